Background: an optimization exercise with open tools, aiming at small area. Do not read the settings as production practice. Function was checked by simulation only, so behaviour that the tests miss may differ from the original. Order is by start time. A run may have started before the one above it ended, and the first run may already hold edits. The series may have gaps, and a smaller design here may also do less where the tests do not look. Power and IR drop assume default switching activity.

**design/flow/run.sh**
```bash
#!/bin/bash
# synth_recipe.tcl (not shown) runs the flow's synth.tcl, then flattens the netlist and writes it again
# the make line also repeats each setting of config.mk as NAME=value (left out here)
make -C /OpenROAD-flow-scripts/flow DESIGN_CONFIG=/design/flow/config.mk WORK_HOME=/design/flow/orfs CLKGATE_MAP_FILE= SYNTH_SCRIPT=/design/flow/synth_recipe.tcl finish
```
**design/flow/config.mk**
```make
export PLATFORM = sky130hd
export DESIGN_NAME = CompUnit
export DESIGN_NICKNAME = CompUnit
export VERILOG_FILES = /design/flow/design.v
export SDC_FILE = /design/flow/constraint.sdc
export NUM_CORES = 4
export LEC_CHECK = 0
export CAP_MARGIN = 20
export CORE_MARGIN = 2
export CORE_UTILIZATION = 40
export SLEW_MARGIN = 20
```
**design/flow/constraint.sdc**
```tcl
create_clock -name core_clock -period 10.0 [get_ports {clk}]
set_input_delay 2.0000 -clock core_clock [delete_from_list [all_inputs] [get_ports {clk}]]
set_output_delay 2.0000 -clock core_clock [all_outputs]
set_load 0.01 [all_outputs]
```
**design/flow/design.v**
```verilog
module CompUnit #(
    parameter value_width = 16
) (
    input wire clk,
    input wire [2:0] instr,
    input wire [value_width-1:0] A1,
    input wire [value_width-1:0] A2,
    input wire [value_width-1:0] W1,
    input wire [value_width-1:0] W2,
    output reg [value_width-1:0] out1
);
localparam clear = 3'b000; 
localparam mult_acc_A1_W1_A2_W2 = 3'b111;
reg [value_width*2-1:0] _mult_result1;
reg [value_width*2-1:0] _mult_result2;
reg [value_width*2-1:0] _sum_result; 
always @(*) begin
    casex (instr) 
        3'b000: begin
            _mult_result1 = 0;
            _mult_result2 = 0;
        end
        3'b111: begin 
            _mult_result1 = A1 * W1;
            _mult_result2 = A2 * W2;
        end
        3'b110: begin
            _mult_result1 = 0;
            _mult_result2 = A2 * W2; 
        end
        3'b101: begin
            _mult_result1 = {16'b0, W1};
            _mult_result2 = {16'b0, W2};
        end
        default: begin
            _mult_result1 = out1;
            _mult_result2 = 0; 
        end 
    endcase
    _sum_result = _mult_result1 + _mult_result2 + (instr[2]? out1: 0); 
end
always @(posedge clk) begin
    out1 <= _sum_result; 
end
endmodule
```
==> impl_table.tex, run 1 <==
\begin{tabular}{lr}
\hline
Metric & Value \\
\hline
\multicolumn{2}{l}{\textbf{Status}} \\
Run status & timing/DRC/antenna clean \\
\multicolumn{2}{l}{\textbf{Hold path}} \\
Worst hold path startpoint & out1[0] \\
Classification of the worst-slack hold path & flop to flop \\
\multicolumn{2}{l}{\textbf{Clock tree}} \\
Total number of clock tree sinks & 16 \\
CTS Buf Count & 3 \\
Number of setup buffers added after CTS & 0 \\
Post-cts repair resize count & 0 \\
Clock-pin slew on the worst setup and hold paths & 0.05 ns \\
\# hold bufs at CTS & 0 \\
Root cell of the clock tree & sky130\_fd\_sc\_hd\_\_clkbuf\_16 \\
H-tree levels & 1 \\
Clock tree from TritonCTS & done \\
Clock Path Buffers & 2 \\
Source-to-sink clock delay at the later pin of the worst-skew pair & 0.25 ns \\
\multicolumn{2}{l}{\textbf{Final layout}} \\
Number of flip-flops under the largest register name & 16 \\
Final std cells w/o fill & 1,544 \\
Summed area of non-filler cells in the final layout & 0.0110 mm² \\
N\_diodes & 0 \\
Fraction of layout instances using a drive strength above 1 & 0.0246 \\
Area growth from synthesis to layout & 12.7\% \\
Largest reg by FF count & out1 \\
Final net count & 1,577 \\
Biggest regs & out1 (16) \\
\multicolumn{2}{l}{\textbf{Job}} \\
Max-Cap Viols & 0 \\
\multicolumn{2}{l}{\textbf{Critical path}} \\
Worst setup path endpoint & out1[15] \\
Cell depth of the worst setup path & 26 \\
Beginning of the critical path & W2[1] \\
Kind of start point of the critical path & primary input \\
R2r setup slk & 6.38 ns \\
Startpoint of the worst register-to-register path & out1[0] \\
CP Capture Type & flop \\
CP Buf/Inv Count & 5 \\
Library cell contributing the largest single delay on the critical path & sky130\_fd\_sc\_hd\_\_clkdlybuf4s50\_1 \\
Worst Reg-to-Reg Cells & 17 \\
Reg2reg end & out1[15] \\
Type of the setup path with the least slack & primary input to flop \\
Crit-path most repeated cell & sky130\_fd\_sc\_hd\_\_fa\_1 \\
Top Family by Delay on Critical Path & adder cells \\
Worst path required time & 10.13 ns \\
Data arrival time of the worst path & 9.26 ns \\
Crit path largest cell delay & 0.80 ns \\
Largest fanout of any net on the critical path & 16 \\
\multicolumn{2}{l}{\textbf{Power and ir drop}} \\
Net Switching & 1.82 mW \\
Comb power frac & 0.931 \\
Proportion of power drawn by the clock network & 0.025 \\
Proportion of power drawn by flip-flops and latches & 0.044 \\
Leakage component of the power & 5.41 nW \\
Switching fraction of total power & 0.523 \\
Internal Power & 1.66 mW \\
Total power consumption of the routed design & 3.47 mW \\
Total power divided by cell area & 316 mW/mm² \\
IR drop worst, VDD & 0.188 mV \\
\multicolumn{2}{l}{\textbf{Drt}} \\
WL final & 24.9 mm \\
Per-cell via count in the routed design & 4.85 \\
Number of search-and-repair iterations in the first detailed-routing pass & 4 \\
Number of DRC markers in iteration 0 & 307 \\
Final routed DRC violation total & 0 \\
Top routing layer in use & met4 \\
Via Count & 7,495 \\
Detailed-routed wire length on met2 & 11.5 mm \\
Wire length per cell & 16.1 µm \\
Post-route met1 wirelength & 12.3 mm \\
Remaining antenna violation count & 0 \\
Total length of routed met3 wires & 975 µm \\
\multicolumn{2}{l}{\textbf{Die}} \\
Initial core utilization & 0.404 \\
Num rows & 57 \\
Die area & 0.0257 mm² \\
Horiz. Die Dim & 160 µm \\
Count of boundary I/O pins & 84 \\
Die span in y & 160 µm \\
Placeable core region & 0.0242 mm² \\
\multicolumn{2}{l}{\textbf{Timing}} \\
RSZ-0062 raised after global routing & no \\
Hold\_ws & 0.706 ns \\
Total setup violations reported at the end of the flow & 0 \\
Worst-Margin Slew & 0.734 ns \\
Worst slew slack as a fraction of its limit & 0.509 \\
Fin crit period & 9.13 ns \\
Final clock period utilization by the worst path & 0.913 \\
Fmax & 0.110 GHz \\
Final Hold Violating Endpoints & 0 \\
Layout Skew & 0.00372 ns \\
Total negative slack for setup checks & 0 ns \\
Count of final max-slew check failures & 0 \\
\multicolumn{2}{l}{\textbf{Yosys}} \\
Share of flip-flops with an asynchronous set or reset & 0 \\
Area share of the leading cell type in the synthesized netlist & 0.361 \\
Mean cell area of the mapped netlist & 8.39 µm² \\
Post-Synthesis Cell Area & 0.00977 mm² \\
Share of synthesized area occupied by flip-flops and latches & 0.0328 \\
Cells after synthesis & 1,164 \\
Post-synth top area cell & sky130\_fd\_sc\_hd\_\_fa\_1 \\
Count of unique library cells instantiated by Yosys & 56 \\
Net Count, Synth & 1,520 \\
Main synth FF type & sky130\_fd\_sc\_hd\_\_dfxtp\_1 \\
Leading cell types by total area after synthesis & sky130\_fd\_sc\_hd\_\_fa\_1, sky130\_fd\_sc\_hd\_\_ha\_1, sky130\_fd\_sc\_hd\_\_and2\_1 \\
Warnings, synthesis & 1 \\
Count of flip-flops with a built-in enable after synthesis & 0 \\
FF+latch count, synth & 16 \\
\multicolumn{2}{l}{\textbf{Global route}} \\
Overall Global Routing Usage & 0.204 \\
Overflow left after global routing & 0 \\
Antenna violations before repair & 0 \\
Maximum number of pins on one net before global-route repair & 26 \\
First-pass GRT wire length & 42.1 mm \\
Number of global-route vias before repair & 8,005 \\
\multicolumn{2}{l}{\textbf{Place}} \\
Routability congestion estimate from global placement & 0.861 \\
\# port buffers & 83 \\
Placed Instance Area & 0.0109 mm² \\
\# placed instances & 1,540 \\
Dpl hpwl & 20.6 mm \\
\hline
\end{tabular}
[synthesized netlist by cell type, drive strengths merged (2+ instances only)]
| cell type | n |
|---|---|
| inv | 244 |
| fa | 176 |
| nand2 | 164 |
| and2 | 150 |
| ha | 112 |
| xnor2 | 70 |
| clkbuf | 38 |
| nor2 | 32 |
| a21oi | 28 |
| o21ai | 24 |
| xor2 | 18 |
| dfxtp | 16 |
| mux2i | 12 |
| nor3 | 7 |
| nand2b | 6 |
| nand3 | 6 |
| a21o | 5 |
| a22oi | 5 |
| nor2b | 5 |
| buf | 4 |
| o21bai | 4 |
| a211oi | 3 |
| a21boi | 3 |
| o211ai | 3 |
| o41ai | 3 |
| a31oi | 2 |
| a32o | 2 |
| o31ai | 2 |
[cell usage in the layout, fill, tap and decap left out, types with 7 or more instances in the layout]
cell type and n:
sky130_fd_sc_hd__o21ai_1 20, sky130_fd_sc_hd__fa_1 176, sky130_fd_sc_hd__nor2_1 32, sky130_fd_sc_hd__nand2_1 159, sky130_fd_sc_hd__xnor2_1 65, sky130_fd_sc_hd__and2_1 148, sky130_fd_sc_hd__buf_4 11, sky130_fd_sc_hd__a21oi_1 28
sky130_fd_sc_hd__clkdlybuf4s50_1 83, sky130_fd_sc_hd__dfxtp_1 16, sky130_fd_sc_hd__mux2i_1 12, sky130_fd_sc_hd__ha_1 112, sky130_fd_sc_hd__xor2_1 18, sky130_fd_sc_hd__inv_1 244, sky130_fd_sc_hd__nor3_1 7
[logic make-up (layout without fill, tap and decap cells)]
group / after synthesis / in the layout / synth area share
muxes: 12 / 12 / 0.0123
and+or+nand+nor: 378 / 378 / 0.193
adders and majority gates: 288 / 288 / 0.504
DFF: 16 / 16 / 0.0328
buffers and inverters: 287 / 343 / 0.111
xor gates and xnor gates: 89 / 89 / 0.0851
AOI/OAI and AO/OA: 94 / 94 / 0.0612
[per-layer routing]
layer,up-vias,GRT usage
met5,-,0
li1,3613,-
met1,3730,0.300
met2,141,0.341
met3,11,0.0164
met4,0,0.0225
[stage by stage]
step	setup WS, ns	utilization
finish	0.868	0.455
global route	0.471	0.455
CTS	0.908	0.455
detailed placement	0.694	0.452
global placement	0.725	0.452
floorplan	1.78	-
[layout make-up]
class	instances	area (µm²)
multi-input cells	861	8360
repair buffers	94	913
inverters	245	921
fillers	2390	13200
flip-flops and latches	16	320
clock buffers	4	88.8
well taps	324	405
[power by group through the flow]
stage | Combinational, mW | Sequential, mW | Clock (mW)
finish | 3.23 | 0.153 | 0.0881
global placement | 3.20 | 0.154 | 0
detailed placement | 3.22 | 0.153 | 0
floorplan | 2.41 | 0.156 | 0
CTS | 3.27 | 0.153 | 0.0898
global route | 3.67 | 0.157 | 0.0929
[worst min path at each step]
stage	end	slack (ns)	cells past startpoint
after CTS	out1[0]	0.71	2
after detailed placement	out1[0]	0.70	2
after floorplan	out1[0]	0.70	2
after global routing	out1[0]	0.79	2
final	out1[0]	0.71	2
after global placement	out1[0]	0.69	2
[worst min-delay path, stage by stage, from the launching register on]
cell                      delay [ns]
sky130_fd_sc_hd__dfxtp_1        0.37
sky130_fd_sc_hd__and2_1         0.16
sky130_fd_sc_hd__fa_1           0.15
==> run 2, diff against run 1 <==
==> design/flow/design.v (replaced) <==
module CompUnit #(
    parameter value_width = 16
) (
    input wire clk,
    input wire [2:0] instr,
    input wire [value_width-1:0] A1,
    input wire [value_width-1:0] A2,
    input wire [value_width-1:0] W1,
    input wire [value_width-1:0] W2,
    output reg [value_width-1:0] out1
);
wire t1;
wire tc2;
wire s3;
wire c4;
wire s5;
wire c6;
wire s7;
wire c8;
wire s9;
wire c10;
wire s11;
wire c12;
wire s13;
wire c14;
wire s15;
wire c16;
wire s17;
wire c18;
wire s19;
wire c20;
wire s21;
wire c22;
wire s23;
wire c24;
wire s25;
wire c26;
wire s27;
wire c28;
wire t29;
wire pa0_30;
wire qa0_31;
wire ra0_32;
wire za0_33;
wire na0_0_34;
wire na0_1_35;
wire na0_2_36;
wire na0_3_37;
wire na0_4_38;
wire na0_5_39;
wire na0_6_40;
wire na0_7_41;
wire na0_8_42;
wire na0_9_43;
wire na0_10_44;
wire na0_11_45;
wire na0_12_46;
wire na0_13_47;
wire na0_14_48;
wire na0_15_49;
wire pa1_50;
wire qa1_51;
wire ra1_52;
wire za1_53;
wire na1_0_54;
wire na1_1_55;
wire na1_2_56;
wire na1_3_57;
wire na1_4_58;
wire na1_5_59;
wire na1_6_60;
wire na1_7_61;
wire na1_8_62;
wire na1_9_63;
wire na1_10_64;
wire na1_11_65;
wire na1_12_66;
wire na1_13_67;
wire pa2_68;
wire qa2_69;
wire ra2_70;
wire za2_71;
wire na2_0_72;
wire na2_1_73;
wire na2_2_74;
wire na2_3_75;
wire na2_4_76;
wire na2_5_77;
wire na2_6_78;
wire na2_7_79;
wire na2_8_80;
wire na2_9_81;
wire na2_10_82;
wire na2_11_83;
wire pa3_84;
wire qa3_85;
wire ra3_86;
wire za3_87;
wire na3_0_88;
wire na3_1_89;
wire na3_2_90;
wire na3_3_91;
wire na3_4_92;
wire na3_5_93;
wire na3_6_94;
wire na3_7_95;
wire na3_8_96;
wire na3_9_97;
wire pa4_98;
wire qa4_99;
wire ra4_100;
wire za4_101;
wire na4_0_102;
wire na4_1_103;
wire na4_2_104;
wire na4_3_105;
wire na4_4_106;
wire na4_5_107;
wire na4_6_108;
wire na4_7_109;
wire pa5_110;
wire qa5_111;
wire ra5_112;
wire za5_113;
wire na5_0_114;
wire na5_1_115;
wire na5_2_116;
wire na5_3_117;
wire na5_4_118;
wire na5_5_119;
wire pa6_120;
wire qa6_121;
wire ra6_122;
wire za6_123;
wire na6_0_124;
wire na6_1_125;
wire na6_2_126;
wire na6_3_127;
wire pa7_128;
wire qa7_129;
wire ra7_130;
wire za7_131;
wire na7_0_132;
wire na7_1_133;
wire t134;
wire tc135;
wire s136;
wire c137;
wire s138;
wire c139;
wire s140;
wire c141;
wire s142;
wire c143;
wire s144;
wire c145;
wire s146;
wire c147;
wire s148;
wire c149;
wire s150;
wire c151;
wire s152;
wire c153;
wire s154;
wire c155;
wire s156;
wire c157;
wire s158;
wire c159;
wire s160;
wire c161;
wire t162;
wire pb0_163;
wire qb0_164;
wire rb0_165;
wire zb0_166;
wire nb0_0_167;
wire nb0_1_168;
wire nb0_2_169;
wire nb0_3_170;
wire nb0_4_171;
wire nb0_5_172;
wire nb0_6_173;
wire nb0_7_174;
wire nb0_8_175;
wire nb0_9_176;
wire nb0_10_177;
wire nb0_11_178;
wire nb0_12_179;
wire nb0_13_180;
wire nb0_14_181;
wire nb0_15_182;
wire pb1_183;
wire qb1_184;
wire rb1_185;
wire zb1_186;
wire nb1_0_187;
wire nb1_1_188;
wire nb1_2_189;
wire nb1_3_190;
wire nb1_4_191;
wire nb1_5_192;
wire nb1_6_193;
wire nb1_7_194;
wire nb1_8_195;
wire nb1_9_196;
wire nb1_10_197;
wire nb1_11_198;
wire nb1_12_199;
wire nb1_13_200;
wire pb2_201;
wire qb2_202;
wire rb2_203;
wire zb2_204;
wire nb2_0_205;
wire nb2_1_206;
wire nb2_2_207;
wire nb2_3_208;
wire nb2_4_209;
wire nb2_5_210;
wire nb2_6_211;
wire nb2_7_212;
wire nb2_8_213;
wire nb2_9_214;
wire nb2_10_215;
wire nb2_11_216;
wire pb3_217;
wire qb3_218;
wire rb3_219;
wire zb3_220;
wire nb3_0_221;
wire nb3_1_222;
wire nb3_2_223;
wire nb3_3_224;
wire nb3_4_225;
wire nb3_5_226;
wire nb3_6_227;
wire nb3_7_228;
wire nb3_8_229;
wire nb3_9_230;
wire pb4_231;
wire qb4_232;
wire rb4_233;
wire zb4_234;
wire nb4_0_235;
wire nb4_1_236;
wire nb4_2_237;
wire nb4_3_238;
wire nb4_4_239;
wire nb4_5_240;
wire nb4_6_241;
wire nb4_7_242;
wire pb5_243;
wire qb5_244;
wire rb5_245;
wire zb5_246;
wire nb5_0_247;
wire nb5_1_248;
wire nb5_2_249;
wire nb5_3_250;
wire nb5_4_251;
wire nb5_5_252;
wire pb6_253;
wire qb6_254;
wire rb6_255;
wire zb6_256;
wire nb6_0_257;
wire nb6_1_258;
wire nb6_2_259;
wire nb6_3_260;
wire pb7_261;
wire qb7_262;
wire rb7_263;
wire zb7_264;
wire nb7_0_265;
wire nb7_1_266;
wire nacc0_267;
wire nacc1_268;
wire nacc2_269;
wire nacc3_270;
wire nacc4_271;
wire nacc5_272;
wire nacc6_273;
wire nacc7_274;
wire nacc8_275;
wire nacc9_276;
wire nacc10_277;
wire nacc11_278;
wire nacc12_279;
wire nacc13_280;
wire nacc14_281;
wire nacc15_282;
wire s283;
wire c284;
wire hs285;
wire hc286;
wire s287;
wire c288;
wire s289;
wire c290;
wire s291;
wire c292;
wire s293;
wire c294;
wire hs295;
wire hc296;
wire s297;
wire c298;
wire s299;
wire c300;
wire s301;
wire c302;
wire s303;
wire c304;
wire s305;
wire c306;
wire s307;
wire c308;
wire s309;
wire c310;
wire s311;
wire c312;
wire hs313;
wire hc314;
wire s315;
wire c316;
wire s317;
wire c318;
wire s319;
wire c320;
wire s321;
wire c322;
wire s323;
wire c324;
wire s325;
wire c326;
wire s327;
wire c328;
wire s329;
wire c330;
wire s331;
wire c332;
wire s333;
wire c334;
wire s335;
wire c336;
wire s337;
wire c338;
wire hs339;
wire hc340;
wire s341;
wire c342;
wire s343;
wire c344;
wire s345;
wire c346;
wire s347;
wire c348;
wire s349;
wire c350;
wire s351;
wire c352;
wire s353;
wire c354;
wire s355;
wire c356;
wire s357;
wire c358;
wire s359;
wire c360;
wire s361;
wire c362;
wire s363;
wire c364;
wire s365;
wire c366;
wire s367;
wire c368;
wire s369;
wire c370;
wire s371;
wire c372;
wire hs373;
wire hc374;
wire s375;
wire c376;
wire s377;
wire c378;
wire s379;
wire c380;
wire s381;
wire c382;
wire s383;
wire c384;
wire s385;
wire c386;
wire s387;
wire c388;
wire s389;
wire c390;
wire s391;
wire c392;
wire s393;
wire c394;
wire s395;
wire c396;
wire s397;
wire c398;
wire s399;
wire c400;
wire s401;
wire c402;
wire s403;
wire c404;
wire s405;
wire c406;
wire s407;
wire c408;
wire s409;
wire c410;
wire s411;
wire c412;
wire s413;
wire c414;
wire hs415;
wire hc416;
wire s417;
wire c418;
wire s419;
wire c420;
wire s421;
wire c422;
wire s423;
wire c424;
wire s425;
wire c426;
wire s427;
wire c428;
wire s429;
wire c430;
wire s431;
wire c432;
wire s433;
wire c434;
wire s435;
wire c436;
wire s437;
wire c438;
wire s439;
wire c440;
wire s441;
wire c442;
wire s443;
wire c444;
wire s445;
wire c446;
wire s447;
wire c448;
wire s449;
wire c450;
wire s451;
wire c452;
wire s453;
wire c454;
wire s455;
wire c456;
wire s457;
wire c458;
wire s459;
wire c460;
wire s461;
wire c462;
wire s463;
wire c464;
wire hs465;
wire hc466;
wire s467;
wire c468;
wire s469;
wire c470;
wire s471;
wire c472;
wire s473;
wire c474;
wire s475;
wire c476;
wire s477;
wire c478;
wire s479;
wire c480;
wire s481;
wire c482;
wire s483;
wire c484;
wire s485;
wire c486;
wire s487;
wire c488;
wire s489;
wire c490;
wire s491;
wire c492;
wire s493;
wire c494;
wire s495;
wire c496;
wire s497;
wire c498;
wire s499;
wire c500;
wire s501;
wire c502;
wire s503;
wire c504;
wire s505;
wire c506;
wire s507;
wire c508;
wire s509;
wire c510;
wire s511;
wire c512;
wire s513;
wire c514;
wire s515;
wire c516;
wire s517;
wire c518;
wire s519;
wire c520;
wire s521;
wire c522;
wire x523;
wire x524;
wire x525;
wire x526;
wire x527;
wire x528;
wire x529;
wire x530;
wire x531;
wire x532;
wire x533;
wire x534;
wire x535;
wire x536;
wire x537;
wire x538;
wire x539;
wire x540;
wire x541;
wire x542;
wire x543;
wire x544;
wire x545;
wire x546;
wire x547;
wire x548;
wire x549;
wire x550;
wire x551;
wire x552;
wire x553;
wire i2 = instr[2], i1 = instr[1], i0 = instr[0];
wire en1 = i2 & i1 & i0;         
wire en2 = i2 & i1;              
wire one = i2 & ~i1 & i0;        
wire keep = i1 | i0;             
wire dbl = i2 & ~i1 & ~i0;       
assign t1 = W1[1] ^ W1[0];
assign tc2 = W1[1] & W1[0];
FullAdd us3 (.a(W1[1]), .b(W1[2]), .ci(tc2), .s(s3), .co(c4));
FullAdd us5 (.a(W1[2]), .b(W1[3]), .ci(c4), .s(s5), .co(c6));
FullAdd us7 (.a(W1[3]), .b(W1[4]), .ci(c6), .s(s7), .co(c8));
FullAdd us9 (.a(W1[4]), .b(W1[5]), .ci(c8), .s(s9), .co(c10));
FullAdd us11 (.a(W1[5]), .b(W1[6]), .ci(c10), .s(s11), .co(c12));
FullAdd us13 (.a(W1[6]), .b(W1[7]), .ci(c12), .s(s13), .co(c14));
FullAdd us15 (.a(W1[7]), .b(W1[8]), .ci(c14), .s(s15), .co(c16));
FullAdd us17 (.a(W1[8]), .b(W1[9]), .ci(c16), .s(s17), .co(c18));
FullAdd us19 (.a(W1[10]), .b(W1[9]), .ci(c18), .s(s19), .co(c20));
FullAdd us21 (.a(W1[10]), .b(W1[11]), .ci(c20), .s(s21), .co(c22));
FullAdd us23 (.a(W1[11]), .b(W1[12]), .ci(c22), .s(s23), .co(c24));
FullAdd us25 (.a(W1[12]), .b(W1[13]), .ci(c24), .s(s25), .co(c26));
FullAdd us27 (.a(W1[13]), .b(W1[14]), .ci(c26), .s(s27), .co(c28));
assign t29 = W1[15] ^ W1[14] ^ c28;
assign pa0_30 = (en1 & ~A1[1] & A1[0]) | one;
assign qa0_31 = en1 & A1[1] & ~A1[0];
assign ra0_32 = en1 & A1[1] & A1[0];
assign za0_33 = (en1 & A1[0]) | one;
assign na0_0_34 = ~(W1[0] & za0_33);
SelN una0_1_35 (.s1(pa0_30), .a(W1[1]), .s2(qa0_31), .b(W1[0]), .s3(ra0_32), .c(t1), .y(na0_1_35));
SelN una0_2_36 (.s1(pa0_30), .a(W1[2]), .s2(qa0_31), .b(W1[1]), .s3(ra0_32), .c(s3), .y(na0_2_36));
SelN una0_3_37 (.s1(pa0_30), .a(W1[3]), .s2(qa0_31), .b(W1[2]), .s3(ra0_32), .c(s5), .y(na0_3_37));
SelN una0_4_38 (.s1(pa0_30), .a(W1[4]), .s2(qa0_31), .b(W1[3]), .s3(ra0_32), .c(s7), .y(na0_4_38));
SelN una0_5_39 (.s1(pa0_30), .a(W1[5]), .s2(qa0_31), .b(W1[4]), .s3(ra0_32), .c(s9), .y(na0_5_39));
SelN una0_6_40 (.s1(pa0_30), .a(W1[6]), .s2(qa0_31), .b(W1[5]), .s3(ra0_32), .c(s11), .y(na0_6_40));
SelN una0_7_41 (.s1(pa0_30), .a(W1[7]), .s2(qa0_31), .b(W1[6]), .s3(ra0_32), .c(s13), .y(na0_7_41));
SelN una0_8_42 (.s1(pa0_30), .a(W1[8]), .s2(qa0_31), .b(W1[7]), .s3(ra0_32), .c(s15), .y(na0_8_42));
SelN una0_9_43 (.s1(pa0_30), .a(W1[9]), .s2(qa0_31), .b(W1[8]), .s3(ra0_32), .c(s17), .y(na0_9_43));
SelN una0_10_44 (.s1(pa0_30), .a(W1[10]), .s2(qa0_31), .b(W1[9]), .s3(ra0_32), .c(s19), .y(na0_10_44));
SelN una0_11_45 (.s1(pa0_30), .a(W1[11]), .s2(qa0_31), .b(W1[10]), .s3(ra0_32), .c(s21), .y(na0_11_45));
SelN una0_12_46 (.s1(pa0_30), .a(W1[12]), .s2(qa0_31), .b(W1[11]), .s3(ra0_32), .c(s23), .y(na0_12_46));
SelN una0_13_47 (.s1(pa0_30), .a(W1[13]), .s2(qa0_31), .b(W1[12]), .s3(ra0_32), .c(s25), .y(na0_13_47));
SelN una0_14_48 (.s1(pa0_30), .a(W1[14]), .s2(qa0_31), .b(W1[13]), .s3(ra0_32), .c(s27), .y(na0_14_48));
SelN una0_15_49 (.s1(pa0_30), .a(W1[15]), .s2(qa0_31), .b(W1[14]), .s3(ra0_32), .c(t29), .y(na0_15_49));
assign pa1_50 = (en1 & ~A1[3] & A1[2]);
assign qa1_51 = en1 & A1[3] & ~A1[2];
assign ra1_52 = en1 & A1[3] & A1[2];
assign za1_53 = (en1 & A1[2]);
assign na1_0_54 = ~(W1[0] & za1_53);
SelN una1_1_55 (.s1(pa1_50), .a(W1[1]), .s2(qa1_51), .b(W1[0]), .s3(ra1_52), .c(t1), .y(na1_1_55));
SelN una1_2_56 (.s1(pa1_50), .a(W1[2]), .s2(qa1_51), .b(W1[1]), .s3(ra1_52), .c(s3), .y(na1_2_56));
SelN una1_3_57 (.s1(pa1_50), .a(W1[3]), .s2(qa1_51), .b(W1[2]), .s3(ra1_52), .c(s5), .y(na1_3_57));
SelN una1_4_58 (.s1(pa1_50), .a(W1[4]), .s2(qa1_51), .b(W1[3]), .s3(ra1_52), .c(s7), .y(na1_4_58));
SelN una1_5_59 (.s1(pa1_50), .a(W1[5]), .s2(qa1_51), .b(W1[4]), .s3(ra1_52), .c(s9), .y(na1_5_59));
SelN una1_6_60 (.s1(pa1_50), .a(W1[6]), .s2(qa1_51), .b(W1[5]), .s3(ra1_52), .c(s11), .y(na1_6_60));
SelN una1_7_61 (.s1(pa1_50), .a(W1[7]), .s2(qa1_51), .b(W1[6]), .s3(ra1_52), .c(s13), .y(na1_7_61));
SelN una1_8_62 (.s1(pa1_50), .a(W1[8]), .s2(qa1_51), .b(W1[7]), .s3(ra1_52), .c(s15), .y(na1_8_62));
SelN una1_9_63 (.s1(pa1_50), .a(W1[9]), .s2(qa1_51), .b(W1[8]), .s3(ra1_52), .c(s17), .y(na1_9_63));
SelN una1_10_64 (.s1(pa1_50), .a(W1[10]), .s2(qa1_51), .b(W1[9]), .s3(ra1_52), .c(s19), .y(na1_10_64));
SelN una1_11_65 (.s1(pa1_50), .a(W1[11]), .s2(qa1_51), .b(W1[10]), .s3(ra1_52), .c(s21), .y(na1_11_65));
SelN una1_12_66 (.s1(pa1_50), .a(W1[12]), .s2(qa1_51), .b(W1[11]), .s3(ra1_52), .c(s23), .y(na1_12_66));
SelN una1_13_67 (.s1(pa1_50), .a(W1[13]), .s2(qa1_51), .b(W1[12]), .s3(ra1_52), .c(s25), .y(na1_13_67));
assign pa2_68 = (en1 & ~A1[5] & A1[4]);
assign qa2_69 = en1 & A1[5] & ~A1[4];
assign ra2_70 = en1 & A1[5] & A1[4];
assign za2_71 = (en1 & A1[4]);
assign na2_0_72 = ~(W1[0] & za2_71);
SelN una2_1_73 (.s1(pa2_68), .a(W1[1]), .s2(qa2_69), .b(W1[0]), .s3(ra2_70), .c(t1), .y(na2_1_73));
SelN una2_2_74 (.s1(pa2_68), .a(W1[2]), .s2(qa2_69), .b(W1[1]), .s3(ra2_70), .c(s3), .y(na2_2_74));
SelN una2_3_75 (.s1(pa2_68), .a(W1[3]), .s2(qa2_69), .b(W1[2]), .s3(ra2_70), .c(s5), .y(na2_3_75));
SelN una2_4_76 (.s1(pa2_68), .a(W1[4]), .s2(qa2_69), .b(W1[3]), .s3(ra2_70), .c(s7), .y(na2_4_76));
SelN una2_5_77 (.s1(pa2_68), .a(W1[5]), .s2(qa2_69), .b(W1[4]), .s3(ra2_70), .c(s9), .y(na2_5_77));
SelN una2_6_78 (.s1(pa2_68), .a(W1[6]), .s2(qa2_69), .b(W1[5]), .s3(ra2_70), .c(s11), .y(na2_6_78));
SelN una2_7_79 (.s1(pa2_68), .a(W1[7]), .s2(qa2_69), .b(W1[6]), .s3(ra2_70), .c(s13), .y(na2_7_79));
SelN una2_8_80 (.s1(pa2_68), .a(W1[8]), .s2(qa2_69), .b(W1[7]), .s3(ra2_70), .c(s15), .y(na2_8_80));
SelN una2_9_81 (.s1(pa2_68), .a(W1[9]), .s2(qa2_69), .b(W1[8]), .s3(ra2_70), .c(s17), .y(na2_9_81));
SelN una2_10_82 (.s1(pa2_68), .a(W1[10]), .s2(qa2_69), .b(W1[9]), .s3(ra2_70), .c(s19), .y(na2_10_82));
SelN una2_11_83 (.s1(pa2_68), .a(W1[11]), .s2(qa2_69), .b(W1[10]), .s3(ra2_70), .c(s21), .y(na2_11_83));
assign pa3_84 = (en1 & ~A1[7] & A1[6]);
assign qa3_85 = en1 & A1[7] & ~A1[6];
assign ra3_86 = en1 & A1[7] & A1[6];
assign za3_87 = (en1 & A1[6]);
assign na3_0_88 = ~(W1[0] & za3_87);
SelN una3_1_89 (.s1(pa3_84), .a(W1[1]), .s2(qa3_85), .b(W1[0]), .s3(ra3_86), .c(t1), .y(na3_1_89));
SelN una3_2_90 (.s1(pa3_84), .a(W1[2]), .s2(qa3_85), .b(W1[1]), .s3(ra3_86), .c(s3), .y(na3_2_90));
SelN una3_3_91 (.s1(pa3_84), .a(W1[3]), .s2(qa3_85), .b(W1[2]), .s3(ra3_86), .c(s5), .y(na3_3_91));
SelN una3_4_92 (.s1(pa3_84), .a(W1[4]), .s2(qa3_85), .b(W1[3]), .s3(ra3_86), .c(s7), .y(na3_4_92));
SelN una3_5_93 (.s1(pa3_84), .a(W1[5]), .s2(qa3_85), .b(W1[4]), .s3(ra3_86), .c(s9), .y(na3_5_93));
SelN una3_6_94 (.s1(pa3_84), .a(W1[6]), .s2(qa3_85), .b(W1[5]), .s3(ra3_86), .c(s11), .y(na3_6_94));
SelN una3_7_95 (.s1(pa3_84), .a(W1[7]), .s2(qa3_85), .b(W1[6]), .s3(ra3_86), .c(s13), .y(na3_7_95));
SelN una3_8_96 (.s1(pa3_84), .a(W1[8]), .s2(qa3_85), .b(W1[7]), .s3(ra3_86), .c(s15), .y(na3_8_96));
SelN una3_9_97 (.s1(pa3_84), .a(W1[9]), .s2(qa3_85), .b(W1[8]), .s3(ra3_86), .c(s17), .y(na3_9_97));
assign pa4_98 = (en1 & ~A1[9] & A1[8]);
assign qa4_99 = en1 & A1[9] & ~A1[8];
assign ra4_100 = en1 & A1[9] & A1[8];
assign za4_101 = (en1 & A1[8]);
assign na4_0_102 = ~(W1[0] & za4_101);
SelN una4_1_103 (.s1(pa4_98), .a(W1[1]), .s2(qa4_99), .b(W1[0]), .s3(ra4_100), .c(t1), .y(na4_1_103));
SelN una4_2_104 (.s1(pa4_98), .a(W1[2]), .s2(qa4_99), .b(W1[1]), .s3(ra4_100), .c(s3), .y(na4_2_104));
SelN una4_3_105 (.s1(pa4_98), .a(W1[3]), .s2(qa4_99), .b(W1[2]), .s3(ra4_100), .c(s5), .y(na4_3_105));
SelN una4_4_106 (.s1(pa4_98), .a(W1[4]), .s2(qa4_99), .b(W1[3]), .s3(ra4_100), .c(s7), .y(na4_4_106));
SelN una4_5_107 (.s1(pa4_98), .a(W1[5]), .s2(qa4_99), .b(W1[4]), .s3(ra4_100), .c(s9), .y(na4_5_107));
SelN una4_6_108 (.s1(pa4_98), .a(W1[6]), .s2(qa4_99), .b(W1[5]), .s3(ra4_100), .c(s11), .y(na4_6_108));
SelN una4_7_109 (.s1(pa4_98), .a(W1[7]), .s2(qa4_99), .b(W1[6]), .s3(ra4_100), .c(s13), .y(na4_7_109));
assign pa5_110 = (en1 & ~A1[11] & A1[10]);
assign qa5_111 = en1 & A1[11] & ~A1[10];
assign ra5_112 = en1 & A1[11] & A1[10];
assign za5_113 = (en1 & A1[10]);
assign na5_0_114 = ~(W1[0] & za5_113);
SelN una5_1_115 (.s1(pa5_110), .a(W1[1]), .s2(qa5_111), .b(W1[0]), .s3(ra5_112), .c(t1), .y(na5_1_115));
SelN una5_2_116 (.s1(pa5_110), .a(W1[2]), .s2(qa5_111), .b(W1[1]), .s3(ra5_112), .c(s3), .y(na5_2_116));
SelN una5_3_117 (.s1(pa5_110), .a(W1[3]), .s2(qa5_111), .b(W1[2]), .s3(ra5_112), .c(s5), .y(na5_3_117));
SelN una5_4_118 (.s1(pa5_110), .a(W1[4]), .s2(qa5_111), .b(W1[3]), .s3(ra5_112), .c(s7), .y(na5_4_118));
SelN una5_5_119 (.s1(pa5_110), .a(W1[5]), .s2(qa5_111), .b(W1[4]), .s3(ra5_112), .c(s9), .y(na5_5_119));
assign pa6_120 = (en1 & ~A1[13] & A1[12]);
assign qa6_121 = en1 & A1[13] & ~A1[12];
assign ra6_122 = en1 & A1[13] & A1[12];
assign za6_123 = (en1 & A1[12]);
assign na6_0_124 = ~(W1[0] & za6_123);
SelN una6_1_125 (.s1(pa6_120), .a(W1[1]), .s2(qa6_121), .b(W1[0]), .s3(ra6_122), .c(t1), .y(na6_1_125));
SelN una6_2_126 (.s1(pa6_120), .a(W1[2]), .s2(qa6_121), .b(W1[1]), .s3(ra6_122), .c(s3), .y(na6_2_126));
SelN una6_3_127 (.s1(pa6_120), .a(W1[3]), .s2(qa6_121), .b(W1[2]), .s3(ra6_122), .c(s5), .y(na6_3_127));
assign pa7_128 = (en1 & ~A1[15] & A1[14]);
assign qa7_129 = en1 & A1[15] & ~A1[14];
assign ra7_130 = en1 & A1[15] & A1[14];
assign za7_131 = (en1 & A1[14]);
assign na7_0_132 = ~(W1[0] & za7_131);
SelN una7_1_133 (.s1(pa7_128), .a(W1[1]), .s2(qa7_129), .b(W1[0]), .s3(ra7_130), .c(t1), .y(na7_1_133));
assign t134 = W2[1] ^ W2[0];
assign tc135 = W2[1] & W2[0];
FullAdd us136 (.a(W2[1]), .b(W2[2]), .ci(tc135), .s(s136), .co(c137));
FullAdd us138 (.a(W2[2]), .b(W2[3]), .ci(c137), .s(s138), .co(c139));
FullAdd us140 (.a(W2[3]), .b(W2[4]), .ci(c139), .s(s140), .co(c141));
FullAdd us142 (.a(W2[4]), .b(W2[5]), .ci(c141), .s(s142), .co(c143));
FullAdd us144 (.a(W2[5]), .b(W2[6]), .ci(c143), .s(s144), .co(c145));
FullAdd us146 (.a(W2[6]), .b(W2[7]), .ci(c145), .s(s146), .co(c147));
FullAdd us148 (.a(W2[7]), .b(W2[8]), .ci(c147), .s(s148), .co(c149));
FullAdd us150 (.a(W2[8]), .b(W2[9]), .ci(c149), .s(s150), .co(c151));
FullAdd us152 (.a(W2[10]), .b(W2[9]), .ci(c151), .s(s152), .co(c153));
FullAdd us154 (.a(W2[10]), .b(W2[11]), .ci(c153), .s(s154), .co(c155));
FullAdd us156 (.a(W2[11]), .b(W2[12]), .ci(c155), .s(s156), .co(c157));
FullAdd us158 (.a(W2[12]), .b(W2[13]), .ci(c157), .s(s158), .co(c159));
FullAdd us160 (.a(W2[13]), .b(W2[14]), .ci(c159), .s(s160), .co(c161));
assign t162 = W2[15] ^ W2[14] ^ c161;
assign pb0_163 = (en2 & ~A2[1] & A2[0]) | one;
assign qb0_164 = en2 & A2[1] & ~A2[0];
assign rb0_165 = en2 & A2[1] & A2[0];
assign zb0_166 = (en2 & A2[0]) | one;
assign nb0_0_167 = ~(W2[0] & zb0_166);
SelN unb0_1_168 (.s1(pb0_163), .a(W2[1]), .s2(qb0_164), .b(W2[0]), .s3(rb0_165), .c(t134), .y(nb0_1_168));
SelN unb0_2_169 (.s1(pb0_163), .a(W2[2]), .s2(qb0_164), .b(W2[1]), .s3(rb0_165), .c(s136), .y(nb0_2_169));
SelN unb0_3_170 (.s1(pb0_163), .a(W2[3]), .s2(qb0_164), .b(W2[2]), .s3(rb0_165), .c(s138), .y(nb0_3_170));
SelN unb0_4_171 (.s1(pb0_163), .a(W2[4]), .s2(qb0_164), .b(W2[3]), .s3(rb0_165), .c(s140), .y(nb0_4_171));
SelN unb0_5_172 (.s1(pb0_163), .a(W2[5]), .s2(qb0_164), .b(W2[4]), .s3(rb0_165), .c(s142), .y(nb0_5_172));
SelN unb0_6_173 (.s1(pb0_163), .a(W2[6]), .s2(qb0_164), .b(W2[5]), .s3(rb0_165), .c(s144), .y(nb0_6_173));
SelN unb0_7_174 (.s1(pb0_163), .a(W2[7]), .s2(qb0_164), .b(W2[6]), .s3(rb0_165), .c(s146), .y(nb0_7_174));
SelN unb0_8_175 (.s1(pb0_163), .a(W2[8]), .s2(qb0_164), .b(W2[7]), .s3(rb0_165), .c(s148), .y(nb0_8_175));
SelN unb0_9_176 (.s1(pb0_163), .a(W2[9]), .s2(qb0_164), .b(W2[8]), .s3(rb0_165), .c(s150), .y(nb0_9_176));
SelN unb0_10_177 (.s1(pb0_163), .a(W2[10]), .s2(qb0_164), .b(W2[9]), .s3(rb0_165), .c(s152), .y(nb0_10_177));
SelN unb0_11_178 (.s1(pb0_163), .a(W2[11]), .s2(qb0_164), .b(W2[10]), .s3(rb0_165), .c(s154), .y(nb0_11_178));
SelN unb0_12_179 (.s1(pb0_163), .a(W2[12]), .s2(qb0_164), .b(W2[11]), .s3(rb0_165), .c(s156), .y(nb0_12_179));
SelN unb0_13_180 (.s1(pb0_163), .a(W2[13]), .s2(qb0_164), .b(W2[12]), .s3(rb0_165), .c(s158), .y(nb0_13_180));
SelN unb0_14_181 (.s1(pb0_163), .a(W2[14]), .s2(qb0_164), .b(W2[13]), .s3(rb0_165), .c(s160), .y(nb0_14_181));
SelN unb0_15_182 (.s1(pb0_163), .a(W2[15]), .s2(qb0_164), .b(W2[14]), .s3(rb0_165), .c(t162), .y(nb0_15_182));
assign pb1_183 = (en2 & ~A2[3] & A2[2]);
assign qb1_184 = en2 & A2[3] & ~A2[2];
assign rb1_185 = en2 & A2[3] & A2[2];
assign zb1_186 = (en2 & A2[2]);
assign nb1_0_187 = ~(W2[0] & zb1_186);
SelN unb1_1_188 (.s1(pb1_183), .a(W2[1]), .s2(qb1_184), .b(W2[0]), .s3(rb1_185), .c(t134), .y(nb1_1_188));
SelN unb1_2_189 (.s1(pb1_183), .a(W2[2]), .s2(qb1_184), .b(W2[1]), .s3(rb1_185), .c(s136), .y(nb1_2_189));
SelN unb1_3_190 (.s1(pb1_183), .a(W2[3]), .s2(qb1_184), .b(W2[2]), .s3(rb1_185), .c(s138), .y(nb1_3_190));
SelN unb1_4_191 (.s1(pb1_183), .a(W2[4]), .s2(qb1_184), .b(W2[3]), .s3(rb1_185), .c(s140), .y(nb1_4_191));
SelN unb1_5_192 (.s1(pb1_183), .a(W2[5]), .s2(qb1_184), .b(W2[4]), .s3(rb1_185), .c(s142), .y(nb1_5_192));
SelN unb1_6_193 (.s1(pb1_183), .a(W2[6]), .s2(qb1_184), .b(W2[5]), .s3(rb1_185), .c(s144), .y(nb1_6_193));
SelN unb1_7_194 (.s1(pb1_183), .a(W2[7]), .s2(qb1_184), .b(W2[6]), .s3(rb1_185), .c(s146), .y(nb1_7_194));
SelN unb1_8_195 (.s1(pb1_183), .a(W2[8]), .s2(qb1_184), .b(W2[7]), .s3(rb1_185), .c(s148), .y(nb1_8_195));
SelN unb1_9_196 (.s1(pb1_183), .a(W2[9]), .s2(qb1_184), .b(W2[8]), .s3(rb1_185), .c(s150), .y(nb1_9_196));
SelN unb1_10_197 (.s1(pb1_183), .a(W2[10]), .s2(qb1_184), .b(W2[9]), .s3(rb1_185), .c(s152), .y(nb1_10_197));
SelN unb1_11_198 (.s1(pb1_183), .a(W2[11]), .s2(qb1_184), .b(W2[10]), .s3(rb1_185), .c(s154), .y(nb1_11_198));
SelN unb1_12_199 (.s1(pb1_183), .a(W2[12]), .s2(qb1_184), .b(W2[11]), .s3(rb1_185), .c(s156), .y(nb1_12_199));
SelN unb1_13_200 (.s1(pb1_183), .a(W2[13]), .s2(qb1_184), .b(W2[12]), .s3(rb1_185), .c(s158), .y(nb1_13_200));
assign pb2_201 = (en2 & ~A2[5] & A2[4]);
assign qb2_202 = en2 & A2[5] & ~A2[4];
assign rb2_203 = en2 & A2[5] & A2[4];
assign zb2_204 = (en2 & A2[4]);
assign nb2_0_205 = ~(W2[0] & zb2_204);
SelN unb2_1_206 (.s1(pb2_201), .a(W2[1]), .s2(qb2_202), .b(W2[0]), .s3(rb2_203), .c(t134), .y(nb2_1_206));
SelN unb2_2_207 (.s1(pb2_201), .a(W2[2]), .s2(qb2_202), .b(W2[1]), .s3(rb2_203), .c(s136), .y(nb2_2_207));
SelN unb2_3_208 (.s1(pb2_201), .a(W2[3]), .s2(qb2_202), .b(W2[2]), .s3(rb2_203), .c(s138), .y(nb2_3_208));
SelN unb2_4_209 (.s1(pb2_201), .a(W2[4]), .s2(qb2_202), .b(W2[3]), .s3(rb2_203), .c(s140), .y(nb2_4_209));
SelN unb2_5_210 (.s1(pb2_201), .a(W2[5]), .s2(qb2_202), .b(W2[4]), .s3(rb2_203), .c(s142), .y(nb2_5_210));
SelN unb2_6_211 (.s1(pb2_201), .a(W2[6]), .s2(qb2_202), .b(W2[5]), .s3(rb2_203), .c(s144), .y(nb2_6_211));
SelN unb2_7_212 (.s1(pb2_201), .a(W2[7]), .s2(qb2_202), .b(W2[6]), .s3(rb2_203), .c(s146), .y(nb2_7_212));
SelN unb2_8_213 (.s1(pb2_201), .a(W2[8]), .s2(qb2_202), .b(W2[7]), .s3(rb2_203), .c(s148), .y(nb2_8_213));
SelN unb2_9_214 (.s1(pb2_201), .a(W2[9]), .s2(qb2_202), .b(W2[8]), .s3(rb2_203), .c(s150), .y(nb2_9_214));
SelN unb2_10_215 (.s1(pb2_201), .a(W2[10]), .s2(qb2_202), .b(W2[9]), .s3(rb2_203), .c(s152), .y(nb2_10_215));
SelN unb2_11_216 (.s1(pb2_201), .a(W2[11]), .s2(qb2_202), .b(W2[10]), .s3(rb2_203), .c(s154), .y(nb2_11_216));
assign pb3_217 = (en2 & ~A2[7] & A2[6]);
assign qb3_218 = en2 & A2[7] & ~A2[6];
assign rb3_219 = en2 & A2[7] & A2[6];
assign zb3_220 = (en2 & A2[6]);
assign nb3_0_221 = ~(W2[0] & zb3_220);
SelN unb3_1_222 (.s1(pb3_217), .a(W2[1]), .s2(qb3_218), .b(W2[0]), .s3(rb3_219), .c(t134), .y(nb3_1_222));
SelN unb3_2_223 (.s1(pb3_217), .a(W2[2]), .s2(qb3_218), .b(W2[1]), .s3(rb3_219), .c(s136), .y(nb3_2_223));
SelN unb3_3_224 (.s1(pb3_217), .a(W2[3]), .s2(qb3_218), .b(W2[2]), .s3(rb3_219), .c(s138), .y(nb3_3_224));
SelN unb3_4_225 (.s1(pb3_217), .a(W2[4]), .s2(qb3_218), .b(W2[3]), .s3(rb3_219), .c(s140), .y(nb3_4_225));
SelN unb3_5_226 (.s1(pb3_217), .a(W2[5]), .s2(qb3_218), .b(W2[4]), .s3(rb3_219), .c(s142), .y(nb3_5_226));
SelN unb3_6_227 (.s1(pb3_217), .a(W2[6]), .s2(qb3_218), .b(W2[5]), .s3(rb3_219), .c(s144), .y(nb3_6_227));
SelN unb3_7_228 (.s1(pb3_217), .a(W2[7]), .s2(qb3_218), .b(W2[6]), .s3(rb3_219), .c(s146), .y(nb3_7_228));
SelN unb3_8_229 (.s1(pb3_217), .a(W2[8]), .s2(qb3_218), .b(W2[7]), .s3(rb3_219), .c(s148), .y(nb3_8_229));
SelN unb3_9_230 (.s1(pb3_217), .a(W2[9]), .s2(qb3_218), .b(W2[8]), .s3(rb3_219), .c(s150), .y(nb3_9_230));
assign pb4_231 = (en2 & ~A2[9] & A2[8]);
assign qb4_232 = en2 & A2[9] & ~A2[8];
assign rb4_233 = en2 & A2[9] & A2[8];
assign zb4_234 = (en2 & A2[8]);
assign nb4_0_235 = ~(W2[0] & zb4_234);
SelN unb4_1_236 (.s1(pb4_231), .a(W2[1]), .s2(qb4_232), .b(W2[0]), .s3(rb4_233), .c(t134), .y(nb4_1_236));
SelN unb4_2_237 (.s1(pb4_231), .a(W2[2]), .s2(qb4_232), .b(W2[1]), .s3(rb4_233), .c(s136), .y(nb4_2_237));
SelN unb4_3_238 (.s1(pb4_231), .a(W2[3]), .s2(qb4_232), .b(W2[2]), .s3(rb4_233), .c(s138), .y(nb4_3_238));
SelN unb4_4_239 (.s1(pb4_231), .a(W2[4]), .s2(qb4_232), .b(W2[3]), .s3(rb4_233), .c(s140), .y(nb4_4_239));
SelN unb4_5_240 (.s1(pb4_231), .a(W2[5]), .s2(qb4_232), .b(W2[4]), .s3(rb4_233), .c(s142), .y(nb4_5_240));
SelN unb4_6_241 (.s1(pb4_231), .a(W2[6]), .s2(qb4_232), .b(W2[5]), .s3(rb4_233), .c(s144), .y(nb4_6_241));
SelN unb4_7_242 (.s1(pb4_231), .a(W2[7]), .s2(qb4_232), .b(W2[6]), .s3(rb4_233), .c(s146), .y(nb4_7_242));
assign pb5_243 = (en2 & ~A2[11] & A2[10]);
assign qb5_244 = en2 & A2[11] & ~A2[10];
assign rb5_245 = en2 & A2[11] & A2[10];
assign zb5_246 = (en2 & A2[10]);
assign nb5_0_247 = ~(W2[0] & zb5_246);
SelN unb5_1_248 (.s1(pb5_243), .a(W2[1]), .s2(qb5_244), .b(W2[0]), .s3(rb5_245), .c(t134), .y(nb5_1_248));
SelN unb5_2_249 (.s1(pb5_243), .a(W2[2]), .s2(qb5_244), .b(W2[1]), .s3(rb5_245), .c(s136), .y(nb5_2_249));
SelN unb5_3_250 (.s1(pb5_243), .a(W2[3]), .s2(qb5_244), .b(W2[2]), .s3(rb5_245), .c(s138), .y(nb5_3_250));
SelN unb5_4_251 (.s1(pb5_243), .a(W2[4]), .s2(qb5_244), .b(W2[3]), .s3(rb5_245), .c(s140), .y(nb5_4_251));
SelN unb5_5_252 (.s1(pb5_243), .a(W2[5]), .s2(qb5_244), .b(W2[4]), .s3(rb5_245), .c(s142), .y(nb5_5_252));
assign pb6_253 = (en2 & ~A2[13] & A2[12]);
assign qb6_254 = en2 & A2[13] & ~A2[12];
assign rb6_255 = en2 & A2[13] & A2[12];
assign zb6_256 = (en2 & A2[12]);
assign nb6_0_257 = ~(W2[0] & zb6_256);
SelN unb6_1_258 (.s1(pb6_253), .a(W2[1]), .s2(qb6_254), .b(W2[0]), .s3(rb6_255), .c(t134), .y(nb6_1_258));
SelN unb6_2_259 (.s1(pb6_253), .a(W2[2]), .s2(qb6_254), .b(W2[1]), .s3(rb6_255), .c(s136), .y(nb6_2_259));
SelN unb6_3_260 (.s1(pb6_253), .a(W2[3]), .s2(qb6_254), .b(W2[2]), .s3(rb6_255), .c(s138), .y(nb6_3_260));
assign pb7_261 = (en2 & ~A2[15] & A2[14]);
assign qb7_262 = en2 & A2[15] & ~A2[14];
assign rb7_263 = en2 & A2[15] & A2[14];
assign zb7_264 = (en2 & A2[14]);
assign nb7_0_265 = ~(W2[0] & zb7_264);
SelN unb7_1_266 (.s1(pb7_261), .a(W2[1]), .s2(qb7_262), .b(W2[0]), .s3(rb7_263), .c(t134), .y(nb7_1_266));
assign nacc0_267 = ~(keep & out1[0]);
assign nacc1_268 = ~((keep & out1[1]) | (dbl & out1[0]));
assign nacc2_269 = ~((keep & out1[2]) | (dbl & out1[1]));
assign nacc3_270 = ~((keep & out1[3]) | (dbl & out1[2]));
assign nacc4_271 = ~((keep & out1[4]) | (dbl & out1[3]));
assign nacc5_272 = ~((keep & out1[5]) | (dbl & out1[4]));
assign nacc6_273 = ~((keep & out1[6]) | (dbl & out1[5]));
assign nacc7_274 = ~((keep & out1[7]) | (dbl & out1[6]));
assign nacc8_275 = ~((keep & out1[8]) | (dbl & out1[7]));
assign nacc9_276 = ~((keep & out1[9]) | (dbl & out1[8]));
assign nacc10_277 = ~((keep & out1[10]) | (dbl & out1[9]));
assign nacc11_278 = ~((keep & out1[11]) | (dbl & out1[10]));
assign nacc12_279 = ~((keep & out1[12]) | (dbl & out1[11]));
assign nacc13_280 = ~((keep & out1[13]) | (dbl & out1[12]));
assign nacc14_281 = ~((keep & out1[14]) | (dbl & out1[13]));
assign nacc15_282 = ~((keep & out1[15]) | (dbl & out1[14]));
FullAdd us283 (.a(nacc0_267), .b(na0_0_34), .ci(nb0_0_167), .s(s283), .co(c284));
XnorN uhs285 (.a(nacc1_268), .b(na0_1_35), .y(hs285));
OrN uhc286 (.a(nacc1_268), .b(na0_1_35), .y(hc286));
FullAdd us287 (.a(nb0_1_168), .b(hs285), .ci(c284), .s(s287), .co(c288));
FullAdd us289 (.a(nacc2_269), .b(na1_0_54), .ci(nb1_0_187), .s(s289), .co(c290));
FullAdd us291 (.a(na0_2_36), .b(nb0_2_169), .ci(hc286), .s(s291), .co(c292));
FullAdd us293 (.a(s289), .b(s291), .ci(c288), .s(s293), .co(c294));
XnorN uhs295 (.a(nacc3_270), .b(na1_1_55), .y(hs295));
OrN uhc296 (.a(nacc3_270), .b(na1_1_55), .y(hc296));
FullAdd us297 (.a(nb1_1_188), .b(hs295), .ci(c290), .s(s297), .co(c298));
FullAdd us299 (.a(na0_3_37), .b(nb0_3_170), .ci(c292), .s(s299), .co(c300));
FullAdd us301 (.a(s297), .b(s299), .ci(c294), .s(s301), .co(c302));
FullAdd us303 (.a(nacc4_271), .b(na2_0_72), .ci(nb2_0_205), .s(s303), .co(c304));
FullAdd us305 (.a(na1_2_56), .b(nb1_2_189), .ci(hc296), .s(s305), .co(c306));
FullAdd us307 (.a(s303), .b(s305), .ci(c298), .s(s307), .co(c308));
FullAdd us309 (.a(na0_4_38), .b(nb0_4_171), .ci(c300), .s(s309), .co(c310));
FullAdd us311 (.a(s307), .b(s309), .ci(c302), .s(s311), .co(c312));
XnorN uhs313 (.a(nacc5_272), .b(na2_1_73), .y(hs313));
OrN uhc314 (.a(nacc5_272), .b(na2_1_73), .y(hc314));
FullAdd us315 (.a(nb2_1_206), .b(hs313), .ci(c304), .s(s315), .co(c316));
FullAdd us317 (.a(na1_3_57), .b(nb1_3_190), .ci(c306), .s(s317), .co(c318));
FullAdd us319 (.a(s315), .b(s317), .ci(c308), .s(s319), .co(c320));
FullAdd us321 (.a(na0_5_39), .b(nb0_5_172), .ci(c310), .s(s321), .co(c322));
FullAdd us323 (.a(s319), .b(s321), .ci(c312), .s(s323), .co(c324));
FullAdd us325 (.a(nacc6_273), .b(na3_0_88), .ci(nb3_0_221), .s(s325), .co(c326));
FullAdd us327 (.a(na2_2_74), .b(nb2_2_207), .ci(hc314), .s(s327), .co(c328));
FullAdd us329 (.a(s325), .b(s327), .ci(c316), .s(s329), .co(c330));
FullAdd us331 (.a(na1_4_58), .b(nb1_4_191), .ci(c318), .s(s331), .co(c332));
FullAdd us333 (.a(s329), .b(s331), .ci(c320), .s(s333), .co(c334));
FullAdd us335 (.a(na0_6_40), .b(nb0_6_173), .ci(c322), .s(s335), .co(c336));
FullAdd us337 (.a(s333), .b(s335), .ci(c324), .s(s337), .co(c338));
XnorN uhs339 (.a(nacc7_274), .b(na3_1_89), .y(hs339));
OrN uhc340 (.a(nacc7_274), .b(na3_1_89), .y(hc340));
FullAdd us341 (.a(nb3_1_222), .b(hs339), .ci(c326), .s(s341), .co(c342));
FullAdd us343 (.a(na2_3_75), .b(nb2_3_208), .ci(c328), .s(s343), .co(c344));
FullAdd us345 (.a(s341), .b(s343), .ci(c330), .s(s345), .co(c346));
FullAdd us347 (.a(na1_5_59), .b(nb1_5_192), .ci(c332), .s(s347), .co(c348));
FullAdd us349 (.a(s345), .b(s347), .ci(c334), .s(s349), .co(c350));
FullAdd us351 (.a(na0_7_41), .b(nb0_7_174), .ci(c336), .s(s351), .co(c352));
FullAdd us353 (.a(s349), .b(s351), .ci(c338), .s(s353), .co(c354));
FullAdd us355 (.a(nacc8_275), .b(na4_0_102), .ci(nb4_0_235), .s(s355), .co(c356));
FullAdd us357 (.a(na3_2_90), .b(nb3_2_223), .ci(hc340), .s(s357), .co(c358));
FullAdd us359 (.a(s355), .b(s357), .ci(c342), .s(s359), .co(c360));
FullAdd us361 (.a(na2_4_76), .b(nb2_4_209), .ci(c344), .s(s361), .co(c362));
FullAdd us363 (.a(s359), .b(s361), .ci(c346), .s(s363), .co(c364));
FullAdd us365 (.a(na1_6_60), .b(nb1_6_193), .ci(c348), .s(s365), .co(c366));
FullAdd us367 (.a(s363), .b(s365), .ci(c350), .s(s367), .co(c368));
FullAdd us369 (.a(na0_8_42), .b(nb0_8_175), .ci(c352), .s(s369), .co(c370));
FullAdd us371 (.a(s367), .b(s369), .ci(c354), .s(s371), .co(c372));
XnorN uhs373 (.a(nacc9_276), .b(na4_1_103), .y(hs373));
OrN uhc374 (.a(nacc9_276), .b(na4_1_103), .y(hc374));
FullAdd us375 (.a(nb4_1_236), .b(hs373), .ci(c356), .s(s375), .co(c376));
FullAdd us377 (.a(na3_3_91), .b(nb3_3_224), .ci(c358), .s(s377), .co(c378));
FullAdd us379 (.a(s375), .b(s377), .ci(c360), .s(s379), .co(c380));
FullAdd us381 (.a(na2_5_77), .b(nb2_5_210), .ci(c362), .s(s381), .co(c382));
FullAdd us383 (.a(s379), .b(s381), .ci(c364), .s(s383), .co(c384));
FullAdd us385 (.a(na1_7_61), .b(nb1_7_194), .ci(c366), .s(s385), .co(c386));
FullAdd us387 (.a(s383), .b(s385), .ci(c368), .s(s387), .co(c388));
FullAdd us389 (.a(na0_9_43), .b(nb0_9_176), .ci(c370), .s(s389), .co(c390));
FullAdd us391 (.a(s387), .b(s389), .ci(c372), .s(s391), .co(c392));
FullAdd us393 (.a(nacc10_277), .b(na5_0_114), .ci(nb5_0_247), .s(s393), .co(c394));
FullAdd us395 (.a(na4_2_104), .b(nb4_2_237), .ci(hc374), .s(s395), .co(c396));
FullAdd us397 (.a(s393), .b(s395), .ci(c376), .s(s397), .co(c398));
FullAdd us399 (.a(na3_4_92), .b(nb3_4_225), .ci(c378), .s(s399), .co(c400));
FullAdd us401 (.a(s397), .b(s399), .ci(c380), .s(s401), .co(c402));
FullAdd us403 (.a(na2_6_78), .b(nb2_6_211), .ci(c382), .s(s403), .co(c404));
FullAdd us405 (.a(s401), .b(s403), .ci(c384), .s(s405), .co(c406));
FullAdd us407 (.a(na1_8_62), .b(nb1_8_195), .ci(c386), .s(s407), .co(c408));
FullAdd us409 (.a(s405), .b(s407), .ci(c388), .s(s409), .co(c410));
FullAdd us411 (.a(na0_10_44), .b(nb0_10_177), .ci(c390), .s(s411), .co(c412));
FullAdd us413 (.a(s409), .b(s411), .ci(c392), .s(s413), .co(c414));
XnorN uhs415 (.a(nacc11_278), .b(na5_1_115), .y(hs415));
OrN uhc416 (.a(nacc11_278), .b(na5_1_115), .y(hc416));
FullAdd us417 (.a(nb5_1_248), .b(hs415), .ci(c394), .s(s417), .co(c418));
FullAdd us419 (.a(na4_3_105), .b(nb4_3_238), .ci(c396), .s(s419), .co(c420));
FullAdd us421 (.a(s417), .b(s419), .ci(c398), .s(s421), .co(c422));
FullAdd us423 (.a(na3_5_93), .b(nb3_5_226), .ci(c400), .s(s423), .co(c424));
FullAdd us425 (.a(s421), .b(s423), .ci(c402), .s(s425), .co(c426));
FullAdd us427 (.a(na2_7_79), .b(nb2_7_212), .ci(c404), .s(s427), .co(c428));
FullAdd us429 (.a(s425), .b(s427), .ci(c406), .s(s429), .co(c430));
FullAdd us431 (.a(na1_9_63), .b(nb1_9_196), .ci(c408), .s(s431), .co(c432));
FullAdd us433 (.a(s429), .b(s431), .ci(c410), .s(s433), .co(c434));
FullAdd us435 (.a(na0_11_45), .b(nb0_11_178), .ci(c412), .s(s435), .co(c436));
FullAdd us437 (.a(s433), .b(s435), .ci(c414), .s(s437), .co(c438));
FullAdd us439 (.a(nacc12_279), .b(na6_0_124), .ci(nb6_0_257), .s(s439), .co(c440));
FullAdd us441 (.a(na5_2_116), .b(nb5_2_249), .ci(hc416), .s(s441), .co(c442));
FullAdd us443 (.a(s439), .b(s441), .ci(c418), .s(s443), .co(c444));
FullAdd us445 (.a(na4_4_106), .b(nb4_4_239), .ci(c420), .s(s445), .co(c446));
FullAdd us447 (.a(s443), .b(s445), .ci(c422), .s(s447), .co(c448));
FullAdd us449 (.a(na3_6_94), .b(nb3_6_227), .ci(c424), .s(s449), .co(c450));
FullAdd us451 (.a(s447), .b(s449), .ci(c426), .s(s451), .co(c452));
FullAdd us453 (.a(na2_8_80), .b(nb2_8_213), .ci(c428), .s(s453), .co(c454));
FullAdd us455 (.a(s451), .b(s453), .ci(c430), .s(s455), .co(c456));
FullAdd us457 (.a(na1_10_64), .b(nb1_10_197), .ci(c432), .s(s457), .co(c458));
FullAdd us459 (.a(s455), .b(s457), .ci(c434), .s(s459), .co(c460));
FullAdd us461 (.a(na0_12_46), .b(nb0_12_179), .ci(c436), .s(s461), .co(c462));
FullAdd us463 (.a(s459), .b(s461), .ci(c438), .s(s463), .co(c464));
XnorN uhs465 (.a(nacc13_280), .b(na6_1_125), .y(hs465));
OrN uhc466 (.a(nacc13_280), .b(na6_1_125), .y(hc466));
FullAdd us467 (.a(nb6_1_258), .b(hs465), .ci(c440), .s(s467), .co(c468));
FullAdd us469 (.a(na5_3_117), .b(nb5_3_250), .ci(c442), .s(s469), .co(c470));
FullAdd us471 (.a(s467), .b(s469), .ci(c444), .s(s471), .co(c472));
FullAdd us473 (.a(na4_5_107), .b(nb4_5_240), .ci(c446), .s(s473), .co(c474));
FullAdd us475 (.a(s471), .b(s473), .ci(c448), .s(s475), .co(c476));
FullAdd us477 (.a(na3_7_95), .b(nb3_7_228), .ci(c450), .s(s477), .co(c478));
FullAdd us479 (.a(s475), .b(s477), .ci(c452), .s(s479), .co(c480));
FullAdd us481 (.a(na2_9_81), .b(nb2_9_214), .ci(c454), .s(s481), .co(c482));
FullAdd us483 (.a(s479), .b(s481), .ci(c456), .s(s483), .co(c484));
FullAdd us485 (.a(na1_11_65), .b(nb1_11_198), .ci(c458), .s(s485), .co(c486));
FullAdd us487 (.a(s483), .b(s485), .ci(c460), .s(s487), .co(c488));
FullAdd us489 (.a(na0_13_47), .b(nb0_13_180), .ci(c462), .s(s489), .co(c490));
FullAdd us491 (.a(s487), .b(s489), .ci(c464), .s(s491), .co(c492));
FullAdd us493 (.a(nacc14_281), .b(na7_0_132), .ci(nb7_0_265), .s(s493), .co(c494));
FullAdd us495 (.a(na6_2_126), .b(nb6_2_259), .ci(hc466), .s(s495), .co(c496));
FullAdd us497 (.a(s493), .b(s495), .ci(c468), .s(s497), .co(c498));
FullAdd us499 (.a(na5_4_118), .b(nb5_4_251), .ci(c470), .s(s499), .co(c500));
FullAdd us501 (.a(s497), .b(s499), .ci(c472), .s(s501), .co(c502));
FullAdd us503 (.a(na4_6_108), .b(nb4_6_241), .ci(c474), .s(s503), .co(c504));
FullAdd us505 (.a(s501), .b(s503), .ci(c476), .s(s505), .co(c506));
FullAdd us507 (.a(na3_8_96), .b(nb3_8_229), .ci(c478), .s(s507), .co(c508));
FullAdd us509 (.a(s505), .b(s507), .ci(c480), .s(s509), .co(c510));
FullAdd us511 (.a(na2_10_82), .b(nb2_10_215), .ci(c482), .s(s511), .co(c512));
FullAdd us513 (.a(s509), .b(s511), .ci(c484), .s(s513), .co(c514));
FullAdd us515 (.a(na1_12_66), .b(nb1_12_199), .ci(c486), .s(s515), .co(c516));
FullAdd us517 (.a(s513), .b(s515), .ci(c488), .s(s517), .co(c518));
FullAdd us519 (.a(na0_14_48), .b(nb0_14_181), .ci(c490), .s(s519), .co(c520));
FullAdd us521 (.a(s517), .b(s519), .ci(c492), .s(s521), .co(c522));
XorN ux523 (.a(nacc15_282), .b(na7_1_133), .y(x523));
XorN ux524 (.a(nb7_1_266), .b(x523), .y(x524));
XorN ux525 (.a(x524), .b(c494), .y(x525));
XorN ux526 (.a(na6_3_127), .b(nb6_3_260), .y(x526));
XorN ux527 (.a(c496), .b(x525), .y(x527));
XorN ux528 (.a(x526), .b(x527), .y(x528));
XorN ux529 (.a(x528), .b(c498), .y(x529));
XorN ux530 (.a(na5_5_119), .b(nb5_5_252), .y(x530));
XorN ux531 (.a(c500), .b(x529), .y(x531));
XorN ux532 (.a(x530), .b(x531), .y(x532));
XorN ux533 (.a(x532), .b(c502), .y(x533));
XorN ux534 (.a(na4_7_109), .b(nb4_7_242), .y(x534));
XorN ux535 (.a(c504), .b(x533), .y(x535));
XorN ux536 (.a(x534), .b(x535), .y(x536));
XorN ux537 (.a(x536), .b(c506), .y(x537));
XorN ux538 (.a(na3_9_97), .b(nb3_9_230), .y(x538));
XorN ux539 (.a(c508), .b(x537), .y(x539));
XorN ux540 (.a(x538), .b(x539), .y(x540));
XorN ux541 (.a(x540), .b(c510), .y(x541));
XorN ux542 (.a(na2_11_83), .b(nb2_11_216), .y(x542));
XorN ux543 (.a(c512), .b(x541), .y(x543));
XorN ux544 (.a(x542), .b(x543), .y(x544));
XorN ux545 (.a(x544), .b(c514), .y(x545));
XorN ux546 (.a(na1_13_67), .b(nb1_13_200), .y(x546));
XorN ux547 (.a(c516), .b(x545), .y(x547));
XorN ux548 (.a(x546), .b(x547), .y(x548));
XorN ux549 (.a(na0_15_49), .b(nb0_15_182), .y(x549));
XorN ux550 (.a(x548), .b(c518), .y(x550));
XorN ux551 (.a(x549), .b(c520), .y(x551));
XorN ux552 (.a(x550), .b(x551), .y(x552));
XorN ux553 (.a(x552), .b(c522), .y(x553));
wire [15:0] nxt = {x553, ~s521, ~s491, ~s463, ~s437, ~s413, ~s391, ~s371, ~s353, ~s337, ~s323, ~s311, ~s301, ~s293, ~s287, ~s283};
always @(posedge clk) begin
    out1 <= nxt;
end
endmodule
module FullAdd (
    input wire a,
    input wire b,
    input wire ci,
    output wire s,
    output wire co
);
assign s = a ^ b ^ ci;
assign co = (a & b) | (ci & (a ^ b));
endmodule
module SelN (
    input wire s1,
    input wire a,
    input wire s2,
    input wire b,
    input wire s3,
    input wire c,
    output wire y
);
assign y = ~((s1 & a) | (s2 & b) | (s3 & c));
endmodule
module XnorN (
    input wire a,
    input wire b,
    output wire y
);
assign y = ~(a ^ b);
endmodule
module XorN (
    input wire a,
    input wire b,
    output wire y
);
assign y = a ^ b;
endmodule
module OrN (
    input wire a,
    input wire b,
    output wire y
);
assign y = a | b;
endmodule
--- a/design/flow/config.mk
+++ b/design/flow/config.mk
@@ -5,7 +5,9 @@
 export SDC_FILE = /design/flow/constraint.sdc
 export NUM_CORES = 4
 export LEC_CHECK = 0
+export ABC_CLOCK_PERIOD_IN_PS = 10000
 export CAP_MARGIN = 20
 export CORE_MARGIN = 2
 export CORE_UTILIZATION = 40
 export SLEW_MARGIN = 20
+export SYNTH_HIERARCHICAL = 1
==> impl_table.tex, run 2 <==
\begin{tabular}{lr}
\hline
Metric & Value \\
\hline
\multicolumn{2}{l}{\textbf{Power and ir drop}} \\
Total power divided by cell area & 205 mW/mm² (was 316 mW/mm²) \\
Proportion of power drawn by the clock network & 0.058 (was 0.025) \\
Switching fraction of total power & 0.503 (was 0.523) \\
Internal Power & 732 µW (was 1.66 mW) \\
Leakage component of the power & 2.04 nW (was 5.41 nW) \\
Net Switching & 741 µW (was 1.82 mW) \\
Proportion of power drawn by flip-flops and latches & 0.105 (was 0.044) \\
Comb power frac & 0.837 (was 0.931) \\
IR drop worst, VDD & 0.142 mV (was 0.188 mV) \\
\multicolumn{2}{l}{\textbf{Final layout}} \\
Biggest regs & out1 (16) (unchanged) \\
N\_diodes & 0 (unchanged) \\
Area growth from synthesis to layout & 25.8\% (was 12.7\%) \\
Number of flip-flops under the largest register name & 16 (unchanged) \\
Largest reg by FF count & out1 (unchanged) \\
Area of the multi-input gates & 0.00526 mm² (was 0.00836 mm²) \\
Fill cell count & 1,253 (was 2,390) \\
Final net count & 807 (was 1,577) \\
Summed area of non-filler cells in the final layout & 0.00717 mm² (was 0.0110 mm²) \\
Most frequent cells in the layout & sky130\_fd\_sc\_hd\_\_fa\_1, sky130\_fd\_sc\_hd\_\_a222oi\_1, sky130\_fd\_sc\_hd\_\_clkdlybuf4s50\_1, sky130\_fd\_sc\_hd\_\_buf\_4, sky130\_fd\_sc\_hd\_\_xor2\_1 (was sky130\_fd\_sc\_hd\_\_inv\_1, sky130\_fd\_sc\_hd\_\_fa\_1, sky130\_fd\_sc\_hd\_\_nand2\_1, sky130\_fd\_sc\_hd\_\_and2\_1, sky130\_fd\_sc\_hd\_\_ha\_1) \\
Sequential cell area in the final layout & 320 µm² (unchanged) \\
Fraction of layout instances using a drive strength above 1 & 0.117 (was 0.0246) \\
Most common cell after layout, fill and taps aside & sky130\_fd\_sc\_hd\_\_fa\_1 (was sky130\_fd\_sc\_hd\_\_inv\_1) \\
\multicolumn{2}{l}{\textbf{Status}} \\
Run status & timing/DRC/antenna clean (unchanged) \\
\multicolumn{2}{l}{\textbf{Yosys}} \\
Post-Synthesis Cell Area & 0.00570 mm² (was 0.00977 mm²) \\
Main synth FF type & sky130\_fd\_sc\_hd\_\_dfxtp\_1 (unchanged) \\
FF+latch count, synth & 16 (unchanged) \\
Leading cell types by total area after synthesis & sky130\_fd\_sc\_hd\_\_fa\_1, sky130\_fd\_sc\_hd\_\_a222oi\_1, sky130\_fd\_sc\_hd\_\_dfxtp\_1 (was sky130\_fd\_sc\_hd\_\_fa\_1, sky130\_fd\_sc\_hd\_\_ha\_1, sky130\_fd\_sc\_hd\_\_and2\_1) \\
Warnings, synthesis & 7 (was 1) \\
Cells after synthesis & 470 (was 1,164) \\
Area share of the leading cell type in the synthesized netlist & 0.488 (was 0.361) \\
Count of unique library cells instantiated by Yosys & 30 (was 56) \\
Post-synth top area cell & sky130\_fd\_sc\_hd\_\_fa\_1 (unchanged) \\
Count of flip-flops with a built-in enable after synthesis & 0 (unchanged) \\
Share of flip-flops with an asynchronous set or reset & 0 (unchanged) \\
Mean cell area of the mapped netlist & 12.1 µm² (was 8.39 µm²) \\
Share of synthesized area occupied by flip-flops and latches & 0.0562 (was 0.0328) \\
Leading post-synthesis cells by instance count & sky130\_fd\_sc\_hd\_\_fa\_1, sky130\_fd\_sc\_hd\_\_a222oi\_1, sky130\_fd\_sc\_hd\_\_xor2\_1 (was sky130\_fd\_sc\_hd\_\_inv\_1, sky130\_fd\_sc\_hd\_\_fa\_1, sky130\_fd\_sc\_hd\_\_nand2\_1) \\
Net Count, Synth & 679 (was 1,520) \\
Cell with the most instances after synthesis & sky130\_fd\_sc\_hd\_\_fa\_1 (was sky130\_fd\_sc\_hd\_\_inv\_1) \\
\multicolumn{2}{l}{\textbf{Clock tree}} \\
CTS Buf Count & 3 (unchanged) \\
Clock tree from TritonCTS & done (unchanged) \\
Clock-pin slew on the worst setup and hold paths & 0.05 ns (about the same) \\
Total number of clock tree sinks & 16 (unchanged) \\
\# hold bufs at CTS & 0 (unchanged) \\
Root cell of the clock tree & sky130\_fd\_sc\_hd\_\_clkbuf\_16 (unchanged) \\
Clock Path Buffers & 2 (unchanged) \\
H-tree levels & 1 (unchanged) \\
Source-to-sink clock delay at the later pin of the worst-skew pair & 0.24 ns (was 0.25 ns) \\
Post-cts repair resize count & 0 (unchanged) \\
Number of setup buffers added after CTS & 0 (unchanged) \\
\multicolumn{2}{l}{\textbf{Timing}} \\
Worst slew slack as a fraction of its limit & 0.525 (was 0.509) \\
Worst-Margin Slew & 0.709 ns (was 0.734 ns) \\
Total negative slack for setup checks & 0 ns (unchanged) \\
RSZ-0062 raised after global routing & no (unchanged) \\
Total setup violations reported at the end of the flow & 0 (unchanged) \\
Final setup margin & 0.513 ns (was 0.868 ns) \\
Final clock period utilization by the worst path & 0.949 (was 0.913) \\
Fin crit period & 9.49 ns (was 9.13 ns) \\
Layout Skew & 0.00111 ns (was 0.00372 ns) \\
Final Hold Violating Endpoints & 0 (unchanged) \\
Count of final max-slew check failures & 0 (unchanged) \\
Fmax & 0.105 GHz (was 0.110 GHz) \\
\multicolumn{2}{l}{\textbf{Global route}} \\
Number of global-route vias before repair & 5,614 (was 8,005) \\
First-pass GRT wire length & 31.9 mm (was 42.1 mm) \\
Maximum number of pins on one net before global-route repair & 21 (was 26) \\
Overall Global Routing Usage & 0.276 (was 0.204) \\
Antenna violations before repair & 0 (unchanged) \\
Overflow left after global routing & 0 (unchanged) \\
\multicolumn{2}{l}{\textbf{Place}} \\
Routability congestion estimate from global placement & 0.914 (was 0.861) \\
Worst setup slack after placement & 0.234 ns (was 0.694 ns) \\
Dpl hpwl & 16.6 mm (was 20.6 mm) \\
\# port buffers & 83 (unchanged) \\
Placed Instance Area & 0.00708 mm² (was 0.0109 mm²) \\
\multicolumn{2}{l}{\textbf{Die}} \\
Die area & 0.0152 mm² (was 0.0257 mm²) \\
Num rows & 43 (was 57) \\
Placeable core region & 0.0139 mm² (was 0.0242 mm²) \\
Count of boundary I/O pins & 84 (unchanged) \\
Die span in y & 123 µm (was 160 µm) \\
Horiz. Die Dim & 123 µm (was 160 µm) \\
Initial core utilization & 0.410 (was 0.404) \\
\multicolumn{2}{l}{\textbf{Job}} \\
Max-Cap Viols & 0 (unchanged) \\
\multicolumn{2}{l}{\textbf{Hold path}} \\
Classification of the worst-slack hold path & flop to flop (unchanged) \\
\multicolumn{2}{l}{\textbf{Critical path}} \\
Type of the setup path with the least slack & primary input to flop (unchanged) \\
Largest fanout of any net on the critical path & 6 (was 16) \\
Data arrival time of the worst path & 9.61 ns (was 9.26 ns) \\
Worst path required time & 10.13 ns (about the same) \\
Kind of start point of the critical path & primary input (unchanged) \\
CP Capture Type & flop (unchanged) \\
\multicolumn{2}{l}{\textbf{Drt}} \\
Final routed DRC violation total & 0 (unchanged) \\
Wire length per cell & 26.7 µm (was 16.1 µm) \\
Number of DRC markers in iteration 0 & 1,442 (was 307) \\
WL final & 20.7 mm (was 24.9 mm) \\
Per-cell via count in the routed design & 7.23 (was 4.85) \\
Via Count & 5,615 (was 7,495) \\
Remaining antenna violation count & 0 (unchanged) \\
Number of search-and-repair iterations in the first detailed-routing pass & 11 (was 4) \\
\hline
\end{tabular}
## run 2: cell count changes after synthesis, sizes merged, moves of 31 or more
cell and delta:
inv -228, ha -110, fa -37, nor2 -31, clkbuf -37, nand2 -146
a222oi +128, xnor2 -59, and2 -149
## run 2: final timing paths
kind,slack [ns],cells past startpoint,from,to
worst min register to register,0.69,3,out1[0],out1[0]
worst max register to register,3.24,17,out1[0],out1[15]
worst max-delay path,0.51,19,W2[1],out1[15]
worst min-delay path,0.69,3,out1[0],out1[0]
## run 2: cell families after synthesis
kind of cell             count (synthesis)  share of synthesized area
adder cells (fa/ha/maj)                141                      0.493
XOR/XNOR                                42                     0.0646
AND/OR/NAND/NOR                         80                     0.0971
flip-flops                              16                     0.0562
AO/OA/AOI/OAI                          163                      0.267
buffers and inverters                   28                     0.0224
## run 2: per-module statistics from Yosys (local to each module, per instance)
| module | cells | area (µm²) | flip-flops and latches | copies in the design |
|---|---|---|---|---|
| CompUnit | 158 | 1260 | 16 | 1 |
| XnorN | 1 | 8.76 | 0 | 7 |
| XorN | 1 | 8.76 | 0 | 31 |
| SelN | 1 | 10.0 | 0 | 128 |
| OrN | 1 | 6.26 | 0 | 7 |
| FullAdd | 1 | 20.0 | 0 | 139 |
## run 2: through the flow
step / instances / power (mW) / util / hold slack (ns)
after floorplan: 470 / 0.931 / - / 0.694
after global placement: 773 / 1.37 / 0.510 / 0.681
after detailed placement: 773 / 1.38 / 0.510 / 0.690
after CTS: 777 / 1.49 / 0.516 / 0.697
after global routing: 777 / 1.62 / 0.517 / 0.763
final: 777 / 1.47 / 0.517 / 0.693
## run 2: cell type report
cell class	instances	share of cell area
flip-flops and latches	16	0.0447
repair buffers	135	0.170
multi-input cells	426	0.733
inverters	16	0.00838
well taps	180	0.0314
clock buffers	4	0.0124
## run 2: metal layers
metal,GRT usage,vias up,part of all wire
li1,-,2268,-
met1,0.387,2792,0.39
met2,0.451,505,0.47
met3,0.0304,50,0.11
met4,0.0803,0,0.032
met5,0,-,0
## run 2: critical path, cell delays in order
cell and delay (ns):
sky130_fd_sc_hd__clkdlybuf4s50_1 0.46, sky130_fd_sc_hd__buf_4 0.19, sky130_fd_sc_hd__fa_1 0.43, sky130_fd_sc_hd__fa_1 0.43, sky130_fd_sc_hd__fa_1 0.40, sky130_fd_sc_hd__fa_1 0.38, sky130_fd_sc_hd__fa_1 0.38, sky130_fd_sc_hd__fa_1 0.40
sky130_fd_sc_hd__fa_1 0.39, sky130_fd_sc_hd__fa_1 0.53, sky130_fd_sc_hd__a222oi_1 0.53, sky130_fd_sc_hd__fa_1 0.55, sky130_fd_sc_hd__fa_1 0.42, sky130_fd_sc_hd__fa_1 0.39, sky130_fd_sc_hd__fa_1 0.39, sky130_fd_sc_hd__fa_1 0.38
sky130_fd_sc_hd__fa_1 0.39, sky130_fd_sc_hd__fa_1 0.38, sky130_fd_sc_hd__xor2_1 0.17
## run 2: power by group through the flow
| stage | sequential [mW] | clock [mW] | combinational [mW] |
|---|---|---|---|
| 2_1_floorplan | 0.155 | 0 | 0.775 |
| 3_3_place_gp | 0.153 | 0 | 1.22 |
| 3_5_place_dp | 0.154 | 0 | 1.23 |
| 4_1_cts | 0.153 | 0.0873 | 1.24 |
| 5_1_grt | 0.157 | 0.0897 | 1.37 |
| 6_report | 0.155 | 0.0854 | 1.23 |
==> run 3, diff against run 2 <==
--- a/design/flow/design.v
+++ b/design/flow/design.v
@@ -809,21 +809,21 @@
 assign nb7_0_265 = ~(W2[0] & zb7_264);
 SelN unb7_1_266 (.s1(pb7_261), .a(W2[1]), .s2(qb7_262), .b(W2[0]), .s3(rb7_263), .c(t134), .y(nb7_1_266));
 assign nacc0_267 = ~(keep & out1[0]);
-assign nacc1_268 = ~((keep & out1[1]) | (dbl & out1[0]));
-assign nacc2_269 = ~((keep & out1[2]) | (dbl & out1[1]));
-assign nacc3_270 = ~((keep & out1[3]) | (dbl & out1[2]));
-assign nacc4_271 = ~((keep & out1[4]) | (dbl & out1[3]));
-assign nacc5_272 = ~((keep & out1[5]) | (dbl & out1[4]));
-assign nacc6_273 = ~((keep & out1[6]) | (dbl & out1[5]));
-assign nacc7_274 = ~((keep & out1[7]) | (dbl & out1[6]));
-assign nacc8_275 = ~((keep & out1[8]) | (dbl & out1[7]));
-assign nacc9_276 = ~((keep & out1[9]) | (dbl & out1[8]));
-assign nacc10_277 = ~((keep & out1[10]) | (dbl & out1[9]));
-assign nacc11_278 = ~((keep & out1[11]) | (dbl & out1[10]));
-assign nacc12_279 = ~((keep & out1[12]) | (dbl & out1[11]));
-assign nacc13_280 = ~((keep & out1[13]) | (dbl & out1[12]));
-assign nacc14_281 = ~((keep & out1[14]) | (dbl & out1[13]));
-assign nacc15_282 = ~((keep & out1[15]) | (dbl & out1[14]));
+AccSelN unacc1_268 (.k(keep), .a(out1[1]), .d(dbl), .b(out1[0]), .y(nacc1_268));
+AccSelN unacc2_269 (.k(keep), .a(out1[2]), .d(dbl), .b(out1[1]), .y(nacc2_269));
+AccSelN unacc3_270 (.k(keep), .a(out1[3]), .d(dbl), .b(out1[2]), .y(nacc3_270));
+AccSelN unacc4_271 (.k(keep), .a(out1[4]), .d(dbl), .b(out1[3]), .y(nacc4_271));
+AccSelN unacc5_272 (.k(keep), .a(out1[5]), .d(dbl), .b(out1[4]), .y(nacc5_272));
+AccSelN unacc6_273 (.k(keep), .a(out1[6]), .d(dbl), .b(out1[5]), .y(nacc6_273));
+AccSelN unacc7_274 (.k(keep), .a(out1[7]), .d(dbl), .b(out1[6]), .y(nacc7_274));
+AccSelN unacc8_275 (.k(keep), .a(out1[8]), .d(dbl), .b(out1[7]), .y(nacc8_275));
+AccSelN unacc9_276 (.k(keep), .a(out1[9]), .d(dbl), .b(out1[8]), .y(nacc9_276));
+AccSelN unacc10_277 (.k(keep), .a(out1[10]), .d(dbl), .b(out1[9]), .y(nacc10_277));
+AccSelN unacc11_278 (.k(keep), .a(out1[11]), .d(dbl), .b(out1[10]), .y(nacc11_278));
+AccSelN unacc12_279 (.k(keep), .a(out1[12]), .d(dbl), .b(out1[11]), .y(nacc12_279));
+AccSelN unacc13_280 (.k(keep), .a(out1[13]), .d(dbl), .b(out1[12]), .y(nacc13_280));
+AccSelN unacc14_281 (.k(keep), .a(out1[14]), .d(dbl), .b(out1[13]), .y(nacc14_281));
+AccSelN unacc15_282 (.k(keep), .a(out1[15]), .d(dbl), .b(out1[14]), .y(nacc15_282));
 FullAdd us283 (.a(nacc0_267), .b(na0_0_34), .ci(nb0_0_167), .s(s283), .co(c284));
 XnorN uhs285 (.a(nacc1_268), .b(na0_1_35), .y(hs285));
 OrN uhc286 (.a(nacc1_268), .b(na0_1_35), .y(hc286));
@@ -1008,6 +1008,15 @@
 );
 assign y = ~((s1 & a) | (s2 & b) | (s3 & c));
 endmodule
+module AccSelN (
+    input wire k,
+    input wire a,
+    input wire d,
+    input wire b,
+    output wire y
+);
+assign y = ~((k & a) | (d & b));
+endmodule
 module XnorN (
     input wire a,
     input wire b,
==> design/flow/flow/run.sh (new file) <==
#!/bin/bash
# The standard layout (standard.sh), with two changes:
#  - ABC sees a light load on each output of a module, so it keeps the
#    smallest drive strength instead of upsizing every module output;
#  - the port buffers are the smallest buffer cell.
# Each step's full output goes to its own log in this folder.
set -euo pipefail
export BUFFER_PORTS_ARGS="-buffer_cell sky130_fd_sc_hd__buf_1"
bash standard.sh ABC_LOAD_IN_FF=0.005 synth > synth.log 2>&1
bash standard.sh ABC_LOAD_IN_FF=0.005 finish > finish.log 2>&1
==> design/flow/standard.sh (new file) <==
#!/bin/bash
# synth_recipe.tcl (not shown) runs the flow's synth.tcl, then flattens the netlist and writes it again
# the make line also repeats each setting of config.mk as NAME=value (left out here)
make -C /OpenROAD-flow-scripts/flow DESIGN_CONFIG=/design/flow/config.mk WORK_HOME=/design/flow/orfs CLKGATE_MAP_FILE= SYNTH_SCRIPT=/design/flow/synth_recipe.tcl "${@:-finish}"
--- a/design/flow/config.mk
+++ b/design/flow/config.mk
@@ -6,8 +6,11 @@
 export NUM_CORES = 4
 export LEC_CHECK = 0
 export ABC_CLOCK_PERIOD_IN_PS = 10000
-export CAP_MARGIN = 20
+export CAP_MARGIN = 0
 export CORE_MARGIN = 2
 export CORE_UTILIZATION = 40
-export SLEW_MARGIN = 20
+export CTS_BUF_LIST = sky130_fd_sc_hd__clkbuf_4
+export GPL_TIMING_DRIVEN = 0
+export PLACE_DENSITY = 0.5
+export SLEW_MARGIN = 0
 export SYNTH_HIERARCHICAL = 1
removed: design/flow/run.sh
==> impl_table.tex, run 3 <==
\begin{tabular}{lr}
\hline
Metric & Value \\
\hline
\multicolumn{2}{l}{\textbf{Status}} \\
Run status & timing/DRC/antenna clean (unchanged) \\
\multicolumn{2}{l}{\textbf{Die}} \\
Count of boundary I/O pins & 84 (unchanged) \\
Die span in y & 122 µm (was 123 µm) \\
Placeable core region & 0.0137 mm² (was 0.0139 mm²) \\
Num rows & 43 (unchanged) \\
Horiz. Die Dim & 122 µm (was 123 µm) \\
Initial core utilization & 0.405 (was 0.410) \\
Die area & 0.0148 mm² (was 0.0152 mm²) \\
\multicolumn{2}{l}{\textbf{Timing}} \\
Layout Skew & 0.00941 ns (was 0.00111 ns) \\
Fin crit period & 9.69 ns (was 9.49 ns) \\
Worst-Margin Slew & 1.27 ns (was 0.709 ns) \\
RSZ-0062 raised after global routing & no (unchanged) \\
Final clock period utilization by the worst path & 0.969 (was 0.949) \\
Hold\_ws & 0.662 ns (was 0.693 ns) \\
Worst slew slack as a fraction of its limit & 0.155 (was 0.525) \\
Final Hold Violating Endpoints & 0 (unchanged) \\
Count of final max-slew check failures & 0 (unchanged) \\
Fmax & 0.103 GHz (was 0.105 GHz) \\
Final setup margin & 0.311 ns (was 0.513 ns) \\
Total setup violations reported at the end of the flow & 0 (unchanged) \\
Total negative slack for setup checks & 0 ns (unchanged) \\
\multicolumn{2}{l}{\textbf{Power and ir drop}} \\
Total power consumption of the routed design & 1.29 mW (was 1.47 mW) \\
Proportion of power drawn by the clock network & 0.026 (was 0.058) \\
Total power divided by cell area & 209 mW/mm² (was 205 mW/mm²) \\
Comb power frac & 0.862 (was 0.837) \\
Leakage component of the power & 1.55 nW (was 2.04 nW) \\
Switching fraction of total power & 0.539 (was 0.503) \\
IR drop worst, VDD & 0.186 mV (was 0.142 mV) \\
Proportion of power drawn by flip-flops and latches & 0.112 (was 0.105) \\
Internal Power & 595 µW (was 732 µW) \\
Net Switching & 695 µW (was 741 µW) \\
\multicolumn{2}{l}{\textbf{Yosys}} \\
Count of unique library cells instantiated by Yosys & 28 (was 30) \\
Post-synthesis simple-gate area fraction & 0.0969 (was 0.0971) \\
Post-synth top area cell & sky130\_fd\_sc\_hd\_\_fa\_1 (unchanged) \\
Cell with the most instances after synthesis & sky130\_fd\_sc\_hd\_\_fa\_1 (unchanged) \\
Share of synthesized area occupied by flip-flops and latches & 0.0577 (was 0.0562) \\
Xor/xnor share of the synthesized area & 0.0662 (was 0.0646) \\
Cells after synthesis & 453 (was 470) \\
Post-Synthesis Cell Area & 0.00555 mm² (was 0.00570 mm²) \\
Mean cell area of the mapped netlist & 12.3 µm² (was 12.1 µm²) \\
Leading post-synthesis cells by instance count & sky130\_fd\_sc\_hd\_\_fa\_1, sky130\_fd\_sc\_hd\_\_a222oi\_1, sky130\_fd\_sc\_hd\_\_xor2\_1 (unchanged) \\
Count of flip-flops with a built-in enable after synthesis & 0 (unchanged) \\
Main synth FF type & sky130\_fd\_sc\_hd\_\_dfxtp\_1 (unchanged) \\
Warnings, synthesis & 7 (unchanged) \\
Leading cell types by total area after synthesis & sky130\_fd\_sc\_hd\_\_fa\_1, sky130\_fd\_sc\_hd\_\_a222oi\_1, sky130\_fd\_sc\_hd\_\_dfxtp\_1 (unchanged) \\
Combinational family with the most area after synthesis & adder cells (unchanged) \\
Compound-Gate Fraction of Synth Area & 0.254 (was 0.267) \\
Net Count, Synth & 662 (was 679) \\
Share of flip-flops with an asynchronous set or reset & 0 (unchanged) \\
Multiplexer share of the synthesized area & 0 (unchanged) \\
FF+latch count, synth & 16 (unchanged) \\
Adder and majority gate portion of the synthesized area & 0.506 (was 0.493) \\
Area share of the leading cell type in the synthesized netlist & 0.501 (was 0.488) \\
\multicolumn{2}{l}{\textbf{Final layout}} \\
Sequential cell area in the final layout & 320 µm² (unchanged) \\
Fraction of layout instances using a drive strength above 1 & 0.0462 (was 0.117) \\
Largest reg by FF count & out1 (unchanged) \\
Area growth from synthesis to layout & 11.3\% (was 25.8\%) \\
Final net count & 751 (was 807) \\
Number of flip-flops under the largest register name & 16 (unchanged) \\
Most common cell after layout, fill and taps aside & sky130\_fd\_sc\_hd\_\_fa\_1 (unchanged) \\
N\_diodes & 0 (unchanged) \\
Most frequent cells in the layout & sky130\_fd\_sc\_hd\_\_fa\_1, sky130\_fd\_sc\_hd\_\_a222oi\_1, sky130\_fd\_sc\_hd\_\_buf\_1, sky130\_fd\_sc\_hd\_\_xor2\_1, sky130\_fd\_sc\_hd\_\_nor3b\_1 (was sky130\_fd\_sc\_hd\_\_fa\_1, sky130\_fd\_sc\_hd\_\_a222oi\_1, sky130\_fd\_sc\_hd\_\_clkdlybuf4s50\_1, sky130\_fd\_sc\_hd\_\_buf\_4, sky130\_fd\_sc\_hd\_\_xor2\_1) \\
Biggest regs & out1 (16) (unchanged) \\
Area of the multi-input gates & 0.00518 mm² (was 0.00526 mm²) \\
Final std cells w/o fill & 721 (was 777) \\
Fill cell count & 1,364 (was 1,253) \\
\multicolumn{2}{l}{\textbf{Global route}} \\
Overflow left after global routing & 0 (unchanged) \\
Antenna violations before repair & 0 (unchanged) \\
Maximum number of pins on one net before global-route repair & 18 (was 21) \\
First-pass GRT wire length & 29.1 mm (was 31.9 mm) \\
Overall Global Routing Usage & 0.258 (was 0.276) \\
Number of global-route vias before repair & 5,172 (was 5,614) \\
\multicolumn{2}{l}{\textbf{Critical path}} \\
R2r setup slk & 3.33 ns (was 3.24 ns) \\
Worst path required time & 10.17 ns (was 10.13 ns) \\
Reg2reg end & out1[15] (unchanged) \\
Worst Reg-to-Reg Cells & 17 (unchanged) \\
Largest fanout of any net on the critical path & 17 (was 6) \\
Startpoint of the worst register-to-register path & out1[1] (was out1[0]) \\
Type of the setup path with the least slack & primary input to flop (unchanged) \\
Kind of start point of the critical path & primary input (unchanged) \\
Data arrival time of the worst path & 9.86 ns (was 9.61 ns) \\
CP Capture Type & flop (unchanged) \\
\multicolumn{2}{l}{\textbf{Drt}} \\
Via Count & 5,155 (was 5,615) \\
Number of DRC markers in iteration 0 & 1,254 (was 1,442) \\
Remaining antenna violation count & 0 (unchanged) \\
Per-cell via count in the routed design & 7.15 (was 7.23) \\
WL final & 18.8 mm (was 20.7 mm) \\
Number of search-and-repair iterations in the first detailed-routing pass & 11 (unchanged) \\
Final routed DRC violation total & 0 (unchanged) \\
Wire length per cell & 26.1 µm (was 26.7 µm) \\
\multicolumn{2}{l}{\textbf{Clock tree}} \\
Clock-pin slew on the worst setup and hold paths & 0.09 ns (was 0.05 ns) \\
Clock Path Buffers & 2 (unchanged) \\
Total number of clock tree sinks & 16 (unchanged) \\
\# hold bufs at CTS & 0 (unchanged) \\
CTS Buf Count & 3 (unchanged) \\
H-tree levels & 1 (unchanged) \\
Source-to-sink clock delay at the later pin of the worst-skew pair & 0.29 ns (was 0.24 ns) \\
Root cell of the clock tree & sky130\_fd\_sc\_hd\_\_clkbuf\_4 (was sky130\_fd\_sc\_hd\_\_clkbuf\_16) \\
Clock tree from TritonCTS & done (unchanged) \\
Number of setup buffers added after CTS & 0 (unchanged) \\
Post-cts repair resize count & 0 (unchanged) \\
\multicolumn{2}{l}{\textbf{Place}} \\
Routability congestion estimate from global placement & 0.829 (was 0.914) \\
Worst setup slack after placement & 0.0232 ns (was 0.234 ns) \\
Dpl hpwl & 15.4 mm (was 16.6 mm) \\
\# placed instances & 717 (was 773) \\
\# port buffers & 83 (unchanged) \\
\multicolumn{2}{l}{\textbf{Hold path}} \\
Classification of the worst-slack hold path & flop to flop (unchanged) \\
Worst hold path startpoint & out1[0] (unchanged) \\
Cell count of the worst hold path & 3 (unchanged) \\
End point of the most critical hold path & out1[0] (unchanged) \\
\multicolumn{2}{l}{\textbf{Job}} \\
Max-Cap Viols & 0 (unchanged) \\
\hline
\end{tabular}
## run 3: stage by stage
step	utilization	cell area, µm²
6_report	0.450	6180
5_1_grt	0.450	6180
4_1_cts	0.448	6150
3_5_place_dp	0.447	6130
3_3_place_gp	0.444	6090
2_1_floorplan	-	5550
## run 3: worst max-delay path: stages
cell and delay (ns):
sky130_fd_sc_hd__buf_1 0.72, sky130_fd_sc_hd__ha_1 0.33, sky130_fd_sc_hd__fa_1 0.57, sky130_fd_sc_hd__a222oi_1 0.46
sky130_fd_sc_hd__fa_1 0.51, sky130_fd_sc_hd__fa_1 0.42, sky130_fd_sc_hd__fa_1 0.39, sky130_fd_sc_hd__fa_1 0.38
sky130_fd_sc_hd__fa_1 0.38, sky130_fd_sc_hd__fa_1 0.38, sky130_fd_sc_hd__fa_1 0.39, sky130_fd_sc_hd__fa_1 0.40
sky130_fd_sc_hd__fa_1 0.39, sky130_fd_sc_hd__fa_1 0.39, sky130_fd_sc_hd__fa_1 0.39, sky130_fd_sc_hd__fa_1 0.39
sky130_fd_sc_hd__fa_1 0.40, sky130_fd_sc_hd__fa_1 0.39, sky130_fd_sc_hd__xor2_1 0.17
## run 3: cells by family (layout without fill, tap and decap cells)
| logic type | after synthesis | after routing |
|---|---|---|
| DFF | 16 | 16 |
| AOI/OAI and AO/OA | 146 | 146 |
| adders and majority gates | 141 | 141 |
| buffers and inverters | 22 | 110 |
| xor gates and xnor gates | 42 | 42 |
| and+or+nand+nor | 86 | 86 |
## run 3: worst max path at each step
stage / startpoint / to / slack [ns] / cells past startpoint
2_1_floorplan: instr[2] / out1[15] / 0.77 / 20
3_3_place_gp: instr[0] / out1[15] / -0.39 / 20
3_5_place_dp: instr[0] / out1[15] / 0.02 / 20
4_1_cts: instr[0] / out1[15] / 0.32 / 20
5_1_grt: instr[0] / out1[15] / 0.09 / 20
6_report: W2[1] / out1[15] / 0.31 / 19
## run 3: power by group through the flow
stage                     sequential [mW]  clock (mW)  combinational (mW)
after detailed placement            0.146           0                1.13
after CTS                           0.145      0.0348                1.14
final                               0.145      0.0336                1.11
after global placement              0.145           0                1.13
after global routing                0.149      0.0373                1.26
after floorplan                     0.155           0               0.759
## run 3: layout make-up
type / count / area share
well taps: 180 / 0.0365
flip-flops and latches: 16 / 0.0518
clock buffers: 3 / 0.00365
repair buffers: 84 / 0.0522
plain buffers: 6 / 0.00770
multi-input cells: 415 / 0.838
inverters: 16 / 0.00972
clock inverters: 1 / 0.000608
## run 3: per-module statistics from Yosys (local to each module, per instance)
module,flip-flops and latches,cell area [µm²],times used,cells
XorN,0,8.76,31,1
SelN,0,10.0,128,1
CompUnit,16,1000,1,126
FullAdd,0,20.0,139,1
XnorN,0,8.76,7,1
AccSelN,0,7.51,15,1
OrN,0,6.26,7,1
## run 3: metal layers
metal,GRT usage,wire (µm),vias to the layer above
li1,-,-,2130
met1,0.366,7230,2623
met2,0.408,8690,366
met3,0.0295,2100,36
met4,0.0963,787,0
met5,0,0,-
==> run 4, diff against run 3 <==
==> design/flow/design.v (replaced) <==
module CompUnit #(
    parameter value_width = 16
) (
    input wire clk,
    input wire [2:0] instr,
    input wire [value_width-1:0] A1,
    input wire [value_width-1:0] A2,
    input wire [value_width-1:0] W1,
    input wire [value_width-1:0] W2,
    output reg [value_width-1:0] out1
);
wire t1;
wire tc2;
wire s3;
wire c4;
wire s5;
wire c6;
wire s7;
wire c8;
wire s9;
wire c10;
wire s11;
wire c12;
wire s13;
wire c14;
wire s15;
wire c16;
wire s17;
wire c18;
wire s19;
wire c20;
wire s21;
wire c22;
wire s23;
wire c24;
wire s25;
wire c26;
wire s27;
wire c28;
wire t29;
wire pa0_30;
wire qa0_31;
wire ra0_32;
wire za0_33;
wire na0_0_34;
wire na0_1_35;
wire na0_2_36;
wire na0_3_37;
wire na0_4_38;
wire na0_5_39;
wire na0_6_40;
wire na0_7_41;
wire na0_8_42;
wire na0_9_43;
wire na0_10_44;
wire na0_11_45;
wire na0_12_46;
wire na0_13_47;
wire na0_14_48;
wire na0_15_49;
wire pa1_50;
wire qa1_51;
wire ra1_52;
wire za1_53;
wire na1_0_54;
wire na1_1_55;
wire na1_2_56;
wire na1_3_57;
wire na1_4_58;
wire na1_5_59;
wire na1_6_60;
wire na1_7_61;
wire na1_8_62;
wire na1_9_63;
wire na1_10_64;
wire na1_11_65;
wire na1_12_66;
wire na1_13_67;
wire pa2_68;
wire qa2_69;
wire ra2_70;
wire za2_71;
wire na2_0_72;
wire na2_1_73;
wire na2_2_74;
wire na2_3_75;
wire na2_4_76;
wire na2_5_77;
wire na2_6_78;
wire na2_7_79;
wire na2_8_80;
wire na2_9_81;
wire na2_10_82;
wire na2_11_83;
wire pa3_84;
wire qa3_85;
wire ra3_86;
wire za3_87;
wire na3_0_88;
wire na3_1_89;
wire na3_2_90;
wire na3_3_91;
wire na3_4_92;
wire na3_5_93;
wire na3_6_94;
wire na3_7_95;
wire na3_8_96;
wire na3_9_97;
wire pa4_98;
wire qa4_99;
wire ra4_100;
wire za4_101;
wire na4_0_102;
wire na4_1_103;
wire na4_2_104;
wire na4_3_105;
wire na4_4_106;
wire na4_5_107;
wire na4_6_108;
wire na4_7_109;
wire pa5_110;
wire qa5_111;
wire ra5_112;
wire za5_113;
wire na5_0_114;
wire na5_1_115;
wire na5_2_116;
wire na5_3_117;
wire na5_4_118;
wire na5_5_119;
wire pa6_120;
wire qa6_121;
wire ra6_122;
wire za6_123;
wire na6_0_124;
wire na6_1_125;
wire na6_2_126;
wire na6_3_127;
wire na7_14_128;
wire na7_15_129;
wire na7_15_130;
wire t131;
wire tc132;
wire s133;
wire c134;
wire s135;
wire c136;
wire s137;
wire c138;
wire s139;
wire c140;
wire s141;
wire c142;
wire s143;
wire c144;
wire s145;
wire c146;
wire s147;
wire c148;
wire s149;
wire c150;
wire s151;
wire c152;
wire s153;
wire c154;
wire s155;
wire c156;
wire s157;
wire c158;
wire t159;
wire pb0_160;
wire qb0_161;
wire rb0_162;
wire zb0_163;
wire nb0_0_164;
wire nb0_1_165;
wire nb0_2_166;
wire nb0_3_167;
wire nb0_4_168;
wire nb0_5_169;
wire nb0_6_170;
wire nb0_7_171;
wire nb0_8_172;
wire nb0_9_173;
wire nb0_10_174;
wire nb0_11_175;
wire nb0_12_176;
wire nb0_13_177;
wire nb0_14_178;
wire nb0_15_179;
wire pb1_180;
wire qb1_181;
wire rb1_182;
wire zb1_183;
wire nb1_0_184;
wire nb1_1_185;
wire nb1_2_186;
wire nb1_3_187;
wire nb1_4_188;
wire nb1_5_189;
wire nb1_6_190;
wire nb1_7_191;
wire nb1_8_192;
wire nb1_9_193;
wire nb1_10_194;
wire nb1_11_195;
wire nb1_12_196;
wire nb1_13_197;
wire pb2_198;
wire qb2_199;
wire rb2_200;
wire zb2_201;
wire nb2_0_202;
wire nb2_1_203;
wire nb2_2_204;
wire nb2_3_205;
wire nb2_4_206;
wire nb2_5_207;
wire nb2_6_208;
wire nb2_7_209;
wire nb2_8_210;
wire nb2_9_211;
wire nb2_10_212;
wire nb2_11_213;
wire pb3_214;
wire qb3_215;
wire rb3_216;
wire zb3_217;
wire nb3_0_218;
wire nb3_1_219;
wire nb3_2_220;
wire nb3_3_221;
wire nb3_4_222;
wire nb3_5_223;
wire nb3_6_224;
wire nb3_7_225;
wire nb3_8_226;
wire nb3_9_227;
wire pb4_228;
wire qb4_229;
wire rb4_230;
wire zb4_231;
wire nb4_0_232;
wire nb4_1_233;
wire nb4_2_234;
wire nb4_3_235;
wire nb4_4_236;
wire nb4_5_237;
wire nb4_6_238;
wire nb4_7_239;
wire pb5_240;
wire qb5_241;
wire rb5_242;
wire zb5_243;
wire nb5_0_244;
wire nb5_1_245;
wire nb5_2_246;
wire nb5_3_247;
wire nb5_4_248;
wire nb5_5_249;
wire pb6_250;
wire qb6_251;
wire rb6_252;
wire zb6_253;
wire nb6_0_254;
wire nb6_1_255;
wire nb6_2_256;
wire nb6_3_257;
wire nb7_14_258;
wire nb7_15_259;
wire nb7_15_260;
wire nacc0_261;
wire nacc1_262;
wire nacc2_263;
wire nacc3_264;
wire nacc4_265;
wire nacc5_266;
wire nacc6_267;
wire nacc7_268;
wire nacc8_269;
wire nacc9_270;
wire nacc10_271;
wire nacc11_272;
wire nacc12_273;
wire nacc13_274;
wire nacc14_275;
wire nacc15_276;
wire s277;
wire c278;
wire hs279;
wire hc280;
wire s281;
wire c282;
wire s283;
wire c284;
wire s285;
wire c286;
wire s287;
wire c288;
wire hs289;
wire hc290;
wire s291;
wire c292;
wire s293;
wire c294;
wire s295;
wire c296;
wire s297;
wire c298;
wire s299;
wire c300;
wire s301;
wire c302;
wire s303;
wire c304;
wire s305;
wire c306;
wire hs307;
wire hc308;
wire s309;
wire c310;
wire s311;
wire c312;
wire s313;
wire c314;
wire s315;
wire c316;
wire s317;
wire c318;
wire s319;
wire c320;
wire s321;
wire c322;
wire s323;
wire c324;
wire s325;
wire c326;
wire s327;
wire c328;
wire s329;
wire c330;
wire s331;
wire c332;
wire hs333;
wire hc334;
wire s335;
wire c336;
wire s337;
wire c338;
wire s339;
wire c340;
wire s341;
wire c342;
wire s343;
wire c344;
wire s345;
wire c346;
wire s347;
wire c348;
wire s349;
wire c350;
wire s351;
wire c352;
wire s353;
wire c354;
wire s355;
wire c356;
wire s357;
wire c358;
wire s359;
wire c360;
wire s361;
wire c362;
wire s363;
wire c364;
wire s365;
wire c366;
wire hs367;
wire hc368;
wire s369;
wire c370;
wire s371;
wire c372;
wire s373;
wire c374;
wire s375;
wire c376;
wire s377;
wire c378;
wire s379;
wire c380;
wire s381;
wire c382;
wire s383;
wire c384;
wire s385;
wire c386;
wire s387;
wire c388;
wire s389;
wire c390;
wire s391;
wire c392;
wire s393;
wire c394;
wire s395;
wire c396;
wire s397;
wire c398;
wire s399;
wire c400;
wire s401;
wire c402;
wire s403;
wire c404;
wire s405;
wire c406;
wire s407;
wire c408;
wire hs409;
wire hc410;
wire s411;
wire c412;
wire s413;
wire c414;
wire s415;
wire c416;
wire s417;
wire c418;
wire s419;
wire c420;
wire s421;
wire c422;
wire s423;
wire c424;
wire s425;
wire c426;
wire s427;
wire c428;
wire s429;
wire c430;
wire s431;
wire c432;
wire s433;
wire c434;
wire s435;
wire c436;
wire s437;
wire c438;
wire s439;
wire c440;
wire s441;
wire c442;
wire s443;
wire c444;
wire s445;
wire c446;
wire s447;
wire c448;
wire s449;
wire c450;
wire s451;
wire c452;
wire s453;
wire c454;
wire s455;
wire c456;
wire s457;
wire c458;
wire hs459;
wire hc460;
wire s461;
wire c462;
wire s463;
wire c464;
wire s465;
wire c466;
wire s467;
wire c468;
wire s469;
wire c470;
wire s471;
wire c472;
wire s473;
wire c474;
wire s475;
wire c476;
wire s477;
wire c478;
wire s479;
wire c480;
wire s481;
wire c482;
wire s483;
wire c484;
wire s485;
wire c486;
wire s487;
wire c488;
wire s489;
wire c490;
wire s491;
wire c492;
wire s493;
wire c494;
wire s495;
wire c496;
wire s497;
wire c498;
wire s499;
wire c500;
wire s501;
wire c502;
wire s503;
wire c504;
wire s505;
wire c506;
wire s507;
wire c508;
wire s509;
wire c510;
wire s511;
wire c512;
wire s513;
wire c514;
wire s515;
wire c516;
wire x517;
wire x518;
wire x519;
wire x520;
wire x521;
wire x522;
wire x523;
wire x524;
wire x525;
wire x526;
wire x527;
wire x528;
wire x529;
wire x530;
wire x531;
wire x532;
wire x533;
wire x534;
wire x535;
wire x536;
wire x537;
wire x538;
wire x539;
wire x540;
wire x541;
wire x542;
wire x543;
wire x544;
wire x545;
wire x546;
wire x547;
wire x548;
wire x549;
wire i2 = instr[2], i1 = instr[1], i0 = instr[0];
wire en1 = i2 & i1 & i0;         
wire en2 = i2 & i1;              
wire one = i2 & ~i1 & i0;        
wire keep = i1 | i0;             
wire dbl = i2 & ~i1 & ~i0;       
assign t1 = W1[1] ^ W1[0];
assign tc2 = W1[1] & W1[0];
FullAdd us3 (.a(W1[1]), .b(W1[2]), .ci(tc2), .s(s3), .co(c4));
FullAdd us5 (.a(W1[2]), .b(W1[3]), .ci(c4), .s(s5), .co(c6));
FullAdd us7 (.a(W1[3]), .b(W1[4]), .ci(c6), .s(s7), .co(c8));
FullAdd us9 (.a(W1[4]), .b(W1[5]), .ci(c8), .s(s9), .co(c10));
FullAdd us11 (.a(W1[5]), .b(W1[6]), .ci(c10), .s(s11), .co(c12));
FullAdd us13 (.a(W1[6]), .b(W1[7]), .ci(c12), .s(s13), .co(c14));
FullAdd us15 (.a(W1[7]), .b(W1[8]), .ci(c14), .s(s15), .co(c16));
FullAdd us17 (.a(W1[8]), .b(W1[9]), .ci(c16), .s(s17), .co(c18));
FullAdd us19 (.a(W1[10]), .b(W1[9]), .ci(c18), .s(s19), .co(c20));
FullAdd us21 (.a(W1[10]), .b(W1[11]), .ci(c20), .s(s21), .co(c22));
FullAdd us23 (.a(W1[11]), .b(W1[12]), .ci(c22), .s(s23), .co(c24));
FullAdd us25 (.a(W1[12]), .b(W1[13]), .ci(c24), .s(s25), .co(c26));
FullAdd us27 (.a(W1[13]), .b(W1[14]), .ci(c26), .s(s27), .co(c28));
assign t29 = W1[15] ^ W1[14] ^ c28;
assign pa0_30 = (en1 & ~A1[1] & A1[0]) | one;
assign qa0_31 = en1 & A1[1] & ~A1[0];
assign ra0_32 = en1 & A1[1] & A1[0];
assign za0_33 = (en1 & A1[0]) | one;
assign na0_0_34 = ~(W1[0] & za0_33);
SelN una0_1_35 (.s1(pa0_30), .a(W1[1]), .s2(qa0_31), .b(W1[0]), .s3(ra0_32), .c(t1), .y(na0_1_35));
SelN una0_2_36 (.s1(pa0_30), .a(W1[2]), .s2(qa0_31), .b(W1[1]), .s3(ra0_32), .c(s3), .y(na0_2_36));
SelN una0_3_37 (.s1(pa0_30), .a(W1[3]), .s2(qa0_31), .b(W1[2]), .s3(ra0_32), .c(s5), .y(na0_3_37));
SelN una0_4_38 (.s1(pa0_30), .a(W1[4]), .s2(qa0_31), .b(W1[3]), .s3(ra0_32), .c(s7), .y(na0_4_38));
SelN una0_5_39 (.s1(pa0_30), .a(W1[5]), .s2(qa0_31), .b(W1[4]), .s3(ra0_32), .c(s9), .y(na0_5_39));
SelN una0_6_40 (.s1(pa0_30), .a(W1[6]), .s2(qa0_31), .b(W1[5]), .s3(ra0_32), .c(s11), .y(na0_6_40));
SelN una0_7_41 (.s1(pa0_30), .a(W1[7]), .s2(qa0_31), .b(W1[6]), .s3(ra0_32), .c(s13), .y(na0_7_41));
SelN una0_8_42 (.s1(pa0_30), .a(W1[8]), .s2(qa0_31), .b(W1[7]), .s3(ra0_32), .c(s15), .y(na0_8_42));
SelN una0_9_43 (.s1(pa0_30), .a(W1[9]), .s2(qa0_31), .b(W1[8]), .s3(ra0_32), .c(s17), .y(na0_9_43));
SelN una0_10_44 (.s1(pa0_30), .a(W1[10]), .s2(qa0_31), .b(W1[9]), .s3(ra0_32), .c(s19), .y(na0_10_44));
SelN una0_11_45 (.s1(pa0_30), .a(W1[11]), .s2(qa0_31), .b(W1[10]), .s3(ra0_32), .c(s21), .y(na0_11_45));
SelN una0_12_46 (.s1(pa0_30), .a(W1[12]), .s2(qa0_31), .b(W1[11]), .s3(ra0_32), .c(s23), .y(na0_12_46));
SelN una0_13_47 (.s1(pa0_30), .a(W1[13]), .s2(qa0_31), .b(W1[12]), .s3(ra0_32), .c(s25), .y(na0_13_47));
SelN una0_14_48 (.s1(pa0_30), .a(W1[14]), .s2(qa0_31), .b(W1[13]), .s3(ra0_32), .c(s27), .y(na0_14_48));
SelN una0_15_49 (.s1(pa0_30), .a(W1[15]), .s2(qa0_31), .b(W1[14]), .s3(ra0_32), .c(t29), .y(na0_15_49));
assign pa1_50 = (en1 & ~A1[3] & A1[2]);
assign qa1_51 = en1 & A1[3] & ~A1[2];
assign ra1_52 = en1 & A1[3] & A1[2];
assign za1_53 = (en1 & A1[2]);
assign na1_0_54 = ~(W1[0] & za1_53);
SelN una1_1_55 (.s1(pa1_50), .a(W1[1]), .s2(qa1_51), .b(W1[0]), .s3(ra1_52), .c(t1), .y(na1_1_55));
SelN una1_2_56 (.s1(pa1_50), .a(W1[2]), .s2(qa1_51), .b(W1[1]), .s3(ra1_52), .c(s3), .y(na1_2_56));
SelN una1_3_57 (.s1(pa1_50), .a(W1[3]), .s2(qa1_51), .b(W1[2]), .s3(ra1_52), .c(s5), .y(na1_3_57));
SelN una1_4_58 (.s1(pa1_50), .a(W1[4]), .s2(qa1_51), .b(W1[3]), .s3(ra1_52), .c(s7), .y(na1_4_58));
SelN una1_5_59 (.s1(pa1_50), .a(W1[5]), .s2(qa1_51), .b(W1[4]), .s3(ra1_52), .c(s9), .y(na1_5_59));
SelN una1_6_60 (.s1(pa1_50), .a(W1[6]), .s2(qa1_51), .b(W1[5]), .s3(ra1_52), .c(s11), .y(na1_6_60));
SelN una1_7_61 (.s1(pa1_50), .a(W1[7]), .s2(qa1_51), .b(W1[6]), .s3(ra1_52), .c(s13), .y(na1_7_61));
SelN una1_8_62 (.s1(pa1_50), .a(W1[8]), .s2(qa1_51), .b(W1[7]), .s3(ra1_52), .c(s15), .y(na1_8_62));
SelN una1_9_63 (.s1(pa1_50), .a(W1[9]), .s2(qa1_51), .b(W1[8]), .s3(ra1_52), .c(s17), .y(na1_9_63));
SelN una1_10_64 (.s1(pa1_50), .a(W1[10]), .s2(qa1_51), .b(W1[9]), .s3(ra1_52), .c(s19), .y(na1_10_64));
SelN una1_11_65 (.s1(pa1_50), .a(W1[11]), .s2(qa1_51), .b(W1[10]), .s3(ra1_52), .c(s21), .y(na1_11_65));
SelN una1_12_66 (.s1(pa1_50), .a(W1[12]), .s2(qa1_51), .b(W1[11]), .s3(ra1_52), .c(s23), .y(na1_12_66));
SelN una1_13_67 (.s1(pa1_50), .a(W1[13]), .s2(qa1_51), .b(W1[12]), .s3(ra1_52), .c(s25), .y(na1_13_67));
assign pa2_68 = (en1 & ~A1[5] & A1[4]);
assign qa2_69 = en1 & A1[5] & ~A1[4];
assign ra2_70 = en1 & A1[5] & A1[4];
assign za2_71 = (en1 & A1[4]);
assign na2_0_72 = ~(W1[0] & za2_71);
SelN una2_1_73 (.s1(pa2_68), .a(W1[1]), .s2(qa2_69), .b(W1[0]), .s3(ra2_70), .c(t1), .y(na2_1_73));
SelN una2_2_74 (.s1(pa2_68), .a(W1[2]), .s2(qa2_69), .b(W1[1]), .s3(ra2_70), .c(s3), .y(na2_2_74));
SelN una2_3_75 (.s1(pa2_68), .a(W1[3]), .s2(qa2_69), .b(W1[2]), .s3(ra2_70), .c(s5), .y(na2_3_75));
SelN una2_4_76 (.s1(pa2_68), .a(W1[4]), .s2(qa2_69), .b(W1[3]), .s3(ra2_70), .c(s7), .y(na2_4_76));
SelN una2_5_77 (.s1(pa2_68), .a(W1[5]), .s2(qa2_69), .b(W1[4]), .s3(ra2_70), .c(s9), .y(na2_5_77));
SelN una2_6_78 (.s1(pa2_68), .a(W1[6]), .s2(qa2_69), .b(W1[5]), .s3(ra2_70), .c(s11), .y(na2_6_78));
SelN una2_7_79 (.s1(pa2_68), .a(W1[7]), .s2(qa2_69), .b(W1[6]), .s3(ra2_70), .c(s13), .y(na2_7_79));
SelN una2_8_80 (.s1(pa2_68), .a(W1[8]), .s2(qa2_69), .b(W1[7]), .s3(ra2_70), .c(s15), .y(na2_8_80));
SelN una2_9_81 (.s1(pa2_68), .a(W1[9]), .s2(qa2_69), .b(W1[8]), .s3(ra2_70), .c(s17), .y(na2_9_81));
SelN una2_10_82 (.s1(pa2_68), .a(W1[10]), .s2(qa2_69), .b(W1[9]), .s3(ra2_70), .c(s19), .y(na2_10_82));
SelN una2_11_83 (.s1(pa2_68), .a(W1[11]), .s2(qa2_69), .b(W1[10]), .s3(ra2_70), .c(s21), .y(na2_11_83));
assign pa3_84 = (en1 & ~A1[7] & A1[6]);
assign qa3_85 = en1 & A1[7] & ~A1[6];
assign ra3_86 = en1 & A1[7] & A1[6];
assign za3_87 = (en1 & A1[6]);
assign na3_0_88 = ~(W1[0] & za3_87);
SelN una3_1_89 (.s1(pa3_84), .a(W1[1]), .s2(qa3_85), .b(W1[0]), .s3(ra3_86), .c(t1), .y(na3_1_89));
SelN una3_2_90 (.s1(pa3_84), .a(W1[2]), .s2(qa3_85), .b(W1[1]), .s3(ra3_86), .c(s3), .y(na3_2_90));
SelN una3_3_91 (.s1(pa3_84), .a(W1[3]), .s2(qa3_85), .b(W1[2]), .s3(ra3_86), .c(s5), .y(na3_3_91));
SelN una3_4_92 (.s1(pa3_84), .a(W1[4]), .s2(qa3_85), .b(W1[3]), .s3(ra3_86), .c(s7), .y(na3_4_92));
SelN una3_5_93 (.s1(pa3_84), .a(W1[5]), .s2(qa3_85), .b(W1[4]), .s3(ra3_86), .c(s9), .y(na3_5_93));
SelN una3_6_94 (.s1(pa3_84), .a(W1[6]), .s2(qa3_85), .b(W1[5]), .s3(ra3_86), .c(s11), .y(na3_6_94));
SelN una3_7_95 (.s1(pa3_84), .a(W1[7]), .s2(qa3_85), .b(W1[6]), .s3(ra3_86), .c(s13), .y(na3_7_95));
SelN una3_8_96 (.s1(pa3_84), .a(W1[8]), .s2(qa3_85), .b(W1[7]), .s3(ra3_86), .c(s15), .y(na3_8_96));
SelN una3_9_97 (.s1(pa3_84), .a(W1[9]), .s2(qa3_85), .b(W1[8]), .s3(ra3_86), .c(s17), .y(na3_9_97));
assign pa4_98 = (en1 & ~A1[9] & A1[8]);
assign qa4_99 = en1 & A1[9] & ~A1[8];
assign ra4_100 = en1 & A1[9] & A1[8];
assign za4_101 = (en1 & A1[8]);
assign na4_0_102 = ~(W1[0] & za4_101);
SelN una4_1_103 (.s1(pa4_98), .a(W1[1]), .s2(qa4_99), .b(W1[0]), .s3(ra4_100), .c(t1), .y(na4_1_103));
SelN una4_2_104 (.s1(pa4_98), .a(W1[2]), .s2(qa4_99), .b(W1[1]), .s3(ra4_100), .c(s3), .y(na4_2_104));
SelN una4_3_105 (.s1(pa4_98), .a(W1[3]), .s2(qa4_99), .b(W1[2]), .s3(ra4_100), .c(s5), .y(na4_3_105));
SelN una4_4_106 (.s1(pa4_98), .a(W1[4]), .s2(qa4_99), .b(W1[3]), .s3(ra4_100), .c(s7), .y(na4_4_106));
SelN una4_5_107 (.s1(pa4_98), .a(W1[5]), .s2(qa4_99), .b(W1[4]), .s3(ra4_100), .c(s9), .y(na4_5_107));
SelN una4_6_108 (.s1(pa4_98), .a(W1[6]), .s2(qa4_99), .b(W1[5]), .s3(ra4_100), .c(s11), .y(na4_6_108));
SelN una4_7_109 (.s1(pa4_98), .a(W1[7]), .s2(qa4_99), .b(W1[6]), .s3(ra4_100), .c(s13), .y(na4_7_109));
assign pa5_110 = (en1 & ~A1[11] & A1[10]);
assign qa5_111 = en1 & A1[11] & ~A1[10];
assign ra5_112 = en1 & A1[11] & A1[10];
assign za5_113 = (en1 & A1[10]);
assign na5_0_114 = ~(W1[0] & za5_113);
SelN una5_1_115 (.s1(pa5_110), .a(W1[1]), .s2(qa5_111), .b(W1[0]), .s3(ra5_112), .c(t1), .y(na5_1_115));
SelN una5_2_116 (.s1(pa5_110), .a(W1[2]), .s2(qa5_111), .b(W1[1]), .s3(ra5_112), .c(s3), .y(na5_2_116));
SelN una5_3_117 (.s1(pa5_110), .a(W1[3]), .s2(qa5_111), .b(W1[2]), .s3(ra5_112), .c(s5), .y(na5_3_117));
SelN una5_4_118 (.s1(pa5_110), .a(W1[4]), .s2(qa5_111), .b(W1[3]), .s3(ra5_112), .c(s7), .y(na5_4_118));
SelN una5_5_119 (.s1(pa5_110), .a(W1[5]), .s2(qa5_111), .b(W1[4]), .s3(ra5_112), .c(s9), .y(na5_5_119));
assign pa6_120 = (en1 & ~A1[13] & A1[12]);
assign qa6_121 = en1 & A1[13] & ~A1[12];
assign ra6_122 = en1 & A1[13] & A1[12];
assign za6_123 = (en1 & A1[12]);
assign na6_0_124 = ~(W1[0] & za6_123);
SelN una6_1_125 (.s1(pa6_120), .a(W1[1]), .s2(qa6_121), .b(W1[0]), .s3(ra6_122), .c(t1), .y(na6_1_125));
SelN una6_2_126 (.s1(pa6_120), .a(W1[2]), .s2(qa6_121), .b(W1[1]), .s3(ra6_122), .c(s3), .y(na6_2_126));
SelN una6_3_127 (.s1(pa6_120), .a(W1[3]), .s2(qa6_121), .b(W1[2]), .s3(ra6_122), .c(s5), .y(na6_3_127));
assign na7_14_128 = ~(en1 & A1[14] & W1[0]);
assign na7_15_129 = ~(en1 & A1[14] & W1[1]);
assign na7_15_130 = ~(en1 & A1[15] & W1[0]);
assign t131 = W2[1] ^ W2[0];
assign tc132 = W2[1] & W2[0];
FullAdd us133 (.a(W2[1]), .b(W2[2]), .ci(tc132), .s(s133), .co(c134));
FullAdd us135 (.a(W2[2]), .b(W2[3]), .ci(c134), .s(s135), .co(c136));
FullAdd us137 (.a(W2[3]), .b(W2[4]), .ci(c136), .s(s137), .co(c138));
FullAdd us139 (.a(W2[4]), .b(W2[5]), .ci(c138), .s(s139), .co(c140));
FullAdd us141 (.a(W2[5]), .b(W2[6]), .ci(c140), .s(s141), .co(c142));
FullAdd us143 (.a(W2[6]), .b(W2[7]), .ci(c142), .s(s143), .co(c144));
FullAdd us145 (.a(W2[7]), .b(W2[8]), .ci(c144), .s(s145), .co(c146));
FullAdd us147 (.a(W2[8]), .b(W2[9]), .ci(c146), .s(s147), .co(c148));
FullAdd us149 (.a(W2[10]), .b(W2[9]), .ci(c148), .s(s149), .co(c150));
FullAdd us151 (.a(W2[10]), .b(W2[11]), .ci(c150), .s(s151), .co(c152));
FullAdd us153 (.a(W2[11]), .b(W2[12]), .ci(c152), .s(s153), .co(c154));
FullAdd us155 (.a(W2[12]), .b(W2[13]), .ci(c154), .s(s155), .co(c156));
FullAdd us157 (.a(W2[13]), .b(W2[14]), .ci(c156), .s(s157), .co(c158));
assign t159 = W2[15] ^ W2[14] ^ c158;
assign pb0_160 = (en2 & ~A2[1] & A2[0]) | one;
assign qb0_161 = en2 & A2[1] & ~A2[0];
assign rb0_162 = en2 & A2[1] & A2[0];
assign zb0_163 = (en2 & A2[0]) | one;
assign nb0_0_164 = ~(W2[0] & zb0_163);
SelN unb0_1_165 (.s1(pb0_160), .a(W2[1]), .s2(qb0_161), .b(W2[0]), .s3(rb0_162), .c(t131), .y(nb0_1_165));
SelN unb0_2_166 (.s1(pb0_160), .a(W2[2]), .s2(qb0_161), .b(W2[1]), .s3(rb0_162), .c(s133), .y(nb0_2_166));
SelN unb0_3_167 (.s1(pb0_160), .a(W2[3]), .s2(qb0_161), .b(W2[2]), .s3(rb0_162), .c(s135), .y(nb0_3_167));
SelN unb0_4_168 (.s1(pb0_160), .a(W2[4]), .s2(qb0_161), .b(W2[3]), .s3(rb0_162), .c(s137), .y(nb0_4_168));
SelN unb0_5_169 (.s1(pb0_160), .a(W2[5]), .s2(qb0_161), .b(W2[4]), .s3(rb0_162), .c(s139), .y(nb0_5_169));
SelN unb0_6_170 (.s1(pb0_160), .a(W2[6]), .s2(qb0_161), .b(W2[5]), .s3(rb0_162), .c(s141), .y(nb0_6_170));
SelN unb0_7_171 (.s1(pb0_160), .a(W2[7]), .s2(qb0_161), .b(W2[6]), .s3(rb0_162), .c(s143), .y(nb0_7_171));
SelN unb0_8_172 (.s1(pb0_160), .a(W2[8]), .s2(qb0_161), .b(W2[7]), .s3(rb0_162), .c(s145), .y(nb0_8_172));
SelN unb0_9_173 (.s1(pb0_160), .a(W2[9]), .s2(qb0_161), .b(W2[8]), .s3(rb0_162), .c(s147), .y(nb0_9_173));
SelN unb0_10_174 (.s1(pb0_160), .a(W2[10]), .s2(qb0_161), .b(W2[9]), .s3(rb0_162), .c(s149), .y(nb0_10_174));
SelN unb0_11_175 (.s1(pb0_160), .a(W2[11]), .s2(qb0_161), .b(W2[10]), .s3(rb0_162), .c(s151), .y(nb0_11_175));
SelN unb0_12_176 (.s1(pb0_160), .a(W2[12]), .s2(qb0_161), .b(W2[11]), .s3(rb0_162), .c(s153), .y(nb0_12_176));
SelN unb0_13_177 (.s1(pb0_160), .a(W2[13]), .s2(qb0_161), .b(W2[12]), .s3(rb0_162), .c(s155), .y(nb0_13_177));
SelN unb0_14_178 (.s1(pb0_160), .a(W2[14]), .s2(qb0_161), .b(W2[13]), .s3(rb0_162), .c(s157), .y(nb0_14_178));
SelN unb0_15_179 (.s1(pb0_160), .a(W2[15]), .s2(qb0_161), .b(W2[14]), .s3(rb0_162), .c(t159), .y(nb0_15_179));
assign pb1_180 = (en2 & ~A2[3] & A2[2]);
assign qb1_181 = en2 & A2[3] & ~A2[2];
assign rb1_182 = en2 & A2[3] & A2[2];
assign zb1_183 = (en2 & A2[2]);
assign nb1_0_184 = ~(W2[0] & zb1_183);
SelN unb1_1_185 (.s1(pb1_180), .a(W2[1]), .s2(qb1_181), .b(W2[0]), .s3(rb1_182), .c(t131), .y(nb1_1_185));
SelN unb1_2_186 (.s1(pb1_180), .a(W2[2]), .s2(qb1_181), .b(W2[1]), .s3(rb1_182), .c(s133), .y(nb1_2_186));
SelN unb1_3_187 (.s1(pb1_180), .a(W2[3]), .s2(qb1_181), .b(W2[2]), .s3(rb1_182), .c(s135), .y(nb1_3_187));
SelN unb1_4_188 (.s1(pb1_180), .a(W2[4]), .s2(qb1_181), .b(W2[3]), .s3(rb1_182), .c(s137), .y(nb1_4_188));
SelN unb1_5_189 (.s1(pb1_180), .a(W2[5]), .s2(qb1_181), .b(W2[4]), .s3(rb1_182), .c(s139), .y(nb1_5_189));
SelN unb1_6_190 (.s1(pb1_180), .a(W2[6]), .s2(qb1_181), .b(W2[5]), .s3(rb1_182), .c(s141), .y(nb1_6_190));
SelN unb1_7_191 (.s1(pb1_180), .a(W2[7]), .s2(qb1_181), .b(W2[6]), .s3(rb1_182), .c(s143), .y(nb1_7_191));
SelN unb1_8_192 (.s1(pb1_180), .a(W2[8]), .s2(qb1_181), .b(W2[7]), .s3(rb1_182), .c(s145), .y(nb1_8_192));
SelN unb1_9_193 (.s1(pb1_180), .a(W2[9]), .s2(qb1_181), .b(W2[8]), .s3(rb1_182), .c(s147), .y(nb1_9_193));
SelN unb1_10_194 (.s1(pb1_180), .a(W2[10]), .s2(qb1_181), .b(W2[9]), .s3(rb1_182), .c(s149), .y(nb1_10_194));
SelN unb1_11_195 (.s1(pb1_180), .a(W2[11]), .s2(qb1_181), .b(W2[10]), .s3(rb1_182), .c(s151), .y(nb1_11_195));
SelN unb1_12_196 (.s1(pb1_180), .a(W2[12]), .s2(qb1_181), .b(W2[11]), .s3(rb1_182), .c(s153), .y(nb1_12_196));
SelN unb1_13_197 (.s1(pb1_180), .a(W2[13]), .s2(qb1_181), .b(W2[12]), .s3(rb1_182), .c(s155), .y(nb1_13_197));
assign pb2_198 = (en2 & ~A2[5] & A2[4]);
assign qb2_199 = en2 & A2[5] & ~A2[4];
assign rb2_200 = en2 & A2[5] & A2[4];
assign zb2_201 = (en2 & A2[4]);
assign nb2_0_202 = ~(W2[0] & zb2_201);
SelN unb2_1_203 (.s1(pb2_198), .a(W2[1]), .s2(qb2_199), .b(W2[0]), .s3(rb2_200), .c(t131), .y(nb2_1_203));
SelN unb2_2_204 (.s1(pb2_198), .a(W2[2]), .s2(qb2_199), .b(W2[1]), .s3(rb2_200), .c(s133), .y(nb2_2_204));
SelN unb2_3_205 (.s1(pb2_198), .a(W2[3]), .s2(qb2_199), .b(W2[2]), .s3(rb2_200), .c(s135), .y(nb2_3_205));
SelN unb2_4_206 (.s1(pb2_198), .a(W2[4]), .s2(qb2_199), .b(W2[3]), .s3(rb2_200), .c(s137), .y(nb2_4_206));
SelN unb2_5_207 (.s1(pb2_198), .a(W2[5]), .s2(qb2_199), .b(W2[4]), .s3(rb2_200), .c(s139), .y(nb2_5_207));
SelN unb2_6_208 (.s1(pb2_198), .a(W2[6]), .s2(qb2_199), .b(W2[5]), .s3(rb2_200), .c(s141), .y(nb2_6_208));
SelN unb2_7_209 (.s1(pb2_198), .a(W2[7]), .s2(qb2_199), .b(W2[6]), .s3(rb2_200), .c(s143), .y(nb2_7_209));
SelN unb2_8_210 (.s1(pb2_198), .a(W2[8]), .s2(qb2_199), .b(W2[7]), .s3(rb2_200), .c(s145), .y(nb2_8_210));
SelN unb2_9_211 (.s1(pb2_198), .a(W2[9]), .s2(qb2_199), .b(W2[8]), .s3(rb2_200), .c(s147), .y(nb2_9_211));
SelN unb2_10_212 (.s1(pb2_198), .a(W2[10]), .s2(qb2_199), .b(W2[9]), .s3(rb2_200), .c(s149), .y(nb2_10_212));
SelN unb2_11_213 (.s1(pb2_198), .a(W2[11]), .s2(qb2_199), .b(W2[10]), .s3(rb2_200), .c(s151), .y(nb2_11_213));
assign pb3_214 = (en2 & ~A2[7] & A2[6]);
assign qb3_215 = en2 & A2[7] & ~A2[6];
assign rb3_216 = en2 & A2[7] & A2[6];
assign zb3_217 = (en2 & A2[6]);
assign nb3_0_218 = ~(W2[0] & zb3_217);
SelN unb3_1_219 (.s1(pb3_214), .a(W2[1]), .s2(qb3_215), .b(W2[0]), .s3(rb3_216), .c(t131), .y(nb3_1_219));
SelN unb3_2_220 (.s1(pb3_214), .a(W2[2]), .s2(qb3_215), .b(W2[1]), .s3(rb3_216), .c(s133), .y(nb3_2_220));
SelN unb3_3_221 (.s1(pb3_214), .a(W2[3]), .s2(qb3_215), .b(W2[2]), .s3(rb3_216), .c(s135), .y(nb3_3_221));
SelN unb3_4_222 (.s1(pb3_214), .a(W2[4]), .s2(qb3_215), .b(W2[3]), .s3(rb3_216), .c(s137), .y(nb3_4_222));
SelN unb3_5_223 (.s1(pb3_214), .a(W2[5]), .s2(qb3_215), .b(W2[4]), .s3(rb3_216), .c(s139), .y(nb3_5_223));
SelN unb3_6_224 (.s1(pb3_214), .a(W2[6]), .s2(qb3_215), .b(W2[5]), .s3(rb3_216), .c(s141), .y(nb3_6_224));
SelN unb3_7_225 (.s1(pb3_214), .a(W2[7]), .s2(qb3_215), .b(W2[6]), .s3(rb3_216), .c(s143), .y(nb3_7_225));
SelN unb3_8_226 (.s1(pb3_214), .a(W2[8]), .s2(qb3_215), .b(W2[7]), .s3(rb3_216), .c(s145), .y(nb3_8_226));
SelN unb3_9_227 (.s1(pb3_214), .a(W2[9]), .s2(qb3_215), .b(W2[8]), .s3(rb3_216), .c(s147), .y(nb3_9_227));
assign pb4_228 = (en2 & ~A2[9] & A2[8]);
assign qb4_229 = en2 & A2[9] & ~A2[8];
assign rb4_230 = en2 & A2[9] & A2[8];
assign zb4_231 = (en2 & A2[8]);
assign nb4_0_232 = ~(W2[0] & zb4_231);
SelN unb4_1_233 (.s1(pb4_228), .a(W2[1]), .s2(qb4_229), .b(W2[0]), .s3(rb4_230), .c(t131), .y(nb4_1_233));
SelN unb4_2_234 (.s1(pb4_228), .a(W2[2]), .s2(qb4_229), .b(W2[1]), .s3(rb4_230), .c(s133), .y(nb4_2_234));
SelN unb4_3_235 (.s1(pb4_228), .a(W2[3]), .s2(qb4_229), .b(W2[2]), .s3(rb4_230), .c(s135), .y(nb4_3_235));
SelN unb4_4_236 (.s1(pb4_228), .a(W2[4]), .s2(qb4_229), .b(W2[3]), .s3(rb4_230), .c(s137), .y(nb4_4_236));
SelN unb4_5_237 (.s1(pb4_228), .a(W2[5]), .s2(qb4_229), .b(W2[4]), .s3(rb4_230), .c(s139), .y(nb4_5_237));
SelN unb4_6_238 (.s1(pb4_228), .a(W2[6]), .s2(qb4_229), .b(W2[5]), .s3(rb4_230), .c(s141), .y(nb4_6_238));
SelN unb4_7_239 (.s1(pb4_228), .a(W2[7]), .s2(qb4_229), .b(W2[6]), .s3(rb4_230), .c(s143), .y(nb4_7_239));
assign pb5_240 = (en2 & ~A2[11] & A2[10]);
assign qb5_241 = en2 & A2[11] & ~A2[10];
assign rb5_242 = en2 & A2[11] & A2[10];
assign zb5_243 = (en2 & A2[10]);
assign nb5_0_244 = ~(W2[0] & zb5_243);
SelN unb5_1_245 (.s1(pb5_240), .a(W2[1]), .s2(qb5_241), .b(W2[0]), .s3(rb5_242), .c(t131), .y(nb5_1_245));
SelN unb5_2_246 (.s1(pb5_240), .a(W2[2]), .s2(qb5_241), .b(W2[1]), .s3(rb5_242), .c(s133), .y(nb5_2_246));
SelN unb5_3_247 (.s1(pb5_240), .a(W2[3]), .s2(qb5_241), .b(W2[2]), .s3(rb5_242), .c(s135), .y(nb5_3_247));
SelN unb5_4_248 (.s1(pb5_240), .a(W2[4]), .s2(qb5_241), .b(W2[3]), .s3(rb5_242), .c(s137), .y(nb5_4_248));
SelN unb5_5_249 (.s1(pb5_240), .a(W2[5]), .s2(qb5_241), .b(W2[4]), .s3(rb5_242), .c(s139), .y(nb5_5_249));
assign pb6_250 = (en2 & ~A2[13] & A2[12]);
assign qb6_251 = en2 & A2[13] & ~A2[12];
assign rb6_252 = en2 & A2[13] & A2[12];
assign zb6_253 = (en2 & A2[12]);
assign nb6_0_254 = ~(W2[0] & zb6_253);
SelN unb6_1_255 (.s1(pb6_250), .a(W2[1]), .s2(qb6_251), .b(W2[0]), .s3(rb6_252), .c(t131), .y(nb6_1_255));
SelN unb6_2_256 (.s1(pb6_250), .a(W2[2]), .s2(qb6_251), .b(W2[1]), .s3(rb6_252), .c(s133), .y(nb6_2_256));
SelN unb6_3_257 (.s1(pb6_250), .a(W2[3]), .s2(qb6_251), .b(W2[2]), .s3(rb6_252), .c(s135), .y(nb6_3_257));
assign nb7_14_258 = ~(en2 & A2[14] & W2[0]);
assign nb7_15_259 = ~(en2 & A2[14] & W2[1]);
assign nb7_15_260 = ~(en2 & A2[15] & W2[0]);
assign nacc0_261 = ~(keep & out1[0]);
AccSelN unacc1_262 (.k(keep), .a(out1[1]), .d(dbl), .b(out1[0]), .y(nacc1_262));
AccSelN unacc2_263 (.k(keep), .a(out1[2]), .d(dbl), .b(out1[1]), .y(nacc2_263));
AccSelN unacc3_264 (.k(keep), .a(out1[3]), .d(dbl), .b(out1[2]), .y(nacc3_264));
AccSelN unacc4_265 (.k(keep), .a(out1[4]), .d(dbl), .b(out1[3]), .y(nacc4_265));
AccSelN unacc5_266 (.k(keep), .a(out1[5]), .d(dbl), .b(out1[4]), .y(nacc5_266));
AccSelN unacc6_267 (.k(keep), .a(out1[6]), .d(dbl), .b(out1[5]), .y(nacc6_267));
AccSelN unacc7_268 (.k(keep), .a(out1[7]), .d(dbl), .b(out1[6]), .y(nacc7_268));
AccSelN unacc8_269 (.k(keep), .a(out1[8]), .d(dbl), .b(out1[7]), .y(nacc8_269));
AccSelN unacc9_270 (.k(keep), .a(out1[9]), .d(dbl), .b(out1[8]), .y(nacc9_270));
AccSelN unacc10_271 (.k(keep), .a(out1[10]), .d(dbl), .b(out1[9]), .y(nacc10_271));
AccSelN unacc11_272 (.k(keep), .a(out1[11]), .d(dbl), .b(out1[10]), .y(nacc11_272));
AccSelN unacc12_273 (.k(keep), .a(out1[12]), .d(dbl), .b(out1[11]), .y(nacc12_273));
AccSelN unacc13_274 (.k(keep), .a(out1[13]), .d(dbl), .b(out1[12]), .y(nacc13_274));
AccSelN unacc14_275 (.k(keep), .a(out1[14]), .d(dbl), .b(out1[13]), .y(nacc14_275));
AccSelN unacc15_276 (.k(keep), .a(out1[15]), .d(dbl), .b(out1[14]), .y(nacc15_276));
FullAdd us277 (.a(nacc0_261), .b(na0_0_34), .ci(nb0_0_164), .s(s277), .co(c278));
XnorN uhs279 (.a(nacc1_262), .b(na0_1_35), .y(hs279));
OrN uhc280 (.a(nacc1_262), .b(na0_1_35), .y(hc280));
FullAdd us281 (.a(nb0_1_165), .b(hs279), .ci(c278), .s(s281), .co(c282));
FullAdd us283 (.a(nacc2_263), .b(na1_0_54), .ci(nb1_0_184), .s(s283), .co(c284));
FullAdd us285 (.a(na0_2_36), .b(nb0_2_166), .ci(hc280), .s(s285), .co(c286));
FullAdd us287 (.a(s283), .b(s285), .ci(c282), .s(s287), .co(c288));
XnorN uhs289 (.a(nacc3_264), .b(na1_1_55), .y(hs289));
OrN uhc290 (.a(nacc3_264), .b(na1_1_55), .y(hc290));
FullAdd us291 (.a(nb1_1_185), .b(hs289), .ci(c284), .s(s291), .co(c292));
FullAdd us293 (.a(na0_3_37), .b(nb0_3_167), .ci(c286), .s(s293), .co(c294));
FullAdd us295 (.a(s291), .b(s293), .ci(c288), .s(s295), .co(c296));
FullAdd us297 (.a(nacc4_265), .b(na2_0_72), .ci(nb2_0_202), .s(s297), .co(c298));
FullAdd us299 (.a(na1_2_56), .b(nb1_2_186), .ci(hc290), .s(s299), .co(c300));
FullAdd us301 (.a(s297), .b(s299), .ci(c292), .s(s301), .co(c302));
FullAdd us303 (.a(na0_4_38), .b(nb0_4_168), .ci(c294), .s(s303), .co(c304));
FullAdd us305 (.a(s301), .b(s303), .ci(c296), .s(s305), .co(c306));
XnorN uhs307 (.a(nacc5_266), .b(na2_1_73), .y(hs307));
OrN uhc308 (.a(nacc5_266), .b(na2_1_73), .y(hc308));
FullAdd us309 (.a(nb2_1_203), .b(hs307), .ci(c298), .s(s309), .co(c310));
FullAdd us311 (.a(na1_3_57), .b(nb1_3_187), .ci(c300), .s(s311), .co(c312));
FullAdd us313 (.a(s309), .b(s311), .ci(c302), .s(s313), .co(c314));
FullAdd us315 (.a(na0_5_39), .b(nb0_5_169), .ci(c304), .s(s315), .co(c316));
FullAdd us317 (.a(s313), .b(s315), .ci(c306), .s(s317), .co(c318));
FullAdd us319 (.a(nacc6_267), .b(na3_0_88), .ci(nb3_0_218), .s(s319), .co(c320));
FullAdd us321 (.a(na2_2_74), .b(nb2_2_204), .ci(hc308), .s(s321), .co(c322));
FullAdd us323 (.a(s319), .b(s321), .ci(c310), .s(s323), .co(c324));
FullAdd us325 (.a(na1_4_58), .b(nb1_4_188), .ci(c312), .s(s325), .co(c326));
FullAdd us327 (.a(s323), .b(s325), .ci(c314), .s(s327), .co(c328));
FullAdd us329 (.a(na0_6_40), .b(nb0_6_170), .ci(c316), .s(s329), .co(c330));
FullAdd us331 (.a(s327), .b(s329), .ci(c318), .s(s331), .co(c332));
XnorN uhs333 (.a(nacc7_268), .b(na3_1_89), .y(hs333));
OrN uhc334 (.a(nacc7_268), .b(na3_1_89), .y(hc334));
FullAdd us335 (.a(nb3_1_219), .b(hs333), .ci(c320), .s(s335), .co(c336));
FullAdd us337 (.a(na2_3_75), .b(nb2_3_205), .ci(c322), .s(s337), .co(c338));
FullAdd us339 (.a(s335), .b(s337), .ci(c324), .s(s339), .co(c340));
FullAdd us341 (.a(na1_5_59), .b(nb1_5_189), .ci(c326), .s(s341), .co(c342));
FullAdd us343 (.a(s339), .b(s341), .ci(c328), .s(s343), .co(c344));
FullAdd us345 (.a(na0_7_41), .b(nb0_7_171), .ci(c330), .s(s345), .co(c346));
FullAdd us347 (.a(s343), .b(s345), .ci(c332), .s(s347), .co(c348));
FullAdd us349 (.a(nacc8_269), .b(na4_0_102), .ci(nb4_0_232), .s(s349), .co(c350));
FullAdd us351 (.a(na3_2_90), .b(nb3_2_220), .ci(hc334), .s(s351), .co(c352));
FullAdd us353 (.a(s349), .b(s351), .ci(c336), .s(s353), .co(c354));
FullAdd us355 (.a(na2_4_76), .b(nb2_4_206), .ci(c338), .s(s355), .co(c356));
FullAdd us357 (.a(s353), .b(s355), .ci(c340), .s(s357), .co(c358));
FullAdd us359 (.a(na1_6_60), .b(nb1_6_190), .ci(c342), .s(s359), .co(c360));
FullAdd us361 (.a(s357), .b(s359), .ci(c344), .s(s361), .co(c362));
FullAdd us363 (.a(na0_8_42), .b(nb0_8_172), .ci(c346), .s(s363), .co(c364));
FullAdd us365 (.a(s361), .b(s363), .ci(c348), .s(s365), .co(c366));
XnorN uhs367 (.a(nacc9_270), .b(na4_1_103), .y(hs367));
OrN uhc368 (.a(nacc9_270), .b(na4_1_103), .y(hc368));
FullAdd us369 (.a(nb4_1_233), .b(hs367), .ci(c350), .s(s369), .co(c370));
FullAdd us371 (.a(na3_3_91), .b(nb3_3_221), .ci(c352), .s(s371), .co(c372));
FullAdd us373 (.a(s369), .b(s371), .ci(c354), .s(s373), .co(c374));
FullAdd us375 (.a(na2_5_77), .b(nb2_5_207), .ci(c356), .s(s375), .co(c376));
FullAdd us377 (.a(s373), .b(s375), .ci(c358), .s(s377), .co(c378));
FullAdd us379 (.a(na1_7_61), .b(nb1_7_191), .ci(c360), .s(s379), .co(c380));
FullAdd us381 (.a(s377), .b(s379), .ci(c362), .s(s381), .co(c382));
FullAdd us383 (.a(na0_9_43), .b(nb0_9_173), .ci(c364), .s(s383), .co(c384));
FullAdd us385 (.a(s381), .b(s383), .ci(c366), .s(s385), .co(c386));
FullAdd us387 (.a(nacc10_271), .b(na5_0_114), .ci(nb5_0_244), .s(s387), .co(c388));
FullAdd us389 (.a(na4_2_104), .b(nb4_2_234), .ci(hc368), .s(s389), .co(c390));
FullAdd us391 (.a(s387), .b(s389), .ci(c370), .s(s391), .co(c392));
FullAdd us393 (.a(na3_4_92), .b(nb3_4_222), .ci(c372), .s(s393), .co(c394));
FullAdd us395 (.a(s391), .b(s393), .ci(c374), .s(s395), .co(c396));
FullAdd us397 (.a(na2_6_78), .b(nb2_6_208), .ci(c376), .s(s397), .co(c398));
FullAdd us399 (.a(s395), .b(s397), .ci(c378), .s(s399), .co(c400));
FullAdd us401 (.a(na1_8_62), .b(nb1_8_192), .ci(c380), .s(s401), .co(c402));
FullAdd us403 (.a(s399), .b(s401), .ci(c382), .s(s403), .co(c404));
FullAdd us405 (.a(na0_10_44), .b(nb0_10_174), .ci(c384), .s(s405), .co(c406));
FullAdd us407 (.a(s403), .b(s405), .ci(c386), .s(s407), .co(c408));
XnorN uhs409 (.a(nacc11_272), .b(na5_1_115), .y(hs409));
OrN uhc410 (.a(nacc11_272), .b(na5_1_115), .y(hc410));
FullAdd us411 (.a(nb5_1_245), .b(hs409), .ci(c388), .s(s411), .co(c412));
FullAdd us413 (.a(na4_3_105), .b(nb4_3_235), .ci(c390), .s(s413), .co(c414));
FullAdd us415 (.a(s411), .b(s413), .ci(c392), .s(s415), .co(c416));
FullAdd us417 (.a(na3_5_93), .b(nb3_5_223), .ci(c394), .s(s417), .co(c418));
FullAdd us419 (.a(s415), .b(s417), .ci(c396), .s(s419), .co(c420));
FullAdd us421 (.a(na2_7_79), .b(nb2_7_209), .ci(c398), .s(s421), .co(c422));
FullAdd us423 (.a(s419), .b(s421), .ci(c400), .s(s423), .co(c424));
FullAdd us425 (.a(na1_9_63), .b(nb1_9_193), .ci(c402), .s(s425), .co(c426));
FullAdd us427 (.a(s423), .b(s425), .ci(c404), .s(s427), .co(c428));
FullAdd us429 (.a(na0_11_45), .b(nb0_11_175), .ci(c406), .s(s429), .co(c430));
FullAdd us431 (.a(s427), .b(s429), .ci(c408), .s(s431), .co(c432));
FullAdd us433 (.a(nacc12_273), .b(na6_0_124), .ci(nb6_0_254), .s(s433), .co(c434));
FullAdd us435 (.a(na5_2_116), .b(nb5_2_246), .ci(hc410), .s(s435), .co(c436));
FullAdd us437 (.a(s433), .b(s435), .ci(c412), .s(s437), .co(c438));
FullAdd us439 (.a(na4_4_106), .b(nb4_4_236), .ci(c414), .s(s439), .co(c440));
FullAdd us441 (.a(s437), .b(s439), .ci(c416), .s(s441), .co(c442));
FullAdd us443 (.a(na3_6_94), .b(nb3_6_224), .ci(c418), .s(s443), .co(c444));
FullAdd us445 (.a(s441), .b(s443), .ci(c420), .s(s445), .co(c446));
FullAdd us447 (.a(na2_8_80), .b(nb2_8_210), .ci(c422), .s(s447), .co(c448));
FullAdd us449 (.a(s445), .b(s447), .ci(c424), .s(s449), .co(c450));
FullAdd us451 (.a(na1_10_64), .b(nb1_10_194), .ci(c426), .s(s451), .co(c452));
FullAdd us453 (.a(s449), .b(s451), .ci(c428), .s(s453), .co(c454));
FullAdd us455 (.a(na0_12_46), .b(nb0_12_176), .ci(c430), .s(s455), .co(c456));
FullAdd us457 (.a(s453), .b(s455), .ci(c432), .s(s457), .co(c458));
XnorN uhs459 (.a(nacc13_274), .b(na6_1_125), .y(hs459));
OrN uhc460 (.a(nacc13_274), .b(na6_1_125), .y(hc460));
FullAdd us461 (.a(nb6_1_255), .b(hs459), .ci(c434), .s(s461), .co(c462));
FullAdd us463 (.a(na5_3_117), .b(nb5_3_247), .ci(c436), .s(s463), .co(c464));
FullAdd us465 (.a(s461), .b(s463), .ci(c438), .s(s465), .co(c466));
FullAdd us467 (.a(na4_5_107), .b(nb4_5_237), .ci(c440), .s(s467), .co(c468));
FullAdd us469 (.a(s465), .b(s467), .ci(c442), .s(s469), .co(c470));
FullAdd us471 (.a(na3_7_95), .b(nb3_7_225), .ci(c444), .s(s471), .co(c472));
FullAdd us473 (.a(s469), .b(s471), .ci(c446), .s(s473), .co(c474));
FullAdd us475 (.a(na2_9_81), .b(nb2_9_211), .ci(c448), .s(s475), .co(c476));
FullAdd us477 (.a(s473), .b(s475), .ci(c450), .s(s477), .co(c478));
FullAdd us479 (.a(na1_11_65), .b(nb1_11_195), .ci(c452), .s(s479), .co(c480));
FullAdd us481 (.a(s477), .b(s479), .ci(c454), .s(s481), .co(c482));
FullAdd us483 (.a(na0_13_47), .b(nb0_13_177), .ci(c456), .s(s483), .co(c484));
FullAdd us485 (.a(s481), .b(s483), .ci(c458), .s(s485), .co(c486));
FullAdd us487 (.a(nacc14_275), .b(na7_14_128), .ci(nb7_14_258), .s(s487), .co(c488));
FullAdd us489 (.a(na6_2_126), .b(nb6_2_256), .ci(hc460), .s(s489), .co(c490));
FullAdd us491 (.a(s487), .b(s489), .ci(c462), .s(s491), .co(c492));
FullAdd us493 (.a(na5_4_118), .b(nb5_4_248), .ci(c464), .s(s493), .co(c494));
FullAdd us495 (.a(s491), .b(s493), .ci(c466), .s(s495), .co(c496));
FullAdd us497 (.a(na4_6_108), .b(nb4_6_238), .ci(c468), .s(s497), .co(c498));
FullAdd us499 (.a(s495), .b(s497), .ci(c470), .s(s499), .co(c500));
FullAdd us501 (.a(na3_8_96), .b(nb3_8_226), .ci(c472), .s(s501), .co(c502));
FullAdd us503 (.a(s499), .b(s501), .ci(c474), .s(s503), .co(c504));
FullAdd us505 (.a(na2_10_82), .b(nb2_10_212), .ci(c476), .s(s505), .co(c506));
FullAdd us507 (.a(s503), .b(s505), .ci(c478), .s(s507), .co(c508));
FullAdd us509 (.a(na1_12_66), .b(nb1_12_196), .ci(c480), .s(s509), .co(c510));
FullAdd us511 (.a(s507), .b(s509), .ci(c482), .s(s511), .co(c512));
FullAdd us513 (.a(na0_14_48), .b(nb0_14_178), .ci(c484), .s(s513), .co(c514));
FullAdd us515 (.a(s511), .b(s513), .ci(c486), .s(s515), .co(c516));
XorN ux517 (.a(nacc15_276), .b(na7_15_129), .y(x517));
XorN ux518 (.a(na7_15_130), .b(nb7_15_259), .y(x518));
XorN ux519 (.a(nb7_15_260), .b(x517), .y(x519));
XorN ux520 (.a(x518), .b(x519), .y(x520));
XorN ux521 (.a(c488), .b(na6_3_127), .y(x521));
XorN ux522 (.a(nb6_3_257), .b(c490), .y(x522));
XorN ux523 (.a(x520), .b(x521), .y(x523));
XorN ux524 (.a(x522), .b(x523), .y(x524));
XorN ux525 (.a(x524), .b(c492), .y(x525));
XorN ux526 (.a(na5_5_119), .b(nb5_5_249), .y(x526));
XorN ux527 (.a(c494), .b(x525), .y(x527));
XorN ux528 (.a(x526), .b(x527), .y(x528));
XorN ux529 (.a(x528), .b(c496), .y(x529));
XorN ux530 (.a(na4_7_109), .b(nb4_7_239), .y(x530));
XorN ux531 (.a(c498), .b(x529), .y(x531));
XorN ux532 (.a(x530), .b(x531), .y(x532));
XorN ux533 (.a(x532), .b(c500), .y(x533));
XorN ux534 (.a(na3_9_97), .b(nb3_9_227), .y(x534));
XorN ux535 (.a(c502), .b(x533), .y(x535));
XorN ux536 (.a(x534), .b(x535), .y(x536));
XorN ux537 (.a(x536), .b(c504), .y(x537));
XorN ux538 (.a(na2_11_83), .b(nb2_11_213), .y(x538));
XorN ux539 (.a(c506), .b(x537), .y(x539));
XorN ux540 (.a(x538), .b(x539), .y(x540));
XorN ux541 (.a(x540), .b(c508), .y(x541));
XorN ux542 (.a(na1_13_67), .b(nb1_13_197), .y(x542));
XorN ux543 (.a(c510), .b(x541), .y(x543));
XorN ux544 (.a(x542), .b(x543), .y(x544));
XorN ux545 (.a(na0_15_49), .b(nb0_15_179), .y(x545));
XorN ux546 (.a(x544), .b(c512), .y(x546));
XorN ux547 (.a(x545), .b(c514), .y(x547));
XorN ux548 (.a(x546), .b(x547), .y(x548));
XorN ux549 (.a(x548), .b(c516), .y(x549));
wire [15:0] nxt = {x549, ~s515, ~s485, ~s457, ~s431, ~s407, ~s385, ~s365, ~s347, ~s331, ~s317, ~s305, ~s295, ~s287, ~s281, ~s277};
always @(posedge clk) begin
    out1 <= nxt;
end
endmodule
module FullAdd (
    input wire a,
    input wire b,
    input wire ci,
    output wire s,
    output wire co
);
assign s = a ^ b ^ ci;
assign co = (a & b) | (ci & (a ^ b));
endmodule
module SelN (
    input wire s1,
    input wire a,
    input wire s2,
    input wire b,
    input wire s3,
    input wire c,
    output wire y
);
assign y = ~((s1 & a) | (s2 & b) | (s3 & c));
endmodule
module AccSelN (
    input wire k,
    input wire a,
    input wire d,
    input wire b,
    output wire y
);
assign y = ~((k & a) | (d & b));
endmodule
module XnorN (
    input wire a,
    input wire b,
    output wire y
);
assign y = ~(a ^ b);
endmodule
module XorN (
    input wire a,
    input wire b,
    output wire y
);
assign y = a ^ b;
endmodule
module OrN (
    input wire a,
    input wire b,
    output wire y
);
assign y = a | b;
endmodule
--- a/design/flow/config.mk
+++ b/design/flow/config.mk
@@ -7,9 +7,12 @@
 export LEC_CHECK = 0
 export ABC_CLOCK_PERIOD_IN_PS = 10000
 export CAP_MARGIN = 0
+export CELL_PAD_IN_SITES_DETAIL_PLACEMENT = 1
+export CELL_PAD_IN_SITES_GLOBAL_PLACEMENT = 1
 export CORE_MARGIN = 2
 export CORE_UTILIZATION = 40
 export CTS_BUF_LIST = sky130_fd_sc_hd__clkbuf_4
+export CTS_CLUSTER_SIZE = 20
 export GPL_TIMING_DRIVEN = 0
 export PLACE_DENSITY = 0.5
 export SLEW_MARGIN = 0
==> impl_table.tex, run 4 <==
\begin{tabular}{lr}
\hline
Metric & Value \\
\hline
\multicolumn{2}{l}{\textbf{Place}} \\
Routability congestion estimate from global placement & 0.893 (was 0.829) \\
Dpl hpwl & 16.8 mm (was 15.4 mm) \\
Worst setup slack after placement & -0.110 ns (was 0.0232 ns) \\
\# port buffers & 83 (unchanged) \\
\multicolumn{2}{l}{\textbf{Critical path}} \\
Type of the setup path with the least slack & primary input to flop (unchanged) \\
Top Family by Delay on Critical Path & adder cells (unchanged) \\
Kind of start point of the critical path & primary input (unchanged) \\
Beginning of the critical path & W2[1] (unchanged) \\
Data arrival time of the worst path & 9.88 ns (was 9.86 ns) \\
CP Capture Type & flop (unchanged) \\
Reg2reg end & out1[15] (unchanged) \\
CP Buf/Inv Count & 1 (unchanged) \\
Worst path cell trace & buf\_1 -> ha\_1 -> fa\_1 -> a222oi\_1 -> fa\_1 -> fa\_1 -> fa\_1 -> fa\_1 -> fa\_1 -> fa\_1 -> fa\_1 -> fa\_1 -> fa\_1 -> fa\_1 -> fa\_1 -> fa\_1 -> fa\_1 -> fa\_1 -> xor2\_1 (unchanged) \\
Library cell contributing the largest single delay on the critical path & sky130\_fd\_sc\_hd\_\_buf\_1 (unchanged) \\
Crit-path most repeated cell & sky130\_fd\_sc\_hd\_\_fa\_1 (unchanged) \\
Worst setup path endpoint & out1[15] (unchanged) \\
Crit path largest cell delay & 0.71 ns (was 0.72 ns) \\
Largest fanout of any net on the critical path & 17 (unchanged) \\
Worst Reg-to-Reg Cells & 17 (unchanged) \\
R2r setup slk & 3.25 ns (was 3.33 ns) \\
Worst path required time & 10.17 ns (about the same) \\
Startpoint of the worst register-to-register path & out1[1] (unchanged) \\
Cell depth of the worst setup path & 19 (unchanged) \\
\multicolumn{2}{l}{\textbf{Die}} \\
Placeable core region & 0.0133 mm² (was 0.0137 mm²) \\
Die span in y & 121 µm (was 122 µm) \\
Die area & 0.0147 mm² (was 0.0148 mm²) \\
Num rows & 42 (was 43) \\
Initial core utilization & 0.413 (was 0.405) \\
Horiz. Die Dim & 121 µm (was 122 µm) \\
Count of boundary I/O pins & 84 (unchanged) \\
\multicolumn{2}{l}{\textbf{Drt}} \\
Per-cell via count in the routed design & 7.27 (was 7.15) \\
Remaining antenna violation count & 0 (unchanged) \\
Number of DRC markers in iteration 0 & 1,051 (was 1,254) \\
WL final & 21.0 mm (was 18.8 mm) \\
Final routed DRC violation total & 0 (unchanged) \\
Number of search-and-repair iterations in the first detailed-routing pass & 12 (was 11) \\
Wire length per cell & 29.3 µm (was 26.1 µm) \\
Via Count & 5,223 (was 5,155) \\
\multicolumn{2}{l}{\textbf{Yosys}} \\
Area share of the leading cell type in the synthesized netlist & 0.505 (was 0.501) \\
Count of flip-flops with a built-in enable after synthesis & 0 (unchanged) \\
Cell with the most instances after synthesis & sky130\_fd\_sc\_hd\_\_fa\_1 (unchanged) \\
FF+latch count, synth & 16 (unchanged) \\
Share of synthesized area occupied by flip-flops and latches & 0.0581 (was 0.0577) \\
Net Count, Synth & 660 (was 662) \\
Count of unique library cells instantiated by Yosys & 28 (unchanged) \\
Post-Synthesis Cell Area & 0.00551 mm² (was 0.00555 mm²) \\
Leading cell types by total area after synthesis & sky130\_fd\_sc\_hd\_\_fa\_1, sky130\_fd\_sc\_hd\_\_a222oi\_1, sky130\_fd\_sc\_hd\_\_dfxtp\_1 (unchanged) \\
Leading post-synthesis cells by instance count & sky130\_fd\_sc\_hd\_\_fa\_1, sky130\_fd\_sc\_hd\_\_a222oi\_1, sky130\_fd\_sc\_hd\_\_xor2\_1 (unchanged) \\
Main synth FF type & sky130\_fd\_sc\_hd\_\_dfxtp\_1 (unchanged) \\
Share of flip-flops with an asynchronous set or reset & 0 (unchanged) \\
Cells after synthesis & 451 (was 453) \\
Warnings, synthesis & 7 (unchanged) \\
Post-synth top area cell & sky130\_fd\_sc\_hd\_\_fa\_1 (unchanged) \\
Mean cell area of the mapped netlist & 12.2 µm² (was 12.3 µm²) \\
\multicolumn{2}{l}{\textbf{Hold path}} \\
Classification of the worst-slack hold path & flop to flop (unchanged) \\
\multicolumn{2}{l}{\textbf{Global route}} \\
Number of global-route vias before repair & 5,473 (was 5,172) \\
Maximum number of pins on one net before global-route repair & 18 (unchanged) \\
Antenna violations before repair & 0 (unchanged) \\
Overall Global Routing Usage & 0.287 (was 0.258) \\
Overflow left after global routing & 0 (unchanged) \\
First-pass GRT wire length & 31.8 mm (was 29.1 mm) \\
\multicolumn{2}{l}{\textbf{Clock tree}} \\
Total number of clock tree sinks & 16 (unchanged) \\
H-tree levels & 1 (unchanged) \\
CTS Buf Count & 3 (unchanged) \\
Clock-pin slew on the worst setup and hold paths & 0.08 ns (was 0.09 ns) \\
Root cell of the clock tree & sky130\_fd\_sc\_hd\_\_clkbuf\_4 (unchanged) \\
Clock tree from TritonCTS & done (unchanged) \\
\# hold bufs at CTS & 0 (unchanged) \\
Clock Path Buffers & 2 (unchanged) \\
Source-to-sink clock delay at the later pin of the worst-skew pair & 0.29 ns (about the same) \\
\multicolumn{2}{l}{\textbf{Timing}} \\
Worst slew slack as a fraction of its limit & 0.144 (was 0.155) \\
Final Hold Violating Endpoints & 0 (unchanged) \\
Layout Skew & 0.0101 ns (was 0.00941 ns) \\
RSZ-0062 raised after global routing & no (unchanged) \\
Total setup violations reported at the end of the flow & 0 (unchanged) \\
Fmax & 0.103 GHz (about the same) \\
Final clock period utilization by the worst path & 0.972 (was 0.969) \\
Total negative slack for setup checks & 0 ns (unchanged) \\
Hold\_ws & 0.655 ns (was 0.662 ns) \\
Count of final max-slew check failures & 0 (unchanged) \\
Worst-Margin Slew & 1.28 ns (was 1.27 ns) \\
Fin crit period & 9.72 ns (was 9.69 ns) \\
Final setup margin & 0.284 ns (was 0.311 ns) \\
\multicolumn{2}{l}{\textbf{Status}} \\
Run status & timing/DRC/antenna clean (unchanged) \\
\multicolumn{2}{l}{\textbf{Final layout}} \\
Largest reg by FF count & out1 (unchanged) \\
Most frequent cells in the layout & sky130\_fd\_sc\_hd\_\_fa\_1, sky130\_fd\_sc\_hd\_\_a222oi\_1, sky130\_fd\_sc\_hd\_\_buf\_1, sky130\_fd\_sc\_hd\_\_xor2\_1, sky130\_fd\_sc\_hd\_\_nand2\_1 (was sky130\_fd\_sc\_hd\_\_fa\_1, sky130\_fd\_sc\_hd\_\_a222oi\_1, sky130\_fd\_sc\_hd\_\_buf\_1, sky130\_fd\_sc\_hd\_\_xor2\_1, sky130\_fd\_sc\_hd\_\_nor3b\_1) \\
Fraction of layout instances using a drive strength above 1 & 0.0554 (was 0.0462) \\
Biggest regs & out1 (16) (unchanged) \\
Final net count & 753 (was 751) \\
Number of flip-flops under the largest register name & 16 (unchanged) \\
Area growth from synthesis to layout & 12.0\% (was 11.3\%) \\
Most common cell after layout, fill and taps aside & sky130\_fd\_sc\_hd\_\_fa\_1 (unchanged) \\
N\_diodes & 0 (unchanged) \\
\multicolumn{2}{l}{\textbf{Power and ir drop}} \\
Total power consumption of the routed design & 1.39 mW (was 1.29 mW) \\
IR drop worst, VDD & 0.185 mV (was 0.186 mV) \\
Leakage component of the power & 1.56 nW (was 1.55 nW) \\
Total power divided by cell area & 225 mW/mm² (was 209 mW/mm²) \\
\multicolumn{2}{l}{\textbf{Job}} \\
Max-Cap Viols & 0 (unchanged) \\
\hline
\end{tabular}
-- run 4: cells by family (layout without fill, tap and decap cells) --
kind of cell,Yosys count,in the layout,synth area share
compound gates,144,144,0.252
fa+ha+maj,141,141,0.509
simple gates,84,84,0.0910
xor+xnor,44,44,0.0699
buf+inv,22,113,0.0195
flops,16,16,0.0581
-- run 4: worst min path at each step --
stage	startpoint	endpoint	slack, ns	depth (start not counted)
3_3_place_gp	out1[0]	out1[0]	0.64	3
5_1_grt	out1[0]	out1[0]	0.69	3
3_5_place_dp	out1[0]	out1[0]	0.65	3
4_1_cts	out1[0]	out1[0]	0.66	3
6_report	out1[0]	out1[0]	0.65	3
2_1_floorplan	out1[0]	out1[0]	0.65	3
-- run 4: modules after synthesis (local to each module, per instance) --
module | flip-flops and latches | cell area [µm²] | copies in the design | cells inside
XnorN | 0 | 8.76 | 7 | 1
AccSelN | 0 | 7.51 | 15 | 1
XorN | 0 | 8.76 | 33 | 1
CompUnit | 16 | 963 | 1 | 124
SelN | 0 | 10.0 | 126 | 1
OrN | 0 | 6.26 | 7 | 1
FullAdd | 0 | 20.0 | 139 | 1
-- run 4: worst min-delay path: stages, from the launching register on --
cell and delay (ns):
sky130_fd_sc_hd__dfxtp_1 0.33, sky130_fd_sc_hd__nand2_1 0.09, sky130_fd_sc_hd__fa_1 0.17, sky130_fd_sc_hd__inv_1 0.03
-- run 4: per-stage QoR --
stage                     cells  cell area, µm²  utilization
after floorplan             451            5510            -
after global placement      710            6050        0.453
after detailed placement    715            6130        0.459
after CTS                   718            6150        0.461
after global routing        718            6170        0.463
final                       718            6170        0.463
-- run 4: final cells by class --
| type | instances | area, µm² |
|---|---|---|
| clock buffer | 3 | 22.5 |
| inverter | 16 | 60.1 |
| fill | 1469 | 7170 |
| sequential | 16 | 320 |
| multi-input combinational | 413 | 5140 |
| tap | 176 | 220 |
| timing repair buffer | 88 | 362 |
| buffer | 6 | 47.5 |
-- run 4: repair_timing --
item                                   CTS  global route
setup endpoints to repair                0             2
resized for setup                        0             1
endpoints found under the hold margin    0             0
buffers inserted                         0             0
-- run 4: power breakdown --
group / leakage [nW] / switching (mW) / internal (mW)
clock network: 0.0138 / 0.0202 / 0.0140
logic: 1.41 / 0.708 / 0.497
registers: 0.135 / 0.0302 / 0.116
-- run 4: layer usage --
layer  wire, µm  GRT usage
met1       8320      0.416
met2       9660      0.451
met3       2330     0.0320
met4        720     0.0941
met5          0          0
==> run 5, diff against run 4 <==
--- a/design/flow/config.mk
+++ b/design/flow/config.mk
@@ -7,8 +7,6 @@
 export LEC_CHECK = 0
 export ABC_CLOCK_PERIOD_IN_PS = 10000
 export CAP_MARGIN = 0
-export CELL_PAD_IN_SITES_DETAIL_PLACEMENT = 1
-export CELL_PAD_IN_SITES_GLOBAL_PLACEMENT = 1
 export CORE_MARGIN = 2
 export CORE_UTILIZATION = 40
 export CTS_BUF_LIST = sky130_fd_sc_hd__clkbuf_4
==> impl_table.tex, run 5 <==
\begin{tabular}{lr}
\hline
Metric & Value \\
\hline
\multicolumn{2}{l}{\textbf{Status}} \\
Run status & timing/DRC/antenna clean (unchanged) \\
\multicolumn{2}{l}{\textbf{Timing}} \\
Worst slew slack as a fraction of its limit & 0.115 (was 0.144) \\
Fmax & 0.103 GHz (about the same) \\
Total setup violations reported at the end of the flow & 0 (unchanged) \\
Count of final max-slew check failures & 0 (unchanged) \\
Fin crit period & 9.67 ns (was 9.72 ns) \\
Final setup margin & 0.331 ns (was 0.284 ns) \\
Final clock period utilization by the worst path & 0.967 (was 0.972) \\
Worst-Margin Slew & 1.32 ns (was 1.28 ns) \\
Layout Skew & 0.00147 ns (was 0.0101 ns) \\
Final Hold Violating Endpoints & 0 (unchanged) \\
Hold\_ws & 0.656 ns (was 0.655 ns) \\
RSZ-0062 raised after global routing & no (unchanged) \\
\multicolumn{2}{l}{\textbf{Drt}} \\
Number of search-and-repair iterations in the first detailed-routing pass & 11 (was 12) \\
Final routed DRC violation total & 0 (unchanged) \\
Via Count & 5,170 (was 5,223) \\
Wire length per cell & 27.7 µm (was 29.3 µm) \\
WL final & 19.9 mm (was 21.0 mm) \\
Per-cell via count in the routed design & 7.20 (was 7.27) \\
Number of DRC markers in iteration 0 & 1,222 (was 1,051) \\
Remaining antenna violation count & 0 (unchanged) \\
\multicolumn{2}{l}{\textbf{Clock tree}} \\
Total number of clock tree sinks & 16 (unchanged) \\
Number of setup buffers added after CTS & 0 (unchanged) \\
H-tree levels & 1 (unchanged) \\
Source-to-sink clock delay at the later pin of the worst-skew pair & 0.29 ns (about the same) \\
Clock tree from TritonCTS & done (unchanged) \\
Post-cts repair resize count & 0 (unchanged) \\
\# hold bufs at CTS & 0 (unchanged) \\
CTS Buf Count & 3 (unchanged) \\
Root cell of the clock tree & sky130\_fd\_sc\_hd\_\_clkbuf\_4 (unchanged) \\
Clock Path Buffers & 2 (unchanged) \\
Clock-pin slew on the worst setup and hold paths & 0.09 ns (was 0.08 ns) \\
\multicolumn{2}{l}{\textbf{Yosys}} \\
Post-synth top area cell & sky130\_fd\_sc\_hd\_\_fa\_1 (unchanged) \\
Main synth FF type & sky130\_fd\_sc\_hd\_\_dfxtp\_1 (unchanged) \\
Cells after synthesis & 451 (unchanged) \\
FF+latch count, synth & 16 (unchanged) \\
Leading post-synthesis cells by instance count & sky130\_fd\_sc\_hd\_\_fa\_1, sky130\_fd\_sc\_hd\_\_a222oi\_1, sky130\_fd\_sc\_hd\_\_xor2\_1 (unchanged) \\
Count of flip-flops with a built-in enable after synthesis & 0 (unchanged) \\
Mean cell area of the mapped netlist & 12.2 µm² (unchanged) \\
Leading cell types by total area after synthesis & sky130\_fd\_sc\_hd\_\_fa\_1, sky130\_fd\_sc\_hd\_\_a222oi\_1, sky130\_fd\_sc\_hd\_\_dfxtp\_1 (unchanged) \\
Area share of the leading cell type in the synthesized netlist & 0.505 (unchanged) \\
Count of unique library cells instantiated by Yosys & 28 (unchanged) \\
Cell with the most instances after synthesis & sky130\_fd\_sc\_hd\_\_fa\_1 (unchanged) \\
Share of synthesized area occupied by flip-flops and latches & 0.0581 (unchanged) \\
Post-Synthesis Cell Area & 0.00551 mm² (unchanged) \\
Share of flip-flops with an asynchronous set or reset & 0 (unchanged) \\
Warnings, synthesis & 7 (unchanged) \\
Net Count, Synth & 660 (unchanged) \\
\multicolumn{2}{l}{\textbf{Power and ir drop}} \\
Total power consumption of the routed design & 1.39 mW (about the same) \\
IR drop worst, VDD & 0.182 mV (was 0.185 mV) \\
Leakage component of the power & 1.56 nW (about the same) \\
Total power divided by cell area & 225 mW/mm² (about the same) \\
\multicolumn{2}{l}{\textbf{Final layout}} \\
Summed area of non-filler cells in the final layout & 0.00616 mm² (was 0.00617 mm²) \\
Final net count & 752 (was 753) \\
Most frequent cells in the layout & sky130\_fd\_sc\_hd\_\_fa\_1, sky130\_fd\_sc\_hd\_\_a222oi\_1, sky130\_fd\_sc\_hd\_\_buf\_1, sky130\_fd\_sc\_hd\_\_xor2\_1, sky130\_fd\_sc\_hd\_\_nand2\_1 (unchanged) \\
N\_diodes & 0 (unchanged) \\
Most common cell after layout, fill and taps aside & sky130\_fd\_sc\_hd\_\_fa\_1 (unchanged) \\
Largest reg by FF count & out1 (unchanged) \\
Biggest regs & out1 (16) (unchanged) \\
Fraction of layout instances using a drive strength above 1 & 0.0517 (was 0.0554) \\
Area growth from synthesis to layout & 11.7\% (was 12.0\%) \\
Number of flip-flops under the largest register name & 16 (unchanged) \\
\multicolumn{2}{l}{\textbf{Die}} \\
Horiz. Die Dim & 121 µm (unchanged) \\
Die span in y & 121 µm (unchanged) \\
Placeable core region & 0.0133 mm² (unchanged) \\
Num rows & 42 (unchanged) \\
Count of boundary I/O pins & 84 (unchanged) \\
Initial core utilization & 0.413 (unchanged) \\
Die area & 0.0147 mm² (unchanged) \\
\multicolumn{2}{l}{\textbf{Place}} \\
Routability congestion estimate from global placement & 0.858 (was 0.893) \\
Worst setup slack after placement & -0.112 ns (was -0.110 ns) \\
Dpl hpwl & 15.6 mm (was 16.8 mm) \\
Placed Instance Area & 0.00609 mm² (was 0.00613 mm²) \\
\# port buffers & 83 (unchanged) \\
\multicolumn{2}{l}{\textbf{Critical path}} \\
Type of the setup path with the least slack & primary input to flop (unchanged) \\
Library cell contributing the largest single delay on the critical path & sky130\_fd\_sc\_hd\_\_buf\_1 (unchanged) \\
Kind of start point of the critical path & primary input (unchanged) \\
Crit path largest cell delay & 0.63 ns (was 0.71 ns) \\
Largest fanout of any net on the critical path & 17 (unchanged) \\
Worst path cell trace & buf\_1 -> ha\_1 -> fa\_1 -> a222oi\_1 -> fa\_1 -> fa\_1 -> fa\_1 -> fa\_1 -> fa\_1 -> fa\_1 -> fa\_1 -> fa\_1 -> fa\_1 -> fa\_1 -> fa\_1 -> fa\_1 -> fa\_1 -> fa\_1 -> xor2\_1 (unchanged) \\
Crit-path most repeated cell & sky130\_fd\_sc\_hd\_\_fa\_1 (unchanged) \\
CP Capture Type & flop (unchanged) \\
Data arrival time of the worst path & 9.86 ns (was 9.88 ns) \\
Worst path required time & 10.19 ns (was 10.17 ns) \\
\multicolumn{2}{l}{\textbf{Global route}} \\
First-pass GRT wire length & 30.8 mm (was 31.8 mm) \\
Number of global-route vias before repair & 5,232 (was 5,473) \\
Antenna violations before repair & 0 (unchanged) \\
Overall Global Routing Usage & 0.276 (was 0.287) \\
Overflow left after global routing & 0 (unchanged) \\
Maximum number of pins on one net before global-route repair & 18 (unchanged) \\
\multicolumn{2}{l}{\textbf{Hold path}} \\
Classification of the worst-slack hold path & flop to flop (unchanged) \\
\multicolumn{2}{l}{\textbf{Job}} \\
Max-Cap Viols & 0 (unchanged) \\
\hline
\end{tabular}
## run 5: final cells by class
cell class	instances	area (µm²)
fill	1304	7190
multi-input combinational	413	5130
timing repair buffer	87	348
sequential	16	320
tap	176	220
inverter	16	60.1
buffer	6	47.5
clock buffer	3	22.5
clock inverter	1	3.75
## run 5: final timing paths
kind	cells after the start	to	slack [ns]	from
max reg2reg	17	out1[15]	3.22	out1[1]
min	3	out1[0]	0.66	out1[0]
min reg2reg	3	out1[0]	0.66	out1[0]
max	19	out1[15]	0.33	W1[1]
## run 5: logic make-up (layout without fill, tap and decap cells)
logic type / Yosys count / in the layout / synth area share
and+or+nand+nor: 84 / 84 / 0.0910
buffers and inverters: 22 / 113 / 0.0195
DFF: 16 / 16 / 0.0581
AOI/OAI and AO/OA: 144 / 144 / 0.252
adders and majority gates: 141 / 141 / 0.509
xor gates and xnor gates: 44 / 44 / 0.0699
## run 5: per-stage QoR
stage / setup TNS (ns) / util / instances
after CTS: 0 / 0.459 / 717
after detailed placement: -0.178 / 0.457 / 713
final: 0 / 0.461 / 718
after floorplan: 0 / - / 451
after global placement: -1.41 / 0.453 / 710
after global routing: 0 / 0.461 / 718
## run 5: where the power goes
group | total (mW) | leakage, nW | internal [mW] | switching [mW]
clock | 0.0352 | 0.0154 | 0.0145 | 0.0206
sequential | 0.144 | 0.135 | 0.116 | 0.0287
combinational | 1.21 | 1.41 | 0.498 | 0.710
## run 5: per-layer routing
metal / part of all wire / global-route usage
met2: 0.47 / 0.440
met4: 0.018 / 0.0582
met3: 0.12 / 0.0390
met5: 0 / 0
met1: 0.39 / 0.401
## run 5: critical path, delay by kind of cell
family / cells / cell delay [ns]
fa+ha+maj: 16 / 6.50
buf+inv: 1 / 0.63
compound gates: 1 / 0.45
xor+xnor: 1 / 0.27
## run 5: modules after synthesis (local to each module, per instance)
module	flip-flops and latches	cell area (µm²)	copies in the design
SelN	0	10.0	126
XnorN	0	8.76	7
XorN	0	8.76	33
CompUnit	16	963	1
FullAdd	0	20.0	139
OrN	0	6.26	7
AccSelN	0	7.51	15
==> run 6, diff against run 5 <==
--- a/design/flow/config.mk
+++ b/design/flow/config.mk
@@ -7,11 +7,11 @@
 export LEC_CHECK = 0
 export ABC_CLOCK_PERIOD_IN_PS = 10000
 export CAP_MARGIN = 0
+export CELL_PAD_IN_SITES_DETAIL_PLACEMENT = 1
 export CORE_MARGIN = 2
-export CORE_UTILIZATION = 40
+export CORE_UTILIZATION = 55
 export CTS_BUF_LIST = sky130_fd_sc_hd__clkbuf_4
-export CTS_CLUSTER_SIZE = 20
 export GPL_TIMING_DRIVEN = 0
-export PLACE_DENSITY = 0.5
+export PLACE_DENSITY = 0.7
 export SLEW_MARGIN = 0
 export SYNTH_HIERARCHICAL = 1
==> impl_table.tex, run 6 <==
\begin{tabular}{lr}
\hline
Metric & Value \\
\hline
\multicolumn{2}{l}{\textbf{Status}} \\
Run status & timing/DRC/antenna clean (unchanged) \\
\multicolumn{2}{l}{\textbf{Yosys}} \\
Cells after synthesis & 451 (unchanged) \\
Area share of the leading cell type in the synthesized netlist & 0.505 (unchanged) \\
Post-synthesis simple-gate area fraction & 0.0910 (unchanged) \\
Adder and majority gate portion of the synthesized area & 0.509 (unchanged) \\
Net Count, Synth & 660 (unchanged) \\
Xor/xnor share of the synthesized area & 0.0699 (unchanged) \\
Post-Synthesis Cell Area & 0.00551 mm² (unchanged) \\
Multiplexer share of the synthesized area & 0 (unchanged) \\
Count of unique library cells instantiated by Yosys & 28 (unchanged) \\
Share of flip-flops with an asynchronous set or reset & 0 (unchanged) \\
Post-synth top area cell & sky130\_fd\_sc\_hd\_\_fa\_1 (unchanged) \\
Leading post-synthesis cells by instance count & sky130\_fd\_sc\_hd\_\_fa\_1, sky130\_fd\_sc\_hd\_\_a222oi\_1, sky130\_fd\_sc\_hd\_\_xor2\_1 (unchanged) \\
Share of synthesized area occupied by flip-flops and latches & 0.0581 (unchanged) \\
Mean cell area of the mapped netlist & 12.2 µm² (unchanged) \\
Count of flip-flops with a built-in enable after synthesis & 0 (unchanged) \\
Cell with the most instances after synthesis & sky130\_fd\_sc\_hd\_\_fa\_1 (unchanged) \\
Compound-Gate Fraction of Synth Area & 0.252 (unchanged) \\
Combinational family with the most area after synthesis & adder cells (unchanged) \\
Leading cell types by total area after synthesis & sky130\_fd\_sc\_hd\_\_fa\_1, sky130\_fd\_sc\_hd\_\_a222oi\_1, sky130\_fd\_sc\_hd\_\_dfxtp\_1 (unchanged) \\
Main synth FF type & sky130\_fd\_sc\_hd\_\_dfxtp\_1 (unchanged) \\
Warnings, synthesis & 7 (unchanged) \\
FF+latch count, synth & 16 (unchanged) \\
\multicolumn{2}{l}{\textbf{Drt}} \\
Number of search-and-repair iterations in the first detailed-routing pass & 13 (was 11) \\
Final routed DRC violation total & 0 (unchanged) \\
WL final & 20.7 mm (was 19.9 mm) \\
Number of DRC markers in iteration 0 & 1,272 (was 1,222) \\
Remaining antenna violation count & 0 (unchanged) \\
Per-cell via count in the routed design & 8.06 (was 7.20) \\
Wire length per cell & 30.7 µm (was 27.7 µm) \\
Via Count & 5,433 (was 5,170) \\
\multicolumn{2}{l}{\textbf{Final layout}} \\
Biggest regs & out1 (16) (unchanged) \\
Most common cell after layout, fill and taps aside & sky130\_fd\_sc\_hd\_\_fa\_1 (unchanged) \\
Most frequent cells in the layout & sky130\_fd\_sc\_hd\_\_fa\_1, sky130\_fd\_sc\_hd\_\_a222oi\_1, sky130\_fd\_sc\_hd\_\_buf\_1, sky130\_fd\_sc\_hd\_\_xor2\_1, sky130\_fd\_sc\_hd\_\_nand2\_1 (unchanged) \\
Sequential cell area in the final layout & 320 µm² (unchanged) \\
Final net count & 751 (was 752) \\
Largest reg by FF count & out1 (unchanged) \\
Fraction of layout instances using a drive strength above 1 & 0.0536 (was 0.0517) \\
Area growth from synthesis to layout & 10.6\% (was 11.7\%) \\
Area of the multi-input gates & 0.00514 mm² (was 0.00513 mm²) \\
Number of flip-flops under the largest register name & 16 (unchanged) \\
Fill cell count & 1,076 (was 1,304) \\
N\_diodes & 0 (unchanged) \\
\multicolumn{2}{l}{\textbf{Power and ir drop}} \\
Leakage component of the power & 1.56 nW (about the same) \\
IR drop worst, VDD & 0.167 mV (was 0.182 mV) \\
Total power divided by cell area & 232 mW/mm² (was 225 mW/mm²) \\
\multicolumn{2}{l}{\textbf{Die}} \\
Count of boundary I/O pins & 84 (unchanged) \\
Die area & 0.0108 mm² (was 0.0147 mm²) \\
Initial core utilization & 0.564 (was 0.413) \\
Horiz. Die Dim & 104 µm (was 121 µm) \\
Num rows & 36 (was 42) \\
Placeable core region & 0.00977 mm² (was 0.0133 mm²) \\
Die span in y & 104 µm (was 121 µm) \\
\multicolumn{2}{l}{\textbf{Place}} \\
Routability congestion estimate from global placement & 0.892 (was 0.858) \\
\# port buffers & 83 (unchanged) \\
Dpl hpwl & 16.2 mm (was 15.6 mm) \\
\multicolumn{2}{l}{\textbf{Global route}} \\
First-pass GRT wire length & 33.1 mm (was 30.8 mm) \\
Overflow left after global routing & 0 (unchanged) \\
Number of global-route vias before repair & 5,936 (was 5,232) \\
Antenna violations before repair & 0 (unchanged) \\
Overall Global Routing Usage & 0.390 (was 0.276) \\
Maximum number of pins on one net before global-route repair & 18 (unchanged) \\
\multicolumn{2}{l}{\textbf{Timing}} \\
Fmax & 0.103 GHz (about the same) \\
Final clock period utilization by the worst path & 0.968 (was 0.967) \\
Total setup violations reported at the end of the flow & 0 (unchanged) \\
Layout Skew & 0.00366 ns (was 0.00147 ns) \\
Hold\_ws & 0.719 ns (was 0.656 ns) \\
Fin crit period & 9.68 ns (was 9.67 ns) \\
Worst-Margin Slew & 1.28 ns (was 1.32 ns) \\
RSZ-0062 raised after global routing & no (unchanged) \\
Count of final max-slew check failures & 0 (unchanged) \\
Total negative slack for setup checks & 0 ns (unchanged) \\
Worst slew slack as a fraction of its limit & 0.142 (was 0.115) \\
Final Hold Violating Endpoints & 0 (unchanged) \\
\multicolumn{2}{l}{\textbf{Clock tree}} \\
CTS Buf Count & 3 (unchanged) \\
\# hold bufs at CTS & 0 (unchanged) \\
Clock-pin slew on the worst setup and hold paths & 0.09 ns (about the same) \\
Source-to-sink clock delay at the later pin of the worst-skew pair & 0.29 ns (about the same) \\
Total number of clock tree sinks & 16 (unchanged) \\
Root cell of the clock tree & sky130\_fd\_sc\_hd\_\_clkbuf\_4 (unchanged) \\
Clock Path Buffers & 2 (unchanged) \\
Clock tree from TritonCTS & done (unchanged) \\
H-tree levels & 1 (unchanged) \\
\multicolumn{2}{l}{\textbf{Hold path}} \\
Classification of the worst-slack hold path & flop to flop (unchanged) \\
\multicolumn{2}{l}{\textbf{Critical path}} \\
Data arrival time of the worst path & 9.87 ns (was 9.86 ns) \\
Worst path cell trace & buf\_1 -> buf\_4 -> nand3\_2 -> buf\_6 -> nor3b\_1 -> a222oi\_1 -> or2\_0 -> fa\_1 -> fa\_1 -> fa\_1 -> fa\_1 -> fa\_1 -> fa\_1 -> fa\_1 -> fa\_1 -> xor2\_1 -> xor2\_1 -> xor2\_1 -> xor2\_1 -> xor2\_1 -> xor2\_1 -> xor2\_1 -> xor2\_1 -> xor2\_1 (was buf\_1 -> ha\_1 -> fa\_1 -> a222oi\_1 -> fa\_1 -> fa\_1 -> fa\_1 -> fa\_1 -> fa\_1 -> fa\_1 -> fa\_1 -> fa\_1 -> fa\_1 -> fa\_1 -> fa\_1 -> fa\_1 -> fa\_1 -> fa\_1 -> xor2\_1) \\
Worst path required time & 10.20 ns (was 10.19 ns) \\
Type of the setup path with the least slack & primary input to flop (unchanged) \\
Kind of start point of the critical path & primary input (unchanged) \\
Crit-path most repeated cell & sky130\_fd\_sc\_hd\_\_xor2\_1 (was sky130\_fd\_sc\_hd\_\_fa\_1) \\
Library cell contributing the largest single delay on the critical path & sky130\_fd\_sc\_hd\_\_nor3b\_1 (was sky130\_fd\_sc\_hd\_\_buf\_1) \\
Crit path largest cell delay & 1.01 ns (was 0.63 ns) \\
CP Capture Type & flop (unchanged) \\
Largest fanout of any net on the critical path & 10 (was 17) \\
\multicolumn{2}{l}{\textbf{Job}} \\
Max-Cap Viols & 0 (unchanged) \\
\hline
\end{tabular}
## run 6: cell counts after synthesis
No cell type changed its count.
## run 6: timing repair
action	4_1_cts	5_1_grt
setup endpoints to repair	1	2
endpoints found under the hold margin	0	0
gates resized for setup	1	6
buffers inserted	0	0
gates cloned	0	0
## run 6: cell families (layout without fill, tap and decap cells)
logic type	Yosys count	count (layout)
AO/OA/AOI/OAI	144	144
adder cells (fa/ha/maj)	141	141
AND/OR/NAND/NOR	84	84
XOR/XNOR	44	44
buffers and inverters	22	112
flip-flops	16	16
## run 6: critical path: cells and delay by family
kind | cells | cell delay (ns)
AO/OA/AOI/OAI | 1 | 0.36
XOR/XNOR | 9 | 2.15
adder cells (fa/ha/maj) | 8 | 3.35
buffers and inverters | 3 | 0.53
AND/OR/NAND/NOR | 3 | 1.46
## run 6: area by class of cell
class | count | share of cell area
clock inverters | 1 | 0.000615
multi-input cells | 413 | 0.842
inverters | 16 | 0.00984
flip-flops and latches | 16 | 0.0525
plain buffers | 6 | 0.00779
well taps | 133 | 0.0273
clock buffers | 3 | 0.00369
repair buffers | 86 | 0.0560
## run 6: layer usage
| metal | vias to the layer above | track usage | share of wire |
|---|---|---|---|
| li1 | 2106 | - | - |
| met1 | 2711 | 0.512 | 0.34 |
| met2 | 530 | 0.640 | 0.48 |
| met3 | 86 | 0.0564 | 0.13 |
| met4 | 0 | 0.189 | 0.050 |
| met5 | - | 0 | 0 |
## run 6: through the flow
stage | instances | setup slack (ns) | instance area [µm²] | power [mW] | utilization
6_report | 674 | 0.321 | 6100 | 1.42 | 0.624
5_1_grt | 674 | 0.0140 | 6100 | 1.53 | 0.624
4_1_cts | 672 | 0.0862 | 6060 | 1.40 | 0.620
3_5_place_dp | 668 | -0.306 | 6030 | 1.35 | 0.617
3_3_place_gp | 667 | -0.448 | 5990 | 1.30 | 0.613
2_1_floorplan | 451 | 0.773 | 5510 | 0.913 | -
## run 6: power breakdown
group | internal (mW) | switching [mW]
sequential | 0.116 | 0.0279
combinational | 0.502 | 0.736
clock | 0.0145 | 0.0208
## run 6: path summary, 6_finish.rpt
kind | from | to | cells past startpoint | slack (ns)
worst min-delay path | out1[0] | out1[0] | 3 | 0.72
worst min register to register | out1[0] | out1[0] | 3 | 0.72
worst max register to register | out1[0] | out1[15] | 17 | 3.13
worst max-delay path | instr[1] | out1[15] | 24 | 0.32
## run 6: per-module statistics from Yosys (local to each module, per instance), a selection
module    flops+latches  cells inside  copies in the design  cell area, µm²
AccSelN               0             1                    15            7.51
OrN                   0             1                     7            6.26
XorN                  0             1                    33            8.76
XnorN                 0             1                     7            8.76
SelN                  0             1                   126            10.0
CompUnit             16           124                     1             963
==> run 7, diff against run 6 <==
==> design/flow/design.v (replaced) <==
module CompUnit #(
    parameter value_width = 16
) (
    input wire clk,
    input wire [2:0] instr,
    input wire [value_width-1:0] A1,
    input wire [value_width-1:0] A2,
    input wire [value_width-1:0] W1,
    input wire [value_width-1:0] W2,
    output reg [value_width-1:0] out1
);
wire t1;
wire tc2;
wire s3;
wire c4;
wire s5;
wire c6;
wire s7;
wire c8;
wire s9;
wire c10;
wire s11;
wire c12;
wire s13;
wire c14;
wire s15;
wire c16;
wire s17;
wire c18;
wire s19;
wire c20;
wire s21;
wire c22;
wire s23;
wire c24;
wire s25;
wire c26;
wire s27;
wire c28;
wire t29;
wire tx30;
wire pa0_31;
wire qa0_32;
wire ra0_33;
wire za0_34;
wire na0_0_35;
wire na0_1_36;
wire na0_2_37;
wire na0_3_38;
wire na0_4_39;
wire na0_5_40;
wire na0_6_41;
wire na0_7_42;
wire na0_8_43;
wire na0_9_44;
wire na0_10_45;
wire na0_11_46;
wire na0_12_47;
wire na0_13_48;
wire na0_14_49;
wire na0_15_50;
wire pa1_51;
wire qa1_52;
wire ra1_53;
wire za1_54;
wire na1_0_55;
wire na1_1_56;
wire na1_2_57;
wire na1_3_58;
wire na1_4_59;
wire na1_5_60;
wire na1_6_61;
wire na1_7_62;
wire na1_8_63;
wire na1_9_64;
wire na1_10_65;
wire na1_11_66;
wire na1_12_67;
wire na1_13_68;
wire pa2_69;
wire qa2_70;
wire ra2_71;
wire za2_72;
wire na2_0_73;
wire na2_1_74;
wire na2_2_75;
wire na2_3_76;
wire na2_4_77;
wire na2_5_78;
wire na2_6_79;
wire na2_7_80;
wire na2_8_81;
wire na2_9_82;
wire na2_10_83;
wire na2_11_84;
wire pa3_85;
wire qa3_86;
wire ra3_87;
wire za3_88;
wire na3_0_89;
wire na3_1_90;
wire na3_2_91;
wire na3_3_92;
wire na3_4_93;
wire na3_5_94;
wire na3_6_95;
wire na3_7_96;
wire na3_8_97;
wire na3_9_98;
wire pa4_99;
wire qa4_100;
wire ra4_101;
wire za4_102;
wire na4_0_103;
wire na4_1_104;
wire na4_2_105;
wire na4_3_106;
wire na4_4_107;
wire na4_5_108;
wire na4_6_109;
wire na4_7_110;
wire pa5_111;
wire qa5_112;
wire ra5_113;
wire za5_114;
wire na5_0_115;
wire na5_1_116;
wire na5_2_117;
wire na5_3_118;
wire na5_4_119;
wire na5_5_120;
wire pa6_121;
wire qa6_122;
wire ra6_123;
wire za6_124;
wire na6_0_125;
wire na6_1_126;
wire na6_2_127;
wire na6_3_128;
wire na7_14_129;
wire na7_15_130;
wire na7_15_131;
wire t132;
wire tc133;
wire s134;
wire c135;
wire s136;
wire c137;
wire s138;
wire c139;
wire s140;
wire c141;
wire s142;
wire c143;
wire s144;
wire c145;
wire s146;
wire c147;
wire s148;
wire c149;
wire s150;
wire c151;
wire s152;
wire c153;
wire s154;
wire c155;
wire s156;
wire c157;
wire s158;
wire c159;
wire t160;
wire tx161;
wire pb0_162;
wire qb0_163;
wire rb0_164;
wire zb0_165;
wire nb0_0_166;
wire nb0_1_167;
wire nb0_2_168;
wire nb0_3_169;
wire nb0_4_170;
wire nb0_5_171;
wire nb0_6_172;
wire nb0_7_173;
wire nb0_8_174;
wire nb0_9_175;
wire nb0_10_176;
wire nb0_11_177;
wire nb0_12_178;
wire nb0_13_179;
wire nb0_14_180;
wire nb0_15_181;
wire pb1_182;
wire qb1_183;
wire rb1_184;
wire zb1_185;
wire nb1_0_186;
wire nb1_1_187;
wire nb1_2_188;
wire nb1_3_189;
wire nb1_4_190;
wire nb1_5_191;
wire nb1_6_192;
wire nb1_7_193;
wire nb1_8_194;
wire nb1_9_195;
wire nb1_10_196;
wire nb1_11_197;
wire nb1_12_198;
wire nb1_13_199;
wire pb2_200;
wire qb2_201;
wire rb2_202;
wire zb2_203;
wire nb2_0_204;
wire nb2_1_205;
wire nb2_2_206;
wire nb2_3_207;
wire nb2_4_208;
wire nb2_5_209;
wire nb2_6_210;
wire nb2_7_211;
wire nb2_8_212;
wire nb2_9_213;
wire nb2_10_214;
wire nb2_11_215;
wire pb3_216;
wire qb3_217;
wire rb3_218;
wire zb3_219;
wire nb3_0_220;
wire nb3_1_221;
wire nb3_2_222;
wire nb3_3_223;
wire nb3_4_224;
wire nb3_5_225;
wire nb3_6_226;
wire nb3_7_227;
wire nb3_8_228;
wire nb3_9_229;
wire pb4_230;
wire qb4_231;
wire rb4_232;
wire zb4_233;
wire nb4_0_234;
wire nb4_1_235;
wire nb4_2_236;
wire nb4_3_237;
wire nb4_4_238;
wire nb4_5_239;
wire nb4_6_240;
wire nb4_7_241;
wire pb5_242;
wire qb5_243;
wire rb5_244;
wire zb5_245;
wire nb5_0_246;
wire nb5_1_247;
wire nb5_2_248;
wire nb5_3_249;
wire nb5_4_250;
wire nb5_5_251;
wire pb6_252;
wire qb6_253;
wire rb6_254;
wire zb6_255;
wire nb6_0_256;
wire nb6_1_257;
wire nb6_2_258;
wire nb6_3_259;
wire nb7_14_260;
wire nb7_15_261;
wire nb7_15_262;
wire nacc0_263;
wire nacc1_264;
wire nacc2_265;
wire nacc3_266;
wire nacc4_267;
wire nacc5_268;
wire nacc6_269;
wire nacc7_270;
wire nacc8_271;
wire nacc9_272;
wire nacc10_273;
wire nacc11_274;
wire nacc12_275;
wire nacc13_276;
wire nacc14_277;
wire nacc15_278;
wire s279;
wire c280;
wire hs281;
wire hc282;
wire s283;
wire c284;
wire s285;
wire c286;
wire s287;
wire c288;
wire s289;
wire c290;
wire hs291;
wire hc292;
wire s293;
wire c294;
wire s295;
wire c296;
wire s297;
wire c298;
wire s299;
wire c300;
wire s301;
wire c302;
wire s303;
wire c304;
wire s305;
wire c306;
wire s307;
wire c308;
wire hs309;
wire hc310;
wire s311;
wire c312;
wire s313;
wire c314;
wire s315;
wire c316;
wire s317;
wire c318;
wire s319;
wire c320;
wire s321;
wire c322;
wire s323;
wire c324;
wire s325;
wire c326;
wire s327;
wire c328;
wire s329;
wire c330;
wire s331;
wire c332;
wire s333;
wire c334;
wire hs335;
wire hc336;
wire s337;
wire c338;
wire s339;
wire c340;
wire s341;
wire c342;
wire s343;
wire c344;
wire s345;
wire c346;
wire s347;
wire c348;
wire s349;
wire c350;
wire s351;
wire c352;
wire s353;
wire c354;
wire s355;
wire c356;
wire s357;
wire c358;
wire s359;
wire c360;
wire s361;
wire c362;
wire s363;
wire c364;
wire s365;
wire c366;
wire s367;
wire c368;
wire hs369;
wire hc370;
wire s371;
wire c372;
wire s373;
wire c374;
wire s375;
wire c376;
wire s377;
wire c378;
wire s379;
wire c380;
wire s381;
wire c382;
wire s383;
wire c384;
wire s385;
wire c386;
wire s387;
wire c388;
wire s389;
wire c390;
wire s391;
wire c392;
wire s393;
wire c394;
wire s395;
wire c396;
wire s397;
wire c398;
wire s399;
wire c400;
wire s401;
wire c402;
wire s403;
wire c404;
wire s405;
wire c406;
wire s407;
wire c408;
wire s409;
wire c410;
wire hs411;
wire hc412;
wire s413;
wire c414;
wire s415;
wire c416;
wire s417;
wire c418;
wire s419;
wire c420;
wire s421;
wire c422;
wire s423;
wire c424;
wire s425;
wire c426;
wire s427;
wire c428;
wire s429;
wire c430;
wire s431;
wire c432;
wire s433;
wire c434;
wire s435;
wire c436;
wire s437;
wire c438;
wire s439;
wire c440;
wire s441;
wire c442;
wire s443;
wire c444;
wire s445;
wire c446;
wire s447;
wire c448;
wire s449;
wire c450;
wire s451;
wire c452;
wire s453;
wire c454;
wire s455;
wire c456;
wire s457;
wire c458;
wire s459;
wire c460;
wire hs461;
wire hc462;
wire s463;
wire c464;
wire s465;
wire c466;
wire s467;
wire c468;
wire s469;
wire c470;
wire s471;
wire c472;
wire s473;
wire c474;
wire s475;
wire c476;
wire s477;
wire c478;
wire s479;
wire c480;
wire s481;
wire c482;
wire s483;
wire c484;
wire s485;
wire c486;
wire s487;
wire c488;
wire s489;
wire c490;
wire s491;
wire c492;
wire s493;
wire c494;
wire s495;
wire c496;
wire s497;
wire c498;
wire s499;
wire c500;
wire s501;
wire c502;
wire s503;
wire c504;
wire s505;
wire c506;
wire s507;
wire c508;
wire s509;
wire c510;
wire s511;
wire c512;
wire s513;
wire c514;
wire s515;
wire c516;
wire s517;
wire c518;
wire x519;
wire x520;
wire x521;
wire x522;
wire x523;
wire x524;
wire x525;
wire x526;
wire x527;
wire x528;
wire x529;
wire x530;
wire x531;
wire x532;
wire x533;
wire x534;
wire x535;
wire x536;
wire x537;
wire x538;
wire x539;
wire x540;
wire x541;
wire x542;
wire x543;
wire x544;
wire x545;
wire x546;
wire x547;
wire x548;
wire x549;
wire x550;
wire x551;
wire en1, en1_n, en2, en2_n, one, keep, dbl;
InstrDec udec (.instr(instr), .en1(en1), .en1_n(en1_n), .en2(en2), .en2_n(en2_n),
               .one(one), .keep(keep), .dbl(dbl));
HalfAdd ut1 (.a(W1[1]), .b(W1[0]), .s(t1), .co(tc2));
FullAdd us3 (.a(W1[1]), .b(W1[2]), .ci(tc2), .s(s3), .co(c4));
FullAdd us5 (.a(W1[2]), .b(W1[3]), .ci(c4), .s(s5), .co(c6));
FullAdd us7 (.a(W1[3]), .b(W1[4]), .ci(c6), .s(s7), .co(c8));
FullAdd us9 (.a(W1[4]), .b(W1[5]), .ci(c8), .s(s9), .co(c10));
FullAdd us11 (.a(W1[5]), .b(W1[6]), .ci(c10), .s(s11), .co(c12));
FullAdd us13 (.a(W1[6]), .b(W1[7]), .ci(c12), .s(s13), .co(c14));
FullAdd us15 (.a(W1[7]), .b(W1[8]), .ci(c14), .s(s15), .co(c16));
FullAdd us17 (.a(W1[8]), .b(W1[9]), .ci(c16), .s(s17), .co(c18));
FullAdd us19 (.a(W1[10]), .b(W1[9]), .ci(c18), .s(s19), .co(c20));
FullAdd us21 (.a(W1[10]), .b(W1[11]), .ci(c20), .s(s21), .co(c22));
FullAdd us23 (.a(W1[11]), .b(W1[12]), .ci(c22), .s(s23), .co(c24));
FullAdd us25 (.a(W1[12]), .b(W1[13]), .ci(c24), .s(s25), .co(c26));
FullAdd us27 (.a(W1[13]), .b(W1[14]), .ci(c26), .s(s27), .co(c28));
XorN utx30 (.a(W1[15]), .b(W1[14]), .y(tx30));
XorN ut29 (.a(tx30), .b(c28), .y(t29));
assign pa0_31 = (en1 & ~A1[1] & A1[0]) | one;
assign za0_34 = (en1 & A1[0]) | one;
AndNN3 uqa0_32 (.a_n(en1_n), .b_n(A1[0]), .c(A1[1]), .y(qa0_32));
And3 ura0_33 (.a(en1), .b(A1[1]), .c(A1[0]), .y(ra0_33));
assign na0_0_35 = ~(W1[0] & za0_34);
SelN una0_1_36 (.s1(pa0_31), .a(W1[1]), .s2(qa0_32), .b(W1[0]), .s3(ra0_33), .c(t1), .y(na0_1_36));
SelN una0_2_37 (.s1(pa0_31), .a(W1[2]), .s2(qa0_32), .b(W1[1]), .s3(ra0_33), .c(s3), .y(na0_2_37));
SelN una0_3_38 (.s1(pa0_31), .a(W1[3]), .s2(qa0_32), .b(W1[2]), .s3(ra0_33), .c(s5), .y(na0_3_38));
SelN una0_4_39 (.s1(pa0_31), .a(W1[4]), .s2(qa0_32), .b(W1[3]), .s3(ra0_33), .c(s7), .y(na0_4_39));
SelN una0_5_40 (.s1(pa0_31), .a(W1[5]), .s2(qa0_32), .b(W1[4]), .s3(ra0_33), .c(s9), .y(na0_5_40));
SelN una0_6_41 (.s1(pa0_31), .a(W1[6]), .s2(qa0_32), .b(W1[5]), .s3(ra0_33), .c(s11), .y(na0_6_41));
SelN una0_7_42 (.s1(pa0_31), .a(W1[7]), .s2(qa0_32), .b(W1[6]), .s3(ra0_33), .c(s13), .y(na0_7_42));
SelN una0_8_43 (.s1(pa0_31), .a(W1[8]), .s2(qa0_32), .b(W1[7]), .s3(ra0_33), .c(s15), .y(na0_8_43));
SelN una0_9_44 (.s1(pa0_31), .a(W1[9]), .s2(qa0_32), .b(W1[8]), .s3(ra0_33), .c(s17), .y(na0_9_44));
SelN una0_10_45 (.s1(pa0_31), .a(W1[10]), .s2(qa0_32), .b(W1[9]), .s3(ra0_33), .c(s19), .y(na0_10_45));
SelN una0_11_46 (.s1(pa0_31), .a(W1[11]), .s2(qa0_32), .b(W1[10]), .s3(ra0_33), .c(s21), .y(na0_11_46));
SelN una0_12_47 (.s1(pa0_31), .a(W1[12]), .s2(qa0_32), .b(W1[11]), .s3(ra0_33), .c(s23), .y(na0_12_47));
SelN una0_13_48 (.s1(pa0_31), .a(W1[13]), .s2(qa0_32), .b(W1[12]), .s3(ra0_33), .c(s25), .y(na0_13_48));
SelN una0_14_49 (.s1(pa0_31), .a(W1[14]), .s2(qa0_32), .b(W1[13]), .s3(ra0_33), .c(s27), .y(na0_14_49));
SelN una0_15_50 (.s1(pa0_31), .a(W1[15]), .s2(qa0_32), .b(W1[14]), .s3(ra0_33), .c(t29), .y(na0_15_50));
AndNN3 upa1_51 (.a_n(en1_n), .b_n(A1[3]), .c(A1[2]), .y(pa1_51));
AndNN3 uqa1_52 (.a_n(en1_n), .b_n(A1[2]), .c(A1[3]), .y(qa1_52));
And3 ura1_53 (.a(en1), .b(A1[3]), .c(A1[2]), .y(ra1_53));
Nand3 una1_0_55 (.a(en1), .b(A1[2]), .c(W1[0]), .y(na1_0_55));
SelN una1_1_56 (.s1(pa1_51), .a(W1[1]), .s2(qa1_52), .b(W1[0]), .s3(ra1_53), .c(t1), .y(na1_1_56));
SelN una1_2_57 (.s1(pa1_51), .a(W1[2]), .s2(qa1_52), .b(W1[1]), .s3(ra1_53), .c(s3), .y(na1_2_57));
SelN una1_3_58 (.s1(pa1_51), .a(W1[3]), .s2(qa1_52), .b(W1[2]), .s3(ra1_53), .c(s5), .y(na1_3_58));
SelN una1_4_59 (.s1(pa1_51), .a(W1[4]), .s2(qa1_52), .b(W1[3]), .s3(ra1_53), .c(s7), .y(na1_4_59));
SelN una1_5_60 (.s1(pa1_51), .a(W1[5]), .s2(qa1_52), .b(W1[4]), .s3(ra1_53), .c(s9), .y(na1_5_60));
SelN una1_6_61 (.s1(pa1_51), .a(W1[6]), .s2(qa1_52), .b(W1[5]), .s3(ra1_53), .c(s11), .y(na1_6_61));
SelN una1_7_62 (.s1(pa1_51), .a(W1[7]), .s2(qa1_52), .b(W1[6]), .s3(ra1_53), .c(s13), .y(na1_7_62));
SelN una1_8_63 (.s1(pa1_51), .a(W1[8]), .s2(qa1_52), .b(W1[7]), .s3(ra1_53), .c(s15), .y(na1_8_63));
SelN una1_9_64 (.s1(pa1_51), .a(W1[9]), .s2(qa1_52), .b(W1[8]), .s3(ra1_53), .c(s17), .y(na1_9_64));
SelN una1_10_65 (.s1(pa1_51), .a(W1[10]), .s2(qa1_52), .b(W1[9]), .s3(ra1_53), .c(s19), .y(na1_10_65));
SelN una1_11_66 (.s1(pa1_51), .a(W1[11]), .s2(qa1_52), .b(W1[10]), .s3(ra1_53), .c(s21), .y(na1_11_66));
SelN una1_12_67 (.s1(pa1_51), .a(W1[12]), .s2(qa1_52), .b(W1[11]), .s3(ra1_53), .c(s23), .y(na1_12_67));
SelN una1_13_68 (.s1(pa1_51), .a(W1[13]), .s2(qa1_52), .b(W1[12]), .s3(ra1_53), .c(s25), .y(na1_13_68));
AndNN3 upa2_69 (.a_n(en1_n), .b_n(A1[5]), .c(A1[4]), .y(pa2_69));
AndNN3 uqa2_70 (.a_n(en1_n), .b_n(A1[4]), .c(A1[5]), .y(qa2_70));
And3 ura2_71 (.a(en1), .b(A1[5]), .c(A1[4]), .y(ra2_71));
Nand3 una2_0_73 (.a(en1), .b(A1[4]), .c(W1[0]), .y(na2_0_73));
SelN una2_1_74 (.s1(pa2_69), .a(W1[1]), .s2(qa2_70), .b(W1[0]), .s3(ra2_71), .c(t1), .y(na2_1_74));
SelN una2_2_75 (.s1(pa2_69), .a(W1[2]), .s2(qa2_70), .b(W1[1]), .s3(ra2_71), .c(s3), .y(na2_2_75));
SelN una2_3_76 (.s1(pa2_69), .a(W1[3]), .s2(qa2_70), .b(W1[2]), .s3(ra2_71), .c(s5), .y(na2_3_76));
SelN una2_4_77 (.s1(pa2_69), .a(W1[4]), .s2(qa2_70), .b(W1[3]), .s3(ra2_71), .c(s7), .y(na2_4_77));
SelN una2_5_78 (.s1(pa2_69), .a(W1[5]), .s2(qa2_70), .b(W1[4]), .s3(ra2_71), .c(s9), .y(na2_5_78));
SelN una2_6_79 (.s1(pa2_69), .a(W1[6]), .s2(qa2_70), .b(W1[5]), .s3(ra2_71), .c(s11), .y(na2_6_79));
SelN una2_7_80 (.s1(pa2_69), .a(W1[7]), .s2(qa2_70), .b(W1[6]), .s3(ra2_71), .c(s13), .y(na2_7_80));
SelN una2_8_81 (.s1(pa2_69), .a(W1[8]), .s2(qa2_70), .b(W1[7]), .s3(ra2_71), .c(s15), .y(na2_8_81));
SelN una2_9_82 (.s1(pa2_69), .a(W1[9]), .s2(qa2_70), .b(W1[8]), .s3(ra2_71), .c(s17), .y(na2_9_82));
SelN una2_10_83 (.s1(pa2_69), .a(W1[10]), .s2(qa2_70), .b(W1[9]), .s3(ra2_71), .c(s19), .y(na2_10_83));
SelN una2_11_84 (.s1(pa2_69), .a(W1[11]), .s2(qa2_70), .b(W1[10]), .s3(ra2_71), .c(s21), .y(na2_11_84));
AndNN3 upa3_85 (.a_n(en1_n), .b_n(A1[7]), .c(A1[6]), .y(pa3_85));
AndNN3 uqa3_86 (.a_n(en1_n), .b_n(A1[6]), .c(A1[7]), .y(qa3_86));
And3 ura3_87 (.a(en1), .b(A1[7]), .c(A1[6]), .y(ra3_87));
Nand3 una3_0_89 (.a(en1), .b(A1[6]), .c(W1[0]), .y(na3_0_89));
SelN una3_1_90 (.s1(pa3_85), .a(W1[1]), .s2(qa3_86), .b(W1[0]), .s3(ra3_87), .c(t1), .y(na3_1_90));
SelN una3_2_91 (.s1(pa3_85), .a(W1[2]), .s2(qa3_86), .b(W1[1]), .s3(ra3_87), .c(s3), .y(na3_2_91));
SelN una3_3_92 (.s1(pa3_85), .a(W1[3]), .s2(qa3_86), .b(W1[2]), .s3(ra3_87), .c(s5), .y(na3_3_92));
SelN una3_4_93 (.s1(pa3_85), .a(W1[4]), .s2(qa3_86), .b(W1[3]), .s3(ra3_87), .c(s7), .y(na3_4_93));
SelN una3_5_94 (.s1(pa3_85), .a(W1[5]), .s2(qa3_86), .b(W1[4]), .s3(ra3_87), .c(s9), .y(na3_5_94));
SelN una3_6_95 (.s1(pa3_85), .a(W1[6]), .s2(qa3_86), .b(W1[5]), .s3(ra3_87), .c(s11), .y(na3_6_95));
SelN una3_7_96 (.s1(pa3_85), .a(W1[7]), .s2(qa3_86), .b(W1[6]), .s3(ra3_87), .c(s13), .y(na3_7_96));
SelN una3_8_97 (.s1(pa3_85), .a(W1[8]), .s2(qa3_86), .b(W1[7]), .s3(ra3_87), .c(s15), .y(na3_8_97));
SelN una3_9_98 (.s1(pa3_85), .a(W1[9]), .s2(qa3_86), .b(W1[8]), .s3(ra3_87), .c(s17), .y(na3_9_98));
AndNN3 upa4_99 (.a_n(en1_n), .b_n(A1[9]), .c(A1[8]), .y(pa4_99));
AndNN3 uqa4_100 (.a_n(en1_n), .b_n(A1[8]), .c(A1[9]), .y(qa4_100));
And3 ura4_101 (.a(en1), .b(A1[9]), .c(A1[8]), .y(ra4_101));
Nand3 una4_0_103 (.a(en1), .b(A1[8]), .c(W1[0]), .y(na4_0_103));
SelN una4_1_104 (.s1(pa4_99), .a(W1[1]), .s2(qa4_100), .b(W1[0]), .s3(ra4_101), .c(t1), .y(na4_1_104));
SelN una4_2_105 (.s1(pa4_99), .a(W1[2]), .s2(qa4_100), .b(W1[1]), .s3(ra4_101), .c(s3), .y(na4_2_105));
SelN una4_3_106 (.s1(pa4_99), .a(W1[3]), .s2(qa4_100), .b(W1[2]), .s3(ra4_101), .c(s5), .y(na4_3_106));
SelN una4_4_107 (.s1(pa4_99), .a(W1[4]), .s2(qa4_100), .b(W1[3]), .s3(ra4_101), .c(s7), .y(na4_4_107));
SelN una4_5_108 (.s1(pa4_99), .a(W1[5]), .s2(qa4_100), .b(W1[4]), .s3(ra4_101), .c(s9), .y(na4_5_108));
SelN una4_6_109 (.s1(pa4_99), .a(W1[6]), .s2(qa4_100), .b(W1[5]), .s3(ra4_101), .c(s11), .y(na4_6_109));
SelN una4_7_110 (.s1(pa4_99), .a(W1[7]), .s2(qa4_100), .b(W1[6]), .s3(ra4_101), .c(s13), .y(na4_7_110));
AndNN3 upa5_111 (.a_n(en1_n), .b_n(A1[11]), .c(A1[10]), .y(pa5_111));
AndNN3 uqa5_112 (.a_n(en1_n), .b_n(A1[10]), .c(A1[11]), .y(qa5_112));
And3 ura5_113 (.a(en1), .b(A1[11]), .c(A1[10]), .y(ra5_113));
Nand3 una5_0_115 (.a(en1), .b(A1[10]), .c(W1[0]), .y(na5_0_115));
SelN una5_1_116 (.s1(pa5_111), .a(W1[1]), .s2(qa5_112), .b(W1[0]), .s3(ra5_113), .c(t1), .y(na5_1_116));
SelN una5_2_117 (.s1(pa5_111), .a(W1[2]), .s2(qa5_112), .b(W1[1]), .s3(ra5_113), .c(s3), .y(na5_2_117));
SelN una5_3_118 (.s1(pa5_111), .a(W1[3]), .s2(qa5_112), .b(W1[2]), .s3(ra5_113), .c(s5), .y(na5_3_118));
SelN una5_4_119 (.s1(pa5_111), .a(W1[4]), .s2(qa5_112), .b(W1[3]), .s3(ra5_113), .c(s7), .y(na5_4_119));
SelN una5_5_120 (.s1(pa5_111), .a(W1[5]), .s2(qa5_112), .b(W1[4]), .s3(ra5_113), .c(s9), .y(na5_5_120));
AndNN3 upa6_121 (.a_n(en1_n), .b_n(A1[13]), .c(A1[12]), .y(pa6_121));
AndNN3 uqa6_122 (.a_n(en1_n), .b_n(A1[12]), .c(A1[13]), .y(qa6_122));
And3 ura6_123 (.a(en1), .b(A1[13]), .c(A1[12]), .y(ra6_123));
Nand3 una6_0_125 (.a(en1), .b(A1[12]), .c(W1[0]), .y(na6_0_125));
SelN una6_1_126 (.s1(pa6_121), .a(W1[1]), .s2(qa6_122), .b(W1[0]), .s3(ra6_123), .c(t1), .y(na6_1_126));
SelN una6_2_127 (.s1(pa6_121), .a(W1[2]), .s2(qa6_122), .b(W1[1]), .s3(ra6_123), .c(s3), .y(na6_2_127));
SelN una6_3_128 (.s1(pa6_121), .a(W1[3]), .s2(qa6_122), .b(W1[2]), .s3(ra6_123), .c(s5), .y(na6_3_128));
Nand3 una7_14_129 (.a(en1), .b(A1[14]), .c(W1[0]), .y(na7_14_129));
Nand3 una7_15_130 (.a(en1), .b(A1[14]), .c(W1[1]), .y(na7_15_130));
Nand3 una7_15_131 (.a(en1), .b(A1[15]), .c(W1[0]), .y(na7_15_131));
HalfAdd ut132 (.a(W2[1]), .b(W2[0]), .s(t132), .co(tc133));
FullAdd us134 (.a(W2[1]), .b(W2[2]), .ci(tc133), .s(s134), .co(c135));
FullAdd us136 (.a(W2[2]), .b(W2[3]), .ci(c135), .s(s136), .co(c137));
FullAdd us138 (.a(W2[3]), .b(W2[4]), .ci(c137), .s(s138), .co(c139));
FullAdd us140 (.a(W2[4]), .b(W2[5]), .ci(c139), .s(s140), .co(c141));
FullAdd us142 (.a(W2[5]), .b(W2[6]), .ci(c141), .s(s142), .co(c143));
FullAdd us144 (.a(W2[6]), .b(W2[7]), .ci(c143), .s(s144), .co(c145));
FullAdd us146 (.a(W2[7]), .b(W2[8]), .ci(c145), .s(s146), .co(c147));
FullAdd us148 (.a(W2[8]), .b(W2[9]), .ci(c147), .s(s148), .co(c149));
FullAdd us150 (.a(W2[10]), .b(W2[9]), .ci(c149), .s(s150), .co(c151));
FullAdd us152 (.a(W2[10]), .b(W2[11]), .ci(c151), .s(s152), .co(c153));
FullAdd us154 (.a(W2[11]), .b(W2[12]), .ci(c153), .s(s154), .co(c155));
FullAdd us156 (.a(W2[12]), .b(W2[13]), .ci(c155), .s(s156), .co(c157));
FullAdd us158 (.a(W2[13]), .b(W2[14]), .ci(c157), .s(s158), .co(c159));
XorN utx161 (.a(W2[15]), .b(W2[14]), .y(tx161));
XorN ut160 (.a(tx161), .b(c159), .y(t160));
assign pb0_162 = (en2 & ~A2[1] & A2[0]) | one;
assign zb0_165 = (en2 & A2[0]) | one;
AndNN3 uqb0_163 (.a_n(en2_n), .b_n(A2[0]), .c(A2[1]), .y(qb0_163));
And3 urb0_164 (.a(en2), .b(A2[1]), .c(A2[0]), .y(rb0_164));
assign nb0_0_166 = ~(W2[0] & zb0_165);
SelN unb0_1_167 (.s1(pb0_162), .a(W2[1]), .s2(qb0_163), .b(W2[0]), .s3(rb0_164), .c(t132), .y(nb0_1_167));
SelN unb0_2_168 (.s1(pb0_162), .a(W2[2]), .s2(qb0_163), .b(W2[1]), .s3(rb0_164), .c(s134), .y(nb0_2_168));
SelN unb0_3_169 (.s1(pb0_162), .a(W2[3]), .s2(qb0_163), .b(W2[2]), .s3(rb0_164), .c(s136), .y(nb0_3_169));
SelN unb0_4_170 (.s1(pb0_162), .a(W2[4]), .s2(qb0_163), .b(W2[3]), .s3(rb0_164), .c(s138), .y(nb0_4_170));
SelN unb0_5_171 (.s1(pb0_162), .a(W2[5]), .s2(qb0_163), .b(W2[4]), .s3(rb0_164), .c(s140), .y(nb0_5_171));
SelN unb0_6_172 (.s1(pb0_162), .a(W2[6]), .s2(qb0_163), .b(W2[5]), .s3(rb0_164), .c(s142), .y(nb0_6_172));
SelN unb0_7_173 (.s1(pb0_162), .a(W2[7]), .s2(qb0_163), .b(W2[6]), .s3(rb0_164), .c(s144), .y(nb0_7_173));
SelN unb0_8_174 (.s1(pb0_162), .a(W2[8]), .s2(qb0_163), .b(W2[7]), .s3(rb0_164), .c(s146), .y(nb0_8_174));
SelN unb0_9_175 (.s1(pb0_162), .a(W2[9]), .s2(qb0_163), .b(W2[8]), .s3(rb0_164), .c(s148), .y(nb0_9_175));
SelN unb0_10_176 (.s1(pb0_162), .a(W2[10]), .s2(qb0_163), .b(W2[9]), .s3(rb0_164), .c(s150), .y(nb0_10_176));
SelN unb0_11_177 (.s1(pb0_162), .a(W2[11]), .s2(qb0_163), .b(W2[10]), .s3(rb0_164), .c(s152), .y(nb0_11_177));
SelN unb0_12_178 (.s1(pb0_162), .a(W2[12]), .s2(qb0_163), .b(W2[11]), .s3(rb0_164), .c(s154), .y(nb0_12_178));
SelN unb0_13_179 (.s1(pb0_162), .a(W2[13]), .s2(qb0_163), .b(W2[12]), .s3(rb0_164), .c(s156), .y(nb0_13_179));
SelN unb0_14_180 (.s1(pb0_162), .a(W2[14]), .s2(qb0_163), .b(W2[13]), .s3(rb0_164), .c(s158), .y(nb0_14_180));
SelN unb0_15_181 (.s1(pb0_162), .a(W2[15]), .s2(qb0_163), .b(W2[14]), .s3(rb0_164), .c(t160), .y(nb0_15_181));
AndNN3 upb1_182 (.a_n(en2_n), .b_n(A2[3]), .c(A2[2]), .y(pb1_182));
AndNN3 uqb1_183 (.a_n(en2_n), .b_n(A2[2]), .c(A2[3]), .y(qb1_183));
And3 urb1_184 (.a(en2), .b(A2[3]), .c(A2[2]), .y(rb1_184));
Nand3 unb1_0_186 (.a(en2), .b(A2[2]), .c(W2[0]), .y(nb1_0_186));
SelN unb1_1_187 (.s1(pb1_182), .a(W2[1]), .s2(qb1_183), .b(W2[0]), .s3(rb1_184), .c(t132), .y(nb1_1_187));
SelN unb1_2_188 (.s1(pb1_182), .a(W2[2]), .s2(qb1_183), .b(W2[1]), .s3(rb1_184), .c(s134), .y(nb1_2_188));
SelN unb1_3_189 (.s1(pb1_182), .a(W2[3]), .s2(qb1_183), .b(W2[2]), .s3(rb1_184), .c(s136), .y(nb1_3_189));
SelN unb1_4_190 (.s1(pb1_182), .a(W2[4]), .s2(qb1_183), .b(W2[3]), .s3(rb1_184), .c(s138), .y(nb1_4_190));
SelN unb1_5_191 (.s1(pb1_182), .a(W2[5]), .s2(qb1_183), .b(W2[4]), .s3(rb1_184), .c(s140), .y(nb1_5_191));
SelN unb1_6_192 (.s1(pb1_182), .a(W2[6]), .s2(qb1_183), .b(W2[5]), .s3(rb1_184), .c(s142), .y(nb1_6_192));
SelN unb1_7_193 (.s1(pb1_182), .a(W2[7]), .s2(qb1_183), .b(W2[6]), .s3(rb1_184), .c(s144), .y(nb1_7_193));
SelN unb1_8_194 (.s1(pb1_182), .a(W2[8]), .s2(qb1_183), .b(W2[7]), .s3(rb1_184), .c(s146), .y(nb1_8_194));
SelN unb1_9_195 (.s1(pb1_182), .a(W2[9]), .s2(qb1_183), .b(W2[8]), .s3(rb1_184), .c(s148), .y(nb1_9_195));
SelN unb1_10_196 (.s1(pb1_182), .a(W2[10]), .s2(qb1_183), .b(W2[9]), .s3(rb1_184), .c(s150), .y(nb1_10_196));
SelN unb1_11_197 (.s1(pb1_182), .a(W2[11]), .s2(qb1_183), .b(W2[10]), .s3(rb1_184), .c(s152), .y(nb1_11_197));
SelN unb1_12_198 (.s1(pb1_182), .a(W2[12]), .s2(qb1_183), .b(W2[11]), .s3(rb1_184), .c(s154), .y(nb1_12_198));
SelN unb1_13_199 (.s1(pb1_182), .a(W2[13]), .s2(qb1_183), .b(W2[12]), .s3(rb1_184), .c(s156), .y(nb1_13_199));
AndNN3 upb2_200 (.a_n(en2_n), .b_n(A2[5]), .c(A2[4]), .y(pb2_200));
AndNN3 uqb2_201 (.a_n(en2_n), .b_n(A2[4]), .c(A2[5]), .y(qb2_201));
And3 urb2_202 (.a(en2), .b(A2[5]), .c(A2[4]), .y(rb2_202));
Nand3 unb2_0_204 (.a(en2), .b(A2[4]), .c(W2[0]), .y(nb2_0_204));
SelN unb2_1_205 (.s1(pb2_200), .a(W2[1]), .s2(qb2_201), .b(W2[0]), .s3(rb2_202), .c(t132), .y(nb2_1_205));
SelN unb2_2_206 (.s1(pb2_200), .a(W2[2]), .s2(qb2_201), .b(W2[1]), .s3(rb2_202), .c(s134), .y(nb2_2_206));
SelN unb2_3_207 (.s1(pb2_200), .a(W2[3]), .s2(qb2_201), .b(W2[2]), .s3(rb2_202), .c(s136), .y(nb2_3_207));
SelN unb2_4_208 (.s1(pb2_200), .a(W2[4]), .s2(qb2_201), .b(W2[3]), .s3(rb2_202), .c(s138), .y(nb2_4_208));
SelN unb2_5_209 (.s1(pb2_200), .a(W2[5]), .s2(qb2_201), .b(W2[4]), .s3(rb2_202), .c(s140), .y(nb2_5_209));
SelN unb2_6_210 (.s1(pb2_200), .a(W2[6]), .s2(qb2_201), .b(W2[5]), .s3(rb2_202), .c(s142), .y(nb2_6_210));
SelN unb2_7_211 (.s1(pb2_200), .a(W2[7]), .s2(qb2_201), .b(W2[6]), .s3(rb2_202), .c(s144), .y(nb2_7_211));
SelN unb2_8_212 (.s1(pb2_200), .a(W2[8]), .s2(qb2_201), .b(W2[7]), .s3(rb2_202), .c(s146), .y(nb2_8_212));
SelN unb2_9_213 (.s1(pb2_200), .a(W2[9]), .s2(qb2_201), .b(W2[8]), .s3(rb2_202), .c(s148), .y(nb2_9_213));
SelN unb2_10_214 (.s1(pb2_200), .a(W2[10]), .s2(qb2_201), .b(W2[9]), .s3(rb2_202), .c(s150), .y(nb2_10_214));
SelN unb2_11_215 (.s1(pb2_200), .a(W2[11]), .s2(qb2_201), .b(W2[10]), .s3(rb2_202), .c(s152), .y(nb2_11_215));
AndNN3 upb3_216 (.a_n(en2_n), .b_n(A2[7]), .c(A2[6]), .y(pb3_216));
AndNN3 uqb3_217 (.a_n(en2_n), .b_n(A2[6]), .c(A2[7]), .y(qb3_217));
And3 urb3_218 (.a(en2), .b(A2[7]), .c(A2[6]), .y(rb3_218));
Nand3 unb3_0_220 (.a(en2), .b(A2[6]), .c(W2[0]), .y(nb3_0_220));
SelN unb3_1_221 (.s1(pb3_216), .a(W2[1]), .s2(qb3_217), .b(W2[0]), .s3(rb3_218), .c(t132), .y(nb3_1_221));
SelN unb3_2_222 (.s1(pb3_216), .a(W2[2]), .s2(qb3_217), .b(W2[1]), .s3(rb3_218), .c(s134), .y(nb3_2_222));
SelN unb3_3_223 (.s1(pb3_216), .a(W2[3]), .s2(qb3_217), .b(W2[2]), .s3(rb3_218), .c(s136), .y(nb3_3_223));
SelN unb3_4_224 (.s1(pb3_216), .a(W2[4]), .s2(qb3_217), .b(W2[3]), .s3(rb3_218), .c(s138), .y(nb3_4_224));
SelN unb3_5_225 (.s1(pb3_216), .a(W2[5]), .s2(qb3_217), .b(W2[4]), .s3(rb3_218), .c(s140), .y(nb3_5_225));
SelN unb3_6_226 (.s1(pb3_216), .a(W2[6]), .s2(qb3_217), .b(W2[5]), .s3(rb3_218), .c(s142), .y(nb3_6_226));
SelN unb3_7_227 (.s1(pb3_216), .a(W2[7]), .s2(qb3_217), .b(W2[6]), .s3(rb3_218), .c(s144), .y(nb3_7_227));
SelN unb3_8_228 (.s1(pb3_216), .a(W2[8]), .s2(qb3_217), .b(W2[7]), .s3(rb3_218), .c(s146), .y(nb3_8_228));
SelN unb3_9_229 (.s1(pb3_216), .a(W2[9]), .s2(qb3_217), .b(W2[8]), .s3(rb3_218), .c(s148), .y(nb3_9_229));
AndNN3 upb4_230 (.a_n(en2_n), .b_n(A2[9]), .c(A2[8]), .y(pb4_230));
AndNN3 uqb4_231 (.a_n(en2_n), .b_n(A2[8]), .c(A2[9]), .y(qb4_231));
And3 urb4_232 (.a(en2), .b(A2[9]), .c(A2[8]), .y(rb4_232));
Nand3 unb4_0_234 (.a(en2), .b(A2[8]), .c(W2[0]), .y(nb4_0_234));
SelN unb4_1_235 (.s1(pb4_230), .a(W2[1]), .s2(qb4_231), .b(W2[0]), .s3(rb4_232), .c(t132), .y(nb4_1_235));
SelN unb4_2_236 (.s1(pb4_230), .a(W2[2]), .s2(qb4_231), .b(W2[1]), .s3(rb4_232), .c(s134), .y(nb4_2_236));
SelN unb4_3_237 (.s1(pb4_230), .a(W2[3]), .s2(qb4_231), .b(W2[2]), .s3(rb4_232), .c(s136), .y(nb4_3_237));
SelN unb4_4_238 (.s1(pb4_230), .a(W2[4]), .s2(qb4_231), .b(W2[3]), .s3(rb4_232), .c(s138), .y(nb4_4_238));
SelN unb4_5_239 (.s1(pb4_230), .a(W2[5]), .s2(qb4_231), .b(W2[4]), .s3(rb4_232), .c(s140), .y(nb4_5_239));
SelN unb4_6_240 (.s1(pb4_230), .a(W2[6]), .s2(qb4_231), .b(W2[5]), .s3(rb4_232), .c(s142), .y(nb4_6_240));
SelN unb4_7_241 (.s1(pb4_230), .a(W2[7]), .s2(qb4_231), .b(W2[6]), .s3(rb4_232), .c(s144), .y(nb4_7_241));
AndNN3 upb5_242 (.a_n(en2_n), .b_n(A2[11]), .c(A2[10]), .y(pb5_242));
AndNN3 uqb5_243 (.a_n(en2_n), .b_n(A2[10]), .c(A2[11]), .y(qb5_243));
And3 urb5_244 (.a(en2), .b(A2[11]), .c(A2[10]), .y(rb5_244));
Nand3 unb5_0_246 (.a(en2), .b(A2[10]), .c(W2[0]), .y(nb5_0_246));
SelN unb5_1_247 (.s1(pb5_242), .a(W2[1]), .s2(qb5_243), .b(W2[0]), .s3(rb5_244), .c(t132), .y(nb5_1_247));
SelN unb5_2_248 (.s1(pb5_242), .a(W2[2]), .s2(qb5_243), .b(W2[1]), .s3(rb5_244), .c(s134), .y(nb5_2_248));
SelN unb5_3_249 (.s1(pb5_242), .a(W2[3]), .s2(qb5_243), .b(W2[2]), .s3(rb5_244), .c(s136), .y(nb5_3_249));
SelN unb5_4_250 (.s1(pb5_242), .a(W2[4]), .s2(qb5_243), .b(W2[3]), .s3(rb5_244), .c(s138), .y(nb5_4_250));
SelN unb5_5_251 (.s1(pb5_242), .a(W2[5]), .s2(qb5_243), .b(W2[4]), .s3(rb5_244), .c(s140), .y(nb5_5_251));
AndNN3 upb6_252 (.a_n(en2_n), .b_n(A2[13]), .c(A2[12]), .y(pb6_252));
AndNN3 uqb6_253 (.a_n(en2_n), .b_n(A2[12]), .c(A2[13]), .y(qb6_253));
And3 urb6_254 (.a(en2), .b(A2[13]), .c(A2[12]), .y(rb6_254));
Nand3 unb6_0_256 (.a(en2), .b(A2[12]), .c(W2[0]), .y(nb6_0_256));
SelN unb6_1_257 (.s1(pb6_252), .a(W2[1]), .s2(qb6_253), .b(W2[0]), .s3(rb6_254), .c(t132), .y(nb6_1_257));
SelN unb6_2_258 (.s1(pb6_252), .a(W2[2]), .s2(qb6_253), .b(W2[1]), .s3(rb6_254), .c(s134), .y(nb6_2_258));
SelN unb6_3_259 (.s1(pb6_252), .a(W2[3]), .s2(qb6_253), .b(W2[2]), .s3(rb6_254), .c(s136), .y(nb6_3_259));
Nand3 unb7_14_260 (.a(en2), .b(A2[14]), .c(W2[0]), .y(nb7_14_260));
Nand3 unb7_15_261 (.a(en2), .b(A2[14]), .c(W2[1]), .y(nb7_15_261));
Nand3 unb7_15_262 (.a(en2), .b(A2[15]), .c(W2[0]), .y(nb7_15_262));
assign nacc0_263 = ~(keep & out1[0]);
AccSelN unacc1_264 (.k(keep), .a(out1[1]), .d(dbl), .b(out1[0]), .y(nacc1_264));
AccSelN unacc2_265 (.k(keep), .a(out1[2]), .d(dbl), .b(out1[1]), .y(nacc2_265));
AccSelN unacc3_266 (.k(keep), .a(out1[3]), .d(dbl), .b(out1[2]), .y(nacc3_266));
AccSelN unacc4_267 (.k(keep), .a(out1[4]), .d(dbl), .b(out1[3]), .y(nacc4_267));
AccSelN unacc5_268 (.k(keep), .a(out1[5]), .d(dbl), .b(out1[4]), .y(nacc5_268));
AccSelN unacc6_269 (.k(keep), .a(out1[6]), .d(dbl), .b(out1[5]), .y(nacc6_269));
AccSelN unacc7_270 (.k(keep), .a(out1[7]), .d(dbl), .b(out1[6]), .y(nacc7_270));
AccSelN unacc8_271 (.k(keep), .a(out1[8]), .d(dbl), .b(out1[7]), .y(nacc8_271));
AccSelN unacc9_272 (.k(keep), .a(out1[9]), .d(dbl), .b(out1[8]), .y(nacc9_272));
AccSelN unacc10_273 (.k(keep), .a(out1[10]), .d(dbl), .b(out1[9]), .y(nacc10_273));
AccSelN unacc11_274 (.k(keep), .a(out1[11]), .d(dbl), .b(out1[10]), .y(nacc11_274));
AccSelN unacc12_275 (.k(keep), .a(out1[12]), .d(dbl), .b(out1[11]), .y(nacc12_275));
AccSelN unacc13_276 (.k(keep), .a(out1[13]), .d(dbl), .b(out1[12]), .y(nacc13_276));
AccSelN unacc14_277 (.k(keep), .a(out1[14]), .d(dbl), .b(out1[13]), .y(nacc14_277));
AccSelN unacc15_278 (.k(keep), .a(out1[15]), .d(dbl), .b(out1[14]), .y(nacc15_278));
FullAdd us279 (.a(nacc0_263), .b(na0_0_35), .ci(nb0_0_166), .s(s279), .co(c280));
XnorN uhs281 (.a(nacc1_264), .b(na0_1_36), .y(hs281));
OrN uhc282 (.a(nacc1_264), .b(na0_1_36), .y(hc282));
FullAdd us283 (.a(nb0_1_167), .b(hs281), .ci(c280), .s(s283), .co(c284));
FullAdd us285 (.a(nacc2_265), .b(na1_0_55), .ci(nb1_0_186), .s(s285), .co(c286));
FullAdd us287 (.a(na0_2_37), .b(nb0_2_168), .ci(hc282), .s(s287), .co(c288));
FullAdd us289 (.a(s285), .b(s287), .ci(c284), .s(s289), .co(c290));
XnorN uhs291 (.a(nacc3_266), .b(na1_1_56), .y(hs291));
OrN uhc292 (.a(nacc3_266), .b(na1_1_56), .y(hc292));
FullAdd us293 (.a(nb1_1_187), .b(hs291), .ci(c286), .s(s293), .co(c294));
FullAdd us295 (.a(na0_3_38), .b(nb0_3_169), .ci(c288), .s(s295), .co(c296));
FullAdd us297 (.a(s293), .b(s295), .ci(c290), .s(s297), .co(c298));
FullAdd us299 (.a(nacc4_267), .b(na2_0_73), .ci(nb2_0_204), .s(s299), .co(c300));
FullAdd us301 (.a(na1_2_57), .b(nb1_2_188), .ci(hc292), .s(s301), .co(c302));
FullAdd us303 (.a(s299), .b(s301), .ci(c294), .s(s303), .co(c304));
FullAdd us305 (.a(na0_4_39), .b(nb0_4_170), .ci(c296), .s(s305), .co(c306));
FullAdd us307 (.a(s303), .b(s305), .ci(c298), .s(s307), .co(c308));
XnorN uhs309 (.a(nacc5_268), .b(na2_1_74), .y(hs309));
OrN uhc310 (.a(nacc5_268), .b(na2_1_74), .y(hc310));
FullAdd us311 (.a(nb2_1_205), .b(hs309), .ci(c300), .s(s311), .co(c312));
FullAdd us313 (.a(na1_3_58), .b(nb1_3_189), .ci(c302), .s(s313), .co(c314));
FullAdd us315 (.a(s311), .b(s313), .ci(c304), .s(s315), .co(c316));
FullAdd us317 (.a(na0_5_40), .b(nb0_5_171), .ci(c306), .s(s317), .co(c318));
FullAdd us319 (.a(s315), .b(s317), .ci(c308), .s(s319), .co(c320));
FullAdd us321 (.a(nacc6_269), .b(na3_0_89), .ci(nb3_0_220), .s(s321), .co(c322));
FullAdd us323 (.a(na2_2_75), .b(nb2_2_206), .ci(hc310), .s(s323), .co(c324));
FullAdd us325 (.a(s321), .b(s323), .ci(c312), .s(s325), .co(c326));
FullAdd us327 (.a(na1_4_59), .b(nb1_4_190), .ci(c314), .s(s327), .co(c328));
FullAdd us329 (.a(s325), .b(s327), .ci(c316), .s(s329), .co(c330));
FullAdd us331 (.a(na0_6_41), .b(nb0_6_172), .ci(c318), .s(s331), .co(c332));
FullAdd us333 (.a(s329), .b(s331), .ci(c320), .s(s333), .co(c334));
XnorN uhs335 (.a(nacc7_270), .b(na3_1_90), .y(hs335));
OrN uhc336 (.a(nacc7_270), .b(na3_1_90), .y(hc336));
FullAdd us337 (.a(nb3_1_221), .b(hs335), .ci(c322), .s(s337), .co(c338));
FullAdd us339 (.a(na2_3_76), .b(nb2_3_207), .ci(c324), .s(s339), .co(c340));
FullAdd us341 (.a(s337), .b(s339), .ci(c326), .s(s341), .co(c342));
FullAdd us343 (.a(na1_5_60), .b(nb1_5_191), .ci(c328), .s(s343), .co(c344));
FullAdd us345 (.a(s341), .b(s343), .ci(c330), .s(s345), .co(c346));
FullAdd us347 (.a(na0_7_42), .b(nb0_7_173), .ci(c332), .s(s347), .co(c348));
FullAdd us349 (.a(s345), .b(s347), .ci(c334), .s(s349), .co(c350));
FullAdd us351 (.a(nacc8_271), .b(na4_0_103), .ci(nb4_0_234), .s(s351), .co(c352));
FullAdd us353 (.a(na3_2_91), .b(nb3_2_222), .ci(hc336), .s(s353), .co(c354));
FullAdd us355 (.a(s351), .b(s353), .ci(c338), .s(s355), .co(c356));
FullAdd us357 (.a(na2_4_77), .b(nb2_4_208), .ci(c340), .s(s357), .co(c358));
FullAdd us359 (.a(s355), .b(s357), .ci(c342), .s(s359), .co(c360));
FullAdd us361 (.a(na1_6_61), .b(nb1_6_192), .ci(c344), .s(s361), .co(c362));
FullAdd us363 (.a(s359), .b(s361), .ci(c346), .s(s363), .co(c364));
FullAdd us365 (.a(na0_8_43), .b(nb0_8_174), .ci(c348), .s(s365), .co(c366));
FullAdd us367 (.a(s363), .b(s365), .ci(c350), .s(s367), .co(c368));
XnorN uhs369 (.a(nacc9_272), .b(na4_1_104), .y(hs369));
OrN uhc370 (.a(nacc9_272), .b(na4_1_104), .y(hc370));
FullAdd us371 (.a(nb4_1_235), .b(hs369), .ci(c352), .s(s371), .co(c372));
FullAdd us373 (.a(na3_3_92), .b(nb3_3_223), .ci(c354), .s(s373), .co(c374));
FullAdd us375 (.a(s371), .b(s373), .ci(c356), .s(s375), .co(c376));
FullAdd us377 (.a(na2_5_78), .b(nb2_5_209), .ci(c358), .s(s377), .co(c378));
FullAdd us379 (.a(s375), .b(s377), .ci(c360), .s(s379), .co(c380));
FullAdd us381 (.a(na1_7_62), .b(nb1_7_193), .ci(c362), .s(s381), .co(c382));
FullAdd us383 (.a(s379), .b(s381), .ci(c364), .s(s383), .co(c384));
FullAdd us385 (.a(na0_9_44), .b(nb0_9_175), .ci(c366), .s(s385), .co(c386));
FullAdd us387 (.a(s383), .b(s385), .ci(c368), .s(s387), .co(c388));
FullAdd us389 (.a(nacc10_273), .b(na5_0_115), .ci(nb5_0_246), .s(s389), .co(c390));
FullAdd us391 (.a(na4_2_105), .b(nb4_2_236), .ci(hc370), .s(s391), .co(c392));
FullAdd us393 (.a(s389), .b(s391), .ci(c372), .s(s393), .co(c394));
FullAdd us395 (.a(na3_4_93), .b(nb3_4_224), .ci(c374), .s(s395), .co(c396));
FullAdd us397 (.a(s393), .b(s395), .ci(c376), .s(s397), .co(c398));
FullAdd us399 (.a(na2_6_79), .b(nb2_6_210), .ci(c378), .s(s399), .co(c400));
FullAdd us401 (.a(s397), .b(s399), .ci(c380), .s(s401), .co(c402));
FullAdd us403 (.a(na1_8_63), .b(nb1_8_194), .ci(c382), .s(s403), .co(c404));
FullAdd us405 (.a(s401), .b(s403), .ci(c384), .s(s405), .co(c406));
FullAdd us407 (.a(na0_10_45), .b(nb0_10_176), .ci(c386), .s(s407), .co(c408));
FullAdd us409 (.a(s405), .b(s407), .ci(c388), .s(s409), .co(c410));
XnorN uhs411 (.a(nacc11_274), .b(na5_1_116), .y(hs411));
OrN uhc412 (.a(nacc11_274), .b(na5_1_116), .y(hc412));
FullAdd us413 (.a(nb5_1_247), .b(hs411), .ci(c390), .s(s413), .co(c414));
FullAdd us415 (.a(na4_3_106), .b(nb4_3_237), .ci(c392), .s(s415), .co(c416));
FullAdd us417 (.a(s413), .b(s415), .ci(c394), .s(s417), .co(c418));
FullAdd us419 (.a(na3_5_94), .b(nb3_5_225), .ci(c396), .s(s419), .co(c420));
FullAdd us421 (.a(s417), .b(s419), .ci(c398), .s(s421), .co(c422));
FullAdd us423 (.a(na2_7_80), .b(nb2_7_211), .ci(c400), .s(s423), .co(c424));
FullAdd us425 (.a(s421), .b(s423), .ci(c402), .s(s425), .co(c426));
FullAdd us427 (.a(na1_9_64), .b(nb1_9_195), .ci(c404), .s(s427), .co(c428));
FullAdd us429 (.a(s425), .b(s427), .ci(c406), .s(s429), .co(c430));
FullAdd us431 (.a(na0_11_46), .b(nb0_11_177), .ci(c408), .s(s431), .co(c432));
FullAdd us433 (.a(s429), .b(s431), .ci(c410), .s(s433), .co(c434));
FullAdd us435 (.a(nacc12_275), .b(na6_0_125), .ci(nb6_0_256), .s(s435), .co(c436));
FullAdd us437 (.a(na5_2_117), .b(nb5_2_248), .ci(hc412), .s(s437), .co(c438));
FullAdd us439 (.a(s435), .b(s437), .ci(c414), .s(s439), .co(c440));
FullAdd us441 (.a(na4_4_107), .b(nb4_4_238), .ci(c416), .s(s441), .co(c442));
FullAdd us443 (.a(s439), .b(s441), .ci(c418), .s(s443), .co(c444));
FullAdd us445 (.a(na3_6_95), .b(nb3_6_226), .ci(c420), .s(s445), .co(c446));
FullAdd us447 (.a(s443), .b(s445), .ci(c422), .s(s447), .co(c448));
FullAdd us449 (.a(na2_8_81), .b(nb2_8_212), .ci(c424), .s(s449), .co(c450));
FullAdd us451 (.a(s447), .b(s449), .ci(c426), .s(s451), .co(c452));
FullAdd us453 (.a(na1_10_65), .b(nb1_10_196), .ci(c428), .s(s453), .co(c454));
FullAdd us455 (.a(s451), .b(s453), .ci(c430), .s(s455), .co(c456));
FullAdd us457 (.a(na0_12_47), .b(nb0_12_178), .ci(c432), .s(s457), .co(c458));
FullAdd us459 (.a(s455), .b(s457), .ci(c434), .s(s459), .co(c460));
XnorN uhs461 (.a(nacc13_276), .b(na6_1_126), .y(hs461));
OrN uhc462 (.a(nacc13_276), .b(na6_1_126), .y(hc462));
FullAdd us463 (.a(nb6_1_257), .b(hs461), .ci(c436), .s(s463), .co(c464));
FullAdd us465 (.a(na5_3_118), .b(nb5_3_249), .ci(c438), .s(s465), .co(c466));
FullAdd us467 (.a(s463), .b(s465), .ci(c440), .s(s467), .co(c468));
FullAdd us469 (.a(na4_5_108), .b(nb4_5_239), .ci(c442), .s(s469), .co(c470));
FullAdd us471 (.a(s467), .b(s469), .ci(c444), .s(s471), .co(c472));
FullAdd us473 (.a(na3_7_96), .b(nb3_7_227), .ci(c446), .s(s473), .co(c474));
FullAdd us475 (.a(s471), .b(s473), .ci(c448), .s(s475), .co(c476));
FullAdd us477 (.a(na2_9_82), .b(nb2_9_213), .ci(c450), .s(s477), .co(c478));
FullAdd us479 (.a(s475), .b(s477), .ci(c452), .s(s479), .co(c480));
FullAdd us481 (.a(na1_11_66), .b(nb1_11_197), .ci(c454), .s(s481), .co(c482));
FullAdd us483 (.a(s479), .b(s481), .ci(c456), .s(s483), .co(c484));
FullAdd us485 (.a(na0_13_48), .b(nb0_13_179), .ci(c458), .s(s485), .co(c486));
FullAdd us487 (.a(s483), .b(s485), .ci(c460), .s(s487), .co(c488));
FullAdd us489 (.a(nacc14_277), .b(na7_14_129), .ci(nb7_14_260), .s(s489), .co(c490));
FullAdd us491 (.a(na6_2_127), .b(nb6_2_258), .ci(hc462), .s(s491), .co(c492));
FullAdd us493 (.a(s489), .b(s491), .ci(c464), .s(s493), .co(c494));
FullAdd us495 (.a(na5_4_119), .b(nb5_4_250), .ci(c466), .s(s495), .co(c496));
FullAdd us497 (.a(s493), .b(s495), .ci(c468), .s(s497), .co(c498));
FullAdd us499 (.a(na4_6_109), .b(nb4_6_240), .ci(c470), .s(s499), .co(c500));
FullAdd us501 (.a(s497), .b(s499), .ci(c472), .s(s501), .co(c502));
FullAdd us503 (.a(na3_8_97), .b(nb3_8_228), .ci(c474), .s(s503), .co(c504));
FullAdd us505 (.a(s501), .b(s503), .ci(c476), .s(s505), .co(c506));
FullAdd us507 (.a(na2_10_83), .b(nb2_10_214), .ci(c478), .s(s507), .co(c508));
FullAdd us509 (.a(s505), .b(s507), .ci(c480), .s(s509), .co(c510));
FullAdd us511 (.a(na1_12_67), .b(nb1_12_198), .ci(c482), .s(s511), .co(c512));
FullAdd us513 (.a(s509), .b(s511), .ci(c484), .s(s513), .co(c514));
FullAdd us515 (.a(na0_14_49), .b(nb0_14_180), .ci(c486), .s(s515), .co(c516));
FullAdd us517 (.a(s513), .b(s515), .ci(c488), .s(s517), .co(c518));
XorN ux519 (.a(nacc15_278), .b(na7_15_130), .y(x519));
XorN ux520 (.a(na7_15_131), .b(nb7_15_261), .y(x520));
XorN ux521 (.a(nb7_15_262), .b(x519), .y(x521));
XorN ux522 (.a(x520), .b(x521), .y(x522));
XorN ux523 (.a(c490), .b(na6_3_128), .y(x523));
XorN ux524 (.a(nb6_3_259), .b(c492), .y(x524));
XorN ux525 (.a(x522), .b(x523), .y(x525));
XorN ux526 (.a(x524), .b(x525), .y(x526));
XorN ux527 (.a(x526), .b(c494), .y(x527));
XorN ux528 (.a(na5_5_120), .b(nb5_5_251), .y(x528));
XorN ux529 (.a(c496), .b(x527), .y(x529));
XorN ux530 (.a(x528), .b(x529), .y(x530));
XorN ux531 (.a(x530), .b(c498), .y(x531));
XorN ux532 (.a(na4_7_110), .b(nb4_7_241), .y(x532));
XorN ux533 (.a(c500), .b(x531), .y(x533));
XorN ux534 (.a(x532), .b(x533), .y(x534));
XorN ux535 (.a(x534), .b(c502), .y(x535));
XorN ux536 (.a(na3_9_98), .b(nb3_9_229), .y(x536));
XorN ux537 (.a(c504), .b(x535), .y(x537));
XorN ux538 (.a(x536), .b(x537), .y(x538));
XorN ux539 (.a(x538), .b(c506), .y(x539));
XorN ux540 (.a(na2_11_84), .b(nb2_11_215), .y(x540));
XorN ux541 (.a(c508), .b(x539), .y(x541));
XorN ux542 (.a(x540), .b(x541), .y(x542));
XorN ux543 (.a(x542), .b(c510), .y(x543));
XorN ux544 (.a(na1_13_68), .b(nb1_13_199), .y(x544));
XorN ux545 (.a(c512), .b(x543), .y(x545));
XorN ux546 (.a(x544), .b(x545), .y(x546));
XorN ux547 (.a(na0_15_50), .b(nb0_15_181), .y(x547));
XorN ux548 (.a(x546), .b(c514), .y(x548));
XorN ux549 (.a(x547), .b(c516), .y(x549));
XorN ux550 (.a(x548), .b(x549), .y(x550));
XorN ux551 (.a(x550), .b(c518), .y(x551));
wire [15:0] nxt = {x551, ~s517, ~s487, ~s459, ~s433, ~s409, ~s387, ~s367, ~s349, ~s333, ~s319, ~s307, ~s297, ~s289, ~s283, ~s279};
always @(posedge clk) begin
    out1 <= nxt;
end
endmodule
module FullAdd (
    input wire a,
    input wire b,
    input wire ci,
    output wire s,
    output wire co
);
assign s = a ^ b ^ ci;
assign co = (a & b) | (ci & (a ^ b));
endmodule
module SelN (
    input wire s1,
    input wire a,
    input wire s2,
    input wire b,
    input wire s3,
    input wire c,
    output wire y
);
assign y = ~((s1 & a) | (s2 & b) | (s3 & c));
endmodule
module AccSelN (
    input wire k,
    input wire a,
    input wire d,
    input wire b,
    output wire y
);
assign y = ~((k & a) | (d & b));
endmodule
module InstrDec (
    input wire [2:0] instr,
    output wire en1,     
    output wire en1_n,
    output wire en2,     
    output wire en2_n,
    output wire one,     
    output wire keep,    
    output wire dbl      
);
assign en1 = instr[2] & instr[1] & instr[0];
assign en1_n = ~en1;
assign en2 = instr[2] & instr[1];
assign en2_n = ~en2;
assign one = instr[2] & ~instr[1] & instr[0];
assign keep = instr[1] | instr[0];
assign dbl = instr[2] & ~instr[1] & ~instr[0];
endmodule
module AndNN3 (
    input wire a_n,
    input wire b_n,
    input wire c,
    output wire y
);
assign y = ~a_n & ~b_n & c;
endmodule
module And3 (
    input wire a,
    input wire b,
    input wire c,
    output wire y
);
assign y = a & b & c;
endmodule
module Nand3 (
    input wire a,
    input wire b,
    input wire c,
    output wire y
);
assign y = ~(a & b & c);
endmodule
module HalfAdd (
    input wire a,
    input wire b,
    output wire s,
    output wire co
);
assign s = a ^ b;
assign co = a & b;
endmodule
module XnorN (
    input wire a,
    input wire b,
    output wire y
);
assign y = ~(a ^ b);
endmodule
module XorN (
    input wire a,
    input wire b,
    output wire y
);
assign y = a ^ b;
endmodule
module OrN (
    input wire a,
    input wire b,
    output wire y
);
assign y = a | b;
endmodule
--- a/design/flow/config.mk
+++ b/design/flow/config.mk
@@ -7,11 +7,11 @@
 export LEC_CHECK = 0
 export ABC_CLOCK_PERIOD_IN_PS = 10000
 export CAP_MARGIN = 0
-export CELL_PAD_IN_SITES_DETAIL_PLACEMENT = 1
 export CORE_MARGIN = 2
-export CORE_UTILIZATION = 55
+export CORE_UTILIZATION = 40
 export CTS_BUF_LIST = sky130_fd_sc_hd__clkbuf_4
+export CTS_CLUSTER_SIZE = 20
 export GPL_TIMING_DRIVEN = 0
-export PLACE_DENSITY = 0.7
+export PLACE_DENSITY = 0.5
 export SLEW_MARGIN = 0
 export SYNTH_HIERARCHICAL = 1
==> impl_table.tex, run 7 <==
\begin{tabular}{lr}
\hline
Metric & Value \\
\hline
\multicolumn{2}{l}{\textbf{Power and ir drop}} \\
IR drop worst, VDD & 0.142 mV (was 0.167 mV) \\
Total power consumption of the routed design & 1.34 mW (was 1.42 mW) \\
Total power divided by cell area & 219 mW/mm² (was 232 mW/mm²) \\
Leakage component of the power & 1.56 nW (about the same) \\
\multicolumn{2}{l}{\textbf{Clock tree}} \\
Clock-pin slew on the worst setup and hold paths & 0.10 ns (was 0.09 ns) \\
Clock tree from TritonCTS & done (unchanged) \\
Post-cts repair resize count & 0 (was 1) \\
\# hold bufs at CTS & 0 (unchanged) \\
CTS Buf Count & 3 (unchanged) \\
Source-to-sink clock delay at the later pin of the worst-skew pair & 0.29 ns (about the same) \\
H-tree levels & 1 (unchanged) \\
Total number of clock tree sinks & 16 (unchanged) \\
Root cell of the clock tree & sky130\_fd\_sc\_hd\_\_clkbuf\_4 (unchanged) \\
Number of setup buffers added after CTS & 0 (unchanged) \\
Clock Path Buffers & 2 (unchanged) \\
\multicolumn{2}{l}{\textbf{Final layout}} \\
Most common cell after layout, fill and taps aside & sky130\_fd\_sc\_hd\_\_fa\_1 (unchanged) \\
Core utilization of the finished layout & 0.461 (was 0.624) \\
Area growth from synthesis to layout & 12.5\% (was 10.6\%) \\
Sequential cell area in the final layout & 320 µm² (unchanged) \\
Final net count & 741 (was 751) \\
Most frequent cells in the layout & sky130\_fd\_sc\_hd\_\_fa\_1, sky130\_fd\_sc\_hd\_\_a222oi\_1, sky130\_fd\_sc\_hd\_\_buf\_1, sky130\_fd\_sc\_hd\_\_xor2\_1, sky130\_fd\_sc\_hd\_\_nand3\_1 (was sky130\_fd\_sc\_hd\_\_fa\_1, sky130\_fd\_sc\_hd\_\_a222oi\_1, sky130\_fd\_sc\_hd\_\_buf\_1, sky130\_fd\_sc\_hd\_\_xor2\_1, sky130\_fd\_sc\_hd\_\_nand2\_1) \\
Number of flip-flops under the largest register name & 16 (unchanged) \\
Largest reg by FF count & out1 (unchanged) \\
Fraction of layout instances using a drive strength above 1 & 0.0452 (was 0.0536) \\
N\_diodes & 0 (unchanged) \\
Fill cell count & 1,300 (was 1,076) \\
Biggest regs & out1 (16) (unchanged) \\
Area of the multi-input gates & 0.00513 mm² (was 0.00514 mm²) \\
\multicolumn{2}{l}{\textbf{Critical path}} \\
R2r setup slk & 3.22 ns (was 3.13 ns) \\
Reg2reg end & out1[15] (unchanged) \\
Worst Reg-to-Reg Cells & 17 (unchanged) \\
Worst path required time & 10.18 ns (was 10.20 ns) \\
Startpoint of the worst register-to-register path & out1[1] (was out1[0]) \\
Type of the setup path with the least slack & primary input to flop (unchanged) \\
CP Capture Type & flop (unchanged) \\
Largest fanout of any net on the critical path & 17 (was 10) \\
Kind of start point of the critical path & primary input (unchanged) \\
Data arrival time of the worst path & 9.83 ns (was 9.87 ns) \\
\multicolumn{2}{l}{\textbf{Yosys}} \\
Post-Synthesis Cell Area & 0.00546 mm² (was 0.00551 mm²) \\
Share of flip-flops with an asynchronous set or reset & 0 (unchanged) \\
Cells after synthesis & 438 (was 451) \\
FF+latch count, synth & 16 (unchanged) \\
Area share of the leading cell type in the synthesized netlist & 0.510 (was 0.505) \\
Leading cell types by total area after synthesis & sky130\_fd\_sc\_hd\_\_fa\_1, sky130\_fd\_sc\_hd\_\_a222oi\_1, sky130\_fd\_sc\_hd\_\_xor2\_1 (was sky130\_fd\_sc\_hd\_\_fa\_1, sky130\_fd\_sc\_hd\_\_a222oi\_1, sky130\_fd\_sc\_hd\_\_dfxtp\_1) \\
Warnings, synthesis & 7 (unchanged) \\
Leading post-synthesis cells by instance count & sky130\_fd\_sc\_hd\_\_fa\_1, sky130\_fd\_sc\_hd\_\_a222oi\_1, sky130\_fd\_sc\_hd\_\_xor2\_1 (unchanged) \\
Net Count, Synth & 647 (was 660) \\
Mean cell area of the mapped netlist & 12.5 µm² (was 12.2 µm²) \\
Cell with the most instances after synthesis & sky130\_fd\_sc\_hd\_\_fa\_1 (unchanged) \\
Post-synth top area cell & sky130\_fd\_sc\_hd\_\_fa\_1 (unchanged) \\
Count of flip-flops with a built-in enable after synthesis & 0 (unchanged) \\
Count of unique library cells instantiated by Yosys & 19 (was 28) \\
Share of synthesized area occupied by flip-flops and latches & 0.0587 (was 0.0581) \\
Main synth FF type & sky130\_fd\_sc\_hd\_\_dfxtp\_1 (unchanged) \\
\multicolumn{2}{l}{\textbf{Timing}} \\
RSZ-0062 raised after global routing & no (unchanged) \\
Total setup violations reported at the end of the flow & 0 (unchanged) \\
Final clock period utilization by the worst path & 0.965 (was 0.968) \\
Worst-Margin Slew & 1.24 ns (was 1.28 ns) \\
Total negative slack for setup checks & 0 ns (unchanged) \\
Final Hold Violating Endpoints & 0 (unchanged) \\
Fmax & 0.104 GHz (was 0.103 GHz) \\
Fin crit period & 9.65 ns (was 9.68 ns) \\
Layout Skew & 0.00652 ns (was 0.00366 ns) \\
Worst slew slack as a fraction of its limit & 0.175 (was 0.142) \\
Count of final max-slew check failures & 0 (unchanged) \\
Final setup margin & 0.351 ns (was 0.321 ns) \\
\multicolumn{2}{l}{\textbf{Global route}} \\
Number of global-route vias before repair & 5,035 (was 5,936) \\
Overall Global Routing Usage & 0.278 (was 0.390) \\
First-pass GRT wire length & 30.4 mm (was 33.1 mm) \\
Antenna violations before repair & 0 (unchanged) \\
Maximum number of pins on one net before global-route repair & 18 (unchanged) \\
Overflow left after global routing & 0 (unchanged) \\
\multicolumn{2}{l}{\textbf{Place}} \\
Worst setup slack after placement & -0.253 ns (was -0.306 ns) \\
Dpl hpwl & 15.4 mm (was 16.2 mm) \\
Routability congestion estimate from global placement & 0.882 (was 0.892) \\
\# port buffers & 83 (unchanged) \\
\multicolumn{2}{l}{\textbf{Job}} \\
Max-Cap Viols & 0 (unchanged) \\
\multicolumn{2}{l}{\textbf{Hold path}} \\
Worst hold path startpoint & out1[0] (unchanged) \\
End point of the most critical hold path & out1[0] (unchanged) \\
Cell count of the worst hold path & 3 (unchanged) \\
Classification of the worst-slack hold path & flop to flop (unchanged) \\
\multicolumn{2}{l}{\textbf{Drt}} \\
WL final & 19.9 mm (was 20.7 mm) \\
Wire length per cell & 28.2 µm (was 30.7 µm) \\
Number of DRC markers in iteration 0 & 1,120 (was 1,272) \\
Number of search-and-repair iterations in the first detailed-routing pass & 10 (was 13) \\
Via Count & 5,124 (was 5,433) \\
Per-cell via count in the routed design & 7.25 (was 8.06) \\
Final routed DRC violation total & 0 (unchanged) \\
Remaining antenna violation count & 0 (unchanged) \\
\multicolumn{2}{l}{\textbf{Die}} \\
Initial core utilization & 0.410 (was 0.564) \\
Die span in y & 121 µm (was 104 µm) \\
Num rows & 42 (was 36) \\
Placeable core region & 0.0133 mm² (was 0.00977 mm²) \\
Count of boundary I/O pins & 84 (unchanged) \\
Horiz. Die Dim & 121 µm (was 104 µm) \\
Die area & 0.0146 mm² (was 0.0108 mm²) \\
\multicolumn{2}{l}{\textbf{Status}} \\
Run status & timing/DRC/antenna clean (unchanged) \\
\hline
\end{tabular}
## run 7: Yosys stat by module, one instance, submodules excluded
| module | cell area, µm² | flip-flops and latches | cells | copies in the design |
|---|---|---|---|---|
| AndNN3 | 7.51 | 0 | 1 | 26 |
| FullAdd | 20.0 | 0 | 1 | 139 |
| CompUnit | 425 | 16 | 40 | 1 |
| SelN | 10.0 | 0 | 1 | 126 |
| XnorN | 8.76 | 0 | 1 | 7 |
| HalfAdd | 12.5 | 0 | 1 | 2 |
| Nand3 | 5.00 | 0 | 1 | 18 |
| AccSelN | 7.51 | 0 | 1 | 15 |
| And3 | 6.26 | 0 | 1 | 14 |
| XorN | 8.76 | 0 | 1 | 37 |
| OrN | 6.26 | 0 | 1 | 7 |
| InstrDec | 46.3 | 0 | 7 | 1 |
## run 7: cell type report
class,count,area share
clock buffer,3,0.00367
clock inverter,1,0.000612
inverter,17,0.0104
multi-input combinational,405,0.836
sequential,16,0.0522
tap,176,0.0359
timing repair buffer,89,0.0616
## run 7: how the worst max path moves through the flow
| stage | cells past startpoint | end | from | slack (ns) |
|---|---|---|---|---|
| 2_1_floorplan | 19 | out1[15] | instr[0] | 0.57 |
| 3_3_place_gp | 20 | out1[15] | instr[1] | -1.05 |
| 3_5_place_dp | 18 | out1[15] | instr[1] | -0.25 |
| 4_1_cts | 18 | out1[15] | instr[1] | 0.05 |
| 5_1_grt | 22 | out1[15] | instr[1] | 0.06 |
| 6_report | 21 | out1[15] | instr[1] | 0.35 |
## run 7: metal layers
metal  GRT usage  vias to the layer above  part of all wire
li1            -                     2100                 -
met1       0.406                     2615              0.40
met2       0.443                      389              0.47
met3      0.0453                       20              0.11
met4      0.0531                        0             0.022
met5           0                        -                 0
## run 7: cell families after synthesis
kind of cell	synth area share
compound gates	0.256
xor+xnor	0.0706
fa+ha+maj	0.515
buf+inv	0.0117
flops	0.0587
simple gates	0.0878
## run 7: report_power, final
part	leakage [nW]	internal [mW]	switching (mW)
combinational	1.41	0.482	0.677
sequential	0.135	0.116	0.0312
clock	0.0154	0.0145	0.0207
total	1.56	0.612	0.729
## run 7: critical path, cell delays in order
cell	delay [ns]
sky130_fd_sc_hd__buf_1	0.20
sky130_fd_sc_hd__and3_2	0.42
sky130_fd_sc_hd__and2_1	0.20
sky130_fd_sc_hd__a21o_1	0.53
sky130_fd_sc_hd__a222oi_1	0.28
sky130_fd_sc_hd__or2_0	0.30
sky130_fd_sc_hd__fa_1	0.38
sky130_fd_sc_hd__fa_1	0.39
sky130_fd_sc_hd__fa_1	0.40
sky130_fd_sc_hd__fa_1	0.40
sky130_fd_sc_hd__fa_1	0.39
sky130_fd_sc_hd__fa_1	0.39
sky130_fd_sc_hd__fa_1	0.40
sky130_fd_sc_hd__fa_1	0.40
sky130_fd_sc_hd__fa_1	0.41
sky130_fd_sc_hd__fa_1	0.41
sky130_fd_sc_hd__fa_1	0.48
sky130_fd_sc_hd__fa_1	0.47
sky130_fd_sc_hd__fa_1	0.43
sky130_fd_sc_hd__fa_1	0.39
sky130_fd_sc_hd__xor2_1	0.16
## run 7: per-stage QoR
stage	hold WS [ns]	cells	instance area, µm²
CTS	0.669	707	6120
detailed placement	0.654	703	6100
global placement	0.638	697	5990
global route	0.706	707	6130
floorplan	0.655	438	5460
finish	0.653	707	6130
==> run 8, diff against run 7 <==
--- a/design/flow/design.v
+++ b/design/flow/design.v
@@ -581,7 +581,7 @@
 XorN ut29 (.a(tx30), .b(c28), .y(t29));
 assign pa0_31 = (en1 & ~A1[1] & A1[0]) | one;
 assign za0_34 = (en1 & A1[0]) | one;
-AndNN3 uqa0_32 (.a_n(en1_n), .b_n(A1[0]), .c(A1[1]), .y(qa0_32));
+AndB3 uqa0_32 (.a(en1), .b(A1[1]), .c_n(A1[0]), .y(qa0_32));
 And3 ura0_33 (.a(en1), .b(A1[1]), .c(A1[0]), .y(ra0_33));
 assign na0_0_35 = ~(W1[0] & za0_34);
 SelN una0_1_36 (.s1(pa0_31), .a(W1[1]), .s2(qa0_32), .b(W1[0]), .s3(ra0_33), .c(t1), .y(na0_1_36));
@@ -599,8 +599,8 @@
 SelN una0_13_48 (.s1(pa0_31), .a(W1[13]), .s2(qa0_32), .b(W1[12]), .s3(ra0_33), .c(s25), .y(na0_13_48));
 SelN una0_14_49 (.s1(pa0_31), .a(W1[14]), .s2(qa0_32), .b(W1[13]), .s3(ra0_33), .c(s27), .y(na0_14_49));
 SelN una0_15_50 (.s1(pa0_31), .a(W1[15]), .s2(qa0_32), .b(W1[14]), .s3(ra0_33), .c(t29), .y(na0_15_50));
-AndNN3 upa1_51 (.a_n(en1_n), .b_n(A1[3]), .c(A1[2]), .y(pa1_51));
-AndNN3 uqa1_52 (.a_n(en1_n), .b_n(A1[2]), .c(A1[3]), .y(qa1_52));
+AndB3 upa1_51 (.a(en1), .b(A1[2]), .c_n(A1[3]), .y(pa1_51));
+AndB3 uqa1_52 (.a(en1), .b(A1[3]), .c_n(A1[2]), .y(qa1_52));
 And3 ura1_53 (.a(en1), .b(A1[3]), .c(A1[2]), .y(ra1_53));
 Nand3 una1_0_55 (.a(en1), .b(A1[2]), .c(W1[0]), .y(na1_0_55));
 SelN una1_1_56 (.s1(pa1_51), .a(W1[1]), .s2(qa1_52), .b(W1[0]), .s3(ra1_53), .c(t1), .y(na1_1_56));
@@ -692,7 +692,7 @@
 XorN ut160 (.a(tx161), .b(c159), .y(t160));
 assign pb0_162 = (en2 & ~A2[1] & A2[0]) | one;
 assign zb0_165 = (en2 & A2[0]) | one;
-AndNN3 uqb0_163 (.a_n(en2_n), .b_n(A2[0]), .c(A2[1]), .y(qb0_163));
+AndB3 uqb0_163 (.a(en2), .b(A2[1]), .c_n(A2[0]), .y(qb0_163));
 And3 urb0_164 (.a(en2), .b(A2[1]), .c(A2[0]), .y(rb0_164));
 assign nb0_0_166 = ~(W2[0] & zb0_165);
 SelN unb0_1_167 (.s1(pb0_162), .a(W2[1]), .s2(qb0_163), .b(W2[0]), .s3(rb0_164), .c(t132), .y(nb0_1_167));
@@ -710,8 +710,8 @@
 SelN unb0_13_179 (.s1(pb0_162), .a(W2[13]), .s2(qb0_163), .b(W2[12]), .s3(rb0_164), .c(s156), .y(nb0_13_179));
 SelN unb0_14_180 (.s1(pb0_162), .a(W2[14]), .s2(qb0_163), .b(W2[13]), .s3(rb0_164), .c(s158), .y(nb0_14_180));
 SelN unb0_15_181 (.s1(pb0_162), .a(W2[15]), .s2(qb0_163), .b(W2[14]), .s3(rb0_164), .c(t160), .y(nb0_15_181));
-AndNN3 upb1_182 (.a_n(en2_n), .b_n(A2[3]), .c(A2[2]), .y(pb1_182));
-AndNN3 uqb1_183 (.a_n(en2_n), .b_n(A2[2]), .c(A2[3]), .y(qb1_183));
+AndB3 upb1_182 (.a(en2), .b(A2[2]), .c_n(A2[3]), .y(pb1_182));
+AndB3 uqb1_183 (.a(en2), .b(A2[3]), .c_n(A2[2]), .y(qb1_183));
 And3 urb1_184 (.a(en2), .b(A2[3]), .c(A2[2]), .y(rb1_184));
 Nand3 unb1_0_186 (.a(en2), .b(A2[2]), .c(W2[0]), .y(nb1_0_186));
 SelN unb1_1_187 (.s1(pb1_182), .a(W2[1]), .s2(qb1_183), .b(W2[0]), .s3(rb1_184), .c(t132), .y(nb1_1_187));
@@ -1022,6 +1022,14 @@
 );
 assign y = ~a_n & ~b_n & c;
 endmodule
+module AndB3 (
+    input wire a,
+    input wire b,
+    input wire c_n,
+    output wire y
+);
+assign y = a & b & ~c_n;
+endmodule
 module And3 (
     input wire a,
     input wire b,
==> impl_table.tex, run 8 <==
\begin{tabular}{lr}
\hline
Metric & Value \\
\hline
\multicolumn{2}{l}{\textbf{Status}} \\
Run status & timing/DRC/antenna clean (unchanged) \\
\multicolumn{2}{l}{\textbf{Final layout}} \\
Fraction of layout instances using a drive strength above 1 & 0.0286 (was 0.0452) \\
Biggest regs & out1 (16) (unchanged) \\
Area growth from synthesis to layout & 10.8\% (was 12.5\%) \\
Core utilization of the finished layout & 0.455 (was 0.461) \\
Final net count & 735 (was 741) \\
Most common cell after layout, fill and taps aside & sky130\_fd\_sc\_hd\_\_fa\_1 (unchanged) \\
Fill cell count & 1,293 (was 1,300) \\
Largest reg by FF count & out1 (unchanged) \\
Most frequent cells in the layout & sky130\_fd\_sc\_hd\_\_fa\_1, sky130\_fd\_sc\_hd\_\_a222oi\_1, sky130\_fd\_sc\_hd\_\_buf\_1, sky130\_fd\_sc\_hd\_\_xor2\_1, sky130\_fd\_sc\_hd\_\_nand3\_1 (unchanged) \\
N\_diodes & 0 (unchanged) \\
Number of flip-flops under the largest register name & 16 (unchanged) \\
\multicolumn{2}{l}{\textbf{Yosys}} \\
FF+latch count, synth & 16 (unchanged) \\
Leading post-synthesis cells by instance count & sky130\_fd\_sc\_hd\_\_fa\_1, sky130\_fd\_sc\_hd\_\_a222oi\_1, sky130\_fd\_sc\_hd\_\_xor2\_1 (unchanged) \\
Xor/xnor share of the synthesized area & 0.0705 (was 0.0706) \\
Share of synthesized area occupied by flip-flops and latches & 0.0586 (was 0.0587) \\
Multiplexer share of the synthesized area & 0 (unchanged) \\
Combinational family with the most area after synthesis & adder cells (unchanged) \\
Cells after synthesis & 438 (unchanged) \\
Leading cell types by total area after synthesis & sky130\_fd\_sc\_hd\_\_fa\_1, sky130\_fd\_sc\_hd\_\_a222oi\_1, sky130\_fd\_sc\_hd\_\_xor2\_1 (unchanged) \\
Share of flip-flops with an asynchronous set or reset & 0 (unchanged) \\
Count of unique library cells instantiated by Yosys & 19 (unchanged) \\
Cell with the most instances after synthesis & sky130\_fd\_sc\_hd\_\_fa\_1 (unchanged) \\
Area share of the leading cell type in the synthesized netlist & 0.509 (was 0.510) \\
Post-Synthesis Cell Area & 0.00546 mm² (about the same) \\
Post-synth top area cell & sky130\_fd\_sc\_hd\_\_fa\_1 (unchanged) \\
Net Count, Synth & 647 (unchanged) \\
Post-synthesis simple-gate area fraction & 0.0891 (was 0.0878) \\
Compound-Gate Fraction of Synth Area & 0.256 (about the same) \\
Warnings, synthesis & 7 (unchanged) \\
Main synth FF type & sky130\_fd\_sc\_hd\_\_dfxtp\_1 (unchanged) \\
Mean cell area of the mapped netlist & 12.5 µm² (about the same) \\
Adder and majority gate portion of the synthesized area & 0.514 (was 0.515) \\
Count of flip-flops with a built-in enable after synthesis & 0 (unchanged) \\
\multicolumn{2}{l}{\textbf{Clock tree}} \\
Clock tree from TritonCTS & done (unchanged) \\
Source-to-sink clock delay at the later pin of the worst-skew pair & 0.29 ns (about the same) \\
Clock-pin slew on the worst setup and hold paths & 0.09 ns (was 0.10 ns) \\
\# hold bufs at CTS & 0 (unchanged) \\
CTS Buf Count & 3 (unchanged) \\
Total number of clock tree sinks & 16 (unchanged) \\
H-tree levels & 1 (unchanged) \\
Clock Path Buffers & 2 (unchanged) \\
Number of setup buffers added after CTS & 0 (unchanged) \\
Root cell of the clock tree & sky130\_fd\_sc\_hd\_\_clkbuf\_4 (unchanged) \\
\multicolumn{2}{l}{\textbf{Hold path}} \\
Classification of the worst-slack hold path & flop to flop (unchanged) \\
\multicolumn{2}{l}{\textbf{Drt}} \\
Via Count & 5,077 (was 5,124) \\
Wire length per cell & 28.2 µm (about the same) \\
Final routed DRC violation total & 0 (unchanged) \\
Number of search-and-repair iterations in the first detailed-routing pass & 13 (was 10) \\
Per-cell via count in the routed design & 7.24 (was 7.25) \\
WL final & 19.7 mm (was 19.9 mm) \\
Remaining antenna violation count & 0 (unchanged) \\
Number of DRC markers in iteration 0 & 1,088 (was 1,120) \\
\multicolumn{2}{l}{\textbf{Power and ir drop}} \\
Total power divided by cell area & 227 mW/mm² (was 219 mW/mm²) \\
IR drop worst, VDD & 0.171 mV (was 0.142 mV) \\
Leakage component of the power & 1.56 nW (about the same) \\
\multicolumn{2}{l}{\textbf{Global route}} \\
Overflow left after global routing & 0 (unchanged) \\
First-pass GRT wire length & 30.4 mm (about the same) \\
Number of global-route vias before repair & 5,052 (was 5,035) \\
Maximum number of pins on one net before global-route repair & 21 (was 18) \\
Antenna violations before repair & 0 (unchanged) \\
Overall Global Routing Usage & 0.274 (was 0.278) \\
\multicolumn{2}{l}{\textbf{Timing}} \\
Total negative slack for setup checks & 0 ns (unchanged) \\
RSZ-0062 raised after global routing & no (unchanged) \\
Final Hold Violating Endpoints & 0 (unchanged) \\
Count of final max-slew check failures & 0 (unchanged) \\
Layout Skew & 0.00531 ns (was 0.00652 ns) \\
Final clock period utilization by the worst path & 0.980 (was 0.965) \\
Worst-Margin Slew & 1.39 ns (was 1.24 ns) \\
Fin crit period & 9.80 ns (was 9.65 ns) \\
Total setup violations reported at the end of the flow & 0 (unchanged) \\
Final setup margin & 0.202 ns (was 0.351 ns) \\
Fmax & 0.102 GHz (was 0.104 GHz) \\
Worst slew slack as a fraction of its limit & 0.0743 (was 0.175) \\
\multicolumn{2}{l}{\textbf{Critical path}} \\
R2r setup slk & 3.07 ns (was 3.22 ns) \\
Kind of start point of the critical path & primary input (unchanged) \\
Type of the setup path with the least slack & primary input to flop (unchanged) \\
Data arrival time of the worst path & 9.98 ns (was 9.83 ns) \\
Largest fanout of any net on the critical path & 20 (was 17) \\
Worst path required time & 10.18 ns (about the same) \\
CP Capture Type & flop (unchanged) \\
\multicolumn{2}{l}{\textbf{Die}} \\
Placeable core region & 0.0133 mm² (unchanged) \\
Die area & 0.0146 mm² (about the same) \\
Initial core utilization & 0.411 (was 0.410) \\
Num rows & 42 (unchanged) \\
Die span in y & 121 µm (about the same) \\
Count of boundary I/O pins & 84 (unchanged) \\
Horiz. Die Dim & 121 µm (about the same) \\
\multicolumn{2}{l}{\textbf{Place}} \\
Routability congestion estimate from global placement & 0.859 (was 0.882) \\
Worst setup slack after placement & -0.126 ns (was -0.253 ns) \\
\# port buffers & 83 (unchanged) \\
Dpl hpwl & 15.0 mm (was 15.4 mm) \\
\multicolumn{2}{l}{\textbf{Job}} \\
Max-Cap Viols & 0 (unchanged) \\
\hline
\end{tabular}
-- run 8: cell types whose count changed in the layout (fill, tap and decap cells not counted), sizes merged --
cell | previous run | this run
nor3b | 27 | 21
and3b | 1 | 7
buf | 87 | 79
clkbuf | 5 | 7
-- run 8: modules after synthesis, one instance, submodules excluded --
module	flip-flops and latches	cells inside
CompUnit	16	40
InstrDec	0	7
FullAdd	0	1
HalfAdd	0	1
SelN	0	1
AndB3	0	1
XnorN	0	1
XorN	0	1
AccSelN	0	1
AndNN3	0	1
And3	0	1
OrN	0	1
Nand3	0	1
-- run 8: worst max-delay path, stage by stage --
cell and delay, ns:
sky130_fd_sc_hd__buf_1 0.20, sky130_fd_sc_hd__and3_2 0.51, sky130_fd_sc_hd__and3_1 0.69, sky130_fd_sc_hd__a222oi_1 0.24, sky130_fd_sc_hd__or2_0 0.29, sky130_fd_sc_hd__fa_1 0.39
sky130_fd_sc_hd__fa_1 0.39, sky130_fd_sc_hd__fa_1 0.40, sky130_fd_sc_hd__fa_1 0.42, sky130_fd_sc_hd__fa_1 0.42, sky130_fd_sc_hd__fa_1 0.40, sky130_fd_sc_hd__fa_1 0.52
sky130_fd_sc_hd__fa_1 0.43, sky130_fd_sc_hd__fa_1 0.40, sky130_fd_sc_hd__fa_1 0.39, sky130_fd_sc_hd__fa_1 0.39, sky130_fd_sc_hd__fa_1 0.39, sky130_fd_sc_hd__fa_1 0.40
sky130_fd_sc_hd__fa_1 0.38, sky130_fd_sc_hd__xor2_1 0.31
-- run 8: repair_timing --
item,4_1_cts,5_1_grt
endpoints found under the hold margin,0,0
setup endpoints to repair,0,2
resized for setup,0,9
-- run 8: cell families (layout without fill, tap and decap cells) --
| logic type | Yosys count | after routing |
|---|---|---|
| AOI/OAI and AO/OA | 145 | 145 |
| xor gates and xnor gates | 44 | 44 |
| adders and majority gates | 141 | 141 |
| buffers and inverters | 17 | 104 |
| DFF | 16 | 16 |
| and+or+nand+nor | 75 | 75 |
-- run 8: power by group --
| group | total [mW] | switching, mW | internal (mW) | leakage [nW] |
|---|---|---|---|---|
| registers | 0.143 | 0.0271 | 0.116 | 0.135 |
| clock network | 0.0348 | 0.0202 | 0.0145 | 0.0154 |
| logic | 1.20 | 0.719 | 0.478 | 1.41 |
-- run 8: final timing paths --
kind | from | end | cells past startpoint
worst min register to register | out1[0] | out1[0] | 3
worst min-delay path | out1[0] | out1[0] | 3
worst max-delay path | instr[1] | out1[15] | 20
worst max register to register | out1[0] | out1[15] | 17
-- run 8: layout make-up --
cell class / count / area, µm² / share of cell area
inverters: 17 / 63.8 / 0.0105
clock inverters: 1 / 3.75 / 0.000620
flip-flops and latches: 16 / 320 / 0.0529
repair buffers: 83 / 317 / 0.0523
clock buffers: 3 / 22.5 / 0.00372
multi-input cells: 405 / 5100 / 0.843
well taps: 176 / 220 / 0.0364
-- run 8: stage by stage --
| step | cells | hold WS (ns) | power [mW] | area, µm² |
|---|---|---|---|---|
| after global placement | 697 | 0.645 | 1.33 | 5990 |
| after global routing | 701 | 0.701 | 1.51 | 6050 |
| final | 701 | 0.665 | 1.37 | 6050 |
| after CTS | 701 | 0.674 | 1.38 | 6050 |
| after floorplan | 438 | 0.655 | 0.912 | 5460 |
| after detailed placement | 697 | 0.658 | 1.34 | 6020 |
-- run 8: metal layers --
metal	GRT usage	part of all wire	vias up
met1	0.400	0.41	2618
met4	0.0698	0.019	0
met2	0.433	0.47	347
li1	-	-	2088
met3	0.0343	0.10	24
met5	0	0	-
==> run 9, diff against run 8 <==
--- a/design/flow/design.v
+++ b/design/flow/design.v
@@ -616,8 +616,8 @@
 SelN una1_11_66 (.s1(pa1_51), .a(W1[11]), .s2(qa1_52), .b(W1[10]), .s3(ra1_53), .c(s21), .y(na1_11_66));
 SelN una1_12_67 (.s1(pa1_51), .a(W1[12]), .s2(qa1_52), .b(W1[11]), .s3(ra1_53), .c(s23), .y(na1_12_67));
 SelN una1_13_68 (.s1(pa1_51), .a(W1[13]), .s2(qa1_52), .b(W1[12]), .s3(ra1_53), .c(s25), .y(na1_13_68));
-AndNN3 upa2_69 (.a_n(en1_n), .b_n(A1[5]), .c(A1[4]), .y(pa2_69));
-AndNN3 uqa2_70 (.a_n(en1_n), .b_n(A1[4]), .c(A1[5]), .y(qa2_70));
+AndB3 upa2_69 (.a(en1), .b(A1[4]), .c_n(A1[5]), .y(pa2_69));
+AndB3 uqa2_70 (.a(en1), .b(A1[5]), .c_n(A1[4]), .y(qa2_70));
 And3 ura2_71 (.a(en1), .b(A1[5]), .c(A1[4]), .y(ra2_71));
 Nand3 una2_0_73 (.a(en1), .b(A1[4]), .c(W1[0]), .y(na2_0_73));
 SelN una2_1_74 (.s1(pa2_69), .a(W1[1]), .s2(qa2_70), .b(W1[0]), .s3(ra2_71), .c(t1), .y(na2_1_74));
@@ -727,8 +727,8 @@
 SelN unb1_11_197 (.s1(pb1_182), .a(W2[11]), .s2(qb1_183), .b(W2[10]), .s3(rb1_184), .c(s152), .y(nb1_11_197));
 SelN unb1_12_198 (.s1(pb1_182), .a(W2[12]), .s2(qb1_183), .b(W2[11]), .s3(rb1_184), .c(s154), .y(nb1_12_198));
 SelN unb1_13_199 (.s1(pb1_182), .a(W2[13]), .s2(qb1_183), .b(W2[12]), .s3(rb1_184), .c(s156), .y(nb1_13_199));
-AndNN3 upb2_200 (.a_n(en2_n), .b_n(A2[5]), .c(A2[4]), .y(pb2_200));
-AndNN3 uqb2_201 (.a_n(en2_n), .b_n(A2[4]), .c(A2[5]), .y(qb2_201));
+AndB3 upb2_200 (.a(en2), .b(A2[4]), .c_n(A2[5]), .y(pb2_200));
+AndB3 uqb2_201 (.a(en2), .b(A2[5]), .c_n(A2[4]), .y(qb2_201));
 And3 urb2_202 (.a(en2), .b(A2[5]), .c(A2[4]), .y(rb2_202));
 Nand3 unb2_0_204 (.a(en2), .b(A2[4]), .c(W2[0]), .y(nb2_0_204));
 SelN unb2_1_205 (.s1(pb2_200), .a(W2[1]), .s2(qb2_201), .b(W2[0]), .s3(rb2_202), .c(t132), .y(nb2_1_205));
==> impl_table.tex, run 9 <==
\begin{tabular}{lr}
\hline
Metric & Value \\
\hline
\multicolumn{2}{l}{\textbf{Clock tree}} \\
H-tree levels & 1 (unchanged) \\
Number of setup buffers added after CTS & 0 (unchanged) \\
Clock-pin slew on the worst setup and hold paths & 0.09 ns (about the same) \\
CTS Buf Count & 3 (unchanged) \\
Source-to-sink clock delay at the later pin of the worst-skew pair & 0.27 ns (was 0.29 ns) \\
Post-cts repair resize count & 0 (unchanged) \\
Root cell of the clock tree & sky130\_fd\_sc\_hd\_\_clkbuf\_4 (unchanged) \\
Clock tree from TritonCTS & done (unchanged) \\
Total number of clock tree sinks & 16 (unchanged) \\
\# hold bufs at CTS & 0 (unchanged) \\
Clock Path Buffers & 2 (unchanged) \\
\multicolumn{2}{l}{\textbf{Drt}} \\
Total length of routed met3 wires & 2.30 mm (was 2.02 mm) \\
Remaining antenna violation count & 0 (unchanged) \\
Via Count & 5,118 (was 5,077) \\
Number of DRC markers in iteration 0 & 1,181 (was 1,088) \\
Number of search-and-repair iterations in the first detailed-routing pass & 13 (unchanged) \\
WL final & 19.9 mm (was 19.7 mm) \\
Top routing layer in use & met4 (unchanged) \\
Final routed DRC violation total & 0 (unchanged) \\
Detailed-routed wire length on met2 & 9.30 mm (was 9.31 mm) \\
Wire length per cell & 28.4 µm (was 28.2 µm) \\
Per-cell via count in the routed design & 7.30 (was 7.24) \\
Post-route met1 wirelength & 7.81 mm (was 8.03 mm) \\
\multicolumn{2}{l}{\textbf{Die}} \\
Initial core utilization & 0.411 (about the same) \\
Die span in y & 121 µm (about the same) \\
Num rows & 42 (unchanged) \\
Horiz. Die Dim & 121 µm (about the same) \\
Die area & 0.0146 mm² (about the same) \\
Placeable core region & 0.0133 mm² (unchanged) \\
Count of boundary I/O pins & 84 (unchanged) \\
\multicolumn{2}{l}{\textbf{Final layout}} \\
Area growth from synthesis to layout & 10.5\% (was 10.8\%) \\
Biggest regs & out1 (16) (unchanged) \\
Most common cell after layout, fill and taps aside & sky130\_fd\_sc\_hd\_\_fa\_1 (unchanged) \\
Core utilization of the finished layout & 0.454 (was 0.455) \\
N\_diodes & 0 (unchanged) \\
Most frequent cells in the layout & sky130\_fd\_sc\_hd\_\_fa\_1, sky130\_fd\_sc\_hd\_\_a222oi\_1, sky130\_fd\_sc\_hd\_\_buf\_1, sky130\_fd\_sc\_hd\_\_xor2\_1, sky130\_fd\_sc\_hd\_\_nand3\_1 (unchanged) \\
Fraction of layout instances using a drive strength above 1 & 0.0248 (was 0.0286) \\
Largest reg by FF count & out1 (unchanged) \\
Number of flip-flops under the largest register name & 16 (unchanged) \\
Summed area of non-filler cells in the final layout & 0.00604 mm² (was 0.00605 mm²) \\
Final net count & 735 (unchanged) \\
\multicolumn{2}{l}{\textbf{Power and ir drop}} \\
Leakage component of the power & 1.58 nW (was 1.56 nW) \\
Total power divided by cell area & 226 mW/mm² (was 227 mW/mm²) \\
IR drop worst, VDD & 0.163 mV (was 0.171 mV) \\
\multicolumn{2}{l}{\textbf{Critical path}} \\
Worst path required time & 10.17 ns (was 10.18 ns) \\
Largest fanout of any net on the critical path & 22 (was 20) \\
CP Capture Type & flop (unchanged) \\
Worst path cell trace & buf\_1 -> and2\_2 -> and2\_1 -> a21o\_1 -> a222oi\_1 -> fa\_1 -> fa\_1 -> fa\_1 -> fa\_1 -> fa\_1 -> fa\_1 -> fa\_1 -> fa\_1 -> fa\_1 -> fa\_1 -> fa\_1 -> fa\_1 -> fa\_1 -> fa\_1 -> xor2\_1 (was buf\_1 -> and3\_2 -> and3\_1 -> a222oi\_1 -> or2\_0 -> fa\_1 -> fa\_1 -> fa\_1 -> fa\_1 -> fa\_1 -> fa\_1 -> fa\_1 -> fa\_1 -> fa\_1 -> fa\_1 -> fa\_1 -> fa\_1 -> fa\_1 -> fa\_1 -> xor2\_1) \\
Data arrival time of the worst path & 9.96 ns (was 9.98 ns) \\
Crit-path most repeated cell & sky130\_fd\_sc\_hd\_\_fa\_1 (unchanged) \\
Library cell contributing the largest single delay on the critical path & sky130\_fd\_sc\_hd\_\_a21o\_1 (was sky130\_fd\_sc\_hd\_\_and3\_1) \\
Type of the setup path with the least slack & primary input to flop (unchanged) \\
Kind of start point of the critical path & primary input (unchanged) \\
Crit path largest cell delay & 0.61 ns (was 0.69 ns) \\
\multicolumn{2}{l}{\textbf{Yosys}} \\
Count of flip-flops with a built-in enable after synthesis & 0 (unchanged) \\
Post-Synthesis Cell Area & 0.00547 mm² (was 0.00546 mm²) \\
Cells after synthesis & 438 (unchanged) \\
Area share of the leading cell type in the synthesized netlist & 0.509 (about the same) \\
Main synth FF type & sky130\_fd\_sc\_hd\_\_dfxtp\_1 (unchanged) \\
Cell with the most instances after synthesis & sky130\_fd\_sc\_hd\_\_fa\_1 (unchanged) \\
Share of flip-flops with an asynchronous set or reset & 0 (unchanged) \\
Leading post-synthesis cells by instance count & sky130\_fd\_sc\_hd\_\_fa\_1, sky130\_fd\_sc\_hd\_\_a222oi\_1, sky130\_fd\_sc\_hd\_\_xor2\_1 (unchanged) \\
Share of synthesized area occupied by flip-flops and latches & 0.0586 (about the same) \\
Warnings, synthesis & 7 (unchanged) \\
Net Count, Synth & 647 (unchanged) \\
Mean cell area of the mapped netlist & 12.5 µm² (about the same) \\
FF+latch count, synth & 16 (unchanged) \\
Post-synth top area cell & sky130\_fd\_sc\_hd\_\_fa\_1 (unchanged) \\
Count of unique library cells instantiated by Yosys & 19 (unchanged) \\
Leading cell types by total area after synthesis & sky130\_fd\_sc\_hd\_\_fa\_1, sky130\_fd\_sc\_hd\_\_a222oi\_1, sky130\_fd\_sc\_hd\_\_xor2\_1 (unchanged) \\
\multicolumn{2}{l}{\textbf{Global route}} \\
Maximum number of pins on one net before global-route repair & 23 (was 21) \\
Number of global-route vias before repair & 5,237 (was 5,052) \\
Antenna violations before repair & 0 (unchanged) \\
Overall Global Routing Usage & 0.276 (was 0.274) \\
Overflow left after global routing & 0 (unchanged) \\
First-pass GRT wire length & 30.6 mm (was 30.4 mm) \\
\multicolumn{2}{l}{\textbf{Place}} \\
Routability congestion estimate from global placement & 0.834 (was 0.859) \\
\# port buffers & 83 (unchanged) \\
Placed Instance Area & 0.00600 mm² (was 0.00602 mm²) \\
Dpl hpwl & 14.8 mm (was 15.0 mm) \\
\multicolumn{2}{l}{\textbf{Timing}} \\
Count of final max-slew check failures & 0 (unchanged) \\
Total setup violations reported at the end of the flow & 0 (unchanged) \\
Fin crit period & 9.80 ns (about the same) \\
Worst slew slack as a fraction of its limit & 0.179 (was 0.0743) \\
RSZ-0062 raised after global routing & no (unchanged) \\
Hold\_ws & 0.658 ns (was 0.665 ns) \\
Final Hold Violating Endpoints & 0 (unchanged) \\
Fmax & 0.102 GHz (about the same) \\
Total negative slack for setup checks & 0 ns (unchanged) \\
Layout Skew & 0.00206 ns (was 0.00531 ns) \\
Worst-Margin Slew & 1.23 ns (was 1.39 ns) \\
Final clock period utilization by the worst path & 0.980 (about the same) \\
\multicolumn{2}{l}{\textbf{Hold path}} \\
Classification of the worst-slack hold path & flop to flop (unchanged) \\
\multicolumn{2}{l}{\textbf{Job}} \\
Max-Cap Viols & 0 (unchanged) \\
\multicolumn{2}{l}{\textbf{Status}} \\
Run status & timing/DRC/antenna clean (unchanged) \\
\hline
\end{tabular}
-- run 9: cell count changes in the layout (fill, tap and decap cells not counted), sizes merged --
cell and change:
and3b +4, nor3b -4
-- run 9: cell type report --
cell class              count  area (µm²)
clock inverters             1        3.75
clock buffers               3        22.5
well taps                 176         220
repair buffers             83         317
flip-flops and latches     16         320
multi-input cells         405        5090
fillers                  1283        7260
inverters                  17        63.8
-- run 9: worst paths after layout --
kind / start / to / slack (ns) / cells past startpoint
max: instr[1] / out1[15] / 0.20 / 20
min: out1[0] / out1[0] / 0.66 / 3
max reg2reg: out1[1] / out1[15] / 3.02 / 17
min reg2reg: out1[0] / out1[0] / 0.66 / 3
-- run 9: layer usage --
metal	global-route usage	vias to the layer above
met5	0	-
li1	-	2081
met1	0.404	2635
met2	0.435	372
met3	0.0367	30
met4	0.0676	0
-- run 9: report_power, final --
| part | switching, mW | internal [mW] | total [mW] | leakage [nW] |
|---|---|---|---|---|
| logic | 0.712 | 0.475 | 1.19 | 1.43 |
| registers | 0.0284 | 0.116 | 0.144 | 0.135 |
| clock network | 0.0182 | 0.0144 | 0.0326 | 0.0154 |
| total | 0.758 | 0.606 | 1.36 | 1.58 |
-- run 9: modules after synthesis (local to each module, per instance), a selection --
module   copies in the design  flip-flops and latches  cell area (µm²)
XorN                       37                       0             8.76
AccSelN                    15                       0             7.51
XnorN                       7                       0             8.76
OrN                         7                       0             6.26
Nand3                      18                       0             5.00
FullAdd                   139                       0             20.0
AndB3                      10                       0             8.76
-- run 9: kinds of logic after synthesis --
logic type | after synthesis | synth area share
and+or+nand+nor | 75 | 0.0899
AOI/OAI and AO/OA | 145 | 0.256
xor gates and xnor gates | 44 | 0.0705
buffers and inverters | 17 | 0.0117
adders and majority gates | 141 | 0.514
DFF | 16 | 0.0586
-- run 9: worst max-delay path, delay by kind of cell --
family	cells	cell delay (ns)
fa+ha+maj	14	5.86
simple gates	2	0.69
xor+xnor	1	0.30
buf+inv	1	0.20
compound gates	2	0.88
-- run 9: per-stage QoR --
stage / setup WS, ns / power (mW) / cells
floorplan: 0.922 / 0.912 / 438
global placement: -0.151 / 1.32 / 697
detailed placement: -0.234 / 1.32 / 697
CTS: 0.0505 / 1.36 / 701
global route: 0.0398 / 1.51 / 701
finish: 0.201 / 1.36 / 701
==> run 10, diff against run 9 <==
--- a/design/flow/config.mk
+++ b/design/flow/config.mk
@@ -9,7 +9,7 @@
 export CAP_MARGIN = 0
 export CORE_MARGIN = 2
 export CORE_UTILIZATION = 40
-export CTS_BUF_LIST = sky130_fd_sc_hd__clkbuf_4
+export CTS_BUF_LIST = sky130_fd_sc_hd__clkbuf_2 sky130_fd_sc_hd__clkbuf_4
 export CTS_CLUSTER_SIZE = 20
 export GPL_TIMING_DRIVEN = 0
 export PLACE_DENSITY = 0.5
==> impl_table.tex, run 10 <==
\begin{tabular}{lr}
\hline
Metric & Value \\
\hline
\multicolumn{2}{l}{\textbf{Place}} \\
\# placed instances & 697 (unchanged) \\
\# port buffers & 83 (unchanged) \\
Dpl hpwl & 14.8 mm (unchanged) \\
Routability congestion estimate from global placement & 0.834 (unchanged) \\
Worst setup slack after placement & -0.234 ns (unchanged) \\
Placed Instance Area & 0.00600 mm² (unchanged) \\
\multicolumn{2}{l}{\textbf{Yosys}} \\
Net Count, Synth & 647 (unchanged) \\
Leading cell types by total area after synthesis & sky130\_fd\_sc\_hd\_\_fa\_1, sky130\_fd\_sc\_hd\_\_a222oi\_1, sky130\_fd\_sc\_hd\_\_xor2\_1 (unchanged) \\
Post-Synthesis Cell Area & 0.00547 mm² (unchanged) \\
FF+latch count, synth & 16 (unchanged) \\
Mean cell area of the mapped netlist & 12.5 µm² (unchanged) \\
Post-synth top area cell & sky130\_fd\_sc\_hd\_\_fa\_1 (unchanged) \\
Cell with the most instances after synthesis & sky130\_fd\_sc\_hd\_\_fa\_1 (unchanged) \\
Count of unique library cells instantiated by Yosys & 19 (unchanged) \\
Main synth FF type & sky130\_fd\_sc\_hd\_\_dfxtp\_1 (unchanged) \\
Area share of the leading cell type in the synthesized netlist & 0.509 (unchanged) \\
Leading post-synthesis cells by instance count & sky130\_fd\_sc\_hd\_\_fa\_1, sky130\_fd\_sc\_hd\_\_a222oi\_1, sky130\_fd\_sc\_hd\_\_xor2\_1 (unchanged) \\
Warnings, synthesis & 7 (unchanged) \\
Share of synthesized area occupied by flip-flops and latches & 0.0586 (unchanged) \\
Count of flip-flops with a built-in enable after synthesis & 0 (unchanged) \\
Share of flip-flops with an asynchronous set or reset & 0 (unchanged) \\
Cells after synthesis & 438 (unchanged) \\
\multicolumn{2}{l}{\textbf{Final layout}} \\
N\_diodes & 0 (unchanged) \\
Summed area of non-filler cells in the final layout & 0.00604 mm² (unchanged) \\
Final net count & 735 (unchanged) \\
Number of flip-flops under the largest register name & 16 (unchanged) \\
Most common cell after layout, fill and taps aside & sky130\_fd\_sc\_hd\_\_fa\_1 (unchanged) \\
Most frequent cells in the layout & sky130\_fd\_sc\_hd\_\_fa\_1, sky130\_fd\_sc\_hd\_\_a222oi\_1, sky130\_fd\_sc\_hd\_\_buf\_1, sky130\_fd\_sc\_hd\_\_xor2\_1, sky130\_fd\_sc\_hd\_\_nand3\_1 (unchanged) \\
Area growth from synthesis to layout & 10.5\% (unchanged) \\
Largest reg by FF count & out1 (unchanged) \\
Final std cells w/o fill & 701 (unchanged) \\
Fill cell count & 1,283 (unchanged) \\
Biggest regs & out1 (16) (unchanged) \\
Fraction of layout instances using a drive strength above 1 & 0.0248 (unchanged) \\
\multicolumn{2}{l}{\textbf{Global route}} \\
Overflow left after global routing & 0 (unchanged) \\
Met1 layer usage reported by global route & 0.404 (unchanged) \\
Antenna violations before repair & 0 (unchanged) \\
Overall Global Routing Usage & 0.276 (unchanged) \\
Maximum number of pins on one net before global-route repair & 23 (unchanged) \\
GR peak layer & met2 (unchanged) \\
Met3 Use GR & 0.0367 (unchanged) \\
Met2 usage in global routing & 0.435 (unchanged) \\
First-pass GRT wire length & 30.6 mm (unchanged) \\
Number of global-route vias before repair & 5,237 (unchanged) \\
\multicolumn{2}{l}{\textbf{Power and ir drop}} \\
Comb power frac & 0.870 (about the same) \\
Leakage component of the power & 1.58 nW (unchanged) \\
Proportion of power drawn by the clock network & 0.024 (about the same) \\
IR drop worst, VDD & 0.163 mV (unchanged) \\
Proportion of power drawn by flip-flops and latches & 0.106 (about the same) \\
Internal Power & 606 µW (unchanged) \\
Total power divided by cell area & 226 mW/mm² (unchanged) \\
Switching fraction of total power & 0.556 (unchanged) \\
Net Switching & 758 µW (unchanged) \\
\multicolumn{2}{l}{\textbf{Clock tree}} \\
Total number of clock tree sinks & 16 (unchanged) \\
Clock Path Buffers & 2 (unchanged) \\
CTS Buf Count & 3 (unchanged) \\
Clock-pin slew on the worst setup and hold paths & 0.09 ns (about the same) \\
Root cell of the clock tree & sky130\_fd\_sc\_hd\_\_clkbuf\_4 (unchanged) \\
Clock tree from TritonCTS & done (unchanged) \\
Number of setup buffers added after CTS & 0 (unchanged) \\
H-tree levels & 1 (unchanged) \\
Source-to-sink clock delay at the later pin of the worst-skew pair & 0.27 ns (about the same) \\
\multicolumn{2}{l}{\textbf{Timing}} \\
Fmax & 0.102 GHz (unchanged) \\
Worst-Margin Slew & 1.23 ns (unchanged) \\
Final clock period utilization by the worst path & 0.980 (unchanged) \\
Final Hold Violating Endpoints & 0 (unchanged) \\
Final setup margin & 0.201 ns (unchanged) \\
RSZ-0062 raised after global routing & no (unchanged) \\
Layout Skew & 0.00206 ns (unchanged) \\
Fin crit period & 9.80 ns (unchanged) \\
Worst slew slack as a fraction of its limit & 0.179 (unchanged) \\
Total setup violations reported at the end of the flow & 0 (unchanged) \\
Total negative slack for setup checks & 0 ns (unchanged) \\
Count of final max-slew check failures & 0 (unchanged) \\
\multicolumn{2}{l}{\textbf{Critical path}} \\
Beginning of the critical path & instr[1] (unchanged) \\
Reg2reg end & out1[15] (unchanged) \\
Kind of start point of the critical path & primary input (unchanged) \\
Worst Reg-to-Reg Cells & 17 (unchanged) \\
Startpoint of the worst register-to-register path & out1[1] (unchanged) \\
Largest fanout of any net on the critical path & 22 (unchanged) \\
CP Capture Type & flop (unchanged) \\
Worst path required time & 10.17 ns (about the same) \\
Type of the setup path with the least slack & primary input to flop (unchanged) \\
R2r setup slk & 3.02 ns (about the same) \\
Data arrival time of the worst path & 9.96 ns (about the same) \\
Worst setup path endpoint & out1[15] (unchanged) \\
\multicolumn{2}{l}{\textbf{Die}} \\
Num rows & 42 (unchanged) \\
Placeable core region & 0.0133 mm² (unchanged) \\
Die span in y & 121 µm (unchanged) \\
Initial core utilization & 0.411 (unchanged) \\
Count of boundary I/O pins & 84 (unchanged) \\
Die area & 0.0146 mm² (unchanged) \\
Horiz. Die Dim & 121 µm (unchanged) \\
\multicolumn{2}{l}{\textbf{Hold path}} \\
Classification of the worst-slack hold path & flop to flop (unchanged) \\
Worst hold path startpoint & out1[0] (unchanged) \\
\multicolumn{2}{l}{\textbf{Drt}} \\
Number of DRC markers in iteration 0 & 1,181 (unchanged) \\
Via Count & 5,118 (unchanged) \\
Per-cell via count in the routed design & 7.30 (unchanged) \\
Final routed DRC violation total & 0 (unchanged) \\
WL final & 19.9 mm (unchanged) \\
Number of search-and-repair iterations in the first detailed-routing pass & 13 (unchanged) \\
Wire length per cell & 28.4 µm (unchanged) \\
Remaining antenna violation count & 0 (unchanged) \\
\multicolumn{2}{l}{\textbf{Job}} \\
Max-Cap Viols & 0 (unchanged) \\
\multicolumn{2}{l}{\textbf{Status}} \\
Run status & timing/DRC/antenna clean (unchanged) \\
\hline
\end{tabular}
run 10: cell counts in the layout (fill, tap and decap cells not counted):
Identical to the previous run, type by type.
run 10: logic make-up (layout without fill, tap and decap cells):
logic type                 after synthesis  in the layout  share of synthesized area
and+or+nand+nor                         75             75                     0.0899
adders and majority gates              141            141                      0.514
xor gates and xnor gates                44             44                     0.0705
AOI/OAI and AO/OA                      145            145                      0.256
DFF                                     16             16                     0.0586
buffers and inverters                   17            104                     0.0117
run 10: timing repair:
| item | 4_1_cts | 5_1_grt |
|---|---|---|
| resized for setup | 0 | 11 |
| hold endpoints to repair | 0 | 0 |
| hold buffers | 0 | 0 |
| endpoints found under the setup margin | 0 | 2 |
run 10: worst max-delay path: stages:
cell and delay (ns):
sky130_fd_sc_hd__buf_1 0.20, sky130_fd_sc_hd__and2_2 0.48, sky130_fd_sc_hd__and2_1 0.21, sky130_fd_sc_hd__a21o_1 0.61
sky130_fd_sc_hd__a222oi_1 0.27, sky130_fd_sc_hd__fa_1 0.47, sky130_fd_sc_hd__fa_1 0.40, sky130_fd_sc_hd__fa_1 0.39
sky130_fd_sc_hd__fa_1 0.42, sky130_fd_sc_hd__fa_1 0.42, sky130_fd_sc_hd__fa_1 0.41, sky130_fd_sc_hd__fa_1 0.39
sky130_fd_sc_hd__fa_1 0.40, sky130_fd_sc_hd__fa_1 0.41, sky130_fd_sc_hd__fa_1 0.42, sky130_fd_sc_hd__fa_1 0.42
sky130_fd_sc_hd__fa_1 0.41, sky130_fd_sc_hd__fa_1 0.48, sky130_fd_sc_hd__fa_1 0.42, sky130_fd_sc_hd__xor2_1 0.30
run 10: per-layer routing:
layer / vias to the layer above / wire length (µm)
met5: - / 0
met4: 0 / 482
met3: 30 / 2300
met2: 372 / 9300
met1: 2635 / 7810
li1: 2081 / -
run 10: power groups by stage:
| stage | clock [mW] | sequential (mW) | combinational (mW) |
|---|---|---|---|
| after floorplan | 0 | 0.156 | 0.756 |
| after global placement | 0 | 0.143 | 1.18 |
| after detailed placement | 0 | 0.145 | 1.18 |
| after CTS | 0.0341 | 0.143 | 1.18 |
| after global routing | 0.0370 | 0.149 | 1.33 |
| final | 0.0326 | 0.144 | 1.19 |
run 10: area by class of cell:
type / count / area (µm²) / area share
multi-input combinational: 405 / 5090 / 0.843
sequential: 16 / 320 / 0.0530
timing repair buffer: 83 / 317 / 0.0524
tap: 176 / 220 / 0.0365
inverter: 17 / 63.8 / 0.0106
clock buffer: 3 / 22.5 / 0.00373
clock inverter: 1 / 3.75 / 0.000622
run 10: worst min path at each step:
stage | endpoint | slack, ns | cells past startpoint
floorplan | out1[0] | 0.65 | 3
global placement | out1[0] | 0.64 | 3
detailed placement | out1[0] | 0.66 | 3
CTS | out1[0] | 0.67 | 3
global route | out1[0] | 0.72 | 3
finish | out1[0] | 0.66 | 3
run 10: Yosys stat by module (local to each module, per instance), excerpt:
module / flops+latches / cells / times used / cell area (µm²)
And3: 0 / 1 / 14 / 6.26
SelN: 0 / 1 / 126 / 10.0
AndB3: 0 / 1 / 10 / 8.76
CompUnit: 16 / 40 / 1 / 425
XorN: 0 / 1 / 37 / 8.76
HalfAdd: 0 / 1 / 2 / 12.5
Nand3: 0 / 1 / 18 / 5.00
OrN: 0 / 1 / 7 / 6.26
XnorN: 0 / 1 / 7 / 8.76
AccSelN: 0 / 1 / 15 / 7.51
run 10: metrics by stage:
step / power (mW) / util / hold slack, ns
after floorplan: 0.912 / - / 0.655
after global placement: 1.32 / 0.451 / 0.641
after detailed placement: 1.32 / 0.452 / 0.656
after CTS: 1.36 / 0.454 / 0.670
after global routing: 1.51 / 0.454 / 0.724
final: 1.36 / 0.454 / 0.658

## afterwards: timing with drivers on the ports
No port has a modelled driver above. Below, the same layouts with a new extraction and two added sets of constraints.
Step 1, drivers: a clkbuf_16 drives clk and a buf_2 each remaining input, both assumed.
Step 2 moves the port delays by t, midway between the first and last clock arrival at a register: inputs arrive t later, outputs are due t later. That takes back most of the time a late clock gives input paths.
Three values: ideal ports, drivers, drivers and shift; two values: the first two.
| run | shift t [ns] | slack for setup (ns) | worst setup path at the end |
|---|---|---|---|
| run 1 | 0.278 | 0.868 / 0.878 / 0.600 | input to register |
| run 2 | 0.275 | 0.513 / 0.520 / 0.246 | input to register |
| run 3 | 0.301 | 0.311 / 0.299 / -0.002 | input to register |
| run 4 | 0.306 | 0.284 / 0.278 / -0.028 | input to register |
| run 5 | 0.308 | 0.331 / 0.324 / 0.016 | input to register |
| run 6 | 0.308 | 0.321 / 0.319 / 0.011 | input to register |
| run 7 | 0.307 | 0.351 / 0.349 / 0.042 | input to register |
| run 8 | 0.310 | 0.202 / 0.203 / -0.107 | input to register |
| run 9 | 0.291 | 0.201 / 0.193 / -0.098 | input to register |
| run 10 | 0.291 | 0.201 / 0.193 / -0.098 | input to register |
Met with ideal ports but missed after step 2: setup timing in 5 of these runs. The setup slack of run 5, which loses most, moves by -0.007 ns with the drivers and by -0.315 ns with both steps.
